This design comes from an exercise in tuning for small area and a short achievable clock period on the open sky130 flow, not from production work.
RTL that was checked went through simulation tests only; none was proved equivalent to the original.
Runs are listed by start time; runs that overlapped did not see each other's results, and the first one shown may already differ from the original design.
Not every run is shown, and edits may drop behaviour that the tests do not exercise.
The RTL of runs 2 to 4, 9, 10, 12 to 17, 20, 23 to 26, 28 to 34, 36, 37, 40 to 43, 48 to 53, 55 and 56 was laid out without a check of its function.
Power and IR drop assume default switching activity.

==> run.sh <==
#!/bin/bash
# synth_recipe.tcl (not shown) runs the flow's synth.tcl, then flattens the netlist and writes it again
# the make line also repeats each setting of config.mk as NAME=value (left out here)
make -C /OpenROAD-flow-scripts/flow DESIGN_CONFIG=/design/flow/config.mk WORK_HOME=/design/flow/orfs CLKGATE_MAP_FILE= SYNTH_SCRIPT=/design/flow/synth_recipe.tcl finish
==> config.mk <==
export PLATFORM = sky130hd
export DESIGN_NAME = ex_datapath
export DESIGN_NICKNAME = ex_datapath
export VERILOG_FILES = /design/flow/design.v
export SDC_FILE = /design/flow/constraint.sdc
export NUM_CORES = 4
export LEC_CHECK = 0
export CAP_MARGIN = 20
export CORE_MARGIN = 2
export CORE_UTILIZATION = 40
export SETUP_SLACK_MARGIN = 0.6
export SLEW_MARGIN = 20
==> constraint.sdc <==
create_clock -name core_clock -period 9.0 [get_ports {CLK}]
set_input_delay 1.8000 -clock core_clock [delete_from_list [all_inputs] [get_ports {CLK}]]
set_output_delay 1.8000 -clock core_clock [all_outputs]
set_load 0.01 [all_outputs]
==> design.v <==
module ALU(
    input [31:0] A,
    input [31:0] B,
    input CIN,
    input [3:0] Op,  
    output reg [31:0] Out,
    output reg Z, N, C, V
);
    always @(*) begin
        Z = 0;
        N = 0;
        C = 0;
        V = 0;
        case (Op)
            4'b0000: {C, Out} = A + B;
            4'b0001: {C, Out} = A + B + CIN;
            4'b0010: {C, Out} = A - B;
            4'b0011: {C, Out} = A - B - CIN;
            4'b0100: {C, Out} = B - A;
            4'b0101: {C, Out} = B - A - CIN;
            4'b0110: Out = A & B;
            4'b0111: Out = A | B;
            4'b1000: Out = A ^ B;
            4'b1001: Out = ~A;
            4'b1010: Out = B;
            4'b1011: Out = ~B;
            4'b1100: Out = A & ~B;
            default: Out = 32'b0;  
        endcase
        Z = (Out == 32'b0) ? 1 : 0;  
        N = Out[31];  
        V = ((Op == 4'b0000 || Op == 4'b0001) && (~(A[31] ^ B[31]) & (A[31] ^ Out[31]))) ||
            ((Op == 4'b0010 || Op == 4'b0011) && (A[31] ^ B[31]) & (A[31] ^ Out[31])) ||
            ((Op == 4'b0100 || Op == 4'b0101) && (B[31] ^ A[31]) & (B[31] ^ Out[31]));  
        if (Op == 4'b0010 || Op == 4'b0011 || Op == 4'b0100 || Op == 4'b0101) begin
            C = (A < B) ? 1 : 0;  
        end
    end
endmodule
module ShifterSignExtender(
    input [31:0] Rm,
    input [11:0] I,
    input [1:0] AM,
    output reg [31:0] N
);
    integer positions;
    always @(*) begin
        case (AM)
            2'b00: begin
                positions = 2 * I[11:8];
                N = ({24'b0, I[7:0]} >> positions) | ({24'b0, I[7:0]} << (32 - positions));  
            end
            2'b01: begin
                N = Rm;  
            end
            2'b10: begin
                N = {20'b0, I};
            end
            2'b11: begin
                case (I[6:5])
                    2'b00: N = Rm << I[11:7];  
                    2'b01: N = Rm >> I[11:7];  
                    2'b10: N = $signed(Rm) >>> I[11:7];  
                    2'b11: N = (Rm >> I[11:7]) | (Rm << (32 - I[11:7]));
                endcase
            end
            default: N = 32'b0;
        endcase
    end
endmodule
module ex_datapath(
    input  wire        CLK,
    input  wire [31:0] A,
    input  wire [31:0] Rm,
    input  wire [11:0] I,
    input  wire [1:0]  AM,
    input  wire        CIN,
    input  wire [3:0]  Op,
    output reg  [31:0] Out,
    output reg         Z,
    output reg         N,
    output reg         C,
    output reg         V
);
    reg [31:0] a_q, rm_q;
    reg [11:0] i_q;
    reg [1:0]  am_q;
    reg        cin_q;
    reg [3:0]  op_q;
    wire [31:0] operand_b;
    wire [31:0] alu_out;
    wire        alu_z, alu_n, alu_c, alu_v;
    always @(posedge CLK) begin
        a_q   <= A;
        rm_q  <= Rm;
        i_q   <= I;
        am_q  <= AM;
        cin_q <= CIN;
        op_q  <= Op;
    end
    ShifterSignExtender shifter(
        .Rm(rm_q),
        .I(i_q),
        .AM(am_q),
        .N(operand_b)
    );
    ALU alu(
        .A(a_q),
        .B(operand_b),
        .CIN(cin_q),
        .Op(op_q),
        .Out(alu_out),
        .Z(alu_z),
        .N(alu_n),
        .C(alu_c),
        .V(alu_v)
    );
    always @(posedge CLK) begin
        Out <= alu_out;
        Z   <= alu_z;
        N   <= alu_n;
        C   <= alu_c;
        V   <= alu_v;
    end
endmodule
==> results of run 1 <==
flip-flops by register name, indices dropped and copies added (netlist names), 2 cells and up:
register / count
a_q: 32
i_q: 12
rm_q: 32
Out: 31
op_q: 4
am_q: 2
routing by layer:
metal	wire [um]	global-route usage, %
met2	60600	71.6
met1	52100	57.0
met5	39	0
met4	14500	35.3
met3	18600	14.8
kinds of logic (layout without fill, tap and decap cells):
| group | count (synthesis) | count (layout) | synth area share, % |
|---|---|---|---|
| compound gates | 1026 | 1026 | 30.5 |
| simple gates | 1011 | 1011 | 22.8 |
| buf+inv | 364 | 557 | 6.51 |
| mux | 279 | 279 | 16.4 |
| fa+ha+maj | 143 | 143 | 7.94 |
| xor+xnor | 143 | 143 | 5.52 |
| flops | 118 | 118 | 10.4 |
| other cells | 0 | 6 | 0 |
timing repair:
| item | 4_1_cts | 5_1_grt |
|---|---|---|
| buffers inserted | 0 | 2 |
| pin swaps | 0 | 5 |
| gates resized for setup | 10 | 73 |
| setup endpoints to repair | 2 | 9 |
| gates cloned | 0 | 2 |
| hold buffers | 0 | 0 |
area by class of cell:
type                    instances  area (sq um)  area share [%]
repair buffers                406          3470            12.7
clock inverters                13           198           0.725
diodes                          6          15.0          0.0551
multi-input cells            2602         19400            71.0
inverters                     119           450            1.65
clock buffers                  19           443            1.62
well taps                     756           946            3.47
flip-flops and latches        118          2380            8.74
layout by cell type, fill, tap and decap left out, drive strengths merged, types with 22 or more instances in the layout:
cell	Yosys	layout
buf	86	285
nor2	245	245
a21oi	244	244
nand2	232	232
o21ai	200	200
mux2i	154	154
ha	140	140
clkdlybuf4s50	0	119
dfxtp	118	118
inv	112	113
xnor2	110	110
nor3	86	86
nand3	82	82
mux4	70	70
o22ai	61	61
mux2	55	55
o211ai	53	53
a211oi	53	53
nor4	50	50
nor2b	43	43
nand4	38	38
nand2b	36	36
a31oi	34	34
and2	33	33
xor2	33	33
a221oi	33	33
a22oi	29	29
a21o	29	29
or3	29	29
and3	28	28
o221ai	27	27
or2	26	26
o31ai	26	26
a211o	22	22
tightest hold or removal path: cells and delay by family (launching register included):
kind,cells,cell delay [ns]
multiplexers,1,0.17
AND/OR/NAND/NOR,1,0.08
flip-flops,1,0.36
AO/OA/AOI/OAI,1,0.13
worst max-delay path by stage:
stage / from / to / slack [ns] / depth (start not counted)
floorplan: i_q[9] / Z / 0.86 / 29
global placement: i_q[7] / Z / 0.32 / 26
detailed placement: i_q[7] / Z / 0.28 / 26
CTS: i_q[7] / Z / 0.66 / 26
global route: i_q[8] / Z / 0.48 / 25
finish: i_q[10] / Z / 0.64 / 24
power groups by stage:
stage | registers [mW] | clock network (mW) | logic (mW)
after CTS | 0.677 | 0.813 | 2.50
after floorplan | 0.636 | 0 | 1.48
after detailed placement | 0.687 | 0 | 2.48
final | 0.688 | 0.807 | 2.69
after global placement | 0.685 | 0 | 2.48
after global routing | 0.685 | 0.833 | 2.78
Yosys cell counts (15+ instances only):
master and instances:
sky130_fd_sc_hd__nand2b_1 35, sky130_fd_sc_hd__clkbuf_1 159, sky130_fd_sc_hd__o21ai_0 194, sky130_fd_sc_hd__nor3_1 82, sky130_fd_sc_hd__buf_1 19, sky130_fd_sc_hd__o211ai_1 53
sky130_fd_sc_hd__o21a_1 21, sky130_fd_sc_hd__a221o_1 17, sky130_fd_sc_hd__a211oi_1 50, sky130_fd_sc_hd__a2111oi_0 18, sky130_fd_sc_hd__a22oi_1 29, sky130_fd_sc_hd__o221ai_1 26
sky130_fd_sc_hd__nand3_1 80, sky130_fd_sc_hd__nand4_1 38, sky130_fd_sc_hd__buf_2 55, sky130_fd_sc_hd__dfxtp_1 118, sky130_fd_sc_hd__a211o_1 21, sky130_fd_sc_hd__a31oi_1 34
sky130_fd_sc_hd__a21oi_1 242, sky130_fd_sc_hd__a2bb2oi_1 15, sky130_fd_sc_hd__a221oi_1 33, sky130_fd_sc_hd__o31ai_1 26, sky130_fd_sc_hd__xnor2_1 109, sky130_fd_sc_hd__o22ai_1 61
sky130_fd_sc_hd__inv_1 110, sky130_fd_sc_hd__nor4_1 46, sky130_fd_sc_hd__or2_2 24, sky130_fd_sc_hd__ha_1 140, sky130_fd_sc_hd__mux4_2 70, sky130_fd_sc_hd__and2_1 32
sky130_fd_sc_hd__xor2_1 33, sky130_fd_sc_hd__nor2_1 245, sky130_fd_sc_hd__nor2b_1 43, sky130_fd_sc_hd__and3_1 28, sky130_fd_sc_hd__mux2i_1 154, sky130_fd_sc_hd__mux2_2 55
sky130_fd_sc_hd__nor3b_1 16, sky130_fd_sc_hd__or3_1 28, sky130_fd_sc_hd__a21o_1 29, sky130_fd_sc_hd__nand2_1 232
stage by stage:
step | std cells | hold slack (ns) | total power, mW | setup WS, ns | utilization, %
2_1_floorplan | 3084 | 0.579 | 2.12 | 0.863 | -
3_3_place_gp | 3997 | 0.745 | 3.17 | 0.316 | 46.4
6_report | 4039 | 0.803 | 4.18 | 0.639 | 48.4
4_1_cts | 4029 | 0.792 | 3.99 | 0.659 | 47.7
3_5_place_dp | 3997 | 0.780 | 3.17 | 0.279 | 46.4
5_1_grt | 4034 | 0.836 | 4.29 | 0.479 | 48.3
==> run_summary.xml, run 1 <==
<?xml version="1.0" encoding="UTF-8"?>
<metrics>
  <group name="floorplan">
    <metric name="initial_utilization" unit="%">40.5</metric>
    <metric name="fp.dieW" unit="um">243</metric>
    <metric name="core-area" unit="sq um">56400</metric>
    <metric name="std_cell_rows" unit="">87</metric>
    <metric name="die-area" unit="sq um">59000</metric>
    <metric name="io_pins" unit="">120</metric>
    <metric name="chipHeight" unit="um">243</metric>
  </group>
  <group name="placed_design">
    <metric name="post_dp_cell_area" unit="sq um">26200</metric>
    <metric name="place.detailed.hpwl" unit="um">111000</metric>
    <metric name="port-buffer-count" unit="">119</metric>
    <metric name="routabilityCongestion" unit="">1.12</metric>
  </group>
  <group name="sta">
    <metric name="setup-tns-final" unit="ns">0</metric>
    <metric name="rsz0062_at_grt" unit="">false</metric>
    <metric name="timing.clock.skew" unit="ns">0.0215</metric>
    <metric name="final-hold-violation-count" unit="">0</metric>
    <metric name="setup_violations" unit="">0</metric>
    <metric name="timing_worst_slew_pin_value" unit="ns">1.26</metric>
    <metric name="min_period_over_period" unit="%">92.9</metric>
    <metric name="slew_violations" unit="">0</metric>
    <metric name="period_minus_slack" unit="ns">8.36</metric>
    <metric name="max_slew_margin" unit="%">15.0</metric>
    <metric name="peak_clock_frequency_supported_by_timing" unit="MHz">120</metric>
  </group>
  <group name="clocking">
    <metric name="clk_pin_slew_worst_paths" unit="ns">0.06</metric>
    <metric name="cts_buffers" unit="">17</metric>
    <metric name="clock_tree.htree_level_count" unit="">4</metric>
    <metric name="cts_root_buffer" unit="">sky130_fd_sc_hd__clkbuf_16</metric>
    <metric name="clkLatencyLatePin" unit="ns">0.51</metric>
    <metric name="clk_buf_depth" unit="">2</metric>
    <metric name="numClockSinks" unit="">118</metric>
    <metric name="cts_tree" unit="">yes</metric>
  </group>
  <group name="detailed_routing">
    <metric name="vias" unit="">29900</metric>
    <metric name="drt-vias-per-instance" unit="">7.40</metric>
    <metric name="wl_per_cell" unit="um">36.1</metric>
    <metric name="drcViolationCount" unit="">0</metric>
    <metric name="drt_iter0_markers" unit="">5174</metric>
    <metric name="totalWireLength" unit="um">146000</metric>
    <metric name="antenna_violating_nets_post_route" unit="">0</metric>
    <metric name="first_pass_iters" unit="">9</metric>
  </group>
  <group name="synthesis">
    <metric name="yosys_most_used_dff" unit="">sky130_fd_sc_hd__dfxtp_1</metric>
    <metric name="yosys_reg_bits" unit="">118</metric>
    <metric name="yosysUniqueCellTypes" unit="">106</metric>
    <metric name="synthesis.instances" unit="">3084</metric>
    <metric name="syn_nets" unit="">3311</metric>
    <metric name="yosysSeqAreaShare" unit="%">10.4</metric>
    <metric name="synth_enable_flop_cells" unit="">0</metric>
    <metric name="area_fraction_of_the_dominant_cell_type_after_synthesis" unit="%">10.4</metric>
    <metric name="syn_area_per_cell" unit="sq um">7.40</metric>
    <metric name="post_synth_main_area_contributors" unit="">sky130_fd_sc_hd__dfxtp_1, sky130_fd_sc_hd__ha_1, sky130_fd_sc_hd__mux4_2</metric>
    <metric name="yosys_warnings" unit="">3</metric>
    <metric name="mappedNetlistArea" unit="sq um">22800</metric>
    <metric name="yosys.area.top_type" unit="">sky130_fd_sc_hd__dfxtp_1</metric>
    <metric name="synth_async_sr_flop_share" unit="%">0</metric>
  </group>
  <group name="global_routing">
    <metric name="vias_in_the_first_global_route" unit="">28400</metric>
    <metric name="grt_residual_overflow" unit="">0</metric>
    <metric name="track_usage" unit="%">47.6</metric>
    <metric name="grt_pass1_wl" unit="um">206000</metric>
    <metric name="number_of_antenna_violations_at_the_first_check_in_global_routing" unit="">9</metric>
    <metric name="grt_max_degree" unit="">133</metric>
  </group>
  <group name="job">
    <metric name="max_cap_violations" unit="">0</metric>
  </group>
  <group name="pwr">
    <metric name="internal_power" unit="mW">2.05</metric>
    <metric name="power.leakage" unit="nW">10.5</metric>
    <metric name="irDropWorstVdd" unit="mV">0.169</metric>
    <metric name="power_switching_share" unit="%">51.0</metric>
    <metric name="p_comb_share" unit="%">64.3</metric>
    <metric name="p_per_area" unit="nW/um^2">153</metric>
    <metric name="seqPwrFrac" unit="%">16.4</metric>
    <metric name="power.switching" unit="mW">2.13</metric>
    <metric name="clock_group_share_of_total_power" unit="%">19.3</metric>
  </group>
  <group name="worst_setup_path">
    <metric name="cp_data_arrival_time" unit="ns">8.76</metric>
    <metric name="cp-start-kind" unit="">flip-flop</metric>
    <metric name="r2r_cells" unit="">24</metric>
    <metric name="r2r-end" unit="">Z</metric>
    <metric name="cp_max_fo" unit="">15</metric>
    <metric name="critPathCaptureType" unit="">flip-flop</metric>
    <metric name="cp.required" unit="ns">9.40</metric>
    <metric name="slowest_delay" unit="ns">0.63</metric>
    <metric name="crit_type" unit="">flip-flop to flip-flop</metric>
    <metric name="worstPathCellList" unit="">buf_4 -&gt; nor2_2 -&gt; buf_4 -&gt; buf_4 -&gt; a21oi_1 -&gt; a21oi_1 -&gt; o31ai_4 -&gt; buf_4 -&gt; fa_1 -&gt; a21o_1 -&gt; o2bb2ai_1 -&gt; or3_4 -&gt; a211oi_1 -&gt; buf_4 -&gt; nand3_1 -&gt; or4_1 -&gt; nor4b_1 -&gt; buf_4 -&gt; xnor2_1 -&gt; o2111ai_1 -&gt; a211o_1 -&gt; nor4_1 -&gt; or4b_2 -&gt; nor4_2</metric>
    <metric name="cp_common_cell" unit="">sky130_fd_sc_hd__buf_4</metric>
    <metric name="critical_path.reg2reg.startpoint" unit="">i_q[10]</metric>
    <metric name="timing.critical_path.max_delay_family" unit="">simple AND/OR/NAND/NOR gates</metric>
    <metric name="regToRegSetupSlack" unit="ns">0.64</metric>
    <metric name="cp_slowest_cell" unit="">sky130_fd_sc_hd__or4b_2</metric>
    <metric name="worst-path-buf-inv" unit="">6</metric>
  </group>
  <group name="hold_path">
    <metric name="hold_path_end" unit="">Out[3]</metric>
    <metric name="hp-class" unit="">flip-flop to flip-flop</metric>
    <metric name="whs_path_depth" unit="">3</metric>
    <metric name="hp-start" unit="">a_q[3]</metric>
  </group>
  <group name="final_layout">
    <metric name="post_route_cells_drive_above_1_share" unit="%">18.0</metric>
    <metric name="stdcell_area" unit="sq um">27300</metric>
    <metric name="final.fill_count" unit="">5767</metric>
    <metric name="syn2layout_area_growth" unit="%">19.5</metric>
    <metric name="num-nets-final" unit="">3491</metric>
  </group>
  <group name="run_status">
    <metric name="status" unit="">timing/DRC/antenna clean</metric>
  </group>
</metrics>
==> run 2, diff against run 1 <==
==> design.v (replaced) <==
module ALU(
    input [31:0] A,
    input [31:0] B,
    input CIN,
    input [3:0] Op,
    output [31:0] Out,
    output C, V
);
    wire add  = (Op[3:1] == 3'b000);
    wire fwd  = (Op[3:1] == 3'b001);
    wire rev  = (Op[3:1] == 3'b010);
    wire arith = add | fwd | rev;
    wire cin  = Op[0] ? (add ? CIN : ~CIN) : ~add;
    wire [31:0] X = A ^ {32{rev}};
    wire [31:0] Y = B ^ {32{fwd}};
    wire [32:0] s = {1'b0, X} + {1'b0, Y} + {32'b0, cin};
    wire cout = s[32];
    wire pall = &(X ^ Y);
    reg [31:0] L;
    always @(*) begin
        case (Op)
            4'b0110: L = A & B;
            4'b0111: L = A | B;
            4'b1000: L = A ^ B;
            4'b1001: L = ~A;
            4'b1010: L = B;
            4'b1011: L = ~B;
            4'b1100: L = A & ~B;
            default: L = 32'b0;
        endcase
    end
    assign Out = arith ? s[31:0] : L;
    assign C = add ? cout : fwd ? ~(cout | pall) : rev ? (cout & ~pall) : 1'b0;
    assign V = arith & ~(X[31] ^ Y[31]) & (s[31] ^ X[31]);
endmodule
module ShifterSignExtender(
    input [31:0] Rm,
    input [11:0] I,
    input [1:0] AM,
    output [31:0] N
);
    wire        am_sh  = AM[1] & AM[0];
    wire [4:0]  sh     = I[11:7];
    wire [1:0]  ty     = I[6:5];
    wire        lsl    = am_sh & (ty == 2'b00);
    wire        rsh    = am_sh & ~ty[1] & ty[0] | am_sh & ty[1] & ~ty[0];
    wire        fill   = am_sh & ty[1] & ~ty[0] & Rm[31];
    wire [31:0] src;
    assign src[7:0]   = AM[0] ? Rm[7:0] : I[7:0];
    assign src[11:8]  = AM[0] ? Rm[11:8] : (AM[1] ? I[11:8] : 4'b0);
    assign src[31:12] = AM[0] ? Rm[31:12] : 20'b0;
    wire [4:0] amt = am_sh ? (lsl ? (5'd0 - sh) : sh)
                           : (AM[1] | AM[0]) ? 5'd0 : {I[11:8], 1'b0};
    wire [63:0] dbl = {src, src} >> amt;
    wire [31:0] rot = dbl[31:0];
    wire [31:0] lmask = 32'hFFFF_FFFF << sh;
    wire [31:0] rmask = 32'hFFFF_FFFF >> sh;
    wire [31:0] keep = lsl ? lmask : rsh ? rmask : 32'hFFFF_FFFF;
    assign N = (rot & keep) | ({32{fill}} & ~keep);
endmodule
module ex_datapath(
    input  wire        CLK,
    input  wire [31:0] A,
    input  wire [31:0] Rm,
    input  wire [11:0] I,
    input  wire [1:0]  AM,
    input  wire        CIN,
    input  wire [3:0]  Op,
    output reg  [31:0] Out,
    output wire        Z,
    output wire        N,
    output reg         C,
    output reg         V
);
    wire [31:0] operand_b;
    reg  [31:0] a_q, b_q;
    reg         cin_q;
    reg  [3:0]  op_q;
    ShifterSignExtender shifter(.Rm(Rm), .I(I), .AM(AM), .N(operand_b));
    always @(posedge CLK) begin
        a_q   <= A;
        b_q   <= operand_b;
        cin_q <= CIN;
        op_q  <= Op;
    end
    wire [31:0] alu_out;
    wire        alu_c, alu_v;
    ALU alu(.A(a_q), .B(b_q), .CIN(cin_q), .Op(op_q), .Out(alu_out), .C(alu_c), .V(alu_v));
    always @(posedge CLK) begin
        Out <= alu_out;
        C   <= alu_c;
        V   <= alu_v;
    end
    assign Z = ~|Out;
    assign N = Out[31];
endmodule
==> run 2 against run 1 <==
  * Via count fell by 62%
  * First-iteration DRC count is 76% lower
  * Sequential cell count fell by 15
  * Count of clock-buffer cells in the layout down 9
  * Still clean
  * Highest routed layer is now met4
  * Final cell count decreased by 54%
  * Sequential share of layout area increased by 7.9 points
  * Global-route usage is 22 points lower
  * Non-clock buffer count fell by 268
  * Register-to-register slack gained 3.3 ns
  * Sequential power is 7.6% lower
  * Fmax rose by 59%
  * Largest cell class unchanged
  * Wire length down 74%
==> run_summary.xml, run 2 <==
<?xml version="1.0" encoding="UTF-8"?>
<metrics>
  <group name="worst_setup_path">
    <metric name="cp_common_cell" unit="">sky130_fd_sc_hd__mux2i_1</metric>
    <metric name="worstPathCellList" unit="">clkdlybuf4s50_1 -&gt; buf_4 -&gt; and4bb_1 -&gt; nand2_1 -&gt; nand2_2 -&gt; mux2_2 -&gt; o21ai_0 -&gt; mux2i_1 -&gt; mux2i_1 -&gt; mux2i_1</metric>
    <metric name="cp.required" unit="ns">9.24</metric>
    <metric name="cp_max_fo" unit="">33</metric>
    <metric name="cp-start-kind" unit="">input port</metric>
    <metric name="cp_slowest_cell" unit="">sky130_fd_sc_hd__and4bb_1</metric>
    <metric name="slowest_delay" unit="ns">0.73</metric>
  </group>
  <group name="final_layout">
    <metric name="stdcell_area" unit="sq um">12400</metric>
    <metric name="antenna-diode-count" unit="">0</metric>
    <metric name="syn2layout_area_growth" unit="%">14.4</metric>
  </group>
  <group name="sta">
    <metric name="rsz0062_at_grt" unit="">false</metric>
    <metric name="max_slew_margin" unit="%">25.6</metric>
    <metric name="setup_violations" unit="">0</metric>
    <metric name="setup-tns-final" unit="ns">0</metric>
    <metric name="timing_worst_slew_pin_value" unit="ns">1.11</metric>
  </group>
  <group name="placed_design">
    <metric name="dp_cells" unit="">1828</metric>
    <metric name="post_dp_cell_area" unit="sq um">12100</metric>
    <metric name="port-buffer-count" unit="">119</metric>
  </group>
  <group name="synthesis">
    <metric name="synthesis.instances" unit="">1461</metric>
    <metric name="post_synth_main_area_contributors" unit="">sky130_fd_sc_hd__dfxtp_1, sky130_fd_sc_hd__ha_1, sky130_fd_sc_hd__xnor2_1</metric>
    <metric name="synth_enable_flop_cells" unit="">0</metric>
    <metric name="yosysUniqueCellTypes" unit="">82</metric>
    <metric name="yosys_warnings" unit="">2</metric>
    <metric name="yosys.area.top_type" unit="">sky130_fd_sc_hd__dfxtp_1</metric>
  </group>
  <group name="pwr">
    <metric name="power" unit="mW">2.15</metric>
    <metric name="irDropWorstVdd" unit="mV">0.0883</metric>
  </group>
  <group name="floorplan">
    <metric name="std_cell_rows" unit="">60</metric>
    <metric name="core-area" unit="sq um">26800</metric>
  </group>
  <group name="detailed_routing">
    <metric name="drt_iter0_markers" unit="">1240</metric>
    <metric name="wl_per_cell" unit="um">20.5</metric>
    <metric name="drt-vias-per-instance" unit="">6.08</metric>
  </group>
  <group name="global_routing">
    <metric name="number_of_antenna_violations_at_the_first_check_in_global_routing" unit="">0</metric>
  </group>
  <group name="run_status">
    <metric name="status" unit="">timing/DRC/antenna clean</metric>
  </group>
  <group name="clocking">
    <metric name="clkLatencyLatePin" unit="ns">0.36</metric>
  </group>
</metrics>
## run 2: cell types whose count changed after synthesis, sizes merged, moves of 66 or more
cell | previous run | this run
a21oi | 244 | 113
clkbuf | 159 | 68
ha | 140 | 68
mux2i | 154 | 60
nand2 | 232 | 113
nor2 | 245 | 93
o21ai | 200 | 134
## run 2: kinds of logic after synthesis
| logic type | after synthesis | synth area share, % |
|---|---|---|
| adder cells (fa/ha/maj) | 70 | 8.20 |
| buffers and inverters | 197 | 7.55 |
| AO/OA/AOI/OAI | 495 | 29.2 |
| AND/OR/NAND/NOR | 400 | 18.0 |
| flip-flops | 103 | 19.0 |
| multiplexers | 89 | 9.47 |
| XOR/XNOR | 107 | 8.63 |
## run 2: how the worst max path moves through the flow
stage          startpoint  endpoint  depth (start not counted)
2_1_floorplan        I[7]   b_q[11]                         12
3_3_place_gp        AM[1]   b_q[22]                         10
3_5_place_dp        AM[1]   b_q[28]                         10
4_1_cts              I[7]   b_q[27]                         11
5_1_grt              I[7]    b_q[9]                         10
6_report            AM[1]    b_q[4]                         10
## run 2: power breakdown
part	leakage (nW)	switching, mW	internal [mW]	total, mW
logic	4.00	0.631	0.509	1.14
registers	0.866	0.0867	0.549	0.636
clock network	0.139	0.175	0.196	0.371
## run 2: layout make-up
type	instances	area [sq um]
Tap cell	341	427
Sequential cell	103	2060
Clock inverter	6	43.8
Inverter	85	319
Clock buffer	10	239
Multi-Input combinational cell	1161	8000
Timing Repair Buffer	138	1330
Fill cell	2666	14400
## run 2: routing by layer
layer  GRT usage (%)  wire length (um)  vias to the layer above
met5               0                 0                        -
met4            11.2              1430                        0
met3            3.18              2590                       78
met2            41.6             17000                      506
met1            35.3             16700                     5229
li1                -                 -                     5405
==> run 3, diff against run 2 <==
--- a/config.mk
+++ b/config.mk
@@ -8,5 +8,5 @@
 export CAP_MARGIN = 20
 export CORE_MARGIN = 2
 export CORE_UTILIZATION = 40
-export SETUP_SLACK_MARGIN = 0.6
+export SETUP_SLACK_MARGIN = 5
 export SLEW_MARGIN = 20
==> run 3 against run 2 <==
  * Still clean
  * Core utilization up 3.3 points
  * Synthesized area is the same
  * Power up 6.8%
  * Die area unchanged
  * Sequential power is essentially flat
  * Synthesized cell count did not move
==> run_summary.xml, run 3 <==
<?xml version="1.0" encoding="UTF-8"?>
<metrics>
  <group name="run_status">
    <metric name="status" unit="">timing/DRC/antenna clean</metric>
  </group>
  <group name="sta">
    <metric name="rsz0062_at_grt" unit="">false</metric>
    <metric name="setup_violations" unit="">0</metric>
  </group>
  <group name="floorplan">
    <metric name="std_cell_rows" unit="">60</metric>
    <metric name="core-area" unit="sq um">26800</metric>
  </group>
  <group name="detailed_routing">
    <metric name="wl_per_cell" unit="um">20.8</metric>
    <metric name="m1WireLength" unit="um">16400</metric>
    <metric name="top_signal_layer_used" unit="">met4</metric>
    <metric name="met2_wirelength" unit="um">18300</metric>
    <metric name="detailroute.wirelength.met3" unit="um">2790</metric>
  </group>
  <group name="pwr">
    <metric name="clock_group_share_of_total_power" unit="%">20.0</metric>
    <metric name="power.switching" unit="mW">0.920</metric>
    <metric name="p_comb_share" unit="%">52.1</metric>
    <metric name="power_switching_share" unit="%">40.1</metric>
    <metric name="seqPwrFrac" unit="%">27.9</metric>
  </group>
  <group name="global_routing">
    <metric name="number_of_antenna_violations_at_the_first_check_in_global_routing" unit="">0</metric>
    <metric name="busiest_layer" unit="">met2</metric>
    <metric name="met3_grt_util" unit="%">2.43</metric>
  </group>
  <group name="final_layout">
    <metric name="area.sequential" unit="sq um">2070</metric>
    <metric name="final.fill_count" unit="">2662</metric>
    <metric name="combined_area_of_the_multi_input_logic_cells" unit="sq um">8330</metric>
    <metric name="antenna-diode-count" unit="">0</metric>
    <metric name="syn2layout_area_growth" unit="%">22.4</metric>
  </group>
  <group name="worst_setup_path">
    <metric name="cp.required" unit="ns">9.24</metric>
    <metric name="worstPathCellList" unit="">buf_12 -&gt; nor3b_4 -&gt; buf_12 -&gt; buf_8 -&gt; xnor2_1 -&gt; ha_1 -&gt; nor2b_2 -&gt; o211ai_1 -&gt; a311o_1 -&gt; nand3_1 -&gt; nand3_1 -&gt; nand3b_1 -&gt; buf_4 -&gt; and3_1 -&gt; or4_1</metric>
    <metric name="cp-start-kind" unit="">flip-flop</metric>
    <metric name="cp_max_fo" unit="">13</metric>
    <metric name="cp_slowest_cell" unit="">sky130_fd_sc_hd__or4_1</metric>
    <metric name="destination_of_the_critical_timing_path" unit="">Out[26]</metric>
    <metric name="slowest_delay" unit="ns">0.49</metric>
  </group>
  <group name="synthesis">
    <metric name="yosys_warnings" unit="">2</metric>
    <metric name="yosysUniqueCellTypes" unit="">82</metric>
    <metric name="yosys.area.top_type" unit="">sky130_fd_sc_hd__dfxtp_1</metric>
  </group>
  <group name="placed_design">
    <metric name="port-buffer-count" unit="">119</metric>
  </group>
</metrics>
## run 3: changes by cell type in the layout (fill, tap and decap cells not counted), moves of 4 or more
cell | previous run | this run
sky130_fd_sc_hd__buf_4 | 19 | 45
sky130_fd_sc_hd__clkdlybuf4s50_1 | 118 | 111
sky130_fd_sc_hd__buf_12 | 0 | 6
sky130_fd_sc_hd__a31oi_1 | 29 | 25
sky130_fd_sc_hd__bufbuf_16 | 0 | 4
## run 3: cell families after synthesis
kind of cell	count (synthesis)	share of synthesized area [%]
and+or+nand+nor	400	18.0
AOI/OAI and AO/OA	495	29.2
xor gates and xnor gates	107	8.63
adders and majority gates	70	8.20
muxes	89	9.47
DFF	103	19.0
buffers and inverters	197	7.55
## run 3: how the worst min path moves through the flow
stage | from | to | slack (ns)
floorplan | a_q[16] | Out[16] | 0.44
global placement | a_q[17] | Out[17] | 0.48
detailed placement | a_q[17] | Out[17] | 0.47
CTS | a_q[17] | Out[17] | 0.50
global route | a_q[31] | Out[31] | 0.55
finish | a_q[17] | Out[17] | 0.50
## run 3: area by class of cell
cell class              count  area share [%]
clock buffers              11            1.83
clock inverters             5           0.781
inverters                  85            2.46
multi-input cells        1167            62.6
flip-flops and latches    103            15.6
well taps                 341            3.21
repair buffers            176            13.5
## run 3: critical path: cells and delay by family, from the launching register on
kind            cells  cell delay, ns
compound gates      2            0.69
xor+xnor            1            0.14
fa+ha+maj           1            0.32
buf+inv             4            0.67
flops               1            0.40
simple gates        7            1.52
## run 3: metrics by stage
stage / setup slack, ns / util (%)
2_1_floorplan: 5.00 / -
3_3_place_gp: 3.14 / 45.4
3_5_place_dp: 3.07 / 45.4
4_1_cts: 4.99 / 48.7
5_1_grt: 5.01 / 49.6
6_report: 5.11 / 49.6
==> run 4, diff against run 3 <==
--- a/config.mk
+++ b/config.mk
@@ -5,6 +5,7 @@
 export SDC_FILE = /design/flow/constraint.sdc
 export NUM_CORES = 4
 export LEC_CHECK = 0
+export ABC_CLOCK_PERIOD_IN_PS = 3500
 export CAP_MARGIN = 20
 export CORE_MARGIN = 2
 export CORE_UTILIZATION = 40
==> run 4 against run 3 <==
  * Power did not move
  * Highest routed layer unchanged
  * Critical path depth unchanged
  * Sequential power about the same
  * Combinational power barely moved
  * Non-clock buffer count stayed put
  * Core utilization stayed put
  * Die area stayed put
  * Fmax did not move
  * Wire length unchanged
  * Clock skew did not move
  * Sequential cell count unchanged
  * Synthesized area is the same
==> run_summary.xml, run 4 <==
<?xml version="1.0" encoding="UTF-8"?>
<metrics>
  <group name="final_layout">
    <metric name="area_share_clock_buf_inv" unit="%">2.61</metric>
    <metric name="dominant_cells" unit="">multi-input combinational cells</metric>
    <metric name="nClkBuffers" unit="">11</metric>
    <metric name="area.sequential" unit="sq um">2070</metric>
    <metric name="antenna-diode-count" unit="">0</metric>
    <metric name="seq-cell-share" unit="%">15.6</metric>
    <metric name="nMultiInputCombCells" unit="">1167</metric>
    <metric name="layout.non_clock_inverters" unit="">85</metric>
    <metric name="n_sequential_cell" unit="">103</metric>
    <metric name="multi_input_area_share" unit="%">62.6</metric>
    <metric name="buffers" unit="">176</metric>
    <metric name="syn2layout_area_growth" unit="%">22.4</metric>
    <metric name="final.fill_count" unit="">2662</metric>
    <metric name="layout.buffer.nonclock.area_share" unit="%">13.5</metric>
  </group>
  <group name="detailed_routing">
    <metric name="wl_per_cell" unit="um">20.8</metric>
    <metric name="met2_wirelength" unit="um">18300</metric>
    <metric name="detailroute.wirelength.met3" unit="um">2790</metric>
    <metric name="top_signal_layer_used" unit="">met4</metric>
    <metric name="m1WireLength" unit="um">16400</metric>
  </group>
  <group name="worst_setup_path">
    <metric name="cp.required" unit="ns">9.24</metric>
    <metric name="cp-start-kind" unit="">flip-flop</metric>
    <metric name="crit_type" unit="">flip-flop to flip-flop</metric>
    <metric name="cp_max_fo" unit="">13</metric>
  </group>
  <group name="run_status">
    <metric name="status" unit="">timing/DRC/antenna clean</metric>
  </group>
  <group name="synthesis">
    <metric name="yosysUniqueCellTypes" unit="">82</metric>
    <metric name="yosys_warnings" unit="">2</metric>
    <metric name="area_fraction_of_the_dominant_cell_type_after_synthesis" unit="%">19.0</metric>
    <metric name="synth_compound_area_share" unit="%">29.2</metric>
    <metric name="synth.mux.area_fraction" unit="%">9.47</metric>
    <metric name="synth_simple_gate_area_share" unit="%">18.0</metric>
    <metric name="synthesized_area_fraction_occupied_by_xor_and_xnor_cells" unit="%">8.63</metric>
    <metric name="largest_family_of_logic_cells_by_synthesized_area" unit="">compound AO/OA/AOI/OAI gates</metric>
    <metric name="synth-adder-area-share" unit="%">8.20</metric>
  </group>
  <group name="sta">
    <metric name="setup_violations" unit="">0</metric>
    <metric name="rsz0062_at_grt" unit="">false</metric>
    <metric name="worst_slack" unit="ns">5.11</metric>
  </group>
  <group name="placed_design">
    <metric name="pre_cts_ws" unit="ns">3.07</metric>
    <metric name="port-buffer-count" unit="">119</metric>
  </group>
  <group name="hold_path">
    <metric name="hp-start" unit="">a_q[17]</metric>
    <metric name="hold_path_end" unit="">Out[17]</metric>
  </group>
  <group name="global_routing">
    <metric name="busiest_layer" unit="">met2</metric>
    <metric name="met3_grt_util" unit="%">2.43</metric>
    <metric name="number_of_antenna_violations_at_the_first_check_in_global_routing" unit="">0</metric>
  </group>
  <group name="pwr">
    <metric name="power.switching" unit="mW">0.920</metric>
    <metric name="p_comb_share" unit="%">52.1</metric>
    <metric name="seqPwrFrac" unit="%">27.9</metric>
  </group>
  <group name="floorplan">
    <metric name="tap_cells" unit="">341</metric>
    <metric name="core-area" unit="sq um">26800</metric>
  </group>
  <group name="clocking">
    <metric name="cts_buffers" unit="">9</metric>
  </group>
</metrics>
-- run 4: cell counts in the layout (fill, tap and decap cells not counted) --
Identical to the previous run, type by type.
-- run 4: power groups by stage --
stage / Combinational, mW / Sequential (mW) / Clock (mW)
floorplan: 0.756 / 0.638 / 0
global placement: 1.10 / 0.648 / 0
detailed placement: 1.12 / 0.650 / 0
CTS: 1.16 / 0.640 / 0.466
global route: 1.30 / 0.651 / 0.483
finish: 1.20 / 0.639 / 0.459
-- run 4: critical path, stage by stage (launching register included) --
cell and delay [ns]:
sky130_fd_sc_hd__dfxtp_4 0.40, sky130_fd_sc_hd__buf_12 0.16, sky130_fd_sc_hd__nor3b_4 0.26, sky130_fd_sc_hd__buf_12 0.15, sky130_fd_sc_hd__buf_8 0.17, sky130_fd_sc_hd__xnor2_1 0.14, sky130_fd_sc_hd__ha_1 0.32, sky130_fd_sc_hd__nor2b_2 0.20
sky130_fd_sc_hd__o211ai_1 0.39, sky130_fd_sc_hd__a311o_1 0.30, sky130_fd_sc_hd__nand3_1 0.15, sky130_fd_sc_hd__nand3_1 0.12, sky130_fd_sc_hd__nand3b_1 0.15, sky130_fd_sc_hd__buf_4 0.19, sky130_fd_sc_hd__and3_1 0.15, sky130_fd_sc_hd__or4_1 0.49
-- run 4: worst max path at each step --
| stage | from | to | slack (ns) | depth (start not counted) |
|---|---|---|---|---|
| CTS | op_q[1] | Out[28] | 4.99 | 15 |
| finish | op_q[1] | Out[26] | 5.11 | 15 |
| floorplan | I[7] | b_q[18] | 5.00 | 13 |
| global route | AM[0] | b_q[5] | 5.01 | 11 |
| detailed placement | AM[1] | b_q[22] | 3.07 | 9 |
| global placement | AM[1] | b_q[22] | 3.14 | 9 |
==> run 5, diff against run 4 <==
==> design.v (replaced) <==
module ALU(
    input  [31:0] X,
    input  [31:0] R,
    input  [1:0]  amt_hi,
    input  [4:0]  msh,
    input         mleft,
    input         fill,
    input         CIN,
    input  [3:0]  Op,
    output [31:0] Out,
    output        C, V
);
    wire add   = (Op[3:1] == 3'b000);
    wire fwd   = (Op[3:1] == 3'b001);
    wire rev   = (Op[3:1] == 3'b010);
    wire arith = add | fwd | rev;
    wire cin   = Op[0] ? (add ? CIN : (fwd | rev) & ~CIN) : (fwd | rev);
    wire sg    = (Op == 4'b0110) | (Op == 4'b0111) | (Op == 4'b1100);
    wire sp    = ~((Op == 4'b0110) | (Op == 4'b1100));
    wire [31:0] r3 = amt_hi[0] ? {R[7:0],   R[31:8]}   : R;
    wire [31:0] r4 = amt_hi[1] ? {r3[15:0], r3[31:16]} : r3;
    wire [31:0] lm = 32'hFFFF_FFFF << msh;    
    wire [31:0] keep;
    genvar j;
    generate for (j = 0; j < 32; j = j + 1) begin : g_keep
        assign keep[j] = mleft ? lm[j] : lm[31 - j];
    end endgenerate
    wire [31:0] Y = (r4 & keep) | ({32{fill}} & ~keep);
    wire [31:0] p  = X ^ Y;
    wire [31:0] g  = X & Y;
    wire [31:0] gk = g & {32{arith}};
    wire [31:0] G0 = {gk[31:1], gk[0] | (p[0] & cin)};
    wire [31:0] P0 = p;
    wire [31:0] G1, P1, G2, P2, G3, P3, G4, P4, G5, P5;
    genvar i;
    generate for (i = 0; i < 32; i = i + 1) begin : g_pf
        if (i & 1) begin
            assign G1[i] = G0[i] | (P0[i] & G0[i - 1]);
            assign P1[i] = P0[i] & P0[i - 1];
        end else begin
            assign G1[i] = G0[i]; assign P1[i] = P0[i];
        end
        if (i & 2) begin
            assign G2[i] = G1[i] | (P1[i] & G1[(i & ~1) - 1]);
            assign P2[i] = P1[i] & P1[(i & ~1) - 1];
        end else begin
            assign G2[i] = G1[i]; assign P2[i] = P1[i];
        end
        if (i & 4) begin
            assign G3[i] = G2[i] | (P2[i] & G2[(i & ~3) - 1]);
            assign P3[i] = P2[i] & P2[(i & ~3) - 1];
        end else begin
            assign G3[i] = G2[i]; assign P3[i] = P2[i];
        end
        if (i & 8) begin
            assign G4[i] = G3[i] | (P3[i] & G3[(i & ~7) - 1]);
            assign P4[i] = P3[i] & P3[(i & ~7) - 1];
        end else begin
            assign G4[i] = G3[i]; assign P4[i] = P3[i];
        end
        if (i & 16) begin
            assign G5[i] = G4[i] | (P4[i] & G4[(i & ~15) - 1]);
            assign P5[i] = P4[i] & P4[(i & ~15) - 1];
        end else begin
            assign G5[i] = G4[i]; assign P5[i] = P4[i];
        end
    end endgenerate
    wire [31:0] c    = {G5[30:0], cin};
    wire        cout = G5[31];
    wire        pall = P5[31];
    wire [31:0] L    = (g & {32{sg}}) | (p & {32{sp}});
    assign Out = L ^ c;
    assign C = add ? cout : fwd ? ~(cout | pall) : rev ? (cout & ~pall) : 1'b0;
    assign V = arith & (c[31] ^ cout);
endmodule
module ShifterSignExtender(
    input  [31:0] Rm,
    input  [11:0] I,
    input  [1:0]  AM,
    input         inv,       
    input         en,        
    output [31:0] R,         
    output [1:0]  amt_hi,    
    output [4:0]  msh,       
    output        mleft,     
    output        fill       
);
    wire        am_sh = AM[1] & AM[0];
    wire [4:0]  sh    = I[11:7];
    wire [1:0]  ty    = I[6:5];
    wire        lsl   = ~ty[1] & ~ty[0];
    wire        asr   = ty[1] & ~ty[0];
    wire [31:0] src;
    assign src[7:0]   = AM[0] ? Rm[7:0] : I[7:0];
    assign src[11:8]  = AM[0] ? Rm[11:8] : (I[11:8] & {4{AM[1]}});
    assign src[31:12] = Rm[31:12] & {20{AM[0]}};
    wire [31:0] s = (src & {32{en}}) ^ {32{inv}};
    wire [4:0] nsh = 5'd0 - sh;
    wire [4:0] amt;
    assign amt[0]   = am_sh & sh[0];
    assign amt[4:1] = am_sh ? (lsl ? nsh[4:1] : sh[4:1])
                            : (I[11:8] & {4{~AM[0] & ~AM[1]}});
    wire [31:0] r0 = amt[0] ? {s[0],     s[31:1]}   : s;
    wire [31:0] r1 = amt[1] ? {r0[1:0],  r0[31:2]}  : r0;
    assign R       = amt[2] ? {r1[3:0],  r1[31:4]}  : r1;
    assign amt_hi  = amt[4:3];
    wire masked = am_sh & (ty != 2'b11);
    assign msh   = sh & {5{masked}};
    assign mleft = lsl;
    assign fill  = en & ((am_sh & asr & Rm[31]) ^ inv);
endmodule
module ex_datapath(
    input  wire        CLK,
    input  wire [31:0] A,
    input  wire [31:0] Rm,
    input  wire [11:0] I,
    input  wire [1:0]  AM,
    input  wire        CIN,
    input  wire [3:0]  Op,
    output reg  [31:0] Out,
    output wire        Z,
    output wire        N,
    output reg         C,
    output reg         V
);
    wire rev  = (Op[3:1] == 3'b010);
    wire fwd  = (Op[3:1] == 3'b001);
    wire invA = rev | (Op == 4'b1001);
    wire enA  = ~((Op == 4'b1010) | (Op == 4'b1011) | (Op[3:2] == 2'b11 & Op[1:0] != 2'b00));
    wire invB = fwd | (Op == 4'b1011) | (Op == 4'b1100);
    wire enB  = ~((Op == 4'b1001) | (Op[3:2] == 2'b11 & Op[1:0] != 2'b00));
    wire [31:0] sh_r;
    wire [1:0]  sh_amt_hi;
    wire [4:0]  sh_msh;
    wire        sh_mleft, sh_fill;
    ShifterSignExtender shifter(.Rm(Rm), .I(I), .AM(AM), .inv(invB), .en(enB),
        .R(sh_r), .amt_hi(sh_amt_hi), .msh(sh_msh), .mleft(sh_mleft), .fill(sh_fill));
    reg [31:0] x_q, r_q;
    reg [1:0]  amt_q;
    reg [4:0]  msh_q;
    reg        mleft_q, fill_q, cin_q;
    reg [3:0]  op_q;
    always @(posedge CLK) begin
        x_q     <= (A & {32{enA}}) ^ {32{invA}};
        r_q     <= sh_r;
        amt_q   <= sh_amt_hi;
        msh_q   <= sh_msh;
        mleft_q <= sh_mleft;
        fill_q  <= sh_fill;
        cin_q   <= CIN;
        op_q    <= Op;
    end
    wire [31:0] alu_out;
    wire        alu_c, alu_v;
    ALU alu(.X(x_q), .R(r_q), .amt_hi(amt_q), .msh(msh_q), .mleft(mleft_q), .fill(fill_q),
            .CIN(cin_q), .Op(op_q), .Out(alu_out), .C(alu_c), .V(alu_v));
    always @(posedge CLK) begin
        Out <= alu_out;
        C   <= alu_c;
        V   <= alu_v;
    end
    assign Z = ~|Out;
    assign N = Out[31];
endmodule
--- a/config.mk
+++ b/config.mk
@@ -5,7 +5,6 @@
 export SDC_FILE = /design/flow/constraint.sdc
 export NUM_CORES = 4
 export LEC_CHECK = 0
-export ABC_CLOCK_PERIOD_IN_PS = 3500
 export CAP_MARGIN = 20
 export CORE_MARGIN = 2
 export CORE_UTILIZATION = 40
==> run 5 against run 4 <==
  * Core utilization fell by 0.90 points
  * Largest power group unchanged
  * Sequential cell count is 9 higher
  * Worst hold slack gained 0.12 ns
  * Design area decreased by 26%
  * Synthesized area down 25%
  * Still clean on timing, DRC and antenna
  * Critical path depth decreased by 7
  * Clock power is 15% lower
  * Fmax rose by 0.88%
  * Highest routed layer unchanged
==> run_summary.xml, run 5 <==
<?xml version="1.0" encoding="UTF-8"?>
<metrics>
  <group name="run_status">
    <metric name="status" unit="">timing/DRC/antenna clean</metric>
  </group>
  <group name="pwr">
    <metric name="largestPowerGroup" unit="">combinational cells</metric>
    <metric name="clk-power" unit="mW">0.391</metric>
    <metric name="seqPwrFrac" unit="%">34.8</metric>
    <metric name="p_comb_share" unit="%">46.4</metric>
  </group>
  <group name="clocking">
    <metric name="cts_buffers" unit="">9</metric>
  </group>
  <group name="worst_setup_path">
    <metric name="cp_common_cell" unit="">sky130_fd_sc_hd__o21ai_0</metric>
    <metric name="timing.critical_path.depth" unit="">8</metric>
    <metric name="cp.required" unit="ns">9.20</metric>
    <metric name="crit_type" unit="">input port to flip-flop</metric>
    <metric name="destination_of_the_critical_timing_path" unit="">r_q[29]</metric>
    <metric name="timing.critical_path.max_delay_family" unit="">compound AO/OA/AOI/OAI gates</metric>
    <metric name="worstPathCellList" unit="">clkdlybuf4s50_1 -&gt; mux2_2 -&gt; nand2_1 -&gt; nand2_2 -&gt; a21oi_1 -&gt; xnor2_1 -&gt; o21ai_0 -&gt; o21ai_0</metric>
    <metric name="cp_max_fo" unit="">19</metric>
    <metric name="cp-start-kind" unit="">input port</metric>
    <metric name="cp_slowest_cell" unit="">sky130_fd_sc_hd__clkdlybuf4s50_1</metric>
    <metric name="worst-path-buf-inv" unit="">1</metric>
  </group>
  <group name="final_layout">
    <metric name="dominant_cells" unit="">multi-input combinational cells</metric>
    <metric name="buffers" unit="">127</metric>
    <metric name="antenna-diode-count" unit="">0</metric>
    <metric name="seq-cell-share" unit="%">22.9</metric>
    <metric name="nClkBuffers" unit="">12</metric>
    <metric name="final.fill_count" unit="">2000</metric>
    <metric name="area_share_clock_buf_inv" unit="%">2.94</metric>
    <metric name="n_sequential_cell" unit="">112</metric>
  </group>
  <group name="sta">
    <metric name="rsz0062_at_grt" unit="">true</metric>
    <metric name="setup_violations" unit="">0</metric>
    <metric name="worst_slack" unit="ns">5.14</metric>
  </group>
  <group name="floorplan">
    <metric name="core-area" unit="sq um">20200</metric>
    <metric name="tap_cells" unit="">270</metric>
  </group>
  <group name="synthesis">
    <metric name="yosysUniqueCellTypes" unit="">64</metric>
    <metric name="yosys_warnings" unit="">1</metric>
  </group>
  <group name="detailed_routing">
    <metric name="wl_per_cell" unit="um">16.6</metric>
  </group>
  <group name="global_routing">
    <metric name="number_of_antenna_violations_at_the_first_check_in_global_routing" unit="">0</metric>
  </group>
</metrics>
[run 5: changes by cell type after synthesis, moves of 23 or more]
cell                       change
sky130_fd_sc_hd__nand2_1      +36
sky130_fd_sc_hd__a211oi_1     -27
sky130_fd_sc_hd__inv_1        -69
sky130_fd_sc_hd__o22ai_1      -31
sky130_fd_sc_hd__a31oi_1      -23
sky130_fd_sc_hd__ha_1         -35
sky130_fd_sc_hd__nand3_1      -45
sky130_fd_sc_hd__a21oi_1      -30
sky130_fd_sc_hd__nor2_1       -64
sky130_fd_sc_hd__clkbuf_1     -38
sky130_fd_sc_hd__o21ai_0      -76
[run 5: how the worst min path moves through the flow]
stage | depth (start not counted) | from | end | slack, ns
final | 1 | op_q[3] | C | 0.62
after floorplan | 2 | op_q[3] | C | 0.51
after CTS | 1 | op_q[3] | C | 0.63
after global placement | 1 | op_q[3] | C | 0.64
after global routing | 1 | op_q[3] | C | 0.67
after detailed placement | 1 | op_q[3] | C | 0.63
[run 5: metal layers]
metal | track usage [%] | up-vias | routed length, um
met1 | 26.4 | 3180 | 9710
met2 | 32.9 | 214 | 10100
met5 | 0 | - | 0
met4 | 5.87 | 0 | 427
li1 | - | 3528 | -
met3 | 2.80 | 20 | 1000
[run 5: logic make-up (layout without fill, tap and decap cells)]
kind of cell | count (synthesis) | in the layout | synth area share [%]
buffers and inverters | 82 | 158 | 4.51
AOI/OAI and AO/OA | 226 | 226 | 17.3
adders and majority gates | 33 | 33 | 5.04
DFF | 112 | 112 | 27.4
xor gates and xnor gates | 97 | 97 | 10.4
and+or+nand+nor | 248 | 248 | 13.6
muxes | 136 | 136 | 21.8
[run 5: what timing repair did]
| item | in CTS | in global routing |
|---|---|---|
| resized for setup | 8 | 11 |
| buffers inserted | 0 | 0 |
| setup endpoints to repair | 40 | 55 |
==> run 6, diff against run 5 <==
==> flow/run.sh (new file) <==
#!/bin/bash
set -euo pipefail
MARGIN=6.5
sed "s|\"\${@:-finish}\"|SETUP_SLACK_MARGIN=${MARGIN} \"\${@:-finish}\"|" standard.sh > standard_margin.sh
grep -q "SETUP_SLACK_MARGIN=${MARGIN}" standard_margin.sh
bash standard_margin.sh > flow_make.log 2>&1
==> standard.sh (new file) <==
#!/bin/bash
# synth_recipe.tcl (not shown) runs the flow's synth.tcl, then flattens the netlist and writes it again
# the make line also repeats each setting of config.mk as NAME=value (left out here)
make -C /OpenROAD-flow-scripts/flow DESIGN_CONFIG=/design/flow/config.mk WORK_HOME=/design/flow/orfs CLKGATE_MAP_FILE= SYNTH_SCRIPT=/design/flow/synth_recipe.tcl "${@:-finish}"
--- a/config.mk
+++ b/config.mk
@@ -8,5 +8,4 @@
 export CAP_MARGIN = 20
 export CORE_MARGIN = 2
 export CORE_UTILIZATION = 40
-export SETUP_SLACK_MARGIN = 5
 export SLEW_MARGIN = 20
removed: run.sh
==> run 6 against run 5 <==
  * Still clean on timing, DRC and antenna
  * Wire length up 46%
  * Final cell count up 10%
  * Combinational power up 57%
  * Design area up 45%
  * Core utilization up 22 points
  * Count of clock-buffer cells in the layout down 2
  * Die area unchanged
  * Synthesized cell count unchanged
  * Sequential share of layout area down 6.5 points
  * First-iteration DRC count up 25%
  * Largest cell class unchanged
==> run_summary.xml, run 6 <==
<?xml version="1.0" encoding="UTF-8"?>
<metrics>
  <group name="detailed_routing">
    <metric name="drt_iter0_markers" unit="">543</metric>
    <metric name="wl_per_cell" unit="um">21.9</metric>
  </group>
  <group name="worst_setup_path">
    <metric name="worst-path-buf-inv" unit="">4</metric>
    <metric name="r2r_cells" unit="">14</metric>
    <metric name="cp-start-kind" unit="">input port</metric>
    <metric name="timing.critical_path.max_delay_family" unit="">multiplexers</metric>
    <metric name="crit_type" unit="">input port to flip-flop</metric>
    <metric name="worstPathCellList" unit="">buf_12 -&gt; nor4bb_4 -&gt; a21oi_4 -&gt; buf_12 -&gt; buf_4 -&gt; xnor2_2 -&gt; mux2i_1 -&gt; buf_4 -&gt; mux2_4 -&gt; mux2i_1</metric>
    <metric name="cp_max_fo" unit="">6</metric>
    <metric name="timing.critical_path.depth" unit="">10</metric>
    <metric name="cp_slowest_cell" unit="">sky130_fd_sc_hd__nor4bb_4</metric>
    <metric name="cp.required" unit="ns">9.29</metric>
  </group>
  <group name="synthesis">
    <metric name="yosys_warnings" unit="">1</metric>
    <metric name="area_fraction_of_the_dominant_cell_type_after_synthesis" unit="%">27.4</metric>
    <metric name="synth_enable_flop_cells" unit="">0</metric>
    <metric name="synthesis.instances" unit="">934</metric>
    <metric name="yosysUniqueCellTypes" unit="">64</metric>
  </group>
  <group name="clocking">
    <metric name="cts_buffers" unit="">9</metric>
    <metric name="numClockSinks" unit="">112</metric>
    <metric name="clk_buf_depth" unit="">2</metric>
    <metric name="clkLatencyLatePin" unit="ns">0.37</metric>
  </group>
  <group name="pwr">
    <metric name="p_comb_share" unit="%">55.6</metric>
    <metric name="clock_group_share_of_total_power" unit="%">15.2</metric>
    <metric name="internal_power" unit="mW">1.68</metric>
    <metric name="seqPwrFrac" unit="%">29.2</metric>
  </group>
  <group name="global_routing">
    <metric name="number_of_antenna_violations_at_the_first_check_in_global_routing" unit="">0</metric>
  </group>
  <group name="floorplan">
    <metric name="die-area" unit="sq um">21600</metric>
    <metric name="core-area" unit="sq um">20200</metric>
  </group>
  <group name="sta">
    <metric name="setup_violations" unit="">0</metric>
    <metric name="worst_slack" unit="ns">5.69</metric>
    <metric name="rsz0062_at_grt" unit="">true</metric>
  </group>
  <group name="run_status">
    <metric name="status" unit="">timing/DRC/antenna clean</metric>
  </group>
  <group name="hold_path">
    <metric name="whs_path_depth" unit="">2</metric>
  </group>
  <group name="final_layout">
    <metric name="antenna-diode-count" unit="">0</metric>
  </group>
</metrics>
run 6: metal layers:
layer,share of wire [%],GRT usage [%]
met1,40,34.5
met2,49,45.3
met3,5.3,2.52
met4,5.7,14.6
met5,0,0
run 6: cells by family after synthesis:
kind of cell,count (synthesis),synth area share (%)
adders and majority gates,33,5.04
DFF,112,27.4
muxes,136,21.8
xor gates and xnor gates,97,10.4
buffers and inverters,82,4.51
AOI/OAI and AO/OA,226,17.3
and+or+nand+nor,248,13.6
run 6: area by class of cell:
class	count	area [sq um]
clock buffer	10	239
fill	1360	5960
inverter	16	70.1
sequential	112	2330
multi-input combinational	746	8210
clock inverter	6	57.6
tap	270	338
timing repair buffer	252	2970
run 6: path summary, 6_finish.rpt:
path / startpoint / endpoint / slack (ns)
setup / recovery: Op[1] / r_q[27] / 5.69
hold / removal: x_q[1] / Out[1] / 0.67
setup reg to reg: amt_q[1] / Out[31] / 5.82
hold reg to reg: x_q[1] / Out[1] / 0.67
run 6: worst min-delay path, cell delays in order (launching register included):
cell	delay, ns
sky130_fd_sc_hd__dfxtp_1	0.38
sky130_fd_sc_hd__ha_4	0.18
sky130_fd_sc_hd__a21oi_1	0.07
run 6: repair_timing:
item | in CTS | in global routing
pin swaps | 87 | 57
setup endpoints to repair | 141 | 133
cloned | 23 | 1
setup buffers | 86 | 20
gates resized for setup | 609 | 112
run 6: power by group through the flow:
| stage | clock, mW | combinational, mW | sequential, mW |
|---|---|---|---|
| final | 0.414 | 1.51 | 0.793 |
| after detailed placement | 0 | 1.05 | 0.747 |
| after CTS | 0.415 | 1.37 | 0.783 |
| after global placement | 0 | 1.05 | 0.746 |
| after floorplan | 0 | 0.694 | 0.744 |
| after global routing | 0.437 | 1.59 | 0.809 |
==> run 7, diff against run 6 <==
==> flow/run.sh (replaced) <==
#!/bin/bash
set -euo pipefail
MARGIN=6
sed "s|\"\${@:-finish}\"|SETUP_SLACK_MARGIN=${MARGIN} \"\${@:-finish}\"|" standard.sh > standard_margin.sh
grep -q "SETUP_SLACK_MARGIN=${MARGIN}" standard_margin.sh
bash standard_margin.sh > flow_make.log 2>&1
==> run 7 against run 6 <==
  * Wire length shrank 2.4%
  * Still clean on timing, DRC and antenna
  * Global-route usage shrank 2.7 points
  * Clock skew shrank 0.0014 ns
  * Synthesized area is the same
  * Sequential power shrank 5.2%
  * Worst hold slack lost 0.033 ns
  * Largest power group unchanged
  * Sequential share of layout area grew 0.59 points
  * Final cell count shrank 1.1%
  * Core utilization shrank 3.9 points
  * Non-clock buffer count shrank 17
  * Critical path type unchanged
==> run_summary.xml, run 7 <==
<?xml version="1.0" encoding="UTF-8"?>
<metrics>
  <group name="worst_setup_path">
    <metric name="timing.critical_path.max_delay_family" unit="">compound AO/OA/AOI/OAI gates</metric>
    <metric name="cp_max_fo" unit="">5</metric>
    <metric name="cp.required" unit="ns">9.29</metric>
    <metric name="worst-path-buf-inv" unit="">1</metric>
    <metric name="worstPathCellList" unit="">clkdlybuf4s15_1 -&gt; nand3b_1 -&gt; a22oi_2 -&gt; xnor2_4 -&gt; mux2i_1 -&gt; mux2i_1 -&gt; nand2_1 -&gt; o21ai_1</metric>
    <metric name="crit_type" unit="">input port to flip-flop</metric>
    <metric name="cp-start-kind" unit="">input port</metric>
    <metric name="cp_slowest_cell" unit="">sky130_fd_sc_hd__clkdlybuf4s15_1</metric>
  </group>
  <group name="placed_design">
    <metric name="port-buffer-count" unit="">119</metric>
  </group>
  <group name="floorplan">
    <metric name="core-area" unit="sq um">20200</metric>
    <metric name="die-area" unit="sq um">21600</metric>
  </group>
  <group name="final_layout">
    <metric name="antenna-diode-count" unit="">0</metric>
    <metric name="final.fill_count" unit="">1500</metric>
    <metric name="post_route_cells_drive_above_1_share" unit="%">42.9</metric>
    <metric name="num-nets-final" unit="">1240</metric>
  </group>
  <group name="pwr">
    <metric name="p_per_area" unit="nW/um^2">190</metric>
  </group>
  <group name="detailed_routing">
    <metric name="drt_iter0_markers" unit="">493</metric>
    <metric name="totalWireLength" unit="um">30200</metric>
    <metric name="wl_per_cell" unit="um">21.6</metric>
  </group>
  <group name="synthesis">
    <metric name="yosysUniqueCellTypes" unit="">64</metric>
    <metric name="yosys_warnings" unit="">1</metric>
    <metric name="synthesis.instances" unit="">934</metric>
    <metric name="synth_enable_flop_cells" unit="">0</metric>
  </group>
  <group name="sta">
    <metric name="rsz0062_at_grt" unit="">true</metric>
    <metric name="setup_violations" unit="">0</metric>
    <metric name="worst_slack" unit="ns">5.77</metric>
  </group>
  <group name="run_status">
    <metric name="status" unit="">timing/DRC/antenna clean</metric>
  </group>
  <group name="global_routing">
    <metric name="number_of_antenna_violations_at_the_first_check_in_global_routing" unit="">0</metric>
  </group>
  <group name="clocking">
    <metric name="clk_buf_depth" unit="">2</metric>
    <metric name="resized_after_cts" unit="">363</metric>
    <metric name="cts_root_buffer" unit="">sky130_fd_sc_hd__clkbuf_16</metric>
    <metric name="post-cts-setup-buffer-count" unit="">69</metric>
    <metric name="numClockSinks" unit="">112</metric>
    <metric name="cts_buffers" unit="">9</metric>
  </group>
</metrics>
-- run 7: cell counts after synthesis --
Identical to the previous run, type by type.
-- run 7: logic make-up (layout without fill, tap and decap cells) --
family                   after synthesis  in the layout  share of synthesized area (%)
AO/OA/AOI/OAI                        226            229                           17.3
XOR/XNOR                              97             97                           10.4
adder cells (fa/ha/maj)               33             33                           5.04
buffers and inverters                 82            267                           4.51
flip-flops                           112            112                           27.4
multiplexers                         136            137                           21.8
AND/OR/NAND/NOR                      248            252                           13.6
-- run 7: path summary, 6_finish.rpt --
kind                              start      to  slack, ns  cells past startpoint
worst min-delay path             x_q[1]  Out[1]       0.64                      2
worst max-delay path               I[9]  r_q[6]       5.77                      8
worst min register to register   x_q[1]  Out[1]       0.64                      2
worst max register to register  mleft_q       V       5.79                     14
-- run 7: routing by layer --
layer / GRT usage (%) / wire length [um]
met1: 30.5 / 11500
met2: 41.8 / 15200
met3: 3.42 / 1650
met4: 10.7 / 1840
met5: 0 / 0
-- run 7: worst reg2reg max path: cells and delay by family, from the launching register on --
| kind | cells | cell delay, ns |
|---|---|---|
| muxes | 1 | 0.33 |
| AOI/OAI and AO/OA | 5 | 1.09 |
| and+or+nand+nor | 4 | 0.64 |
| DFF | 1 | 0.37 |
| adders and majority gates | 1 | 0.29 |
| buffers and inverters | 3 | 0.44 |
-- run 7: cell type report --
cell class	count	area (sq um)	area share, %
tap	270	338	2.52
timing repair inverter	1	7.51	0.0560
clock inverter	3	42.5	0.317
sequential	112	2280	17.0
timing repair buffer	235	2520	18.8
multi-input combinational	748	7910	59.0
inverter	16	67.6	0.504
clock buffer	12	246	1.84
-- run 7: power by group --
group          internal [mW]  switching (mW)  total (mW)  leakage, nW
combinational          0.730           0.667        1.40         4.10
clock                  0.222           0.185       0.407        0.139
sequential             0.632           0.120       0.752        0.946
==> run 8, diff against run 7 <==
==> flow/run.sh (replaced) <==
#!/bin/bash
set -euo pipefail
MARGIN=5
export BUFFER_PORTS_ARGS="-buffer_cell sky130_fd_sc_hd__buf_1"
sed "s|\"\${@:-finish}\"|SETUP_SLACK_MARGIN=${MARGIN} \"\${@:-finish}\"|" standard.sh > standard_margin.sh
grep -q "SETUP_SLACK_MARGIN=${MARGIN}" standard_margin.sh
bash standard_margin.sh > flow_make.log 2>&1
==> run 8 against run 7 <==
  * Worst hold slack got worse by 0.0069 ns
  * Core utilization decreased by 22 points
  * Still clean
  * Combinational power decreased by 39%
  * Highest routed layer unchanged
  * Global-route usage decreased by 4.6 points
  * Setup slack got worse by 0.62 ns
==> run_summary.xml, run 8 <==
<?xml version="1.0" encoding="UTF-8"?>
<metrics>
  <group name="clocking">
    <metric name="cts_buffers" unit="">9</metric>
    <metric name="post-cts-setup-buffer-count" unit="">0</metric>
    <metric name="resized_after_cts" unit="">1</metric>
    <metric name="clk_buf_depth" unit="">2</metric>
    <metric name="numClockSinks" unit="">112</metric>
    <metric name="cts_root_buffer" unit="">sky130_fd_sc_hd__clkbuf_16</metric>
  </group>
  <group name="sta">
    <metric name="slew_violations" unit="">0</metric>
    <metric name="min_period_over_period" unit="%">42.8</metric>
    <metric name="rsz0062_at_grt" unit="">true</metric>
    <metric name="period_minus_slack" unit="ns">3.85</metric>
    <metric name="setup_violations" unit="">0</metric>
  </group>
  <group name="synthesis">
    <metric name="synth_enable_flop_cells" unit="">0</metric>
    <metric name="yosysUniqueCellTypes" unit="">64</metric>
    <metric name="yosys_warnings" unit="">1</metric>
    <metric name="largest_family_of_logic_cells_by_synthesized_area" unit="">multiplexers</metric>
    <metric name="synth-adder-area-share" unit="%">5.04</metric>
    <metric name="synth_simple_gate_area_share" unit="%">13.6</metric>
    <metric name="yosysSeqAreaShare" unit="%">27.4</metric>
    <metric name="synthesized_area_fraction_occupied_by_xor_and_xnor_cells" unit="%">10.4</metric>
    <metric name="synth_compound_area_share" unit="%">17.3</metric>
    <metric name="most_used_standard_cell_by_instance_count_after_synthesis" unit="">sky130_fd_sc_hd__nand2_1</metric>
    <metric name="synth.mux.area_fraction" unit="%">21.8</metric>
  </group>
  <group name="floorplan">
    <metric name="fp.dieW" unit="um">147</metric>
    <metric name="core-area" unit="sq um">20200</metric>
    <metric name="die-area" unit="sq um">21600</metric>
  </group>
  <group name="pwr">
    <metric name="power_switching_share" unit="%">38.0</metric>
    <metric name="power_drawn_by_the_sequential_cells" unit="mW">0.721</metric>
    <metric name="internal_power" unit="mW">1.21</metric>
    <metric name="p_comb_share" unit="%">43.5</metric>
    <metric name="largestPowerGroup" unit="">combinational cells</metric>
    <metric name="power.switching" unit="mW">0.740</metric>
    <metric name="seqPwrFrac" unit="%">37.0</metric>
    <metric name="pg_comb" unit="mW">0.848</metric>
    <metric name="p_per_area" unit="nW/um^2">215</metric>
  </group>
  <group name="run_status">
    <metric name="status" unit="">timing/DRC/antenna clean</metric>
  </group>
  <group name="final_layout">
    <metric name="antenna-diode-count" unit="">0</metric>
    <metric name="post_route_cells_drive_above_1_share" unit="%">11.9</metric>
    <metric name="num-nets-final" unit="">1125</metric>
  </group>
  <group name="detailed_routing">
    <metric name="wl_per_cell" unit="um">16.7</metric>
    <metric name="totalWireLength" unit="um">21400</metric>
    <metric name="drt_iter0_markers" unit="">451</metric>
  </group>
  <group name="worst_setup_path">
    <metric name="r2r_cells" unit="">11</metric>
    <metric name="cp.required" unit="ns">9.22</metric>
    <metric name="cp-start-kind" unit="">flip-flop</metric>
    <metric name="cp_max_fo" unit="">34</metric>
    <metric name="crit_type" unit="">flip-flop to flip-flop</metric>
  </group>
  <group name="global_routing">
    <metric name="number_of_antenna_violations_at_the_first_check_in_global_routing" unit="">0</metric>
  </group>
  <group name="placed_design">
    <metric name="port-buffer-count" unit="">119</metric>
  </group>
  <group name="hold_path">
    <metric name="whs_path_depth" unit="">1</metric>
  </group>
</metrics>
[run 8: final cells by class]
type                       count  area (sq um)
fill                        2051         11100
clock buffer                  11           253
sequential                   112          2250
clock inverter                 5          31.3
multi-input combinational    740          5630
inverter                      16          60.1
tap                          270           338
timing repair buffer         129           523
[run 8: layer usage]
| layer | routed length, um | track usage, % |
|---|---|---|
| met1 | 9870 | 26.9 |
| met2 | 9990 | 32.1 |
| met4 | 605 | 7.02 |
| met5 | 0 | 0 |
| met3 | 957 | 2.76 |
[run 8: cells by family after synthesis]
kind of cell | after synthesis
AO/OA/AOI/OAI | 226
XOR/XNOR | 97
adder cells (fa/ha/maj) | 33
buffers and inverters | 82
flip-flops | 112
multiplexers | 136
AND/OR/NAND/NOR | 248
[run 8: path summary, 6_finish.rpt]
path,slack [ns],end,start
max,5.15,Out[6],amt_q[1]
min,0.63,C,op_q[3]
max reg2reg,5.15,Out[6],amt_q[1]
min reg2reg,0.63,C,op_q[3]
[run 8: critical path: stages, from the launching register on]
cell and delay (ns):
sky130_fd_sc_hd__dfxtp_1 0.32, sky130_fd_sc_hd__buf_4 0.40, sky130_fd_sc_hd__mux4_2 0.57, sky130_fd_sc_hd__mux2_2 0.31
sky130_fd_sc_hd__ha_1 0.36, sky130_fd_sc_hd__nand4_1 0.27, sky130_fd_sc_hd__nor2_1 0.20, sky130_fd_sc_hd__o21ai_0 0.27
sky130_fd_sc_hd__a21boi_0 0.42, sky130_fd_sc_hd__a21o_1 0.17, sky130_fd_sc_hd__a22oi_1 0.07, sky130_fd_sc_hd__a21boi_0 0.35
[run 8: stage by stage]
stage | util, % | setup WS, ns
after global placement | 43.4 | 4.75
after CTS | 44.9 | 5.00
final | 45.0 | 5.15
after detailed placement | 43.5 | 4.64
after global routing | 45.0 | 4.94
after floorplan | - | 5.42
==> run 9, diff against run 8 <==
==> design.v (replaced) <==
module ALU(
    input  [31:0] X,
    input  [31:0] R,
    input  [1:0]  amt_hi,
    input         CIN,
    input  [3:0]  Op,
    output [31:0] Out,
    output        Z, C, V
);
    wire add   = (Op[3:1] == 3'b000);
    wire fsub  = (Op[3:1] == 3'b001);
    wire rsub  = (Op[3:1] == 3'b010);
    wire arith = add | fsub | rsub;
    wire cin   = rsub ? ~(Op[0] & CIN) : (add | fsub) & Op[0] & CIN;
    wire vg = fsub | (Op == 4'b0110) | (Op == 4'b0111);
    wire vp = add | rsub | (Op == 4'b0111) | (Op == 4'b1000) | (Op == 4'b1010);
    wire vk = fsub | (Op == 4'b1001) | (Op == 4'b1011) | (Op == 4'b1100);
    wire [31:0] r3 = amt_hi[0] ? {R[7:0],   R[31:8]}   : R;
    wire [31:0] Y  = amt_hi[1] ? {r3[15:0], r3[31:16]} : r3;
    wire [31:0] p  = X ^ Y;
    wire [31:0] g  = X & Y;
    wire [31:0] gk = g & {32{arith}};
    wire [31:0] G0 = {gk[31:1], gk[0] | (p[0] & cin)};
    wire [31:0] P0 = p;
    wire [31:0] G1, P1, G2, P2, G3, P3, G4, P4, G5, P5;
    genvar i;
    generate for (i = 0; i < 32; i = i + 1) begin : g_pf
        if (i & 1) begin
            assign G1[i] = G0[i] | (P0[i] & G0[i - 1]);
            assign P1[i] = P0[i] & P0[i - 1];
        end else begin
            assign G1[i] = G0[i]; assign P1[i] = P0[i];
        end
        if (i & 2) begin
            assign G2[i] = G1[i] | (P1[i] & G1[(i & ~1) - 1]);
            assign P2[i] = P1[i] & P1[(i & ~1) - 1];
        end else begin
            assign G2[i] = G1[i]; assign P2[i] = P1[i];
        end
        if (i & 4) begin
            assign G3[i] = G2[i] | (P2[i] & G2[(i & ~3) - 1]);
            assign P3[i] = P2[i] & P2[(i & ~3) - 1];
        end else begin
            assign G3[i] = G2[i]; assign P3[i] = P2[i];
        end
        if (i & 8) begin
            assign G4[i] = G3[i] | (P3[i] & G3[(i & ~7) - 1]);
            assign P4[i] = P3[i] & P3[(i & ~7) - 1];
        end else begin
            assign G4[i] = G3[i]; assign P4[i] = P3[i];
        end
        if (i & 16) begin
            assign G5[i] = G4[i] | (P4[i] & G4[(i & ~15) - 1]);
            assign P5[i] = P4[i] & P4[(i & ~15) - 1];
        end else begin
            assign G5[i] = G4[i]; assign P5[i] = P4[i];
        end
    end endgenerate
    wire [31:0] c    = {G5[30:0], cin};
    wire        cout = G5[31];
    wire        pall = P5[31];
    wire wg = vg ^ vk, wp = vp ^ vk;
    wire [31:0] L    = {32{vk}} ^ ((g & {32{wg}}) | (p & {32{wp}}));
    assign Out = L ^ c;
    assign Z = ~|Out;
    assign C = add ? cout : (fsub | rsub) & cout & ~pall;
    assign V = arith & (c[31] ^ cout);
endmodule
module ShifterSignExtender(
    input  [31:0] Rm,
    input  [11:0] I,
    input  [1:0]  AM,
    input         en,
    output [31:0] R,         
    output [1:0]  amt_hi     
);
    wire        am_sh = AM[1] & AM[0];
    wire [4:0]  sh    = I[11:7];
    wire [1:0]  ty    = I[6:5];
    wire        lsl   = am_sh & ~ty[1] & ~ty[0];
    wire        rsh   = am_sh & (ty[1] ^ ty[0]);
    wire        fill  = en & am_sh & ty[1] & ~ty[0] & Rm[31];
    wire [31:0] ge = 32'hFFFF_FFFF << sh;      
    wire [31:0] keep;
    genvar i;
    generate for (i = 0; i < 32; i = i + 1) begin : g_keep
        assign keep[i] = en & ~(rsh & ~ge[i]) & ~(lsl & ~ge[31 - i]);
    end endgenerate
    wire [31:0] sel;
    assign sel[7:0]   = AM[0] ? Rm[7:0] : I[7:0];
    assign sel[11:8]  = AM[0] ? Rm[11:8] : (I[11:8] & {4{AM[1]}});
    assign sel[31:12] = Rm[31:12] & {20{AM[0]}};
    wire [31:0] s = (sel & keep) | ({32{fill}} & ~keep);
    wire [4:0] nsh = 5'd0 - sh;
    wire [4:0] amt;
    assign amt[0]   = am_sh & sh[0];
    assign amt[4:1] = am_sh ? (lsl ? nsh[4:1] : sh[4:1])
                            : (I[11:8] & {4{~AM[0] & ~AM[1]}});
    wire [31:0] r0 = amt[0] ? {s[0],     s[31:1]}   : s;
    wire [31:0] r1 = amt[1] ? {r0[1:0],  r0[31:2]}  : r0;
    assign R       = amt[2] ? {r1[3:0],  r1[31:4]}  : r1;
    assign amt_hi  = amt[4:3];
endmodule
module ex_datapath(
    input  wire        CLK,
    input  wire [31:0] A,
    input  wire [31:0] Rm,
    input  wire [11:0] I,
    input  wire [1:0]  AM,
    input  wire        CIN,
    input  wire [3:0]  Op,
    output reg  [31:0] Out,
    output reg         Z,
    output wire        N,
    output reg         C,
    output reg         V
);
    wire invA = (Op[3:1] == 3'b001) | (Op[3:1] == 3'b010) | (Op == 4'b1100);
    wire zA   = (Op[3:1] == 3'b101) | (Op[3:2] == 2'b11 & Op[1:0] != 2'b00);
    wire enB  = (Op != 4'b1001);
    wire [31:0] sh_r;
    wire [1:0]  sh_amt_hi;
    ShifterSignExtender shifter(.Rm(Rm), .I(I), .AM(AM), .en(enB),
        .R(sh_r), .amt_hi(sh_amt_hi));
    reg [31:0] x_q, r_q;
    reg [1:0]  amt_q;
    reg        cin_q;
    reg [3:0]  op_q;
    always @(posedge CLK) begin
        x_q   <= (A & {32{~zA}}) ^ {32{invA}};
        r_q   <= sh_r;
        amt_q <= sh_amt_hi;
        cin_q <= CIN;
        op_q  <= Op;
    end
    wire [31:0] alu_out;
    wire        alu_z, alu_c, alu_v;
    ALU alu(.X(x_q), .R(r_q), .amt_hi(amt_q), .CIN(cin_q), .Op(op_q),
            .Out(alu_out), .Z(alu_z), .C(alu_c), .V(alu_v));
    always @(posedge CLK) begin
        Out <= alu_out;
        Z   <= alu_z;
        C   <= alu_c;
        V   <= alu_v;
    end
    assign N = Out[31];
endmodule
==> run 9 against run 8 <==
  * Via count grew 27%
  * Final cell count grew 15%
  * Clock skew rose by 0.0018 ns
  * Synthesized cell count rose by 17%
  * Fmax is 3.7% lower
  * Synthesized area increased by 11%
  * Sequential cell count decreased by 6
  * Global-route usage grew 3.5 points
  * Power is 9.1% higher
  * Clock power down 3%
  * Design area rose by 19%
  * First-iteration DRC count rose by 120%
  * Largest power group unchanged
==> run_summary.xml, run 9 <==
<?xml version="1.0" encoding="UTF-8"?>
<metrics>
  <group name="synthesis">
    <metric name="yosysSeqAreaShare" unit="%">23.3</metric>
    <metric name="yosysUniqueCellTypes" unit="">87</metric>
    <metric name="yosys_warnings" unit="">1</metric>
    <metric name="synth_enable_flop_cells" unit="">0</metric>
  </group>
  <group name="sta">
    <metric name="period_minus_slack" unit="ns">4.00</metric>
    <metric name="min_period_over_period" unit="%">44.4</metric>
    <metric name="slew_violations" unit="">0</metric>
    <metric name="setup_violations" unit="">0</metric>
    <metric name="worst_slack" unit="ns">5.00</metric>
    <metric name="rsz0062_at_grt" unit="">true</metric>
  </group>
  <group name="worst_setup_path">
    <metric name="timing.critical_path.max_delay_family" unit="">simple AND/OR/NAND/NOR gates</metric>
    <metric name="crit_type" unit="">flip-flop to flip-flop</metric>
    <metric name="cp_max_fo" unit="">7</metric>
    <metric name="r2r-end" unit="">Z</metric>
    <metric name="critical_path.reg2reg.startpoint" unit="">amt_q[0]</metric>
    <metric name="cp_slowest_cell" unit="">sky130_fd_sc_hd__or4b_4</metric>
    <metric name="regToRegSetupSlack" unit="ns">5.00</metric>
    <metric name="worstPathCellList" unit="">buf_4 -&gt; mux4_2 -&gt; ha_4 -&gt; nand3_1 -&gt; nor2_4 -&gt; a21oi_4 -&gt; o2111a_2 -&gt; o31ai_4 -&gt; nor2_1 -&gt; or4_1 -&gt; or4b_4 -&gt; nor4b_2</metric>
  </group>
  <group name="clocking">
    <metric name="cts_root_buffer" unit="">sky130_fd_sc_hd__clkbuf_16</metric>
    <metric name="clk_buf_depth" unit="">2</metric>
  </group>
  <group name="final_layout">
    <metric name="antenna-diode-count" unit="">0</metric>
    <metric name="postLayoutCoreUtil" unit="%">48.1</metric>
    <metric name="num-nets-final" unit="">1302</metric>
    <metric name="final.fill_count" unit="">2138</metric>
  </group>
  <group name="detailed_routing">
    <metric name="totalWireLength" unit="um">29000</metric>
    <metric name="drt_iter0_markers" unit="">981</metric>
    <metric name="m1WireLength" unit="um">12400</metric>
    <metric name="met2_wirelength" unit="um">13200</metric>
  </group>
  <group name="floorplan">
    <metric name="fp.dieW" unit="um">155</metric>
    <metric name="die-area" unit="sq um">24000</metric>
  </group>
  <group name="hold_path">
    <metric name="hold_path_end" unit="">V</metric>
    <metric name="hp-start" unit="">x_q[31]</metric>
  </group>
  <group name="pwr">
    <metric name="p_per_area" unit="nW/um^2">197</metric>
  </group>
  <group name="run_status">
    <metric name="status" unit="">timing/DRC/antenna clean</metric>
  </group>
</metrics>
## run 9: cell type report
cell class,count,area share [%]
timing repair buffer,176,9.04
multi-input combinational,871,64.9
sequential,106,19.7
inverter,18,0.624
tap,285,3.29
clock inverter,6,0.404
clock buffer,9,2.08
## run 9: where the power goes
part | leakage (nW) | total, mW | switching [mW] | internal, mW
registers | 0.892 | 0.645 | 0.0640 | 0.581
clock network | 0.125 | 0.370 | 0.183 | 0.187
logic | 3.00 | 1.11 | 0.610 | 0.503
total | 4.02 | 2.13 | 0.858 | 1.27
## run 9: how the worst max path moves through the flow
stage | end | startpoint
final | Z | amt_q[0]
after CTS | Z | amt_q[1]
after global routing | Z | amt_q[0]
after floorplan | Z | amt_q[1]
after global placement | Z | amt_q[0]
after detailed placement | Z | amt_q[0]
## run 9: logic make-up (layout without fill, tap and decap cells)
| family | after synthesis | count (layout) | synth area share, % |
|---|---|---|---|
| fa+ha+maj | 36 | 36 | 4.95 |
| flops | 106 | 106 | 23.3 |
| mux | 129 | 129 | 18.9 |
| buf+inv | 122 | 209 | 5.52 |
| xor+xnor | 67 | 67 | 6.45 |
| compound gates | 327 | 327 | 25.4 |
| simple gates | 309 | 312 | 15.4 |
## run 9: routing by layer
layer / GRT usage (%) / vias up
met4: 11.0 / 0
met3: 2.94 / 63
met5: 0 / -
met2: 36.7 / 404
li1: - / 4264
met1: 31.6 / 4170
## run 9: timing repair
action / 4_1_cts / 5_1_grt
setup endpoints to repair: 37 / 33
gates resized for setup: 68 / 46
cloned: 1 / 3
endpoints found under the hold margin: 0 / 0
pin swaps: 9 / 27
setup buffers: 18 / 26
==> run 10, diff against run 9 <==
==> flow/run.sh (replaced) <==
#!/bin/bash
set -euo pipefail
MARGIN=6
export BUFFER_PORTS_ARGS="-buffer_cell sky130_fd_sc_hd__buf_1"
sed "s|\"\${@:-finish}\"|SETUP_SLACK_MARGIN=${MARGIN} \"\${@:-finish}\"|" standard.sh > standard_margin.sh
grep -q "SETUP_SLACK_MARGIN=${MARGIN}" standard_margin.sh
bash standard_margin.sh > flow_make.log 2>&1
==> run 10 against run 9 <==
  * Global-route usage is 3.2 points higher
  * Design area rose by 20%
  * Largest cell class unchanged
  * Synthesized cell count unchanged
  * Setup slack worse by 0.0071 ns
  * Final cell count increased by 5.0%
  * Clock power rose by 4%
  * Via count grew 9.3%
  * Still clean on timing, DRC and antenna
==> run_summary.xml, run 10 <==
<?xml version="1.0" encoding="UTF-8"?>
<metrics>
  <group name="run_status">
    <metric name="status" unit="">timing/DRC/antenna clean</metric>
  </group>
  <group name="worst_setup_path">
    <metric name="cp_max_fo" unit="">6</metric>
    <metric name="cp_slowest_cell" unit="">sky130_fd_sc_hd__or4b_4</metric>
    <metric name="timing.critical_path.max_delay_family" unit="">simple AND/OR/NAND/NOR gates</metric>
    <metric name="worstPathCellList" unit="">buf_6 -&gt; buf_16 -&gt; mux4_2 -&gt; ha_4 -&gt; nand4_1 -&gt; or2_4 -&gt; o21ai_4 -&gt; a32o_2 -&gt; a22oi_2 -&gt; xnor2_2 -&gt; or4_1 -&gt; or4b_4 -&gt; nor4b_4</metric>
    <metric name="crit_type" unit="">flip-flop to flip-flop</metric>
  </group>
  <group name="final_layout">
    <metric name="final_common_cell" unit="">sky130_fd_sc_hd__buf_1</metric>
    <metric name="postLayoutCoreUtil" unit="%">57.7</metric>
    <metric name="syn2layout_area_growth" unit="%">42.8</metric>
    <metric name="antenna-diode-count" unit="">0</metric>
  </group>
  <group name="floorplan">
    <metric name="core-area" unit="sq um">22500</metric>
    <metric name="fp.dieW" unit="um">155</metric>
    <metric name="die-area" unit="sq um">24000</metric>
  </group>
  <group name="detailed_routing">
    <metric name="drcViolationCount" unit="">0</metric>
    <metric name="drt_iter0_markers" unit="">947</metric>
    <metric name="m1WireLength" unit="um">13600</metric>
    <metric name="met2_wirelength" unit="um">16400</metric>
    <metric name="totalWireLength" unit="um">34200</metric>
    <metric name="antenna_violating_nets_post_route" unit="">0</metric>
  </group>
  <group name="synthesis">
    <metric name="synth_enable_flop_cells" unit="">0</metric>
    <metric name="yosysUniqueCellTypes" unit="">87</metric>
    <metric name="yosysSeqAreaShare" unit="%">23.3</metric>
    <metric name="synth_async_sr_flop_share" unit="%">0</metric>
    <metric name="yosys_warnings" unit="">1</metric>
  </group>
  <group name="global_routing">
    <metric name="vias_in_the_first_global_route" unit="">9030</metric>
  </group>
  <group name="pwr">
    <metric name="p_per_area" unit="nW/um^2">181</metric>
  </group>
  <group name="sta">
    <metric name="rsz0062_at_grt" unit="">true</metric>
    <metric name="period_minus_slack" unit="ns">4.00</metric>
    <metric name="slew_violations" unit="">0</metric>
    <metric name="setup_violations" unit="">0</metric>
    <metric name="worst_slack" unit="ns">5.00</metric>
    <metric name="setup-tns-final" unit="ns">0</metric>
  </group>
  <group name="clocking">
    <metric name="clk_buf_depth" unit="">2</metric>
    <metric name="cts_root_buffer" unit="">sky130_fd_sc_hd__clkbuf_16</metric>
  </group>
</metrics>
## run 10: report_power, final
part / internal [mW] / switching (mW) / total, mW
sequential: 0.581 / 0.0710 / 0.652
combinational: 0.609 / 0.700 / 1.31
clock: 0.203 / 0.183 / 0.386
## run 10: cells by family (layout without fill, tap and decap cells)
family | Yosys count | count (layout) | share of synthesized area, %
compound gates | 327 | 328 | 25.4
flops | 106 | 106 | 23.3
mux | 129 | 129 | 18.9
buf+inv | 122 | 281 | 5.52
xor+xnor | 67 | 67 | 6.45
fa+ha+maj | 36 | 36 | 4.95
simple gates | 309 | 313 | 15.4
## run 10: per-layer routing
| layer | track usage, % | vias to the layer above |
|---|---|---|
| met5 | 0 | - |
| met4 | 11.5 | 0 |
| met3 | 4.43 | 112 |
| met2 | 44.6 | 528 |
| met1 | 33.4 | 4674 |
| li1 | - | 4418 |
## run 10: layout make-up
cell class,instances,area [sq um]
clock buffers,11,253
clock inverters,5,37.5
fillers,1810,9510
inverters,18,72.6
multi-input cells,873,8280
flip-flops and latches,106,2130
well taps,285,357
repair buffers,247,1860
## run 10: worst paths after layout
kind / depth (start not counted) / end / start / slack, ns
setup / recovery: 13 / Z / amt_q[0] / 5.00
setup reg to reg: 13 / Z / amt_q[0] / 5.00
hold / removal: 4 / Out[25] / x_q[24] / 0.81
hold reg to reg: 4 / Out[25] / x_q[24] / 0.81
## run 10: what timing repair did
item	CTS	global route
gates cloned	10	0
pin swaps	75	63
gates resized for setup	247	121
endpoints found under the setup margin	97	50
buffers inserted	74	35
==> run 11, diff against run 10 <==
==> design.v: back to that of run 5 <==
==> flow/run.sh (replaced) <==
#!/bin/bash
set -euo pipefail
MARGIN=5.5
export BUFFER_PORTS_ARGS="-buffer_cell sky130_fd_sc_hd__buf_1"
sed "s|\"\${@:-finish}\"|SETUP_SLACK_MARGIN=${MARGIN} \"\${@:-finish}\"|" standard.sh > standard_margin.sh
grep -q "SETUP_SLACK_MARGIN=${MARGIN}" standard_margin.sh
bash standard_margin.sh > flow_make.log 2>&1
==> run 11 against run 10 <==
  * Still clean on timing, DRC and antenna
  * Power shrank 15%
  * Sequential cell count grew 6
  * Combinational power shrank 32%
  * Synthesized area shrank 9.9%
  * Design area shrank 27%
  * Die area shrank 9.7%
  * Core utilization shrank 11 points
  * Via count shrank 26%
  * Synthesized cell count shrank 15%
  * Sequential share of layout area grew 7.5 points
  * Critical endpoint is now V
  * Largest power group unchanged
==> run_summary.xml, run 11 <==
<?xml version="1.0" encoding="UTF-8"?>
<metrics>
  <group name="floorplan">
    <metric name="core-area" unit="sq um">20200</metric>
    <metric name="die-area" unit="sq um">21600</metric>
  </group>
  <group name="detailed_routing">
    <metric name="totalWireLength" unit="um">22600</metric>
    <metric name="drcViolationCount" unit="">0</metric>
  </group>
  <group name="sta">
    <metric name="setup_violations" unit="">0</metric>
    <metric name="rsz0062_at_grt" unit="">true</metric>
  </group>
  <group name="worst_setup_path">
    <metric name="cp_max_fo" unit="">21</metric>
    <metric name="critical_path.reg2reg.startpoint" unit="">msh_q[2]</metric>
    <metric name="timing.critical_path.max_delay_family" unit="">simple AND/OR/NAND/NOR gates</metric>
    <metric name="worstPathCellList" unit="">or3_1 -&gt; a21oi_1 -&gt; o21ai_0 -&gt; mux2_2 -&gt; ha_1 -&gt; nand4_1 -&gt; nor3_1 -&gt; a32oi_2 -&gt; nand4_4 -&gt; nand4_1 -&gt; a211o_1 -&gt; a21oi_2</metric>
    <metric name="cp_slowest_cell" unit="">sky130_fd_sc_hd__or3_1</metric>
    <metric name="regToRegSetupSlack" unit="ns">5.54</metric>
  </group>
  <group name="run_status">
    <metric name="status" unit="">timing/DRC/antenna clean</metric>
  </group>
  <group name="final_layout">
    <metric name="syn2layout_area_growth" unit="%">15.8</metric>
    <metric name="final_common_cell" unit="">sky130_fd_sc_hd__nand2_1</metric>
    <metric name="antenna-diode-count" unit="">0</metric>
  </group>
  <group name="synthesis">
    <metric name="yosysUniqueCellTypes" unit="">64</metric>
    <metric name="yosys_warnings" unit="">1</metric>
    <metric name="synth_enable_flop_cells" unit="">0</metric>
  </group>
  <group name="pwr">
    <metric name="power_drawn_by_the_sequential_cells" unit="mW">0.729</metric>
    <metric name="clock_group_share_of_total_power" unit="%">19.1</metric>
    <metric name="power.switching" unit="mW">0.765</metric>
    <metric name="clk-power" unit="mW">0.383</metric>
    <metric name="seqPwrFrac" unit="%">36.4</metric>
    <metric name="pg_comb" unit="mW">0.892</metric>
    <metric name="internal_power" unit="mW">1.24</metric>
    <metric name="p_comb_share" unit="%">44.5</metric>
  </group>
  <group name="global_routing">
    <metric name="busiest_layer" unit="">met2</metric>
    <metric name="grt.met1_usage" unit="%">27.2</metric>
    <metric name="vias_in_the_first_global_route" unit="">6413</metric>
    <metric name="met3_grt_util" unit="%">2.24</metric>
  </group>
  <group name="clocking">
    <metric name="cts_root_buffer" unit="">sky130_fd_sc_hd__clkbuf_16</metric>
    <metric name="post-cts-setup-buffer-count" unit="">8</metric>
    <metric name="clk_buf_depth" unit="">2</metric>
  </group>
</metrics>
==> run 11: metrics by stage <==
stage	power [mW]	area, sq um	worst slack, ns	hold slack (ns)
6_report	2.00	9480	5.54	0.653
5_1_grt	2.13	9480	5.42	0.687
4_1_cts	1.97	9160	5.50	0.664
3_5_place_dp	1.57	8750	4.72	0.645
3_3_place_gp	1.57	8750	4.77	0.642
2_1_floorplan	1.33	8200	5.53	0.511
==> run 11: kinds of logic (layout without fill, tap and decap cells) <==
kind of cell / count (synthesis) / in the layout / share of synthesized area [%]
and+or+nand+nor: 248 / 248 / 13.6
AOI/OAI and AO/OA: 226 / 227 / 17.3
muxes: 136 / 136 / 21.8
DFF: 112 / 112 / 27.4
xor gates and xnor gates: 97 / 97 / 10.4
buffers and inverters: 82 / 181 / 4.51
adders and majority gates: 33 / 33 / 5.04
==> run 11: layout make-up <==
type / instances / area [sq um]
sequential: 112 / 2260
fill: 1989 / 10700
multi-input combinational: 741 / 5790
clock inverter: 4 / 28.8
inverter: 16 / 63.8
tap: 270 / 338
clock buffer: 12 / 256
timing repair buffer: 149 / 742
==> run 11: how the worst max path moves through the flow <==
stage | start | depth (start not counted) | slack (ns) | endpoint
after floorplan | amt_q[0] | 12 | 5.53 | Out[22]
after global placement | Op[3] | 9 | 4.77 | r_q[7]
after detailed placement | Op[3] | 8 | 4.72 | r_q[0]
after CTS | Op[3] | 8 | 5.50 | r_q[0]
after global routing | msh_q[2] | 12 | 5.42 | V
final | msh_q[2] | 12 | 5.54 | V
==> run 11: routing by layer <==
| metal | up-vias | wire length, um |
|---|---|---|
| met5 | - | 0 |
| met4 | 0 | 544 |
| li1 | 3582 | - |
| met2 | 228 | 11000 |
| met1 | 3359 | 10100 |
| met3 | 30 | 979 |
==> run 12, diff against run 11 <==
--- a/design.v
+++ b/design.v
@@ -11,12 +11,14 @@
     output        C, V
 );
     wire add   = (Op[3:1] == 3'b000);
-    wire fwd   = (Op[3:1] == 3'b001);
-    wire rev   = (Op[3:1] == 3'b010);
-    wire arith = add | fwd | rev;
-    wire cin   = Op[0] ? (add ? CIN : (fwd | rev) & ~CIN) : (fwd | rev);
-    wire sg    = (Op == 4'b0110) | (Op == 4'b0111) | (Op == 4'b1100);
-    wire sp    = ~((Op == 4'b0110) | (Op == 4'b1100));
+    wire fsub  = (Op[3:1] == 3'b001);
+    wire rsub  = (Op[3:1] == 3'b010);
+    wire arith = add | fsub | rsub;
+    wire cin   = rsub ? ~(Op[0] & CIN) : (add | fsub) & Op[0] & CIN;
+    wire vg = fsub | (Op == 4'b0110) | (Op == 4'b0111);
+    wire vp = add | rsub | (Op == 4'b0111) | (Op == 4'b1000) | (Op == 4'b1010);
+    wire vk = fsub | (Op == 4'b1001) | (Op == 4'b1011) | (Op == 4'b1100);
+    wire wg = vg ^ vk, wp = vp ^ vk;
     wire [31:0] r3 = amt_hi[0] ? {R[7:0],   R[31:8]}   : R;
     wire [31:0] r4 = amt_hi[1] ? {r3[15:0], r3[31:16]} : r3;
     wire [31:0] lm = 32'hFFFF_FFFF << msh;    
@@ -68,16 +70,15 @@
     wire [31:0] c    = {G5[30:0], cin};
     wire        cout = G5[31];
     wire        pall = P5[31];
-    wire [31:0] L    = (g & {32{sg}}) | (p & {32{sp}});
+    wire [31:0] L    = {32{vk}} ^ ((g & {32{wg}}) | (p & {32{wp}}));
     assign Out = L ^ c;
-    assign C = add ? cout : fwd ? ~(cout | pall) : rev ? (cout & ~pall) : 1'b0;
+    assign C = add ? cout : (fsub | rsub) & cout & ~pall;
     assign V = arith & (c[31] ^ cout);
 endmodule
 module ShifterSignExtender(
     input  [31:0] Rm,
     input  [11:0] I,
     input  [1:0]  AM,
-    input         inv,       
     input         en,        
     output [31:0] R,         
     output [1:0]  amt_hi,    
@@ -94,7 +95,7 @@
     assign src[7:0]   = AM[0] ? Rm[7:0] : I[7:0];
     assign src[11:8]  = AM[0] ? Rm[11:8] : (I[11:8] & {4{AM[1]}});
     assign src[31:12] = Rm[31:12] & {20{AM[0]}};
-    wire [31:0] s = (src & {32{en}}) ^ {32{inv}};
+    wire [31:0] s = src & {32{en}};
     wire [4:0] nsh = 5'd0 - sh;
     wire [4:0] amt;
     assign amt[0]   = am_sh & sh[0];
@@ -107,7 +108,7 @@
     wire masked = am_sh & (ty != 2'b11);
     assign msh   = sh & {5{masked}};
     assign mleft = lsl;
-    assign fill  = en & ((am_sh & asr & Rm[31]) ^ inv);
+    assign fill  = en & am_sh & asr & Rm[31];
 endmodule
 module ex_datapath(
     input  wire        CLK,
@@ -123,17 +124,14 @@
     output reg         C,
     output reg         V
 );
-    wire rev  = (Op[3:1] == 3'b010);
-    wire fwd  = (Op[3:1] == 3'b001);
-    wire invA = rev | (Op == 4'b1001);
-    wire enA  = ~((Op == 4'b1010) | (Op == 4'b1011) | (Op[3:2] == 2'b11 & Op[1:0] != 2'b00));
-    wire invB = fwd | (Op == 4'b1011) | (Op == 4'b1100);
-    wire enB  = ~((Op == 4'b1001) | (Op[3:2] == 2'b11 & Op[1:0] != 2'b00));
+    wire invA = (Op[3:1] == 3'b001) | (Op[3:1] == 3'b010) | (Op == 4'b1100);
+    wire zA   = (Op[3:1] == 3'b101) | (Op[3:2] == 2'b11 & Op[1:0] != 2'b00);
+    wire enB  = (Op != 4'b1001);
     wire [31:0] sh_r;
     wire [1:0]  sh_amt_hi;
     wire [4:0]  sh_msh;
     wire        sh_mleft, sh_fill;
-    ShifterSignExtender shifter(.Rm(Rm), .I(I), .AM(AM), .inv(invB), .en(enB),
+    ShifterSignExtender shifter(.Rm(Rm), .I(I), .AM(AM), .en(enB),
         .R(sh_r), .amt_hi(sh_amt_hi), .msh(sh_msh), .mleft(sh_mleft), .fill(sh_fill));
     reg [31:0] x_q, r_q;
     reg [1:0]  amt_q;
@@ -141,7 +139,7 @@
     reg        mleft_q, fill_q, cin_q;
     reg [3:0]  op_q;
     always @(posedge CLK) begin
-        x_q     <= (A & {32{enA}}) ^ {32{invA}};
+        x_q     <= (A & {32{~zA}}) ^ {32{invA}};
         r_q     <= sh_r;
         amt_q   <= sh_amt_hi;
         msh_q   <= sh_msh;
==> run 12 against run 11 <==
  * Fmax hardly changed
  * Wire length grew 8.5%
  * Design area up 6.8%
  * Synthesized area rose by 2.2%
  * Critical endpoint is now Out[19]
  * Final cell count grew 2.2%
  * Sequential power fell by 3.2%
  * Sequential cell count unchanged
  * Critical path depth increased by 3
  * Count of clock-buffer cells in the layout unchanged
  * Power is 0.51% higher
  * Largest cell class unchanged
==> run_summary.xml, run 12 <==
<?xml version="1.0" encoding="UTF-8"?>
<metrics>
  <group name="synthesis">
    <metric name="yosys_warnings" unit="">1</metric>
    <metric name="synth_enable_flop_cells" unit="">0</metric>
    <metric name="yosysUniqueCellTypes" unit="">66</metric>
    <metric name="synth_async_sr_flop_share" unit="%">0</metric>
    <metric name="syn_area_per_cell" unit="sq um">8.82</metric>
  </group>
  <group name="pwr">
    <metric name="internal_power" unit="mW">1.25</metric>
    <metric name="power" unit="mW">2.01</metric>
    <metric name="pg_comb" unit="mW">0.927</metric>
    <metric name="power_drawn_by_the_sequential_cells" unit="mW">0.706</metric>
    <metric name="power.switching" unit="mW">0.766</metric>
    <metric name="seqPwrFrac" unit="%">35.1</metric>
    <metric name="clk-power" unit="mW">0.380</metric>
    <metric name="clock_group_share_of_total_power" unit="%">18.9</metric>
    <metric name="p_comb_share" unit="%">46.0</metric>
  </group>
  <group name="run_status">
    <metric name="status" unit="">timing/DRC/antenna clean</metric>
  </group>
  <group name="worst_setup_path">
    <metric name="worstPathCellList" unit="">or2_4 -&gt; a21o_1 -&gt; buf_4 -&gt; nand2_1 -&gt; o21ai_0 -&gt; mux2_2 -&gt; ha_4 -&gt; nand4_1 -&gt; nor2_1 -&gt; and3_4 -&gt; a221o_2 -&gt; buf_4 -&gt; nand4_1 -&gt; a21oi_1 -&gt; xnor2_2</metric>
    <metric name="timing.critical_path.max_delay_family" unit="">simple AND/OR/NAND/NOR gates</metric>
    <metric name="cp_slowest_cell" unit="">sky130_fd_sc_hd__dfxtp_4</metric>
  </group>
  <group name="placed_design">
    <metric name="pre_cts_ws" unit="ns">4.46</metric>
    <metric name="post_dp_cell_area" unit="sq um">8990</metric>
  </group>
  <group name="final_layout">
    <metric name="final_common_cell" unit="">sky130_fd_sc_hd__nand2_1</metric>
    <metric name="stdcell_area" unit="sq um">10100</metric>
    <metric name="antenna-diode-count" unit="">0</metric>
  </group>
  <group name="clocking">
    <metric name="clk_buf_depth" unit="">2</metric>
    <metric name="cts_root_buffer" unit="">sky130_fd_sc_hd__clkbuf_16</metric>
    <metric name="clkLatencyLatePin" unit="ns">0.36</metric>
  </group>
  <group name="detailed_routing">
    <metric name="drcViolationCount" unit="">0</metric>
    <metric name="totalWireLength" unit="um">24500</metric>
  </group>
  <group name="floorplan">
    <metric name="core-area" unit="sq um">20400</metric>
    <metric name="die-area" unit="sq um">22100</metric>
  </group>
  <group name="sta">
    <metric name="final.hold.worst_slack" unit="ns">0.731</metric>
    <metric name="setup_violations" unit="">0</metric>
  </group>
  <group name="global_routing">
    <metric name="vias_in_the_first_global_route" unit="">6962</metric>
  </group>
  <group name="hold_path">
    <metric name="hp-class" unit="">flip-flop to flip-flop</metric>
  </group>
</metrics>
[run 12: per-layer routing]
layer	track usage, %	wire length, um	vias up
met4	8.19	785	0
met5	0	0	-
li1	-	-	3705
met1	29.5	10900	3553
met2	35.1	11600	252
met3	3.19	1320	41
[run 12: cell families after synthesis]
family                     after synthesis  synth area share, %
AOI/OAI and AO/OA                      227                 17.7
xor gates and xnor gates                91                 9.52
adders and majority gates               33                 4.93
buffers and inverters                   89                 4.47
DFF                                    112                 26.8
muxes                                  135                 22.1
and+or+nand+nor                        262                 14.5
[run 12: worst min-delay path: stages (launching register included)]
cell and delay, ns:
sky130_fd_sc_hd__dfxtp_1 0.36, sky130_fd_sc_hd__ha_4 0.18, sky130_fd_sc_hd__a311oi_1 0.12
[run 12: layout make-up]
type	instances	area (sq um)
Clock buffer	12	256
Multi-Input combinational cell	750	6220
Tap cell	270	338
Clock inverter	3	26.3
Sequential cell	112	2270
Timing Repair Buffer	166	932
Inverter	19	75.1
Timing Repair inverter	1	7.51
Fill cell	1941	10200
[run 12: repair_timing]
action / in CTS / in global routing
endpoints found under the hold margin: 0 / 0
pin swaps: 6 / 11
resized for setup: 51 / 61
gates cloned: 4 / 1
buffers inserted: 17 / 16
setup endpoints to repair: 60 / 51
[run 12: path summary, 6_finish.rpt]
check | startpoint | cells past startpoint | endpoint | slack, ns
hold reg to reg | x_q[12] | 2 | Out[13] | 0.73
setup / recovery | msh_q[0] | 15 | Out[19] | 5.55
setup reg to reg | msh_q[0] | 15 | Out[19] | 5.55
hold / removal | x_q[12] | 2 | Out[13] | 0.73
==> run 13, diff against run 12 <==
--- a/design.v
+++ b/design.v
@@ -2,8 +2,9 @@
     input  [31:0] X,
     input  [31:0] R,
     input  [1:0]  amt_hi,
-    input  [4:0]  msh,
-    input         mleft,
+    input  [3:0]  gt,
+    input  [3:0]  eq,
+    input  [7:0]  ge,
     input         fill,
     input         CIN,
     input  [3:0]  Op,
@@ -21,11 +22,10 @@
     wire wg = vg ^ vk, wp = vp ^ vk;
     wire [31:0] r3 = amt_hi[0] ? {R[7:0],   R[31:8]}   : R;
     wire [31:0] r4 = amt_hi[1] ? {r3[15:0], r3[31:16]} : r3;
-    wire [31:0] lm = 32'hFFFF_FFFF << msh;    
     wire [31:0] keep;
     genvar j;
     generate for (j = 0; j < 32; j = j + 1) begin : g_keep
-        assign keep[j] = mleft ? lm[j] : lm[31 - j];
+        assign keep[j] = gt[j / 8] | (eq[j / 8] & ge[j % 8]);
     end endgenerate
     wire [31:0] Y = (r4 & keep) | ({32{fill}} & ~keep);
     wire [31:0] p  = X ^ Y;
@@ -82,20 +82,20 @@
     input         en,        
     output [31:0] R,         
     output [1:0]  amt_hi,    
-    output [4:0]  msh,       
-    output        mleft,     
-    output        fill       
+    output [3:0]  gt,
+    output [3:0]  eq,
+    output [7:0]  ge,
+    output        fill
 );
     wire        am_sh = AM[1] & AM[0];
     wire [4:0]  sh    = I[11:7];
     wire [1:0]  ty    = I[6:5];
     wire        lsl   = ~ty[1] & ~ty[0];
     wire        asr   = ty[1] & ~ty[0];
-    wire [31:0] src;
-    assign src[7:0]   = AM[0] ? Rm[7:0] : I[7:0];
-    assign src[11:8]  = AM[0] ? Rm[11:8] : (I[11:8] & {4{AM[1]}});
-    assign src[31:12] = Rm[31:12] & {20{AM[0]}};
-    wire [31:0] s = src & {32{en}};
+    wire [31:0] s;
+    assign s[7:0]   = AM[0] ? Rm[7:0] : I[7:0];
+    assign s[11:8]  = AM[0] ? Rm[11:8] : (I[11:8] & {4{AM[1]}});
+    assign s[31:12] = Rm[31:12] & {20{AM[0]}};
     wire [4:0] nsh = 5'd0 - sh;
     wire [4:0] amt;
     assign amt[0]   = am_sh & sh[0];
@@ -106,9 +106,17 @@
     assign R       = amt[2] ? {r1[3:0],  r1[31:4]}  : r1;
     assign amt_hi  = amt[4:3];
     wire masked = am_sh & (ty != 2'b11);
-    assign msh   = sh & {5{masked}};
-    assign mleft = lsl;
-    assign fill  = en & am_sh & asr & Rm[31];
+    genvar a, b;
+    generate for (a = 0; a < 4; a = a + 1) begin : g_a
+        wire [1:0] aa = lsl ? a : 3 - a;
+        assign gt[a] = en & (~masked | (aa > sh[4:3]));
+        assign eq[a] = en & masked & (aa == sh[4:3]);
+    end endgenerate
+    generate for (b = 0; b < 8; b = b + 1) begin : g_b
+        wire [2:0] bb = lsl ? b : 7 - b;
+        assign ge[b] = (bb >= sh[2:0]);
+    end endgenerate
+    assign fill = en & am_sh & asr & Rm[31];
 endmodule
 module ex_datapath(
     input  wire        CLK,
@@ -129,34 +137,39 @@
     wire enB  = (Op != 4'b1001);
     wire [31:0] sh_r;
     wire [1:0]  sh_amt_hi;
-    wire [4:0]  sh_msh;
-    wire        sh_mleft, sh_fill;
+    wire [3:0]  sh_gt, sh_eq;
+    wire [7:0]  sh_ge;
+    wire        sh_fill;
     ShifterSignExtender shifter(.Rm(Rm), .I(I), .AM(AM), .en(enB),
-        .R(sh_r), .amt_hi(sh_amt_hi), .msh(sh_msh), .mleft(sh_mleft), .fill(sh_fill));
+        .R(sh_r), .amt_hi(sh_amt_hi), .gt(sh_gt), .eq(sh_eq), .ge(sh_ge), .fill(sh_fill));
     reg [31:0] x_q, r_q;
     reg [1:0]  amt_q;
-    reg [4:0]  msh_q;
-    reg        mleft_q, fill_q, cin_q;
+    reg [3:0]  gt_q, eq_q;
+    reg [7:0]  ge_q;
+    reg        fill_q, cin_q;
     reg [3:0]  op_q;
     always @(posedge CLK) begin
-        x_q     <= (A & {32{~zA}}) ^ {32{invA}};
-        r_q     <= sh_r;
-        amt_q   <= sh_amt_hi;
-        msh_q   <= sh_msh;
-        mleft_q <= sh_mleft;
-        fill_q  <= sh_fill;
-        cin_q   <= CIN;
-        op_q    <= Op;
+        x_q    <= (A & {32{~zA}}) ^ {32{invA}};
+        r_q    <= sh_r;
+        amt_q  <= sh_amt_hi;
+        gt_q   <= sh_gt;
+        eq_q   <= sh_eq;
+        ge_q   <= sh_ge;
+        fill_q <= sh_fill;
+        cin_q  <= CIN;
+        op_q   <= Op;
     end
     wire [31:0] alu_out;
     wire        alu_c, alu_v;
-    ALU alu(.X(x_q), .R(r_q), .amt_hi(amt_q), .msh(msh_q), .mleft(mleft_q), .fill(fill_q),
+    ALU alu(.X(x_q), .R(r_q), .amt_hi(amt_q), .gt(gt_q), .eq(eq_q), .ge(ge_q), .fill(fill_q),
             .CIN(cin_q), .Op(op_q), .Out(alu_out), .C(alu_c), .V(alu_v));
+    reg [3:0] zb;    
     always @(posedge CLK) begin
         Out <= alu_out;
         C   <= alu_c;
         V   <= alu_v;
+        zb  <= {~|alu_out[31:24], ~|alu_out[23:16], ~|alu_out[15:8], ~|alu_out[7:0]};
     end
-    assign Z = ~|Out;
+    assign Z = &zb;
     assign N = Out[31];
 endmodule
==> run 13 against run 12 <==
  * Design area increased by 5.1%
  * Count of clock-buffer cells in the layout up 11
  * Still clean
  * Global-route usage is 0.39 points lower
  * Synthesized area is 2.6% higher
  * Final cell count increased by 0.30%
  * Register-to-register slack got worse by 0.29 ns
  * Die area grew 2.5%
  * Clock skew increased by 0.010 ns
  * Sequential power rose by 8.8%
  * First-iteration DRC count decreased by 30%
  * Critical path depth down 3
  * Wire length down 1.5%
==> run_summary.xml, run 13 <==
<?xml version="1.0" encoding="UTF-8"?>
<metrics>
  <group name="run_status">
    <metric name="status" unit="">timing/DRC/antenna clean</metric>
  </group>
  <group name="synthesis">
    <metric name="synth_async_sr_flop_share" unit="%">0</metric>
    <metric name="synth_simple_gate_area_share" unit="%">12.1</metric>
    <metric name="yosysUniqueCellTypes" unit="">68</metric>
    <metric name="largest_family_of_logic_cells_by_synthesized_area" unit="">multiplexers</metric>
    <metric name="synth_enable_flop_cells" unit="">0</metric>
    <metric name="synth_compound_area_share" unit="%">17.9</metric>
    <metric name="yosys_warnings" unit="">1</metric>
    <metric name="syn_area_per_cell" unit="sq um">9.22</metric>
  </group>
  <group name="worst_setup_path">
    <metric name="r2r-end" unit="">zb[3]</metric>
    <metric name="r2r_cells" unit="">12</metric>
    <metric name="critical_path.reg2reg.startpoint" unit="">amt_q[1]</metric>
    <metric name="cp_slowest_cell" unit="">sky130_fd_sc_hd__mux4_2</metric>
    <metric name="worstPathCellList" unit="">buf_12 -&gt; mux4_2 -&gt; mux2_2 -&gt; ha_4 -&gt; and3_1 -&gt; nand4_1 -&gt; buf_4 -&gt; nor3_4 -&gt; o21ai_0 -&gt; o2bb2ai_1 -&gt; a2111o_1 -&gt; nor4b_2</metric>
    <metric name="timing.critical_path.max_delay_family" unit="">simple AND/OR/NAND/NOR gates</metric>
  </group>
  <group name="clocking">
    <metric name="cts_root_buffer" unit="">sky130_fd_sc_hd__clkbuf_16</metric>
  </group>
  <group name="detailed_routing">
    <metric name="top_signal_layer_used" unit="">met4</metric>
    <metric name="totalWireLength" unit="um">24200</metric>
    <metric name="met2_wirelength" unit="um">11200</metric>
    <metric name="m1WireLength" unit="um">10900</metric>
  </group>
  <group name="pwr">
    <metric name="power" unit="mW">2.43</metric>
  </group>
  <group name="global_routing">
    <metric name="met3_grt_util" unit="%">3.64</metric>
    <metric name="busiest_layer" unit="">met2</metric>
    <metric name="grt.met1_usage" unit="%">28.1</metric>
  </group>
  <group name="floorplan">
    <metric name="die-area" unit="sq um">22700</metric>
  </group>
  <group name="final_layout">
    <metric name="stdcell_area" unit="sq um">10600</metric>
    <metric name="final_common_cell" unit="">sky130_fd_sc_hd__dfxtp_1</metric>
    <metric name="antenna-diode-count" unit="">0</metric>
  </group>
  <group name="sta">
    <metric name="final.hold.worst_slack" unit="ns">0.703</metric>
    <metric name="setup_violations" unit="">0</metric>
  </group>
  <group name="placed_design">
    <metric name="post_dp_cell_area" unit="sq um">9340</metric>
    <metric name="pre_cts_ws" unit="ns">4.54</metric>
  </group>
  <group name="hold_path">
    <metric name="whs_path_depth" unit="">1</metric>
    <metric name="hold_path_end" unit="">C</metric>
  </group>
</metrics>
run 13: cell count changes in the layout (fill, tap and decap cells not counted), sizes merged, moves of 8 or more:
cell    previous run  this run
a21oi             61        78
clkbuf            14        24
dfxtp            112       126
ha                33        43
mux2i             60        73
nand2            126       101
nand4             15         7
nor2              44        30
xnor2             36        54
xor2              55        34
run 13: area by class of cell:
| cell class | instances | area, sq um |
|---|---|---|
| tap | 275 | 344 |
| clock buffer | 23 | 468 |
| inverter | 18 | 67.6 |
| fill | 1953 | 10400 |
| clock inverter | 7 | 88.8 |
| multi-input combinational | 726 | 6240 |
| timing repair buffer | 162 | 908 |
| sequential | 126 | 2530 |
run 13: worst max path at each step:
stage | from | to | slack, ns | depth (start not counted)
floorplan | amt_q[0] | zb[2] | 5.49 | 13
global placement | amt_q[0] | zb[3] | 4.62 | 11
detailed placement | amt_q[0] | zb[3] | 4.54 | 11
CTS | amt_q[0] | zb[2] | 5.32 | 15
global route | amt_q[1] | zb[3] | 5.10 | 12
finish | amt_q[1] | zb[3] | 5.26 | 12
run 13: cells by family after synthesis:
family,after synthesis
AO/OA/AOI/OAI,239
buffers and inverters,81
XOR/XNOR,88
adder cells (fa/ha/maj),44
multiplexers,138
flip-flops,126
AND/OR/NAND/NOR,216
run 13: power by group:
part / total (mW) / switching [mW] / internal [mW]
clock network: 0.648 / 0.232 / 0.416
logic: 1.01 / 0.536 / 0.475
registers: 0.768 / 0.0788 / 0.690
total: 2.43 / 0.846 / 1.58
run 13: what timing repair did:
item | CTS | global route
pin swaps | 16 | 16
setup endpoints to repair | 66 | 45
buffers inserted | 21 | 9
gates cloned | 2 | 1
gates resized for setup | 47 | 31
==> run 14, diff against run 13 <==
==> flow/run.sh (replaced) <==
#!/bin/bash
set -euo pipefail
MARGIN=6
export BUFFER_PORTS_ARGS="-buffer_cell sky130_fd_sc_hd__buf_1"
sed "s|\"\${@:-finish}\"|SETUP_SLACK_MARGIN=${MARGIN} \"\${@:-finish}\"|" standard.sh > standard_margin.sh
grep -q "SETUP_SLACK_MARGIN=${MARGIN}" standard_margin.sh
bash standard_margin.sh > flow_make.log 2>&1
==> run 14 against run 13 <==
  * Still clean on timing, DRC and antenna
  * Register-to-register slack about the same
  * Largest cell class unchanged
  * Non-clock buffer count increased by 51
  * Final cell count increased by 4.0%
  * Worst hold slack improved by 0.0072 ns
  * Sequential power about the same
  * Count of clock-buffer cells in the layout increased by 1
  * Clock power decreased by 2%
  * Largest power group unchanged
==> run_summary.xml, run 14 <==
<?xml version="1.0" encoding="UTF-8"?>
<metrics>
  <group name="synthesis">
    <metric name="yosysUniqueCellTypes" unit="">68</metric>
    <metric name="largest_family_of_logic_cells_by_synthesized_area" unit="">multiplexers</metric>
    <metric name="synth_enable_flop_cells" unit="">0</metric>
    <metric name="synth_async_sr_flop_share" unit="%">0</metric>
    <metric name="syn_area_per_cell" unit="sq um">9.22</metric>
    <metric name="synth_simple_gate_area_share" unit="%">12.1</metric>
  </group>
  <group name="worst_setup_path">
    <metric name="destination_of_the_critical_timing_path" unit="">zb[2]</metric>
    <metric name="r2r_cells" unit="">12</metric>
    <metric name="critical_path.startpoint" unit="">amt_q[0]</metric>
    <metric name="r2r-end" unit="">zb[2]</metric>
  </group>
  <group name="sta">
    <metric name="timing.clock.skew" unit="ns">0.0245</metric>
    <metric name="setup_violations" unit="">0</metric>
  </group>
  <group name="run_status">
    <metric name="status" unit="">timing/DRC/antenna clean</metric>
  </group>
  <group name="detailed_routing">
    <metric name="drcViolationCount" unit="">0</metric>
    <metric name="m1WireLength" unit="um">11300</metric>
    <metric name="top_signal_layer_used" unit="">met4</metric>
    <metric name="met2_wirelength" unit="um">12700</metric>
  </group>
  <group name="final_layout">
    <metric name="final.fill_count" unit="">1830</metric>
    <metric name="antenna-diode-count" unit="">0</metric>
    <metric name="area.sequential" unit="sq um">2530</metric>
    <metric name="final_common_cell" unit="">sky130_fd_sc_hd__dfxtp_1</metric>
  </group>
  <group name="pwr">
    <metric name="power" unit="mW">2.53</metric>
    <metric name="power_drawn_by_the_sequential_cells" unit="mW">0.769</metric>
    <metric name="clk-power" unit="mW">0.635</metric>
    <metric name="clock_group_share_of_total_power" unit="%">25.1</metric>
    <metric name="seqPwrFrac" unit="%">30.4</metric>
    <metric name="pg_comb" unit="mW">1.13</metric>
  </group>
  <group name="floorplan">
    <metric name="die-area" unit="sq um">22700</metric>
    <metric name="fp.dieW" unit="um">151</metric>
  </group>
  <group name="hold_path">
    <metric name="hold_path_end" unit="">V</metric>
    <metric name="whs_path_depth" unit="">2</metric>
  </group>
  <group name="placed_design">
    <metric name="pre_cts_ws" unit="ns">4.62</metric>
  </group>
  <group name="global_routing">
    <metric name="grt.met1_usage" unit="%">29.5</metric>
    <metric name="met3_grt_util" unit="%">3.27</metric>
  </group>
</metrics>
[run 14: cell counts after synthesis]
Identical to the previous run, type by type.
[run 14: area by class of cell]
class                      count  share of cell area [%]
sequential                   126                    21.7
clock buffer                  24                    4.21
inverter                      18                   0.654
multi-input combinational    728                    57.0
tap                          275                    2.95
timing repair buffer         213                    13.0
clock inverter                 6                   0.514
[run 14: cells by family (layout without fill, tap and decap cells)]
| family | Yosys count | after routing |
|---|---|---|
| compound gates | 239 | 242 |
| simple gates | 216 | 216 |
| mux | 138 | 138 |
| flops | 126 | 126 |
| xor+xnor | 88 | 88 |
| buf+inv | 81 | 261 |
| fa+ha+maj | 44 | 44 |
[run 14: worst max-delay path, cell delays in order (launching register included)]
cell and delay, ns:
sky130_fd_sc_hd__dfxtp_4 0.39, sky130_fd_sc_hd__buf_12 0.14, sky130_fd_sc_hd__mux4_2 0.49, sky130_fd_sc_hd__mux2_4 0.31, sky130_fd_sc_hd__ha_4 0.26, sky130_fd_sc_hd__a211oi_4 0.26
sky130_fd_sc_hd__nor4_4 0.07, sky130_fd_sc_hd__a311oi_4 0.45, sky130_fd_sc_hd__o221ai_4 0.21, sky130_fd_sc_hd__a22o_1 0.28, sky130_fd_sc_hd__xnor2_1 0.15, sky130_fd_sc_hd__or4_1 0.49
sky130_fd_sc_hd__nor4_2 0.14
[run 14: metrics by stage]
stage	std cells	instance area, sq um	utilization (%)	hold WS [ns]
2_1_floorplan	932	9020	-	0.548
3_3_place_gp	1272	9430	44.9	0.697
3_5_place_dp	1273	9450	44.9	0.718
4_1_cts	1364	11100	52.8	0.723
5_1_grt	1390	11700	55.6	0.762
6_report	1390	11700	55.6	0.710
[run 14: timing repair]
item / CTS / global route
resized for setup: 98 / 64
pin swaps: 28 / 22
endpoints found under the setup margin: 68 / 72
gates cloned: 6 / 9
buffers inserted: 55 / 17
==> run 15, diff against run 14 <==
==> design.v: back to that of run 12 <==
==> run 15 against run 14 <==
  * Non-clock buffer count rose by 13
  * Highest routed layer unchanged
  * Combinational power fell by 4%
  * Synthesized area fell by 2.5%
  * Sequential share of layout area fell by 2.0 points
  * First-iteration DRC count rose by 46%
  * Core utilization rose by 1.3 points
  * Largest power group unchanged
  * Power fell by 12%
  * Register-to-register slack improved by 0.37 ns
  * Fmax rose by 11%
  * Synthesized cell count rose by 1.8%
  * Clock skew fell by 0.015 ns
==> run_summary.xml, run 15 <==
<?xml version="1.0" encoding="UTF-8"?>
<metrics>
  <group name="worst_setup_path">
    <metric name="timing.critical_path.max_delay_family" unit="">multiplexers</metric>
    <metric name="crit_type" unit="">flip-flop to flip-flop</metric>
    <metric name="worstPathCellList" unit="">buf_12 -&gt; buf_4 -&gt; mux4_2 -&gt; mux2_2 -&gt; ha_4 -&gt; nor3_4 -&gt; a32oi_4 -&gt; a221oi_4 -&gt; buf_4 -&gt; nor2_2 -&gt; and4_1 -&gt; nor4_2</metric>
    <metric name="slowest_delay" unit="ns">0.50</metric>
    <metric name="worst-path-buf-inv" unit="">3</metric>
    <metric name="cp_slowest_cell" unit="">sky130_fd_sc_hd__mux4_2</metric>
    <metric name="critical_path.startpoint" unit="">amt_q[1]</metric>
  </group>
  <group name="final_layout">
    <metric name="final_common_cell" unit="">sky130_fd_sc_hd__nand2_1</metric>
    <metric name="postLayoutCoreUtil" unit="%">56.8</metric>
    <metric name="biggest_regs" unit="">Out: 32 flops, r_q: 32 flops, x_q: 32 flops</metric>
    <metric name="final.fill_count" unit="">1730</metric>
    <metric name="antenna-diode-count" unit="">0</metric>
  </group>
  <group name="global_routing">
    <metric name="busiest_layer" unit="">met2</metric>
    <metric name="grt.met1_usage" unit="%">35.5</metric>
    <metric name="met3_grt_util" unit="%">4.02</metric>
  </group>
  <group name="floorplan">
    <metric name="die-area" unit="sq um">22100</metric>
    <metric name="std_cell_rows" unit="">52</metric>
    <metric name="fp.dieW" unit="um">149</metric>
  </group>
  <group name="sta">
    <metric name="setup_violations" unit="">0</metric>
  </group>
  <group name="synthesis">
    <metric name="syn_area_per_cell" unit="sq um">8.82</metric>
    <metric name="synth_async_sr_flop_share" unit="%">0</metric>
    <metric name="post_synth_main_area_contributors" unit="">sky130_fd_sc_hd__dfxtp_1, sky130_fd_sc_hd__mux4_2, sky130_fd_sc_hd__mux2i_1</metric>
    <metric name="yosysUniqueCellTypes" unit="">66</metric>
    <metric name="syn_nets" unit="">1066</metric>
  </group>
  <group name="clocking">
    <metric name="numClockSinks" unit="">112</metric>
    <metric name="clk_pin_slew_worst_paths" unit="ns">0.07</metric>
    <metric name="cts_tree" unit="">yes</metric>
  </group>
  <group name="placed_design">
    <metric name="pre_cts_ws" unit="ns">4.93</metric>
    <metric name="port-buffer-count" unit="">119</metric>
  </group>
  <group name="detailed_routing">
    <metric name="met2_wirelength" unit="um">12900</metric>
    <metric name="top_signal_layer_used" unit="">met4</metric>
    <metric name="totalWireLength" unit="um">28300</metric>
    <metric name="m1WireLength" unit="um">12600</metric>
  </group>
  <group name="run_status">
    <metric name="status" unit="">timing/DRC/antenna clean</metric>
  </group>
</metrics>
-- run 15: path summary, 6_finish.rpt --
kind / slack (ns) / cells after the start / end
worst min register to register: 0.77 / 3 / V
worst max register to register: 5.64 / 12 / Out[10]
worst min-delay path: 0.77 / 3 / V
worst max-delay path: 5.64 / 12 / Out[10]
-- run 15: cell type report --
cell class	count	area, sq um	area share (%)
clock buffers	11	243	2.10
clock inverters	5	62.6	0.541
inverters	19	95.1	0.822
multi-input cells	750	6800	58.8
flip-flops and latches	112	2270	19.6
well taps	270	338	2.92
repair buffers	226	1750	15.1
repair inverters	1	7.51	0.0649
-- run 15: kinds of logic after synthesis --
kind of cell	share of synthesized area, %
AOI/OAI and AO/OA	17.7
xor gates and xnor gates	9.52
adders and majority gates	4.93
buffers and inverters	4.47
DFF	26.8
muxes	22.1
and+or+nand+nor	14.5
-- run 15: through the flow --
step	total power, mW	cell area, sq um	hold slack (ns)	std cells
6_report	2.23	11600	0.774	1394
5_1_grt	2.35	11600	0.812	1394
4_1_cts	2.16	11100	0.768	1372
3_5_place_dp	1.57	9250	0.721	1280
3_3_place_gp	1.56	9250	0.734	1280
2_1_floorplan	1.34	8830	0.606	949
-- run 15: where the power goes --
group / total (mW) / switching [mW] / leakage, nW / internal, mW
clock network: 0.418 / 0.191 / 0.148 / 0.226
logic: 1.09 / 0.563 / 3.38 / 0.531
registers: 0.721 / 0.103 / 0.945 / 0.618
total: 2.23 / 0.857 / 4.48 / 1.38
-- run 15: timing repair --
action,CTS,global route
resized for setup,176,74
hold endpoints to repair,0,0
cloned,13,0
pin swaps,63,43
setup endpoints to repair,97,63
setup buffers,63,22
-- run 15: tightest hold or removal path: cells and delay by family (launching register included) --
kind / cells / cell delay [ns]
adder cells (fa/ha/maj): 1 / 0.23
flip-flops: 1 / 0.32
AO/OA/AOI/OAI: 2 / 0.18
==> run 16, diff against run 15 <==
--- a/design.v
+++ b/design.v
@@ -1,9 +1,9 @@
 module ALU(
     input  [31:0] X,
     input  [31:0] R,
-    input  [1:0]  amt_hi,
-    input  [4:0]  msh,
-    input         mleft,
+    input  [3:0]  gt,
+    input  [3:0]  eq,
+    input  [7:0]  ge,
     input         fill,
     input         CIN,
     input  [3:0]  Op,
@@ -19,15 +19,12 @@
     wire vp = add | rsub | (Op == 4'b0111) | (Op == 4'b1000) | (Op == 4'b1010);
     wire vk = fsub | (Op == 4'b1001) | (Op == 4'b1011) | (Op == 4'b1100);
     wire wg = vg ^ vk, wp = vp ^ vk;
-    wire [31:0] r3 = amt_hi[0] ? {R[7:0],   R[31:8]}   : R;
-    wire [31:0] r4 = amt_hi[1] ? {r3[15:0], r3[31:16]} : r3;
-    wire [31:0] lm = 32'hFFFF_FFFF << msh;    
     wire [31:0] keep;
     genvar j;
     generate for (j = 0; j < 32; j = j + 1) begin : g_keep
-        assign keep[j] = mleft ? lm[j] : lm[31 - j];
+        assign keep[j] = gt[j / 8] | (eq[j / 8] & ge[j % 8]);
     end endgenerate
-    wire [31:0] Y = (r4 & keep) | ({32{fill}} & ~keep);
+    wire [31:0] Y = (R & keep) | ({32{fill}} & ~keep);
     wire [31:0] p  = X ^ Y;
     wire [31:0] g  = X & Y;
     wire [31:0] gk = g & {32{arith}};
@@ -81,21 +78,20 @@
     input  [1:0]  AM,
     input         en,        
     output [31:0] R,         
-    output [1:0]  amt_hi,    
-    output [4:0]  msh,       
-    output        mleft,     
-    output        fill       
+    output [3:0]  gt,
+    output [3:0]  eq,
+    output [7:0]  ge,
+    output        fill
 );
     wire        am_sh = AM[1] & AM[0];
     wire [4:0]  sh    = I[11:7];
     wire [1:0]  ty    = I[6:5];
     wire        lsl   = ~ty[1] & ~ty[0];
     wire        asr   = ty[1] & ~ty[0];
-    wire [31:0] src;
-    assign src[7:0]   = AM[0] ? Rm[7:0] : I[7:0];
-    assign src[11:8]  = AM[0] ? Rm[11:8] : (I[11:8] & {4{AM[1]}});
-    assign src[31:12] = Rm[31:12] & {20{AM[0]}};
-    wire [31:0] s = src & {32{en}};
+    wire [31:0] s;
+    assign s[7:0]   = AM[0] ? Rm[7:0] : I[7:0];
+    assign s[11:8]  = AM[0] ? Rm[11:8] : (I[11:8] & {4{AM[1]}});
+    assign s[31:12] = Rm[31:12] & {20{AM[0]}};
     wire [4:0] nsh = 5'd0 - sh;
     wire [4:0] amt;
     assign amt[0]   = am_sh & sh[0];
@@ -103,12 +99,21 @@
                             : (I[11:8] & {4{~AM[0] & ~AM[1]}});
     wire [31:0] r0 = amt[0] ? {s[0],     s[31:1]}   : s;
     wire [31:0] r1 = amt[1] ? {r0[1:0],  r0[31:2]}  : r0;
-    assign R       = amt[2] ? {r1[3:0],  r1[31:4]}  : r1;
-    assign amt_hi  = amt[4:3];
+    wire [31:0] r2 = amt[2] ? {r1[3:0],  r1[31:4]}  : r1;
+    wire [31:0] r3 = amt[3] ? {r2[7:0],  r2[31:8]}  : r2;
+    assign R       = amt[4] ? {r3[15:0], r3[31:16]} : r3;
     wire masked = am_sh & (ty != 2'b11);
-    assign msh   = sh & {5{masked}};
-    assign mleft = lsl;
-    assign fill  = en & am_sh & asr & Rm[31];
+    genvar a, b;
+    generate for (a = 0; a < 4; a = a + 1) begin : g_a
+        wire [1:0] aa = lsl ? a : 3 - a;
+        assign gt[a] = en & (~masked | (aa > sh[4:3]));
+        assign eq[a] = en & masked & (aa == sh[4:3]);
+    end endgenerate
+    generate for (b = 0; b < 8; b = b + 1) begin : g_b
+        wire [2:0] bb = lsl ? b : 7 - b;
+        assign ge[b] = (bb >= sh[2:0]);
+    end endgenerate
+    assign fill = en & am_sh & asr & Rm[31];
 endmodule
 module ex_datapath(
     input  wire        CLK,
@@ -128,35 +133,38 @@
     wire zA   = (Op[3:1] == 3'b101) | (Op[3:2] == 2'b11 & Op[1:0] != 2'b00);
     wire enB  = (Op != 4'b1001);
     wire [31:0] sh_r;
-    wire [1:0]  sh_amt_hi;
-    wire [4:0]  sh_msh;
-    wire        sh_mleft, sh_fill;
+    wire [3:0]  sh_gt, sh_eq;
+    wire [7:0]  sh_ge;
+    wire        sh_fill;
     ShifterSignExtender shifter(.Rm(Rm), .I(I), .AM(AM), .en(enB),
-        .R(sh_r), .amt_hi(sh_amt_hi), .msh(sh_msh), .mleft(sh_mleft), .fill(sh_fill));
+        .R(sh_r), .gt(sh_gt), .eq(sh_eq), .ge(sh_ge), .fill(sh_fill));
     reg [31:0] x_q, r_q;
-    reg [1:0]  amt_q;
-    reg [4:0]  msh_q;
-    reg        mleft_q, fill_q, cin_q;
+    reg [3:0]  gt_q, eq_q;
+    reg [7:0]  ge_q;
+    reg        fill_q, cin_q;
     reg [3:0]  op_q;
     always @(posedge CLK) begin
-        x_q     <= (A & {32{~zA}}) ^ {32{invA}};
-        r_q     <= sh_r;
-        amt_q   <= sh_amt_hi;
-        msh_q   <= sh_msh;
-        mleft_q <= sh_mleft;
-        fill_q  <= sh_fill;
-        cin_q   <= CIN;
-        op_q    <= Op;
+        x_q    <= (A & {32{~zA}}) ^ {32{invA}};
+        r_q    <= sh_r;
+        gt_q   <= sh_gt;
+        eq_q   <= sh_eq;
+        ge_q   <= sh_ge;
+        fill_q <= sh_fill;
+        cin_q  <= CIN;
+        op_q   <= Op;
     end
     wire [31:0] alu_out;
     wire        alu_c, alu_v;
-    ALU alu(.X(x_q), .R(r_q), .amt_hi(amt_q), .msh(msh_q), .mleft(mleft_q), .fill(fill_q),
+    ALU alu(.X(x_q), .R(r_q), .gt(gt_q), .eq(eq_q), .ge(ge_q), .fill(fill_q),
             .CIN(cin_q), .Op(op_q), .Out(alu_out), .C(alu_c), .V(alu_v));
+    reg [7:0] zb;    
     always @(posedge CLK) begin
         Out <= alu_out;
         C   <= alu_c;
         V   <= alu_v;
+        zb  <= {~|alu_out[31:28], ~|alu_out[27:24], ~|alu_out[23:20], ~|alu_out[19:16],
+                ~|alu_out[15:12], ~|alu_out[11:8],  ~|alu_out[7:4],   ~|alu_out[3:0]};
     end
-    assign Z = ~|Out;
+    assign Z = &zb;
     assign N = Out[31];
 endmodule
==> flow/run.sh (replaced) <==
#!/bin/bash
set -euo pipefail
MARGIN=5.5
export BUFFER_PORTS_ARGS="-buffer_cell sky130_fd_sc_hd__buf_1"
sed "s|\"\${@:-finish}\"|SETUP_SLACK_MARGIN=${MARGIN} \"\${@:-finish}\"|" standard.sh > standard_margin.sh
grep -q "SETUP_SLACK_MARGIN=${MARGIN}" standard_margin.sh
bash standard_margin.sh > flow_make.log 2>&1
==> run 16 against run 15 <==
  * Still clean
  * Sequential cell count grew 16
  * Count of clock-buffer cells in the layout grew 7
  * Combinational power down 17%
  * Synthesized cell count up 5.0%
  * Critical path depth is 2 lower
  * Fmax shrank 1.6%
  * Power is 7.7% higher
  * Register-to-register slack about the same
  * Via count is 7.8% lower
  * Largest cell class unchanged
  * Largest power group unchanged
  * Highest routed layer unchanged
==> run_summary.xml, run 16 <==
<?xml version="1.0" encoding="UTF-8"?>
<metrics>
  <group name="pwr">
    <metric name="power.leakage" unit="nW">4.27</metric>
    <metric name="internal_power" unit="mW">1.56</metric>
    <metric name="power.switching" unit="mW">0.843</metric>
    <metric name="clk-power" unit="mW">0.723</metric>
    <metric name="largestPowerGroup" unit="">combinational cells</metric>
    <metric name="power_drawn_by_the_sequential_cells" unit="mW">0.777</metric>
    <metric name="clock_group_share_of_total_power" unit="%">30.1</metric>
    <metric name="p_comb_share" unit="%">37.7</metric>
    <metric name="power_switching_share" unit="%">35.1</metric>
    <metric name="pg_comb" unit="mW">0.905</metric>
    <metric name="seqPwrFrac" unit="%">32.3</metric>
  </group>
  <group name="synthesis">
    <metric name="post_synth_main_area_contributors" unit="">sky130_fd_sc_hd__dfxtp_1, sky130_fd_sc_hd__mux2i_1, sky130_fd_sc_hd__ha_1</metric>
    <metric name="syn_area_per_cell" unit="sq um">8.77</metric>
    <metric name="synth_enable_flop_cells" unit="">0</metric>
    <metric name="synth_async_sr_flop_share" unit="%">0</metric>
    <metric name="syn_nets" unit="">1123</metric>
    <metric name="yosysUniqueCellTypes" unit="">76</metric>
  </group>
  <group name="final_layout">
    <metric name="final_common_cell" unit="">sky130_fd_sc_hd__dfxtp_1</metric>
    <metric name="biggest_regs" unit="">Out: 32 flops, r_q: 32 flops, x_q: 32 flops</metric>
    <metric name="num-nets-final" unit="">1222</metric>
    <metric name="antenna-diode-count" unit="">0</metric>
  </group>
  <group name="worst_setup_path">
    <metric name="r2r-end" unit="">zb[6]</metric>
    <metric name="crit_type" unit="">input port to flip-flop</metric>
    <metric name="regToRegSetupSlack" unit="ns">5.64</metric>
    <metric name="r2r_cells" unit="">12</metric>
    <metric name="critical_path.startpoint" unit="">I[6]</metric>
    <metric name="destination_of_the_critical_timing_path" unit="">r_q[16]</metric>
  </group>
  <group name="clocking">
    <metric name="numClockSinks" unit="">128</metric>
    <metric name="clkLatencyLatePin" unit="ns">0.42</metric>
    <metric name="cts_tree" unit="">yes</metric>
    <metric name="clk_pin_slew_worst_paths" unit="ns">0.06</metric>
    <metric name="clk_buf_depth" unit="">2</metric>
  </group>
  <group name="placed_design">
    <metric name="port-buffer-count" unit="">119</metric>
    <metric name="routabilityCongestion" unit="">0.886</metric>
  </group>
  <group name="global_routing">
    <metric name="met3_grt_util" unit="%">3.59</metric>
    <metric name="busiest_layer" unit="">met2</metric>
    <metric name="grt.met1_usage" unit="%">27.2</metric>
  </group>
  <group name="detailed_routing">
    <metric name="vias" unit="">7600</metric>
    <metric name="totalWireLength" unit="um">23900</metric>
  </group>
  <group name="run_status">
    <metric name="status" unit="">timing/DRC/antenna clean</metric>
  </group>
  <group name="floorplan">
    <metric name="die-area" unit="sq um">23000</metric>
    <metric name="std_cell_rows" unit="">54</metric>
    <metric name="core-area" unit="sq um">21600</metric>
    <metric name="fp.dieW" unit="um">152</metric>
  </group>
  <group name="hold_path">
    <metric name="whs_path_depth" unit="">2</metric>
    <metric name="hp-class" unit="">flip-flop to flip-flop</metric>
    <metric name="hold_path_end" unit="">Out[25]</metric>
  </group>
  <group name="sta">
    <metric name="rsz0062_at_grt" unit="">true</metric>
    <metric name="setup_violations" unit="">0</metric>
  </group>
</metrics>
[run 16: metrics by stage]
stage	hold slack [ns]	worst slack, ns	instances	utilization, %	area [sq um]
final	0.723	5.58	1388	47.8	10300
after global routing	0.787	5.46	1388	47.8	10300
after CTS	0.721	5.50	1379	46.9	10100
after detailed placement	0.715	4.44	1341	43.3	9350
after global placement	0.721	4.49	1341	43.3	9350
after floorplan	0.583	5.49	996	-	8760
[run 16: layer usage]
metal  wire [um]  up-vias
li1            -     3823
met1       11200     3509
met2       10800      225
met3        1180       43
met4         722        0
met5           0        -
[run 16: cells by family after synthesis]
group	Yosys count	synth area share (%)
compound gates	227	17.6
xor+xnor	87	9.07
fa+ha+maj	44	6.27
buf+inv	76	4.08
flops	128	29.3
mux	151	17.8
simple gates	283	15.8
[run 16: critical path, cell delays in order]
cell and delay (ns):
sky130_fd_sc_hd__buf_1 0.17, sky130_fd_sc_hd__nor2_4 0.19, sky130_fd_sc_hd__buf_4 0.15, sky130_fd_sc_hd__mux2i_4 0.34, sky130_fd_sc_hd__o21ai_4 0.11, sky130_fd_sc_hd__buf_12 0.16
sky130_fd_sc_hd__o21ai_0 0.26, sky130_fd_sc_hd__o21ai_0 0.17, sky130_fd_sc_hd__mux2i_1 0.20, sky130_fd_sc_hd__mux2i_1 0.13
[run 16: what timing repair did]
item,4_1_cts,5_1_grt
pin swaps,4,5
resized for setup,20,34
cloned,1,5
buffers inserted,5,4
setup endpoints to repair,43,38
[run 16: area by class of cell]
cell class / instances / area (sq um)
clock buffer: 18 / 439
clock inverter: 14 / 189
timing repair buffer: 139 / 692
inverter: 13 / 48.8
fill: 2134 / 11300
sequential: 128 / 2570
tap: 280 / 350
multi-input combinational: 796 / 6050
==> run 17, diff against run 16 <==
==> flow/run.sh (replaced) <==
#!/bin/bash
set -euo pipefail
MARGIN=6
export BUFFER_PORTS_ARGS="-buffer_cell sky130_fd_sc_hd__buf_1"
sed "s|\"\${@:-finish}\"|SETUP_SLACK_MARGIN=${MARGIN} \"\${@:-finish}\"|" standard.sh > standard_margin.sh
grep -q "SETUP_SLACK_MARGIN=${MARGIN}" standard_margin.sh
bash standard_margin.sh > flow_make.log 2>&1
==> run 17 against run 16 <==
  * Still clean on timing, DRC and antenna
  * Global-route usage grew 2.8 points
  * Synthesized cell count unchanged
  * Critical path depth up 1
  * Synthesized area unchanged
  * Clock skew is 0.0071 ns higher
  * Sequential share of layout area down 3.6 points
  * Final cell count is 4.0% higher
  * First-iteration DRC count grew 50%
  * Design area rose by 18%
  * Critical path type unchanged
  * Critical endpoint is now r_q[7]
  * Largest power group unchanged
==> run_summary.xml, run 17 <==
<?xml version="1.0" encoding="UTF-8"?>
<metrics>
  <group name="worst_setup_path">
    <metric name="worstPathCellList" unit="">buf_12 -&gt; inv_8 -&gt; ha_4 -&gt; mux2i_4 -&gt; buf_12 -&gt; o21ai_4 -&gt; buf_12 -&gt; mux2i_4 -&gt; mux2i_4 -&gt; mux2i_1 -&gt; mux2i_1</metric>
    <metric name="crit_type" unit="">input port to flip-flop</metric>
    <metric name="timing.critical_path.max_delay_family" unit="">multiplexers</metric>
    <metric name="cp_slowest_cell" unit="">sky130_fd_sc_hd__mux2i_4</metric>
    <metric name="r2r_cells" unit="">15</metric>
    <metric name="worst-path-buf-inv" unit="">4</metric>
    <metric name="slowest_delay" unit="ns">0.30</metric>
  </group>
  <group name="synthesis">
    <metric name="syn_nets" unit="">1123</metric>
    <metric name="post_synth_main_area_contributors" unit="">sky130_fd_sc_hd__dfxtp_1, sky130_fd_sc_hd__mux2i_1, sky130_fd_sc_hd__ha_1</metric>
    <metric name="yosysUniqueCellTypes" unit="">76</metric>
    <metric name="synthesized_area_fraction_occupied_by_xor_and_xnor_cells" unit="%">9.07</metric>
    <metric name="syn_area_per_cell" unit="sq um">8.77</metric>
  </group>
  <group name="pwr">
    <metric name="clock_group_share_of_total_power" unit="%">26.1</metric>
    <metric name="power.switching" unit="mW">0.959</metric>
    <metric name="power.leakage" unit="nW">4.79</metric>
    <metric name="p_comb_share" unit="%">43.8</metric>
    <metric name="power_switching_share" unit="%">36.4</metric>
  </group>
  <group name="final_layout">
    <metric name="biggest_regs" unit="">Out: 32 flops, r_q: 32 flops, x_q: 32 flops</metric>
    <metric name="final_common_cell" unit="">sky130_fd_sc_hd__nand2_1</metric>
    <metric name="antenna-diode-count" unit="">0</metric>
    <metric name="num-nets-final" unit="">1278</metric>
    <metric name="final.fill_count" unit="">1881</metric>
  </group>
  <group name="floorplan">
    <metric name="std_cell_rows" unit="">54</metric>
    <metric name="core-area" unit="sq um">21600</metric>
    <metric name="die-area" unit="sq um">23000</metric>
  </group>
  <group name="clocking">
    <metric name="clkLatencyLatePin" unit="ns">0.43</metric>
    <metric name="cts_tree" unit="">yes</metric>
    <metric name="resized_after_cts" unit="">217</metric>
  </group>
  <group name="sta">
    <metric name="setup_violations" unit="">0</metric>
  </group>
  <group name="hold_path">
    <metric name="whs_path_depth" unit="">2</metric>
    <metric name="hp-class" unit="">flip-flop to flip-flop</metric>
  </group>
  <group name="detailed_routing">
    <metric name="vias" unit="">8104</metric>
    <metric name="totalWireLength" unit="um">27300</metric>
  </group>
  <group name="run_status">
    <metric name="status" unit="">timing/DRC/antenna clean</metric>
  </group>
</metrics>
## run 17: routing by layer
layer	track usage, %	part of all wire [%]
met1	29.1	43
met2	38.3	48
met3	3.95	5.4
met4	9.03	3.2
met5	0	0
## run 17: logic make-up (layout without fill, tap and decap cells)
group                    count (synthesis)  count (layout)
AND/OR/NAND/NOR                        283             286
AO/OA/AOI/OAI                          227             229
multiplexers                           151             151
flip-flops                             128             128
XOR/XNOR                                87              87
buffers and inverters                   76             239
adder cells (fa/ha/maj)                 44              44
## run 17: cell type report
type | instances | area share, %
multi-input cells | 797 | 59.0
flip-flops and latches | 128 | 21.2
well taps | 280 | 2.87
inverters | 13 | 0.513
clock inverters | 12 | 1.08
clock buffers | 20 | 3.82
repair buffers | 194 | 11.5
## run 17: through the flow
step           total power [mW]  hold WS [ns]  instance area, sq um  setup slack (ns)  cells
6_report                   2.64         0.732                 12200              5.69   1444
3_3_place_gp               1.66         0.715                  9430              4.49   1341
3_5_place_dp               1.67         0.726                  9430              4.45   1341
4_1_cts                    2.53         0.739                 11500              5.81   1424
2_1_floorplan              1.44         0.583                  8890              5.58    996
5_1_grt                    2.78         0.775                 12200              5.59   1444
## run 17: worst max path at each step
stage,startpoint,end,depth (start not counted)
floorplan,I[7],r_q[9],11
global placement,I[7],r_q[10],10
detailed placement,I[7],r_q[10],10
CTS,I[6],r_q[9],12
global route,AM[0],r_q[20],10
finish,I[8],r_q[7],11
## run 17: power groups by stage
stage / sequential [mW] / combinational, mW / clock (mW)
after floorplan: 0.802 / 0.638 / 0
after CTS: 0.789 / 1.04 / 0.696
after global placement: 0.793 / 0.866 / 0
after detailed placement: 0.792 / 0.876 / 0
after global routing: 0.808 / 1.25 / 0.722
final: 0.794 / 1.15 / 0.687
==> run 18, diff against run 17 <==
==> design.v: back to that of run 5 <==
==> flow/run.sh (replaced) <==
#!/bin/bash
set -euo pipefail
MARGIN=5.5
export BUFFER_PORTS_ARGS="-buffer_cell sky130_fd_sc_hd__buf_1"
sed "s|\"\${@:-finish}\"|SETUP_SLACK_MARGIN=${MARGIN} \"\${@:-finish}\"|" standard.sh > standard_margin.sh
grep -q "SETUP_SLACK_MARGIN=${MARGIN}" standard_margin.sh
bash standard_margin.sh > flow_make.log 2>&1
--- a/config.mk
+++ b/config.mk
@@ -9,3 +9,4 @@
 export CORE_MARGIN = 2
 export CORE_UTILIZATION = 40
 export SLEW_MARGIN = 20
+export TNS_END_PERCENT = 5
==> run 18 against run 17 <==
  * Final cell count down 10%
  * Core utilization shrank 10 points
  * Design area decreased by 23%
==> run_summary.xml, run 18 <==
<?xml version="1.0" encoding="UTF-8"?>
<metrics>
  <group name="run_status">
    <metric name="status" unit="">timing/DRC/antenna clean</metric>
  </group>
  <group name="final_layout">
    <metric name="postLayoutCoreUtil" unit="%">46.3</metric>
    <metric name="final_common_cell" unit="">sky130_fd_sc_hd__nand2_1</metric>
    <metric name="stdcell_area" unit="sq um">9350</metric>
    <metric name="biggest_regs" unit="">Out: 32 flops, r_q: 32 flops, x_q: 32 flops</metric>
    <metric name="antenna-diode-count" unit="">0</metric>
    <metric name="final.fill_count" unit="">2010</metric>
    <metric name="num-nets-final" unit="">1141</metric>
  </group>
  <group name="synthesis">
    <metric name="syn_area_per_cell" unit="sq um">8.77</metric>
    <metric name="synthesized_area_fraction_occupied_by_xor_and_xnor_cells" unit="%">10.4</metric>
    <metric name="post_synth_main_area_contributors" unit="">sky130_fd_sc_hd__dfxtp_1, sky130_fd_sc_hd__xnor2_1, sky130_fd_sc_hd__mux2i_1</metric>
    <metric name="largest_family_of_logic_cells_by_synthesized_area" unit="">multiplexers</metric>
    <metric name="yosysUniqueCellTypes" unit="">64</metric>
    <metric name="syn_nets" unit="">1051</metric>
  </group>
  <group name="sta">
    <metric name="setup_violations" unit="">0</metric>
    <metric name="final.hold.worst_slack" unit="ns">0.660</metric>
    <metric name="worst_slack" unit="ns">5.53</metric>
  </group>
  <group name="placed_design">
    <metric name="post_dp_cell_area" unit="sq um">8750</metric>
    <metric name="routabilityCongestion" unit="">0.917</metric>
    <metric name="pre_cts_ws" unit="ns">4.72</metric>
  </group>
  <group name="worst_setup_path">
    <metric name="timing.critical_path.max_delay_family" unit="">simple AND/OR/NAND/NOR gates</metric>
    <metric name="crit_type" unit="">flip-flop to flip-flop</metric>
    <metric name="r2r_cells" unit="">12</metric>
  </group>
  <group name="floorplan">
    <metric name="chipHeight" unit="um">147</metric>
    <metric name="std_cell_rows" unit="">52</metric>
    <metric name="die-area" unit="sq um">21600</metric>
    <metric name="core-area" unit="sq um">20200</metric>
  </group>
  <group name="pwr">
    <metric name="power.leakage" unit="nW">3.63</metric>
    <metric name="power" unit="mW">1.98</metric>
  </group>
  <group name="detailed_routing">
    <metric name="vias" unit="">7174</metric>
    <metric name="totalWireLength" unit="um">22100</metric>
  </group>
  <group name="hold_path">
    <metric name="whs_path_depth" unit="">1</metric>
  </group>
  <group name="clocking">
    <metric name="clkLatencyLatePin" unit="ns">0.36</metric>
    <metric name="resized_after_cts" unit="">19</metric>
  </group>
</metrics>
-- run 18: changes by cell type after synthesis, moves of 19 or more --
cell,previous run,this run
sky130_fd_sc_hd__o21ai_0,28,47
sky130_fd_sc_hd__mux4_2,0,30
sky130_fd_sc_hd__nand3_1,37,16
sky130_fd_sc_hd__xnor2_1,35,84
sky130_fd_sc_hd__nand2_1,121,146
sky130_fd_sc_hd__xor2_1,48,13
sky130_fd_sc_hd__mux2i_1,116,68
-- run 18: report_power, final --
part / internal [mW] / total (mW) / leakage (nW) / switching [mW]
clock: 0.203 / 0.383 / 0.135 / 0.180
sequential: 0.629 / 0.723 / 0.945 / 0.0946
combinational: 0.396 / 0.876 / 2.55 / 0.481
total: 1.23 / 1.98 / 3.63 / 0.755
-- run 18: final cells by class --
type | instances | share of cell area (%)
inverter | 16 | 0.683
clock buffer | 12 | 2.74
multi-input combinational | 741 | 61.3
sequential | 112 | 24.2
tap | 270 | 3.61
timing repair buffer | 144 | 7.12
clock inverter | 4 | 0.308
-- run 18: layer usage --
| layer | GRT usage (%) | vias up | wire [um] |
|---|---|---|---|
| li1 | - | 3575 | - |
| met1 | 27.2 | 3376 | 9970 |
| met2 | 32.8 | 196 | 10600 |
| met3 | 2.24 | 27 | 1000 |
| met4 | 6.97 | 0 | 518 |
| met5 | 0 | - | 0 |
-- run 18: worst max-delay path by stage --
stage / start / endpoint / slack (ns) / cells after the start
after floorplan: amt_q[0] / Out[22] / 5.53 / 12
after global routing: msh_q[1] / Out[19] / 5.41 / 15
final: msh_q[2] / V / 5.53 / 12
after CTS: amt_q[1] / Out[6] / 5.43 / 11
after global placement: Op[3] / r_q[7] / 4.77 / 9
after detailed placement: Op[3] / r_q[0] / 4.72 / 8
==> run 19, diff against run 18 <==
--- a/config.mk
+++ b/config.mk
@@ -8,5 +8,6 @@
 export CAP_MARGIN = 20
 export CORE_MARGIN = 2
 export CORE_UTILIZATION = 40
+export CTS_BUF_LIST = sky130_fd_sc_hd__clkbuf_4 sky130_fd_sc_hd__clkbuf_8
 export SLEW_MARGIN = 20
 export TNS_END_PERCENT = 5
==> run 19 against run 18 <==
  * Still clean
  * Power decreased by 5.0%
  * Die area is the same
  * Wire length down 0.12%
  * Count of clock-buffer cells in the layout unchanged
  * Via count down 1.1%
  * Clock skew up 0.0076 ns
  * Synthesized cell count is the same
  * Critical endpoint unchanged
  * Largest cell class unchanged
  * Highest routed layer unchanged
==> run_summary.xml, run 19 <==
<?xml version="1.0" encoding="UTF-8"?>
<metrics>
  <group name="run_status">
    <metric name="status" unit="">timing/DRC/antenna clean</metric>
  </group>
  <group name="pwr">
    <metric name="power_drawn_by_the_sequential_cells" unit="mW">0.723</metric>
    <metric name="power.leakage" unit="nW">3.58</metric>
    <metric name="clk-power" unit="mW">0.289</metric>
    <metric name="internal_power" unit="mW">1.14</metric>
    <metric name="seqPwrFrac" unit="%">38.4</metric>
    <metric name="clock_group_share_of_total_power" unit="%">15.3</metric>
    <metric name="power" unit="mW">1.88</metric>
    <metric name="pg_comb" unit="mW">0.872</metric>
    <metric name="p_comb_share" unit="%">46.3</metric>
    <metric name="power.switching" unit="mW">0.743</metric>
  </group>
  <group name="placed_design">
    <metric name="pre_cts_ws" unit="ns">4.72</metric>
    <metric name="routabilityCongestion" unit="">0.917</metric>
  </group>
  <group name="global_routing">
    <metric name="busiest_layer" unit="">met2</metric>
    <metric name="grt.met1_usage" unit="%">27.2</metric>
    <metric name="met3_grt_util" unit="%">2.24</metric>
  </group>
  <group name="worst_setup_path">
    <metric name="critical_path.startpoint" unit="">msh_q[2]</metric>
    <metric name="crit_type" unit="">flip-flop to flip-flop</metric>
    <metric name="r2r_cells" unit="">12</metric>
    <metric name="destination_of_the_critical_timing_path" unit="">V</metric>
    <metric name="timing.critical_path.max_delay_family" unit="">simple AND/OR/NAND/NOR gates</metric>
    <metric name="timing.critical_path.depth" unit="">12</metric>
  </group>
  <group name="floorplan">
    <metric name="chipHeight" unit="um">147</metric>
    <metric name="std_cell_rows" unit="">52</metric>
    <metric name="core-area" unit="sq um">20200</metric>
  </group>
  <group name="final_layout">
    <metric name="final_common_cell" unit="">sky130_fd_sc_hd__nand2_1</metric>
    <metric name="postLayoutCoreUtil" unit="%">45.7</metric>
    <metric name="num-nets-final" unit="">1139</metric>
    <metric name="antenna-diode-count" unit="">0</metric>
  </group>
  <group name="detailed_routing">
    <metric name="vias" unit="">7096</metric>
  </group>
  <group name="synthesis">
    <metric name="post_synth_main_area_contributors" unit="">sky130_fd_sc_hd__dfxtp_1, sky130_fd_sc_hd__xnor2_1, sky130_fd_sc_hd__mux2i_1</metric>
    <metric name="syn_area_per_cell" unit="sq um">8.77</metric>
  </group>
  <group name="clocking">
    <metric name="resized_after_cts" unit="">16</metric>
  </group>
  <group name="sta">
    <metric name="setup_violations" unit="">0</metric>
  </group>
</metrics>
[run 19: cell counts after synthesis]
No cell type changed its count.
[run 19: worst register-to-register path, cell delays in order (launching register included)]
cell,delay [ns]
sky130_fd_sc_hd__dfxtp_4,0.44
sky130_fd_sc_hd__or3_1,0.46
sky130_fd_sc_hd__a21oi_1,0.20
sky130_fd_sc_hd__o21ai_0,0.10
sky130_fd_sc_hd__mux2_2,0.31
sky130_fd_sc_hd__ha_1,0.39
sky130_fd_sc_hd__nand4_1,0.25
sky130_fd_sc_hd__nor3_1,0.21
sky130_fd_sc_hd__o211ai_1,0.22
sky130_fd_sc_hd__nand4_4,0.19
sky130_fd_sc_hd__nand4_1,0.17
sky130_fd_sc_hd__a211o_1,0.30
sky130_fd_sc_hd__a21oi_2,0.14
[run 19: per-stage QoR]
stage               instances  instance area, sq um  hold slack (ns)
floorplan                 934                  8200            0.511
global placement         1266                  8750            0.642
detailed placement       1266                  8750            0.645
CTS                      1285                  9020            0.668
global route             1297                  9230            0.691
finish                   1297                  9230            0.663
[run 19: logic make-up (layout without fill, tap and decap cells)]
kind of cell | after synthesis | in the layout | share of synthesized area [%]
simple gates | 248 | 248 | 13.6
compound gates | 226 | 227 | 17.3
mux | 136 | 136 | 21.8
flops | 112 | 112 | 27.4
xor+xnor | 97 | 97 | 10.4
buf+inv | 82 | 174 | 4.51
fa+ha+maj | 33 | 33 | 5.04
[run 19: final cells by class]
type                            count  area [sq um]
Sequential cell                   112          2260
Tap cell                          270           338
Inverter                           16          63.8
Multi-Input combinational cell    741          5720
Timing Repair Buffer              142           651
Clock buffer                       12           159
Fill cell                        2026         10900
Clock inverter                      4          28.8
[run 19: metal layers]
metal | vias to the layer above | routed length, um
li1 | 3567 | -
met1 | 3325 | 10100
met2 | 176 | 10600
met3 | 28 | 889
met4 | 0 | 467
met5 | - | 0
==> run 20, diff against run 19 <==
--- a/design.v
+++ b/design.v
@@ -19,10 +19,19 @@
     wire sp    = ~((Op == 4'b0110) | (Op == 4'b1100));
     wire [31:0] r3 = amt_hi[0] ? {R[7:0],   R[31:8]}   : R;
     wire [31:0] r4 = amt_hi[1] ? {r3[15:0], r3[31:16]} : r3;
-    wire [31:0] lm = 32'hFFFF_FFFF << msh;    
-    wire [31:0] keep;
+    wire [3:0] gt_hi, eq_hi;
+    wire [7:0] ge_lo;
+    wire [31:0] lm, keep;
     genvar j;
+    generate for (j = 0; j < 4; j = j + 1) begin : g_hi
+        assign gt_hi[j] = (j > msh[4:3]);
+        assign eq_hi[j] = (j == msh[4:3]);
+    end endgenerate
+    generate for (j = 0; j < 8; j = j + 1) begin : g_lo
+        assign ge_lo[j] = (j >= msh[2:0]);
+    end endgenerate
     generate for (j = 0; j < 32; j = j + 1) begin : g_keep
+        assign lm[j]   = gt_hi[j / 8] | (eq_hi[j / 8] & ge_lo[j % 8]);
         assign keep[j] = mleft ? lm[j] : lm[31 - j];
     end endgenerate
     wire [31:0] Y = (r4 & keep) | ({32{fill}} & ~keep);
@@ -95,10 +104,15 @@
     assign src[11:8]  = AM[0] ? Rm[11:8] : (I[11:8] & {4{AM[1]}});
     assign src[31:12] = Rm[31:12] & {20{AM[0]}};
     wire [31:0] s = (src & {32{en}}) ^ {32{inv}};
-    wire [4:0] nsh = 5'd0 - sh;
+    wire [4:0] flip;
+    assign flip[0] = 1'b0;
+    assign flip[1] = sh[0];
+    assign flip[2] = sh[0] | sh[1];
+    assign flip[3] = sh[0] | sh[1] | sh[2];
+    assign flip[4] = sh[0] | sh[1] | sh[2] | sh[3];
     wire [4:0] amt;
     assign amt[0]   = am_sh & sh[0];
-    assign amt[4:1] = am_sh ? (lsl ? nsh[4:1] : sh[4:1])
+    assign amt[4:1] = am_sh ? (sh[4:1] ^ (flip[4:1] & {4{lsl}}))
                             : (I[11:8] & {4{~AM[0] & ~AM[1]}});
     wire [31:0] r0 = amt[0] ? {s[0],     s[31:1]}   : s;
     wire [31:0] r1 = amt[1] ? {r0[1:0],  r0[31:2]}  : r0;
==> run 20 against run 19 <==
  * Still clean on timing, DRC and antenna
  * Sequential share of layout area down 0.92 points
  * Combinational power rose by 4.8%
  * Synthesized cell count fell by 0.11%
  * Non-clock buffer count increased by 15
  * Count of clock-buffer cells in the layout grew 2
  * Setup slack got worse by 0.041 ns
  * Largest cell class unchanged
==> run_summary.xml, run 20 <==
<?xml version="1.0" encoding="UTF-8"?>
<metrics>
  <group name="sta">
    <metric name="setup_violations" unit="">0</metric>
  </group>
  <group name="final_layout">
    <metric name="nMultiInputCombCells" unit="">745</metric>
    <metric name="final.fill_count" unit="">2001</metric>
    <metric name="layout.non_clock_inverters" unit="">7</metric>
    <metric name="area_share_clock_buf_inv" unit="%">1.90</metric>
    <metric name="antenna-diode-count" unit="">0</metric>
    <metric name="buffers" unit="">157</metric>
    <metric name="combined_area_of_the_multi_input_logic_cells" unit="sq um">5950</metric>
    <metric name="multi_input_area_share" unit="%">61.9</metric>
    <metric name="seq-cell-share" unit="%">23.6</metric>
    <metric name="area.sequential" unit="sq um">2270</metric>
    <metric name="dominant_cells" unit="">multi-input combinational cells</metric>
    <metric name="n_sequential_cell" unit="">112</metric>
  </group>
  <group name="pwr">
    <metric name="power.switching" unit="mW">0.756</metric>
    <metric name="power.leakage" unit="nW">3.79</metric>
    <metric name="clock_group_share_of_total_power" unit="%">14.9</metric>
    <metric name="power" unit="mW">1.92</metric>
    <metric name="seqPwrFrac" unit="%">37.5</metric>
  </group>
  <group name="synthesis">
    <metric name="synth_simple_gate_area_share" unit="%">14.6</metric>
    <metric name="synth_compound_area_share" unit="%">19.4</metric>
    <metric name="syn_area_per_cell" unit="sq um">8.86</metric>
    <metric name="synth.mux.area_fraction" unit="%">20.0</metric>
    <metric name="post_synth_main_area_contributors" unit="">sky130_fd_sc_hd__dfxtp_1, sky130_fd_sc_hd__mux4_2, sky130_fd_sc_hd__xnor2_1</metric>
  </group>
  <group name="floorplan">
    <metric name="core-area" unit="sq um">20200</metric>
    <metric name="std_cell_rows" unit="">52</metric>
    <metric name="chipHeight" unit="um">148</metric>
  </group>
  <group name="global_routing">
    <metric name="met3_grt_util" unit="%">3.33</metric>
    <metric name="grt.met1_usage" unit="%">26.5</metric>
  </group>
  <group name="clocking">
    <metric name="resized_after_cts" unit="">37</metric>
  </group>
  <group name="run_status">
    <metric name="status" unit="">timing/DRC/antenna clean</metric>
  </group>
  <group name="worst_setup_path">
    <metric name="critical_path.startpoint" unit="">amt_q[0]</metric>
    <metric name="crit_type" unit="">flip-flop to flip-flop</metric>
  </group>
  <group name="placed_design">
    <metric name="routabilityCongestion" unit="">0.882</metric>
    <metric name="pre_cts_ws" unit="ns">4.80</metric>
  </group>
</metrics>
## run 20: changes by cell type after synthesis, moves of 6 or more
cell / change
sky130_fd_sc_hd__mux2i_1: -13
sky130_fd_sc_hd__o21ai_0: -17
sky130_fd_sc_hd__nand4_1: -6
sky130_fd_sc_hd__clkbuf_1: +12
sky130_fd_sc_hd__xor2_1: +13
sky130_fd_sc_hd__xnor2_1: -16
sky130_fd_sc_hd__nand2_1: -23
sky130_fd_sc_hd__inv_1: -9
sky130_fd_sc_hd__nor2_1: +26
## run 20: power by group through the flow
stage                     clock network (mW)  registers, mW  logic [mW]
after detailed placement                   0          0.730       0.848
after floorplan                            0          0.732       0.607
after global routing                   0.316          0.736       0.998
final                                  0.286          0.721       0.914
after global placement                     0          0.725       0.848
after CTS                              0.293          0.718       0.874
## run 20: path summary, 6_finish.rpt
kind	endpoint	slack, ns	cells after the start
max	Out[23]	5.51	11
min	Out[1]	0.65	2
max reg2reg	Out[23]	5.51	11
min reg2reg	Out[1]	0.65	2
## run 20: per-stage QoR
stage / hold WS, ns / instances / utilization (%) / area, sq um
after floorplan: 0.575 / 933 / - / 8300
after global placement: 0.618 / 1265 / 43.8 / 8870
after detailed placement: 0.633 / 1265 / 43.8 / 8870
after CTS: 0.650 / 1294 / 46.1 / 9330
after global routing: 0.696 / 1307 / 47.5 / 9600
final: 0.646 / 1307 / 47.5 / 9600
## run 20: worst max-delay path, delay by kind of cell, from the launching register on
family,cells,cell delay [ns]
AO/OA/AOI/OAI,4,0.87
multiplexers,2,0.85
AND/OR/NAND/NOR,3,0.79
flip-flops,1,0.39
adder cells (fa/ha/maj),1,0.31
buffers and inverters,1,0.16
## run 20: per-layer routing
metal	up-vias	wire length, um
met5	-	0
met4	0	452
met3	28	1090
met2	220	11200
met1	3446	10100
li1	3615	-
==> run 21, diff against run 20 <==
--- a/design.v
+++ b/design.v
@@ -19,19 +19,10 @@
     wire sp    = ~((Op == 4'b0110) | (Op == 4'b1100));
     wire [31:0] r3 = amt_hi[0] ? {R[7:0],   R[31:8]}   : R;
     wire [31:0] r4 = amt_hi[1] ? {r3[15:0], r3[31:16]} : r3;
-    wire [3:0] gt_hi, eq_hi;
-    wire [7:0] ge_lo;
-    wire [31:0] lm, keep;
+    wire [31:0] lm = 32'hFFFF_FFFF << msh;    
+    wire [31:0] keep;
     genvar j;
-    generate for (j = 0; j < 4; j = j + 1) begin : g_hi
-        assign gt_hi[j] = (j > msh[4:3]);
-        assign eq_hi[j] = (j == msh[4:3]);
-    end endgenerate
-    generate for (j = 0; j < 8; j = j + 1) begin : g_lo
-        assign ge_lo[j] = (j >= msh[2:0]);
-    end endgenerate
     generate for (j = 0; j < 32; j = j + 1) begin : g_keep
-        assign lm[j]   = gt_hi[j / 8] | (eq_hi[j / 8] & ge_lo[j % 8]);
         assign keep[j] = mleft ? lm[j] : lm[31 - j];
     end endgenerate
     wire [31:0] Y = (r4 & keep) | ({32{fill}} & ~keep);
@@ -104,15 +95,10 @@
     assign src[11:8]  = AM[0] ? Rm[11:8] : (I[11:8] & {4{AM[1]}});
     assign src[31:12] = Rm[31:12] & {20{AM[0]}};
     wire [31:0] s = (src & {32{en}}) ^ {32{inv}};
-    wire [4:0] flip;
-    assign flip[0] = 1'b0;
-    assign flip[1] = sh[0];
-    assign flip[2] = sh[0] | sh[1];
-    assign flip[3] = sh[0] | sh[1] | sh[2];
-    assign flip[4] = sh[0] | sh[1] | sh[2] | sh[3];
+    wire [4:0] nsh = 5'd0 - sh;
     wire [4:0] amt;
     assign amt[0]   = am_sh & sh[0];
-    assign amt[4:1] = am_sh ? (sh[4:1] ^ (flip[4:1] & {4{lsl}}))
+    assign amt[4:1] = am_sh ? (lsl ? nsh[4:1] : sh[4:1])
                             : (I[11:8] & {4{~AM[0] & ~AM[1]}});
     wire [31:0] r0 = amt[0] ? {s[0],     s[31:1]}   : s;
     wire [31:0] r1 = amt[1] ? {r0[1:0],  r0[31:2]}  : r0;
==> flow/run.sh (replaced) <==
#!/bin/bash
set -euo pipefail
MARGIN=5.65
export BUFFER_PORTS_ARGS="-buffer_cell sky130_fd_sc_hd__buf_1"
sed "s|\"\${@:-finish}\"|SETUP_SLACK_MARGIN=${MARGIN} \"\${@:-finish}\"|" standard.sh > standard_margin.sh
grep -q "SETUP_SLACK_MARGIN=${MARGIN}" standard_margin.sh
bash standard_margin.sh > flow_make.log 2>&1
==> run 21 against run 20 <==
  * Still clean on timing, DRC and antenna
  * Setup slack gained 0.18 ns
  * First-iteration DRC count shrank 11%
  * Core utilization grew 2.9 points
  * Non-clock buffer count grew 25
  * Critical endpoint is now Out[27]
  * Largest power group unchanged
==> run_summary.xml, run 21 <==
<?xml version="1.0" encoding="UTF-8"?>
<metrics>
  <group name="run_status">
    <metric name="status" unit="">timing/DRC/antenna clean</metric>
  </group>
  <group name="final_layout">
    <metric name="final.fill_count" unit="">1918</metric>
    <metric name="combined_area_of_the_multi_input_logic_cells" unit="sq um">6190</metric>
    <metric name="biggest_regs" unit="">Out: 32 flops, r_q: 32 flops, x_q: 32 flops</metric>
    <metric name="postLayoutCoreUtil" unit="%">50.3</metric>
    <metric name="antenna-diode-count" unit="">0</metric>
    <metric name="area.sequential" unit="sq um">2270</metric>
  </group>
  <group name="floorplan">
    <metric name="chipHeight" unit="um">147</metric>
    <metric name="std_cell_rows" unit="">52</metric>
    <metric name="core-area" unit="sq um">20200</metric>
    <metric name="fp.dieW" unit="um">147</metric>
    <metric name="die-area" unit="sq um">21600</metric>
  </group>
  <group name="detailed_routing">
    <metric name="drcViolationCount" unit="">0</metric>
    <metric name="totalWireLength" unit="um">24300</metric>
    <metric name="m1WireLength" unit="um">10400</metric>
    <metric name="met2_wirelength" unit="um">11700</metric>
    <metric name="top_signal_layer_used" unit="">met4</metric>
    <metric name="wl_per_cell" unit="um">18.2</metric>
    <metric name="antenna_violating_nets_post_route" unit="">0</metric>
    <metric name="detailroute.wirelength.met3" unit="um">1180</metric>
    <metric name="drt-vias-per-instance" unit="">5.60</metric>
  </group>
  <group name="worst_setup_path">
    <metric name="crit_type" unit="">flip-flop to flip-flop</metric>
    <metric name="worst-path-buf-inv" unit="">2</metric>
    <metric name="r2r-end" unit="">Out[27]</metric>
    <metric name="critical_path.startpoint" unit="">msh_q[3]</metric>
    <metric name="regToRegSetupSlack" unit="ns">5.69</metric>
    <metric name="timing.critical_path.max_delay_family" unit="">compound AO/OA/AOI/OAI gates</metric>
    <metric name="timing.critical_path.depth" unit="">14</metric>
    <metric name="r2r_cells" unit="">14</metric>
  </group>
  <group name="global_routing">
    <metric name="grt.met1_usage" unit="%">26.8</metric>
    <metric name="vias_in_the_first_global_route" unit="">6473</metric>
    <metric name="met3_grt_util" unit="%">2.95</metric>
    <metric name="grt_pass1_wl" unit="um">34300</metric>
  </group>
  <group name="synthesis">
    <metric name="synth_async_sr_flop_share" unit="%">0</metric>
    <metric name="syn_area_per_cell" unit="sq um">8.77</metric>
    <metric name="synthesis.instances" unit="">934</metric>
    <metric name="syn_nets" unit="">1051</metric>
    <metric name="synth_compound_area_share" unit="%">17.3</metric>
    <metric name="yosysSeqAreaShare" unit="%">27.4</metric>
    <metric name="post_synth_main_area_contributors" unit="">sky130_fd_sc_hd__dfxtp_1, sky130_fd_sc_hd__xnor2_1, sky130_fd_sc_hd__mux2i_1</metric>
    <metric name="synth.mux.area_fraction" unit="%">21.8</metric>
    <metric name="synth_simple_gate_area_share" unit="%">13.6</metric>
  </group>
  <group name="placed_design">
    <metric name="pre_cts_ws" unit="ns">4.66</metric>
    <metric name="routabilityCongestion" unit="">0.918</metric>
  </group>
  <group name="sta">
    <metric name="setup_violations" unit="">0</metric>
    <metric name="final.hold.worst_slack" unit="ns">0.638</metric>
    <metric name="timing.clock.skew" unit="ns">0.0158</metric>
  </group>
  <group name="pwr">
    <metric name="irDropWorstVdd" unit="mV">0.0695</metric>
    <metric name="power.leakage" unit="nW">3.89</metric>
  </group>
</metrics>
[run 21: area by class of cell]
| type | instances | share of cell area, % |
|---|---|---|
| timing repair inverter | 1 | 0.0740 |
| clock buffer | 10 | 1.36 |
| timing repair buffer | 182 | 10.5 |
| tap | 270 | 3.33 |
| multi-input combinational | 741 | 61.0 |
| sequential | 112 | 22.4 |
| inverter | 16 | 0.629 |
| clock inverter | 6 | 0.740 |
[run 21: per-stage QoR]
step	total power, mW	cells	instance area [sq um]
final	2.08	1338	10100
after CTS	1.91	1293	9160
after floorplan	1.33	934	8200
after detailed placement	1.57	1267	8770
after global placement	1.57	1267	8770
after global routing	2.20	1338	10100
[run 21: what timing repair did]
action | CTS | global route
pin swaps | 6 | 21
gates cloned | 1 | 6
gates resized for setup | 33 | 110
setup endpoints to repair | 96 | 60
buffers inserted | 9 | 39
[run 21: where the power goes]
| group | internal, mW | switching (mW) | leakage [nW] |
|---|---|---|---|
| logic | 0.489 | 0.527 | 2.84 |
| registers | 0.629 | 0.112 | 0.946 |
| clock network | 0.140 | 0.179 | 0.105 |
[run 21: worst register-to-register path: cells and delay by family (launching register included)]
| kind | cells | cell delay (ns) |
|---|---|---|
| xor+xnor | 1 | 0.14 |
| simple gates | 2 | 0.28 |
| fa+ha+maj | 1 | 0.25 |
| compound gates | 7 | 1.32 |
| buf+inv | 2 | 0.40 |
| flops | 1 | 0.41 |
| mux | 1 | 0.40 |
[run 21: worst min path at each step]
stage             from      to  cells after the start
2_1_floorplan  op_q[3]       C                      2
3_3_place_gp   op_q[3]       C                      1
3_5_place_dp   op_q[3]       C                      1
4_1_cts         x_q[1]  Out[1]                      2
5_1_grt         x_q[1]  Out[1]                      2
6_report        x_q[1]  Out[1]                      2
==> run 22, diff against run 21 <==
==> flow/run.sh (replaced) <==
#!/bin/bash
set -euo pipefail
MARGIN=5.8
export BUFFER_PORTS_ARGS="-buffer_cell sky130_fd_sc_hd__buf_1"
sed "s|\"\${@:-finish}\"|SETUP_SLACK_MARGIN=${MARGIN} \"\${@:-finish}\"|" standard.sh > standard_margin.sh
grep -q "SETUP_SLACK_MARGIN=${MARGIN}" standard_margin.sh
bash standard_margin.sh > flow_make.log 2>&1
==> run 22 against run 21 <==
  * Critical path depth shrank 6
  * Register-to-register slack gained 0.12 ns
  * Final cell count is essentially flat
  * Still clean on timing, DRC and antenna
  * Core utilization grew 0.43 points
  * Fmax grew 1.1%
  * Synthesized cell count is the same
  * Die area is the same
  * Worst hold slack gained 0.0026 ns
  * Highest routed layer unchanged
  * Wire length grew 0.56%
  * First-iteration DRC count grew 5.4%
  * Setup slack gained 0.037 ns
==> run_summary.xml, run 22 <==
<?xml version="1.0" encoding="UTF-8"?>
<metrics>
  <group name="run_status">
    <metric name="status" unit="">timing/DRC/antenna clean</metric>
  </group>
  <group name="synthesis">
    <metric name="syn_area_per_cell" unit="sq um">8.77</metric>
    <metric name="yosysSeqAreaShare" unit="%">27.4</metric>
    <metric name="synth_simple_gate_area_share" unit="%">13.6</metric>
    <metric name="post_synth_main_area_contributors" unit="">sky130_fd_sc_hd__dfxtp_1, sky130_fd_sc_hd__xnor2_1, sky130_fd_sc_hd__mux2i_1</metric>
    <metric name="synth_compound_area_share" unit="%">17.3</metric>
    <metric name="syn_nets" unit="">1051</metric>
    <metric name="synthesis.instances" unit="">934</metric>
    <metric name="synth_async_sr_flop_share" unit="%">0</metric>
  </group>
  <group name="worst_setup_path">
    <metric name="r2r_cells" unit="">10</metric>
    <metric name="regToRegSetupSlack" unit="ns">5.81</metric>
    <metric name="crit_type" unit="">input port to flip-flop</metric>
    <metric name="r2r-end" unit="">V</metric>
  </group>
  <group name="final_layout">
    <metric name="layout.non_clock_inverters" unit="">16</metric>
    <metric name="dominant_cells" unit="">multi-input combinational cells</metric>
    <metric name="nMultiInputCombCells" unit="">741</metric>
    <metric name="layout.buffer.nonclock.area_share" unit="%">10.8</metric>
    <metric name="area_share_clock_buf_inv" unit="%">1.94</metric>
    <metric name="n_sequential_cell" unit="">112</metric>
    <metric name="final.fill_count" unit="">1901</metric>
    <metric name="antenna-diode-count" unit="">0</metric>
    <metric name="buffers" unit="">184</metric>
    <metric name="post_layout_nonfiller_instances" unit="">1339</metric>
    <metric name="combined_area_of_the_multi_input_logic_cells" unit="sq um">6250</metric>
    <metric name="seq-cell-share" unit="%">22.2</metric>
    <metric name="multi_input_area_share" unit="%">61.1</metric>
    <metric name="nClkBuffers" unit="">10</metric>
  </group>
  <group name="global_routing">
    <metric name="grt.met1_usage" unit="%">28.6</metric>
    <metric name="met3_grt_util" unit="%">3.39</metric>
    <metric name="vias_in_the_first_global_route" unit="">7006</metric>
    <metric name="grt_pass1_wl" unit="um">37800</metric>
  </group>
  <group name="detailed_routing">
    <metric name="totalWireLength" unit="um">24500</metric>
    <metric name="antenna_violating_nets_post_route" unit="">0</metric>
    <metric name="drcViolationCount" unit="">0</metric>
    <metric name="drt-vias-per-instance" unit="">5.64</metric>
    <metric name="top_signal_layer_used" unit="">met4</metric>
    <metric name="m1WireLength" unit="um">10600</metric>
    <metric name="wl_per_cell" unit="um">18.3</metric>
  </group>
  <group name="floorplan">
    <metric name="std_cell_rows" unit="">52</metric>
    <metric name="fp.dieW" unit="um">147</metric>
    <metric name="die-area" unit="sq um">21600</metric>
    <metric name="chipHeight" unit="um">147</metric>
  </group>
  <group name="pwr">
    <metric name="power.leakage" unit="nW">3.94</metric>
  </group>
  <group name="hold_path">
    <metric name="hp-start" unit="">x_q[2]</metric>
    <metric name="hold_path_end" unit="">Out[2]</metric>
    <metric name="whs_path_depth" unit="">2</metric>
  </group>
  <group name="sta">
    <metric name="setup_violations" unit="">0</metric>
  </group>
  <group name="placed_design">
    <metric name="dp_cells" unit="">1266</metric>
    <metric name="routabilityCongestion" unit="">0.883</metric>
  </group>
</metrics>
## run 22: logic make-up after synthesis
kind of cell | Yosys count
AND/OR/NAND/NOR | 248
AO/OA/AOI/OAI | 226
multiplexers | 136
flip-flops | 112
XOR/XNOR | 97
buffers and inverters | 82
adder cells (fa/ha/maj) | 33
## run 22: how the worst max path moves through the flow
stage                     slack (ns)  startpoint       to  cells past startpoint
after floorplan                 5.77       AM[1]  r_q[25]                      8
after global placement          4.77       Op[3]   r_q[7]                      9
after detailed placement        4.68       Op[3]   r_q[7]                      9
after CTS                       5.71     Out[30]        Z                      4
after global routing            5.62       AM[0]   r_q[8]                     10
final                           5.73       Op[2]  r_q[13]                      8
## run 22: through the flow
step	util [%]	hold slack [ns]	cell area [sq um]	power (mW)	setup slack, ns
after floorplan	-	0.511	8250	1.34	5.77
after global placement	43.5	0.654	8770	1.57	4.77
after detailed placement	43.5	0.656	8770	1.58	4.68
after CTS	48.2	0.646	9720	2.00	5.71
after global routing	50.7	0.675	10200	2.21	5.62
final	50.7	0.640	10200	2.09	5.73
## run 22: report_power, final
part | total [mW] | switching (mW) | leakage, nW | internal [mW]
sequential | 0.741 | 0.112 | 0.947 | 0.629
clock | 0.309 | 0.176 | 0.0963 | 0.133
combinational | 1.04 | 0.536 | 2.89 | 0.500
total | 2.09 | 0.824 | 3.94 | 1.26
## run 22: critical path, delay by kind of cell
| kind | cells | cell delay, ns |
|---|---|---|
| buffers and inverters | 1 | 0.29 |
| AOI/OAI and AO/OA | 1 | 0.08 |
| muxes | 3 | 0.72 |
| xor gates and xnor gates | 1 | 0.36 |
| and+or+nand+nor | 2 | 0.32 |
## run 22: what timing repair did
item                                    4_1_cts  5_1_grt
setup buffers                                27       25
pin swaps                                    23       13
cloned                                        5        0
resized for setup                            88       70
endpoints found under the setup margin       96       75
==> run 23, diff against run 22 <==
--- a/design.v
+++ b/design.v
@@ -11,18 +11,29 @@
     output        C, V
 );
     wire add   = (Op[3:1] == 3'b000);
-    wire fwd   = (Op[3:1] == 3'b001);
-    wire rev   = (Op[3:1] == 3'b010);
-    wire arith = add | fwd | rev;
-    wire cin   = Op[0] ? (add ? CIN : (fwd | rev) & ~CIN) : (fwd | rev);
-    wire sg    = (Op == 4'b0110) | (Op == 4'b0111) | (Op == 4'b1100);
-    wire sp    = ~((Op == 4'b0110) | (Op == 4'b1100));
+    wire fsub  = (Op[3:1] == 3'b001);
+    wire rsub  = (Op[3:1] == 3'b010);
+    wire arith = add | fsub | rsub;
+    wire cin   = rsub ? ~(Op[0] & CIN) : (add | fsub) & Op[0] & CIN;
+    wire vg = fsub | (Op == 4'b0110) | (Op == 4'b0111);
+    wire vp = add | rsub | (Op == 4'b0111) | (Op == 4'b1000) | (Op == 4'b1010);
+    wire vk = fsub | (Op == 4'b1001) | (Op == 4'b1011) | (Op == 4'b1100);
+    wire wg = vg ^ vk, wp = vp ^ vk;
     wire [31:0] r3 = amt_hi[0] ? {R[7:0],   R[31:8]}   : R;
     wire [31:0] r4 = amt_hi[1] ? {r3[15:0], r3[31:16]} : r3;
-    wire [31:0] lm = 32'hFFFF_FFFF << msh;    
-    wire [31:0] keep;
+    wire [3:0] gt_hi, eq_hi;
+    wire [7:0] ge_lo;
+    wire [31:0] lm, keep;
     genvar j;
+    generate for (j = 0; j < 4; j = j + 1) begin : g_hi
+        assign gt_hi[j] = (j > msh[4:3]);
+        assign eq_hi[j] = (j == msh[4:3]);
+    end endgenerate
+    generate for (j = 0; j < 8; j = j + 1) begin : g_lo
+        assign ge_lo[j] = (j >= msh[2:0]);
+    end endgenerate
     generate for (j = 0; j < 32; j = j + 1) begin : g_keep
+        assign lm[j]   = gt_hi[j / 8] | (eq_hi[j / 8] & ge_lo[j % 8]);
         assign keep[j] = mleft ? lm[j] : lm[31 - j];
     end endgenerate
     wire [31:0] Y = (r4 & keep) | ({32{fill}} & ~keep);
@@ -68,16 +79,15 @@
     wire [31:0] c    = {G5[30:0], cin};
     wire        cout = G5[31];
     wire        pall = P5[31];
-    wire [31:0] L    = (g & {32{sg}}) | (p & {32{sp}});
+    wire [31:0] L    = {32{vk}} ^ ((g & {32{wg}}) | (p & {32{wp}}));
     assign Out = L ^ c;
-    assign C = add ? cout : fwd ? ~(cout | pall) : rev ? (cout & ~pall) : 1'b0;
+    assign C = add ? cout : (fsub | rsub) & cout & ~pall;
     assign V = arith & (c[31] ^ cout);
 endmodule
 module ShifterSignExtender(
     input  [31:0] Rm,
     input  [11:0] I,
     input  [1:0]  AM,
-    input         inv,       
     input         en,        
     output [31:0] R,         
     output [1:0]  amt_hi,    
@@ -94,11 +104,16 @@
     assign src[7:0]   = AM[0] ? Rm[7:0] : I[7:0];
     assign src[11:8]  = AM[0] ? Rm[11:8] : (I[11:8] & {4{AM[1]}});
     assign src[31:12] = Rm[31:12] & {20{AM[0]}};
-    wire [31:0] s = (src & {32{en}}) ^ {32{inv}};
-    wire [4:0] nsh = 5'd0 - sh;
+    wire [31:0] s = src & {32{en}};
+    wire [4:0] flip;
+    assign flip[0] = 1'b0;
+    assign flip[1] = sh[0];
+    assign flip[2] = sh[0] | sh[1];
+    assign flip[3] = sh[0] | sh[1] | sh[2];
+    assign flip[4] = sh[0] | sh[1] | sh[2] | sh[3];
     wire [4:0] amt;
     assign amt[0]   = am_sh & sh[0];
-    assign amt[4:1] = am_sh ? (lsl ? nsh[4:1] : sh[4:1])
+    assign amt[4:1] = am_sh ? (sh[4:1] ^ (flip[4:1] & {4{lsl}}))
                             : (I[11:8] & {4{~AM[0] & ~AM[1]}});
     wire [31:0] r0 = amt[0] ? {s[0],     s[31:1]}   : s;
     wire [31:0] r1 = amt[1] ? {r0[1:0],  r0[31:2]}  : r0;
@@ -107,7 +122,7 @@
     wire masked = am_sh & (ty != 2'b11);
     assign msh   = sh & {5{masked}};
     assign mleft = lsl;
-    assign fill  = en & ((am_sh & asr & Rm[31]) ^ inv);
+    assign fill  = en & am_sh & asr & Rm[31];
 endmodule
 module ex_datapath(
     input  wire        CLK,
@@ -123,17 +138,14 @@
     output reg         C,
     output reg         V
 );
-    wire rev  = (Op[3:1] == 3'b010);
-    wire fwd  = (Op[3:1] == 3'b001);
-    wire invA = rev | (Op == 4'b1001);
-    wire enA  = ~((Op == 4'b1010) | (Op == 4'b1011) | (Op[3:2] == 2'b11 & Op[1:0] != 2'b00));
-    wire invB = fwd | (Op == 4'b1011) | (Op == 4'b1100);
-    wire enB  = ~((Op == 4'b1001) | (Op[3:2] == 2'b11 & Op[1:0] != 2'b00));
+    wire invA = (Op[3:1] == 3'b001) | (Op[3:1] == 3'b010) | (Op == 4'b1100);
+    wire zA   = (Op[3:1] == 3'b101) | (Op[3:2] == 2'b11 & Op[1:0] != 2'b00);
+    wire enB  = (Op != 4'b1001);
     wire [31:0] sh_r;
     wire [1:0]  sh_amt_hi;
     wire [4:0]  sh_msh;
     wire        sh_mleft, sh_fill;
-    ShifterSignExtender shifter(.Rm(Rm), .I(I), .AM(AM), .inv(invB), .en(enB),
+    ShifterSignExtender shifter(.Rm(Rm), .I(I), .AM(AM), .en(enB),
         .R(sh_r), .amt_hi(sh_amt_hi), .msh(sh_msh), .mleft(sh_mleft), .fill(sh_fill));
     reg [31:0] x_q, r_q;
     reg [1:0]  amt_q;
@@ -141,7 +153,7 @@
     reg        mleft_q, fill_q, cin_q;
     reg [3:0]  op_q;
     always @(posedge CLK) begin
-        x_q     <= (A & {32{enA}}) ^ {32{invA}};
+        x_q     <= (A & {32{~zA}}) ^ {32{invA}};
         r_q     <= sh_r;
         amt_q   <= sh_amt_hi;
         msh_q   <= sh_msh;
==> flow/run.sh (replaced) <==
#!/bin/bash
set -euo pipefail
MARGIN=5.5
export BUFFER_PORTS_ARGS="-buffer_cell sky130_fd_sc_hd__buf_1"
sed "s|\"\${@:-finish}\"|SETUP_SLACK_MARGIN=${MARGIN} \"\${@:-finish}\"|" standard.sh > standard_margin.sh
grep -q "SETUP_SLACK_MARGIN=${MARGIN}" standard_margin.sh
bash standard_margin.sh > flow_make.log 2>&1
==> run 23 against run 22 <==
  * First-iteration DRC count rose by 8.7%
  * Synthesized cell count rose by 3.3%
  * Critical path type is now flip-flop to flip-flop
  * Sequential share of layout area rose by 1.7 points
  * Clock power rose by 8.4%
  * Critical path depth rose by 5
  * Wire length fell by 3.3%
  * Still clean
  * Non-clock buffer count fell by 40
  * Sequential power fell by 8.4%
  * Highest routed layer unchanged
  * Final cell count fell by 0.97%
==> run_summary.xml, run 23 <==
<?xml version="1.0" encoding="UTF-8"?>
<metrics>
  <group name="pwr">
    <metric name="power.switching" unit="mW">0.680</metric>
    <metric name="power.leakage" unit="nW">3.75</metric>
    <metric name="clk-power" unit="mW">0.335</metric>
    <metric name="seqPwrFrac" unit="%">37.9</metric>
    <metric name="internal_power" unit="mW">1.11</metric>
    <metric name="pg_comb" unit="mW">0.777</metric>
  </group>
  <group name="global_routing">
    <metric name="vias_in_the_first_global_route" unit="">6877</metric>
    <metric name="grt_pass1_wl" unit="um">36900</metric>
  </group>
  <group name="floorplan">
    <metric name="std_cell_rows" unit="">52</metric>
    <metric name="die-area" unit="sq um">21900</metric>
    <metric name="fp.dieW" unit="um">148</metric>
  </group>
  <group name="worst_setup_path">
    <metric name="r2r_cells" unit="">13</metric>
    <metric name="crit_type" unit="">flip-flop to flip-flop</metric>
    <metric name="timing.critical_path.depth" unit="">13</metric>
    <metric name="worst-path-buf-inv" unit="">0</metric>
    <metric name="timing.critical_path.max_delay_family" unit="">compound AO/OA/AOI/OAI gates</metric>
  </group>
  <group name="detailed_routing">
    <metric name="totalWireLength" unit="um">23700</metric>
    <metric name="drt-vias-per-instance" unit="">5.72</metric>
    <metric name="wl_per_cell" unit="um">17.8</metric>
  </group>
  <group name="synthesis">
    <metric name="yosysSeqAreaShare" unit="%">27.1</metric>
    <metric name="syn_nets" unit="">1081</metric>
    <metric name="post_synth_main_area_contributors" unit="">sky130_fd_sc_hd__dfxtp_1, sky130_fd_sc_hd__mux4_2, sky130_fd_sc_hd__nand2_1</metric>
    <metric name="syn_area_per_cell" unit="sq um">8.59</metric>
    <metric name="synthesis.instances" unit="">965</metric>
  </group>
  <group name="final_layout">
    <metric name="postLayoutCoreUtil" unit="%">46.5</metric>
    <metric name="antenna-diode-count" unit="">0</metric>
    <metric name="stdcell_area" unit="sq um">9430</metric>
  </group>
  <group name="run_status">
    <metric name="status" unit="">timing/DRC/antenna clean</metric>
  </group>
  <group name="hold_path">
    <metric name="whs_path_depth" unit="">3</metric>
  </group>
  <group name="sta">
    <metric name="worst_slack" unit="ns">5.52</metric>
    <metric name="setup_violations" unit="">0</metric>
    <metric name="final.hold.worst_slack" unit="ns">0.760</metric>
  </group>
  <group name="placed_design">
    <metric name="pre_cts_ws" unit="ns">4.04</metric>
    <metric name="dp_cells" unit="">1295</metric>
  </group>
</metrics>
run 23: cell count changes after synthesis, moves of 12 or more:
cell,previous run,this run
sky130_fd_sc_hd__a21o_1,4,16
sky130_fd_sc_hd__xor2_1,13,48
sky130_fd_sc_hd__xnor2_1,84,37
sky130_fd_sc_hd__nor2_1,27,54
sky130_fd_sc_hd__mux2i_1,68,41
sky130_fd_sc_hd__nand2_1,146,134
run 23: final timing paths:
check	startpoint	end	slack, ns
hold / removal	x_q[18]	Out[19]	0.76
setup / recovery	msh_q[4]	Out[14]	5.52
hold reg to reg	x_q[18]	Out[19]	0.76
setup reg to reg	msh_q[4]	Out[14]	5.52
run 23: timing repair:
| action | CTS | global route |
|---|---|---|
| cloned | 1 | 0 |
| pin swaps | 1 | 3 |
| resized for setup | 27 | 33 |
| buffers inserted | 4 | 10 |
| setup endpoints to repair | 60 | 57 |
run 23: cells by family (layout without fill, tap and decap cells):
| logic type | after synthesis | in the layout | synth area share [%] |
|---|---|---|---|
| compound gates | 283 | 283 | 22.5 |
| xor+xnor | 85 | 85 | 8.99 |
| fa+ha+maj | 32 | 32 | 4.83 |
| buf+inv | 81 | 171 | 4.23 |
| flops | 112 | 112 | 27.1 |
| mux | 106 | 106 | 18.1 |
| simple gates | 266 | 267 | 14.3 |
run 23: layer usage:
layer,vias up,share of wire (%),global-route usage [%]
met5,-,0,0
met4,0,2.3,7.29
met3,35,4.5,2.87
met2,213,48,35.5
met1,3591,45,28.3
li1,3741,-,-
run 23: area by class of cell:
cell class | count | area (sq um) | share of cell area, %
clock buffer | 9 | 124 | 1.31
clock inverter | 7 | 101 | 1.07
inverter | 11 | 45.0 | 0.477
multi-input combinational | 773 | 5870 | 62.2
sequential | 112 | 2260 | 24.0
tap | 270 | 338 | 3.58
timing repair buffer | 144 | 692 | 7.33
==> run 24, diff against run 23 <==
==> flow/run.sh (replaced) <==
#!/bin/bash
set -euo pipefail
MARGIN=5.75
export BUFFER_PORTS_ARGS="-buffer_cell sky130_fd_sc_hd__buf_1"
sed "s|\"\${@:-finish}\"|SETUP_SLACK_MARGIN=${MARGIN} \"\${@:-finish}\"|" standard.sh > standard_margin.sh
grep -q "SETUP_SLACK_MARGIN=${MARGIN}" standard_margin.sh
bash standard_margin.sh > flow_make.log 2>&1
==> run 24 against run 23 <==
  * Still clean on timing, DRC and antenna
  * Count of clock-buffer cells in the layout rose by 4
  * Non-clock buffer count increased by 18
  * Clock skew hardly changed
  * First-iteration DRC count is 20% higher
  * Largest cell class unchanged
==> run_summary.xml, run 24 <==
<?xml version="1.0" encoding="UTF-8"?>
<metrics>
  <group name="synthesis">
    <metric name="synth_simple_gate_area_share" unit="%">14.3</metric>
    <metric name="synth_compound_area_share" unit="%">22.5</metric>
    <metric name="yosysSeqAreaShare" unit="%">27.1</metric>
    <metric name="syn_area_per_cell" unit="sq um">8.59</metric>
    <metric name="post_synth_main_area_contributors" unit="">sky130_fd_sc_hd__dfxtp_1, sky130_fd_sc_hd__mux4_2, sky130_fd_sc_hd__nand2_1</metric>
    <metric name="largest_family_of_logic_cells_by_synthesized_area" unit="">compound AO/OA/AOI/OAI gates</metric>
    <metric name="syn_nets" unit="">1081</metric>
    <metric name="synth.mux.area_fraction" unit="%">18.1</metric>
  </group>
  <group name="pwr">
    <metric name="internal_power" unit="mW">1.14</metric>
    <metric name="power.leakage" unit="nW">3.89</metric>
    <metric name="seqPwrFrac" unit="%">37.4</metric>
    <metric name="power.switching" unit="mW">0.729</metric>
  </group>
  <group name="final_layout">
    <metric name="postLayoutCoreUtil" unit="%">49.9</metric>
    <metric name="stdcell_area" unit="sq um">10100</metric>
    <metric name="antenna-diode-count" unit="">0</metric>
  </group>
  <group name="worst_setup_path">
    <metric name="crit_type" unit="">flip-flop to flip-flop</metric>
    <metric name="worst-path-buf-inv" unit="">1</metric>
    <metric name="timing.critical_path.max_delay_family" unit="">compound AO/OA/AOI/OAI gates</metric>
  </group>
  <group name="run_status">
    <metric name="status" unit="">timing/DRC/antenna clean</metric>
  </group>
  <group name="detailed_routing">
    <metric name="drt-vias-per-instance" unit="">5.82</metric>
    <metric name="totalWireLength" unit="um">25500</metric>
    <metric name="wl_per_cell" unit="um">19.0</metric>
  </group>
  <group name="floorplan">
    <metric name="fp.dieW" unit="um">148</metric>
    <metric name="std_cell_rows" unit="">52</metric>
  </group>
  <group name="sta">
    <metric name="final.hold.worst_slack" unit="ns">0.738</metric>
    <metric name="period_minus_slack" unit="ns">3.29</metric>
  </group>
  <group name="placed_design">
    <metric name="dp_cells" unit="">1292</metric>
    <metric name="pre_cts_ws" unit="ns">4.00</metric>
  </group>
  <group name="global_routing">
    <metric name="grt.met1_usage" unit="%">29.6</metric>
    <metric name="busiest_layer" unit="">met2</metric>
    <metric name="met3_grt_util" unit="%">2.96</metric>
    <metric name="grt_pass1_wl" unit="um">38900</metric>
    <metric name="vias_in_the_first_global_route" unit="">7130</metric>
    <metric name="groute.layer.met2.usage" unit="%">38.4</metric>
  </group>
</metrics>
run 24: timing repair:
item,CTS,global route
setup buffers,17,16
setup endpoints to repair,65,67
resized for setup,78,65
pin swaps,13,22
hold buffers,0,0
cloned,3,1
run 24: worst paths after layout:
check,start,end,slack (ns),cells past startpoint
max,op_q[2],Out[29],5.71,5
min,x_q[10],Out[11],0.74,3
max reg2reg,op_q[2],Out[29],5.71,5
min reg2reg,x_q[10],Out[11],0.74,3
run 24: layer usage:
layer  share of wire [%]  vias up
met5                   0        -
met4                 2.7        0
met3                 5.1       45
met2                  48      286
met1                  44     3717
li1                    -     3777
run 24: cell type report:
type,instances,share of cell area (%)
clock buffers,13,1.64
repair buffers,162,8.79
multi-input cells,774,63.2
flip-flops and latches,112,22.4
clock inverters,3,0.247
inverters,11,0.445
well taps,270,3.34
run 24: logic make-up after synthesis:
kind of cell    Yosys count
xor+xnor                 85
compound gates          283
simple gates            266
mux                     106
fa+ha+maj                32
flops                   112
buf+inv                  81
run 24: worst reg2reg max path, cell delays in order, from the launching register on:
cell and delay, ns:
sky130_fd_sc_hd__dfxtp_1 0.81, sky130_fd_sc_hd__clkinv_1 0.71, sky130_fd_sc_hd__o21ai_1 1.03, sky130_fd_sc_hd__a221oi_1 0.23, sky130_fd_sc_hd__a21oi_1 0.28, sky130_fd_sc_hd__xnor2_1 0.16
run 24: power groups by stage:
| stage | Clock, mW | Combinational (mW) | Sequential, mW |
|---|---|---|---|
| after CTS | 0.301 | 0.795 | 0.692 |
| after global routing | 0.323 | 0.948 | 0.710 |
| after floorplan | 0 | 0.524 | 0.701 |
| final | 0.297 | 0.874 | 0.698 |
| after global placement | 0 | 0.734 | 0.697 |
| after detailed placement | 0 | 0.736 | 0.698 |
==> run 25, diff against run 24 <==
--- a/design.v
+++ b/design.v
@@ -166,11 +166,13 @@
     wire        alu_c, alu_v;
     ALU alu(.X(x_q), .R(r_q), .amt_hi(amt_q), .msh(msh_q), .mleft(mleft_q), .fill(fill_q),
             .CIN(cin_q), .Op(op_q), .Out(alu_out), .C(alu_c), .V(alu_v));
+    reg [3:0] zb;    
     always @(posedge CLK) begin
         Out <= alu_out;
         C   <= alu_c;
         V   <= alu_v;
+        zb  <= {~|alu_out[31:24], ~|alu_out[23:16], ~|alu_out[15:8], ~|alu_out[7:0]};
     end
-    assign Z = ~|Out;
+    assign Z = &zb;
     assign N = Out[31];
 endmodule
==> run 25 against run 24 <==
  * Via count is 15% higher
  * Critical endpoint is now zb[3]
  * Fmax is 12% lower
  * Clock power increased by 75%
  * Critical path depth increased by 7
  * Power grew 19%
  * First-iteration DRC count up 26%
  * Final cell count up 12%
  * Count of clock-buffer cells in the layout is 10 higher
  * Highest routed layer unchanged
  * Sequential cell count increased by 4
  * Largest power group unchanged
==> run_summary.xml, run 25 <==
<?xml version="1.0" encoding="UTF-8"?>
<metrics>
  <group name="clocking">
    <metric name="numClockSinks" unit="">116</metric>
    <metric name="cts_hold_repair.buffers" unit="">0</metric>
  </group>
  <group name="worst_setup_path">
    <metric name="crit_type" unit="">flip-flop to flip-flop</metric>
    <metric name="critical_path.startpoint" unit="">amt_q[1]</metric>
    <metric name="r2r-end" unit="">zb[3]</metric>
    <metric name="r2r_cells" unit="">12</metric>
    <metric name="regToRegSetupSlack" unit="ns">5.26</metric>
  </group>
  <group name="hold_path">
    <metric name="whs_path_depth" unit="">3</metric>
    <metric name="hp-start" unit="">x_q[31]</metric>
  </group>
  <group name="global_routing">
    <metric name="groute.layer.met2.usage" unit="%">38.8</metric>
    <metric name="vias_in_the_first_global_route" unit="">8336</metric>
    <metric name="grt_pass1_wl" unit="um">44100</metric>
    <metric name="met3_grt_util" unit="%">4.43</metric>
    <metric name="grt.met1_usage" unit="%">29.4</metric>
    <metric name="busiest_layer" unit="">met2</metric>
  </group>
  <group name="synthesis">
    <metric name="syn_area_per_cell" unit="sq um">8.23</metric>
    <metric name="post_synth_main_area_contributors" unit="">sky130_fd_sc_hd__dfxtp_1, sky130_fd_sc_hd__mux4_2, sky130_fd_sc_hd__nand2_1</metric>
  </group>
  <group name="floorplan">
    <metric name="fp.dieW" unit="um">154</metric>
    <metric name="std_cell_rows" unit="">54</metric>
  </group>
  <group name="sta">
    <metric name="final.hold.worst_slack" unit="ns">0.661</metric>
    <metric name="period_minus_slack" unit="ns">3.74</metric>
  </group>
  <group name="final_layout">
    <metric name="antenna-diode-count" unit="">0</metric>
    <metric name="stdcell_area" unit="sq um">11100</metric>
    <metric name="postLayoutCoreUtil" unit="%">50.7</metric>
  </group>
  <group name="pwr">
    <metric name="power.leakage" unit="nW">4.20</metric>
  </group>
  <group name="detailed_routing">
    <metric name="top_signal_layer_used" unit="">met4</metric>
    <metric name="met2_wirelength" unit="um">13400</metric>
    <metric name="detailroute.wirelength.met3" unit="um">1700</metric>
    <metric name="drt-vias-per-instance" unit="">5.97</metric>
    <metric name="totalWireLength" unit="um">28000</metric>
    <metric name="wl_per_cell" unit="um">18.6</metric>
  </group>
  <group name="placed_design">
    <metric name="dp_cells" unit="">1419</metric>
    <metric name="pre_cts_ws" unit="ns">4.24</metric>
  </group>
  <group name="run_status">
    <metric name="status" unit="">timing/DRC/antenna clean</metric>
  </group>
</metrics>
[run 25: cell types whose count changed in the layout (fill, tap and decap cells not counted), sizes merged, moves of 7 or more]
| cell | change |
|---|---|
| nor2 | +12 |
| buf | +23 |
| clkbuf | +10 |
| mux4 | +8 |
| and2 | +7 |
| o311ai | +8 |
| xnor2 | -11 |
| nand2 | +46 |
| mux2i | -20 |
| nor4 | -7 |
| nand3 | +15 |
| o21ai | +31 |
| a21o | -8 |
[run 25: report_power, final]
part           internal (mW)  switching (mW)  leakage (nW)  total (mW)
sequential             0.625          0.0588         0.977       0.684
combinational          0.448           0.564          3.00        1.01
clock                  0.308           0.211         0.222       0.519
total                   1.38           0.834          4.20        2.21
[run 25: critical path: cells and delay by family (launching register included)]
kind | cells | cell delay, ns
buffers and inverters | 2 | 0.25
muxes | 2 | 0.84
and+or+nand+nor | 5 | 1.28
DFF | 1 | 0.40
AOI/OAI and AO/OA | 2 | 0.61
adders and majority gates | 1 | 0.26
[run 25: kinds of logic after synthesis]
kind of cell | after synthesis | synth area share [%]
compound gates | 323 | 23.4
xor+xnor | 74 | 7.19
fa+ha+maj | 32 | 4.44
buf+inv | 100 | 4.64
flops | 116 | 25.8
mux | 95 | 16.6
simple gates | 355 | 18.0
[run 25: cell type report]
| class | instances | area, sq um | share of cell area (%) |
|---|---|---|---|
| clock buffers | 23 | 304 | 2.73 |
| flip-flops and latches | 116 | 2350 | 21.1 |
| repair buffers | 185 | 1050 | 9.41 |
| well taps | 280 | 350 | 3.14 |
| multi-input cells | 879 | 6910 | 62.0 |
| clock inverters | 9 | 126 | 1.13 |
| inverters | 13 | 52.6 | 0.472 |
[run 25: what timing repair did]
action	in CTS	in global routing
gates resized for setup	93	63
pin swaps	16	32
setup endpoints to repair	66	56
setup buffers	31	21
gates cloned	1	1
==> run 26, diff against run 25 <==
==> flow/run.sh (replaced) <==
#!/bin/bash
set -euo pipefail
MARGIN=5.5
export BUFFER_PORTS_ARGS="-buffer_cell sky130_fd_sc_hd__buf_1"
sed "s|\"\${@:-finish}\"|SETUP_SLACK_MARGIN=${MARGIN} \"\${@:-finish}\"|" standard.sh > standard_margin.sh
grep -q "SETUP_SLACK_MARGIN=${MARGIN}" standard_margin.sh
bash standard_margin.sh > flow_make.log 2>&1
==> run 26 against run 25 <==
  * Via count down 2.0%
  * Still clean on timing, DRC and antenna
  * Sequential share of layout area up 0.59 points
  * Design area down 2.7%
  * Power down 1.5%
  * Critical path depth unchanged
  * Non-clock buffer count down 16
  * Clock power up 4.4%
  * Fmax down 0.95%
  * Clock skew down 0.0029 ns
  * Worst hold slack better by 0.078 ns
==> run_summary.xml, run 26 <==
<?xml version="1.0" encoding="UTF-8"?>
<metrics>
  <group name="synthesis">
    <metric name="synth-adder-area-share" unit="%">4.44</metric>
    <metric name="synth_compound_area_share" unit="%">23.4</metric>
    <metric name="synthesized_area_fraction_occupied_by_xor_and_xnor_cells" unit="%">7.19</metric>
    <metric name="post_synth_main_area_contributors" unit="">sky130_fd_sc_hd__dfxtp_1, sky130_fd_sc_hd__mux4_2, sky130_fd_sc_hd__nand2_1</metric>
    <metric name="largest_family_of_logic_cells_by_synthesized_area" unit="">compound AO/OA/AOI/OAI gates</metric>
  </group>
  <group name="run_status">
    <metric name="status" unit="">timing/DRC/antenna clean</metric>
  </group>
  <group name="global_routing">
    <metric name="vias_in_the_first_global_route" unit="">8323</metric>
    <metric name="grt_pass1_wl" unit="um">43500</metric>
  </group>
  <group name="detailed_routing">
    <metric name="drt-vias-per-instance" unit="">5.91</metric>
    <metric name="totalWireLength" unit="um">27300</metric>
  </group>
  <group name="sta">
    <metric name="final.hold.worst_slack" unit="ns">0.739</metric>
    <metric name="period_minus_slack" unit="ns">3.77</metric>
    <metric name="slew_violations" unit="">0</metric>
  </group>
  <group name="worst_setup_path">
    <metric name="worst-path-buf-inv" unit="">1</metric>
    <metric name="critical_path.startpoint" unit="">amt_q[0]</metric>
    <metric name="crit_type" unit="">flip-flop to flip-flop</metric>
    <metric name="timing.critical_path.max_delay_family" unit="">simple AND/OR/NAND/NOR gates</metric>
  </group>
  <group name="pwr">
    <metric name="power.switching" unit="mW">0.802</metric>
    <metric name="power_drawn_by_the_sequential_cells" unit="mW">0.680</metric>
    <metric name="seqPwrFrac" unit="%">31.2</metric>
    <metric name="p_comb_share" unit="%">44.0</metric>
    <metric name="pg_comb" unit="mW">0.960</metric>
    <metric name="power_switching_share" unit="%">36.7</metric>
    <metric name="clock_group_share_of_total_power" unit="%">24.8</metric>
    <metric name="internal_power" unit="mW">1.38</metric>
  </group>
  <group name="floorplan">
    <metric name="io_pins" unit="">120</metric>
    <metric name="die-area" unit="sq um">23700</metric>
    <metric name="fp.dieW" unit="um">154</metric>
    <metric name="core-area" unit="sq um">22000</metric>
    <metric name="std_cell_rows" unit="">54</metric>
  </group>
  <group name="placed_design">
    <metric name="routabilityCongestion" unit="">0.872</metric>
  </group>
  <group name="clocking">
    <metric name="cts_tree" unit="">yes</metric>
    <metric name="numClockSinks" unit="">116</metric>
  </group>
  <group name="final_layout">
    <metric name="antenna-diode-count" unit="">0</metric>
  </group>
</metrics>
run 26: cell types whose count changed in the layout (fill, tap and decap cells not counted), sizes merged:
cell	previous run	this run
bufinv	3	4
clkbuf	24	23
clkinv	5	3
clkinvlp	2	3
buf	183	168
and2	14	15
run 26: metrics by stage:
stage | cell area (sq um) | utilization [%] | cells | total power [mW] | setup WS, ns
after floorplan | 9170 | - | 1095 | 1.32 | 5.27
after global placement | 9610 | 43.8 | 1421 | 1.53 | 4.32
after detailed placement | 9610 | 43.8 | 1421 | 1.54 | 4.18
after CTS | 10700 | 48.8 | 1484 | 2.18 | 5.23
after global routing | 10800 | 49.4 | 1490 | 2.32 | 5.08
final | 10800 | 49.4 | 1490 | 2.18 | 5.23
run 26: logic make-up after synthesis:
kind of cell | after synthesis
DFF | 116
xor gates and xnor gates | 74
buffers and inverters | 100
AOI/OAI and AO/OA | 323
adders and majority gates | 32
muxes | 95
and+or+nand+nor | 355
run 26: area by class of cell:
cell class	instances	area, sq um	area share, %
Multi-Input combinational cell	880	6720	62.0
Sequential cell	116	2350	21.7
Timing Repair Buffer	169	915	8.44
Tap cell	280	350	3.23
Clock buffer	23	304	2.81
Clock inverter	9	150	1.39
Inverter	13	52.6	0.485
run 26: metal layers:
metal / vias up / routed length, um / GRT usage, %
met2: 324 / 13200 / 38.6
met3: 50 / 1560 / 4.17
met4: 0 / 888 / 9.39
met5: - / 0 / 0
li1: 4242 / - / -
met1: 4193 / 11600 / 29.5
run 26: final timing paths:
kind	slack [ns]	cells past startpoint	end
max	5.23	12	zb[3]
min	0.74	3	C
max reg2reg	5.23	12	zb[3]
min reg2reg	0.74	3	C
run 26: repair_timing:
action,CTS,global route
resized for setup,85,25
pin swaps,25,5
gates cloned,2,1
setup buffers,29,5
hold buffers,0,0
endpoints found under the setup margin,65,46
==> run 27, diff against run 26 <==
==> design.v: back to that of run 5 <==
==> flow/run.sh (replaced) <==
#!/bin/bash
set -euo pipefail
MARGIN=5.6
export BUFFER_PORTS_ARGS="-buffer_cell sky130_fd_sc_hd__buf_1"
sed "s|\"\${@:-finish}\"|SETUP_SLACK_MARGIN=${MARGIN} \"\${@:-finish}\"|" standard.sh > standard_margin.sh
grep -q "SETUP_SLACK_MARGIN=${MARGIN}" standard_margin.sh
bash standard_margin.sh > flow_make.log 2>&1
--- a/config.mk
+++ b/config.mk
@@ -5,9 +5,9 @@
 export SDC_FILE = /design/flow/constraint.sdc
 export NUM_CORES = 4
 export LEC_CHECK = 0
-export CAP_MARGIN = 20
+export CAP_MARGIN = 50
 export CORE_MARGIN = 2
 export CORE_UTILIZATION = 40
 export CTS_BUF_LIST = sky130_fd_sc_hd__clkbuf_4 sky130_fd_sc_hd__clkbuf_8
-export SLEW_MARGIN = 20
+export SLEW_MARGIN = 60
 export TNS_END_PERCENT = 5
==> run 27 against run 26 <==
  * Clock skew is 0.0063 ns higher
  * Critical path depth fell by 5
  * Setup slack improved by 0.38 ns
  * Clock power is 41% lower
  * Global-route usage shrank 3.2 points
  * Fmax grew 11%
  * Non-clock buffer count down 14
  * Register-to-register slack improved by 0.43 ns
  * Critical path type is now input port to flip-flop
  * Largest cell class unchanged
  * Largest power group unchanged
  * Highest routed layer unchanged
==> run_summary.xml, run 27 <==
<?xml version="1.0" encoding="UTF-8"?>
<metrics>
  <group name="detailed_routing">
    <metric name="m1WireLength" unit="um">10100</metric>
    <metric name="met2_wirelength" unit="um">10800</metric>
    <metric name="totalWireLength" unit="um">22800</metric>
    <metric name="detailroute.wirelength.met3" unit="um">1100</metric>
    <metric name="drt-vias-per-instance" unit="">5.55</metric>
  </group>
  <group name="worst_setup_path">
    <metric name="destination_of_the_critical_timing_path" unit="">r_q[22]</metric>
    <metric name="timing.critical_path.max_delay_family" unit="">multiplexers</metric>
    <metric name="timing.critical_path.depth" unit="">7</metric>
    <metric name="critical_path.startpoint" unit="">AM[0]</metric>
    <metric name="regToRegSetupSlack" unit="ns">5.66</metric>
    <metric name="crit_type" unit="">input port to flip-flop</metric>
    <metric name="slowest_delay" unit="ns">0.48</metric>
    <metric name="r2r_cells" unit="">13</metric>
    <metric name="worst-path-buf-inv" unit="">3</metric>
  </group>
  <group name="clocking">
    <metric name="cts_hold_repair.buffers" unit="">0</metric>
    <metric name="numClockSinks" unit="">112</metric>
    <metric name="cts_tree" unit="">yes</metric>
  </group>
  <group name="final_layout">
    <metric name="area.sequential" unit="sq um">2270</metric>
    <metric name="postLayoutCoreUtil" unit="%">47.8</metric>
    <metric name="antenna-diode-count" unit="">0</metric>
    <metric name="combined_area_of_the_multi_input_logic_cells" unit="sq um">5950</metric>
    <metric name="stdcell_area" unit="sq um">9650</metric>
    <metric name="post_layout_nonfiller_instances" unit="">1311</metric>
  </group>
  <group name="sta">
    <metric name="final.hold.worst_slack" unit="ns">0.657</metric>
    <metric name="period_minus_slack" unit="ns">3.39</metric>
    <metric name="slew_violations" unit="">0</metric>
  </group>
  <group name="floorplan">
    <metric name="die-area" unit="sq um">21600</metric>
    <metric name="io_pins" unit="">120</metric>
    <metric name="std_cell_rows" unit="">52</metric>
    <metric name="fp.dieW" unit="um">147</metric>
  </group>
  <group name="global_routing">
    <metric name="grt_pass1_wl" unit="um">34000</metric>
    <metric name="grt_max_degree" unit="">37</metric>
    <metric name="vias_in_the_first_global_route" unit="">6431</metric>
  </group>
  <group name="placed_design">
    <metric name="pre_cts_ws" unit="ns">4.88</metric>
    <metric name="dp_cells" unit="">1270</metric>
    <metric name="post_dp_cell_area" unit="sq um">8830</metric>
  </group>
  <group name="pwr">
    <metric name="pg_comb" unit="mW">0.931</metric>
    <metric name="p_comb_share" unit="%">47.1</metric>
    <metric name="power.switching" unit="mW">0.777</metric>
    <metric name="power_drawn_by_the_sequential_cells" unit="mW">0.727</metric>
    <metric name="clock_group_share_of_total_power" unit="%">16.2</metric>
    <metric name="power_switching_share" unit="%">39.3</metric>
    <metric name="seqPwrFrac" unit="%">36.8</metric>
    <metric name="internal_power" unit="mW">1.20</metric>
    <metric name="power" unit="mW">1.98</metric>
  </group>
  <group name="hold_path">
    <metric name="hold_path_end" unit="">Out[1]</metric>
    <metric name="whs_path_depth" unit="">2</metric>
  </group>
  <group name="run_status">
    <metric name="status" unit="">timing/DRC/antenna clean</metric>
  </group>
  <group name="job">
    <metric name="max_cap_violations" unit="">0</metric>
  </group>
</metrics>
[run 27: cell types whose count changed after synthesis, moves of 14 or more]
| cell | change |
|---|---|
| sky130_fd_sc_hd__clkbuf_1 | -33 |
| sky130_fd_sc_hd__mux2i_1 | +47 |
| sky130_fd_sc_hd__nand2_1 | -34 |
| sky130_fd_sc_hd__nand3_1 | -14 |
| sky130_fd_sc_hd__nor2_1 | -38 |
| sky130_fd_sc_hd__o21ai_0 | -37 |
| sky130_fd_sc_hd__xnor2_1 | +58 |
| sky130_fd_sc_hd__xor2_1 | -35 |
[run 27: cell families (layout without fill, tap and decap cells)]
family | count (synthesis) | after routing | synth area share, %
AOI/OAI and AO/OA | 226 | 227 | 17.3
xor gates and xnor gates | 97 | 97 | 10.4
adders and majority gates | 33 | 33 | 5.04
buffers and inverters | 82 | 188 | 4.51
DFF | 112 | 112 | 27.4
muxes | 136 | 136 | 21.8
and+or+nand+nor | 248 | 248 | 13.6
[run 27: per-layer routing]
| metal | vias up | global-route usage (%) |
|---|---|---|
| met3 | 50 | 2.70 |
| met4 | 0 | 7.69 |
| met5 | - | 0 |
| met2 | 235 | 32.3 |
| met1 | 3392 | 26.9 |
| li1 | 3595 | - |
[run 27: cell type report]
| class | instances | area share [%] |
|---|---|---|
| clock inverter | 6 | 0.778 |
| multi-input combinational | 741 | 61.6 |
| clock buffer | 10 | 1.43 |
| tap | 270 | 3.50 |
| timing repair buffer | 155 | 8.43 |
| inverter | 16 | 0.661 |
| timing repair inverter | 1 | 0.0519 |
| sequential | 112 | 23.5 |
[run 27: timing repair]
item | 4_1_cts | 5_1_grt
buffers inserted | 11 | 10
cloned | 1 | 3
gates resized for setup | 22 | 66
setup endpoints to repair | 55 | 59
pin swaps | 7 | 15
==> run 28, diff against run 27 <==
==> design.v: back to that of run 23 <==
==> run 28 against run 27 <==
  * Via count grew 5.2%
  * Largest cell class unchanged
  * Still clean
  * Die area grew 1.1%
  * Sequential cell count is the same
  * Clock power shrank 2%
  * Final cell count grew 2.3%
  * Highest routed layer unchanged
  * Design area grew 1.2%
  * Wire length grew 7.3%
  * Count of clock-buffer cells in the layout shrank 1
  * Clock skew is essentially flat
==> run_summary.xml, run 28 <==
<?xml version="1.0" encoding="UTF-8"?>
<metrics>
  <group name="worst_setup_path">
    <metric name="crit_type" unit="">flip-flop to flip-flop</metric>
    <metric name="critical_path.startpoint" unit="">msh_q[3]</metric>
    <metric name="slowest_delay" unit="ns">0.38</metric>
    <metric name="timing.critical_path.max_delay_family" unit="">compound AO/OA/AOI/OAI gates</metric>
    <metric name="worst-path-buf-inv" unit="">2</metric>
  </group>
  <group name="sta">
    <metric name="period_minus_slack" unit="ns">3.42</metric>
    <metric name="final.hold.worst_slack" unit="ns">0.741</metric>
    <metric name="slew_violations" unit="">0</metric>
  </group>
  <group name="pwr">
    <metric name="clock_group_share_of_total_power" unit="%">17.3</metric>
    <metric name="power.switching" unit="mW">0.709</metric>
    <metric name="seqPwrFrac" unit="%">37.7</metric>
    <metric name="p_comb_share" unit="%">45.0</metric>
  </group>
  <group name="floorplan">
    <metric name="io_pins" unit="">120</metric>
    <metric name="die-area" unit="sq um">21900</metric>
  </group>
  <group name="job">
    <metric name="max_cap_violations" unit="">0</metric>
  </group>
  <group name="run_status">
    <metric name="status" unit="">timing/DRC/antenna clean</metric>
  </group>
  <group name="final_layout">
    <metric name="antenna-diode-count" unit="">0</metric>
  </group>
  <group name="clocking">
    <metric name="cts_hold_repair.buffers" unit="">0</metric>
    <metric name="numClockSinks" unit="">112</metric>
    <metric name="cts_tree" unit="">yes</metric>
  </group>
  <group name="synthesis">
    <metric name="syn_area_per_cell" unit="sq um">8.59</metric>
  </group>
  <group name="detailed_routing">
    <metric name="met2_wirelength" unit="um">11700</metric>
    <metric name="detailroute.wirelength.met3" unit="um">1270</metric>
    <metric name="totalWireLength" unit="um">24400</metric>
    <metric name="m1WireLength" unit="um">11000</metric>
    <metric name="drt-vias-per-instance" unit="">5.70</metric>
  </group>
  <group name="global_routing">
    <metric name="busiest_layer" unit="">met2</metric>
    <metric name="grt.met1_usage" unit="%">29.0</metric>
    <metric name="groute.layer.met2.usage" unit="%">35.9</metric>
    <metric name="grt_max_degree" unit="">33</metric>
    <metric name="met3_grt_util" unit="%">3.30</metric>
    <metric name="vias_in_the_first_global_route" unit="">6995</metric>
    <metric name="grt_pass1_wl" unit="um">37600</metric>
  </group>
  <group name="placed_design">
    <metric name="dp_cells" unit="">1297</metric>
  </group>
</metrics>
-- run 28: repair_timing --
item | in CTS | in global routing
buffers inserted | 14 | 12
cloned | 1 | 1
pin swaps | 3 | 6
setup endpoints to repair | 61 | 47
gates resized for setup | 22 | 51
-- run 28: final timing paths --
| check | endpoint | slack [ns] | depth (start not counted) |
|---|---|---|---|
| max | Out[22] | 5.58 | 14 |
| min | Out[1] | 0.74 | 3 |
| max reg2reg | Out[22] | 5.58 | 14 |
| min reg2reg | Out[1] | 0.74 | 3 |
-- run 28: metrics by stage --
stage	util [%]	power (mW)	area (sq um)	setup slack, ns
final	48.1	1.81	9760	5.58
after global routing	48.1	1.93	9760	5.45
after floorplan	-	1.22	8320	5.57
after global placement	43.7	1.43	8870	4.14
after detailed placement	44.1	1.44	8950	4.76
after CTS	46.1	1.77	9360	5.46
-- run 28: power groups by stage --
stage,Combinational (mW),Sequential (mW),Clock (mW)
finish,0.817,0.684,0.314
global route,0.890,0.697,0.344
CTS,0.764,0.684,0.318
detailed placement,0.740,0.700,0
global placement,0.732,0.698,0
floorplan,0.522,0.701,0
-- run 28: cell type report --
class                           instances  area (sq um)  area share (%)
Multi-Input combinational cell        773          6070            62.2
Inverter                               11          45.0           0.461
Timing Repair Buffer                  159           837            8.58
Sequential cell                       112          2270            23.2
Clock inverter                          7          80.1           0.820
Clock buffer                            9           124            1.27
Tap cell                              270           338            3.46
-- run 28: logic make-up (layout without fill, tap and decap cells) --
family / Yosys count / after routing / synth area share [%]
AOI/OAI and AO/OA: 283 / 283 / 22.5
adders and majority gates: 32 / 32 / 4.83
and+or+nand+nor: 266 / 267 / 14.3
muxes: 106 / 106 / 18.1
DFF: 112 / 112 / 27.1
xor gates and xnor gates: 85 / 85 / 8.99
buffers and inverters: 81 / 186 / 4.23
==> run 29, diff against run 28 <==
--- a/config.mk
+++ b/config.mk
@@ -10,4 +10,3 @@
 export CORE_UTILIZATION = 40
 export CTS_BUF_LIST = sky130_fd_sc_hd__clkbuf_4 sky130_fd_sc_hd__clkbuf_8
 export SLEW_MARGIN = 60
-export TNS_END_PERCENT = 5
==> run 29 against run 28 <==
  * Synthesized area unchanged
  * Count of clock-buffer cells in the layout is 3 higher
  * Combinational power up 4.8%
  * Clock skew down 0.011 ns
  * Via count is 2.4% higher
  * Clock power is 6.4% lower
  * Sequential power is 0.9% higher
  * Largest power group unchanged
==> run_summary.xml, run 29 <==
<?xml version="1.0" encoding="UTF-8"?>
<metrics>
  <group name="run_status">
    <metric name="status" unit="">timing/DRC/antenna clean</metric>
  </group>
  <group name="final_layout">
    <metric name="antenna-diode-count" unit="">0</metric>
  </group>
  <group name="sta">
    <metric name="slew_violations" unit="">0</metric>
    <metric name="period_minus_slack" unit="ns">3.35</metric>
    <metric name="timing.clock.skew" unit="ns">0.00822</metric>
    <metric name="worst_slack" unit="ns">5.65</metric>
  </group>
  <group name="floorplan">
    <metric name="core-area" unit="sq um">20300</metric>
    <metric name="io_pins" unit="">120</metric>
    <metric name="die-area" unit="sq um">21900</metric>
  </group>
  <group name="clocking">
    <metric name="cts_hold_repair.buffers" unit="">0</metric>
    <metric name="resized_after_cts" unit="">34</metric>
    <metric name="cts_tree" unit="">yes</metric>
    <metric name="numClockSinks" unit="">112</metric>
  </group>
  <group name="synthesis">
    <metric name="synth_compound_area_share" unit="%">22.5</metric>
    <metric name="synth.mux.area_fraction" unit="%">18.1</metric>
    <metric name="synth_simple_gate_area_share" unit="%">14.3</metric>
    <metric name="synth-adder-area-share" unit="%">4.83</metric>
    <metric name="syn_area_per_cell" unit="sq um">8.59</metric>
  </group>
  <group name="worst_setup_path">
    <metric name="critical_path.startpoint" unit="">I[5]</metric>
    <metric name="worstPathCellList" unit="">buf_1 -&gt; nor3b_1 -&gt; o21bai_2 -&gt; a21oi_4 -&gt; buf_4 -&gt; mux2i_1 -&gt; mux2i_1 -&gt; a22o_1</metric>
    <metric name="timing.critical_path.max_delay_family" unit="">compound AO/OA/AOI/OAI gates</metric>
    <metric name="worst-path-buf-inv" unit="">2</metric>
    <metric name="slowest_delay" unit="ns">0.30</metric>
  </group>
  <group name="detailed_routing">
    <metric name="totalWireLength" unit="um">25300</metric>
    <metric name="drt-vias-per-instance" unit="">5.78</metric>
  </group>
  <group name="global_routing">
    <metric name="groute.layer.met2.usage" unit="%">35.9</metric>
    <metric name="vias_in_the_first_global_route" unit="">6932</metric>
    <metric name="grt_max_degree" unit="">33</metric>
    <metric name="grt.met1_usage" unit="%">29.7</metric>
    <metric name="grt_pass1_wl" unit="um">38000</metric>
    <metric name="busiest_layer" unit="">met2</metric>
    <metric name="met3_grt_util" unit="%">3.15</metric>
  </group>
  <group name="job">
    <metric name="max_cap_violations" unit="">0</metric>
  </group>
  <group name="placed_design">
    <metric name="pre_cts_ws" unit="ns">4.90</metric>
  </group>
</metrics>
==> run 29: cell counts after synthesis <==
No cell type changed its count.
==> run 29: per-layer routing <==
layer  share of wire, %  wire, um  up-vias
met5                  0         0        -
met4                3.0       757        0
met3                5.3      1350       40
met2                 48     12100      310
met1                 44     11200     3675
li1                   -         -     3810
==> run 29: worst paths after layout <==
path                            endpoint  slack, ns  depth (start not counted)
worst max-delay path             r_q[16]       5.65                          8
worst min-delay path              Out[1]       0.73                          3
worst max register to register   Out[22]       5.68                         11
worst min register to register    Out[1]       0.73                          3
==> run 29: final cells by class <==
type,instances,area [sq um],area share (%)
Clock inverter,3,25.0,0.248
Timing Repair Buffer,175,967,9.60
Inverter,11,45.0,0.447
Multi-Input combinational cell,773,6260,62.1
Tap cell,270,338,3.35
Sequential cell,112,2270,22.6
Clock buffer,12,165,1.64
==> run 29: where the power goes <==
group / switching (mW) / internal [mW]
Clock: 0.171 / 0.123
Sequential: 0.0828 / 0.607
Combinational: 0.461 / 0.395
==> run 29: through the flow <==
stage / power [mW] / hold WS, ns / instances / area [sq um] / util [%]
floorplan: 1.22 / 0.661 / 965 / 8320 / -
finish: 1.84 / 0.730 / 1356 / 10100 / 49.6
global route: 1.95 / 0.783 / 1356 / 10100 / 49.6
detailed placement: 1.44 / 0.709 / 1295 / 8950 / 44.1
CTS: 1.76 / 0.729 / 1326 / 9410 / 46.4
global placement: 1.43 / 0.736 / 1292 / 8850 / 43.6
==> run 29: worst min-delay path, stage by stage, from the launching register on <==
cell and delay (ns):
sky130_fd_sc_hd__dfxtp_1 0.33, sky130_fd_sc_hd__ha_1 0.15, sky130_fd_sc_hd__a22oi_1 0.08, sky130_fd_sc_hd__xnor2_1 0.14
==> run 30, diff against run 29 <==
--- a/design.v
+++ b/design.v
@@ -5,20 +5,13 @@
     input  [4:0]  msh,
     input         mleft,
     input         fill,
-    input         CIN,
-    input  [3:0]  Op,
+    input         arith,     
+    input         cin,       
+    input         csub,      
+    input         wg, wp, vk,  
     output [31:0] Out,
     output        C, V
 );
-    wire add   = (Op[3:1] == 3'b000);
-    wire fsub  = (Op[3:1] == 3'b001);
-    wire rsub  = (Op[3:1] == 3'b010);
-    wire arith = add | fsub | rsub;
-    wire cin   = rsub ? ~(Op[0] & CIN) : (add | fsub) & Op[0] & CIN;
-    wire vg = fsub | (Op == 4'b0110) | (Op == 4'b0111);
-    wire vp = add | rsub | (Op == 4'b0111) | (Op == 4'b1000) | (Op == 4'b1010);
-    wire vk = fsub | (Op == 4'b1001) | (Op == 4'b1011) | (Op == 4'b1100);
-    wire wg = vg ^ vk, wp = vp ^ vk;
     wire [31:0] r3 = amt_hi[0] ? {R[7:0],   R[31:8]}   : R;
     wire [31:0] r4 = amt_hi[1] ? {r3[15:0], r3[31:16]} : r3;
     wire [3:0] gt_hi, eq_hi;
@@ -81,7 +74,7 @@
     wire        pall = P5[31];
     wire [31:0] L    = {32{vk}} ^ ((g & {32{wg}}) | (p & {32{wp}}));
     assign Out = L ^ c;
-    assign C = add ? cout : (fsub | rsub) & cout & ~pall;
+    assign C = arith & cout & ~(csub & pall);
     assign V = arith & (c[31] ^ cout);
 endmodule
 module ShifterSignExtender(
@@ -141,6 +134,14 @@
     wire invA = (Op[3:1] == 3'b001) | (Op[3:1] == 3'b010) | (Op == 4'b1100);
     wire zA   = (Op[3:1] == 3'b101) | (Op[3:2] == 2'b11 & Op[1:0] != 2'b00);
     wire enB  = (Op != 4'b1001);
+    wire add   = (Op[3:1] == 3'b000);
+    wire fsub  = (Op[3:1] == 3'b001);
+    wire rsub  = (Op[3:1] == 3'b010);
+    wire arith = add | fsub | rsub;
+    wire cin   = rsub ? ~(Op[0] & CIN) : (add | fsub) & Op[0] & CIN;
+    wire vg = fsub | (Op == 4'b0110) | (Op == 4'b0111);
+    wire vp = add | rsub | (Op == 4'b0111) | (Op == 4'b1000) | (Op == 4'b1010);
+    wire vk = fsub | (Op == 4'b1001) | (Op == 4'b1011) | (Op == 4'b1100);
     wire [31:0] sh_r;
     wire [1:0]  sh_amt_hi;
     wire [4:0]  sh_msh;
@@ -150,8 +151,8 @@
     reg [31:0] x_q, r_q;
     reg [1:0]  amt_q;
     reg [4:0]  msh_q;
-    reg        mleft_q, fill_q, cin_q;
-    reg [3:0]  op_q;
+    reg        mleft_q, fill_q;
+    reg        arith_q, cin_q, csub_q, wg_q, wp_q, vk_q;
     always @(posedge CLK) begin
         x_q     <= (A & {32{~zA}}) ^ {32{invA}};
         r_q     <= sh_r;
@@ -159,13 +160,17 @@
         msh_q   <= sh_msh;
         mleft_q <= sh_mleft;
         fill_q  <= sh_fill;
-        cin_q   <= CIN;
-        op_q    <= Op;
+        arith_q <= arith;
+        cin_q   <= cin;
+        csub_q  <= fsub | rsub;
+        wg_q    <= vg ^ vk;
+        wp_q    <= vp ^ vk;
+        vk_q    <= vk;
     end
     wire [31:0] alu_out;
     wire        alu_c, alu_v;
     ALU alu(.X(x_q), .R(r_q), .amt_hi(amt_q), .msh(msh_q), .mleft(mleft_q), .fill(fill_q),
-            .CIN(cin_q), .Op(op_q), .Out(alu_out), .C(alu_c), .V(alu_v));
+            .arith(arith_q), .cin(cin_q), .csub(csub_q), .wg(wg_q), .wp(wp_q), .vk(vk_q), .Out(alu_out), .C(alu_c), .V(alu_v));
     always @(posedge CLK) begin
         Out <= alu_out;
         C   <= alu_c;
--- a/config.mk
+++ b/config.mk
@@ -10,3 +10,4 @@
 export CORE_UTILIZATION = 40
 export CTS_BUF_LIST = sky130_fd_sc_hd__clkbuf_4 sky130_fd_sc_hd__clkbuf_8
 export SLEW_MARGIN = 60
+export TNS_END_PERCENT = 5
==> run 30 against run 29 <==
  * Non-clock buffer count shrank 22
  * Power grew 9.2%
  * Global-route usage shrank 0.47 points
  * Wire length shrank 9.8%
  * Register-to-register slack lost 0.04 ns
  * Critical endpoint is now Out[15]
==> run_summary.xml, run 30 <==
<?xml version="1.0" encoding="UTF-8"?>
<metrics>
  <group name="run_status">
    <metric name="status" unit="">timing/DRC/antenna clean</metric>
  </group>
  <group name="pwr">
    <metric name="largestPowerGroup" unit="">combinational cells</metric>
    <metric name="internal_power" unit="mW">1.26</metric>
    <metric name="power.switching" unit="mW">0.749</metric>
    <metric name="pg_comb" unit="mW">0.796</metric>
  </group>
  <group name="synthesis">
    <metric name="synth-adder-area-share" unit="%">5.03</metric>
    <metric name="synth.mux.area_fraction" unit="%">20.0</metric>
    <metric name="synth_simple_gate_area_share" unit="%">12.1</metric>
    <metric name="synth_compound_area_share" unit="%">19.4</metric>
  </group>
  <group name="global_routing">
    <metric name="grt_max_degree" unit="">33</metric>
    <metric name="met3_grt_util" unit="%">4.53</metric>
    <metric name="grt_pass1_wl" unit="um">35900</metric>
    <metric name="groute.layer.met2.usage" unit="%">33.2</metric>
    <metric name="grt.met1_usage" unit="%">29.6</metric>
    <metric name="busiest_layer" unit="">met2</metric>
  </group>
  <group name="worst_setup_path">
    <metric name="timing.critical_path.depth" unit="">11</metric>
    <metric name="r2r_cells" unit="">11</metric>
    <metric name="worstPathCellList" unit="">buf_12 -&gt; mux4_2 -&gt; mux2_2 -&gt; ha_1 -&gt; nand4_1 -&gt; or3_4 -&gt; o211ai_4 -&gt; nand3_1 -&gt; o22ai_1 -&gt; a22o_1 -&gt; xnor2_1</metric>
    <metric name="slowest_delay" unit="ns">0.55</metric>
    <metric name="timing.critical_path.max_delay_family" unit="">multiplexers</metric>
  </group>
  <group name="floorplan">
    <metric name="io_pins" unit="">120</metric>
  </group>
  <group name="sta">
    <metric name="slew_violations" unit="">0</metric>
    <metric name="period_minus_slack" unit="ns">3.36</metric>
    <metric name="final.hold.worst_slack" unit="ns">0.684</metric>
    <metric name="worst_slack" unit="ns">5.64</metric>
  </group>
  <group name="final_layout">
    <metric name="post_layout_nonfiller_instances" unit="">1257</metric>
    <metric name="antenna-diode-count" unit="">0</metric>
    <metric name="stdcell_area" unit="sq um">9490</metric>
  </group>
  <group name="clocking">
    <metric name="cts_tree" unit="">yes</metric>
    <metric name="numClockSinks" unit="">113</metric>
    <metric name="cts_hold_repair.buffers" unit="">0</metric>
  </group>
  <group name="detailed_routing">
    <metric name="drt-vias-per-instance" unit="">5.56</metric>
  </group>
  <group name="placed_design">
    <metric name="dp_cells" unit="">1199</metric>
    <metric name="pre_cts_ws" unit="ns">5.06</metric>
  </group>
</metrics>
==> run 30: cell count changes after synthesis, sizes merged, moves of 12 or more <==
cell,before,now
xnor2,37,53
nor2,54,36
nand2,134,108
a21oi,82,59
a22oi,33,46
o21ai,56,44
==> run 30: what timing repair did <==
item,4_1_cts,5_1_grt
endpoints found under the setup margin,35,48
pin swaps,1,8
buffers inserted,11,11
gates resized for setup,27,30
gates cloned,2,0
==> run 30: layout make-up <==
| class | count | area [sq um] |
|---|---|---|
| timing repair buffer | 153 | 771 |
| tap | 265 | 332 |
| sequential | 113 | 2290 |
| clock buffer | 21 | 289 |
| inverter | 8 | 33.8 |
| clock inverter | 11 | 128 |
| fill | 1863 | 9970 |
| multi-input combinational | 685 | 5640 |
| timing repair inverter | 1 | 5.00 |
==> run 30: worst register-to-register path: stages (launching register included) <==
cell and delay (ns):
sky130_fd_sc_hd__dfxtp_2 0.39, sky130_fd_sc_hd__buf_12 0.19, sky130_fd_sc_hd__mux4_2 0.56, sky130_fd_sc_hd__mux2_2 0.32
sky130_fd_sc_hd__ha_1 0.36, sky130_fd_sc_hd__nand4_1 0.14, sky130_fd_sc_hd__or3_4 0.42, sky130_fd_sc_hd__o211ai_4 0.14
sky130_fd_sc_hd__nand3_1 0.21, sky130_fd_sc_hd__o22ai_1 0.26, sky130_fd_sc_hd__a22o_1 0.18, sky130_fd_sc_hd__xnor2_1 0.12
==> run 30: path summary, 6_finish.rpt <==
| check | start | to | slack (ns) |
|---|---|---|---|
| worst max-delay path | amt_q[1] | Out[15] | 5.64 |
| worst min-delay path | csub_q | C | 0.68 |
| worst max register to register | amt_q[1] | Out[15] | 5.64 |
| worst min register to register | csub_q | C | 0.68 |
==> run 30: metal layers <==
layer	vias up	part of all wire, %
met5	-	0
met4	0	2.9
met3	43	6.5
met2	281	45
met1	3224	46
li1	3443	-
==> run 31, diff against run 30 <==
==> config.mk (replaced) <==
export PLATFORM = sky130hd
export DESIGN_NAME = ex_datapath
export DESIGN_NICKNAME = ex_datapath
export VERILOG_FILES = /design/flow/design.v
export SDC_FILE = /design/flow/constraint.sdc
export NUM_CORES = 4
export LEC_CHECK = 0
export CAP_MARGIN = 20
export CORE_MARGIN = 2
export CORE_UTILIZATION = 40
export SLEW_MARGIN = 20
export TNS_END_PERCENT = 5
==> run 31 against run 30 <==
  * Still clean
  * Design area is 1.5% higher
  * Synthesized cell count is the same
  * Synthesized area did not move
  * Die area unchanged
  * Via count rose by 1.1%
  * Core utilization up 0.71 points
  * Largest cell class unchanged
  * Largest power group unchanged
==> run_summary.xml, run 31 <==
<?xml version="1.0" encoding="UTF-8"?>
<metrics>
  <group name="run_status">
    <metric name="status" unit="">timing/DRC/antenna clean</metric>
  </group>
  <group name="worst_setup_path">
    <metric name="destination_of_the_critical_timing_path" unit="">Out[19]</metric>
    <metric name="worstPathCellList" unit="">buf_8 -&gt; mux4_2 -&gt; mux2_2 -&gt; ha_1 -&gt; a21oi_2 -&gt; o221a_4 -&gt; o21ai_2 -&gt; a22oi_4 -&gt; o22ai_1 -&gt; a22oi_1 -&gt; xnor2_1</metric>
    <metric name="cp_slowest_cell" unit="">sky130_fd_sc_hd__mux4_2</metric>
    <metric name="critical_path.startpoint" unit="">amt_q[0]</metric>
    <metric name="slowest_delay" unit="ns">0.57</metric>
    <metric name="timing.critical_path.max_delay_family" unit="">compound AO/OA/AOI/OAI gates</metric>
    <metric name="r2r-end" unit="">Out[19]</metric>
    <metric name="regToRegSetupSlack" unit="ns">5.61</metric>
    <metric name="r2r_cells" unit="">11</metric>
    <metric name="timing.critical_path.depth" unit="">11</metric>
    <metric name="critical_path.reg2reg.startpoint" unit="">amt_q[0]</metric>
  </group>
  <group name="synthesis">
    <metric name="syn_area_per_cell" unit="sq um">9.15</metric>
    <metric name="yosys_most_used_dff" unit="">sky130_fd_sc_hd__dfxtp_1</metric>
    <metric name="synth_enable_flop_cells" unit="">0</metric>
    <metric name="yosysUniqueCellTypes" unit="">65</metric>
    <metric name="synth_async_sr_flop_share" unit="%">0</metric>
  </group>
  <group name="clocking">
    <metric name="numClockSinks" unit="">113</metric>
    <metric name="cts_root_buffer" unit="">sky130_fd_sc_hd__clkbuf_16</metric>
    <metric name="cts_hold_repair.buffers" unit="">0</metric>
    <metric name="clock_tree.htree_level_count" unit="">4</metric>
    <metric name="cts_tree" unit="">yes</metric>
  </group>
  <group name="final_layout">
    <metric name="final.fill_count" unit="">1859</metric>
    <metric name="post_layout_nonfiller_instances" unit="">1252</metric>
    <metric name="antenna-diode-count" unit="">0</metric>
    <metric name="biggest_regs" unit="">Out: 32 flops, r_q: 32 flops, x_q: 32 flops</metric>
  </group>
  <group name="pwr">
    <metric name="p_per_area" unit="nW/um^2">233</metric>
  </group>
  <group name="floorplan">
    <metric name="io_pins" unit="">120</metric>
    <metric name="core-area" unit="sq um">19500</metric>
    <metric name="std_cell_rows" unit="">51</metric>
    <metric name="fp.dieW" unit="um">145</metric>
    <metric name="chipHeight" unit="um">145</metric>
  </group>
  <group name="global_routing">
    <metric name="grt_residual_overflow" unit="">0</metric>
    <metric name="vias_in_the_first_global_route" unit="">6624</metric>
    <metric name="grt_max_degree" unit="">33</metric>
    <metric name="grt_pass1_wl" unit="um">36200</metric>
  </group>
  <group name="hold_path">
    <metric name="hp-start" unit="">csub_q</metric>
    <metric name="hp-class" unit="">flip-flop to flip-flop</metric>
    <metric name="hold_path_end" unit="">C</metric>
  </group>
  <group name="placed_design">
    <metric name="pre_cts_ws" unit="ns">4.73</metric>
    <metric name="dp_cells" unit="">1199</metric>
  </group>
  <group name="sta">
    <metric name="period_minus_slack" unit="ns">3.39</metric>
    <metric name="timing.clock.skew" unit="ns">0.0115</metric>
    <metric name="slew_violations" unit="">0</metric>
    <metric name="timing_worst_slew_pin_value" unit="ns">1.03</metric>
    <metric name="worst_slack" unit="ns">5.61</metric>
  </group>
  <group name="detailed_routing">
    <metric name="first_pass_iters" unit="">5</metric>
    <metric name="totalWireLength" unit="um">23000</metric>
    <metric name="drt-vias-per-instance" unit="">5.64</metric>
  </group>
</metrics>
-- run 31: power breakdown --
group          switching [mW]  internal, mW
Sequential             0.0865         0.625
Combinational           0.434         0.356
Clock                   0.236         0.504
-- run 31: cell families after synthesis --
kind of cell / count (synthesis) / synth area share, %
AND/OR/NAND/NOR: 212 / 12.1
AO/OA/AOI/OAI: 229 / 19.4
multiplexers: 112 / 20.0
buffers and inverters: 72 / 4.01
XOR/XNOR: 100 / 11.0
flip-flops: 113 / 28.4
adder cells (fa/ha/maj): 32 / 5.03
-- run 31: layer usage --
layer	track usage, %	vias up	wire [um]
met4	7.77	0	488
met3	3.81	30	1330
li1	-	3425	-
met2	33.7	281	10700
met5	0	-	0
met1	29.8	3331	10500
-- run 31: final cells by class --
| type | count | area, sq um | area share (%) |
|---|---|---|---|
| repair buffers | 150 | 738 | 7.67 |
| clock buffers | 22 | 464 | 4.82 |
| flip-flops and latches | 113 | 2280 | 23.7 |
| clock inverters | 9 | 179 | 1.86 |
| inverters | 8 | 33.8 | 0.351 |
| multi-input cells | 685 | 5600 | 58.1 |
| well taps | 265 | 332 | 3.44 |
-- run 31: metrics by stage --
step	hold WS (ns)	utilization (%)	area, sq um	power, mW
2_1_floorplan	0.494	-	7960	1.24
3_3_place_gp	0.650	43.8	8530	1.45
3_5_place_dp	0.631	43.8	8530	1.45
4_1_cts	0.656	48.3	9400	2.22
5_1_grt	0.688	49.5	9630	2.36
6_report	0.662	49.5	9630	2.24
-- run 31: what timing repair did --
action                                  CTS  global route
cloned                                    1             0
pin swaps                                 5             9
endpoints found under the setup margin   62            56
buffers inserted                         10            11
gates resized for setup                  32            32
==> run 32, diff against run 31 <==
--- a/design.v
+++ b/design.v
@@ -1,9 +1,10 @@
 module ALU(
     input  [31:0] X,
     input  [31:0] R,
-    input  [1:0]  amt_hi,
-    input  [4:0]  msh,
-    input         mleft,
+    input  [2:0]  amt_hi,
+    input  [3:0]  gt,
+    input  [3:0]  eq,
+    input  [7:0]  ge,
     input         fill,
     input         arith,     
     input         cin,       
@@ -12,22 +13,13 @@
     output [31:0] Out,
     output        C, V
 );
-    wire [31:0] r3 = amt_hi[0] ? {R[7:0],   R[31:8]}   : R;
-    wire [31:0] r4 = amt_hi[1] ? {r3[15:0], r3[31:16]} : r3;
-    wire [3:0] gt_hi, eq_hi;
-    wire [7:0] ge_lo;
-    wire [31:0] lm, keep;
+    wire [31:0] r2 = amt_hi[0] ? {R[3:0],   R[31:4]}   : R;
+    wire [31:0] r3 = amt_hi[1] ? {r2[7:0],  r2[31:8]}  : r2;
+    wire [31:0] r4 = amt_hi[2] ? {r3[15:0], r3[31:16]} : r3;
+    wire [31:0] keep;
     genvar j;
-    generate for (j = 0; j < 4; j = j + 1) begin : g_hi
-        assign gt_hi[j] = (j > msh[4:3]);
-        assign eq_hi[j] = (j == msh[4:3]);
-    end endgenerate
-    generate for (j = 0; j < 8; j = j + 1) begin : g_lo
-        assign ge_lo[j] = (j >= msh[2:0]);
-    end endgenerate
     generate for (j = 0; j < 32; j = j + 1) begin : g_keep
-        assign lm[j]   = gt_hi[j / 8] | (eq_hi[j / 8] & ge_lo[j % 8]);
-        assign keep[j] = mleft ? lm[j] : lm[31 - j];
+        assign keep[j] = gt[j / 8] | (eq[j / 8] & ge[j % 8]);
     end endgenerate
     wire [31:0] Y = (r4 & keep) | ({32{fill}} & ~keep);
     wire [31:0] p  = X ^ Y;
@@ -83,10 +75,11 @@
     input  [1:0]  AM,
     input         en,        
     output [31:0] R,         
-    output [1:0]  amt_hi,    
-    output [4:0]  msh,       
-    output        mleft,     
-    output        fill       
+    output [2:0]  amt_hi,    
+    output [3:0]  gt,        
+    output [3:0]  eq,        
+    output [7:0]  ge,        
+    output        fill
 );
     wire        am_sh = AM[1] & AM[0];
     wire [4:0]  sh    = I[11:7];
@@ -109,12 +102,19 @@
     assign amt[4:1] = am_sh ? (sh[4:1] ^ (flip[4:1] & {4{lsl}}))
                             : (I[11:8] & {4{~AM[0] & ~AM[1]}});
     wire [31:0] r0 = amt[0] ? {s[0],     s[31:1]}   : s;
-    wire [31:0] r1 = amt[1] ? {r0[1:0],  r0[31:2]}  : r0;
-    assign R       = amt[2] ? {r1[3:0],  r1[31:4]}  : r1;
-    assign amt_hi  = amt[4:3];
+    assign R       = amt[1] ? {r0[1:0],  r0[31:2]}  : r0;
+    assign amt_hi  = amt[4:2];
     wire masked = am_sh & (ty != 2'b11);
-    assign msh   = sh & {5{masked}};
-    assign mleft = lsl;
+    genvar a, b;
+    generate for (a = 0; a < 4; a = a + 1) begin : g_a
+        wire [1:0] aa = lsl ? a : 3 - a;
+        assign gt[a] = ~masked | (aa > sh[4:3]);
+        assign eq[a] = masked & (aa == sh[4:3]);
+    end endgenerate
+    generate for (b = 0; b < 8; b = b + 1) begin : g_b
+        wire [2:0] bb = lsl ? b : 7 - b;
+        assign ge[b] = (bb >= sh[2:0]);
+    end endgenerate
     assign fill  = en & am_sh & asr & Rm[31];
 endmodule
 module ex_datapath(
@@ -143,22 +143,25 @@
     wire vp = add | rsub | (Op == 4'b0111) | (Op == 4'b1000) | (Op == 4'b1010);
     wire vk = fsub | (Op == 4'b1001) | (Op == 4'b1011) | (Op == 4'b1100);
     wire [31:0] sh_r;
-    wire [1:0]  sh_amt_hi;
-    wire [4:0]  sh_msh;
-    wire        sh_mleft, sh_fill;
+    wire [2:0]  sh_amt_hi;
+    wire [3:0]  sh_gt, sh_eq;
+    wire [7:0]  sh_ge;
+    wire        sh_fill;
     ShifterSignExtender shifter(.Rm(Rm), .I(I), .AM(AM), .en(enB),
-        .R(sh_r), .amt_hi(sh_amt_hi), .msh(sh_msh), .mleft(sh_mleft), .fill(sh_fill));
+        .R(sh_r), .amt_hi(sh_amt_hi), .gt(sh_gt), .eq(sh_eq), .ge(sh_ge), .fill(sh_fill));
     reg [31:0] x_q, r_q;
-    reg [1:0]  amt_q;
-    reg [4:0]  msh_q;
-    reg        mleft_q, fill_q;
+    reg [2:0]  amt_q;
+    reg [3:0]  gt_q, eq_q;
+    reg [7:0]  ge_q;
+    reg        fill_q;
     reg        arith_q, cin_q, csub_q, wg_q, wp_q, vk_q;
     always @(posedge CLK) begin
         x_q     <= (A & {32{~zA}}) ^ {32{invA}};
         r_q     <= sh_r;
         amt_q   <= sh_amt_hi;
-        msh_q   <= sh_msh;
-        mleft_q <= sh_mleft;
+        gt_q    <= sh_gt;
+        eq_q    <= sh_eq;
+        ge_q    <= sh_ge;
         fill_q  <= sh_fill;
         arith_q <= arith;
         cin_q   <= cin;
@@ -169,7 +172,7 @@
     end
     wire [31:0] alu_out;
     wire        alu_c, alu_v;
-    ALU alu(.X(x_q), .R(r_q), .amt_hi(amt_q), .msh(msh_q), .mleft(mleft_q), .fill(fill_q),
+    ALU alu(.X(x_q), .R(r_q), .amt_hi(amt_q), .gt(gt_q), .eq(eq_q), .ge(ge_q), .fill(fill_q),
             .arith(arith_q), .cin(cin_q), .csub(csub_q), .wg(wg_q), .wp(wp_q), .vk(vk_q), .Out(alu_out), .C(alu_c), .V(alu_v));
     always @(posedge CLK) begin
         Out <= alu_out;
==> flow/run.sh (replaced) <==
#!/bin/bash
set -euo pipefail
MARGIN=5.7
export BUFFER_PORTS_ARGS="-buffer_cell sky130_fd_sc_hd__buf_1"
sed "s|\"\${@:-finish}\"|SETUP_SLACK_MARGIN=${MARGIN} \"\${@:-finish}\"|" standard.sh > standard_margin.sh
grep -q "SETUP_SLACK_MARGIN=${MARGIN}" standard_margin.sh
bash standard_margin.sh > flow_make.log 2>&1
--- a/config.mk
+++ b/config.mk
@@ -5,8 +5,9 @@
 export SDC_FILE = /design/flow/constraint.sdc
 export NUM_CORES = 4
 export LEC_CHECK = 0
-export CAP_MARGIN = 20
+export CAP_MARGIN = 50
 export CORE_MARGIN = 2
 export CORE_UTILIZATION = 40
-export SLEW_MARGIN = 20
+export CTS_BUF_LIST = sky130_fd_sc_hd__clkbuf_4 sky130_fd_sc_hd__clkbuf_8
+export SLEW_MARGIN = 60
 export TNS_END_PERCENT = 5
==> run 32 against run 31 <==
  * Critical path depth up 2
  * Largest power group unchanged
  * Highest routed layer unchanged
  * Critical endpoint is now V
  * Global-route usage down 0.64 points
  * Core utilization fell by 0.17 points
  * Fmax up 0.19%
  * Sequential power increased by 9.0%
  * Register-to-register slack about the same
  * Sequential cell count is 11 higher
  * Still clean
==> run_summary.xml, run 32 <==
<?xml version="1.0" encoding="UTF-8"?>
<metrics>
  <group name="worst_setup_path">
    <metric name="worstPathCellList" unit="">clkbuf_16 -&gt; buf_4 -&gt; mux4_2 -&gt; mux2i_1 -&gt; o21ai_1 -&gt; ha_2 -&gt; a21oi_2 -&gt; o21ai_2 -&gt; a221o_1 -&gt; a21o_4 -&gt; a21o_4 -&gt; a311o_1 -&gt; a21oi_1</metric>
    <metric name="timing.critical_path.max_delay_family" unit="">compound AO/OA/AOI/OAI gates</metric>
    <metric name="destination_of_the_critical_timing_path" unit="">V</metric>
    <metric name="critical_path.startpoint" unit="">amt_q[0]</metric>
    <metric name="cp_slowest_cell" unit="">sky130_fd_sc_hd__mux4_2</metric>
    <metric name="r2r_cells" unit="">13</metric>
    <metric name="r2r-end" unit="">V</metric>
  </group>
  <group name="sta">
    <metric name="timing_worst_slew_pin_value" unit="ns">0.585</metric>
    <metric name="final.hold.worst_slack" unit="ns">0.562</metric>
  </group>
  <group name="global_routing">
    <metric name="met3_grt_util" unit="%">3.57</metric>
    <metric name="grt_pass1_wl" unit="um">36100</metric>
  </group>
  <group name="placed_design">
    <metric name="post_dp_cell_area" unit="sq um">8800</metric>
  </group>
  <group name="final_layout">
    <metric name="antenna-diode-count" unit="">0</metric>
    <metric name="stdcell_area" unit="sq um">9910</metric>
    <metric name="final.fill_count" unit="">1928</metric>
    <metric name="area.sequential" unit="sq um">2500</metric>
  </group>
  <group name="pwr">
    <metric name="power" unit="mW">2.07</metric>
    <metric name="power_switching_share" unit="%">36.9</metric>
    <metric name="clock_group_share_of_total_power" unit="%">22.3</metric>
  </group>
  <group name="detailed_routing">
    <metric name="drt-vias-per-instance" unit="">5.57</metric>
  </group>
  <group name="floorplan">
    <metric name="std_cell_rows" unit="">52</metric>
    <metric name="fp.dieW" unit="um">147</metric>
    <metric name="chipHeight" unit="um">147</metric>
  </group>
  <group name="clocking">
    <metric name="resized_after_cts" unit="">23</metric>
    <metric name="cts_tree" unit="">yes</metric>
    <metric name="numClockSinks" unit="">124</metric>
  </group>
  <group name="synthesis">
    <metric name="synth_enable_flop_cells" unit="">0</metric>
    <metric name="yosysUniqueCellTypes" unit="">59</metric>
    <metric name="largest_family_of_logic_cells_by_synthesized_area" unit="">compound AO/OA/AOI/OAI gates</metric>
    <metric name="synth-adder-area-share" unit="%">6.44</metric>
    <metric name="synth_async_sr_flop_share" unit="%">0</metric>
  </group>
  <group name="hold_path">
    <metric name="hold_path_end" unit="">C</metric>
    <metric name="hp-start" unit="">csub_q</metric>
  </group>
  <group name="run_status">
    <metric name="status" unit="">timing/DRC/antenna clean</metric>
  </group>
</metrics>
run 32: cell types whose count changed after synthesis, moves of 6 or more:
cell                       previous run  this run
sky130_fd_sc_hd__o21ai_0             39        49
sky130_fd_sc_hd__a311oi_1             0        12
sky130_fd_sc_hd__dfxtp_1            113       124
sky130_fd_sc_hd__nand2_1            108       153
sky130_fd_sc_hd__buf_2               18        11
sky130_fd_sc_hd__ha_1                32        42
sky130_fd_sc_hd__a31oi_1             10         4
sky130_fd_sc_hd__and3_1               4        18
sky130_fd_sc_hd__mux2_2              36         2
sky130_fd_sc_hd__buf_1                7        19
sky130_fd_sc_hd__o21bai_1             1         8
sky130_fd_sc_hd__a22o_1              17         0
run 32: power by group through the flow:
stage	clock [mW]	sequential (mW)	combinational (mW)
after global placement	0	0.783	0.703
after floorplan	0	0.779	0.506
final	0.461	0.775	0.834
after detailed placement	0	0.786	0.708
after CTS	0.473	0.772	0.758
after global routing	0.499	0.789	0.908
run 32: kinds of logic after synthesis:
group / count (synthesis)
XOR/XNOR: 100
buffers and inverters: 77
multiplexers: 78
flip-flops: 124
AO/OA/AOI/OAI: 241
adder cells (fa/ha/maj): 42
AND/OR/NAND/NOR: 261
run 32: per-stage QoR:
| step | setup WS (ns) | std cells |
|---|---|---|
| floorplan | 5.59 | 923 |
| global placement | 4.47 | 1252 |
| detailed placement | 5.02 | 1255 |
| CTS | 5.62 | 1306 |
| global route | 5.53 | 1339 |
| finish | 5.62 | 1339 |
run 32: cell type report:
type                            instances  area share [%]
Tap cell                              270            3.41
Inverter                               10           0.379
Clock buffer                           21            2.79
Sequential cell                       124            25.2
Clock inverter                         11           0.947
Timing Repair Buffer                  180            10.2
Multi-Input combinational cell        723            57.0
==> run 33, diff against run 32 <==
--- a/config.mk
+++ b/config.mk
@@ -5,9 +5,9 @@
 export SDC_FILE = /design/flow/constraint.sdc
 export NUM_CORES = 4
 export LEC_CHECK = 0
-export CAP_MARGIN = 50
+export CAP_MARGIN = 20
 export CORE_MARGIN = 2
 export CORE_UTILIZATION = 40
 export CTS_BUF_LIST = sky130_fd_sc_hd__clkbuf_4 sky130_fd_sc_hd__clkbuf_8
-export SLEW_MARGIN = 60
+export SLEW_MARGIN = 20
 export TNS_END_PERCENT = 5
==> run 33 against run 32 <==
  * Register-to-register slack got worse by 0.02 ns
  * Synthesized area unchanged
  * Critical path type unchanged
  * Fmax is 0.50% lower
  * Clock skew is 0.0064 ns lower
  * Still clean
  * First-iteration DRC count down 0.85%
  * Design area decreased by 1.5%
  * Clock power rose by 16%
  * Critical path depth shrank 1
  * Sequential share of layout area grew 0.31 points
  * Final cell count fell by 1.5%
  * Sequential power about the same
==> run_summary.xml, run 33 <==
<?xml version="1.0" encoding="UTF-8"?>
<metrics>
  <group name="worst_setup_path">
    <metric name="worstPathCellList" unit="">clkbuf_16 -&gt; mux4_2 -&gt; mux2i_1 -&gt; o21ai_0 -&gt; ha_1 -&gt; a211o_1 -&gt; o2111ai_1 -&gt; o211ai_1 -&gt; a211oi_2 -&gt; nor2_1 -&gt; o221ai_1 -&gt; a21oi_2</metric>
    <metric name="worst-path-buf-inv" unit="">1</metric>
    <metric name="r2r-end" unit="">V</metric>
    <metric name="cp_slowest_cell" unit="">sky130_fd_sc_hd__mux4_2</metric>
    <metric name="r2r_cells" unit="">12</metric>
    <metric name="cp_max_fo" unit="">8</metric>
    <metric name="timing.critical_path.max_delay_family" unit="">compound AO/OA/AOI/OAI gates</metric>
  </group>
  <group name="synthesis">
    <metric name="yosysUniqueCellTypes" unit="">59</metric>
    <metric name="post_synth_main_area_contributors" unit="">sky130_fd_sc_hd__dfxtp_1, sky130_fd_sc_hd__mux4_2, sky130_fd_sc_hd__nand2_1</metric>
    <metric name="synth_async_sr_flop_share" unit="%">0</metric>
  </group>
  <group name="floorplan">
    <metric name="chipHeight" unit="um">147</metric>
    <metric name="std_cell_rows" unit="">52</metric>
    <metric name="fp.dieW" unit="um">147</metric>
  </group>
  <group name="pwr">
    <metric name="pg_comb" unit="mW">0.803</metric>
    <metric name="largestPowerGroup" unit="">combinational cells</metric>
    <metric name="clock_group_share_of_total_power" unit="%">25.3</metric>
    <metric name="power_drawn_by_the_sequential_cells" unit="mW">0.774</metric>
    <metric name="power_switching_share" unit="%">35.9</metric>
  </group>
  <group name="detailed_routing">
    <metric name="drt_iter0_markers" unit="">581</metric>
    <metric name="drt-vias-per-instance" unit="">5.51</metric>
  </group>
  <group name="sta">
    <metric name="worst_slack" unit="ns">5.60</metric>
    <metric name="setup-tns-final" unit="ns">0</metric>
    <metric name="timing_worst_slew_pin_value" unit="ns">1.08</metric>
  </group>
  <group name="clocking">
    <metric name="clkLatencyLatePin" unit="ns">0.45</metric>
    <metric name="clk_pin_slew_worst_paths" unit="ns">0.08</metric>
    <metric name="cts_tree" unit="">yes</metric>
  </group>
  <group name="run_status">
    <metric name="status" unit="">timing/DRC/antenna clean</metric>
  </group>
  <group name="placed_design">
    <metric name="post_dp_cell_area" unit="sq um">8740</metric>
  </group>
  <group name="job">
    <metric name="max_cap_violations" unit="">0</metric>
  </group>
  <group name="global_routing">
    <metric name="grt_pass1_wl" unit="um">36000</metric>
  </group>
  <group name="final_layout">
    <metric name="stdcell_area" unit="sq um">9760</metric>
    <metric name="final.fill_count" unit="">1974</metric>
  </group>
  <group name="hold_path">
    <metric name="hold_path_end" unit="">C</metric>
    <metric name="hp-start" unit="">csub_q</metric>
  </group>
</metrics>
-- run 33: final cells by class --
type	count	area (sq um)	area share, %
Clock inverter	13	191	1.96
Multi-Input combinational cell	725	5620	57.5
Timing Repair Buffer	158	843	8.64
Clock buffer	18	241	2.47
Antenna cell	1	2.50	0.0256
Sequential cell	124	2490	25.5
Tap cell	270	338	3.46
Inverter	10	37.5	0.385
-- run 33: cell families after synthesis --
family	after synthesis	share of synthesized area, %
DFF	124	30.4
AOI/OAI and AO/OA	241	19.8
buffers and inverters	77	3.85
adders and majority gates	42	6.44
xor gates and xnor gates	100	10.7
muxes	78	14.7
and+or+nand+nor	261	14.1
-- run 33: routing by layer --
layer  vias up  routed length (um)  global-route usage, %
met5         -                   0                      0
met4         0                 410                   6.94
met3        30                1270                   3.73
met2       259               10700                   33.9
met1      3377               10500                   28.9
li1       3598                   -                      -
-- run 33: how the worst max path moves through the flow --
stage / startpoint / to / slack, ns
final: amt_q[0] / V / 5.60
after global routing: amt_q[0] / V / 5.45
after floorplan: amt_q[1] / V / 5.59
after CTS: amt_q[1] / V / 5.61
after detailed placement: AM[0] / r_q[14] / 4.38
after global placement: AM[0] / r_q[19] / 4.47
-- run 33: through the flow --
stage | hold slack, ns | std cells | total power, mW
floorplan | 0.479 | 923 | 1.28
global placement | 0.567 | 1252 | 1.49
detailed placement | 0.567 | 1252 | 1.49
CTS | 0.596 | 1304 | 2.07
global route | 0.605 | 1319 | 2.24
finish | 0.601 | 1319 | 2.11
-- run 33: repair_timing --
item	4_1_cts	5_1_grt
gates resized for setup	32	28
gates cloned	4	1
pin swaps	11	21
buffers inserted	17	13
setup endpoints to repair	72	59
==> run 34, diff against run 33 <==
==> design.v: back to that of run 30 <==
==> flow/run.sh (replaced) <==
#!/bin/bash
set -euo pipefail
MARGIN=5.6
export BUFFER_PORTS_ARGS="-buffer_cell sky130_fd_sc_hd__buf_1"
sed "s|\"\${@:-finish}\"|SETUP_SLACK_MARGIN=${MARGIN} \"\${@:-finish}\"|" standard.sh > standard_margin.sh
grep -q "SETUP_SLACK_MARGIN=${MARGIN}" standard_margin.sh
bash standard_margin.sh > flow_make.log 2>&1
==> run 34 against run 33 <==
  * Still clean
  * Fmax increased by 1.5%
  * Synthesized area decreased by 2.5%
  * Sequential power decreased by 7.6%
  * Global-route usage increased by 0.23 points
  * Design area decreased by 0.49%
  * Clock power increased by 6.0%
  * Worst hold slack improved by 0.083 ns
  * Clock skew decreased by 0.0025 ns
  * Critical path depth unchanged
  * Register-to-register slack improved by 0.05 ns
  * Power decreased by 0.61%
  * Sequential share of layout area decreased by 2.0 points
  * Critical path type unchanged
  * Critical endpoint unchanged
==> run_summary.xml, run 34 <==
<?xml version="1.0" encoding="UTF-8"?>
<metrics>
  <group name="worst_setup_path">
    <metric name="cp_max_fo" unit="">8</metric>
    <metric name="cp_slowest_cell" unit="">sky130_fd_sc_hd__dfxtp_4</metric>
  </group>
  <group name="synthesis">
    <metric name="synth_async_sr_flop_share" unit="%">0</metric>
    <metric name="post_synth_main_area_contributors" unit="">sky130_fd_sc_hd__dfxtp_1, sky130_fd_sc_hd__mux4_2, sky130_fd_sc_hd__xnor2_1</metric>
    <metric name="yosysUniqueCellTypes" unit="">65</metric>
  </group>
  <group name="sta">
    <metric name="worst_slack" unit="ns">5.65</metric>
    <metric name="timing_worst_slew_pin_value" unit="ns">1.02</metric>
    <metric name="final.hold.worst_slack" unit="ns">0.685</metric>
  </group>
  <group name="final_layout">
    <metric name="dominant_cells" unit="">multi-input combinational cells</metric>
    <metric name="layout.buffer.nonclock.area_share" unit="%">9.21</metric>
    <metric name="combined_area_of_the_multi_input_logic_cells" unit="sq um">5710</metric>
    <metric name="seq-cell-share" unit="%">23.5</metric>
    <metric name="stdcell_area" unit="sq um">9710</metric>
    <metric name="final.fill_count" unit="">1866</metric>
    <metric name="nMultiInputCombCells" unit="">685</metric>
    <metric name="buffers" unit="">166</metric>
    <metric name="layout.non_clock_inverters" unit="">8</metric>
    <metric name="n_sequential_cell" unit="">113</metric>
    <metric name="multi_input_area_share" unit="%">58.7</metric>
    <metric name="antenna-diode-count" unit="">0</metric>
    <metric name="area.sequential" unit="sq um">2290</metric>
  </group>
  <group name="floorplan">
    <metric name="fp.dieW" unit="um">145</metric>
    <metric name="chipHeight" unit="um">145</metric>
    <metric name="tap_cells" unit="">265</metric>
    <metric name="std_cell_rows" unit="">51</metric>
  </group>
  <group name="global_routing">
    <metric name="grt_pass1_wl" unit="um">35900</metric>
  </group>
  <group name="detailed_routing">
    <metric name="drt-vias-per-instance" unit="">5.61</metric>
    <metric name="drt_iter0_markers" unit="">553</metric>
  </group>
  <group name="pwr">
    <metric name="power_switching_share" unit="%">35.5</metric>
  </group>
  <group name="clocking">
    <metric name="clk_pin_slew_worst_paths" unit="ns">0.08</metric>
    <metric name="cts_tree" unit="">yes</metric>
    <metric name="clkLatencyLatePin" unit="ns">0.46</metric>
  </group>
  <group name="job">
    <metric name="max_cap_violations" unit="">0</metric>
  </group>
  <group name="run_status">
    <metric name="status" unit="">timing/DRC/antenna clean</metric>
  </group>
</metrics>
## run 34: cell count changes in the layout (fill, tap and decap cells not counted), sizes merged, moves of 10 or more
cell / previous run / this run
mux2: 2 / 36
a311oi: 12 / 0
o21ai: 54 / 44
dfxtp: 124 / 113
a22o: 0 / 17
ha: 42 / 32
nand2: 153 / 108
and3: 18 / 4
## run 34: cell families (layout without fill, tap and decap cells)
group                      count (synthesis)  in the layout  share of synthesized area, %
xor gates and xnor gates                 100            100                          11.0
muxes                                    112            112                          20.0
adders and majority gates                 32             32                          5.03
and+or+nand+nor                          212            212                          12.1
DFF                                      113            113                          28.4
AOI/OAI and AO/OA                        229            229                          19.4
buffers and inverters                     72            205                          4.01
## run 34: power groups by stage
stage | combinational (mW) | clock (mW) | sequential [mW]
after global placement | 0.728 | 0 | 0.718
after detailed placement | 0.732 | 0 | 0.719
after global routing | 0.889 | 0.592 | 0.731
after floorplan | 0.512 | 0 | 0.726
after CTS | 0.760 | 0.573 | 0.709
final | 0.817 | 0.565 | 0.715
## run 34: final timing paths
kind                            endpoint  depth (start not counted)  slack, ns
worst max-delay path                   V                         12       5.65
worst min register to register         C                          2       0.68
worst max register to register         V                         12       5.65
worst min-delay path                   C                          2       0.68
## run 34: worst min-delay path, delay by kind of cell, from the launching register on
| kind | cells | cell delay (ns) |
|---|---|---|
| AO/OA/AOI/OAI | 1 | 0.14 |
| flip-flops | 1 | 0.36 |
| AND/OR/NAND/NOR | 1 | 0.14 |
## run 34: metal layers
metal  vias up  wire length (um)  GRT usage [%]
met5         -                 0              0
met4         0               606           7.57
met3        45              1230           3.84
met2       250             10800           33.1
met1      3350             10800           29.8
li1       3463                 -              -
## run 34: timing repair
item,in CTS,in global routing
cloned,1,2
endpoints found under the setup margin,62,51
pin swaps,4,7
gates resized for setup,34,49
buffers inserted,14,21
==> run 35, diff against run 34 <==
==> design.v: back to that of run 5 <==
==> flow/run.sh (replaced) <==
#!/bin/bash
set -euo pipefail
MARGIN=5.5
export BUFFER_PORTS_ARGS="-buffer_cell sky130_fd_sc_hd__buf_1"
sed "s|\"\${@:-finish}\"|SETUP_SLACK_MARGIN=${MARGIN} \"\${@:-finish}\"|" standard.sh > standard_margin.sh
grep -q "SETUP_SLACK_MARGIN=${MARGIN}" standard_margin.sh
bash standard_margin.sh > flow_make.log 2>&1
--- a/config.mk
+++ b/config.mk
@@ -10,4 +10,3 @@
 export CORE_UTILIZATION = 40
 export CTS_BUF_LIST = sky130_fd_sc_hd__clkbuf_4 sky130_fd_sc_hd__clkbuf_8
 export SLEW_MARGIN = 20
-export TNS_END_PERCENT = 5
==> run 35 against run 34 <==
  * Critical path depth is the same
  * Non-clock buffer count decreased by 24
  * Clock skew increased by 0.00084 ns
  * Still clean on timing, DRC and antenna
  * Sequential share of layout area is 0.85 points higher
  * Global-route usage shrank 1.4 points
  * Largest cell class unchanged
  * Sequential cell count is 1 lower
==> run_summary.xml, run 35 <==
<?xml version="1.0" encoding="UTF-8"?>
<metrics>
  <group name="job">
    <metric name="max_cap_violations" unit="">0</metric>
  </group>
  <group name="global_routing">
    <metric name="busiest_layer" unit="">met2</metric>
    <metric name="grt_pass1_wl" unit="um">34300</metric>
    <metric name="groute.layer.met2.usage" unit="%">32.8</metric>
    <metric name="grt.met1_usage" unit="%">27.2</metric>
    <metric name="met3_grt_util" unit="%">2.33</metric>
  </group>
  <group name="worst_setup_path">
    <metric name="regToRegSetupSlack" unit="ns">5.60</metric>
    <metric name="r2r-end" unit="">V</metric>
    <metric name="cp_data_arrival_time" unit="ns">3.73</metric>
    <metric name="r2r_cells" unit="">12</metric>
    <metric name="timing.critical_path.depth" unit="">12</metric>
    <metric name="cp_max_fo" unit="">9</metric>
    <metric name="cp_slowest_cell" unit="">sky130_fd_sc_hd__dfxtp_4</metric>
  </group>
  <group name="synthesis">
    <metric name="post_synth_main_area_contributors" unit="">sky130_fd_sc_hd__dfxtp_1, sky130_fd_sc_hd__xnor2_1, sky130_fd_sc_hd__mux2i_1</metric>
    <metric name="synthesis.instances" unit="">934</metric>
    <metric name="yosysUniqueCellTypes" unit="">64</metric>
    <metric name="area_fraction_of_the_dominant_cell_type_after_synthesis" unit="%">27.4</metric>
    <metric name="synth_async_sr_flop_share" unit="%">0</metric>
    <metric name="yosys_most_used_dff" unit="">sky130_fd_sc_hd__dfxtp_1</metric>
    <metric name="yosys.area.top_type" unit="">sky130_fd_sc_hd__dfxtp_1</metric>
  </group>
  <group name="floorplan">
    <metric name="die-area" unit="sq um">21600</metric>
    <metric name="chipHeight" unit="um">147</metric>
    <metric name="fp.dieW" unit="um">147</metric>
    <metric name="std_cell_rows" unit="">52</metric>
  </group>
  <group name="final_layout">
    <metric name="final_common_cell" unit="">sky130_fd_sc_hd__nand2_1</metric>
    <metric name="stdcell_area" unit="sq um">9290</metric>
    <metric name="antenna-diode-count" unit="">0</metric>
  </group>
  <group name="clocking">
    <metric name="numClockSinks" unit="">112</metric>
    <metric name="cts_buffers" unit="">9</metric>
    <metric name="clkLatencyLatePin" unit="ns">0.40</metric>
    <metric name="resized_after_cts" unit="">25</metric>
    <metric name="post-cts-setup-buffer-count" unit="">8</metric>
    <metric name="clk_pin_slew_worst_paths" unit="ns">0.11</metric>
    <metric name="cts_tree" unit="">yes</metric>
  </group>
  <group name="hold_path">
    <metric name="hold_path_end" unit="">Out[0]</metric>
    <metric name="whs_path_depth" unit="">2</metric>
  </group>
  <group name="detailed_routing">
    <metric name="detailroute.wirelength.met3" unit="um">891</metric>
    <metric name="top_signal_layer_used" unit="">met4</metric>
    <metric name="met2_wirelength" unit="um">10800</metric>
    <metric name="drcViolationCount" unit="">0</metric>
    <metric name="m1WireLength" unit="um">10200</metric>
    <metric name="drt_iter0_markers" unit="">499</metric>
    <metric name="drt-vias-per-instance" unit="">5.54</metric>
  </group>
  <group name="sta">
    <metric name="final.hold.worst_slack" unit="ns">0.664</metric>
    <metric name="peak_clock_frequency_supported_by_timing" unit="MHz">294</metric>
    <metric name="worst_slack" unit="ns">5.60</metric>
    <metric name="timing_worst_slew_pin_value" unit="ns">1.01</metric>
  </group>
  <group name="pwr">
    <metric name="irDropWorstVdd" unit="mV">0.0684</metric>
  </group>
  <group name="run_status">
    <metric name="status" unit="">timing/DRC/antenna clean</metric>
  </group>
</metrics>
-- run 35: cell types whose count changed after synthesis, moves of 6 or more --
cell                       change
sky130_fd_sc_hd__nand2_1      +38
sky130_fd_sc_hd__xor2_1       -34
sky130_fd_sc_hd__xnor2_1      +31
sky130_fd_sc_hd__mux2i_1      +26
sky130_fd_sc_hd__a21oi_1      +21
sky130_fd_sc_hd__a22o_1       -13
sky130_fd_sc_hd__a22oi_1       -8
sky130_fd_sc_hd__inv_1         +8
sky130_fd_sc_hd__o21ai_0       +8
sky130_fd_sc_hd__nor2_1        -7
sky130_fd_sc_hd__o211ai_1      -6
-- run 35: cell families (layout without fill, tap and decap cells) --
family / after synthesis / count (layout) / synth area share, %
XOR/XNOR: 97 / 97 / 10.4
AO/OA/AOI/OAI: 226 / 227 / 17.3
buffers and inverters: 82 / 175 / 4.51
flip-flops: 112 / 112 / 27.4
multiplexers: 136 / 136 / 21.8
AND/OR/NAND/NOR: 248 / 248 / 13.6
adder cells (fa/ha/maj): 33 / 33 / 5.04
-- run 35: final cells by class --
cell class / instances / area, sq um
timing repair inverter: 1 / 5.00
tap: 270 / 338
fill: 2021 / 10900
sequential: 112 / 2260
timing repair buffer: 142 / 668
clock inverter: 4 / 28.8
clock buffer: 12 / 159
inverter: 16 / 63.8
multi-input combinational: 741 / 5760
-- run 35: through the flow --
step | utilization (%) | instances
after CTS | 45.0 | 1291
after detailed placement | 43.4 | 1266
final | 46.0 | 1298
after global routing | 46.0 | 1298
after global placement | 43.4 | 1266
after floorplan | - | 934
-- run 35: power breakdown --
part           switching [mW]  leakage [nW]  internal [mW]
registers              0.0990         0.945          0.628
logic                   0.484          2.56          0.399
clock network           0.169        0.0920          0.119
==> run 36, diff against run 35 <==
==> design.v (replaced) <==
module ALU(
    input  [31:0] X,
    input  [31:0] R,
    input  [1:0]  amt_hi,
    input  [4:0]  msh,
    input         mleft,
    input         fill,
    input         arith,     
    input         cin,       
    input         csub,      
    input         wg, wp, vk,  
    output [31:0] Out,
    output        C, V
);
    wire [31:0] r3 = amt_hi[0] ? {R[7:0],   R[31:8]}   : R;
    wire [31:0] r4 = amt_hi[1] ? {r3[15:0], r3[31:16]} : r3;
    wire [3:0] gt_hi, eq_hi;
    wire [7:0] ge_lo;
    wire [31:0] lm, keep;
    genvar j;
    generate for (j = 0; j < 4; j = j + 1) begin : g_hi
        assign gt_hi[j] = (j > msh[4:3]);
        assign eq_hi[j] = (j == msh[4:3]);
    end endgenerate
    generate for (j = 0; j < 8; j = j + 1) begin : g_lo
        assign ge_lo[j] = (j >= msh[2:0]);
    end endgenerate
    generate for (j = 0; j < 32; j = j + 1) begin : g_keep
        assign lm[j]   = gt_hi[j / 8] | (eq_hi[j / 8] & ge_lo[j % 8]);
        assign keep[j] = mleft ? lm[j] : lm[31 - j];
    end endgenerate
    wire [31:0] Y = (r4 & keep) | ({32{fill}} & ~keep);
    wire [31:0] p  = X ^ Y;
    wire [31:0] g  = X & Y;
    wire [31:0] gk = g & {32{arith}};
    wire [31:0] G0 = {gk[31:1], gk[0] | (p[0] & cin)};
    wire [31:0] P0 = p;
    wire [31:0] G1, P1, G2, P2, G3, P3, G4, P4, G5, P5;
    genvar i;
    generate for (i = 0; i < 32; i = i + 1) begin : g_pf
        if (i >= 1) begin
            assign G1[i] = G0[i] | (P0[i] & G0[i - 1]);
            assign P1[i] = P0[i] & P0[i - 1];
        end else begin
            assign G1[i] = G0[i]; assign P1[i] = P0[i];
        end
        if (i >= 2) begin
            assign G2[i] = G1[i] | (P1[i] & G1[i - 2]);
            assign P2[i] = P1[i] & P1[i - 2];
        end else begin
            assign G2[i] = G1[i]; assign P2[i] = P1[i];
        end
        if (i >= 4) begin
            assign G3[i] = G2[i] | (P2[i] & G2[i - 4]);
            assign P3[i] = P2[i] & P2[i - 4];
        end else begin
            assign G3[i] = G2[i]; assign P3[i] = P2[i];
        end
        if (i >= 8) begin
            assign G4[i] = G3[i] | (P3[i] & G3[i - 8]);
            assign P4[i] = P3[i] & P3[i - 8];
        end else begin
            assign G4[i] = G3[i]; assign P4[i] = P3[i];
        end
        if (i >= 16) begin
            assign G5[i] = G4[i] | (P4[i] & G4[i - 16]);
            assign P5[i] = P4[i] & P4[i - 16];
        end else begin
            assign G5[i] = G4[i]; assign P5[i] = P4[i];
        end
    end endgenerate
    wire [31:0] c    = {G5[30:0], cin};
    wire        cout = G5[31];
    wire        pall = P5[31];
    wire [31:0] L    = {32{vk}} ^ ((g & {32{wg}}) | (p & {32{wp}}));
    assign Out = L ^ c;
    assign C = arith & cout & ~(csub & pall);
    assign V = arith & (c[31] ^ cout);
endmodule
module ShifterSignExtender(
    input  [31:0] Rm,
    input  [11:0] I,
    input  [1:0]  AM,
    input         en,        
    output [31:0] R,         
    output [1:0]  amt_hi,    
    output [4:0]  msh,       
    output        mleft,     
    output        fill       
);
    wire        am_sh = AM[1] & AM[0];
    wire [4:0]  sh    = I[11:7];
    wire [1:0]  ty    = I[6:5];
    wire        lsl   = ~ty[1] & ~ty[0];
    wire        asr   = ty[1] & ~ty[0];
    wire [31:0] src;
    assign src[7:0]   = AM[0] ? Rm[7:0] : I[7:0];
    assign src[11:8]  = AM[0] ? Rm[11:8] : (I[11:8] & {4{AM[1]}});
    assign src[31:12] = Rm[31:12] & {20{AM[0]}};
    wire [31:0] s = src & {32{en}};
    wire [4:0] flip;
    assign flip[0] = 1'b0;
    assign flip[1] = sh[0];
    assign flip[2] = sh[0] | sh[1];
    assign flip[3] = sh[0] | sh[1] | sh[2];
    assign flip[4] = sh[0] | sh[1] | sh[2] | sh[3];
    wire [4:0] amt;
    assign amt[0]   = am_sh & sh[0];
    assign amt[4:1] = am_sh ? (sh[4:1] ^ (flip[4:1] & {4{lsl}}))
                            : (I[11:8] & {4{~AM[0] & ~AM[1]}});
    wire [31:0] r0 = amt[0] ? {s[0],     s[31:1]}   : s;
    wire [31:0] r1 = amt[1] ? {r0[1:0],  r0[31:2]}  : r0;
    assign R       = amt[2] ? {r1[3:0],  r1[31:4]}  : r1;
    assign amt_hi  = amt[4:3];
    wire masked = am_sh & (ty != 2'b11);
    assign msh   = sh & {5{masked}};
    assign mleft = lsl;
    assign fill  = en & am_sh & asr & Rm[31];
endmodule
module ex_datapath(
    input  wire        CLK,
    input  wire [31:0] A,
    input  wire [31:0] Rm,
    input  wire [11:0] I,
    input  wire [1:0]  AM,
    input  wire        CIN,
    input  wire [3:0]  Op,
    output reg  [31:0] Out,
    output wire        Z,
    output wire        N,
    output reg         C,
    output reg         V
);
    wire invA = (Op[3:1] == 3'b001) | (Op[3:1] == 3'b010) | (Op == 4'b1100);
    wire zA   = (Op[3:1] == 3'b101) | (Op[3:2] == 2'b11 & Op[1:0] != 2'b00);
    wire enB  = (Op != 4'b1001);
    wire add   = (Op[3:1] == 3'b000);
    wire fsub  = (Op[3:1] == 3'b001);
    wire rsub  = (Op[3:1] == 3'b010);
    wire arith = add | fsub | rsub;
    wire cin   = rsub ? ~(Op[0] & CIN) : (add | fsub) & Op[0] & CIN;
    wire vg = fsub | (Op == 4'b0110) | (Op == 4'b0111);
    wire vp = add | rsub | (Op == 4'b0111) | (Op == 4'b1000) | (Op == 4'b1010);
    wire vk = fsub | (Op == 4'b1001) | (Op == 4'b1011) | (Op == 4'b1100);
    wire [31:0] sh_r;
    wire [1:0]  sh_amt_hi;
    wire [4:0]  sh_msh;
    wire        sh_mleft, sh_fill;
    ShifterSignExtender shifter(.Rm(Rm), .I(I), .AM(AM), .en(enB),
        .R(sh_r), .amt_hi(sh_amt_hi), .msh(sh_msh), .mleft(sh_mleft), .fill(sh_fill));
    reg [31:0] x_q, r_q;
    reg [1:0]  amt_q;
    reg [4:0]  msh_q;
    reg        mleft_q, fill_q;
    reg        arith_q, cin_q, csub_q, wg_q, wp_q, vk_q;
    always @(posedge CLK) begin
        x_q     <= (A & {32{~zA}}) ^ {32{invA}};
        r_q     <= sh_r;
        amt_q   <= sh_amt_hi;
        msh_q   <= sh_msh;
        mleft_q <= sh_mleft;
        fill_q  <= sh_fill;
        arith_q <= arith;
        cin_q   <= cin;
        csub_q  <= fsub | rsub;
        wg_q    <= vg ^ vk;
        wp_q    <= vp ^ vk;
        vk_q    <= vk;
    end
    wire [31:0] alu_out;
    wire        alu_c, alu_v;
    ALU alu(.X(x_q), .R(r_q), .amt_hi(amt_q), .msh(msh_q), .mleft(mleft_q), .fill(fill_q),
            .arith(arith_q), .cin(cin_q), .csub(csub_q), .wg(wg_q), .wp(wp_q), .vk(vk_q), .Out(alu_out), .C(alu_c), .V(alu_v));
    always @(posedge CLK) begin
        Out <= alu_out;
        C   <= alu_c;
        V   <= alu_v;
    end
    assign Z = ~|Out;
    assign N = Out[31];
endmodule
==> flow/run.sh (replaced) <==
#!/bin/bash
set -euo pipefail
MARGIN=5.9
export BUFFER_PORTS_ARGS="-buffer_cell sky130_fd_sc_hd__buf_1"
sed "s|\"\${@:-finish}\"|SETUP_SLACK_MARGIN=${MARGIN} \"\${@:-finish}\"|" standard.sh > standard_margin.sh
grep -q "SETUP_SLACK_MARGIN=${MARGIN}" standard_margin.sh
bash standard_margin.sh > flow_make.log 2>&1
--- a/config.mk
+++ b/config.mk
@@ -5,8 +5,9 @@
 export SDC_FILE = /design/flow/constraint.sdc
 export NUM_CORES = 4
 export LEC_CHECK = 0
-export CAP_MARGIN = 20
+export CAP_MARGIN = 50
 export CORE_MARGIN = 2
 export CORE_UTILIZATION = 40
 export CTS_BUF_LIST = sky130_fd_sc_hd__clkbuf_4 sky130_fd_sc_hd__clkbuf_8
-export SLEW_MARGIN = 20
+export SLEW_MARGIN = 60
+export TNS_END_PERCENT = 5
==> run 36 against run 35 <==
  * Still clean
  * Fmax is 0.74% higher
  * Synthesized area up 4.6%
  * Global-route usage rose by 2.2 points
  * Wire length up 11%
  * Via count increased by 9.8%
  * Combinational power increased by 7.0%
  * Clock skew fell by 0.0081 ns
  * Critical path type unchanged
  * Critical endpoint is now Out[29]
==> run_summary.xml, run 36 <==
<?xml version="1.0" encoding="UTF-8"?>
<metrics>
  <group name="clocking">
    <metric name="cts_tree" unit="">yes</metric>
    <metric name="cts_buffers" unit="">17</metric>
    <metric name="post-cts-setup-buffer-count" unit="">16</metric>
    <metric name="numClockSinks" unit="">113</metric>
    <metric name="clk_pin_slew_worst_paths" unit="ns">0.07</metric>
    <metric name="resized_after_cts" unit="">58</metric>
  </group>
  <group name="worst_setup_path">
    <metric name="cp_max_fo" unit="">7</metric>
    <metric name="regToRegSetupSlack" unit="ns">5.62</metric>
    <metric name="r2r_cells" unit="">13</metric>
    <metric name="cp_data_arrival_time" unit="ns">3.71</metric>
  </group>
  <group name="sta">
    <metric name="final.hold.worst_slack" unit="ns">0.655</metric>
    <metric name="timing_worst_slew_pin_value" unit="ns">0.541</metric>
  </group>
  <group name="synthesis">
    <metric name="area_fraction_of_the_dominant_cell_type_after_synthesis" unit="%">26.4</metric>
    <metric name="synth.mux.area_fraction" unit="%">18.0</metric>
    <metric name="largest_family_of_logic_cells_by_synthesized_area" unit="">compound AO/OA/AOI/OAI gates</metric>
    <metric name="synth_simple_gate_area_share" unit="%">15.8</metric>
    <metric name="synth-adder-area-share" unit="%">4.67</metric>
    <metric name="yosys.area.top_type" unit="">sky130_fd_sc_hd__dfxtp_1</metric>
    <metric name="post_synth_main_area_contributors" unit="">sky130_fd_sc_hd__dfxtp_1, sky130_fd_sc_hd__mux4_2, sky130_fd_sc_hd__nand2_1</metric>
    <metric name="synthesis.instances" unit="">988</metric>
    <metric name="yosysUniqueCellTypes" unit="">72</metric>
    <metric name="synth_compound_area_share" unit="%">21.0</metric>
  </group>
  <group name="global_routing">
    <metric name="grt_pass1_wl" unit="um">39000</metric>
  </group>
  <group name="final_layout">
    <metric name="antenna-diode-count" unit="">0</metric>
    <metric name="final_common_cell" unit="">sky130_fd_sc_hd__nand2_1</metric>
    <metric name="stdcell_area" unit="sq um">10400</metric>
  </group>
  <group name="floorplan">
    <metric name="std_cell_rows" unit="">53</metric>
    <metric name="fp.dieW" unit="um">150</metric>
  </group>
  <group name="detailed_routing">
    <metric name="drt_iter0_markers" unit="">634</metric>
    <metric name="drcViolationCount" unit="">0</metric>
    <metric name="drt-vias-per-instance" unit="">5.70</metric>
  </group>
  <group name="run_status">
    <metric name="status" unit="">timing/DRC/antenna clean</metric>
  </group>
  <group name="hold_path">
    <metric name="whs_path_depth" unit="">2</metric>
  </group>
  <group name="pwr">
    <metric name="irDropWorstVdd" unit="mV">0.0741</metric>
  </group>
</metrics>
-- run 36: how the worst max path moves through the flow --
stage / from / end / slack (ns) / cells after the start
finish: amt_q[1] / Out[29] / 5.62 / 13
global route: Out[14] / Z / 5.51 / 4
CTS: Out[2] / Z / 5.60 / 4
detailed placement: Op[3] / r_q[9] / 5.05 / 8
global placement: I[7] / r_q[21] / 4.77 / 8
floorplan: I[7] / r_q[20] / 5.74 / 9
-- run 36: per-stage QoR --
step	total power [mW]	setup slack (ns)	utilization (%)	std cells
3_3_place_gp	1.57	4.77	44.1	1322
3_5_place_dp	1.57	5.05	44.2	1322
2_1_floorplan	1.35	5.74	-	988
5_1_grt	2.28	5.51	49.5	1385
4_1_cts	2.12	5.60	48.3	1374
6_report	2.14	5.62	49.5	1385
-- run 36: area by class of cell --
class,instances,area (sq um)
clock inverter,14,156
fill,2011,10600
tap,275,344
inverter,8,33.8
multi-input combinational,796,6440
timing repair buffer,160,888
timing repair inverter,1,7.51
clock buffer,18,248
sequential,113,2300
-- run 36: kinds of logic (layout without fill, tap and decap cells) --
group                    count (synthesis)  in the layout
AND/OR/NAND/NOR                        298            298
AO/OA/AOI/OAI                          273            273
flip-flops                             113            113
XOR/XNOR                                97             97
multiplexers                            96             96
buffers and inverters                   79            201
adder cells (fa/ha/maj)                 32             32
-- run 36: layer usage --
layer	vias up	share of wire, %	global-route usage [%]
met2	301	46	35.2
met5	-	0	0
met4	0	1.5	5.90
met1	3683	47	31.5
met3	30	5.8	3.42
li1	3879	-	-
-- run 36: power by group --
| group | internal, mW | switching, mW | total (mW) |
|---|---|---|---|
| Combinational | 0.438 | 0.507 | 0.945 |
| Sequential | 0.623 | 0.0914 | 0.714 |
| Clock | 0.256 | 0.229 | 0.485 |
| Total | 1.32 | 0.828 | 2.14 |
==> run 37, diff against run 36 <==
==> flow/run.sh (replaced) <==
#!/bin/bash
set -euo pipefail
MARGIN=5.7
export BUFFER_PORTS_ARGS="-buffer_cell sky130_fd_sc_hd__buf_1"
sed "s|\"\${@:-finish}\"|SETUP_SLACK_MARGIN=${MARGIN} \"\${@:-finish}\"|" standard.sh > standard_margin.sh
grep -q "SETUP_SLACK_MARGIN=${MARGIN}" standard_margin.sh
bash standard_margin.sh > flow_make.log 2>&1
==> run 37 against run 36 <==
  * Still clean
  * Worst hold slack better by 0.070 ns
  * Wire length up 0.26%
  * Global-route usage grew 0.37 points
  * Design area is 0.36% higher
  * Sequential cell count unchanged
==> run_summary.xml, run 37 <==
<?xml version="1.0" encoding="UTF-8"?>
<metrics>
  <group name="run_status">
    <metric name="status" unit="">timing/DRC/antenna clean</metric>
  </group>
  <group name="final_layout">
    <metric name="biggest_regs" unit="">Out: 32 flops, r_q: 32 flops, x_q: 32 flops</metric>
    <metric name="final_common_cell" unit="">sky130_fd_sc_hd__nand2_1</metric>
    <metric name="stdcell_area" unit="sq um">10400</metric>
    <metric name="postLayoutCoreUtil" unit="%">49.7</metric>
    <metric name="num-nets-final" unit="">1208</metric>
    <metric name="antenna-diode-count" unit="">0</metric>
  </group>
  <group name="global_routing">
    <metric name="grt_pass1_wl" unit="um">39700</metric>
  </group>
  <group name="pwr">
    <metric name="irDropWorstVdd" unit="mV">0.0853</metric>
    <metric name="power" unit="mW">2.21</metric>
  </group>
  <group name="synthesis">
    <metric name="syn_nets" unit="">1104</metric>
    <metric name="mappedNetlistArea" unit="sq um">8570</metric>
    <metric name="post_synth_main_area_contributors" unit="">sky130_fd_sc_hd__dfxtp_1, sky130_fd_sc_hd__mux4_2, sky130_fd_sc_hd__nand2_1</metric>
    <metric name="yosys_reg_bits" unit="">113</metric>
    <metric name="synthesis.instances" unit="">988</metric>
    <metric name="area_fraction_of_the_dominant_cell_type_after_synthesis" unit="%">26.4</metric>
    <metric name="yosysUniqueCellTypes" unit="">72</metric>
    <metric name="yosys.area.top_type" unit="">sky130_fd_sc_hd__dfxtp_1</metric>
  </group>
  <group name="sta">
    <metric name="final.hold.worst_slack" unit="ns">0.725</metric>
    <metric name="worst_slack" unit="ns">5.59</metric>
    <metric name="timing_worst_slew_pin_value" unit="ns">0.549</metric>
  </group>
  <group name="detailed_routing">
    <metric name="drcViolationCount" unit="">0</metric>
    <metric name="drt_iter0_markers" unit="">576</metric>
  </group>
  <group name="clocking">
    <metric name="cts_tree" unit="">yes</metric>
    <metric name="resized_after_cts" unit="">80</metric>
    <metric name="clk_pin_slew_worst_paths" unit="ns">0.07</metric>
    <metric name="clk_buf_depth" unit="">2</metric>
    <metric name="numClockSinks" unit="">113</metric>
    <metric name="post-cts-setup-buffer-count" unit="">17</metric>
  </group>
  <group name="worst_setup_path">
    <metric name="critical_path.startpoint" unit="">amt_q[1]</metric>
    <metric name="cp_data_arrival_time" unit="ns">3.74</metric>
    <metric name="cp_max_fo" unit="">8</metric>
  </group>
  <group name="placed_design">
    <metric name="pre_cts_ws" unit="ns">5.08</metric>
  </group>
  <group name="floorplan">
    <metric name="fp.dieW" unit="um">150</metric>
  </group>
</metrics>
==> run 37: area by class of cell <==
type	instances	area (sq um)	share of cell area (%)
inverter	8	33.8	0.323
clock inverter	9	155	1.48
clock buffer	23	298	2.85
multi-input combinational	796	6420	61.5
tap	275	344	3.29
timing repair buffer	156	896	8.57
sequential	113	2300	22.0
==> run 37: cells by family after synthesis <==
logic type | share of synthesized area (%)
buffers and inverters | 4.13
multiplexers | 18.0
XOR/XNOR | 9.92
AO/OA/AOI/OAI | 21.0
adder cells (fa/ha/maj) | 4.67
flip-flops | 26.4
AND/OR/NAND/NOR | 15.8
==> run 37: report_power, final <==
part	total, mW	switching, mW	internal, mW
logic	0.946	0.501	0.445
registers	0.723	0.100	0.623
clock network	0.539	0.206	0.333
==> run 37: routing by layer <==
layer  routed length [um]  track usage [%]
met4                  357             6.04
met1                11500             31.3
met5                    0                0
met2                11600             36.0
met3                 1560             4.21
==> run 37: final timing paths <==
check                  to  slack [ns]  cells past startpoint
setup / recovery  Out[23]        5.59                     11
setup reg to reg  Out[23]        5.59                     11
hold reg to reg   Out[30]        0.72                      2
hold / removal    Out[30]        0.72                      2
==> run 37: worst max-delay path, stage by stage, from the launching register on <==
cell and delay (ns):
sky130_fd_sc_hd__dfxtp_4 0.41, sky130_fd_sc_hd__buf_12 0.15, sky130_fd_sc_hd__mux4_2 0.53, sky130_fd_sc_hd__mux2_4 0.29, sky130_fd_sc_hd__ha_4 0.24, sky130_fd_sc_hd__a21oi_1 0.26
sky130_fd_sc_hd__a21oi_1 0.13, sky130_fd_sc_hd__o2111ai_2 0.31, sky130_fd_sc_hd__nand4_1 0.22, sky130_fd_sc_hd__a31oi_1 0.41, sky130_fd_sc_hd__o21ai_0 0.17, sky130_fd_sc_hd__xnor2_1 0.16
==> run 38, diff against run 37 <==
==> design.v: back to that of run 5 <==
==> flow/run.sh (replaced) <==
#!/bin/bash
set -euo pipefail
MARGIN=5.5
export BUFFER_PORTS_ARGS="-buffer_cell sky130_fd_sc_hd__buf_1"
sed "s|\"\${@:-finish}\"|SETUP_SLACK_MARGIN=${MARGIN} \"\${@:-finish}\"|" standard.sh > standard_margin.sh
grep -q "SETUP_SLACK_MARGIN=${MARGIN}" standard_margin.sh
bash standard_margin.sh > flow_make.log 2>&1
--- a/config.mk
+++ b/config.mk
@@ -5,9 +5,10 @@
 export SDC_FILE = /design/flow/constraint.sdc
 export NUM_CORES = 4
 export LEC_CHECK = 0
-export CAP_MARGIN = 50
+export CAP_MARGIN = 20
 export CORE_MARGIN = 2
 export CORE_UTILIZATION = 40
 export CTS_BUF_LIST = sky130_fd_sc_hd__clkbuf_4 sky130_fd_sc_hd__clkbuf_8
-export SLEW_MARGIN = 60
-export TNS_END_PERCENT = 5
+export CTS_CLUSTER_DIAMETER = 100
+export CTS_CLUSTER_SIZE = 40
+export SLEW_MARGIN = 20
==> run 38 against run 37 <==
  * Non-clock buffer count decreased by 14
  * Still clean on timing, DRC and antenna
  * Worst hold slack got worse by 0.061 ns
  * Register-to-register slack barely moved
  * Final cell count is 5.9% lower
  * Count of clock-buffer cells in the layout down 11
  * Core utilization is 3.7 points lower
  * Synthesized area down 4.4%
  * Highest routed layer unchanged
==> run_summary.xml, run 38 <==
<?xml version="1.0" encoding="UTF-8"?>
<metrics>
  <group name="run_status">
    <metric name="status" unit="">timing/DRC/antenna clean</metric>
  </group>
  <group name="pwr">
    <metric name="clock_group_share_of_total_power" unit="%">15.2</metric>
    <metric name="seqPwrFrac" unit="%">38.3</metric>
    <metric name="irDropWorstVdd" unit="mV">0.0684</metric>
    <metric name="p_comb_share" unit="%">46.5</metric>
    <metric name="clk-power" unit="mW">0.288</metric>
    <metric name="power_switching_share" unit="%">39.6</metric>
    <metric name="largestPowerGroup" unit="">combinational cells</metric>
    <metric name="power.switching" unit="mW">0.751</metric>
    <metric name="power_drawn_by_the_sequential_cells" unit="mW">0.727</metric>
    <metric name="internal_power" unit="mW">1.15</metric>
    <metric name="pg_comb" unit="mW">0.883</metric>
  </group>
  <group name="synthesis">
    <metric name="mappedNetlistArea" unit="sq um">8190</metric>
    <metric name="synthesized_area_fraction_occupied_by_xor_and_xnor_cells" unit="%">10.4</metric>
    <metric name="yosys_reg_bits" unit="">112</metric>
    <metric name="synth-adder-area-share" unit="%">5.04</metric>
    <metric name="largest_family_of_logic_cells_by_synthesized_area" unit="">multiplexers</metric>
    <metric name="synth_compound_area_share" unit="%">17.3</metric>
    <metric name="yosys.area.top_type" unit="">sky130_fd_sc_hd__dfxtp_1</metric>
    <metric name="syn_nets" unit="">1051</metric>
    <metric name="synth_simple_gate_area_share" unit="%">13.6</metric>
    <metric name="yosysUniqueCellTypes" unit="">64</metric>
    <metric name="synth.mux.area_fraction" unit="%">21.8</metric>
    <metric name="synthesis.instances" unit="">934</metric>
  </group>
  <group name="worst_setup_path">
    <metric name="r2r_cells" unit="">12</metric>
    <metric name="r2r-end" unit="">V</metric>
    <metric name="critical_path.startpoint" unit="">msh_q[1]</metric>
    <metric name="cp_data_arrival_time" unit="ns">3.73</metric>
    <metric name="cp_max_fo" unit="">9</metric>
  </group>
  <group name="final_layout">
    <metric name="num-nets-final" unit="">1140</metric>
    <metric name="area.sequential" unit="sq um">2260</metric>
    <metric name="stdcell_area" unit="sq um">9290</metric>
    <metric name="biggest_regs" unit="">Out: 32 flops, r_q: 32 flops, x_q: 32 flops</metric>
    <metric name="postLayoutCoreUtil" unit="%">46.0</metric>
  </group>
  <group name="clocking">
    <metric name="cts_tree" unit="">yes</metric>
    <metric name="resized_after_cts" unit="">25</metric>
    <metric name="clk_buf_depth" unit="">2</metric>
    <metric name="clk_pin_slew_worst_paths" unit="ns">0.11</metric>
    <metric name="post-cts-setup-buffer-count" unit="">8</metric>
  </group>
  <group name="detailed_routing">
    <metric name="detailroute.wirelength.met3" unit="um">891</metric>
    <metric name="top_signal_layer_used" unit="">met4</metric>
    <metric name="drt_iter0_markers" unit="">499</metric>
    <metric name="m1WireLength" unit="um">10200</metric>
  </group>
  <group name="global_routing">
    <metric name="met3_grt_util" unit="%">2.33</metric>
    <metric name="grt.met1_usage" unit="%">27.2</metric>
    <metric name="busiest_layer" unit="">met2</metric>
  </group>
  <group name="sta">
    <metric name="timing_worst_slew_pin_value" unit="ns">1.01</metric>
  </group>
  <group name="hold_path">
    <metric name="hold_path_end" unit="">Out[0]</metric>
  </group>
  <group name="floorplan">
    <metric name="fp.dieW" unit="um">147</metric>
  </group>
</metrics>
==> run 38: cell count changes in the layout (fill, tap and decap cells not counted), moves of 16 or more <==
cell / before / now
sky130_fd_sc_hd__mux2i_1: 18 / 67
sky130_fd_sc_hd__xor2_1: 50 / 13
sky130_fd_sc_hd__nor2_1: 52 / 25
sky130_fd_sc_hd__ha_4: 16 / 0
sky130_fd_sc_hd__xnor2_1: 47 / 82
sky130_fd_sc_hd__ha_1: 12 / 32
==> run 38: per-stage QoR <==
step                cells  hold slack (ns)  worst slack, ns  total power, mW
global route         1298            0.682             5.46             2.02
floorplan             934            0.511             5.53             1.33
global placement     1266            0.642             4.77             1.57
detailed placement   1266            0.645             4.72             1.57
finish               1298            0.664             5.60             1.90
CTS                  1291            0.668             5.50             1.88
==> run 38: worst max-delay path, stage by stage (launching register included) <==
cell,delay (ns)
sky130_fd_sc_hd__dfxtp_4,0.40
sky130_fd_sc_hd__or2_2,0.33
sky130_fd_sc_hd__a31oi_1,0.25
sky130_fd_sc_hd__o21a_1,0.15
sky130_fd_sc_hd__mux2_2,0.35
sky130_fd_sc_hd__ha_1,0.37
sky130_fd_sc_hd__nand4_1,0.25
sky130_fd_sc_hd__nor3_1,0.24
sky130_fd_sc_hd__o211ai_1,0.19
sky130_fd_sc_hd__nand4_4,0.17
sky130_fd_sc_hd__nand4_1,0.17
sky130_fd_sc_hd__a211o_1,0.30
sky130_fd_sc_hd__a21oi_2,0.14
==> run 38: layout make-up <==
| cell class | count | area share (%) |
|---|---|---|
| Timing Repair Buffer | 142 | 7.20 |
| Sequential cell | 112 | 24.4 |
| Timing Repair inverter | 1 | 0.0539 |
| Multi-Input combinational cell | 741 | 62.0 |
| Clock buffer | 12 | 1.71 |
| Clock inverter | 4 | 0.310 |
| Tap cell | 270 | 3.64 |
| Inverter | 16 | 0.687 |
==> run 39, diff against run 38 <==
--- a/config.mk
+++ b/config.mk
@@ -7,8 +7,6 @@
 export LEC_CHECK = 0
 export CAP_MARGIN = 20
 export CORE_MARGIN = 2
-export CORE_UTILIZATION = 40
+export CORE_UTILIZATION = 65
 export CTS_BUF_LIST = sky130_fd_sc_hd__clkbuf_4 sky130_fd_sc_hd__clkbuf_8
-export CTS_CLUSTER_DIAMETER = 100
-export CTS_CLUSTER_SIZE = 40
 export SLEW_MARGIN = 20
==> run 39 against run 38 <==
  * Still clean on timing, DRC and antenna
  * Sequential power decreased by 2%
  * Critical path depth decreased by 4
  * Final cell count down 7.6%
  * Power increased by 1.5%
  * Critical endpoint is now r_q[7]
  * Largest cell class unchanged
==> run_summary.xml, run 39 <==
<?xml version="1.0" encoding="UTF-8"?>
<metrics>
  <group name="final_layout">
    <metric name="postLayoutCoreUtil" unit="%">74.7</metric>
    <metric name="biggest_regs" unit="">Out: 32 flops, r_q: 32 flops, x_q: 32 flops</metric>
    <metric name="post_layout_nonfiller_instances" unit="">1199</metric>
    <metric name="num-nets-final" unit="">1139</metric>
    <metric name="post_route_cells_drive_above_1_share" unit="%">17.8</metric>
    <metric name="stdcell_area" unit="sq um">9320</metric>
  </group>
  <group name="pwr">
    <metric name="irDropWorstVdd" unit="mV">0.105</metric>
    <metric name="seqPwrFrac" unit="%">37.2</metric>
    <metric name="clock_group_share_of_total_power" unit="%">15.7</metric>
    <metric name="power.switching" unit="mW">0.752</metric>
    <metric name="power" unit="mW">1.93</metric>
    <metric name="p_comb_share" unit="%">47.2</metric>
    <metric name="power_switching_share" unit="%">39.0</metric>
  </group>
  <group name="hold_path">
    <metric name="whs_path_depth" unit="">2</metric>
  </group>
  <group name="global_routing">
    <metric name="number_of_antenna_violations_at_the_first_check_in_global_routing" unit="">0</metric>
    <metric name="grt.met1_usage" unit="%">36.7</metric>
    <metric name="busiest_layer" unit="">met2</metric>
  </group>
  <group name="synthesis">
    <metric name="synth_simple_gate_area_share" unit="%">13.6</metric>
    <metric name="synthesis.instances" unit="">934</metric>
    <metric name="largest_family_of_logic_cells_by_synthesized_area" unit="">multiplexers</metric>
    <metric name="yosysUniqueCellTypes" unit="">64</metric>
    <metric name="synth_compound_area_share" unit="%">17.3</metric>
    <metric name="yosys_warnings" unit="">1</metric>
    <metric name="synth-adder-area-share" unit="%">5.04</metric>
    <metric name="mappedNetlistArea" unit="sq um">8190</metric>
    <metric name="synth.mux.area_fraction" unit="%">21.8</metric>
    <metric name="synthesized_area_fraction_occupied_by_xor_and_xnor_cells" unit="%">10.4</metric>
    <metric name="yosys.area.top_type" unit="">sky130_fd_sc_hd__dfxtp_1</metric>
  </group>
  <group name="sta">
    <metric name="setup_violations" unit="">0</metric>
    <metric name="timing_worst_slew_pin_value" unit="ns">0.983</metric>
    <metric name="final.hold.worst_slack" unit="ns">0.670</metric>
  </group>
  <group name="worst_setup_path">
    <metric name="regToRegSetupSlack" unit="ns">5.64</metric>
    <metric name="r2r-end" unit="">V</metric>
    <metric name="cp.required" unit="ns">9.25</metric>
    <metric name="critical_path.startpoint" unit="">Op[1]</metric>
    <metric name="r2r_cells" unit="">13</metric>
  </group>
  <group name="placed_design">
    <metric name="pre_cts_ws" unit="ns">4.40</metric>
    <metric name="dp_cells" unit="">1164</metric>
  </group>
  <group name="clocking">
    <metric name="cts_tree" unit="">yes</metric>
    <metric name="clk_pin_slew_worst_paths" unit="ns">0.09</metric>
    <metric name="clk_buf_depth" unit="">2</metric>
  </group>
  <group name="detailed_routing">
    <metric name="m1WireLength" unit="um">8450</metric>
    <metric name="drt_iter0_markers" unit="">727</metric>
    <metric name="drt-vias-per-instance" unit="">6.24</metric>
    <metric name="detailroute.wirelength.met3" unit="um">1480</metric>
    <metric name="totalWireLength" unit="um">21900</metric>
    <metric name="top_signal_layer_used" unit="">met4</metric>
  </group>
  <group name="floorplan">
    <metric name="fp.dieW" unit="um">116</metric>
  </group>
  <group name="run_status">
    <metric name="status" unit="">timing/DRC/antenna clean</metric>
  </group>
</metrics>
==> run 39: cell counts after synthesis <==
Identical to the previous run, type by type.
==> run 39: cells by family (layout without fill, tap and decap cells) <==
family	after synthesis	in the layout
mux	136	136
flops	112	112
compound gates	226	227
buf+inv	82	174
xor+xnor	97	97
fa+ha+maj	33	33
simple gates	248	248
==> run 39: how the worst max path moves through the flow <==
stage	endpoint	slack [ns]	cells past startpoint
after floorplan	Out[22]	5.53	12
after global placement	r_q[22]	4.30	7
after detailed placement	r_q[5]	4.40	6
after CTS	r_q[5]	5.50	6
after global routing	r_q[7]	5.44	8
final	r_q[7]	5.56	8
==> run 39: cell type report <==
class	instances	area, sq um
repair buffers	142	688
fillers	973	3150
clock buffers	11	145
flip-flops and latches	112	2260
inverters	16	63.8
clock inverters	5	56.3
well taps	172	215
multi-input cells	741	5880
==> run 39: what timing repair did <==
action | 4_1_cts | 5_1_grt
gates resized for setup | 40 | 46
pin swaps | 4 | 10
endpoints found under the hold margin | 0 | 0
gates cloned | 1 | 1
buffers inserted | 5 | 11
setup endpoints to repair | 92 | 47
==> run 39: worst max-delay path: stages <==
cell,delay (ns)
sky130_fd_sc_hd__buf_2,0.18
sky130_fd_sc_hd__mux2_2,0.49
sky130_fd_sc_hd__a211oi_1,0.41
sky130_fd_sc_hd__xnor2_1,0.16
sky130_fd_sc_hd__mux2i_2,0.27
sky130_fd_sc_hd__nor2_1,0.09
sky130_fd_sc_hd__a21oi_1,0.17
sky130_fd_sc_hd__o21ai_0,0.09
==> run 39: power by group through the flow <==
stage	logic (mW)	clock network, mW	registers (mW)
2_1_floorplan	0.595	0	0.737
3_3_place_gp	0.818	0	0.718
3_5_place_dp	0.834	0	0.728
4_1_cts	0.857	0.304	0.716
5_1_grt	0.985	0.326	0.733
6_report	0.909	0.302	0.716
## Run 40: large edit since run 39, in outline
design.v: 164 -> 1478 lines; modules unchanged: 0
  ALU: edited, 75 -> 1011 lines, not shown
  P_INV: new, 1 line, not shown
  P_ND2: new, 1 line, not shown
  P_NR2: new, 1 line, not shown
  P_AN2: new, 1 line, not shown
  P_XOR2: new, 1 line, not shown
  P_XNR2: new, 1 line, not shown
  P_MX2I: new, 1 line, not shown
  and 8 more new or edited modules, 0 of them shown
==> flow/run.sh (replaced) <==
#!/bin/bash
set -euo pipefail
MARGIN=6.2
export BUFFER_PORTS_ARGS="-buffer_cell sky130_fd_sc_hd__buf_1"
sed "s|\"\${@:-finish}\"|SETUP_SLACK_MARGIN=${MARGIN} \"\${@:-finish}\"|" standard.sh > standard_margin.sh
grep -q "SETUP_SLACK_MARGIN=${MARGIN}" standard_margin.sh
bash standard_margin.sh > flow_make.log 2>&1
--- a/config.mk
+++ b/config.mk
@@ -7,6 +7,8 @@
 export LEC_CHECK = 0
 export CAP_MARGIN = 20
 export CORE_MARGIN = 2
-export CORE_UTILIZATION = 65
+export CORE_UTILIZATION = 40
 export CTS_BUF_LIST = sky130_fd_sc_hd__clkbuf_4 sky130_fd_sc_hd__clkbuf_8
 export SLEW_MARGIN = 20
+export SYNTH_HIERARCHICAL = 1
+export TNS_END_PERCENT = 5
==> run 40 against run 39 <==
  * Setup slack improved by 0.13 ns
  * Sequential share of layout area fell by 0.42 points
  * Design area rose by 14%
  * Critical path depth rose by 2
  * Power rose by 9.0%
  * Critical path type unchanged
==> run_summary.xml, run 40 <==
<?xml version="1.0" encoding="UTF-8"?>
<metrics>
  <group name="pwr">
    <metric name="seqPwrFrac" unit="%">35.0</metric>
    <metric name="power" unit="mW">2.10</metric>
    <metric name="largestPowerGroup" unit="">combinational cells</metric>
    <metric name="clk-power" unit="mW">0.441</metric>
    <metric name="clock_group_share_of_total_power" unit="%">21.0</metric>
    <metric name="power_drawn_by_the_sequential_cells" unit="mW">0.736</metric>
    <metric name="p_comb_share" unit="%">44.0</metric>
    <metric name="power_switching_share" unit="%">39.2</metric>
    <metric name="power.switching" unit="mW">0.823</metric>
  </group>
  <group name="worst_setup_path">
    <metric name="r2r_cells" unit="">14</metric>
    <metric name="r2r-end" unit="">zb[1]</metric>
    <metric name="critical_path.startpoint" unit="">Op[1]</metric>
    <metric name="regToRegSetupSlack" unit="ns">5.96</metric>
    <metric name="destination_of_the_critical_timing_path" unit="">rn_q[23]</metric>
    <metric name="cp.required" unit="ns">9.35</metric>
  </group>
  <group name="floorplan">
    <metric name="tap_cells" unit="">270</metric>
  </group>
  <group name="detailed_routing">
    <metric name="drt_iter0_markers" unit="">545</metric>
    <metric name="totalWireLength" unit="um">23200</metric>
  </group>
  <group name="final_layout">
    <metric name="layout.buffer.nonclock.area_share" unit="%">9.20</metric>
    <metric name="biggest_regs" unit="">Out: 32 flops, rn_q: 32 flops, xn_q: 32 flops</metric>
    <metric name="buffers" unit="">164</metric>
    <metric name="postLayoutCoreUtil" unit="%">52.1</metric>
    <metric name="combined_area_of_the_multi_input_logic_cells" unit="sq um">6060</metric>
    <metric name="area.sequential" unit="sq um">2530</metric>
    <metric name="layout.non_clock_inverters" unit="">88</metric>
    <metric name="stdcell_area" unit="sq um">10600</metric>
    <metric name="area_share_clock_buf_inv" unit="%">3.28</metric>
    <metric name="post_route_cells_drive_above_1_share" unit="%">19.1</metric>
    <metric name="nMultiInputCombCells" unit="">728</metric>
    <metric name="n_sequential_cell" unit="">126</metric>
  </group>
  <group name="placed_design">
    <metric name="dp_cells" unit="">1334</metric>
    <metric name="pre_cts_ws" unit="ns">4.67</metric>
  </group>
  <group name="synthesis">
    <metric name="yosysUniqueCellTypes" unit="">35</metric>
    <metric name="synth.mux.area_fraction" unit="%">28.5</metric>
    <metric name="synth_simple_gate_area_share" unit="%">11.5</metric>
    <metric name="yosys_warnings" unit="">7</metric>
    <metric name="synth_compound_area_share" unit="%">15.0</metric>
    <metric name="largest_family_of_logic_cells_by_synthesized_area" unit="">multiplexers</metric>
    <metric name="mappedNetlistArea" unit="sq um">8300</metric>
    <metric name="synthesized_area_fraction_occupied_by_xor_and_xnor_cells" unit="%">3.69</metric>
    <metric name="yosys.area.top_type" unit="">sky130_fd_sc_hd__dfxtp_1</metric>
  </group>
  <group name="sta">
    <metric name="timing_worst_slew_pin_value" unit="ns">0.471</metric>
    <metric name="final.hold.worst_slack" unit="ns">0.451</metric>
  </group>
  <group name="clocking">
    <metric name="clk_buf_depth" unit="">2</metric>
    <metric name="cts_tree" unit="">yes</metric>
  </group>
  <group name="global_routing">
    <metric name="number_of_antenna_violations_at_the_first_check_in_global_routing" unit="">0</metric>
    <metric name="grt.met1_usage" unit="%">28.1</metric>
    <metric name="busiest_layer" unit="">met2</metric>
  </group>
  <group name="run_status">
    <metric name="status" unit="">timing/DRC/antenna clean</metric>
  </group>
</metrics>
-- run 40: worst max-delay path, cell delays in order --
cell and delay [ns]:
sky130_fd_sc_hd__buf_4 0.13, sky130_fd_sc_hd__and4bb_4 0.41, sky130_fd_sc_hd__buf_6 0.12, sky130_fd_sc_hd__nor2_2 0.05, sky130_fd_sc_hd__and2_1 0.15, sky130_fd_sc_hd__mux2i_2 0.25, sky130_fd_sc_hd__mux2i_2 0.16, sky130_fd_sc_hd__mux2i_1 0.24
sky130_fd_sc_hd__mux2i_1 0.14, sky130_fd_sc_hd__mux2i_1 0.23
-- run 40: metal layers --
metal,wire [um],up-vias
met4,454,0
met1,10600,3434
li1,-,3750
met5,0,-
met3,1250,33
met2,10900,243
-- run 40: Yosys stat by module (local to each module, per instance), excerpt --
module       cells inside  cell area [sq um]  times used
P_AOI21                 1               8.76          32
ex_datapath           241               3260           1
P_ND2                   1               3.75          84
P_MX2I                  1               10.0         236
P_O21A                  1               7.51           1
P_INV                   1               3.75          78
P_A222OI                1               10.0          32
P_HA                    1               12.5          32
P_XNR2                  1               8.76          20
P_XOR2                  1               8.76          12
P_AN2                   1               6.26          12
P_OAI21                 1               5.00          80
P_NR2                   1               3.75          82
-- run 40: worst min path at each step --
stage	from	end	slack, ns	cells after the start
floorplan	csub_q	C	0.38	1
global placement	csub_q	C	0.44	1
detailed placement	csub_q	C	0.44	1
CTS	csub_q	C	0.46	1
global route	csub_q	C	0.49	1
finish	csub_q	C	0.45	1
-- run 40: repair_timing --
item,CTS,global route
pin swaps,21,5
resized for setup,89,47
setup endpoints to repair,69,76
buffers inserted,33,2
cloned,6,1
==> run 41, diff against run 40 <==
==> flow/run.sh (replaced) <==
#!/bin/bash
set -euo pipefail
MARGIN=5.8
export BUFFER_PORTS_ARGS="-buffer_cell sky130_fd_sc_hd__buf_1"
sed "s|\"\${@:-finish}\"|SETUP_SLACK_MARGIN=${MARGIN} \"\${@:-finish}\"|" standard.sh > standard_margin.sh
grep -q "SETUP_SLACK_MARGIN=${MARGIN}" standard_margin.sh
bash standard_margin.sh > flow_make.log 2>&1
==> run 41 against run 40 <==
  * Still clean
  * Core utilization is 0.89 points lower
  * Sequential cell count stayed put
  * Synthesized area stayed put
  * First-iteration DRC count is 11% higher
  * Largest cell class unchanged
==> run_summary.xml, run 41 <==
<?xml version="1.0" encoding="UTF-8"?>
<metrics>
  <group name="synthesis">
    <metric name="synth_simple_gate_area_share" unit="%">11.5</metric>
    <metric name="yosys_warnings" unit="">7</metric>
    <metric name="largest_family_of_logic_cells_by_synthesized_area" unit="">multiplexers</metric>
    <metric name="synth_compound_area_share" unit="%">15.0</metric>
    <metric name="yosysUniqueCellTypes" unit="">35</metric>
    <metric name="synth.mux.area_fraction" unit="%">28.5</metric>
    <metric name="mappedNetlistArea" unit="sq um">8300</metric>
    <metric name="yosys.area.top_type" unit="">sky130_fd_sc_hd__dfxtp_1</metric>
  </group>
  <group name="worst_setup_path">
    <metric name="r2r-end" unit="">zb[1]</metric>
    <metric name="r2r_cells" unit="">16</metric>
    <metric name="destination_of_the_critical_timing_path" unit="">rn_q[14]</metric>
    <metric name="regToRegSetupSlack" unit="ns">5.92</metric>
    <metric name="cp.required" unit="ns">9.38</metric>
    <metric name="critical_path.startpoint" unit="">I[6]</metric>
  </group>
  <group name="detailed_routing">
    <metric name="top_signal_layer_used" unit="">met4</metric>
    <metric name="drt_iter0_markers" unit="">603</metric>
    <metric name="totalWireLength" unit="um">23100</metric>
    <metric name="met2_wirelength" unit="um">10800</metric>
    <metric name="detailroute.wirelength.met3" unit="um">1100</metric>
    <metric name="m1WireLength" unit="um">10700</metric>
  </group>
  <group name="pwr">
    <metric name="power_drawn_by_the_sequential_cells" unit="mW">0.734</metric>
    <metric name="power" unit="mW">2.07</metric>
    <metric name="clk-power" unit="mW">0.442</metric>
    <metric name="power.switching" unit="mW">0.811</metric>
    <metric name="p_comb_share" unit="%">43.2</metric>
    <metric name="power_switching_share" unit="%">39.2</metric>
    <metric name="seqPwrFrac" unit="%">35.5</metric>
    <metric name="largestPowerGroup" unit="">combinational cells</metric>
  </group>
  <group name="final_layout">
    <metric name="nMultiInputCombCells" unit="">728</metric>
    <metric name="layout.buffer.nonclock.area_share" unit="%">8.70</metric>
    <metric name="area.sequential" unit="sq um">2530</metric>
    <metric name="combined_area_of_the_multi_input_logic_cells" unit="sq um">5950</metric>
    <metric name="post_route_cells_drive_above_1_share" unit="%">17.2</metric>
    <metric name="postLayoutCoreUtil" unit="%">51.2</metric>
    <metric name="buffers" unit="">158</metric>
    <metric name="biggest_regs" unit="">Out: 32 flops, rn_q: 32 flops, xn_q: 32 flops</metric>
    <metric name="n_sequential_cell" unit="">126</metric>
  </group>
  <group name="sta">
    <metric name="timing_worst_slew_pin_value" unit="ns">0.521</metric>
    <metric name="final.hold.worst_slack" unit="ns">0.457</metric>
  </group>
  <group name="hold_path">
    <metric name="whs_path_depth" unit="">1</metric>
    <metric name="hold_path_end" unit="">C</metric>
    <metric name="hp-start" unit="">csub_q</metric>
  </group>
  <group name="clocking">
    <metric name="cts_tree" unit="">yes</metric>
    <metric name="clk_buf_depth" unit="">2</metric>
  </group>
  <group name="global_routing">
    <metric name="grt.met1_usage" unit="%">27.4</metric>
    <metric name="number_of_antenna_violations_at_the_first_check_in_global_routing" unit="">0</metric>
  </group>
  <group name="floorplan">
    <metric name="initial_utilization" unit="%">40.9</metric>
  </group>
  <group name="placed_design">
    <metric name="dp_cells" unit="">1334</metric>
  </group>
  <group name="run_status">
    <metric name="status" unit="">timing/DRC/antenna clean</metric>
  </group>
</metrics>
[run 41: cell counts after synthesis]
Identical to the previous run, type by type.
[run 41: timing repair]
item	in CTS	in global routing
gates cloned	5	2
endpoints found under the setup margin	61	41
pin swaps	10	10
setup buffers	21	8
hold buffers	0	0
resized for setup	56	57
[run 41: per-module statistics from Yosys, one instance, submodules excluded, excerpt]
module,cells,flops+latches,copies in the design
P_A222OI,1,0,32
P_AN2,1,0,12
P_AOI21,1,0,32
P_HA,1,0,32
P_INV,1,0,78
P_MX2I,1,0,236
P_ND2,1,0,84
P_NR2,1,0,82
P_O21A,1,0,1
P_OAI21,1,0,80
P_XNR2,1,0,20
P_XOR2,1,0,12
ex_datapath,241,126,1
[run 41: metrics by stage]
stage | setup WS (ns) | area (sq um)
2_1_floorplan | 5.39 | 8400
3_3_place_gp | 4.68 | 9210
3_5_place_dp | 4.67 | 9210
4_1_cts | 5.77 | 10000
5_1_grt | 5.65 | 10400
6_report | 5.73 | 10400
[run 41: worst max-delay path: stages]
cell and delay, ns:
sky130_fd_sc_hd__buf_8 0.10, sky130_fd_sc_hd__or2_4 0.27, sky130_fd_sc_hd__nand2b_4 0.16, sky130_fd_sc_hd__clkinv_4 0.05, sky130_fd_sc_hd__ha_4 0.13, sky130_fd_sc_hd__and3_4 0.21, sky130_fd_sc_hd__a21o_4 0.16, sky130_fd_sc_hd__buf_12 0.14
sky130_fd_sc_hd__mux2i_1 0.30, sky130_fd_sc_hd__mux2i_1 0.16, sky130_fd_sc_hd__mux2i_1 0.16
[run 41: logic make-up (layout without fill, tap and decap cells)]
logic type / after synthesis / in the layout
xor gates and xnor gates: 35 / 35
DFF: 126 / 126
buffers and inverters: 94 / 277
AOI/OAI and AO/OA: 183 / 185
adders and majority gates: 44 / 44
and+or+nand+nor: 224 / 228
muxes: 236 / 236
==> run 42: too many edits to list; what changed since run 41 <==
design.v: 1478 -> 1526 lines; modules unchanged: 14
  ALU: edited, 1011 -> 1011 lines, shown in part
  P_OR2: new, 1 line
  AmtDec: new, 47 lines, not shown
  ex_datapath: edited, 93 -> 93 lines, not shown
==> module ALU as of run 42, first 17 of 1011 lines <==
module ALU(
    input  [31:0] xn,
    input  [31:0] Rn,
    input         amt4,
    input  [3:0]  gtn,
    input  [3:0]  eqn,
    input  [7:0]  gen,
    input         fill,
    input         arith,
    input         cinn,
    input         vg, vp, vk,
    output [31:0] Out,
    output [3:0]  zb,
    output        cout, c31, pall, p31, g31
);
    wire w159;
    wire w160;
==> module P_OR2 as of run 42 <==
module P_OR2(input A, B, output Y);         assign Y = A | B;              endmodule
==> flow/run.sh (replaced) <==
#!/bin/bash
set -euo pipefail
MARGIN=5.9
export BUFFER_PORTS_ARGS="-buffer_cell sky130_fd_sc_hd__buf_1"
sed "s|\"\${@:-finish}\"|SETUP_SLACK_MARGIN=${MARGIN} \"\${@:-finish}\"|" standard.sh > standard_margin.sh
grep -q "SETUP_SLACK_MARGIN=${MARGIN}" standard_margin.sh
bash standard_margin.sh > flow_make.log 2>&1
==> run 42 against run 41 <==
  * Critical path type unchanged
  * Worst hold slack improved by 0.0080 ns
  * Largest power group unchanged
  * Non-clock buffer count shrank 3
  * Power up 4.9%
  * Highest routed layer unchanged
  * Count of clock-buffer cells in the layout down 2
==> run_summary.xml, run 42 <==
<?xml version="1.0" encoding="UTF-8"?>
<metrics>
  <group name="run_status">
    <metric name="status" unit="">timing/DRC/antenna clean</metric>
  </group>
  <group name="worst_setup_path">
    <metric name="cp.required" unit="ns">9.34</metric>
    <metric name="cp-start-kind" unit="">input port</metric>
    <metric name="worstPathCellList" unit="">buf_8 -&gt; and4bb_4 -&gt; nor2_4 -&gt; and2_4 -&gt; and2_4 -&gt; mux2i_4 -&gt; mux2i_4 -&gt; mux2i_2 -&gt; mux2i_1 -&gt; mux2i_1</metric>
    <metric name="cp_slowest_cell" unit="">sky130_fd_sc_hd__and4bb_4</metric>
  </group>
  <group name="detailed_routing">
    <metric name="detailroute.wirelength.met3" unit="um">1090</metric>
    <metric name="met2_wirelength" unit="um">10300</metric>
    <metric name="top_signal_layer_used" unit="">met4</metric>
    <metric name="m1WireLength" unit="um">10100</metric>
  </group>
  <group name="pwr">
    <metric name="largestPowerGroup" unit="">combinational cells</metric>
    <metric name="power.switching" unit="mW">0.837</metric>
    <metric name="power_switching_share" unit="%">38.5</metric>
    <metric name="power_drawn_by_the_sequential_cells" unit="mW">0.746</metric>
    <metric name="clk-power" unit="mW">0.497</metric>
    <metric name="p_comb_share" unit="%">42.7</metric>
    <metric name="seqPwrFrac" unit="%">34.4</metric>
    <metric name="clock_group_share_of_total_power" unit="%">22.9</metric>
    <metric name="power" unit="mW">2.17</metric>
  </group>
  <group name="final_layout">
    <metric name="postLayoutCoreUtil" unit="%">50.9</metric>
    <metric name="post_route_cells_drive_above_1_share" unit="%">16.0</metric>
    <metric name="biggest_regs" unit="">Out: 32 flops, rn_q: 32 flops, xn_q: 32 flops</metric>
  </group>
  <group name="synthesis">
    <metric name="yosysUniqueCellTypes" unit="">33</metric>
    <metric name="synth.mux.area_fraction" unit="%">29.0</metric>
    <metric name="mappedNetlistArea" unit="sq um">8300</metric>
    <metric name="synth_simple_gate_area_share" unit="%">11.5</metric>
    <metric name="yosys_warnings" unit="">7</metric>
    <metric name="largest_family_of_logic_cells_by_synthesized_area" unit="">multiplexers</metric>
  </group>
  <group name="clocking">
    <metric name="cts_hold_repair.buffers" unit="">0</metric>
    <metric name="post-cts-setup-buffer-count" unit="">20</metric>
    <metric name="resized_after_cts" unit="">71</metric>
  </group>
  <group name="sta">
    <metric name="timing_worst_slew_pin_value" unit="ns">0.460</metric>
  </group>
  <group name="floorplan">
    <metric name="initial_utilization" unit="%">40.9</metric>
  </group>
  <group name="global_routing">
    <metric name="number_of_antenna_violations_at_the_first_check_in_global_routing" unit="">0</metric>
  </group>
  <group name="placed_design">
    <metric name="place.detailed.hpwl" unit="um">15900</metric>
  </group>
</metrics>
-- run 42: cell count changes after synthesis, moves of 3 or more --
cell / previous run / this run
sky130_fd_sc_hd__or4_1: 3 / 0
sky130_fd_sc_hd__nor3_1: 4 / 0
sky130_fd_sc_hd__mux2i_1: 236 / 240
sky130_fd_sc_hd__nand2_1: 96 / 100
sky130_fd_sc_hd__o21ai_0: 4 / 0
sky130_fd_sc_hd__or2_1: 1 / 6
sky130_fd_sc_hd__o21ba_2: 4 / 0
-- run 42: metrics by stage --
stage / cells / hold slack [ns] / cell area, sq um / worst slack, ns
4_1_cts: 1390 / 0.449 / 10200 / 5.87
6_report: 1394 / 0.465 / 10300 / 5.77
5_1_grt: 1394 / 0.475 / 10300 / 5.73
3_5_place_dp: 1334 / 0.435 / 9190 / 4.59
2_1_floorplan: 940 / 0.384 / 8350 / 5.17
3_3_place_gp: 1334 / 0.441 / 9190 / 4.59
-- run 42: layer usage --
layer  up-vias  global-route usage (%)
li1       3677                       -
met1      3276                    26.2
met2       217                    33.5
met3        40                    3.61
met4         0                    9.05
met5         -                       0
-- run 42: cell families after synthesis --
logic type / count (synthesis)
buffers and inverters: 95
AOI/OAI and AO/OA: 177
adders and majority gates: 43
and+or+nand+nor: 223
xor gates and xnor gates: 36
DFF: 126
muxes: 240
-- run 42: layout make-up --
cell class	count	area [sq um]	share of cell area [%]
inverters	90	338	3.27
well taps	270	338	3.27
clock buffers	20	263	2.54
clock inverters	12	136	1.32
repair buffers	155	972	9.40
multi-input cells	721	5760	55.7
flip-flops and latches	126	2530	24.4
-- run 42: path summary, 6_finish.rpt --
check,start,endpoint,cells past startpoint,slack [ns]
setup / recovery,Op[1],rn_q[28],10,5.77
hold / removal,csub_q,C,1,0.47
setup reg to reg,eqn_q[0],zb[1],15,6.08
hold reg to reg,csub_q,C,1,0.47
==> run 43, diff against run 42 <==
==> flow/run.sh (replaced) <==
#!/bin/bash
set -euo pipefail
MARGIN=6.2
export BUFFER_PORTS_ARGS="-buffer_cell sky130_fd_sc_hd__buf_1"
sed "s|\"\${@:-finish}\"|SETUP_SLACK_MARGIN=${MARGIN} \"\${@:-finish}\"|" standard.sh > standard_margin.sh
grep -q "SETUP_SLACK_MARGIN=${MARGIN}" standard_margin.sh
bash standard_margin.sh > flow_make.log 2>&1
==> run 43 against run 42 <==
  * Still clean
  * Global-route usage up 0.22 points
  * Combinational power hardly changed
  * Design area is 0.52% higher
  * Clock skew rose by 0.00072 ns
  * Wire length rose by 0.53%
  * Synthesized area unchanged
  * Clock power barely moved
  * Fmax fell by 0.46%
==> run_summary.xml, run 43 <==
<?xml version="1.0" encoding="UTF-8"?>
<metrics>
  <group name="worst_setup_path">
    <metric name="crit_type" unit="">input port to flip-flop</metric>
    <metric name="r2r-end" unit="">zb[3]</metric>
    <metric name="r2r_cells" unit="">15</metric>
    <metric name="critical_path.reg2reg.startpoint" unit="">amt4_q</metric>
    <metric name="regToRegSetupSlack" unit="ns">6.09</metric>
    <metric name="destination_of_the_critical_timing_path" unit="">rn_q[7]</metric>
    <metric name="cp.required" unit="ns">9.31</metric>
    <metric name="cp-start-kind" unit="">input port</metric>
    <metric name="critical_path.startpoint" unit="">Op[1]</metric>
  </group>
  <group name="synthesis">
    <metric name="synthesis.instances" unit="">940</metric>
    <metric name="yosys_warnings" unit="">7</metric>
    <metric name="mappedNetlistArea" unit="sq um">8300</metric>
    <metric name="yosysUniqueCellTypes" unit="">33</metric>
    <metric name="yosys_reg_bits" unit="">126</metric>
    <metric name="area_fraction_of_the_dominant_cell_type_after_synthesis" unit="%">30.4</metric>
  </group>
  <group name="pwr">
    <metric name="power_switching_share" unit="%">38.6</metric>
    <metric name="irDropWorstVdd" unit="mV">0.0991</metric>
    <metric name="power.switching" unit="mW">0.839</metric>
    <metric name="p_comb_share" unit="%">42.7</metric>
    <metric name="clock_group_share_of_total_power" unit="%">22.9</metric>
    <metric name="power" unit="mW">2.17</metric>
    <metric name="seqPwrFrac" unit="%">34.4</metric>
  </group>
  <group name="hold_path">
    <metric name="hold_path_end" unit="">C</metric>
    <metric name="whs_path_depth" unit="">1</metric>
    <metric name="hp-start" unit="">csub_q</metric>
  </group>
  <group name="clocking">
    <metric name="cts_hold_repair.buffers" unit="">0</metric>
    <metric name="post-cts-setup-buffer-count" unit="">24</metric>
    <metric name="clk_buf_depth" unit="">2</metric>
    <metric name="resized_after_cts" unit="">90</metric>
    <metric name="clk_pin_slew_worst_paths" unit="ns">0.08</metric>
  </group>
  <group name="sta">
    <metric name="rsz0062_at_grt" unit="">true</metric>
    <metric name="timing_worst_slew_pin_value" unit="ns">0.441</metric>
    <metric name="slew_violations" unit="">0</metric>
  </group>
  <group name="global_routing">
    <metric name="number_of_antenna_violations_at_the_first_check_in_global_routing" unit="">0</metric>
    <metric name="busiest_layer" unit="">met2</metric>
    <metric name="grt.met1_usage" unit="%">26.3</metric>
    <metric name="groute.layer.met2.usage" unit="%">34.2</metric>
    <metric name="met3_grt_util" unit="%">3.43</metric>
  </group>
  <group name="final_layout">
    <metric name="post_route_cells_drive_above_1_share" unit="%">16.6</metric>
    <metric name="stdcell_area" unit="sq um">10400</metric>
    <metric name="post_layout_nonfiller_instances" unit="">1395</metric>
    <metric name="biggest_regs" unit="">Out: 32 flops, rn_q: 32 flops, xn_q: 32 flops</metric>
  </group>
  <group name="placed_design">
    <metric name="post_dp_cell_area" unit="sq um">9190</metric>
    <metric name="place.detailed.hpwl" unit="um">15900</metric>
    <metric name="dp_cells" unit="">1334</metric>
  </group>
  <group name="run_status">
    <metric name="status" unit="">timing/DRC/antenna clean</metric>
  </group>
  <group name="floorplan">
    <metric name="core-area" unit="sq um">20300</metric>
    <metric name="initial_utilization" unit="%">40.9</metric>
    <metric name="std_cell_rows" unit="">52</metric>
  </group>
</metrics>
-- run 43: power by group through the flow --
stage	Combinational (mW)	Sequential (mW)	Clock, mW
6_report	0.929	0.748	0.497
3_3_place_gp	0.827	0.765	0
5_1_grt	1.03	0.760	0.533
2_1_floorplan	0.581	0.792	0
4_1_cts	0.918	0.750	0.505
3_5_place_dp	0.836	0.765	0
-- run 43: cells by family after synthesis --
family,share of synthesized area (%)
AOI/OAI and AO/OA,14.4
muxes,29.0
and+or+nand+nor,11.5
DFF,30.4
adders and majority gates,6.48
buffers and inverters,4.46
xor gates and xnor gates,3.80
-- run 43: metal layers --
metal | wire, um | part of all wire (%)
met1 | 10100 | 46
met2 | 10300 | 46
met3 | 1020 | 4.6
met4 | 758 | 3.4
met5 | 0 | 0
-- run 43: stage by stage --
stage | hold slack, ns | utilization (%) | setup slack [ns]
floorplan | 0.384 | - | 5.17
global placement | 0.441 | 45.3 | 4.59
detailed placement | 0.435 | 45.3 | 4.59
CTS | 0.449 | 50.7 | 5.87
global route | 0.475 | 51.2 | 5.71
finish | 0.456 | 51.2 | 5.75
-- run 43: layout make-up --
cell class / instances / area [sq um]
timing repair buffer: 156 / 992
multi-input combinational: 721 / 5800
fill: 1982 / 9910
inverter: 90 / 338
clock buffer: 20 / 263
sequential: 126 / 2530
clock inverter: 12 / 136
tap: 270 / 338
-- run 43: worst max-delay path, cell delays in order --
cell                       delay [ns]
sky130_fd_sc_hd__buf_8           0.10
sky130_fd_sc_hd__and4bb_4        0.40
sky130_fd_sc_hd__nor2b_4         0.07
sky130_fd_sc_hd__buf_12          0.15
sky130_fd_sc_hd__mux2i_4         0.21
sky130_fd_sc_hd__mux2i_2         0.31
sky130_fd_sc_hd__mux2i_1         0.16
sky130_fd_sc_hd__mux2i_1         0.23
sky130_fd_sc_hd__mux2i_1         0.14
## Run 44: large edit since run 43, in outline
design.v: 1526 -> 1508 lines; modules unchanged: 14
  ALU: edited, 1011 -> 1011 lines, shown in part
  ShifterSignExtender: edited, 322 -> 305 lines, not shown
  AmtDec: edited, 47 -> 47 lines, not shown
  ex_datapath: edited, 93 -> 92 lines, not shown
==> module ALU, changes in run 44, first 26 of 1032 lines <==
@@ -13,6 +13,14 @@
     output [3:0]  zb,
     output        cout, c31, pall, p31, g31
 );
+    wire w151;
+    wire w152;
+    wire w153;
+    wire w154;
+    wire w155;
+    wire w156;
+    wire w157;
+    wire w158;
     wire w159;
     wire w160;
     wire w161;
@@ -498,514 +506,506 @@
     wire w641;
     wire w642;
     wire w643;
-    wire w644;
-    wire w645;
-    wire w646;
-    wire w647;
-    wire w648;
-    wire w649;
-    wire w650;
==> flow/run.sh (replaced) <==
#!/bin/bash
set -euo pipefail
MARGIN=6.3
export BUFFER_PORTS_ARGS="-buffer_cell sky130_fd_sc_hd__buf_1"
sed "s|\"\${@:-finish}\"|SETUP_SLACK_MARGIN=${MARGIN} \"\${@:-finish}\"|" standard.sh > standard_margin.sh
grep -q "SETUP_SLACK_MARGIN=${MARGIN}" standard_margin.sh
bash standard_margin.sh > flow_make.log 2>&1
==> run 44 against run 43 <==
  * Still clean on timing, DRC and antenna
  * Global-route usage is 0.42 points lower
  * Wire length is 2.5% lower
  * Non-clock buffer count is 6 lower
  * Sequential share of layout area is 0.65 points higher
  * Sequential cell count unchanged
  * Critical path depth rose by 1
  * First-iteration DRC count decreased by 12%
  * Register-to-register slack lost 0.04 ns
  * Clock power is 1% higher
  * Via count fell by 1.4%
  * Core utilization shrank 1.1 points
  * Largest cell class unchanged
  * Highest routed layer unchanged
==> run_summary.xml, run 44 <==
<?xml version="1.0" encoding="UTF-8"?>
<metrics>
  <group name="run_status">
    <metric name="status" unit="">timing/DRC/antenna clean</metric>
  </group>
  <group name="placed_design">
    <metric name="dp_cells" unit="">1324</metric>
  </group>
  <group name="pwr">
    <metric name="power_switching_share" unit="%">38.5</metric>
    <metric name="power_drawn_by_the_sequential_cells" unit="mW">0.750</metric>
    <metric name="pg_comb" unit="mW">0.940</metric>
    <metric name="largestPowerGroup" unit="">combinational cells</metric>
    <metric name="clk-power" unit="mW">0.502</metric>
    <metric name="clock_group_share_of_total_power" unit="%">22.9</metric>
  </group>
  <group name="floorplan">
    <metric name="initial_utilization" unit="%">40.8</metric>
    <metric name="core-area" unit="sq um">20200</metric>
  </group>
  <group name="sta">
    <metric name="timing_worst_slew_pin_value" unit="ns">0.471</metric>
  </group>
  <group name="hold_path">
    <metric name="hp-start" unit="">csub_q</metric>
    <metric name="hold_path_end" unit="">C</metric>
  </group>
  <group name="synthesis">
    <metric name="yosys_reg_bits" unit="">126</metric>
    <metric name="synthesis.instances" unit="">928</metric>
    <metric name="mappedNetlistArea" unit="sq um">8260</metric>
    <metric name="yosysUniqueCellTypes" unit="">33</metric>
  </group>
  <group name="clocking">
    <metric name="cts_hold_repair.buffers" unit="">0</metric>
    <metric name="clk_pin_slew_worst_paths" unit="ns">0.08</metric>
    <metric name="clk_buf_depth" unit="">2</metric>
  </group>
  <group name="worst_setup_path">
    <metric name="cp_slowest_cell" unit="">sky130_fd_sc_hd__mux2i_1</metric>
    <metric name="slowest_delay" unit="ns">0.31</metric>
    <metric name="cp_common_cell" unit="">sky130_fd_sc_hd__mux2i_1</metric>
    <metric name="destination_of_the_critical_timing_path" unit="">rn_q[22]</metric>
    <metric name="worstPathCellList" unit="">buf_8 -&gt; or2_1 -&gt; nor2_1 -&gt; nand2_1 -&gt; inv_2 -&gt; mux2i_4 -&gt; buf_12 -&gt; mux2i_1 -&gt; mux2i_1 -&gt; mux2i_1</metric>
    <metric name="cp.required" unit="ns">9.37</metric>
    <metric name="timing.critical_path.depth" unit="">10</metric>
    <metric name="r2r_cells" unit="">15</metric>
    <metric name="critical_path.startpoint" unit="">I[6]</metric>
    <metric name="worst-path-buf-inv" unit="">3</metric>
    <metric name="critical_path.reg2reg.startpoint" unit="">eqn_q[2]</metric>
  </group>
  <group name="final_layout">
    <metric name="post_layout_nonfiller_instances" unit="">1377</metric>
    <metric name="biggest_regs" unit="">Out: 32 flops, rn_q: 32 flops, xn_q: 32 flops</metric>
  </group>
  <group name="global_routing">
    <metric name="number_of_antenna_violations_at_the_first_check_in_global_routing" unit="">0</metric>
  </group>
</metrics>
run 44: cell types whose count changed after synthesis, moves of 2 or more:
cell	change
sky130_fd_sc_hd__o21bai_1	-2
sky130_fd_sc_hd__nand3b_1	+2
sky130_fd_sc_hd__o22ai_1	+2
sky130_fd_sc_hd__and2_1	-8
sky130_fd_sc_hd__nand2_1	-2
sky130_fd_sc_hd__o21ai_0	+2
sky130_fd_sc_hd__or2_1	-2
sky130_fd_sc_hd__a21oi_1	-8
sky130_fd_sc_hd__o21ba_2	+4
sky130_fd_sc_hd__nor2_1	+2
run 44: cell families after synthesis:
group | synth area share (%)
compound gates | 14.8
xor+xnor | 3.71
fa+ha+maj | 6.52
buf+inv | 4.36
flops | 30.6
mux | 29.2
simple gates | 10.8
run 44: what timing repair did:
| action | 4_1_cts | 5_1_grt |
|---|---|---|
| gates resized for setup | 64 | 14 |
| setup endpoints to repair | 135 | 144 |
| buffers inserted | 18 | 0 |
| pin swaps | 8 | 1 |
| cloned | 4 | 0 |
run 44: stage by stage:
step	utilization, %	area, sq um	worst slack [ns]	total power, mW	hold WS [ns]
floorplan	-	8300	5.17	1.39	0.384
global placement	45.2	9150	4.74	1.61	0.424
detailed placement	45.2	9150	4.75	1.63	0.429
CTS	49.8	10100	5.86	2.20	0.444
global route	50.1	10100	5.78	2.35	0.462
finish	50.1	10100	5.82	2.19	0.452
run 44: routing by layer:
layer	vias up	GRT usage (%)	routed length (um)
met4	0	7.60	561
met1	3226	26.5	10200
met2	193	32.6	9840
met3	35	4.20	1110
met5	-	0	0
li1	3644	-	-
run 44: cell type report:
class | count | area (sq um)
tap | 270 | 338
fill | 1968 | 10100
sequential | 126 | 2530
clock inverter | 14 | 169
multi-input combinational | 710 | 5660
clock buffer | 17 | 234
inverter | 90 | 338
timing repair buffer | 150 | 877
==> run 45, diff against run 44 <==
==> flow/run.sh (replaced) <==
#!/bin/bash
set -euo pipefail
MARGIN=6.0
export BUFFER_PORTS_ARGS="-buffer_cell sky130_fd_sc_hd__buf_1"
sed "s|\"\${@:-finish}\"|SETUP_SLACK_MARGIN=${MARGIN} \"\${@:-finish}\"|" standard.sh > standard_margin.sh
grep -q "SETUP_SLACK_MARGIN=${MARGIN}" standard_margin.sh
bash standard_margin.sh > flow_make.log 2>&1
==> run 45 against run 44 <==
  * Die area did not move
  * Sequential cell count did not move
  * Largest power group unchanged
  * Highest routed layer unchanged
  * Count of clock-buffer cells in the layout did not move
  * Worst hold slack improved by 0.012 ns
==> run_summary.xml, run 45 <==
<?xml version="1.0" encoding="UTF-8"?>
<metrics>
  <group name="worst_setup_path">
    <metric name="r2r_cells" unit="">14</metric>
    <metric name="worstPathCellList" unit="">buf_8 -&gt; or2_1 -&gt; nor2_1 -&gt; nand2_1 -&gt; inv_2 -&gt; mux2i_4 -&gt; buf_12 -&gt; mux2i_1 -&gt; mux2i_1 -&gt; mux2i_1</metric>
    <metric name="cp_common_cell" unit="">sky130_fd_sc_hd__mux2i_1</metric>
    <metric name="slowest_delay" unit="ns">0.29</metric>
    <metric name="worst-path-buf-inv" unit="">3</metric>
    <metric name="cp.required" unit="ns">9.37</metric>
    <metric name="critical_path.reg2reg.startpoint" unit="">eqn_q[2]</metric>
    <metric name="timing.critical_path.depth" unit="">10</metric>
  </group>
  <group name="pwr">
    <metric name="power_drawn_by_the_sequential_cells" unit="mW">0.749</metric>
    <metric name="pg_comb" unit="mW">0.913</metric>
    <metric name="seqPwrFrac" unit="%">34.6</metric>
    <metric name="clock_group_share_of_total_power" unit="%">23.3</metric>
    <metric name="irDropWorstVdd" unit="mV">0.0750</metric>
    <metric name="largestPowerGroup" unit="">combinational cells</metric>
    <metric name="clk-power" unit="mW">0.504</metric>
    <metric name="power_switching_share" unit="%">38.5</metric>
  </group>
  <group name="clocking">
    <metric name="clk_pin_slew_worst_paths" unit="ns">0.08</metric>
    <metric name="clk_buf_depth" unit="">2</metric>
    <metric name="cts_hold_repair.buffers" unit="">0</metric>
  </group>
  <group name="final_layout">
    <metric name="combined_area_of_the_multi_input_logic_cells" unit="sq um">5580</metric>
    <metric name="final.fill_count" unit="">1983</metric>
    <metric name="biggest_regs" unit="">Out: 32 flops, rn_q: 32 flops, xn_q: 32 flops</metric>
    <metric name="area.sequential" unit="sq um">2530</metric>
  </group>
  <group name="floorplan">
    <metric name="core-area" unit="sq um">20200</metric>
    <metric name="initial_utilization" unit="%">40.8</metric>
    <metric name="chipHeight" unit="um">148</metric>
  </group>
  <group name="run_status">
    <metric name="status" unit="">timing/DRC/antenna clean</metric>
  </group>
  <group name="hold_path">
    <metric name="hold_path_end" unit="">C</metric>
  </group>
  <group name="synthesis">
    <metric name="yosysUniqueCellTypes" unit="">33</metric>
    <metric name="yosys_reg_bits" unit="">126</metric>
    <metric name="mappedNetlistArea" unit="sq um">8260</metric>
  </group>
  <group name="sta">
    <metric name="worst_slack" unit="ns">5.84</metric>
    <metric name="final.hold.worst_slack" unit="ns">0.463</metric>
    <metric name="timing_worst_slew_pin_value" unit="ns">0.462</metric>
  </group>
</metrics>
==> run 45: cell counts after synthesis <==
Identical to the previous run, type by type.
==> run 45: layout make-up <==
type / count / area share (%)
clock inverter: 14 / 1.69
inverter: 90 / 3.38
clock buffer: 17 / 2.34
multi-input combinational: 710 / 55.8
tap: 270 / 3.38
sequential: 126 / 25.4
timing repair buffer: 142 / 8.00
==> run 45: how the worst max path moves through the flow <==
| stage | start | end |
|---|---|---|
| after CTS | I[6] | rn_q[21] |
| after floorplan | I[5] | rn_q[0] |
| after global routing | I[6] | rn_q[21] |
| after detailed placement | AM[0] | rn_q[21] |
| final | I[6] | rn_q[21] |
| after global placement | AM[0] | rn_q[21] |
==> run 45: stage by stage <==
step,power [mW],instances,area [sq um],util [%]
3_5_place_dp,1.63,1324,9150,45.2
2_1_floorplan,1.39,928,8300,-
6_report,2.17,1369,9990,49.4
3_3_place_gp,1.61,1324,9150,45.2
5_1_grt,2.32,1369,9990,49.4
4_1_cts,2.18,1369,9920,49.0
==> run 45: logic make-up (layout without fill, tap and decap cells) <==
family / after synthesis / count (layout) / share of synthesized area (%)
mux: 241 / 241 / 29.2
simple gates: 214 / 215 / 10.8
compound gates: 176 / 176 / 14.8
flops: 126 / 126 / 30.6
buf+inv: 93 / 263 / 4.36
fa+ha+maj: 43 / 43 / 6.52
xor+xnor: 35 / 35 / 3.71
==> run 45: repair_timing <==
| action | in CTS | in global routing |
|---|---|---|
| setup endpoints to repair | 78 | 49 |
| pin swaps | 3 | 2 |
| buffers inserted | 10 | 0 |
| gates resized for setup | 44 | 17 |
| cloned | 4 | 0 |
==> run 45: layer usage <==
layer,vias up,GRT usage (%),wire length (um)
met2,186,32.7,9900
met3,32,3.27,998
met5,-,0,0
met1,3197,26.7,10200
met4,0,7.45,455
li1,3626,-,-
==> run 46, diff against run 45 <==
==> flow/run.sh (replaced) <==
#!/bin/bash
set -euo pipefail
MARGIN=6.15
export BUFFER_PORTS_ARGS="-buffer_cell sky130_fd_sc_hd__buf_1"
sed "s|\"\${@:-finish}\"|SETUP_SLACK_MARGIN=${MARGIN} \"\${@:-finish}\"|" standard.sh > standard_margin.sh
grep -q "SETUP_SLACK_MARGIN=${MARGIN}" standard_margin.sh
bash standard_margin.sh > flow_make.log 2>&1
==> run 46 against run 45 <==
  * Still clean
  * Power is 0.31% higher
  * Fmax shrank 0.35%
  * Sequential cell count did not move
  * Count of clock-buffer cells in the layout is the same
  * Via count increased by 0.53%
  * Clock skew about the same
  * Design area increased by 0.31%
  * Wire length grew 0.24%
  * Global-route usage barely moved
  * Non-clock buffer count did not move
  * Die area did not move
  * Critical path type unchanged
  * Largest power group unchanged
  * Highest routed layer unchanged
==> run_summary.xml, run 46 <==
<?xml version="1.0" encoding="UTF-8"?>
<metrics>
  <group name="sta">
    <metric name="final.hold.worst_slack" unit="ns">0.464</metric>
  </group>
  <group name="worst_setup_path">
    <metric name="cp.required" unit="ns">9.39</metric>
    <metric name="critical_path.startpoint" unit="">I[6]</metric>
    <metric name="r2r_cells" unit="">14</metric>
    <metric name="worst-path-buf-inv" unit="">3</metric>
    <metric name="worstPathCellList" unit="">buf_8 -&gt; or2_1 -&gt; nor2_1 -&gt; nand2_1 -&gt; inv_2 -&gt; mux2i_4 -&gt; buf_12 -&gt; mux2i_1 -&gt; mux2i_1 -&gt; mux2i_1</metric>
    <metric name="cp_common_cell" unit="">sky130_fd_sc_hd__mux2i_1</metric>
  </group>
  <group name="final_layout">
    <metric name="nMultiInputCombCells" unit="">710</metric>
    <metric name="multi_input_area_share" unit="%">56.0</metric>
    <metric name="stdcell_area" unit="sq um">10000</metric>
    <metric name="seq-cell-share" unit="%">25.2</metric>
    <metric name="postLayoutCoreUtil" unit="%">49.5</metric>
    <metric name="area.sequential" unit="sq um">2530</metric>
    <metric name="nClkBuffers" unit="">17</metric>
    <metric name="post_layout_nonfiller_instances" unit="">1369</metric>
    <metric name="layout.non_clock_inverters" unit="">90</metric>
    <metric name="biggest_regs" unit="">Out: 32 flops, rn_q: 32 flops, xn_q: 32 flops</metric>
  </group>
  <group name="clocking">
    <metric name="clk_pin_slew_worst_paths" unit="ns">0.08</metric>
    <metric name="clk_buf_depth" unit="">2</metric>
  </group>
  <group name="pwr">
    <metric name="clock_group_share_of_total_power" unit="%">23.2</metric>
    <metric name="largestPowerGroup" unit="">combinational cells</metric>
    <metric name="power_drawn_by_the_sequential_cells" unit="mW">0.750</metric>
  </group>
  <group name="synthesis">
    <metric name="synth_compound_area_share" unit="%">14.8</metric>
    <metric name="synth.mux.area_fraction" unit="%">29.2</metric>
    <metric name="synthesized_area_fraction_occupied_by_xor_and_xnor_cells" unit="%">3.71</metric>
    <metric name="yosys_reg_bits" unit="">126</metric>
    <metric name="yosysUniqueCellTypes" unit="">33</metric>
  </group>
  <group name="floorplan">
    <metric name="tap_cells" unit="">270</metric>
    <metric name="core-area" unit="sq um">20200</metric>
    <metric name="initial_utilization" unit="%">40.8</metric>
    <metric name="chipHeight" unit="um">148</metric>
  </group>
  <group name="hold_path">
    <metric name="hold_path_end" unit="">C</metric>
  </group>
  <group name="placed_design">
    <metric name="dp_cells" unit="">1324</metric>
  </group>
  <group name="run_status">
    <metric name="status" unit="">timing/DRC/antenna clean</metric>
  </group>
</metrics>
-- run 46: cell counts after synthesis --
No cell type changed its count.
-- run 46: per-module statistics from Yosys (local to each module, per instance), excerpt --
module    times used  cell area (sq um)
P_ND2             90               3.75
P_INV             80               3.75
P_O21A             1               7.51
P_HA              32               12.5
P_OAI21           80               5.00
P_AOI21           32               8.76
P_MX2I           240               10.0
P_A222OI          32               10.0
P_OR2              4               6.26
P_XNR2            21               8.76
P_AN2              8               6.26
P_XOR2            12               8.76
P_NR2             84               3.75
-- run 46: per-layer routing --
metal	up-vias	track usage [%]	wire length, um
met2	204	32.8	10000
met1	3218	26.8	10200
li1	3628	-	-
met3	28	3.21	969
met5	-	0	0
met4	0	7.26	418
-- run 46: logic make-up (layout without fill, tap and decap cells) --
| group | Yosys count | after routing |
|---|---|---|
| multiplexers | 241 | 241 |
| AND/OR/NAND/NOR | 214 | 215 |
| AO/OA/AOI/OAI | 176 | 176 |
| flip-flops | 126 | 126 |
| buffers and inverters | 93 | 263 |
| adder cells (fa/ha/maj) | 43 | 43 |
| XOR/XNOR | 35 | 35 |
-- run 46: repair_timing --
action                                  4_1_cts  5_1_grt
pin swaps                                     6        1
cloned                                        4        0
gates resized for setup                      54       13
setup buffers                                10        0
endpoints found under the setup margin       83       59
-- run 46: through the flow --
stage               worst slack, ns  power [mW]
detailed placement             4.75        1.63
finish                         5.83        2.17
global placement               4.74        1.61
floorplan                      5.17        1.39
global route                   5.79        2.32
CTS                            5.86        2.18
-- run 46: worst max path at each step --
stage / end / slack [ns] / cells past startpoint
after floorplan: rn_q[0] / 5.17 / 8
after global placement: rn_q[21] / 4.74 / 9
after detailed placement: rn_q[21] / 4.75 / 9
after CTS: rn_q[21] / 5.86 / 11
after global routing: rn_q[21] / 5.79 / 8
final: rn_q[3] / 5.83 / 10
==> run 47, diff against run 46 <==
==> flow/run.sh (replaced) <==
#!/bin/bash
set -euo pipefail
MARGIN=5.8
export BUFFER_PORTS_ARGS="-buffer_cell sky130_fd_sc_hd__buf_1"
sed "s|\"\${@:-finish}\"|SETUP_SLACK_MARGIN=${MARGIN} \"\${@:-finish}\"|" standard.sh > standard_margin.sh
grep -q "SETUP_SLACK_MARGIN=${MARGIN}" standard_margin.sh
bash standard_margin.sh > flow_make.log 2>&1
==> run 47 against run 46 <==
  * Count of clock-buffer cells in the layout did not move
  * Design area decreased by 0.80%
  * Synthesized area stayed put
  * Non-clock buffer count up 4
  * Fmax down 2.1%
  * Global-route usage is 0.29 points lower
  * Die area unchanged
  * Wire length is 0.44% lower
  * Sequential power hardly changed
  * Core utilization is 0.40 points lower
  * Power decreased by 0.58%
  * Critical path depth unchanged
  * Critical path type unchanged
  * Largest power group unchanged
  * Highest routed layer unchanged
==> run_summary.xml, run 47 <==
<?xml version="1.0" encoding="UTF-8"?>
<metrics>
  <group name="run_status">
    <metric name="status" unit="">timing/DRC/antenna clean</metric>
  </group>
  <group name="clocking">
    <metric name="clk_buf_depth" unit="">2</metric>
    <metric name="resized_after_cts" unit="">22</metric>
    <metric name="clk_pin_slew_worst_paths" unit="ns">0.08</metric>
    <metric name="post-cts-setup-buffer-count" unit="">7</metric>
  </group>
  <group name="final_layout">
    <metric name="biggest_regs" unit="">Out: 32 flops, rn_q: 32 flops, xn_q: 32 flops</metric>
    <metric name="num-nets-final" unit="">1218</metric>
  </group>
  <group name="global_routing">
    <metric name="grt.met1_usage" unit="%">26.6</metric>
    <metric name="groute.layer.met2.usage" unit="%">32.0</metric>
    <metric name="met3_grt_util" unit="%">3.15</metric>
    <metric name="track_usage" unit="%">19.8</metric>
    <metric name="busiest_layer" unit="">met2</metric>
  </group>
  <group name="worst_setup_path">
    <metric name="cp.required" unit="ns">9.38</metric>
    <metric name="worstPathCellList" unit="">buf_2 -&gt; or2_1 -&gt; nor2_1 -&gt; nand2_1 -&gt; inv_2 -&gt; mux2i_4 -&gt; buf_12 -&gt; mux2i_1 -&gt; mux2i_1 -&gt; mux2i_1</metric>
    <metric name="r2r_cells" unit="">15</metric>
    <metric name="cp_common_cell" unit="">sky130_fd_sc_hd__mux2i_1</metric>
  </group>
  <group name="pwr">
    <metric name="p_per_area" unit="nW/um^2">217</metric>
    <metric name="clock_group_share_of_total_power" unit="%">23.3</metric>
    <metric name="power_drawn_by_the_sequential_cells" unit="mW">0.750</metric>
  </group>
  <group name="detailed_routing">
    <metric name="m1WireLength" unit="um">10200</metric>
    <metric name="met2_wirelength" unit="um">9920</metric>
    <metric name="totalWireLength" unit="um">21500</metric>
    <metric name="top_signal_layer_used" unit="">met4</metric>
    <metric name="detailroute.wirelength.met3" unit="um">980</metric>
  </group>
  <group name="placed_design">
    <metric name="pre_cts_ws" unit="ns">4.75</metric>
    <metric name="place.detailed.hpwl" unit="um">16100</metric>
  </group>
  <group name="synthesis">
    <metric name="yosys_reg_bits" unit="">126</metric>
    <metric name="yosysUniqueCellTypes" unit="">33</metric>
    <metric name="synth_enable_flop_cells" unit="">0</metric>
  </group>
  <group name="sta">
    <metric name="worst_slack" unit="ns">5.76</metric>
    <metric name="timing_worst_slew_pin_value" unit="ns">0.530</metric>
  </group>
  <group name="floorplan">
    <metric name="chipHeight" unit="um">148</metric>
    <metric name="initial_utilization" unit="%">40.8</metric>
  </group>
  <group name="hold_path">
    <metric name="hold_path_end" unit="">C</metric>
  </group>
</metrics>
-- run 47: worst max path at each step --
stage,start,end,slack (ns),cells after the start
final,I[5],rn_q[14],5.76,10
after global routing,I[5],rn_q[22],5.70,10
after CTS,I[6],rn_q[21],5.76,11
after detailed placement,AM[0],rn_q[21],4.75,9
after global placement,AM[0],rn_q[21],4.74,9
after floorplan,I[5],rn_q[0],5.17,8
-- run 47: final cells by class --
cell class                 count  area [sq um]  area share [%]
multi-input combinational    710          5540            55.7
sequential                   126          2530            25.5
timing repair buffer         146           792            7.97
inverter                      90           338            3.40
tap                          270           338            3.40
clock buffer                  17           234            2.35
clock inverter                14           169            1.70
-- run 47: logic make-up after synthesis --
logic type / Yosys count / share of synthesized area (%)
xor gates and xnor gates: 35 / 3.71
AOI/OAI and AO/OA: 176 / 14.8
DFF: 126 / 30.6
adders and majority gates: 43 / 6.52
and+or+nand+nor: 214 / 10.8
muxes: 241 / 29.2
buffers and inverters: 93 / 4.36
-- run 47: Yosys stat by module, one instance, submodules excluded, a selection --
module       cells  flops+latches
P_A222OI         1              0
P_MX2I           1              0
P_ND2            1              0
P_NR2            1              0
P_OAI21          1              0
P_OR2            1              0
P_XNR2           1              0
P_XOR2           1              0
ex_datapath    212            126
-- run 47: worst max-delay path, delay by kind of cell --
family        cells  cell delay [ns]
mux               4             0.96
buf+inv           3             0.44
simple gates      3             0.41
-- run 47: per-stage QoR --
stage	power, mW	std cells	util [%]	hold slack, ns	cell area [sq um]
2_1_floorplan	1.39	928	-	0.384	8300
6_report	2.16	1373	49.1	0.449	9940
4_1_cts	2.16	1365	48.4	0.444	9790
5_1_grt	2.31	1373	49.1	0.462	9940
3_5_place_dp	1.63	1324	45.2	0.429	9150
3_3_place_gp	1.61	1324	45.2	0.424	9150
--- run 48: outline of the changes from run 47 ---
design.v: 1508 -> 1505 lines; modules unchanged: 16
  ALU: edited, 1011 -> 1011 lines, shown in part
  P_ND3: new, 1 line
  P_AN3: new, 1 line
  P_O211AI: new, 1 line, not shown
  P_O311AI: new, 1 line, not shown
  P_O411AI: new, 1 line, not shown
  AmtDec: edited, 47 -> 39 lines, not shown
==> module ALU, changes in run 48, first 9 of 1024 lines <==
@@ -13,6 +13,10 @@
     output [3:0]  zb,
     output        cout, c31, pall, p31, g31
 );
+    wire w147;
+    wire w148;
+    wire w149;
+    wire w150;
     wire w151;
==> module P_ND3 as of run 48 <==
module P_ND3(input A, B, C, output Y);      assign Y = ~(A & B & C);       endmodule
==> module P_AN3 as of run 48 <==
module P_AN3(input A, B, C, output Y);      assign Y = A & B & C;          endmodule
==> flow/run.sh (replaced) <==
#!/bin/bash
set -euo pipefail
MARGIN=6.05
export BUFFER_PORTS_ARGS="-buffer_cell sky130_fd_sc_hd__buf_1"
sed "s|\"\${@:-finish}\"|SETUP_SLACK_MARGIN=${MARGIN} \"\${@:-finish}\"|" standard.sh > standard_margin.sh
grep -q "SETUP_SLACK_MARGIN=${MARGIN}" standard_margin.sh
bash standard_margin.sh > flow_make.log 2>&1
==> run 48 against run 47 <==
  * Setup slack better by 0.10 ns
  * Synthesized area about the same
  * Die area about the same
  * Count of clock-buffer cells in the layout up 6
  * Non-clock buffer count down 2
  * Critical endpoint is now rn_q[4]
  * Register-to-register slack better by 0.06 ns
  * First-iteration DRC count up 25%
==> run_summary.xml, run 48 <==
<?xml version="1.0" encoding="UTF-8"?>
<metrics>
  <group name="hold_path">
    <metric name="hold_path_end" unit="">C</metric>
  </group>
  <group name="pwr">
    <metric name="p_per_area" unit="nW/um^2">219</metric>
    <metric name="clock_group_share_of_total_power" unit="%">23.7</metric>
    <metric name="power_drawn_by_the_sequential_cells" unit="mW">0.746</metric>
    <metric name="power" unit="mW">2.22</metric>
  </group>
  <group name="clocking">
    <metric name="resized_after_cts" unit="">40</metric>
    <metric name="clk_buf_depth" unit="">2</metric>
    <metric name="post-cts-setup-buffer-count" unit="">9</metric>
  </group>
  <group name="final_layout">
    <metric name="area.sequential" unit="sq um">2530</metric>
    <metric name="area_share_clock_buf_inv" unit="%">4.26</metric>
    <metric name="layout.non_clock_inverters" unit="">88</metric>
    <metric name="multi_input_area_share" unit="%">56.2</metric>
    <metric name="buffers" unit="">144</metric>
    <metric name="n_sequential_cell" unit="">126</metric>
    <metric name="num-nets-final" unit="">1213</metric>
    <metric name="layout.buffer.nonclock.area_share" unit="%">7.90</metric>
    <metric name="postLayoutCoreUtil" unit="%">49.9</metric>
    <metric name="seq-cell-share" unit="%">25.0</metric>
    <metric name="combined_area_of_the_multi_input_logic_cells" unit="sq um">5670</metric>
    <metric name="nMultiInputCombCells" unit="">709</metric>
    <metric name="biggest_regs" unit="">Out: 32 flops, rn_q: 32 flops, xn_q: 32 flops</metric>
  </group>
  <group name="worst_setup_path">
    <metric name="worst-path-buf-inv" unit="">3</metric>
    <metric name="cp.required" unit="ns">9.36</metric>
    <metric name="timing.critical_path.max_delay_family" unit="">multiplexers</metric>
    <metric name="r2r_cells" unit="">14</metric>
    <metric name="worstPathCellList" unit="">buf_12 -&gt; or2_4 -&gt; nor2_4 -&gt; mux2i_4 -&gt; buf_12 -&gt; clkbuf_16 -&gt; mux2i_2 -&gt; mux2i_1 -&gt; mux2i_1</metric>
  </group>
  <group name="sta">
    <metric name="final.hold.worst_slack" unit="ns">0.441</metric>
    <metric name="timing_worst_slew_pin_value" unit="ns">0.492</metric>
  </group>
  <group name="synthesis">
    <metric name="yosys_reg_bits" unit="">126</metric>
  </group>
  <group name="floorplan">
    <metric name="initial_utilization" unit="%">40.8</metric>
    <metric name="chipHeight" unit="um">148</metric>
  </group>
  <group name="run_status">
    <metric name="status" unit="">timing/DRC/antenna clean</metric>
  </group>
  <group name="placed_design">
    <metric name="place.detailed.hpwl" unit="um">16200</metric>
  </group>
  <group name="global_routing">
    <metric name="track_usage" unit="%">20.1</metric>
  </group>
</metrics>
==> run 48: cell types whose count changed after synthesis <==
cell and delta:
sky130_fd_sc_hd__and2_1 -4, sky130_fd_sc_hd__or2_1 -3, sky130_fd_sc_hd__inv_1 -2, sky130_fd_sc_hd__nand2_1 -2, sky130_fd_sc_hd__nand3_1 +2, sky130_fd_sc_hd__nor2_1 +2
sky130_fd_sc_hd__and3_1 +1, sky130_fd_sc_hd__o211ai_2 +1, sky130_fd_sc_hd__o311ai_1 +1, sky130_fd_sc_hd__or4_1 +1
==> run 48: metrics by stage <==
step           instances  worst slack, ns  area (sq um)
6_report            1369             5.87         10100
5_1_grt             1369             5.81         10100
4_1_cts             1364             5.87          9880
3_5_place_dp        1321             4.63          9160
3_3_place_gp        1321             4.66          9160
2_1_floorplan        925             5.21          8310
==> run 48: cell families (layout without fill, tap and decap cells) <==
logic type | Yosys count | count (layout) | synth area share [%]
AO/OA/AOI/OAI | 178 | 178 | 15.1
XOR/XNOR | 35 | 35 | 3.72
adder cells (fa/ha/maj) | 43 | 43 | 6.52
buffers and inverters | 91 | 264 | 4.28
flip-flops | 126 | 126 | 30.6
multiplexers | 241 | 241 | 29.2
AND/OR/NAND/NOR | 211 | 212 | 10.6
==> run 48: metal layers <==
layer  vias to the layer above  part of all wire [%]  global-route usage [%]
met3                        34                   4.7                    3.46
met5                         -                     0                       0
met1                      3240                    46                    26.2
met4                         0                   2.6                    7.36
met2                       222                    47                    33.4
li1                       3633                     -                       -
==> run 48: worst max-delay path by stage <==
stage	from	endpoint	depth (start not counted)
2_1_floorplan	I[5]	rn_q[0]	6
5_1_grt	I[6]	rn_q[18]	9
4_1_cts	I[5]	rn_q[15]	9
3_5_place_dp	AM[0]	rn_q[13]	6
3_3_place_gp	AM[0]	rn_q[15]	6
6_report	I[6]	rn_q[4]	9
==> run 49, diff against run 48 <==
--- a/design.v
+++ b/design.v
@@ -2,9 +2,9 @@
     input  [31:0] xn,
     input  [31:0] Rn,
     input         amt4,
-    input  [3:0]  gtn,
-    input  [3:0]  eqn,
-    input  [7:0]  gen,
+    input  [4:0]  msh,       
+    input         mleft,     
+    input         bz,        
     input         fill,
     input         arith,
     input         cinn,
@@ -13,6 +13,18 @@
     output [3:0]  zb,
     output        cout, c31, pall, p31, g31
 );
+    wire [3:0]  gtn, eqn;
+    wire [7:0]  gen;
+    genvar a, b;
+    generate for (a = 0; a < 4; a = a + 1) begin : g_a
+        wire [1:0] aa = mleft ? a : 3 - a;
+        assign gtn[a] = bz | ~(aa > msh[4:3]);
+        assign eqn[a] = bz | ~(aa == msh[4:3]);
+    end endgenerate
+    generate for (b = 0; b < 8; b = b + 1) begin : g_b
+        wire [2:0] bb = mleft ? b : 7 - b;
+        assign gen[b] = ~(bb >= msh[2:0]);
+    end endgenerate
     wire w147;
     wire w148;
     wire w149;
@@ -1448,18 +1460,7 @@
     wire       sel_rm = AM[0];
     wire       ie_hi  = AM[1];
     wire       fill   = enB & asr & Rm[31];
-    wire [3:0] gt, eq;
-    wire [7:0] ge;
-    genvar a, b;
-    generate for (a = 0; a < 4; a = a + 1) begin : g_a
-        wire [1:0] aa = lsl ? a : 3 - a;
-        assign gt[a] = enB & (~masked | (aa > sh[4:3]));
-        assign eq[a] = enB & masked & (aa == sh[4:3]);
-    end endgenerate
-    generate for (b = 0; b < 8; b = b + 1) begin : g_b
-        wire [2:0] bb = lsl ? b : 7 - b;
-        assign ge[b] = (bb >= sh[2:0]);
-    end endgenerate
+    wire [4:0] msh = sh & {5{masked}};
     wire [31:0] xn;
     XSel xsel(.A(A), .x0(invA), .x1(~zA ^ invA), .Xn(xn));
     wire [31:0] sh_rn;
@@ -1467,17 +1468,17 @@
                                 .amt(amt[3:0]), .Rn(sh_rn));
     reg [31:0] xn_q, rn_q;
     reg        amt4_q, fill_q;
-    reg [3:0]  gtn_q, eqn_q;
-    reg [7:0]  gen_q;
+    reg [4:0]  msh_q;
+    reg        mleft_q, bz_q;
     reg        arith_q, cinn_q, csub_q, vg_q, vp_q, vk_q;
     always @(posedge CLK) begin
         xn_q    <= xn;
         rn_q    <= sh_rn;
         amt4_q  <= amt[4];
         fill_q  <= fill;
-        gtn_q   <= ~gt;
-        eqn_q   <= ~eq;
-        gen_q   <= ~ge;
+        msh_q   <= msh;
+        mleft_q <= lsl;
+        bz_q    <= ~enB;
         arith_q <= arith;
         cinn_q  <= ~cin;
         csub_q  <= fsub | rsub;
@@ -1488,7 +1489,7 @@
     wire [31:0] alu_out;
     wire [3:0]  alu_zb;
     wire        cout, c31, pall, p31, g31;
-    ALU alu(.xn(xn_q), .Rn(rn_q), .amt4(amt4_q), .gtn(gtn_q), .eqn(eqn_q), .gen(gen_q),
+    ALU alu(.xn(xn_q), .Rn(rn_q), .amt4(amt4_q), .msh(msh_q), .mleft(mleft_q), .bz(bz_q),
             .fill(fill_q), .arith(arith_q), .cinn(cinn_q), .vg(vg_q), .vp(vp_q), .vk(vk_q),
             .Out(alu_out), .zb(alu_zb), .cout(cout), .c31(c31), .pall(pall), .p31(p31), .g31(g31));
     wire alu_c = arith_q & cout & ~(csub_q & pall);
==> run 49 against run 48 <==
  * Non-clock buffer count is 19 higher
  * Synthesized area is 2.1% lower
  * Via count is 0.73% higher
  * Fmax is 12% lower
  * Clock skew is 0.0053 ns higher
  * Sequential cell count is 9 lower
  * Combinational power is 6% higher
  * Critical endpoint is now zb[2]
==> run_summary.xml, run 49 <==
<?xml version="1.0" encoding="UTF-8"?>
<metrics>
  <group name="worst_setup_path">
    <metric name="r2r_cells" unit="">19</metric>
    <metric name="timing.critical_path.max_delay_family" unit="">compound AO/OA/AOI/OAI gates</metric>
    <metric name="cp.required" unit="ns">9.36</metric>
    <metric name="worst-path-buf-inv" unit="">2</metric>
  </group>
  <group name="synthesis">
    <metric name="yosys_reg_bits" unit="">117</metric>
    <metric name="synth_compound_area_share" unit="%">14.8</metric>
    <metric name="largest_family_of_logic_cells_by_synthesized_area" unit="">multiplexers</metric>
    <metric name="synth-adder-area-share" unit="%">6.51</metric>
    <metric name="synth.mux.area_fraction" unit="%">29.9</metric>
  </group>
  <group name="detailed_routing">
    <metric name="met2_wirelength" unit="um">9950</metric>
    <metric name="m1WireLength" unit="um">10100</metric>
    <metric name="top_signal_layer_used" unit="">met4</metric>
    <metric name="detailroute.wirelength.met3" unit="um">1080</metric>
    <metric name="drt-vias-per-instance" unit="">5.23</metric>
  </group>
  <group name="clocking">
    <metric name="clk_buf_depth" unit="">2</metric>
  </group>
  <group name="placed_design">
    <metric name="dp_cells" unit="">1306</metric>
    <metric name="place.detailed.hpwl" unit="um">15500</metric>
    <metric name="pre_cts_ws" unit="ns">4.48</metric>
  </group>
  <group name="final_layout">
    <metric name="post_layout_nonfiller_instances" unit="">1374</metric>
    <metric name="stdcell_area" unit="sq um">10300</metric>
    <metric name="biggest_regs" unit="">Out: 32 flops, rn_q: 32 flops, xn_q: 32 flops</metric>
  </group>
  <group name="pwr">
    <metric name="clock_group_share_of_total_power" unit="%">24.6</metric>
    <metric name="power_drawn_by_the_sequential_cells" unit="mW">0.699</metric>
    <metric name="power" unit="mW">2.26</metric>
  </group>
  <group name="global_routing">
    <metric name="met3_grt_util" unit="%">3.59</metric>
    <metric name="groute.layer.met2.usage" unit="%">32.0</metric>
    <metric name="track_usage" unit="%">19.8</metric>
  </group>
  <group name="floorplan">
    <metric name="chipHeight" unit="um">146</metric>
    <metric name="initial_utilization" unit="%">41.1</metric>
  </group>
  <group name="sta">
    <metric name="worst_slack" unit="ns">5.44</metric>
    <metric name="setup-tns-final" unit="ns">0</metric>
    <metric name="final.hold.worst_slack" unit="ns">0.462</metric>
  </group>
  <group name="job">
    <metric name="max_cap_violations" unit="">0</metric>
  </group>
  <group name="run_status">
    <metric name="status" unit="">timing/DRC/antenna clean</metric>
  </group>
</metrics>
## run 49: changes by cell type after synthesis, moves of 3 or more
cell | previous run | this run
sky130_fd_sc_hd__a211oi_1 | 0 | 4
sky130_fd_sc_hd__a21o_1 | 7 | 3
sky130_fd_sc_hd__a21oi_1 | 12 | 8
sky130_fd_sc_hd__and2_1 | 6 | 10
sky130_fd_sc_hd__dfxtp_1 | 126 | 117
sky130_fd_sc_hd__nor2b_1 | 3 | 6
sky130_fd_sc_hd__o21ba_2 | 4 | 0
sky130_fd_sc_hd__o221ai_1 | 0 | 4
sky130_fd_sc_hd__o22ai_1 | 4 | 1
## run 49: cell type report
cell class / instances / area [sq um] / share of cell area, %
clock buffers: 23 / 279 / 2.71
inverters: 87 / 337 / 3.27
flip-flops and latches: 117 / 2350 / 22.8
clock inverters: 9 / 176 / 1.71
repair buffers: 163 / 835 / 8.10
multi-input cells: 710 / 6000 / 58.2
well taps: 265 / 332 / 3.22
## run 49: modules after synthesis, one instance, submodules excluded, excerpt
module | flip-flops and latches | cells
P_O311AI | 0 | 1
ex_datapath | 117 | 156
ALU | 0 | 48
P_AN2 | 0 | 1
P_ND2 | 0 | 1
P_OAI21 | 0 | 1
P_O211AI | 0 | 1
P_XNR2 | 0 | 1
P_ND3 | 0 | 1
P_XOR2 | 0 | 1
P_O21A | 0 | 1
P_INV | 0 | 1
P_A222OI | 0 | 1
P_HA | 0 | 1
P_AN3 | 0 | 1
P_OR2 | 0 | 1
## run 49: worst max path at each step
stage	from	endpoint	slack [ns]	cells after the start
after floorplan	I[5]	rn_q[0]	5.21	6
after global placement	AM[0]	rn_q[31]	4.58	6
after detailed placement	AM[0]	rn_q[3]	4.48	6
after CTS	mleft_q	zb[3]	5.51	20
after global routing	mleft_q	zb[3]	5.27	20
final	mleft_q	zb[2]	5.44	19
==> run 50, diff against run 49 <==
==> flow/run.sh (replaced) <==
#!/bin/bash
set -euo pipefail
MARGIN=6.25
export BUFFER_PORTS_ARGS="-buffer_cell sky130_fd_sc_hd__buf_1"
sed "s|\"\${@:-finish}\"|SETUP_SLACK_MARGIN=${MARGIN} \"\${@:-finish}\"|" standard.sh > standard_margin.sh
grep -q "SETUP_SLACK_MARGIN=${MARGIN}" standard_margin.sh
bash standard_margin.sh > flow_make.log 2>&1
==> run 50 against run 49 <==
  * Critical endpoint unchanged
  * Non-clock buffer count rose by 7
  * Design area rose by 2.4%
  * Fmax rose by 0.44%
  * Still clean
  * Clock power barely moved
  * Synthesized cell count did not move
  * Worst hold slack got worse by 0.0099 ns
==> run_summary.xml, run 50 <==
<?xml version="1.0" encoding="UTF-8"?>
<metrics>
  <group name="pwr">
    <metric name="p_comb_share" unit="%">45.0</metric>
    <metric name="clock_group_share_of_total_power" unit="%">24.4</metric>
    <metric name="irDropWorstVdd" unit="mV">0.0872</metric>
    <metric name="power" unit="mW">2.28</metric>
    <metric name="power_drawn_by_the_sequential_cells" unit="mW">0.699</metric>
  </group>
  <group name="sta">
    <metric name="final.hold.worst_slack" unit="ns">0.452</metric>
    <metric name="setup-tns-final" unit="ns">0</metric>
    <metric name="worst_slack" unit="ns">5.46</metric>
    <metric name="timing.clock.skew" unit="ns">0.0179</metric>
  </group>
  <group name="worst_setup_path">
    <metric name="cp.required" unit="ns">9.36</metric>
    <metric name="r2r_cells" unit="">19</metric>
    <metric name="slowest_delay" unit="ns">0.38</metric>
    <metric name="timing.critical_path.max_delay_family" unit="">compound AO/OA/AOI/OAI gates</metric>
    <metric name="r2r-end" unit="">zb[2]</metric>
    <metric name="worst-path-buf-inv" unit="">2</metric>
  </group>
  <group name="job">
    <metric name="max_cap_violations" unit="">0</metric>
  </group>
  <group name="synthesis">
    <metric name="synth_compound_area_share" unit="%">14.8</metric>
    <metric name="yosys_reg_bits" unit="">117</metric>
    <metric name="synth.mux.area_fraction" unit="%">29.9</metric>
    <metric name="area_fraction_of_the_dominant_cell_type_after_synthesis" unit="%">29.9</metric>
    <metric name="mappedNetlistArea" unit="sq um">8080</metric>
    <metric name="synth-adder-area-share" unit="%">6.51</metric>
    <metric name="largest_family_of_logic_cells_by_synthesized_area" unit="">multiplexers</metric>
  </group>
  <group name="clocking">
    <metric name="clk_buf_depth" unit="">2</metric>
  </group>
  <group name="floorplan">
    <metric name="initial_utilization" unit="%">41.1</metric>
    <metric name="std_cell_rows" unit="">51</metric>
    <metric name="chipHeight" unit="um">146</metric>
  </group>
  <group name="detailed_routing">
    <metric name="antenna_violating_nets_post_route" unit="">0</metric>
    <metric name="drt-vias-per-instance" unit="">5.26</metric>
  </group>
  <group name="final_layout">
    <metric name="num-nets-final" unit="">1229</metric>
    <metric name="top_library_cells_by_usage_in_the_layout_fill_and_taps_aside" unit="">sky130_fd_sc_hd__mux2i_1, sky130_fd_sc_hd__dfxtp_1, sky130_fd_sc_hd__buf_1</metric>
  </group>
  <group name="placed_design">
    <metric name="place.detailed.hpwl" unit="um">15500</metric>
  </group>
  <group name="global_routing">
    <metric name="track_usage" unit="%">19.8</metric>
  </group>
  <group name="run_status">
    <metric name="status" unit="">timing/DRC/antenna clean</metric>
  </group>
</metrics>
-- run 50: cell counts after synthesis --
No cell type changed its count.
-- run 50: layer usage --
| layer | vias up | GRT usage (%) | part of all wire, % |
|---|---|---|---|
| li1 | 3665 | - | - |
| met1 | 3334 | 26.2 | 46 |
| met2 | 219 | 31.9 | 46 |
| met3 | 46 | 3.59 | 4.9 |
| met4 | 0 | 8.64 | 3.0 |
| met5 | - | 0 | 0 |
-- run 50: modules after synthesis, one instance, submodules excluded, a selection --
module	cells inside	times used	flip-flops and latches
ex_datapath	156	1	117
ALU	48	1	0
P_O211AI	1	1	0
P_HA	1	32	0
P_OR2	1	1	0
P_ND3	1	1	0
P_OAI21	1	80	0
P_ND2	1	88	0
-- run 50: stage by stage --
stage,instances,cell area [sq um]
2_1_floorplan,917,8160
3_3_place_gp,1306,8980
3_5_place_dp,1306,8980
4_1_cts,1357,9980
5_1_grt,1381,10600
6_report,1381,10600
-- run 50: timing repair --
action | in CTS | in global routing
cloned | 1 | 3
hold buffers | 0 | 0
pin swaps | 17 | 34
resized for setup | 80 | 90
endpoints found under the setup margin | 80 | 135
setup buffers | 18 | 21
-- run 50: final cells by class --
cell class              count  area (sq um)
fillers                  1824          9100
multi-input cells         710          6080
flip-flops and latches    117          2350
repair buffers            170           997
inverters                  87           337
well taps                 265           332
clock buffers              23           279
clock inverters             9           176
-- run 50: how the worst max path moves through the flow --
stage,startpoint,endpoint,slack [ns],cells after the start
after global routing,mleft_q,zb[3],5.26,19
after floorplan,I[5],rn_q[0],5.21,6
after detailed placement,AM[0],rn_q[3],4.48,6
after CTS,mleft_q,zb[3],5.51,20
after global placement,AM[0],rn_q[31],4.58,6
final,mleft_q,zb[2],5.46,19
==> run 51, diff against run 50 <==
--- a/design.v
+++ b/design.v
@@ -2,9 +2,9 @@
     input  [31:0] xn,
     input  [31:0] Rn,
     input         amt4,
-    input  [4:0]  msh,       
-    input         mleft,     
-    input         bz,        
+    input  [3:0]  gtn,
+    input  [3:0]  eqn,
+    input  [7:0]  gen,
     input         fill,
     input         arith,
     input         cinn,
@@ -13,18 +13,6 @@
     output [3:0]  zb,
     output        cout, c31, pall, p31, g31
 );
-    wire [3:0]  gtn, eqn;
-    wire [7:0]  gen;
-    genvar a, b;
-    generate for (a = 0; a < 4; a = a + 1) begin : g_a
-        wire [1:0] aa = mleft ? a : 3 - a;
-        assign gtn[a] = bz | ~(aa > msh[4:3]);
-        assign eqn[a] = bz | ~(aa == msh[4:3]);
-    end endgenerate
-    generate for (b = 0; b < 8; b = b + 1) begin : g_b
-        wire [2:0] bb = mleft ? b : 7 - b;
-        assign gen[b] = ~(bb >= msh[2:0]);
-    end endgenerate
     wire w147;
     wire w148;
     wire w149;
@@ -1046,7 +1034,7 @@
     input  [11:0] I,
     input         sel_rm,    
     input         ie_hi,     
-    input  [3:0]  amt,
+    input  [15:0] amt,       
     output [31:0] Rn
 );
     wire w1;
@@ -1225,30 +1213,30 @@
     P_MX2I u42(.A0(w6), .A1(w7), .S(amt[0]), .Y(w42));
     P_MX2I u43(.A0(w7), .A1(w8), .S(amt[0]), .Y(w43));
     P_MX2I u44(.A0(w8), .A1(w10), .S(amt[0]), .Y(w44));
-    P_MX2I u45(.A0(w10), .A1(w12), .S(amt[0]), .Y(w45));
-    P_MX2I u46(.A0(w12), .A1(w14), .S(amt[0]), .Y(w46));
-    P_MX2I u47(.A0(w14), .A1(w16), .S(amt[0]), .Y(w47));
-    P_MX2I u48(.A0(w16), .A1(w17), .S(amt[0]), .Y(w48));
-    P_MX2I u49(.A0(w17), .A1(w18), .S(amt[0]), .Y(w49));
-    P_MX2I u50(.A0(w18), .A1(w19), .S(amt[0]), .Y(w50));
-    P_MX2I u51(.A0(w19), .A1(w20), .S(amt[0]), .Y(w51));
-    P_MX2I u52(.A0(w20), .A1(w21), .S(amt[0]), .Y(w52));
-    P_MX2I u53(.A0(w21), .A1(w22), .S(amt[0]), .Y(w53));
-    P_MX2I u54(.A0(w22), .A1(w23), .S(amt[0]), .Y(w54));
-    P_MX2I u55(.A0(w23), .A1(w24), .S(amt[0]), .Y(w55));
-    P_MX2I u56(.A0(w24), .A1(w25), .S(amt[0]), .Y(w56));
-    P_MX2I u57(.A0(w25), .A1(w26), .S(amt[0]), .Y(w57));
-    P_MX2I u58(.A0(w26), .A1(w27), .S(amt[0]), .Y(w58));
-    P_MX2I u59(.A0(w27), .A1(w28), .S(amt[0]), .Y(w59));
-    P_MX2I u60(.A0(w28), .A1(w29), .S(amt[0]), .Y(w60));
-    P_MX2I u61(.A0(w29), .A1(w30), .S(amt[0]), .Y(w61));
-    P_MX2I u62(.A0(w30), .A1(w31), .S(amt[0]), .Y(w62));
-    P_MX2I u63(.A0(w31), .A1(w32), .S(amt[0]), .Y(w63));
-    P_MX2I u64(.A0(w32), .A1(w33), .S(amt[0]), .Y(w64));
-    P_MX2I u65(.A0(w33), .A1(w34), .S(amt[0]), .Y(w65));
-    P_MX2I u66(.A0(w34), .A1(w35), .S(amt[0]), .Y(w66));
-    P_MX2I u67(.A0(w35), .A1(w36), .S(amt[0]), .Y(w67));
-    P_MX2I u68(.A0(w36), .A1(w1), .S(amt[0]), .Y(w68));
+    P_MX2I u45(.A0(w10), .A1(w12), .S(amt[4]), .Y(w45));
+    P_MX2I u46(.A0(w12), .A1(w14), .S(amt[4]), .Y(w46));
+    P_MX2I u47(.A0(w14), .A1(w16), .S(amt[4]), .Y(w47));
+    P_MX2I u48(.A0(w16), .A1(w17), .S(amt[4]), .Y(w48));
+    P_MX2I u49(.A0(w17), .A1(w18), .S(amt[4]), .Y(w49));
+    P_MX2I u50(.A0(w18), .A1(w19), .S(amt[4]), .Y(w50));
+    P_MX2I u51(.A0(w19), .A1(w20), .S(amt[4]), .Y(w51));
+    P_MX2I u52(.A0(w20), .A1(w21), .S(amt[4]), .Y(w52));
+    P_MX2I u53(.A0(w21), .A1(w22), .S(amt[8]), .Y(w53));
+    P_MX2I u54(.A0(w22), .A1(w23), .S(amt[8]), .Y(w54));
+    P_MX2I u55(.A0(w23), .A1(w24), .S(amt[8]), .Y(w55));
+    P_MX2I u56(.A0(w24), .A1(w25), .S(amt[8]), .Y(w56));
+    P_MX2I u57(.A0(w25), .A1(w26), .S(amt[8]), .Y(w57));
+    P_MX2I u58(.A0(w26), .A1(w27), .S(amt[8]), .Y(w58));
+    P_MX2I u59(.A0(w27), .A1(w28), .S(amt[8]), .Y(w59));
+    P_MX2I u60(.A0(w28), .A1(w29), .S(amt[8]), .Y(w60));
+    P_MX2I u61(.A0(w29), .A1(w30), .S(amt[12]), .Y(w61));
+    P_MX2I u62(.A0(w30), .A1(w31), .S(amt[12]), .Y(w62));
+    P_MX2I u63(.A0(w31), .A1(w32), .S(amt[12]), .Y(w63));
+    P_MX2I u64(.A0(w32), .A1(w33), .S(amt[12]), .Y(w64));
+    P_MX2I u65(.A0(w33), .A1(w34), .S(amt[12]), .Y(w65));
+    P_MX2I u66(.A0(w34), .A1(w35), .S(amt[12]), .Y(w66));
+    P_MX2I u67(.A0(w35), .A1(w36), .S(amt[12]), .Y(w67));
+    P_MX2I u68(.A0(w36), .A1(w1), .S(amt[12]), .Y(w68));
     P_MX2I u69(.A0(w37), .A1(w39), .S(amt[1]), .Y(w69));
     P_MX2I u70(.A0(w38), .A1(w40), .S(amt[1]), .Y(w70));
     P_MX2I u71(.A0(w39), .A1(w41), .S(amt[1]), .Y(w71));
@@ -1257,30 +1245,30 @@
     P_MX2I u74(.A0(w42), .A1(w44), .S(amt[1]), .Y(w74));
     P_MX2I u75(.A0(w43), .A1(w45), .S(amt[1]), .Y(w75));
     P_MX2I u76(.A0(w44), .A1(w46), .S(amt[1]), .Y(w76));
-    P_MX2I u77(.A0(w45), .A1(w47), .S(amt[1]), .Y(w77));
-    P_MX2I u78(.A0(w46), .A1(w48), .S(amt[1]), .Y(w78));
-    P_MX2I u79(.A0(w47), .A1(w49), .S(amt[1]), .Y(w79));
-    P_MX2I u80(.A0(w48), .A1(w50), .S(amt[1]), .Y(w80));
-    P_MX2I u81(.A0(w49), .A1(w51), .S(amt[1]), .Y(w81));
-    P_MX2I u82(.A0(w50), .A1(w52), .S(amt[1]), .Y(w82));
-    P_MX2I u83(.A0(w51), .A1(w53), .S(amt[1]), .Y(w83));
-    P_MX2I u84(.A0(w52), .A1(w54), .S(amt[1]), .Y(w84));
-    P_MX2I u85(.A0(w53), .A1(w55), .S(amt[1]), .Y(w85));
-    P_MX2I u86(.A0(w54), .A1(w56), .S(amt[1]), .Y(w86));
-    P_MX2I u87(.A0(w55), .A1(w57), .S(amt[1]), .Y(w87));
-    P_MX2I u88(.A0(w56), .A1(w58), .S(amt[1]), .Y(w88));
-    P_MX2I u89(.A0(w57), .A1(w59), .S(amt[1]), .Y(w89));
-    P_MX2I u90(.A0(w58), .A1(w60), .S(amt[1]), .Y(w90));
-    P_MX2I u91(.A0(w59), .A1(w61), .S(amt[1]), .Y(w91));
-    P_MX2I u92(.A0(w60), .A1(w62), .S(amt[1]), .Y(w92));
-    P_MX2I u93(.A0(w61), .A1(w63), .S(amt[1]), .Y(w93));
-    P_MX2I u94(.A0(w62), .A1(w64), .S(amt[1]), .Y(w94));
-    P_MX2I u95(.A0(w63), .A1(w65), .S(amt[1]), .Y(w95));
-    P_MX2I u96(.A0(w64), .A1(w66), .S(amt[1]), .Y(w96));
-    P_MX2I u97(.A0(w65), .A1(w67), .S(amt[1]), .Y(w97));
-    P_MX2I u98(.A0(w66), .A1(w68), .S(amt[1]), .Y(w98));
-    P_MX2I u99(.A0(w67), .A1(w37), .S(amt[1]), .Y(w99));
-    P_MX2I u100(.A0(w68), .A1(w38), .S(amt[1]), .Y(w100));
+    P_MX2I u77(.A0(w45), .A1(w47), .S(amt[5]), .Y(w77));
+    P_MX2I u78(.A0(w46), .A1(w48), .S(amt[5]), .Y(w78));
+    P_MX2I u79(.A0(w47), .A1(w49), .S(amt[5]), .Y(w79));
+    P_MX2I u80(.A0(w48), .A1(w50), .S(amt[5]), .Y(w80));
+    P_MX2I u81(.A0(w49), .A1(w51), .S(amt[5]), .Y(w81));
+    P_MX2I u82(.A0(w50), .A1(w52), .S(amt[5]), .Y(w82));
+    P_MX2I u83(.A0(w51), .A1(w53), .S(amt[5]), .Y(w83));
+    P_MX2I u84(.A0(w52), .A1(w54), .S(amt[5]), .Y(w84));
+    P_MX2I u85(.A0(w53), .A1(w55), .S(amt[9]), .Y(w85));
+    P_MX2I u86(.A0(w54), .A1(w56), .S(amt[9]), .Y(w86));
+    P_MX2I u87(.A0(w55), .A1(w57), .S(amt[9]), .Y(w87));
+    P_MX2I u88(.A0(w56), .A1(w58), .S(amt[9]), .Y(w88));
+    P_MX2I u89(.A0(w57), .A1(w59), .S(amt[9]), .Y(w89));
+    P_MX2I u90(.A0(w58), .A1(w60), .S(amt[9]), .Y(w90));
+    P_MX2I u91(.A0(w59), .A1(w61), .S(amt[9]), .Y(w91));
+    P_MX2I u92(.A0(w60), .A1(w62), .S(amt[9]), .Y(w92));
+    P_MX2I u93(.A0(w61), .A1(w63), .S(amt[13]), .Y(w93));
+    P_MX2I u94(.A0(w62), .A1(w64), .S(amt[13]), .Y(w94));
+    P_MX2I u95(.A0(w63), .A1(w65), .S(amt[13]), .Y(w95));
+    P_MX2I u96(.A0(w64), .A1(w66), .S(amt[13]), .Y(w96));
+    P_MX2I u97(.A0(w65), .A1(w67), .S(amt[13]), .Y(w97));
+    P_MX2I u98(.A0(w66), .A1(w68), .S(amt[13]), .Y(w98));
+    P_MX2I u99(.A0(w67), .A1(w37), .S(amt[13]), .Y(w99));
+    P_MX2I u100(.A0(w68), .A1(w38), .S(amt[13]), .Y(w100));
     P_MX2I u101(.A0(w69), .A1(w73), .S(amt[2]), .Y(w101));
     P_MX2I u102(.A0(w70), .A1(w74), .S(amt[2]), .Y(w102));
     P_MX2I u103(.A0(w71), .A1(w75), .S(amt[2]), .Y(w103));
@@ -1289,30 +1277,30 @@
     P_MX2I u106(.A0(w74), .A1(w78), .S(amt[2]), .Y(w106));
     P_MX2I u107(.A0(w75), .A1(w79), .S(amt[2]), .Y(w107));
     P_MX2I u108(.A0(w76), .A1(w80), .S(amt[2]), .Y(w108));
-    P_MX2I u109(.A0(w77), .A1(w81), .S(amt[2]), .Y(w109));
-    P_MX2I u110(.A0(w78), .A1(w82), .S(amt[2]), .Y(w110));
-    P_MX2I u111(.A0(w79), .A1(w83), .S(amt[2]), .Y(w111));
-    P_MX2I u112(.A0(w80), .A1(w84), .S(amt[2]), .Y(w112));
-    P_MX2I u113(.A0(w81), .A1(w85), .S(amt[2]), .Y(w113));
-    P_MX2I u114(.A0(w82), .A1(w86), .S(amt[2]), .Y(w114));
-    P_MX2I u115(.A0(w83), .A1(w87), .S(amt[2]), .Y(w115));
-    P_MX2I u116(.A0(w84), .A1(w88), .S(amt[2]), .Y(w116));
-    P_MX2I u117(.A0(w85), .A1(w89), .S(amt[2]), .Y(w117));
-    P_MX2I u118(.A0(w86), .A1(w90), .S(amt[2]), .Y(w118));
-    P_MX2I u119(.A0(w87), .A1(w91), .S(amt[2]), .Y(w119));
-    P_MX2I u120(.A0(w88), .A1(w92), .S(amt[2]), .Y(w120));
-    P_MX2I u121(.A0(w89), .A1(w93), .S(amt[2]), .Y(w121));
-    P_MX2I u122(.A0(w90), .A1(w94), .S(amt[2]), .Y(w122));
-    P_MX2I u123(.A0(w91), .A1(w95), .S(amt[2]), .Y(w123));
-    P_MX2I u124(.A0(w92), .A1(w96), .S(amt[2]), .Y(w124));
-    P_MX2I u125(.A0(w93), .A1(w97), .S(amt[2]), .Y(w125));
-    P_MX2I u126(.A0(w94), .A1(w98), .S(amt[2]), .Y(w126));
-    P_MX2I u127(.A0(w95), .A1(w99), .S(amt[2]), .Y(w127));
-    P_MX2I u128(.A0(w96), .A1(w100), .S(amt[2]), .Y(w128));
-    P_MX2I u129(.A0(w97), .A1(w69), .S(amt[2]), .Y(w129));
-    P_MX2I u130(.A0(w98), .A1(w70), .S(amt[2]), .Y(w130));
-    P_MX2I u131(.A0(w99), .A1(w71), .S(amt[2]), .Y(w131));
-    P_MX2I u132(.A0(w100), .A1(w72), .S(amt[2]), .Y(w132));
+    P_MX2I u109(.A0(w77), .A1(w81), .S(amt[6]), .Y(w109));
+    P_MX2I u110(.A0(w78), .A1(w82), .S(amt[6]), .Y(w110));
+    P_MX2I u111(.A0(w79), .A1(w83), .S(amt[6]), .Y(w111));
+    P_MX2I u112(.A0(w80), .A1(w84), .S(amt[6]), .Y(w112));
+    P_MX2I u113(.A0(w81), .A1(w85), .S(amt[6]), .Y(w113));
+    P_MX2I u114(.A0(w82), .A1(w86), .S(amt[6]), .Y(w114));
+    P_MX2I u115(.A0(w83), .A1(w87), .S(amt[6]), .Y(w115));
+    P_MX2I u116(.A0(w84), .A1(w88), .S(amt[6]), .Y(w116));
+    P_MX2I u117(.A0(w85), .A1(w89), .S(amt[10]), .Y(w117));
+    P_MX2I u118(.A0(w86), .A1(w90), .S(amt[10]), .Y(w118));
+    P_MX2I u119(.A0(w87), .A1(w91), .S(amt[10]), .Y(w119));
+    P_MX2I u120(.A0(w88), .A1(w92), .S(amt[10]), .Y(w120));
+    P_MX2I u121(.A0(w89), .A1(w93), .S(amt[10]), .Y(w121));
+    P_MX2I u122(.A0(w90), .A1(w94), .S(amt[10]), .Y(w122));
+    P_MX2I u123(.A0(w91), .A1(w95), .S(amt[10]), .Y(w123));
+    P_MX2I u124(.A0(w92), .A1(w96), .S(amt[10]), .Y(w124));
+    P_MX2I u125(.A0(w93), .A1(w97), .S(amt[14]), .Y(w125));
+    P_MX2I u126(.A0(w94), .A1(w98), .S(amt[14]), .Y(w126));
+    P_MX2I u127(.A0(w95), .A1(w99), .S(amt[14]), .Y(w127));
+    P_MX2I u128(.A0(w96), .A1(w100), .S(amt[14]), .Y(w128));
+    P_MX2I u129(.A0(w97), .A1(w69), .S(amt[14]), .Y(w129));
+    P_MX2I u130(.A0(w98), .A1(w70), .S(amt[14]), .Y(w130));
+    P_MX2I u131(.A0(w99), .A1(w71), .S(amt[14]), .Y(w131));
+    P_MX2I u132(.A0(w100), .A1(w72), .S(amt[14]), .Y(w132));
     P_MX2I u133(.A0(w101), .A1(w109), .S(amt[3]), .Y(Rn[0]));
     P_MX2I u134(.A0(w102), .A1(w110), .S(amt[3]), .Y(Rn[1]));
     P_MX2I u135(.A0(w103), .A1(w111), .S(amt[3]), .Y(Rn[2]));
@@ -1321,30 +1309,30 @@
     P_MX2I u138(.A0(w106), .A1(w114), .S(amt[3]), .Y(Rn[5]));
     P_MX2I u139(.A0(w107), .A1(w115), .S(amt[3]), .Y(Rn[6]));
     P_MX2I u140(.A0(w108), .A1(w116), .S(amt[3]), .Y(Rn[7]));
-    P_MX2I u141(.A0(w109), .A1(w117), .S(amt[3]), .Y(Rn[8]));
-    P_MX2I u142(.A0(w110), .A1(w118), .S(amt[3]), .Y(Rn[9]));
-    P_MX2I u143(.A0(w111), .A1(w119), .S(amt[3]), .Y(Rn[10]));
-    P_MX2I u144(.A0(w112), .A1(w120), .S(amt[3]), .Y(Rn[11]));
-    P_MX2I u145(.A0(w113), .A1(w121), .S(amt[3]), .Y(Rn[12]));
-    P_MX2I u146(.A0(w114), .A1(w122), .S(amt[3]), .Y(Rn[13]));
-    P_MX2I u147(.A0(w115), .A1(w123), .S(amt[3]), .Y(Rn[14]));
-    P_MX2I u148(.A0(w116), .A1(w124), .S(amt[3]), .Y(Rn[15]));
-    P_MX2I u149(.A0(w117), .A1(w125), .S(amt[3]), .Y(Rn[16]));
-    P_MX2I u150(.A0(w118), .A1(w126), .S(amt[3]), .Y(Rn[17]));
-    P_MX2I u151(.A0(w119), .A1(w127), .S(amt[3]), .Y(Rn[18]));
-    P_MX2I u152(.A0(w120), .A1(w128), .S(amt[3]), .Y(Rn[19]));
-    P_MX2I u153(.A0(w121), .A1(w129), .S(amt[3]), .Y(Rn[20]));
-    P_MX2I u154(.A0(w122), .A1(w130), .S(amt[3]), .Y(Rn[21]));
-    P_MX2I u155(.A0(w123), .A1(w131), .S(amt[3]), .Y(Rn[22]));
-    P_MX2I u156(.A0(w124), .A1(w132), .S(amt[3]), .Y(Rn[23]));
-    P_MX2I u157(.A0(w125), .A1(w101), .S(amt[3]), .Y(Rn[24]));
-    P_MX2I u158(.A0(w126), .A1(w102), .S(amt[3]), .Y(Rn[25]));
-    P_MX2I u159(.A0(w127), .A1(w103), .S(amt[3]), .Y(Rn[26]));
-    P_MX2I u160(.A0(w128), .A1(w104), .S(amt[3]), .Y(Rn[27]));
-    P_MX2I u161(.A0(w129), .A1(w105), .S(amt[3]), .Y(Rn[28]));
-    P_MX2I u162(.A0(w130), .A1(w106), .S(amt[3]), .Y(Rn[29]));
-    P_MX2I u163(.A0(w131), .A1(w107), .S(amt[3]), .Y(Rn[30]));
-    P_MX2I u164(.A0(w132), .A1(w108), .S(amt[3]), .Y(Rn[31]));
+    P_MX2I u141(.A0(w109), .A1(w117), .S(amt[7]), .Y(Rn[8]));
+    P_MX2I u142(.A0(w110), .A1(w118), .S(amt[7]), .Y(Rn[9]));
+    P_MX2I u143(.A0(w111), .A1(w119), .S(amt[7]), .Y(Rn[10]));
+    P_MX2I u144(.A0(w112), .A1(w120), .S(amt[7]), .Y(Rn[11]));
+    P_MX2I u145(.A0(w113), .A1(w121), .S(amt[7]), .Y(Rn[12]));
+    P_MX2I u146(.A0(w114), .A1(w122), .S(amt[7]), .Y(Rn[13]));
+    P_MX2I u147(.A0(w115), .A1(w123), .S(amt[7]), .Y(Rn[14]));
+    P_MX2I u148(.A0(w116), .A1(w124), .S(amt[7]), .Y(Rn[15]));
+    P_MX2I u149(.A0(w117), .A1(w125), .S(amt[11]), .Y(Rn[16]));
+    P_MX2I u150(.A0(w118), .A1(w126), .S(amt[11]), .Y(Rn[17]));
+    P_MX2I u151(.A0(w119), .A1(w127), .S(amt[11]), .Y(Rn[18]));
+    P_MX2I u152(.A0(w120), .A1(w128), .S(amt[11]), .Y(Rn[19]));
+    P_MX2I u153(.A0(w121), .A1(w129), .S(amt[11]), .Y(Rn[20]));
+    P_MX2I u154(.A0(w122), .A1(w130), .S(amt[11]), .Y(Rn[21]));
+    P_MX2I u155(.A0(w123), .A1(w131), .S(amt[11]), .Y(Rn[22]));
+    P_MX2I u156(.A0(w124), .A1(w132), .S(amt[11]), .Y(Rn[23]));
+    P_MX2I u157(.A0(w125), .A1(w101), .S(amt[15]), .Y(Rn[24]));
+    P_MX2I u158(.A0(w126), .A1(w102), .S(amt[15]), .Y(Rn[25]));
+    P_MX2I u159(.A0(w127), .A1(w103), .S(amt[15]), .Y(Rn[26]));
+    P_MX2I u160(.A0(w128), .A1(w104), .S(amt[15]), .Y(Rn[27]));
+    P_MX2I u161(.A0(w129), .A1(w105), .S(amt[15]), .Y(Rn[28]));
+    P_MX2I u162(.A0(w130), .A1(w106), .S(amt[15]), .Y(Rn[29]));
+    P_MX2I u163(.A0(w131), .A1(w107), .S(amt[15]), .Y(Rn[30]));
+    P_MX2I u164(.A0(w132), .A1(w108), .S(amt[15]), .Y(Rn[31]));
 endmodule
 module XSel(
     input  [31:0] A,
@@ -1387,7 +1375,8 @@
 module AmtDec(
     input  [1:0]  AM,
     input  [11:5] I,
-    output [4:0]  amt
+    output [15:0] amt,
+    output        amt4
 );
     wire w133;
     wire w134;
@@ -1414,14 +1403,26 @@
     P_NR2 u9(.A(w140), .B(w133), .Y(w141));
     P_XNR2 u10(.A(AM[1]), .B(AM[0]), .Y(w142));
     P_AN3 u11(.A(I[7]), .B(AM[1]), .C(AM[0]), .Y(amt[0]));
-    P_ND2 u12(.A(w142), .B(I[8]), .Y(w143));
-    P_MX2I u13(.A0(w143), .A1(I[8]), .S(w135), .Y(amt[1]));
-    P_ND2 u14(.A(w142), .B(I[9]), .Y(w144));
-    P_MX2I u15(.A0(w144), .A1(I[9]), .S(w137), .Y(amt[2]));
-    P_ND2 u16(.A(w142), .B(I[10]), .Y(w145));
-    P_MX2I u17(.A0(w145), .A1(I[10]), .S(w139), .Y(amt[3]));
-    P_ND2 u18(.A(w142), .B(I[11]), .Y(w146));
-    P_MX2I u19(.A0(w146), .A1(I[11]), .S(w141), .Y(amt[4]));
+    P_AN3 u12(.A(I[7]), .B(AM[1]), .C(AM[0]), .Y(amt[4]));
+    P_AN3 u13(.A(I[7]), .B(AM[1]), .C(AM[0]), .Y(amt[8]));
+    P_AN3 u14(.A(I[7]), .B(AM[1]), .C(AM[0]), .Y(amt[12]));
+    P_ND2 u15(.A(w142), .B(I[8]), .Y(w143));
+    P_MX2I u16(.A0(w143), .A1(I[8]), .S(w135), .Y(amt[1]));
+    P_MX2I u17(.A0(w143), .A1(I[8]), .S(w135), .Y(amt[5]));
+    P_MX2I u18(.A0(w143), .A1(I[8]), .S(w135), .Y(amt[9]));
+    P_MX2I u19(.A0(w143), .A1(I[8]), .S(w135), .Y(amt[13]));
+    P_ND2 u20(.A(w142), .B(I[9]), .Y(w144));
+    P_MX2I u21(.A0(w144), .A1(I[9]), .S(w137), .Y(amt[2]));
+    P_MX2I u22(.A0(w144), .A1(I[9]), .S(w137), .Y(amt[6]));
+    P_MX2I u23(.A0(w144), .A1(I[9]), .S(w137), .Y(amt[10]));
+    P_MX2I u24(.A0(w144), .A1(I[9]), .S(w137), .Y(amt[14]));
+    P_ND2 u25(.A(w142), .B(I[10]), .Y(w145));
+    P_MX2I u26(.A0(w145), .A1(I[10]), .S(w139), .Y(amt[3]));
+    P_MX2I u27(.A0(w145), .A1(I[10]), .S(w139), .Y(amt[7]));
+    P_MX2I u28(.A0(w145), .A1(I[10]), .S(w139), .Y(amt[11]));
+    P_MX2I u29(.A0(w145), .A1(I[10]), .S(w139), .Y(amt[15]));
+    P_ND2 u30(.A(w142), .B(I[11]), .Y(w146));
+    P_MX2I u31(.A0(w146), .A1(I[11]), .S(w141), .Y(amt4));
 endmodule
 module ex_datapath(
     input  wire        CLK,
@@ -1455,30 +1456,42 @@
     wire       lsl   = am_sh & (ty == 2'b00);
     wire       asr   = am_sh & (ty == 2'b10);
     wire       masked = am_sh & (ty != 2'b11);
-    wire [4:0] amt;
-    AmtDec amtdec(.AM(AM), .I(I[11:5]), .amt(amt));
+    wire [15:0] amt;
+    wire        amt4;
+    AmtDec amtdec(.AM(AM), .I(I[11:5]), .amt(amt), .amt4(amt4));
     wire       sel_rm = AM[0];
     wire       ie_hi  = AM[1];
     wire       fill   = enB & asr & Rm[31];
-    wire [4:0] msh = sh & {5{masked}};
+    wire [3:0] gt, eq;
+    wire [7:0] ge;
+    genvar a, b;
+    generate for (a = 0; a < 4; a = a + 1) begin : g_a
+        wire [1:0] aa = lsl ? a : 3 - a;
+        assign gt[a] = enB & (~masked | (aa > sh[4:3]));
+        assign eq[a] = enB & masked & (aa == sh[4:3]);
+    end endgenerate
+    generate for (b = 0; b < 8; b = b + 1) begin : g_b
+        wire [2:0] bb = lsl ? b : 7 - b;
+        assign ge[b] = (bb >= sh[2:0]);
+    end endgenerate
     wire [31:0] xn;
     XSel xsel(.A(A), .x0(invA), .x1(~zA ^ invA), .Xn(xn));
     wire [31:0] sh_rn;
     ShifterSignExtender shifter(.Rm(Rm), .I(I), .sel_rm(sel_rm), .ie_hi(ie_hi),
-                                .amt(amt[3:0]), .Rn(sh_rn));
+                                .amt(amt), .Rn(sh_rn));
     reg [31:0] xn_q, rn_q;
     reg        amt4_q, fill_q;
-    reg [4:0]  msh_q;
-    reg        mleft_q, bz_q;
+    reg [3:0]  gtn_q, eqn_q;
+    reg [7:0]  gen_q;
     reg        arith_q, cinn_q, csub_q, vg_q, vp_q, vk_q;
     always @(posedge CLK) begin
         xn_q    <= xn;
         rn_q    <= sh_rn;
-        amt4_q  <= amt[4];
+        amt4_q  <= amt4;
         fill_q  <= fill;
-        msh_q   <= msh;
-        mleft_q <= lsl;
-        bz_q    <= ~enB;
+        gtn_q   <= ~gt;
+        eqn_q   <= ~eq;
+        gen_q   <= ~ge;
         arith_q <= arith;
         cinn_q  <= ~cin;
         csub_q  <= fsub | rsub;
@@ -1489,7 +1502,7 @@
     wire [31:0] alu_out;
     wire [3:0]  alu_zb;
     wire        cout, c31, pall, p31, g31;
-    ALU alu(.xn(xn_q), .Rn(rn_q), .amt4(amt4_q), .msh(msh_q), .mleft(mleft_q), .bz(bz_q),
+    ALU alu(.xn(xn_q), .Rn(rn_q), .amt4(amt4_q), .gtn(gtn_q), .eqn(eqn_q), .gen(gen_q),
             .fill(fill_q), .arith(arith_q), .cinn(cinn_q), .vg(vg_q), .vp(vp_q), .vk(vk_q),
             .Out(alu_out), .zb(alu_zb), .cout(cout), .c31(c31), .pall(pall), .p31(p31), .g31(g31));
     wire alu_c = arith_q & cout & ~(csub_q & pall);
==> flow/run.sh (replaced) <==
#!/bin/bash
set -euo pipefail
MARGIN=6.1
export BUFFER_PORTS_ARGS="-buffer_cell sky130_fd_sc_hd__buf_1"
sed "s|\"\${@:-finish}\"|SETUP_SLACK_MARGIN=${MARGIN} \"\${@:-finish}\"|" standard.sh > standard_margin.sh
grep -q "SETUP_SLACK_MARGIN=${MARGIN}" standard_margin.sh
bash standard_margin.sh > flow_make.log 2>&1
==> run 51 against run 50 <==
  * Final cell count increased by 1.5%
  * Critical path type is now input port to flip-flop
  * Synthesized area rose by 3.5%
  * Setup slack improved by 0.45 ns
  * Largest cell class unchanged
  * Wire length rose by 11%
  * Design area grew 3.4%
  * Via count is 3.6% higher
==> run_summary.xml, run 51 <==
<?xml version="1.0" encoding="UTF-8"?>
<metrics>
  <group name="global_routing">
    <metric name="groute.layer.met2.usage" unit="%">35.1</metric>
    <metric name="grt_residual_overflow" unit="">0</metric>
    <metric name="met3_grt_util" unit="%">4.82</metric>
    <metric name="busiest_layer" unit="">met2</metric>
    <metric name="vias_in_the_first_global_route" unit="">6997</metric>
    <metric name="track_usage" unit="%">21.6</metric>
    <metric name="grt.met1_usage" unit="%">27.6</metric>
  </group>
  <group name="final_layout">
    <metric name="post_layout_nonfiller_instances" unit="">1402</metric>
    <metric name="num-nets-final" unit="">1246</metric>
    <metric name="final.fill_count" unit="">1855</metric>
    <metric name="combined_area_of_the_multi_input_logic_cells" unit="sq um">6210</metric>
    <metric name="area.sequential" unit="sq um">2530</metric>
    <metric name="stdcell_area" unit="sq um">10900</metric>
    <metric name="top_library_cells_by_usage_in_the_layout_fill_and_taps_aside" unit="">sky130_fd_sc_hd__mux2i_1, sky130_fd_sc_hd__dfxtp_1, sky130_fd_sc_hd__buf_1</metric>
  </group>
  <group name="worst_setup_path">
    <metric name="critical_path.startpoint" unit="">I[5]</metric>
    <metric name="slowest_delay" unit="ns">0.27</metric>
    <metric name="cp.required" unit="ns">9.37</metric>
  </group>
  <group name="synthesis">
    <metric name="largest_family_of_logic_cells_by_synthesized_area" unit="">multiplexers</metric>
    <metric name="synth-adder-area-share" unit="%">6.44</metric>
    <metric name="synth.mux.area_fraction" unit="%">29.9</metric>
    <metric name="yosys_reg_bits" unit="">126</metric>
    <metric name="mappedNetlistArea" unit="sq um">8360</metric>
    <metric name="area_fraction_of_the_dominant_cell_type_after_synthesis" unit="%">30.2</metric>
    <metric name="synth_compound_area_share" unit="%">14.9</metric>
    <metric name="synth_async_sr_flop_share" unit="%">0</metric>
  </group>
  <group name="clocking">
    <metric name="cts_hold_repair.buffers" unit="">0</metric>
    <metric name="clk_buf_depth" unit="">2</metric>
  </group>
  <group name="floorplan">
    <metric name="initial_utilization" unit="%">41.0</metric>
    <metric name="std_cell_rows" unit="">52</metric>
    <metric name="chipHeight" unit="um">149</metric>
  </group>
  <group name="sta">
    <metric name="final.hold.worst_slack" unit="ns">0.492</metric>
    <metric name="rsz0062_at_grt" unit="">true</metric>
    <metric name="timing.clock.skew" unit="ns">0.0154</metric>
    <metric name="setup-tns-final" unit="ns">0</metric>
    <metric name="worst_slack" unit="ns">5.91</metric>
  </group>
  <group name="pwr">
    <metric name="power" unit="mW">2.32</metric>
    <metric name="p_comb_share" unit="%">45.4</metric>
  </group>
  <group name="detailed_routing">
    <metric name="drt-vias-per-instance" unit="">5.37</metric>
    <metric name="top_signal_layer_used" unit="">met4</metric>
    <metric name="m1WireLength" unit="um">10900</metric>
    <metric name="totalWireLength" unit="um">24600</metric>
    <metric name="detailroute.wirelength.met3" unit="um">1570</metric>
    <metric name="met2_wirelength" unit="um">11300</metric>
    <metric name="antenna_violating_nets_post_route" unit="">0</metric>
  </group>
  <group name="run_status">
    <metric name="status" unit="">timing/DRC/antenna clean</metric>
  </group>
  <group name="job">
    <metric name="max_cap_violations" unit="">0</metric>
  </group>
  <group name="placed_design">
    <metric name="pre_cts_ws" unit="ns">4.66</metric>
    <metric name="place.detailed.hpwl" unit="um">17000</metric>
    <metric name="post_dp_cell_area" unit="sq um">9420</metric>
  </group>
</metrics>
==> run 51: cell types whose count changed after synthesis, moves of 4 or more <==
cell | before | now
sky130_fd_sc_hd__dfxtp_1 | 117 | 126
sky130_fd_sc_hd__mux2i_1 | 241 | 250
sky130_fd_sc_hd__a211oi_1 | 4 | 0
sky130_fd_sc_hd__a21o_1 | 3 | 7
sky130_fd_sc_hd__a21oi_1 | 8 | 12
sky130_fd_sc_hd__and2_1 | 10 | 6
sky130_fd_sc_hd__o21ba_2 | 0 | 4
sky130_fd_sc_hd__o221ai_1 | 4 | 0
==> run 51: final cells by class <==
| cell class | count | share of cell area, % |
|---|---|---|
| sequential | 126 | 23.2 |
| multi-input combinational | 722 | 56.9 |
| clock buffer | 18 | 2.27 |
| tap | 270 | 3.10 |
| inverter | 88 | 3.03 |
| clock inverter | 14 | 1.55 |
| timing repair buffer | 164 | 9.95 |
==> run 51: timing repair <==
action                                  4_1_cts  5_1_grt
gates resized for setup                      48       76
endpoints found under the setup margin      111      100
hold endpoints to repair                      0        0
setup buffers                                24       13
pin swaps                                     6       17
cloned                                        2        2
==> run 51: worst max-delay path, delay by kind of cell <==
family / cells / cell delay [ns]
mux: 4 / 0.85
simple gates: 2 / 0.38
buf+inv: 3 / 0.43
==> run 51: worst max path at each step <==
stage                    end
floorplan           rn_q[16]
global placement    gtn_q[1]
detailed placement  rn_q[14]
CTS                 rn_q[14]
global route        rn_q[31]
finish              rn_q[14]
==> run 51: cell families after synthesis <==
logic type / count (synthesis)
AOI/OAI and AO/OA: 178
and+or+nand+nor: 214
DFF: 126
buffers and inverters: 91
xor gates and xnor gates: 35
adders and majority gates: 43
muxes: 250
==> run 52, diff against run 51 <==
==> flow/run.sh (replaced) <==
#!/bin/bash
set -euo pipefail
MARGIN=6.3
export BUFFER_PORTS_ARGS="-buffer_cell sky130_fd_sc_hd__buf_1"
sed "s|\"\${@:-finish}\"|SETUP_SLACK_MARGIN=${MARGIN} \"\${@:-finish}\"|" standard.sh > standard_margin.sh
grep -q "SETUP_SLACK_MARGIN=${MARGIN}" standard_margin.sh
bash standard_margin.sh > flow_make.log 2>&1
==> run 52 against run 51 <==
  * Critical path type unchanged
  * Combinational power shrank 5%
  * First-iteration DRC count grew 33%
  * Count of clock-buffer cells in the layout up 1
  * Still clean
  * Wire length decreased by 1.7%
==> run_summary.xml, run 52 <==
<?xml version="1.0" encoding="UTF-8"?>
<metrics>
  <group name="synthesis">
    <metric name="synth-adder-area-share" unit="%">6.44</metric>
    <metric name="yosys_reg_bits" unit="">126</metric>
    <metric name="area_fraction_of_the_dominant_cell_type_after_synthesis" unit="%">30.2</metric>
    <metric name="largest_family_of_logic_cells_by_synthesized_area" unit="">multiplexers</metric>
    <metric name="synth_async_sr_flop_share" unit="%">0</metric>
    <metric name="mappedNetlistArea" unit="sq um">8360</metric>
  </group>
  <group name="detailed_routing">
    <metric name="detailroute.wirelength.met3" unit="um">1360</metric>
    <metric name="drt-vias-per-instance" unit="">5.31</metric>
    <metric name="m1WireLength" unit="um">10800</metric>
    <metric name="top_signal_layer_used" unit="">met4</metric>
    <metric name="totalWireLength" unit="um">24200</metric>
    <metric name="antenna_violating_nets_post_route" unit="">0</metric>
  </group>
  <group name="placed_design">
    <metric name="place.detailed.hpwl" unit="um">17100</metric>
    <metric name="pre_cts_ws" unit="ns">4.64</metric>
  </group>
  <group name="run_status">
    <metric name="status" unit="">timing/DRC/antenna clean</metric>
  </group>
  <group name="clocking">
    <metric name="post-cts-setup-buffer-count" unit="">32</metric>
    <metric name="clk_buf_depth" unit="">2</metric>
  </group>
  <group name="final_layout">
    <metric name="num-nets-final" unit="">1248</metric>
    <metric name="top_library_cells_by_usage_in_the_layout_fill_and_taps_aside" unit="">sky130_fd_sc_hd__mux2i_1, sky130_fd_sc_hd__dfxtp_1, sky130_fd_sc_hd__buf_1</metric>
    <metric name="stdcell_area" unit="sq um">10800</metric>
    <metric name="combined_area_of_the_multi_input_logic_cells" unit="sq um">6020</metric>
    <metric name="final.fill_count" unit="">1874</metric>
  </group>
  <group name="global_routing">
    <metric name="groute.layer.met2.usage" unit="%">37.5</metric>
    <metric name="grt.met1_usage" unit="%">28.1</metric>
    <metric name="grt_residual_overflow" unit="">0</metric>
    <metric name="track_usage" unit="%">22.0</metric>
  </group>
  <group name="sta">
    <metric name="worst_slack" unit="ns">5.88</metric>
    <metric name="setup-tns-final" unit="ns">0</metric>
    <metric name="timing.clock.skew" unit="ns">0.0161</metric>
  </group>
  <group name="floorplan">
    <metric name="std_cell_rows" unit="">52</metric>
    <metric name="chipHeight" unit="um">149</metric>
  </group>
  <group name="worst_setup_path">
    <metric name="worst-path-buf-inv" unit="">3</metric>
  </group>
  <group name="job">
    <metric name="max_cap_violations" unit="">0</metric>
  </group>
  <group name="pwr">
    <metric name="p_comb_share" unit="%">44.1</metric>
  </group>
</metrics>
[run 52: per-stage QoR]
step	cells	hold WS (ns)	util [%]	power [mW]
floorplan	937	0.384	-	1.41
global placement	1329	0.472	46.3	1.65
detailed placement	1329	0.475	46.3	1.66
CTS	1397	0.490	52.0	2.25
global route	1404	0.515	53.1	2.42
finish	1404	0.486	53.1	2.27
[run 52: worst paths after layout]
kind | startpoint | to | slack (ns) | depth (start not counted)
min reg2reg | cinn_q | Out[0] | 0.49 | 1
max reg2reg | amt4_q | zb[3] | 6.09 | 17
min | cinn_q | Out[0] | 0.49 | 1
max | I[6] | rn_q[18] | 5.88 | 9
[run 52: cells by family after synthesis]
kind of cell               count (synthesis)
muxes                                    250
and+or+nand+nor                          214
AOI/OAI and AO/OA                        178
DFF                                      126
buffers and inverters                     91
adders and majority gates                 43
xor gates and xnor gates                  35
[run 52: final cells by class]
class	count	area share [%]
timing repair buffer	167	10.8
clock buffer	19	2.36
multi-input combinational	721	55.7
tap	270	3.12
inverter	88	3.08
sequential	126	23.4
clock inverter	13	1.53
[run 52: worst reg2reg max path: cells and delay by family (launching register included)]
| family | cells | cell delay, ns |
|---|---|---|
| compound gates | 5 | 0.74 |
| xor+xnor | 1 | 0.18 |
| fa+ha+maj | 1 | 0.32 |
| buf+inv | 3 | 0.44 |
| flops | 1 | 0.41 |
| mux | 2 | 0.33 |
| simple gates | 5 | 0.41 |
[run 52: power groups by stage]
| stage | Sequential (mW) | Combinational, mW | Clock (mW) |
|---|---|---|---|
| 6_report | 0.749 | 1.00 | 0.523 |
| 4_1_cts | 0.752 | 0.970 | 0.529 |
| 3_5_place_dp | 0.768 | 0.895 | 0 |
| 2_1_floorplan | 0.795 | 0.619 | 0 |
| 3_3_place_gp | 0.768 | 0.884 | 0 |
| 5_1_grt | 0.761 | 1.11 | 0.554 |
==> run 53, diff against run 52 <==
==> design.v: back to that of run 48 <==
==> flow/run.sh (replaced) <==
#!/bin/bash
set -euo pipefail
MARGIN=6.05
export BUFFER_PORTS_ARGS="-buffer_cell sky130_fd_sc_hd__buf_1"
export CTS_ARGS="-sink_clustering_enable -sink_clustering_size 30 -sink_clustering_max_diameter 60 -buf_list {sky130_fd_sc_hd__clkbuf_4 sky130_fd_sc_hd__clkbuf_8}"
sed "s|\"\${@:-finish}\"|SETUP_SLACK_MARGIN=${MARGIN} \"\${@:-finish}\"|" standard.sh > standard_margin.sh
grep -q "SETUP_SLACK_MARGIN=${MARGIN}" standard_margin.sh
bash standard_margin.sh > flow_make.log 2>&1
--- a/config.mk
+++ b/config.mk
@@ -8,7 +8,6 @@
 export CAP_MARGIN = 20
 export CORE_MARGIN = 2
 export CORE_UTILIZATION = 40
-export CTS_BUF_LIST = sky130_fd_sc_hd__clkbuf_4 sky130_fd_sc_hd__clkbuf_8
 export SLEW_MARGIN = 20
 export SYNTH_HIERARCHICAL = 1
 export TNS_END_PERCENT = 5
==> run 53 against run 52 <==
  * Final cell count down 2.5%
  * Design area decreased by 6.6%
  * Fmax down 0.50%
  * Die area shrank 1.3%
  * Critical path type unchanged
  * Setup slack got worse by 0.016 ns
  * Count of clock-buffer cells in the layout is 4 higher
==> run_summary.xml, run 53 <==
<?xml version="1.0" encoding="UTF-8"?>
<metrics>
  <group name="run_status">
    <metric name="status" unit="">timing/DRC/antenna clean</metric>
  </group>
  <group name="worst_setup_path">
    <metric name="regToRegSetupSlack" unit="ns">6.03</metric>
    <metric name="critical_path.startpoint" unit="">I[6]</metric>
    <metric name="r2r-end" unit="">zb[1]</metric>
    <metric name="critical_path.reg2reg.startpoint" unit="">amt4_q</metric>
    <metric name="r2r_cells" unit="">14</metric>
  </group>
  <group name="sta">
    <metric name="final-hold-violation-count" unit="">0</metric>
    <metric name="timing.clock.skew" unit="ns">0.0122</metric>
    <metric name="worst_slack" unit="ns">5.87</metric>
    <metric name="final.hold.worst_slack" unit="ns">0.441</metric>
    <metric name="min_period_over_period" unit="%">34.8</metric>
    <metric name="setup-tns-final" unit="ns">0</metric>
  </group>
  <group name="final_layout">
    <metric name="top_library_cells_by_usage_in_the_layout_fill_and_taps_aside" unit="">sky130_fd_sc_hd__mux2i_1, sky130_fd_sc_hd__dfxtp_1, sky130_fd_sc_hd__buf_1</metric>
    <metric name="combined_area_of_the_multi_input_logic_cells" unit="sq um">5670</metric>
    <metric name="post_layout_nonfiller_instances" unit="">1369</metric>
    <metric name="postLayoutCoreUtil" unit="%">49.9</metric>
    <metric name="final.fill_count" unit="">1883</metric>
  </group>
  <group name="synthesis">
    <metric name="mappedNetlistArea" unit="sq um">8250</metric>
    <metric name="synth_async_sr_flop_share" unit="%">0</metric>
    <metric name="yosys_reg_bits" unit="">126</metric>
    <metric name="area_fraction_of_the_dominant_cell_type_after_synthesis" unit="%">30.6</metric>
  </group>
  <group name="floorplan">
    <metric name="chipHeight" unit="um">148</metric>
    <metric name="initial_utilization" unit="%">40.8</metric>
    <metric name="std_cell_rows" unit="">52</metric>
  </group>
  <group name="detailed_routing">
    <metric name="drt-vias-per-instance" unit="">5.21</metric>
    <metric name="detailroute.wirelength.met3" unit="um">1030</metric>
    <metric name="antenna_violating_nets_post_route" unit="">0</metric>
    <metric name="m1WireLength" unit="um">10100</metric>
    <metric name="drcViolationCount" unit="">0</metric>
    <metric name="totalWireLength" unit="um">22000</metric>
  </group>
  <group name="pwr">
    <metric name="p_comb_share" unit="%">42.7</metric>
    <metric name="irDropWorstVdd" unit="mV">0.0714</metric>
    <metric name="power_drawn_by_the_sequential_cells" unit="mW">0.746</metric>
    <metric name="power" unit="mW">2.22</metric>
    <metric name="largestPowerGroup" unit="">combinational cells</metric>
    <metric name="pg_comb" unit="mW">0.946</metric>
    <metric name="clk-power" unit="mW">0.524</metric>
  </group>
  <group name="global_routing">
    <metric name="grt_residual_overflow" unit="">0</metric>
    <metric name="track_usage" unit="%">20.1</metric>
    <metric name="groute.layer.met2.usage" unit="%">33.4</metric>
    <metric name="grt.met1_usage" unit="%">26.2</metric>
  </group>
  <group name="clocking">
    <metric name="clk_buf_depth" unit="">2</metric>
    <metric name="post-cts-setup-buffer-count" unit="">9</metric>
  </group>
  <group name="hold_path">
    <metric name="hp-start" unit="">csub_q</metric>
    <metric name="whs_path_depth" unit="">1</metric>
  </group>
  <group name="placed_design">
    <metric name="pre_cts_ws" unit="ns">4.63</metric>
    <metric name="dp_cells" unit="">1321</metric>
    <metric name="place.detailed.hpwl" unit="um">16200</metric>
  </group>
  <group name="job">
    <metric name="max_cap_violations" unit="">0</metric>
  </group>
</metrics>
run 53: cell count changes after synthesis:
cell and change:
sky130_fd_sc_hd__mux2i_1 -9, sky130_fd_sc_hd__and3_1 -3
run 53: kinds of logic (layout without fill, tap and decap cells):
kind of cell | count (synthesis) | in the layout | synth area share, %
muxes | 241 | 241 | 29.2
and+or+nand+nor | 211 | 212 | 10.6
AOI/OAI and AO/OA | 178 | 178 | 15.1
DFF | 126 | 126 | 30.6
buffers and inverters | 91 | 264 | 4.28
adders and majority gates | 43 | 43 | 6.52
xor gates and xnor gates | 35 | 35 | 3.72
run 53: critical path, delay by kind of cell:
kind | cells | cell delay (ns)
muxes | 4 | 0.86
buffers and inverters | 3 | 0.43
and+or+nand+nor | 2 | 0.41
run 53: worst max-delay path by stage:
stage | endpoint | depth (start not counted) | slack, ns
floorplan | rn_q[0] | 6 | 5.21
global placement | rn_q[15] | 6 | 4.66
detailed placement | rn_q[13] | 6 | 4.63
CTS | rn_q[15] | 9 | 5.87
global route | rn_q[18] | 9 | 5.81
finish | rn_q[4] | 9 | 5.87
run 53: layout make-up:
cell class,count,area share [%]
Timing Repair Buffer,144,7.90
Sequential cell,126,25.0
Clock buffer,23,2.95
Tap cell,270,3.34
Multi-Input combinational cell,709,56.2
Inverter,88,3.31
Clock inverter,9,1.31
run 53: modules after synthesis, one instance, submodules excluded, a selection:
module / flops+latches / area, sq um / copies in the design
P_AOI21: 0 / 8.76 / 32
P_MX2I: 0 / 10.0 / 240
P_ND2: 0 / 3.75 / 88
P_NR2: 0 / 3.75 / 86
P_O211AI: 0 / 12.5 / 1
P_O411AI: 0 / 12.5 / 1
P_OAI21: 0 / 5.00 / 80
P_OR2: 0 / 6.26 / 1
P_XNR2: 0 / 8.76 / 21
ex_datapath: 126 / 3130 / 1
==> run 54: too many edits to list; what changed since run 53 <==
design.v: 1505 -> 1506 lines; modules unchanged: 19
  ALU: edited, 1011 -> 1075 lines, shown in part
  ShifterSignExtender: edited, 305 -> 241 lines, not shown
  AmtDec: edited, 39 -> 39 lines, not shown
  ex_datapath: edited, 92 -> 93 lines, not shown
==> module ALU, changes in run 54, first 7 of 1082 lines <==
@@ -1,7 +1,7 @@
 module ALU(
     input  [31:0] xn,
-    input  [31:0] Rn,
-    input         amt4,
+    input  [31:0] R,
+    input         amt3, amt4,
==> flow/run.sh (replaced) <==
#!/bin/bash
set -euo pipefail
MARGIN=6.2
export BUFFER_PORTS_ARGS="-buffer_cell sky130_fd_sc_hd__buf_1"
sed "s|\"\${@:-finish}\"|SETUP_SLACK_MARGIN=${MARGIN} \"\${@:-finish}\"|" standard.sh > standard_margin.sh
grep -q "SETUP_SLACK_MARGIN=${MARGIN}" standard_margin.sh
bash standard_margin.sh > flow_make.log 2>&1
--- a/config.mk
+++ b/config.mk
@@ -8,6 +8,7 @@
 export CAP_MARGIN = 20
 export CORE_MARGIN = 2
 export CORE_UTILIZATION = 40
+export CTS_BUF_LIST = sky130_fd_sc_hd__clkbuf_4 sky130_fd_sc_hd__clkbuf_8
 export SLEW_MARGIN = 20
 export SYNTH_HIERARCHICAL = 1
 export TNS_END_PERCENT = 5
==> run 54 against run 53 <==
  * Sequential cell count rose by 1
  * Count of clock-buffer cells in the layout stayed put
  * Design area is 1.6% higher
  * Clock power is 6.1% higher
==> run_summary.xml, run 54 <==
<?xml version="1.0" encoding="UTF-8"?>
<metrics>
  <group name="run_status">
    <metric name="status" unit="">timing/DRC/antenna clean</metric>
  </group>
  <group name="detailed_routing">
    <metric name="drcViolationCount" unit="">0</metric>
    <metric name="antenna_violating_nets_post_route" unit="">0</metric>
    <metric name="drt-vias-per-instance" unit="">5.15</metric>
    <metric name="m1WireLength" unit="um">10400</metric>
    <metric name="totalWireLength" unit="um">21500</metric>
    <metric name="detailroute.wirelength.met3" unit="um">981</metric>
  </group>
  <group name="sta">
    <metric name="final-hold-violation-count" unit="">0</metric>
    <metric name="final.hold.worst_slack" unit="ns">0.424</metric>
    <metric name="timing.clock.skew" unit="ns">0.0108</metric>
    <metric name="setup-tns-final" unit="ns">0</metric>
    <metric name="worst_slack" unit="ns">5.93</metric>
    <metric name="min_period_over_period" unit="%">34.2</metric>
  </group>
  <group name="placed_design">
    <metric name="dp_cells" unit="">1321</metric>
    <metric name="place.detailed.hpwl" unit="um">15800</metric>
    <metric name="pre_cts_ws" unit="ns">4.76</metric>
    <metric name="routabilityCongestion" unit="">0.875</metric>
  </group>
  <group name="clocking">
    <metric name="clk_buf_depth" unit="">2</metric>
  </group>
  <group name="global_routing">
    <metric name="track_usage" unit="%">19.4</metric>
    <metric name="grt_residual_overflow" unit="">0</metric>
  </group>
  <group name="synthesis">
    <metric name="yosys_reg_bits" unit="">127</metric>
    <metric name="mappedNetlistArea" unit="sq um">8270</metric>
    <metric name="most_used_standard_cell_by_instance_count_after_synthesis" unit="">sky130_fd_sc_hd__mux2i_1</metric>
    <metric name="synth_async_sr_flop_share" unit="%">0</metric>
    <metric name="area_fraction_of_the_dominant_cell_type_after_synthesis" unit="%">30.7</metric>
    <metric name="syn_area_per_cell" unit="sq um">8.93</metric>
  </group>
  <group name="worst_setup_path">
    <metric name="cp_max_fo" unit="">39</metric>
    <metric name="r2r-end" unit="">zb[2]</metric>
    <metric name="crit_type" unit="">input port to flip-flop</metric>
    <metric name="timing.critical_path.max_delay_family" unit="">simple AND/OR/NAND/NOR gates</metric>
    <metric name="worst-path-buf-inv" unit="">2</metric>
    <metric name="critical_path.reg2reg.startpoint" unit="">amt3_q</metric>
    <metric name="regToRegSetupSlack" unit="ns">5.95</metric>
    <metric name="r2r_cells" unit="">18</metric>
  </group>
  <group name="final_layout">
    <metric name="final.fill_count" unit="">1930</metric>
    <metric name="post_layout_nonfiller_instances" unit="">1381</metric>
    <metric name="postLayoutCoreUtil" unit="%">50.7</metric>
    <metric name="top_library_cells_by_usage_in_the_layout_fill_and_taps_aside" unit="">sky130_fd_sc_hd__mux2i_1, sky130_fd_sc_hd__dfxtp_1, sky130_fd_sc_hd__buf_1</metric>
  </group>
  <group name="floorplan">
    <metric name="chipHeight" unit="um">148</metric>
    <metric name="std_cell_rows" unit="">52</metric>
    <metric name="fp.dieW" unit="um">148</metric>
    <metric name="initial_utilization" unit="%">40.9</metric>
  </group>
  <group name="pwr">
    <metric name="power" unit="mW">2.30</metric>
    <metric name="p_comb_share" unit="%">43.5</metric>
    <metric name="seqPwrFrac" unit="%">32.4</metric>
    <metric name="irDropWorstVdd" unit="mV">0.0919</metric>
  </group>
  <group name="hold_path">
    <metric name="hp-start" unit="">csub_q</metric>
    <metric name="whs_path_depth" unit="">1</metric>
  </group>
  <group name="job">
    <metric name="max_cap_violations" unit="">0</metric>
  </group>
</metrics>
==> run 54: layout make-up <==
class	count	area, sq um	share of cell area, %
Multi-Input combinational cell	709	5740	55.9
Sequential cell	127	2550	24.8
Timing Repair Buffer	155	846	8.24
Tap cell	270	338	3.29
Inverter	88	330	3.22
Clock buffer	23	304	2.96
Clock inverter	9	155	1.51
==> run 54: worst max path at each step <==
stage	end	slack, ns	cells after the start	from
after CTS	V	5.92	16	amt3_q
after detailed placement	gtn_q[0]	4.76	7	AM[0]
after floorplan	r_q[0]	5.32	5	I[5]
after global routing	zb[2]	5.79	18	amt3_q
final	gtn_q[0]	5.93	8	AM[0]
after global placement	gtn_q[0]	4.83	7	AM[0]
==> run 54: cell families (layout without fill, tap and decap cells) <==
family	Yosys count	after routing	share of synthesized area, %
AOI/OAI and AO/OA	178	178	15.1
xor gates and xnor gates	35	35	3.71
adders and majority gates	43	43	6.51
buffers and inverters	91	275	4.27
DFF	127	127	30.7
muxes	241	241	29.2
and+or+nand+nor	211	212	10.5
==> run 54: timing repair <==
action | in CTS | in global routing
cloned | 0 | 2
buffers inserted | 19 | 7
endpoints found under the setup margin | 82 | 111
resized for setup | 37 | 48
pin swaps | 10 | 22
==> run 54: metal layers <==
layer	vias to the layer above	track usage (%)
met5	-	0
met4	0	7.40
met3	27	3.09
met2	199	30.4
met1	3209	26.8
li1	3671	-
==> run 54: power by group through the flow <==
| stage | Sequential, mW | Combinational (mW) | Clock, mW |
|---|---|---|---|
| after global routing | 0.759 | 1.11 | 0.592 |
| after global placement | 0.765 | 0.845 | 0 |
| after floorplan | 0.797 | 0.590 | 0 |
| after detailed placement | 0.764 | 0.858 | 0 |
| final | 0.747 | 1.00 | 0.556 |
| after CTS | 0.746 | 0.936 | 0.567 |
==> run 55, diff against run 54 <==
--- a/design.v
+++ b/design.v
@@ -2,9 +2,9 @@
     input  [31:0] xn,
     input  [31:0] R,
     input         amt3, amt4,
-    input  [3:0]  gtn,
-    input  [3:0]  eqn,
-    input  [7:0]  gen,
+    input  [4:0]  msh,       
+    input         mleft,     
+    input         bz,        
     input         fill,
     input         arith,
     input         cinn,
@@ -13,6 +13,18 @@
     output [3:0]  zb,
     output        cout, c31, pall, p31, g31
 );
+    wire [3:0]  gtn, eqn;
+    wire [7:0]  gen;
+    genvar a, b;
+    generate for (a = 0; a < 4; a = a + 1) begin : g_a
+        wire [1:0] aa = mleft ? a : 3 - a;
+        assign gtn[a] = bz | ~(aa > msh[4:3]);
+        assign eqn[a] = bz | ~(aa == msh[4:3]);
+    end endgenerate
+    generate for (b = 0; b < 8; b = b + 1) begin : g_b
+        wire [2:0] bb = mleft ? b : 7 - b;
+        assign gen[b] = ~(bb >= msh[2:0]);
+    end endgenerate
     wire w115;
     wire w116;
     wire w117;
@@ -1448,18 +1460,7 @@
     wire       sel_rm = AM[0];
     wire       ie_hi  = AM[1];
     wire       fill   = enB & asr & Rm[31];
-    wire [3:0] gt, eq;
-    wire [7:0] ge;
-    genvar a, b;
-    generate for (a = 0; a < 4; a = a + 1) begin : g_a
-        wire [1:0] aa = lsl ? a : 3 - a;
-        assign gt[a] = enB & (~masked | (aa > sh[4:3]));
-        assign eq[a] = enB & masked & (aa == sh[4:3]);
-    end endgenerate
-    generate for (b = 0; b < 8; b = b + 1) begin : g_b
-        wire [2:0] bb = lsl ? b : 7 - b;
-        assign ge[b] = (bb >= sh[2:0]);
-    end endgenerate
+    wire [4:0] msh = sh & {5{masked}};
     wire [31:0] xn;
     XSel xsel(.A(A), .x0(invA), .x1(~zA ^ invA), .Xn(xn));
     wire [31:0] sh_r;
@@ -1467,8 +1468,8 @@
                                 .amt(amt[2:0]), .R(sh_r));
     reg [31:0] xn_q, r_q;
     reg        amt3_q, amt4_q, fill_q;
-    reg [3:0]  gtn_q, eqn_q;
-    reg [7:0]  gen_q;
+    reg [4:0]  msh_q;
+    reg        mleft_q, bz_q;
     reg        arith_q, cinn_q, csub_q, vg_q, vp_q, vk_q;
     always @(posedge CLK) begin
         xn_q    <= xn;
@@ -1476,9 +1477,9 @@
         amt3_q  <= amt[3];
         amt4_q  <= amt[4];
         fill_q  <= fill;
-        gtn_q   <= ~gt;
-        eqn_q   <= ~eq;
-        gen_q   <= ~ge;
+        msh_q   <= msh;
+        mleft_q <= lsl;
+        bz_q    <= ~enB;
         arith_q <= arith;
         cinn_q  <= ~cin;
         csub_q  <= fsub | rsub;
@@ -1489,7 +1490,7 @@
     wire [31:0] alu_out;
     wire [3:0]  alu_zb;
     wire        cout, c31, pall, p31, g31;
-    ALU alu(.xn(xn_q), .R(r_q), .amt3(amt3_q), .amt4(amt4_q), .gtn(gtn_q), .eqn(eqn_q), .gen(gen_q),
+    ALU alu(.xn(xn_q), .R(r_q), .amt3(amt3_q), .amt4(amt4_q), .msh(msh_q), .mleft(mleft_q), .bz(bz_q),
             .fill(fill_q), .arith(arith_q), .cinn(cinn_q), .vg(vg_q), .vp(vp_q), .vk(vk_q),
             .Out(alu_out), .zb(alu_zb), .cout(cout), .c31(c31), .pall(pall), .p31(p31), .g31(g31));
     wire alu_c = arith_q & cout & ~(csub_q & pall);
==> flow/run.sh (replaced) <==
#!/bin/bash
set -euo pipefail
MARGIN=6.0
export BUFFER_PORTS_ARGS="-buffer_cell sky130_fd_sc_hd__buf_1"
sed "s|\"\${@:-finish}\"|SETUP_SLACK_MARGIN=${MARGIN} \"\${@:-finish}\"|" standard.sh > standard_margin.sh
grep -q "SETUP_SLACK_MARGIN=${MARGIN}" standard_margin.sh
bash standard_margin.sh > flow_make.log 2>&1
==> run 55 against run 54 <==
  * Still clean
  * Register-to-register slack got worse by 0.54 ns
  * Clock power decreased by 6.7%
  * Die area down 2.0%
  * Synthesized area fell by 2.1%
  * Combinational power hardly changed
  * Final cell count decreased by 0.72%
  * Critical path type is now flip-flop to flip-flop
  * Largest cell class unchanged
  * Highest routed layer unchanged
==> run_summary.xml, run 55 <==
<?xml version="1.0" encoding="UTF-8"?>
<metrics>
  <group name="run_status">
    <metric name="status" unit="">timing/DRC/antenna clean</metric>
  </group>
  <group name="pwr">
    <metric name="irDropWorstVdd" unit="mV">0.0700</metric>
    <metric name="pg_comb" unit="mW">1.02</metric>
    <metric name="power" unit="mW">2.23</metric>
    <metric name="largestPowerGroup" unit="">combinational cells</metric>
    <metric name="power_drawn_by_the_sequential_cells" unit="mW">0.697</metric>
    <metric name="clk-power" unit="mW">0.519</metric>
    <metric name="p_comb_share" unit="%">45.6</metric>
  </group>
  <group name="worst_setup_path">
    <metric name="critical_path.reg2reg.startpoint" unit="">mleft_q</metric>
    <metric name="regToRegSetupSlack" unit="ns">5.41</metric>
    <metric name="critical_path.startpoint" unit="">mleft_q</metric>
    <metric name="crit_type" unit="">flip-flop to flip-flop</metric>
    <metric name="cp_max_fo" unit="">8</metric>
    <metric name="r2r_cells" unit="">20</metric>
  </group>
  <group name="synthesis">
    <metric name="synth.mux.area_fraction" unit="%">29.8</metric>
    <metric name="synth-adder-area-share" unit="%">6.49</metric>
    <metric name="largest_family_of_logic_cells_by_synthesized_area" unit="">multiplexers</metric>
    <metric name="area_fraction_of_the_dominant_cell_type_after_synthesis" unit="%">29.8</metric>
    <metric name="mappedNetlistArea" unit="sq um">8100</metric>
    <metric name="synth_async_sr_flop_share" unit="%">0</metric>
    <metric name="synthesized_area_fraction_occupied_by_xor_and_xnor_cells" unit="%">3.79</metric>
  </group>
  <group name="placed_design">
    <metric name="place.detailed.hpwl" unit="um">15800</metric>
    <metric name="dp_cells" unit="">1311</metric>
  </group>
  <group name="detailed_routing">
    <metric name="drcViolationCount" unit="">0</metric>
    <metric name="detailroute.wirelength.met3" unit="um">1100</metric>
    <metric name="m1WireLength" unit="um">9880</metric>
    <metric name="totalWireLength" unit="um">21800</metric>
    <metric name="drt-vias-per-instance" unit="">5.18</metric>
    <metric name="antenna_violating_nets_post_route" unit="">0</metric>
  </group>
  <group name="global_routing">
    <metric name="track_usage" unit="%">19.9</metric>
    <metric name="groute.layer.met2.usage" unit="%">32.3</metric>
    <metric name="met3_grt_util" unit="%">3.56</metric>
    <metric name="grt.met1_usage" unit="%">26.3</metric>
    <metric name="grt_residual_overflow" unit="">0</metric>
  </group>
  <group name="job">
    <metric name="max_cap_violations" unit="">0</metric>
  </group>
  <group name="final_layout">
    <metric name="postLayoutCoreUtil" unit="%">51.2</metric>
    <metric name="post_layout_nonfiller_instances" unit="">1371</metric>
    <metric name="top_library_cells_by_usage_in_the_layout_fill_and_taps_aside" unit="">sky130_fd_sc_hd__mux2i_1, sky130_fd_sc_hd__buf_1, sky130_fd_sc_hd__dfxtp_1</metric>
  </group>
  <group name="sta">
    <metric name="final-hold-violation-count" unit="">0</metric>
    <metric name="min_period_over_period" unit="%">39.9</metric>
    <metric name="worst_slack" unit="ns">5.41</metric>
    <metric name="timing.clock.skew" unit="ns">0.0149</metric>
    <metric name="setup-tns-final" unit="ns">0</metric>
  </group>
  <group name="floorplan">
    <metric name="chipHeight" unit="um">146</metric>
    <metric name="std_cell_rows" unit="">52</metric>
    <metric name="initial_utilization" unit="%">40.4</metric>
  </group>
  <group name="clocking">
    <metric name="post-cts-setup-buffer-count" unit="">18</metric>
    <metric name="resized_after_cts" unit="">77</metric>
  </group>
  <group name="hold_path">
    <metric name="whs_path_depth" unit="">1</metric>
  </group>
</metrics>
## run 55: changes by cell type in the layout (fill, tap and decap cells not counted), sizes merged, moves of 3 or more
| cell | delta |
|---|---|
| a211oi | +3 |
| a21o | -4 |
| a21oi | -4 |
| and2 | +5 |
| dfxtp | -9 |
| nor2b | +3 |
| o21ba | -4 |
| o221ai | +4 |
## run 55: cell type report
type / instances / area, sq um
clock buffer: 23 / 304
clock inverter: 8 / 121
fill: 1943 / 9780
inverter: 87 / 338
multi-input combinational: 709 / 5990
sequential: 118 / 2370
tap: 270 / 338
timing repair buffer: 156 / 796
## run 55: critical path, cell delays in order (launching register included)
cell and delay (ns):
sky130_fd_sc_hd__dfxtp_4 0.37, sky130_fd_sc_hd__inv_6 0.06, sky130_fd_sc_hd__ha_4 0.31, sky130_fd_sc_hd__clkinvlp_4 0.15
sky130_fd_sc_hd__o221ai_4 0.28, sky130_fd_sc_hd__o21ai_2 0.11, sky130_fd_sc_hd__mux2i_2 0.17, sky130_fd_sc_hd__ha_1 0.35
sky130_fd_sc_hd__nor2_1 0.13, sky130_fd_sc_hd__nand2_1 0.07, sky130_fd_sc_hd__o21a_2 0.16, sky130_fd_sc_hd__o21ai_4 0.21
sky130_fd_sc_hd__a21oi_4 0.09, sky130_fd_sc_hd__o21ai_4 0.21, sky130_fd_sc_hd__a21oi_4 0.13, sky130_fd_sc_hd__clkbuf_16 0.19
sky130_fd_sc_hd__o21ai_2 0.14, sky130_fd_sc_hd__xnor2_1 0.16, sky130_fd_sc_hd__nor2_1 0.07, sky130_fd_sc_hd__nand2_1 0.06
sky130_fd_sc_hd__nor2_1 0.04
==> run 56, diff against run 55 <==
==> flow/run.sh (replaced) <==
#!/bin/bash
set -euo pipefail
MARGIN=6.15
export BUFFER_PORTS_ARGS="-buffer_cell sky130_fd_sc_hd__buf_1"
sed "s|\"\${@:-finish}\"|SETUP_SLACK_MARGIN=${MARGIN} \"\${@:-finish}\"|" standard.sh > standard_margin.sh
grep -q "SETUP_SLACK_MARGIN=${MARGIN}" standard_margin.sh
bash standard_margin.sh > flow_make.log 2>&1
==> run 56 against run 55 <==
  * Core utilization did not move
  * Fmax did not move
  * Sequential power barely moved
  * Sequential cell count did not move
  * Critical endpoint unchanged
  * Critical path depth did not move
  * Combinational power barely moved
  * Sequential share of layout area did not move
==> run_summary.xml, run 56 <==
<?xml version="1.0" encoding="UTF-8"?>
<metrics>
  <group name="run_status">
    <metric name="status" unit="">timing/DRC/antenna clean</metric>
  </group>
  <group name="worst_setup_path">
    <metric name="worst-path-buf-inv" unit="">3</metric>
    <metric name="slowest_delay" unit="ns">0.37</metric>
    <metric name="cp_slowest_cell" unit="">sky130_fd_sc_hd__dfxtp_4</metric>
    <metric name="timing.critical_path.max_delay_family" unit="">compound AO/OA/AOI/OAI gates</metric>
    <metric name="cp_max_fo" unit="">8</metric>
    <metric name="timing.critical_path.depth" unit="">20</metric>
    <metric name="regToRegSetupSlack" unit="ns">5.41</metric>
    <metric name="cp_common_cell" unit="">sky130_fd_sc_hd__nor2_1</metric>
    <metric name="worstPathCellList" unit="">inv_6 -&gt; ha_4 -&gt; clkinvlp_4 -&gt; o221ai_4 -&gt; o21ai_2 -&gt; mux2i_2 -&gt; ha_1 -&gt; nor2_1 -&gt; nand2_1 -&gt; o21a_2 -&gt; o21ai_4 -&gt; a21oi_4 -&gt; o21ai_4 -&gt; a21oi_4 -&gt; clkbuf_16 -&gt; o21ai_2 -&gt; xnor2_1 -&gt; nor2_1 -&gt; nand2_1 -&gt; nor2_1</metric>
  </group>
  <group name="global_routing">
    <metric name="grt.met1_usage" unit="%">26.3</metric>
    <metric name="met3_grt_util" unit="%">3.56</metric>
    <metric name="grt_residual_overflow" unit="">0</metric>
    <metric name="groute.layer.met2.usage" unit="%">32.3</metric>
  </group>
  <group name="floorplan">
    <metric name="std_cell_rows" unit="">52</metric>
  </group>
  <group name="job">
    <metric name="max_cap_violations" unit="">0</metric>
  </group>
  <group name="sta">
    <metric name="timing.clock.skew" unit="ns">0.0149</metric>
    <metric name="setup-tns-final" unit="ns">0</metric>
  </group>
  <group name="synthesis">
    <metric name="synth.mux.area_fraction" unit="%">29.8</metric>
    <metric name="synth_async_sr_flop_share" unit="%">0</metric>
    <metric name="synthesized_area_fraction_occupied_by_xor_and_xnor_cells" unit="%">3.79</metric>
    <metric name="mappedNetlistArea" unit="sq um">8100</metric>
    <metric name="synth-adder-area-share" unit="%">6.49</metric>
    <metric name="area_fraction_of_the_dominant_cell_type_after_synthesis" unit="%">29.8</metric>
  </group>
  <group name="pwr">
    <metric name="power" unit="mW">2.23</metric>
    <metric name="irDropWorstVdd" unit="mV">0.0700</metric>
  </group>
  <group name="final_layout">
    <metric name="top_library_cells_by_usage_in_the_layout_fill_and_taps_aside" unit="">sky130_fd_sc_hd__mux2i_1, sky130_fd_sc_hd__buf_1, sky130_fd_sc_hd__dfxtp_1</metric>
  </group>
  <group name="hold_path">
    <metric name="whs_path_depth" unit="">1</metric>
  </group>
  <group name="detailed_routing">
    <metric name="drt-vias-per-instance" unit="">5.18</metric>
    <metric name="totalWireLength" unit="um">21800</metric>
    <metric name="drcViolationCount" unit="">0</metric>
  </group>
  <group name="clocking">
    <metric name="resized_after_cts" unit="">77</metric>
    <metric name="post-cts-setup-buffer-count" unit="">18</metric>
  </group>
  <group name="placed_design">
    <metric name="place.detailed.hpwl" unit="um">15800</metric>
  </group>
</metrics>
[run 56: cell counts in the layout (fill, tap and decap cells not counted)]
Identical to the previous run, type by type.
[run 56: worst max path at each step]
stage,from,end
2_1_floorplan,I[5],r_q[0]
3_3_place_gp,mleft_q,zb[3]
3_5_place_dp,mleft_q,zb[2]
4_1_cts,mleft_q,zb[2]
5_1_grt,mleft_q,zb[2]
6_report,mleft_q,zb[2]
[run 56: layout make-up]
cell class / count / area (sq um)
timing repair buffer: 156 / 796
clock buffer: 23 / 304
tap: 270 / 338
multi-input combinational: 709 / 5990
inverter: 87 / 338
fill: 1943 / 9780
clock inverter: 8 / 121
sequential: 118 / 2370
[run 56: metal layers]
metal  up-vias  routed length, um  part of all wire [%]
met3        49               1100                   5.0
li1       3621                  -                     -
met4         0                577                   2.6
met5         -                  0                     0
met1      3212               9880                    45
met2       215              10200                    47
[run 56: per-module statistics from Yosys (local to each module, per instance), a selection]
module | area [sq um] | flip-flops and latches | cells inside
P_OR2 | 6.26 | 0 | 1
P_AOI21 | 8.76 | 0 | 1
ALU | 352 | 0 | 48
P_ND3 | 5.00 | 0 | 1
P_MX2I | 10.0 | 0 | 1
P_O211AI | 12.5 | 0 | 1
ex_datapath | 2620 | 118 | 157
P_INV | 3.75 | 0 | 1
[run 56: stage by stage]
stage	worst slack [ns]	hold WS (ns)	cell area, sq um	std cells	util [%]
finish	5.41	0.469	10300	1371	51.2
global route	5.19	0.509	10300	1371	51.2
CTS	5.51	0.456	9960	1360	49.7
detailed placement	4.70	0.449	9000	1311	44.9
global placement	4.79	0.454	9000	1311	44.9
floorplan	5.32	0.384	8180	918	-
[run 56: power by group]
group	switching (mW)	internal [mW]	leakage [nW]
Clock	0.212	0.307	0.219
Combinational	0.599	0.419	3.08
Sequential	0.0521	0.645	0.991
==> run 57, diff against run 56 <==
==> design.v: back to that of run 54 <==
==> flow/run.sh (replaced) <==
#!/bin/bash
set -euo pipefail
MARGIN=6.0
export BUFFER_PORTS_ARGS="-buffer_cell sky130_fd_sc_hd__buf_1"
sed "s|\"\${@:-finish}\"|SETUP_SLACK_MARGIN=${MARGIN} \"\${@:-finish}\"|" standard.sh > standard_margin.sh
grep -q "SETUP_SLACK_MARGIN=${MARGIN}" standard_margin.sh
bash standard_margin.sh > flow_make.log 2>&1
==> run 57 against run 56 <==
  * Still clean on timing, DRC and antenna
  * First-iteration DRC count up 13%
  * Global-route usage down 0.53 points
  * Final cell count grew 0.73%
  * Wire length is 1.3% lower
  * Clock power grew 7.3%
  * Critical endpoint is now gtn_q[0]
  * Largest power group unchanged
==> run_summary.xml, run 57 <==
<?xml version="1.0" encoding="UTF-8"?>
<metrics>
  <group name="run_status">
    <metric name="status" unit="">timing/DRC/antenna clean</metric>
  </group>
  <group name="sta">
    <metric name="setup-tns-final" unit="ns">0</metric>
    <metric name="worst_slack" unit="ns">5.93</metric>
    <metric name="timing.clock.skew" unit="ns">0.0108</metric>
  </group>
  <group name="detailed_routing">
    <metric name="met2_wirelength" unit="um">9670</metric>
    <metric name="drt-vias-per-instance" unit="">5.14</metric>
    <metric name="totalWireLength" unit="um">21500</metric>
    <metric name="detailroute.wirelength.met3" unit="um">902</metric>
    <metric name="drcViolationCount" unit="">0</metric>
    <metric name="top_signal_layer_used" unit="">met4</metric>
  </group>
  <group name="job">
    <metric name="max_cap_violations" unit="">0</metric>
  </group>
  <group name="worst_setup_path">
    <metric name="slowest_delay" unit="ns">0.42</metric>
    <metric name="worst-path-buf-inv" unit="">2</metric>
    <metric name="cp_max_fo" unit="">39</metric>
    <metric name="timing.critical_path.max_delay_family" unit="">simple AND/OR/NAND/NOR gates</metric>
    <metric name="cp_slowest_cell" unit="">sky130_fd_sc_hd__or3_4</metric>
  </group>
  <group name="clocking">
    <metric name="clkLatencyLatePin" unit="ns">0.45</metric>
    <metric name="resized_after_cts" unit="">37</metric>
    <metric name="post-cts-setup-buffer-count" unit="">19</metric>
  </group>
  <group name="global_routing">
    <metric name="met3_grt_util" unit="%">3.09</metric>
    <metric name="grt.met1_usage" unit="%">26.8</metric>
    <metric name="grt_residual_overflow" unit="">0</metric>
    <metric name="busiest_layer" unit="">met2</metric>
  </group>
  <group name="synthesis">
    <metric name="synth_async_sr_flop_share" unit="%">0</metric>
    <metric name="mappedNetlistArea" unit="sq um">8270</metric>
    <metric name="area_fraction_of_the_dominant_cell_type_after_synthesis" unit="%">30.7</metric>
  </group>
  <group name="placed_design">
    <metric name="pre_cts_ws" unit="ns">4.76</metric>
    <metric name="place.detailed.hpwl" unit="um">15800</metric>
  </group>
  <group name="final_layout">
    <metric name="area.sequential" unit="sq um">2550</metric>
    <metric name="final.fill_count" unit="">1930</metric>
    <metric name="top_library_cells_by_usage_in_the_layout_fill_and_taps_aside" unit="">sky130_fd_sc_hd__mux2i_1, sky130_fd_sc_hd__dfxtp_1, sky130_fd_sc_hd__buf_1</metric>
    <metric name="combined_area_of_the_multi_input_logic_cells" unit="sq um">5740</metric>
  </group>
  <group name="pwr">
    <metric name="irDropWorstVdd" unit="mV">0.0921</metric>
  </group>
  <group name="floorplan">
    <metric name="std_cell_rows" unit="">52</metric>
  </group>
</metrics>
[run 57: cell count changes after synthesis, sizes merged, moves of 3 or more]
cell / before / now
a211oi: 4 / 1
a21o: 3 / 7
a21oi: 40 / 44
and2: 11 / 6
dfxtp: 118 / 127
nor2b: 6 / 3
o21ba: 0 / 4
o221ai: 4 / 0
[run 57: area by class of cell]
type / instances / area share (%)
tap: 270 / 3.29
clock inverter: 9 / 1.51
multi-input combinational: 709 / 55.9
sequential: 127 / 24.8
clock buffer: 23 / 2.96
timing repair buffer: 155 / 8.24
inverter: 88 / 3.22
[run 57: cells by family after synthesis]
kind of cell | share of synthesized area, %
mux | 29.2
simple gates | 10.5
flops | 30.7
xor+xnor | 3.71
buf+inv | 4.27
fa+ha+maj | 6.51
compound gates | 15.1
[run 57: report_power, final]
part,internal [mW],leakage (nW),switching (mW),total [mW]
Clock,0.337,0.233,0.219,0.557
Combinational,0.419,3.12,0.582,1.00
Sequential,0.690,1.07,0.0570,0.747
Total,1.45,4.42,0.858,2.30
[run 57: final timing paths]
path | startpoint | endpoint | slack [ns] | depth (start not counted)
max | AM[0] | gtn_q[0] | 5.93 | 8
max reg2reg | amt3_q | zb[2] | 5.95 | 18
min reg2reg | csub_q | C | 0.42 | 1
min | csub_q | C | 0.42 | 1
[run 57: per-stage QoR]
| stage | util (%) | cells | hold slack [ns] | cell area, sq um | power [mW] |
|---|---|---|---|---|---|
| floorplan | - | 926 | 0.384 | 8310 | 1.39 |
| global placement | 45.3 | 1321 | 0.425 | 9160 | 1.61 |
| detailed placement | 45.3 | 1321 | 0.407 | 9160 | 1.62 |
| CTS | 49.2 | 1372 | 0.420 | 9950 | 2.25 |
| global route | 50.7 | 1381 | 0.439 | 10300 | 2.46 |
| finish | 50.7 | 1381 | 0.425 | 10300 | 2.30 |
==> run 58, diff against run 57 <==
--- a/config.mk
+++ b/config.mk
@@ -7,7 +7,7 @@
 export LEC_CHECK = 0
 export CAP_MARGIN = 20
 export CORE_MARGIN = 2
-export CORE_UTILIZATION = 40
+export CORE_UTILIZATION = 50
 export CTS_BUF_LIST = sky130_fd_sc_hd__clkbuf_4 sky130_fd_sc_hd__clkbuf_8
 export SLEW_MARGIN = 20
 export SYNTH_HIERARCHICAL = 1
==> run 58 against run 57 <==
  * Critical endpoint is now zb[3]
  * Highest routed layer unchanged
  * Fmax shrank 2.6%
  * Count of clock-buffer cells in the layout fell by 3
  * Sequential share of layout area rose by 0.16 points
  * Register-to-register slack got worse by 0.10 ns
  * Power is 2.1% lower
  * Still clean on timing, DRC and antenna
  * Synthesized area stayed put
==> run_summary.xml, run 58 <==
<?xml version="1.0" encoding="UTF-8"?>
<metrics>
  <group name="final_layout">
    <metric name="top_library_cells_by_usage_in_the_layout_fill_and_taps_aside" unit="">sky130_fd_sc_hd__mux2i_1, sky130_fd_sc_hd__dfxtp_1, sky130_fd_sc_hd__buf_1</metric>
    <metric name="final.fill_count" unit="">1447</metric>
    <metric name="postLayoutCoreUtil" unit="%">62.4</metric>
  </group>
  <group name="placed_design">
    <metric name="place.detailed.hpwl" unit="um">15500</metric>
  </group>
  <group name="worst_setup_path">
    <metric name="slowest_delay" unit="ns">0.44</metric>
    <metric name="worst-path-buf-inv" unit="">3</metric>
    <metric name="timing.critical_path.max_delay_family" unit="">compound AO/OA/AOI/OAI gates</metric>
    <metric name="cp.required" unit="ns">9.41</metric>
    <metric name="cp_slowest_cell" unit="">sky130_fd_sc_hd__dfxtp_4</metric>
  </group>
  <group name="sta">
    <metric name="timing.clock.skew" unit="ns">0.00988</metric>
    <metric name="final.hold.worst_slack" unit="ns">0.438</metric>
    <metric name="setup-tns-final" unit="ns">0</metric>
  </group>
  <group name="detailed_routing">
    <metric name="totalWireLength" unit="um">21300</metric>
    <metric name="drt-vias-per-instance" unit="">5.34</metric>
    <metric name="drt_iter0_markers" unit="">506</metric>
  </group>
  <group name="pwr">
    <metric name="seqPwrFrac" unit="%">33.1</metric>
    <metric name="power" unit="mW">2.26</metric>
    <metric name="p_comb_share" unit="%">44.4</metric>
    <metric name="internal_power" unit="mW">1.38</metric>
    <metric name="irDropWorstVdd" unit="mV">0.0904</metric>
    <metric name="power_switching_share" unit="%">38.9</metric>
  </group>
  <group name="run_status">
    <metric name="status" unit="">timing/DRC/antenna clean</metric>
  </group>
  <group name="synthesis">
    <metric name="largest_family_of_logic_cells_by_synthesized_area" unit="">multiplexers</metric>
    <metric name="synth_simple_gate_area_share" unit="%">10.5</metric>
    <metric name="mappedNetlistArea" unit="sq um">8270</metric>
    <metric name="synth_compound_area_share" unit="%">15.1</metric>
    <metric name="synth.mux.area_fraction" unit="%">29.2</metric>
    <metric name="synth_async_sr_flop_share" unit="%">0</metric>
    <metric name="synthesized_area_fraction_occupied_by_xor_and_xnor_cells" unit="%">3.71</metric>
  </group>
  <group name="clocking">
    <metric name="post-cts-setup-buffer-count" unit="">23</metric>
    <metric name="resized_after_cts" unit="">49</metric>
  </group>
  <group name="global_routing">
    <metric name="grt_residual_overflow" unit="">0</metric>
  </group>
  <group name="floorplan">
    <metric name="std_cell_rows" unit="">47</metric>
  </group>
  <group name="job">
    <metric name="max_cap_violations" unit="">0</metric>
  </group>
</metrics>
## run 58: cell counts after synthesis
No cell type changed its count.
## run 58: final timing paths
path	from	end	slack [ns]	cells after the start
max	amt3_q	zb[3]	5.85	18
min	csub_q	C	0.44	1
max reg2reg	amt3_q	zb[3]	5.85	18
min reg2reg	csub_q	C	0.44	1
## run 58: final cells by class
cell class | count | area (sq um) | share of cell area (%)
Tap cell | 220 | 275 | 2.70
Multi-Input combinational cell | 709 | 5750 | 56.4
Timing Repair Buffer | 162 | 886 | 8.68
Clock buffer | 20 | 275 | 2.70
Sequential cell | 127 | 2550 | 25.0
Inverter | 88 | 330 | 3.24
Clock inverter | 12 | 134 | 1.31
## run 58: power by group through the flow
stage / combinational, mW / sequential [mW] / clock (mW)
3_5_place_dp: 0.849 / 0.765 / 0
2_1_floorplan: 0.590 / 0.797 / 0
4_1_cts: 0.942 / 0.747 / 0.513
5_1_grt: 1.10 / 0.758 / 0.536
6_report: 1.00 / 0.747 / 0.507
3_3_place_gp: 0.841 / 0.763 / 0
## run 58: through the flow
step / instance area [sq um] / worst slack, ns / cells
final: 10200 / 5.85 / 1338
after global routing: 10200 / 5.72 / 1338
after CTS: 9920 / 5.96 / 1325
after detailed placement: 9090 / 4.73 / 1270
after global placement: 9090 / 4.77 / 1270
after floorplan: 8310 / 5.32 / 926
## run 58: cells by family after synthesis
group,count (synthesis)
fa+ha+maj,43
flops,127
xor+xnor,35
compound gates,178
buf+inv,91
simple gates,211
mux,241
## run 58: metal layers
layer  routed length [um]  part of all wire (%)  GRT usage (%)  vias up
met4                  520                   2.4           9.92        0
met2                10100                    47           39.4      209
met1                 9780                    46           31.4     3231
met3                  962                   4.5           3.52       35
met5                    0                     0              0        -
li1                     -                     -              -     3676
==> run 59, diff against run 58 <==
--- a/config.mk
+++ b/config.mk
@@ -7,8 +7,7 @@
 export LEC_CHECK = 0
 export CAP_MARGIN = 20
 export CORE_MARGIN = 2
-export CORE_UTILIZATION = 50
+export CORE_UTILIZATION = 40
 export CTS_BUF_LIST = sky130_fd_sc_hd__clkbuf_4 sky130_fd_sc_hd__clkbuf_8
 export SLEW_MARGIN = 20
 export SYNTH_HIERARCHICAL = 1
-export TNS_END_PERCENT = 5
==> run 59 against run 58 <==
  * First-iteration DRC count increased by 37%
  * Largest cell class unchanged
  * Sequential power grew 0.8%
  * Via count is 4.9% higher
  * Synthesized cell count unchanged
  * Wire length is 17% higher
  * Non-clock buffer count increased by 3
  * Still clean
  * Global-route usage down 2.0 points
  * Clock power is about 10% higher
  * Setup slack lost 0.064 ns
  * Critical path depth did not move
  * Register-to-register slack lost 0.06 ns
==> run_summary.xml, run 59 <==
<?xml version="1.0" encoding="UTF-8"?>
<metrics>
  <group name="run_status">
    <metric name="status" unit="">timing/DRC/antenna clean</metric>
  </group>
  <group name="detailed_routing">
    <metric name="totalWireLength" unit="um">24900</metric>
    <metric name="drt-vias-per-instance" unit="">5.38</metric>
    <metric name="drt_iter0_markers" unit="">691</metric>
  </group>
  <group name="final_layout">
    <metric name="n_sequential_cell" unit="">127</metric>
    <metric name="top_library_cells_by_usage_in_the_layout_fill_and_taps_aside" unit="">sky130_fd_sc_hd__mux2i_1, sky130_fd_sc_hd__dfxtp_1, sky130_fd_sc_hd__buf_1</metric>
    <metric name="multi_input_area_share" unit="%">56.1</metric>
    <metric name="dominant_cells" unit="">multi-input combinational cells</metric>
    <metric name="buffers" unit="">165</metric>
    <metric name="nClkBuffers" unit="">19</metric>
    <metric name="layout.buffer.nonclock.area_share" unit="%">9.89</metric>
    <metric name="combined_area_of_the_multi_input_logic_cells" unit="sq um">6050</metric>
  </group>
  <group name="worst_setup_path">
    <metric name="slowest_delay" unit="ns">0.40</metric>
    <metric name="timing.critical_path.max_delay_family" unit="">compound AO/OA/AOI/OAI gates</metric>
    <metric name="cp.required" unit="ns">9.40</metric>
    <metric name="cp_slowest_cell" unit="">sky130_fd_sc_hd__dfxtp_4</metric>
    <metric name="worst-path-buf-inv" unit="">3</metric>
  </group>
  <group name="pwr">
    <metric name="p_comb_share" unit="%">44.9</metric>
    <metric name="power_drawn_by_the_sequential_cells" unit="mW">0.753</metric>
    <metric name="pg_comb" unit="mW">1.07</metric>
    <metric name="irDropWorstVdd" unit="mV">0.101</metric>
    <metric name="internal_power" unit="mW">1.46</metric>
    <metric name="clk-power" unit="mW">0.560</metric>
    <metric name="power_switching_share" unit="%">38.8</metric>
  </group>
  <group name="global_routing">
    <metric name="grt_residual_overflow" unit="">0</metric>
    <metric name="grt.met1_usage" unit="%">29.0</metric>
    <metric name="busiest_layer" unit="">met2</metric>
    <metric name="groute.layer.met2.usage" unit="%">34.6</metric>
  </group>
  <group name="synthesis">
    <metric name="mappedNetlistArea" unit="sq um">8270</metric>
  </group>
  <group name="floorplan">
    <metric name="tap_cells" unit="">270</metric>
  </group>
  <group name="sta">
    <metric name="timing.clock.skew" unit="ns">0.0137</metric>
    <metric name="setup-tns-final" unit="ns">0</metric>
  </group>
  <group name="job">
    <metric name="max_cap_violations" unit="">0</metric>
  </group>
  <group name="placed_design">
    <metric name="place.detailed.hpwl" unit="um">16500</metric>
  </group>
</metrics>
[run 59: cell counts after synthesis]
Identical to the previous run, type by type.
[run 59: Yosys stat by module, one instance, submodules excluded, excerpt]
module	cells	flops+latches	copies in the design	area, sq um
P_AN2	1	0	4	6.26
P_AOI21	1	0	32	8.76
P_MX2I	1	0	240	10.0
P_ND2	1	0	88	3.75
P_ND3	1	0	1	5.00
P_NR2	1	0	86	3.75
P_O211AI	1	0	1	12.5
P_O21A	1	0	1	7.51
P_O311AI	1	0	1	8.76
P_XNR2	1	0	21	8.76
ex_datapath	213	127	1	3150
[run 59: final timing paths]
check	startpoint	to	slack (ns)	cells past startpoint
worst max-delay path	amt3_q	zb[2]	5.78	18
worst min-delay path	cinn_q	Out[0]	0.50	1
worst max register to register	amt3_q	zb[2]	5.78	18
worst min register to register	cinn_q	Out[0]	0.50	1
[run 59: per-layer routing]
metal	vias to the layer above	routed length (um)
met3	61	1490
met4	0	903
li1	3692	-
met1	3459	11200
met2	288	11300
met5	-	0
[run 59: metrics by stage]
stage	util, %	power (mW)	cell area, sq um	worst slack [ns]	instances
finish	53.3	2.38	10800	5.78	1394
global route	53.3	2.53	10800	5.67	1394
CTS	50.5	2.28	10200	5.88	1373
detailed placement	46.1	1.65	9330	4.77	1319
global placement	46.1	1.64	9330	4.83	1319
floorplan	-	1.41	8520	5.32	926
[run 59: cell families after synthesis]
kind of cell / Yosys count / share of synthesized area (%)
compound gates: 178 / 15.1
buf+inv: 91 / 4.27
simple gates: 211 / 10.5
fa+ha+maj: 43 / 6.51
xor+xnor: 35 / 3.71
flops: 127 / 30.7
mux: 241 / 29.2
[run 59: timing repair]
action / 4_1_cts / 5_1_grt
buffers inserted: 20 / 14
cloned: 2 / 7
setup endpoints to repair: 110 / 70
gates resized for setup: 42 / 77
pin swaps: 14 / 20
==> run 60, diff against run 59 <==
--- a/config.mk
+++ b/config.mk
@@ -5,9 +5,10 @@
 export SDC_FILE = /design/flow/constraint.sdc
 export NUM_CORES = 4
 export LEC_CHECK = 0
-export CAP_MARGIN = 20
+export CAP_MARGIN = 0
 export CORE_MARGIN = 2
 export CORE_UTILIZATION = 40
 export CTS_BUF_LIST = sky130_fd_sc_hd__clkbuf_4 sky130_fd_sc_hd__clkbuf_8
-export SLEW_MARGIN = 20
+export SLEW_MARGIN = 0
 export SYNTH_HIERARCHICAL = 1
+export TNS_END_PERCENT = 5
==> run 60 against run 59 <==
  * Final cell count fell by 0.93%
  * Sequential power fell by 0.8%
  * Critical path depth fell by 10
  * Wire length fell by 14%
  * Worst hold slack got worse by 0.071 ns
  * Synthesized cell count did not move
  * Non-clock buffer count fell by 10
  * First-iteration DRC count fell by 26%
  * Highest routed layer unchanged
==> run_summary.xml, run 60 <==
<?xml version="1.0" encoding="UTF-8"?>
<metrics>
  <group name="run_status">
    <metric name="status" unit="">timing/DRC/antenna clean</metric>
  </group>
  <group name="worst_setup_path">
    <metric name="cp.required" unit="ns">9.34</metric>
    <metric name="critical_path.reg2reg.startpoint" unit="">amt3_q</metric>
    <metric name="destination_of_the_critical_timing_path" unit="">gtn_q[0]</metric>
    <metric name="r2r_cells" unit="">18</metric>
    <metric name="regToRegSetupSlack" unit="ns">5.95</metric>
    <metric name="cp_slowest_cell" unit="">sky130_fd_sc_hd__or3_4</metric>
    <metric name="slowest_delay" unit="ns">0.42</metric>
  </group>
  <group name="floorplan">
    <metric name="tap_cells" unit="">270</metric>
  </group>
  <group name="synthesis">
    <metric name="synth_compound_area_share" unit="%">15.1</metric>
    <metric name="mappedNetlistArea" unit="sq um">8270</metric>
    <metric name="synth_simple_gate_area_share" unit="%">10.5</metric>
    <metric name="synth.mux.area_fraction" unit="%">29.2</metric>
    <metric name="largest_family_of_logic_cells_by_synthesized_area" unit="">multiplexers</metric>
  </group>
  <group name="detailed_routing">
    <metric name="drt-vias-per-instance" unit="">5.14</metric>
    <metric name="totalWireLength" unit="um">21500</metric>
  </group>
  <group name="final_layout">
    <metric name="layout.buffer.nonclock.area_share" unit="%">8.24</metric>
    <metric name="buffers" unit="">155</metric>
    <metric name="post_layout_nonfiller_instances" unit="">1381</metric>
    <metric name="combined_area_of_the_multi_input_logic_cells" unit="sq um">5740</metric>
    <metric name="nClkBuffers" unit="">23</metric>
    <metric name="multi_input_area_share" unit="%">55.9</metric>
  </group>
  <group name="global_routing">
    <metric name="grt.met1_usage" unit="%">26.8</metric>
    <metric name="groute.layer.met2.usage" unit="%">30.4</metric>
    <metric name="busiest_layer" unit="">met2</metric>
  </group>
  <group name="hold_path">
    <metric name="whs_path_depth" unit="">1</metric>
    <metric name="hp-start" unit="">csub_q</metric>
    <metric name="hold_path_end" unit="">C</metric>
  </group>
  <group name="job">
    <metric name="max_cap_violations" unit="">0</metric>
  </group>
  <group name="placed_design">
    <metric name="place.detailed.hpwl" unit="um">15800</metric>
    <metric name="dp_cells" unit="">1321</metric>
  </group>
  <group name="sta">
    <metric name="setup-tns-final" unit="ns">0</metric>
    <metric name="timing.clock.skew" unit="ns">0.0108</metric>
  </group>
  <group name="pwr">
    <metric name="irDropWorstVdd" unit="mV">0.0921</metric>
  </group>
</metrics>
-- run 60: changes by cell type in the layout (fill, tap and decap cells not counted), sizes merged --
cell      previous run  this run
buf                160       153
a2bb2oi              2         1
and3                 2         1
clkbuf              24        25
inv                 89        88
clkinvlp             4         1
o22ai                5         4
-- run 60: timing repair --
item	4_1_cts	5_1_grt
gates cloned	0	2
endpoints found under the setup margin	79	71
resized for setup	37	47
buffers inserted	19	7
pin swaps	10	22
-- run 60: worst max-delay path: cells and delay by family --
family | cells | cell delay, ns
and+or+nand+nor | 3 | 0.65
buffers and inverters | 2 | 0.38
AOI/OAI and AO/OA | 2 | 0.27
adders and majority gates | 1 | 0.30
-- run 60: metrics by stage --
stage,power [mW],worst slack (ns),utilization (%)
5_1_grt,2.46,5.79,50.7
2_1_floorplan,1.39,5.32,-
6_report,2.30,5.93,50.7
4_1_cts,2.25,5.92,49.2
3_5_place_dp,1.62,4.76,45.3
3_3_place_gp,1.61,4.83,45.3
-- run 60: power breakdown --
group	switching (mW)	leakage (nW)	internal, mW
logic	0.582	3.12	0.419
registers	0.0570	1.07	0.690
clock network	0.219	0.233	0.337
-- run 60: per-module statistics from Yosys (local to each module, per instance), a selection --
| module | times used | flops+latches | cells inside |
|---|---|---|---|
| P_O211AI | 1 | 0 | 1 |
| P_MX2I | 240 | 0 | 1 |
| P_XNR2 | 21 | 0 | 1 |
| P_OR2 | 1 | 0 | 1 |
| P_HA | 32 | 0 | 1 |
| ex_datapath | 1 | 127 | 213 |
| P_O21A | 1 | 0 | 1 |
| P_INV | 78 | 0 | 1 |
-- run 60: routing by layer --
layer / up-vias / wire (um)
met4: 0 / 461
met5: - / 0
met3: 24 / 902
met2: 190 / 9670
met1: 3217 / 10500
li1: 3668 / -
==> run 61, diff against run 60 <==
--- a/config.mk
+++ b/config.mk
@@ -5,10 +5,11 @@
 export SDC_FILE = /design/flow/constraint.sdc
 export NUM_CORES = 4
 export LEC_CHECK = 0
-export CAP_MARGIN = 0
+export CAP_MARGIN = 20
 export CORE_MARGIN = 2
 export CORE_UTILIZATION = 40
 export CTS_BUF_LIST = sky130_fd_sc_hd__clkbuf_4 sky130_fd_sc_hd__clkbuf_8
-export SLEW_MARGIN = 0
+export GPL_TIMING_DRIVEN = 0
+export SLEW_MARGIN = 20
 export SYNTH_HIERARCHICAL = 1
 export TNS_END_PERCENT = 5
==> run 61 against run 60 <==
  * Final cell count hardly changed
  * Register-to-register slack lost 0.18 ns
  * Sequential share of layout area shrank 0.14 points
  * Die area did not move
  * Largest power group unchanged
  * Still clean on timing, DRC and antenna
==> run_summary.xml, run 61 <==
<?xml version="1.0" encoding="UTF-8"?>
<metrics>
  <group name="run_status">
    <metric name="status" unit="">timing/DRC/antenna clean</metric>
  </group>
  <group name="detailed_routing">
    <metric name="totalWireLength" unit="um">21500</metric>
    <metric name="vias" unit="">7148</metric>
    <metric name="drt-vias-per-instance" unit="">5.17</metric>
  </group>
  <group name="hold_path">
    <metric name="hp-class" unit="">flip-flop to flip-flop</metric>
  </group>
  <group name="global_routing">
    <metric name="grt_residual_overflow" unit="">0</metric>
    <metric name="track_usage" unit="%">19.9</metric>
    <metric name="number_of_antenna_violations_at_the_first_check_in_global_routing" unit="">0</metric>
    <metric name="vias_in_the_first_global_route" unit="">6679</metric>
  </group>
  <group name="synthesis">
    <metric name="mappedNetlistArea" unit="sq um">8270</metric>
    <metric name="yosysUniqueCellTypes" unit="">37</metric>
    <metric name="most_used_standard_cell_by_instance_count_after_synthesis" unit="">sky130_fd_sc_hd__mux2i_1</metric>
    <metric name="area_fraction_of_the_dominant_cell_type_after_synthesis" unit="%">30.7</metric>
  </group>
  <group name="pwr">
    <metric name="p_per_area" unit="nW/um^2">223</metric>
    <metric name="power_switching_share" unit="%">38.3</metric>
    <metric name="largestPowerGroup" unit="">combinational cells</metric>
    <metric name="internal_power" unit="mW">1.42</metric>
    <metric name="p_comb_share" unit="%">43.2</metric>
    <metric name="irDropWorstVdd" unit="mV">0.0998</metric>
    <metric name="clock_group_share_of_total_power" unit="%">23.8</metric>
    <metric name="pg_comb" unit="mW">0.996</metric>
    <metric name="power.switching" unit="mW">0.884</metric>
    <metric name="seqPwrFrac" unit="%">33.0</metric>
    <metric name="power" unit="mW">2.31</metric>
    <metric name="power_drawn_by_the_sequential_cells" unit="mW">0.760</metric>
    <metric name="clk-power" unit="mW">0.549</metric>
  </group>
  <group name="final_layout">
    <metric name="top_library_cells_by_usage_in_the_layout_fill_and_taps_aside" unit="">sky130_fd_sc_hd__mux2i_1, sky130_fd_sc_hd__dfxtp_1, sky130_fd_sc_hd__buf_1</metric>
    <metric name="num-nets-final" unit="">1226</metric>
    <metric name="antenna-diode-count" unit="">0</metric>
  </group>
  <group name="clocking">
    <metric name="numClockSinks" unit="">127</metric>
    <metric name="cts_buffers" unit="">17</metric>
    <metric name="cts_tree" unit="">yes</metric>
    <metric name="cts_root_buffer" unit="">sky130_fd_sc_hd__clkbuf_8</metric>
    <metric name="clk_buf_depth" unit="">2</metric>
  </group>
  <group name="sta">
    <metric name="setup-tns-final" unit="ns">0</metric>
    <metric name="timing.clock.skew" unit="ns">0.0127</metric>
    <metric name="timing_worst_slew_pin_value" unit="ns">0.744</metric>
  </group>
  <group name="worst_setup_path">
    <metric name="worst-path-buf-inv" unit="">3</metric>
    <metric name="cp_max_fo" unit="">7</metric>
    <metric name="timing.critical_path.max_delay_family" unit="">compound AO/OA/AOI/OAI gates</metric>
    <metric name="cp.required" unit="ns">9.36</metric>
    <metric name="slowest_delay" unit="ns">0.45</metric>
    <metric name="cp_slowest_cell" unit="">sky130_fd_sc_hd__dfxtp_4</metric>
  </group>
  <group name="placed_design">
    <metric name="post_dp_cell_area" unit="sq um">9260</metric>
    <metric name="port-buffer-count" unit="">118</metric>
    <metric name="place.detailed.hpwl" unit="um">15700</metric>
  </group>
  <group name="floorplan">
    <metric name="initial_utilization" unit="%">40.9</metric>
    <metric name="die-area" unit="sq um">21800</metric>
  </group>
  <group name="job">
    <metric name="max_cap_violations" unit="">0</metric>
  </group>
</metrics>
==> run 61: timing repair <==
action | CTS | global route
hold buffers | 0 | 0
gates resized for setup | 45 | 29
setup endpoints to repair | 82 | 74
buffers inserted | 26 | 5
pin swaps | 12 | 14
==> run 61: layer usage <==
layer	routed length [um]	share of wire (%)	GRT usage [%]	up-vias
li1	-	-	-	3649
met1	10200	47	27.2	3278
met2	9890	46	31.8	195
met3	1000	4.7	2.93	26
met4	416	1.9	7.45	0
met5	0	0	0	-
==> run 61: final timing paths <==
| check | start | end | slack [ns] | depth (start not counted) |
|---|---|---|---|---|
| worst max-delay path | amt3_q | zb[2] | 5.77 | 18 |
| worst min-delay path | csub_q | C | 0.42 | 1 |
| worst max register to register | amt3_q | zb[2] | 5.77 | 18 |
| worst min register to register | csub_q | C | 0.42 | 1 |
==> run 61: layout make-up <==
| cell class | count | area [sq um] |
|---|---|---|
| inverters | 88 | 330 |
| well taps | 270 | 338 |
| clock inverters | 15 | 209 |
| plain buffers | 3 | 23.8 |
| multi-input cells | 708 | 5720 |
| repair buffers | 154 | 941 |
| fillers | 1917 | 9880 |
| clock buffers | 17 | 234 |
| flip-flops and latches | 127 | 2560 |
==> run 61: through the flow <==
step	std cells	util, %	worst slack (ns)
finish	1382	51.2	5.77
global route	1382	51.2	5.60
CTS	1377	50.3	5.85
detailed placement	1319	45.8	4.37
global placement	1314	44.9	3.61
floorplan	926	-	5.32
==> run 61: cells by family after synthesis <==
group / synth area share (%)
and+or+nand+nor: 10.5
DFF: 30.7
muxes: 29.2
xor gates and xnor gates: 3.71
buffers and inverters: 4.27
AOI/OAI and AO/OA: 15.1
adders and majority gates: 6.51
==> run 62, diff against run 61 <==
--- a/config.mk
+++ b/config.mk
@@ -8,8 +8,7 @@
 export CAP_MARGIN = 20
 export CORE_MARGIN = 2
 export CORE_UTILIZATION = 40
-export CTS_BUF_LIST = sky130_fd_sc_hd__clkbuf_4 sky130_fd_sc_hd__clkbuf_8
-export GPL_TIMING_DRIVEN = 0
+export CTS_BUF_LIST = sky130_fd_sc_hd__clkbuf_16
 export SLEW_MARGIN = 20
 export SYNTH_HIERARCHICAL = 1
 export TNS_END_PERCENT = 5
==> run 62 against run 61 <==
  * Power increased by 6.3%
  * Wire length grew 1.7%
  * Clock power up 27%
  * Die area is the same
  * Combinational power is essentially flat
  * Setup slack better by 0.14 ns
  * Core utilization grew 0.33 points
  * Largest cell class unchanged
  * Via count increased by 0.78%
  * Still clean on timing, DRC and antenna
  * Count of clock-buffer cells in the layout unchanged
  * Worst hold slack got worse by 0.00097 ns
==> run_summary.xml, run 62 <==
<?xml version="1.0" encoding="UTF-8"?>
<metrics>
  <group name="run_status">
    <metric name="status" unit="">timing/DRC/antenna clean</metric>
  </group>
  <group name="worst_setup_path">
    <metric name="slowest_delay" unit="ns">0.42</metric>
    <metric name="regToRegSetupSlack" unit="ns">5.95</metric>
    <metric name="cp_slowest_cell" unit="">sky130_fd_sc_hd__or3_4</metric>
    <metric name="cp_max_fo" unit="">39</metric>
    <metric name="destination_of_the_critical_timing_path" unit="">gen_q[3]</metric>
    <metric name="cp.required" unit="ns">9.34</metric>
  </group>
  <group name="global_routing">
    <metric name="track_usage" unit="%">19.6</metric>
  </group>
  <group name="final_layout">
    <metric name="area.sequential" unit="sq um">2550</metric>
    <metric name="final.fill_count" unit="">1907</metric>
    <metric name="top_library_cells_by_usage_in_the_layout_fill_and_taps_aside" unit="">sky130_fd_sc_hd__mux2i_1, sky130_fd_sc_hd__dfxtp_1, sky130_fd_sc_hd__buf_1</metric>
    <metric name="num-nets-final" unit="">1227</metric>
    <metric name="combined_area_of_the_multi_input_logic_cells" unit="sq um">5730</metric>
  </group>
  <group name="synthesis">
    <metric name="yosysUniqueCellTypes" unit="">37</metric>
    <metric name="largest_family_of_logic_cells_by_synthesized_area" unit="">multiplexers</metric>
    <metric name="mappedNetlistArea" unit="sq um">8270</metric>
    <metric name="area_fraction_of_the_dominant_cell_type_after_synthesis" unit="%">30.7</metric>
    <metric name="synth.mux.area_fraction" unit="%">29.2</metric>
    <metric name="most_used_standard_cell_by_instance_count_after_synthesis" unit="">sky130_fd_sc_hd__mux2i_1</metric>
    <metric name="synthesized_area_fraction_occupied_by_xor_and_xnor_cells" unit="%">3.71</metric>
    <metric name="synth_simple_gate_area_share" unit="%">10.5</metric>
  </group>
  <group name="clocking">
    <metric name="numClockSinks" unit="">127</metric>
    <metric name="cts_root_buffer" unit="">sky130_fd_sc_hd__clkbuf_16</metric>
  </group>
  <group name="floorplan">
    <metric name="die-area" unit="sq um">21800</metric>
  </group>
  <group name="placed_design">
    <metric name="dp_cells" unit="">1321</metric>
    <metric name="post_dp_cell_area" unit="sq um">9160</metric>
    <metric name="pre_cts_ws" unit="ns">4.76</metric>
    <metric name="port-buffer-count" unit="">119</metric>
  </group>
  <group name="detailed_routing">
    <metric name="vias" unit="">7204</metric>
    <metric name="drt-vias-per-instance" unit="">5.21</metric>
  </group>
  <group name="pwr">
    <metric name="power" unit="mW">2.45</metric>
    <metric name="p_per_area" unit="nW/um^2">235</metric>
  </group>
  <group name="sta">
    <metric name="worst_slack" unit="ns">5.92</metric>
    <metric name="setup-tns-final" unit="ns">0</metric>
  </group>
</metrics>
-- run 62: cell counts after synthesis --
Identical to the previous run, type by type.
-- run 62: critical path: cells and delay by family --
| kind | cells | cell delay, ns |
|---|---|---|
| adder cells (fa/ha/maj) | 1 | 0.29 |
| AND/OR/NAND/NOR | 3 | 0.75 |
| buffers and inverters | 1 | 0.20 |
| AO/OA/AOI/OAI | 2 | 0.36 |
-- run 62: what timing repair did --
| item | in CTS | in global routing |
|---|---|---|
| buffers inserted | 21 | 7 |
| hold buffers | 0 | 0 |
| pin swaps | 13 | 21 |
| gates resized for setup | 43 | 40 |
| cloned | 0 | 2 |
| endpoints found under the hold margin | 0 | 0 |
| setup endpoints to repair | 78 | 65 |
-- run 62: power breakdown --
part | switching [mW] | internal [mW]
Clock | 0.241 | 0.456
Combinational | 0.586 | 0.420
Sequential | 0.0577 | 0.691
-- run 62: worst min path at each step --
| stage | startpoint | endpoint | slack, ns |
|---|---|---|---|
| 5_1_grt | csub_q | C | 0.44 |
| 6_report | csub_q | C | 0.42 |
| 3_5_place_dp | csub_q | C | 0.41 |
| 3_3_place_gp | csub_q | C | 0.43 |
| 4_1_cts | csub_q | C | 0.42 |
| 2_1_floorplan | csub_q | C | 0.38 |
-- run 62: area by class of cell --
cell class | instances | area share (%)
flip-flops and latches | 127 | 24.5
multi-input cells | 709 | 54.9
inverters | 88 | 3.17
clock inverters | 15 | 1.70
clock buffers | 17 | 4.08
well taps | 270 | 3.24
repair buffers | 157 | 8.41
-- run 62: per-layer routing --
metal | routed length [um] | track usage, % | part of all wire [%] | vias to the layer above
li1 | - | - | - | 3677
met3 | 1020 | 3.36 | 4.6 | 29
met4 | 371 | 5.77 | 1.7 | 0
met2 | 9940 | 31.3 | 45 | 199
met1 | 10500 | 27.2 | 48 | 3299
met5 | 0 | 0 | 0 | -
==> run 63, diff against run 62 <==
--- a/config.mk
+++ b/config.mk
@@ -8,7 +8,7 @@
 export CAP_MARGIN = 20
 export CORE_MARGIN = 2
 export CORE_UTILIZATION = 40
-export CTS_BUF_LIST = sky130_fd_sc_hd__clkbuf_16
+export CTS_BUF_LIST = sky130_fd_sc_hd__clkbuf_4
 export SLEW_MARGIN = 20
 export SYNTH_HIERARCHICAL = 1
 export TNS_END_PERCENT = 5
==> run 63 against run 62 <==
  * Count of clock-buffer cells in the layout up 2
  * Via count shrank 1.5%
  * Critical path depth unchanged
  * Combinational power is 4% lower
  * Sequential share of layout area increased by 1.1 points
  * Synthesized area is the same
  * Fmax fell by 0.63%
  * Still clean on timing, DRC and antenna
  * Largest cell class unchanged
==> run_summary.xml, run 63 <==
<?xml version="1.0" encoding="UTF-8"?>
<metrics>
  <group name="worst_setup_path">
    <metric name="cp_slowest_cell" unit="">sky130_fd_sc_hd__ha_2</metric>
    <metric name="cp_max_fo" unit="">39</metric>
    <metric name="slowest_delay" unit="ns">0.45</metric>
    <metric name="cp.required" unit="ns">9.44</metric>
    <metric name="timing.critical_path.max_delay_family" unit="">simple AND/OR/NAND/NOR gates</metric>
    <metric name="worst-path-buf-inv" unit="">1</metric>
  </group>
  <group name="final_layout">
    <metric name="seq-cell-share" unit="%">25.5</metric>
    <metric name="area.sequential" unit="sq um">2550</metric>
    <metric name="nMultiInputCombCells" unit="">708</metric>
    <metric name="multi_input_area_share" unit="%">56.9</metric>
    <metric name="final.fill_count" unit="">1960</metric>
    <metric name="area_share_clock_buf_inv" unit="%">3.13</metric>
    <metric name="layout.non_clock_inverters" unit="">88</metric>
    <metric name="combined_area_of_the_multi_input_logic_cells" unit="sq um">5690</metric>
    <metric name="nClkBuffers" unit="">19</metric>
    <metric name="buffers" unit="">149</metric>
  </group>
  <group name="synthesis">
    <metric name="synthesized_area_fraction_occupied_by_xor_and_xnor_cells" unit="%">3.71</metric>
    <metric name="yosysUniqueCellTypes" unit="">37</metric>
    <metric name="most_used_standard_cell_by_instance_count_after_synthesis" unit="">sky130_fd_sc_hd__mux2i_1</metric>
    <metric name="mappedNetlistArea" unit="sq um">8270</metric>
    <metric name="synth_simple_gate_area_share" unit="%">10.5</metric>
    <metric name="area_fraction_of_the_dominant_cell_type_after_synthesis" unit="%">30.7</metric>
  </group>
  <group name="sta">
    <metric name="worst_slack" unit="ns">5.90</metric>
  </group>
  <group name="clocking">
    <metric name="resized_after_cts" unit="">50</metric>
    <metric name="post-cts-setup-buffer-count" unit="">19</metric>
    <metric name="cts_root_buffer" unit="">sky130_fd_sc_hd__clkbuf_4</metric>
  </group>
  <group name="placed_design">
    <metric name="dp_cells" unit="">1321</metric>
    <metric name="pre_cts_ws" unit="ns">4.76</metric>
    <metric name="post_dp_cell_area" unit="sq um">9160</metric>
  </group>
  <group name="hold_path">
    <metric name="hp-start" unit="">csub_q</metric>
  </group>
  <group name="pwr">
    <metric name="p_per_area" unit="nW/um^2">215</metric>
    <metric name="power" unit="mW">2.15</metric>
  </group>
  <group name="run_status">
    <metric name="status" unit="">timing/DRC/antenna clean</metric>
  </group>
  <group name="detailed_routing">
    <metric name="vias" unit="">7098</metric>
  </group>
</metrics>
## run 63: cell counts after synthesis
No cell type changed its count.
## run 63: worst register-to-register path: stages (launching register included)
cell	delay, ns
sky130_fd_sc_hd__dfxtp_4	0.45
sky130_fd_sc_hd__buf_12	0.16
sky130_fd_sc_hd__mux2i_4	0.24
sky130_fd_sc_hd__mux2i_1	0.11
sky130_fd_sc_hd__mux2i_1	0.23
sky130_fd_sc_hd__ha_1	0.31
sky130_fd_sc_hd__nor2_2	0.12
sky130_fd_sc_hd__nand2_2	0.07
sky130_fd_sc_hd__o21ai_2	0.20
sky130_fd_sc_hd__a21oi_4	0.08
sky130_fd_sc_hd__o21ai_4	0.25
sky130_fd_sc_hd__a21oi_4	0.09
sky130_fd_sc_hd__buf_12	0.16
sky130_fd_sc_hd__o21ai_1	0.18
sky130_fd_sc_hd__xnor2_1	0.15
sky130_fd_sc_hd__nor2_1	0.07
sky130_fd_sc_hd__nand2_1	0.07
sky130_fd_sc_hd__nor2_1	0.04
## run 63: per-layer routing
metal	global-route usage [%]	part of all wire, %	vias up
li1	-	-	3652
met1	26.9	49	3222
met2	30.7	44	198
met3	3.27	4.9	26
met4	6.83	2.1	0
met5	0	0	-
## run 63: worst max path at each step
stage / start / cells past startpoint / end
after CTS: zb[0] / 2 / Z
after floorplan: I[5] / 5 / r_q[0]
after global routing: amt3_q / 17 / zb[2]
after detailed placement: AM[0] / 7 / gtn_q[0]
final: AM[0] / 7 / gtn_q[0]
after global placement: AM[0] / 7 / gtn_q[0]
## run 63: power by group
part           internal [mW]  switching, mW
sequential             0.689         0.0597
combinational          0.400          0.570
clock                  0.222          0.206
total                   1.31          0.836
==> run 64, diff against run 63 <==
--- a/config.mk
+++ b/config.mk
@@ -8,7 +8,7 @@
 export CAP_MARGIN = 20
 export CORE_MARGIN = 2
 export CORE_UTILIZATION = 40
-export CTS_BUF_LIST = sky130_fd_sc_hd__clkbuf_4
+export CTS_BUF_LIST = sky130_fd_sc_hd__clkbuf_2 sky130_fd_sc_hd__clkbuf_4
 export SLEW_MARGIN = 20
 export SYNTH_HIERARCHICAL = 1
 export TNS_END_PERCENT = 5
==> run 64 against run 63 <==
  * Setup slack unchanged
  * Synthesized cell count is the same
  * Worst hold slack stayed put
  * Sequential share of layout area unchanged
  * Global-route usage stayed put
  * Wire length is the same
  * First-iteration DRC count unchanged
  * Clock power barely moved
  * Die area unchanged
  * Power is the same
  * Synthesized area is the same
  * Final cell count stayed put
  * Largest power group unchanged
==> run_summary.xml, run 64 <==
<?xml version="1.0" encoding="UTF-8"?>
<metrics>
  <group name="run_status">
    <metric name="status" unit="">timing/DRC/antenna clean</metric>
  </group>
  <group name="clocking">
    <metric name="clkLatencyLatePin" unit="ns">0.55</metric>
    <metric name="cts_buffers" unit="">17</metric>
    <metric name="cts_root_buffer" unit="">sky130_fd_sc_hd__clkbuf_4</metric>
  </group>
  <group name="detailed_routing">
    <metric name="detailroute.wirelength.met3" unit="um">1050</metric>
    <metric name="met2_wirelength" unit="um">9430</metric>
    <metric name="top_signal_layer_used" unit="">met4</metric>
    <metric name="vias" unit="">7098</metric>
    <metric name="m1WireLength" unit="um">10400</metric>
    <metric name="totalWireLength" unit="um">21300</metric>
  </group>
  <group name="floorplan">
    <metric name="tap_cells" unit="">270</metric>
    <metric name="chipHeight" unit="um">148</metric>
  </group>
  <group name="final_layout">
    <metric name="nMultiInputCombCells" unit="">708</metric>
    <metric name="area.sequential" unit="sq um">2550</metric>
    <metric name="dominant_cells" unit="">multi-input combinational cells</metric>
    <metric name="multi_input_area_share" unit="%">56.9</metric>
    <metric name="seq-cell-share" unit="%">25.5</metric>
    <metric name="area_share_clock_buf_inv" unit="%">3.13</metric>
    <metric name="layout.non_clock_inverters" unit="">88</metric>
    <metric name="buffers" unit="">149</metric>
    <metric name="final.fill_count" unit="">1960</metric>
    <metric name="combined_area_of_the_multi_input_logic_cells" unit="sq um">5690</metric>
    <metric name="nClkBuffers" unit="">19</metric>
  </group>
  <group name="synthesis">
    <metric name="area_fraction_of_the_dominant_cell_type_after_synthesis" unit="%">30.7</metric>
    <metric name="yosys_warnings" unit="">7</metric>
    <metric name="yosysUniqueCellTypes" unit="">37</metric>
    <metric name="synthesis.instances" unit="">926</metric>
    <metric name="most_used_standard_cell_by_instance_count_after_synthesis" unit="">sky130_fd_sc_hd__mux2i_1</metric>
    <metric name="mappedNetlistArea" unit="sq um">8270</metric>
    <metric name="yosys_most_used_dff" unit="">sky130_fd_sc_hd__dfxtp_1</metric>
  </group>
  <group name="hold_path">
    <metric name="hp-start" unit="">csub_q</metric>
  </group>
  <group name="pwr">
    <metric name="seqPwrFrac" unit="%">34.9</metric>
    <metric name="power.switching" unit="mW">0.836</metric>
    <metric name="power_switching_share" unit="%">38.9</metric>
    <metric name="p_comb_share" unit="%">45.2</metric>
    <metric name="power" unit="mW">2.15</metric>
    <metric name="p_per_area" unit="nW/um^2">215</metric>
    <metric name="clock_group_share_of_total_power" unit="%">20.0</metric>
    <metric name="internal_power" unit="mW">1.31</metric>
  </group>
  <group name="worst_setup_path">
    <metric name="critical_path.startpoint" unit="">AM[0]</metric>
    <metric name="cp.required" unit="ns">9.44</metric>
    <metric name="cp_max_fo" unit="">39</metric>
    <metric name="r2r-end" unit="">zb[2]</metric>
    <metric name="regToRegSetupSlack" unit="ns">5.94</metric>
    <metric name="destination_of_the_critical_timing_path" unit="">gtn_q[0]</metric>
    <metric name="critPathCaptureType" unit="">flip-flop</metric>
  </group>
  <group name="sta">
    <metric name="rsz0062_at_grt" unit="">true</metric>
    <metric name="worst_slack" unit="ns">5.90</metric>
  </group>
  <group name="placed_design">
    <metric name="pre_cts_ws" unit="ns">4.76</metric>
  </group>
</metrics>
run 64: metal layers:
metal | vias to the layer above | GRT usage (%)
met5 | - | 0
met4 | 0 | 6.83
met3 | 26 | 3.27
met2 | 198 | 30.7
met1 | 3222 | 26.9
li1 | 3652 | -
run 64: per-stage QoR:
step | cells | hold slack [ns] | cell area [sq um] | utilization (%)
final | 1375 | 0.429 | 9990 | 49.4
after global routing | 1375 | 0.444 | 9990 | 49.4
after CTS | 1373 | 0.425 | 9890 | 48.9
after detailed placement | 1321 | 0.407 | 9160 | 45.3
after global placement | 1321 | 0.425 | 9160 | 45.3
after floorplan | 926 | 0.384 | 8310 | -
run 64: power groups by stage:
stage	Sequential (mW)	Combinational [mW]	Clock (mW)
after floorplan	0.797	0.590	0
after global placement	0.765	0.845	0
after detailed placement	0.764	0.858	0
after CTS	0.748	0.947	0.439
after global routing	0.762	1.07	0.466
final	0.749	0.970	0.429
run 64: critical path, stage by stage:
cell and delay, ns:
sky130_fd_sc_hd__clkbuf_8 0.26, sky130_fd_sc_hd__nand2_1 0.19, sky130_fd_sc_hd__or3_4 0.42, sky130_fd_sc_hd__ha_2 0.45, sky130_fd_sc_hd__nor2b_1 0.15, sky130_fd_sc_hd__o21ai_0 0.08, sky130_fd_sc_hd__a21o_1 0.18
run 64: kinds of logic after synthesis:
kind of cell    count (synthesis)  share of synthesized area [%]
flops                         127                           30.7
xor+xnor                       35                           3.71
simple gates                  211                           10.5
compound gates                178                           15.1
mux                           241                           29.2
fa+ha+maj                      43                           6.51
buf+inv                        91                           4.27
run 64: repair_timing:
| action | 4_1_cts | 5_1_grt |
|---|---|---|
| endpoints found under the setup margin | 79 | 65 |
| pin swaps | 19 | 11 |
| resized for setup | 50 | 18 |
| buffers inserted | 19 | 1 |
| cloned | 1 | 0 |
| hold buffers | 0 | 0 |
==> run 65, diff against run 64 <==
==> flow/run.sh (replaced) <==
#!/bin/bash
set -euo pipefail
MARGIN=5.9
export BUFFER_PORTS_ARGS="-buffer_cell sky130_fd_sc_hd__buf_1"
sed "s|\"\${@:-finish}\"|SETUP_SLACK_MARGIN=${MARGIN} \"\${@:-finish}\"|" standard.sh > standard_margin.sh
grep -q "SETUP_SLACK_MARGIN=${MARGIN}" standard_margin.sh
bash standard_margin.sh > flow_make.log 2>&1
--- a/config.mk
+++ b/config.mk
@@ -8,7 +8,7 @@
 export CAP_MARGIN = 20
 export CORE_MARGIN = 2
 export CORE_UTILIZATION = 40
-export CTS_BUF_LIST = sky130_fd_sc_hd__clkbuf_2 sky130_fd_sc_hd__clkbuf_4
+export CTS_BUF_LIST = sky130_fd_sc_hd__clkbuf_4
 export SLEW_MARGIN = 20
 export SYNTH_HIERARCHICAL = 1
 export TNS_END_PERCENT = 5
==> run 65 against run 64 <==
  * Synthesized cell count unchanged
  * Critical path depth unchanged
  * Final cell count decreased by 0.51%
==> run_summary.xml, run 65 <==
<?xml version="1.0" encoding="UTF-8"?>
<metrics>
  <group name="final_layout">
    <metric name="post_layout_nonfiller_instances" unit="">1368</metric>
    <metric name="top_library_cells_by_usage_in_the_layout_fill_and_taps_aside" unit="">sky130_fd_sc_hd__mux2i_1, sky130_fd_sc_hd__dfxtp_1, sky130_fd_sc_hd__buf_1</metric>
    <metric name="stdcell_area" unit="sq um">9940</metric>
    <metric name="postLayoutCoreUtil" unit="%">49.1</metric>
    <metric name="combined_area_of_the_multi_input_logic_cells" unit="sq um">5700</metric>
    <metric name="area.sequential" unit="sq um">2550</metric>
  </group>
  <group name="detailed_routing">
    <metric name="vias" unit="">7075</metric>
    <metric name="totalWireLength" unit="um">21300</metric>
    <metric name="m1WireLength" unit="um">10400</metric>
    <metric name="met2_wirelength" unit="um">9370</metric>
    <metric name="detailroute.wirelength.met3" unit="um">1040</metric>
  </group>
  <group name="clocking">
    <metric name="clk_pin_slew_worst_paths" unit="ns">0.10</metric>
    <metric name="clkLatencyLatePin" unit="ns">0.56</metric>
    <metric name="cts_hold_repair.buffers" unit="">0</metric>
    <metric name="cts_buffers" unit="">17</metric>
  </group>
  <group name="placed_design">
    <metric name="dp_cells" unit="">1321</metric>
    <metric name="post_dp_cell_area" unit="sq um">9160</metric>
    <metric name="pre_cts_ws" unit="ns">4.76</metric>
  </group>
  <group name="pwr">
    <metric name="largestPowerGroup" unit="">combinational cells</metric>
    <metric name="power_switching_share" unit="%">39.2</metric>
    <metric name="clock_group_share_of_total_power" unit="%">20.1</metric>
    <metric name="power" unit="mW">2.13</metric>
    <metric name="power_drawn_by_the_sequential_cells" unit="mW">0.751</metric>
    <metric name="internal_power" unit="mW">1.30</metric>
    <metric name="p_per_area" unit="nW/um^2">214</metric>
    <metric name="seqPwrFrac" unit="%">35.2</metric>
  </group>
  <group name="global_routing">
    <metric name="busiest_layer" unit="">met2</metric>
    <metric name="groute.layer.met2.usage" unit="%">29.9</metric>
    <metric name="met3_grt_util" unit="%">3.27</metric>
  </group>
  <group name="worst_setup_path">
    <metric name="timing.critical_path.max_delay_family" unit="">simple AND/OR/NAND/NOR gates</metric>
    <metric name="worst-path-buf-inv" unit="">1</metric>
    <metric name="cp.required" unit="ns">9.45</metric>
    <metric name="r2r-end" unit="">zb[2]</metric>
    <metric name="worstPathCellList" unit="">clkbuf_8 -&gt; nand2_1 -&gt; or3_1 -&gt; ha_2 -&gt; nor2b_1 -&gt; o21ai_0 -&gt; a21o_1</metric>
    <metric name="critPathCaptureType" unit="">flip-flop</metric>
    <metric name="timing.critical_path.depth" unit="">7</metric>
    <metric name="cp_slowest_cell" unit="">sky130_fd_sc_hd__ha_2</metric>
    <metric name="critical_path.startpoint" unit="">AM[0]</metric>
    <metric name="cp_max_fo" unit="">39</metric>
    <metric name="slowest_delay" unit="ns">0.48</metric>
  </group>
  <group name="sta">
    <metric name="rsz0062_at_grt" unit="">true</metric>
    <metric name="worst_slack" unit="ns">5.83</metric>
  </group>
  <group name="synthesis">
    <metric name="mappedNetlistArea" unit="sq um">8270</metric>
    <metric name="yosysUniqueCellTypes" unit="">37</metric>
    <metric name="most_used_standard_cell_by_instance_count_after_synthesis" unit="">sky130_fd_sc_hd__mux2i_1</metric>
    <metric name="yosys_most_used_dff" unit="">sky130_fd_sc_hd__dfxtp_1</metric>
    <metric name="synthesis.instances" unit="">926</metric>
  </group>
  <group name="run_status">
    <metric name="status" unit="">timing/DRC/antenna clean</metric>
  </group>
  <group name="floorplan">
    <metric name="chipHeight" unit="um">148</metric>
  </group>
</metrics>
-- run 65: changes by cell type in the layout (fill, tap and decap cells not counted), sizes merged --
cell    delta
buf        -8
clkbuf     +1
-- run 65: kinds of logic (layout without fill, tap and decap cells) --
| logic type | after synthesis | in the layout | synth area share, % |
|---|---|---|---|
| simple gates | 211 | 211 | 10.5 |
| fa+ha+maj | 43 | 43 | 6.51 |
| mux | 241 | 241 | 29.2 |
| compound gates | 178 | 178 | 15.1 |
| other cells | 0 | 1 | 0 |
| buf+inv | 91 | 262 | 4.27 |
| flops | 127 | 127 | 30.7 |
| xor+xnor | 35 | 35 | 3.71 |
-- run 65: layout make-up --
class	count	share of cell area (%)
Multi-Input combinational cell	708	57.3
Clock buffer	19	1.43
Inverter	88	3.32
Timing Repair Buffer	142	7.17
Clock inverter	13	1.71
Tap cell	270	3.40
Sequential cell	127	25.6
Antenna cell	1	0.0252
-- run 65: modules after synthesis (local to each module, per instance), excerpt --
| module | cell area (sq um) | copies in the design | cells |
|---|---|---|---|
| P_O21A | 7.51 | 1 | 1 |
| P_OR2 | 6.26 | 1 | 1 |
| P_HA | 12.5 | 32 | 1 |
| P_A222OI | 10.0 | 32 | 1 |
| P_ND2 | 3.75 | 88 | 1 |
| P_OAI21 | 5.00 | 80 | 1 |
| P_O311AI | 8.76 | 1 | 1 |
| ex_datapath | 3150 | 1 | 213 |
-- run 65: repair_timing --
| action | 4_1_cts | 5_1_grt |
|---|---|---|
| pin swaps | 2 | 14 |
| endpoints found under the setup margin | 79 | 50 |
| gates cloned | 0 | 1 |
| setup buffers | 9 | 4 |
| gates resized for setup | 20 | 46 |
==> run 66, diff against run 65 <==
==> flow/run.sh (replaced) <==
#!/bin/bash
set -euo pipefail
MARGIN=6.15
export BUFFER_PORTS_ARGS="-buffer_cell sky130_fd_sc_hd__buf_1"
sed "s|\"\${@:-finish}\"|SETUP_SLACK_MARGIN=${MARGIN} \"\${@:-finish}\"|" standard.sh > standard_margin.sh
grep -q "SETUP_SLACK_MARGIN=${MARGIN}" standard_margin.sh
bash standard_margin.sh > flow_make.log 2>&1
==> run 66 against run 65 <==
  * Die area did not move
  * Register-to-register slack barely moved
  * Still clean
  * Critical path depth rose by 11
  * Sequential cell count did not move
  * Non-clock buffer count rose by 18
  * Global-route usage rose by 0.44 points
  * Power rose by 2.3%
==> run_summary.xml, run 66 <==
<?xml version="1.0" encoding="UTF-8"?>
<metrics>
  <group name="final_layout">
    <metric name="top_library_cells_by_usage_in_the_layout_fill_and_taps_aside" unit="">sky130_fd_sc_hd__mux2i_1, sky130_fd_sc_hd__dfxtp_1, sky130_fd_sc_hd__buf_1</metric>
  </group>
  <group name="detailed_routing">
    <metric name="totalWireLength" unit="um">21800</metric>
    <metric name="vias" unit="">7169</metric>
    <metric name="met2_wirelength" unit="um">9700</metric>
    <metric name="m1WireLength" unit="um">10600</metric>
  </group>
  <group name="synthesis">
    <metric name="yosysUniqueCellTypes" unit="">37</metric>
    <metric name="most_used_standard_cell_by_instance_count_after_synthesis" unit="">sky130_fd_sc_hd__mux2i_1</metric>
    <metric name="synth_simple_gate_area_share" unit="%">10.5</metric>
    <metric name="synth-adder-area-share" unit="%">6.51</metric>
    <metric name="yosys_most_used_dff" unit="">sky130_fd_sc_hd__dfxtp_1</metric>
    <metric name="synthesized_area_fraction_occupied_by_xor_and_xnor_cells" unit="%">3.71</metric>
    <metric name="mappedNetlistArea" unit="sq um">8270</metric>
    <metric name="synthesis.instances" unit="">926</metric>
    <metric name="synth_compound_area_share" unit="%">15.1</metric>
  </group>
  <group name="placed_design">
    <metric name="pre_cts_ws" unit="ns">4.76</metric>
    <metric name="dp_cells" unit="">1321</metric>
  </group>
  <group name="floorplan">
    <metric name="chipHeight" unit="um">148</metric>
  </group>
  <group name="global_routing">
    <metric name="busiest_layer" unit="">met2</metric>
    <metric name="groute.layer.met2.usage" unit="%">31.0</metric>
  </group>
  <group name="worst_setup_path">
    <metric name="cp_slowest_cell" unit="">sky130_fd_sc_hd__dfxtp_4</metric>
    <metric name="worstPathCellList" unit="">buf_4 -&gt; mux2i_2 -&gt; mux2i_1 -&gt; mux2i_1 -&gt; ha_1 -&gt; nor2_1 -&gt; nand2_1 -&gt; o21a_1 -&gt; o21ai_2 -&gt; a21oi_2 -&gt; o21ai_4 -&gt; a21oi_4 -&gt; buf_12 -&gt; o21ai_1 -&gt; xnor2_1 -&gt; nor2_1 -&gt; nand2_1 -&gt; nor2_1</metric>
    <metric name="worst-path-buf-inv" unit="">2</metric>
    <metric name="timing.critical_path.depth" unit="">18</metric>
    <metric name="critPathCaptureType" unit="">flip-flop</metric>
    <metric name="cp.required" unit="ns">9.47</metric>
    <metric name="timing.critical_path.max_delay_family" unit="">compound AO/OA/AOI/OAI gates</metric>
  </group>
  <group name="sta">
    <metric name="rsz0062_at_grt" unit="">true</metric>
    <metric name="worst_slack" unit="ns">5.93</metric>
  </group>
  <group name="clocking">
    <metric name="cts_buffers" unit="">17</metric>
    <metric name="clkLatencyLatePin" unit="ns">0.56</metric>
    <metric name="cts_hold_repair.buffers" unit="">0</metric>
  </group>
  <group name="pwr">
    <metric name="clock_group_share_of_total_power" unit="%">19.7</metric>
    <metric name="seqPwrFrac" unit="%">34.4</metric>
  </group>
  <group name="run_status">
    <metric name="status" unit="">timing/DRC/antenna clean</metric>
  </group>
</metrics>
-- run 66: cell counts after synthesis --
No cell type changed its count.
-- run 66: timing repair --
item	in CTS	in global routing
cloned	1	4
resized for setup	56	45
buffers inserted	24	4
setup endpoints to repair	115	110
hold endpoints to repair	0	0
pin swaps	19	16
-- run 66: area by class of cell --
cell class / count / area [sq um] / share of cell area (%)
multi-input combinational: 709 / 5740 / 56.2
inverter: 88 / 330 / 3.23
clock buffer: 19 / 143 / 1.40
antenna: 1 / 2.50 / 0.0245
sequential: 127 / 2550 / 25.0
tap: 270 / 338 / 3.30
clock inverter: 13 / 170 / 1.66
timing repair buffer: 160 / 947 / 9.27
-- run 66: power by group through the flow --
stage	combinational, mW	sequential, mW	clock [mW]
finish	1.00	0.749	0.430
CTS	0.963	0.748	0.439
global placement	0.845	0.765	0
global route	1.10	0.762	0.466
detailed placement	0.858	0.764	0
floorplan	0.590	0.797	0
-- run 66: worst paths after layout --
kind	slack (ns)	to	from
setup / recovery	5.93	zb[2]	amt3_q
setup reg to reg	5.93	zb[2]	amt3_q
hold reg to reg	0.43	C	csub_q
hold / removal	0.43	C	csub_q
-- run 66: cell families (layout without fill, tap and decap cells) --
logic type               after synthesis  in the layout
AO/OA/AOI/OAI                        178            178
other                                  0              1
flip-flops                           127            127
XOR/XNOR                              35             35
adder cells (fa/ha/maj)               43             43
multiplexers                         241            241
AND/OR/NAND/NOR                      211            212
buffers and inverters                 91            280
-- run 66: modules after synthesis (local to each module, per instance), a selection --
module    copies in the design  cells inside  flip-flops and latches
P_O211AI                     1             1                       0
P_OR2                        1             1                       0
P_AN3                        1             1                       0
P_NR2                       86             1                       0
P_AN2                        4             1                       0
P_MX2I                     240             1                       0
P_HA                        32             1                       0
P_XOR2                      12             1                       0
P_A222OI                    32             1                       0

[re-timing with driven ports]
Ports are ideal in the flow. The routed layouts listed here were re-timed in OpenROAD. Step 1, drivers: a clkbuf_16 drives CLK and a buf_2 each remaining input, both assumed. Step 2, shift: input delay + t, output delay - t, t = (earliest + latest rising clock arrival at the registers) / 2. This alone moves slack from input paths to output paths. a / b / c = ideal / step 1 / step 2; a / b = the first two.
run | shift t [ns] | setup slack, ns | worst data-port slew with drivers (ns)
run 1 | 0.561 | 0.639 / 0.639 / 0.639 | 0.12
run 2 | 0.405 | 3.727 / 3.752 / 3.347 | 0.05
run 3 | 0.402 | 5.110 / 5.110 / 4.744 | 0.04
run 4 | 0.402 | 5.110 / 5.110 / 4.744 | 0.04
run 5 | 0.394 | 5.143 / 5.159 / 4.766 | 0.04
run 6 | 0.410 | 5.692 / 5.693 / 5.283 | 0.12
run 7 | 0.403 | 5.766 / 5.773 / 5.384 | 0.12
run 8 | 0.402 | 5.150 / 5.150 / 4.865 | 0.04
run 9 | 0.406 | 5.003 / 5.003 / 4.731 | 0.06
run 10 | 0.413 | 4.996 / 4.996 / 4.844 | 0.07
run 11 | 0.401 | 5.544 / 5.544 / 5.224 | 0.04
run 12 | 0.401 | 5.547 / 5.547 / 5.308 | 0.04
run 13 | 0.460 | 5.256 / 5.256 / 5.256 | 0.04
run 14 | 0.462 | 5.267 / 5.267 / 5.267 | 0.04
run 15 | 0.407 | 5.639 / 5.639 / 5.430 | 0.07
run 16 | 0.466 | 5.583 / 5.607 / 5.142 | 0.04
run 17 | 0.463 | 5.688 / 5.660 / 5.197 | 0.07
run 18 | 0.401 | 5.533 / 5.533 / 5.224 | 0.04
run 19 | 0.433 | 5.547 / 5.522 / 5.165 | 0.04
run 20 | 0.425 | 5.506 / 5.489 / 5.246 | 0.04
run 21 | 0.434 | 5.691 / 5.684 / 5.286 | 0.03
run 22 | 0.438 | 5.728 / 5.714 / 5.307 | 0.04
run 23 | 0.441 | 5.517 / 5.517 / 5.175 | 0.03
run 24 | 0.438 | 5.712 / 5.703 / 5.342 | 0.04
run 25 | 0.490 | 5.261 / 5.261 / 4.925 | 0.04
run 26 | 0.487 | 5.226 / 5.226 / 4.901 | 0.03
run 27 | 0.434 | 5.610 / 5.623 / 5.189 | 0.03
run 28 | 0.439 | 5.583 / 5.583 / 5.213 | 0.04
run 29 | 0.438 | 5.649 / 5.669 / 5.231 | 0.04
run 30 | 0.502 | 5.643 / 5.624 / 5.218 | 0.04
run 31 | 0.462 | 5.610 / 5.595 / 5.274 | 0.03
run 32 | 0.483 | 5.617 / 5.617 / 5.260 | 0.06
run 33 | 0.480 | 5.600 / 5.600 / 5.228 | 0.07
run 34 | 0.490 | 5.649 / 5.617 / 5.212 | 0.03
run 35 | 0.429 | 5.596 / 5.596 / 5.220 | 0.04
run 36 | 0.490 | 5.621 / 5.593 / 5.176 | 0.03
run 37 | 0.483 | 5.592 / 5.592 / 5.169 | 0.03
run 38 | 0.429 | 5.596 / 5.596 / 5.220 | 0.04
run 39 | 0.418 | 5.557 / 5.560 / 5.142 | 0.04
run 40 | 0.490 | 5.685 / 5.697 / 5.206 | 0.05
run 41 | 0.487 | 5.733 / 5.729 / 5.242 | 0.05
run 42 | 0.483 | 5.767 / 5.764 / 5.281 | 0.06
run 43 | 0.489 | 5.753 / 5.750 / 5.260 | 0.06
run 44 | 0.491 | 5.823 / 5.823 / 5.332 | 0.05
run 45 | 0.498 | 5.843 / 5.843 / 5.345 | 0.05
run 46 | 0.496 | 5.832 / 5.832 / 5.335 | 0.05
run 47 | 0.497 | 5.764 / 5.783 / 5.286 | 0.03
run 48 | 0.481 | 5.867 / 5.855 / 5.374 | 0.06
run 49 | 0.490 | 5.441 / 5.441 / 5.045 | 0.03
run 50 | 0.487 | 5.456 / 5.456 / 5.277 | 0.08
run 51 | 0.490 | 5.906 / 5.901 / 5.411 | 0.09
run 52 | 0.496 | 5.882 / 5.841 / 5.345 | 0.17
run 53 | 0.481 | 5.867 / 5.855 / 5.374 | 0.06
run 54 | 0.484 | 5.926 / 5.905 / 5.421 | 0.06
run 55 | 0.492 | 5.407 / 5.407 / 5.068 | 0.03
run 56 | 0.492 | 5.407 / 5.407 / 5.068 | 0.03
run 57 | 0.485 | 5.929 / 5.909 / 5.423 | 0.06
run 58 | 0.500 | 5.848 / 5.848 / 5.435 | 0.06
run 59 | 0.498 | 5.784 / 5.784 / 5.499 | 0.09
run 60 | 0.485 | 5.929 / 5.909 / 5.423 | 0.06
run 61 | 0.489 | 5.774 / 5.774 / 5.343 | 0.05
run 62 | 0.457 | 5.917 / 5.900 / 5.443 | 0.06
run 63 | 0.583 | 5.897 / 5.899 / 5.315 | 0.04
run 64 | 0.583 | 5.897 / 5.899 / 5.315 | 0.04
run 65 | 0.591 | 5.832 / 5.837 / 5.246 | 0.04
run 66 | 0.587 | 5.928 / 5.928 / 5.397 | 0.06
After both steps every run listed still meets setup and hold. For run 65, which loses most, drivers alone change the setup slack by +0.005 ns; drivers and shift together by -0.586 ns.
